This design comes from an exercise in tuning for small area on the open sky130 flow, not from production work. At most, simulation tests tie the RTL to the original design; equivalence was not proved. Runs are listed by start time; runs that overlapped did not see each other's results, and the first one shown may already differ from the original design. The series may have gaps, and a smaller design here may also do less where the tests do not look. Only the layout flow was run in runs 2, 3, 7 to 9, 11 and 16; the RTL was not checked for function there. In runs 14 to 16 the design's own scripts or RTL, not TritonCTS, make the clock network. No driver is modelled on the clock port, so clock power and skew are understated where the tree is cut down; a real chip needs a root buffer or a tree. Power and IR drop assume default switching activity.

[flow/run.sh]
#!/bin/bash
# synth_recipe.tcl (not shown) runs the flow's synth.tcl, then flattens the netlist and writes it again
# the make line also repeats each setting of config.mk as NAME=value (left out here)
make -C /OpenROAD-flow-scripts/flow DESIGN_CONFIG=/design/flow/config.mk WORK_HOME=/design/flow/orfs CLKGATE_MAP_FILE= SYNTH_SCRIPT=/design/flow/synth_recipe.tcl finish
[flow/config.mk]
export PLATFORM = sky130hd
export DESIGN_NAME = MLP
export DESIGN_NICKNAME = MLP
export VERILOG_FILES = /design/flow/design.v
export SDC_FILE = /design/flow/constraint.sdc
export NUM_CORES = 4
export LEC_CHECK = 0
export CAP_MARGIN = 20
export CORE_MARGIN = 2
export CORE_UTILIZATION = 40
export SLEW_MARGIN = 20
[flow/constraint.sdc]
create_clock -name core_clock -period 7.0 [get_ports {clk}]
set_input_delay 1.4000 -clock core_clock [delete_from_list [all_inputs] [get_ports {clk}]]
set_output_delay 1.4000 -clock core_clock [all_outputs]
set_load 0.01 [all_outputs]
[flow/design.v]
`timescale  1ns/10ps
module neuron2
(
    input   clk,         
    input   rst,         
    input   input1,      
    input   input2,      
    input   [7:0]  weight1,
    input   [7:0]  weight2,
    input   [7:0]  bias,
    output  reg [9:0] neuron_out
);
    reg [9:0] tmp_out;
    always@(posedge clk) begin
        if (rst) begin
            neuron_out <= 10'b000000000;          
        end
        else begin
            tmp_out <= (input1 * weight1) + (input2 * weight2) + bias;
            neuron_out <= (tmp_out <= 10'b000000000) ? 10'b000000000 : tmp_out[9:0];
        end
    end
endmodule
`timescale  1ns/10ps
module neuron3
(
    input   clk,                 
    input   rst,                 
    input   [9:0] input1,       
    input   [9:0] input2,   
    input   [9:0] input3,     
    input   [7:0]  weight1,
    input   [7:0]  weight2,
    input   [7:0]  weight3,
    input   [7:0]  bias,
    output  reg [10:0] neuron_out
);
    reg     [10:0] tmp_out;
    always@(posedge clk) begin
        if (rst) begin
            neuron_out <= 11'b00000000000;          
        end
        else begin
            tmp_out <= (input1 * weight1) + (input2 * weight2) + (input3 * weight3) + bias;
            neuron_out <= (tmp_out <= 11'b00000000000) ? 11'b00000000000 : tmp_out[10:0];
        end
    end
endmodule
`timescale 1ns/10ps
module  MLP (
    input clk,               
    input reset,             
    input in1,               
    input in2,               
    input signed [7:0] hidden_weight1,
    input signed [7:0] hidden_weight2,
    input signed [7:0] hidden_bias1,
    input signed [7:0] hidden_weight3,
    input signed [7:0] hidden_weight4,
    input signed [7:0] hidden_bias2  ,
    input signed [7:0] hidden_weight5,
    input signed [7:0] hidden_weight6,
    input signed [7:0] hidden_bias3  ,
    input signed [7:0] output_weight1,
    input signed [7:0] output_weight2,
    input signed [7:0] output_weight3,
    input signed [7:0] output_bias   ,
    output reg final_out     
);
    wire [9:0] hidden_neuron1_out;
    wire [9:0] hidden_neuron2_out;
    wire [9:0] hidden_neuron3_out;
    neuron2 hidden_neuron1(
        .clk(clk),
        .rst(reset),
        .input1(in1),
        .input2(in2),
        .weight1(hidden_weight1),
        .weight2(hidden_weight2),
        .bias(hidden_bias1),
        .neuron_out(hidden_neuron1_out)
    );
    neuron2 hidden_neuron2(
        .clk(clk),
        .rst(reset),
        .input1(in1),
        .input2(in2),
        .weight1(hidden_weight3),
        .weight2(hidden_weight4),
        .bias(hidden_bias2),
        .neuron_out(hidden_neuron2_out)
    );
    neuron2 hidden_neuron3(
        .clk(clk),
        .rst(reset),
        .input1(in1),
        .input2(in2),
        .weight1(hidden_weight5),
        .weight2(hidden_weight6),
        .bias(hidden_bias3),
        .neuron_out(hidden_neuron3_out)
    );
    wire [10:0] output_neuron_out;
    neuron3 output_neuron(
        .clk(clk),
        .rst(reset),
        .input1(hidden_neuron1_out),
        .input2(hidden_neuron2_out),
        .input3(hidden_neuron3_out),
        .weight1(output_weight1),
        .weight2(output_weight2),
        .weight3(output_weight3),
        .bias(output_bias),
        .neuron_out(output_neuron_out)
    );
    always@(posedge clk) begin
        if(reset) begin                  
            final_out <= 0;
        end
        else begin
            final_out <= output_neuron_out[10];
        end
    end 
endmodule
==> impl_metrics.toml, run 1 <==
[outcome]
run_status = "no timing/DRC/antenna violations"

[critical_path]
timing.critical_path.required_ns = 7.08
worst-r2r-cell-count = 19
start_of_the_worst_register_to_register_path = "hidden_neuron1.neuron_out[3]$_SDFF_PP0_"
timing.critical_path.cells = "clkdlybuf4s50_1, buf_4, nand2_1, fa_1, fa_1, fa_1, inv_1, fa_1, fa_1, fa_1, inv_1, fa_1, inv_1, ha_1, inv_1, o21bai_1, a21oi_1, o21ai_1, xnor2_1, xnor2_1"
rrSetupSlack_ns = 1.42
timing.critical_path.slowest_cell_delay_ns = 0.58
worstSetupPathType = "in2reg"
critical_path.top_delay_family = "adder cells"
crit_path_max_fanout = 4
critical_path.slowest_cell = "sky130_fd_sc_hd__fa_1"
crit_buf_inv = 6
startpoint_type = "primary input"
worst_setup_path_end_kind = "flip-flop"
reg_to_reg_end = "output_neuron.tmp_out[10]$_DFFE_PN_"
critical_path.most_common_cell = "sky130_fd_sc_hd__fa_1"
critical_path_arrival_ns = 6.80

[logic_synthesis]
yosys.area.top_type_share = 0.352
syn_inst = 892
synth_area_in_compound_gates = 0.0242
synth-seq-area-share = 0.183
top_cells_by_count_synth = "sky130_fd_sc_hd__inv_1 (218), sky130_fd_sc_hd__fa_1 (151), sky130_fd_sc_hd__nand2_1 (116), sky130_fd_sc_hd__and2_1 (104), sky130_fd_sc_hd__ha_1 (78)"
ys_types = 23
synth-edff-count = 31
ys_ff_latch = 63
yosys.cell_count.top_type = "sky130_fd_sc_hd__inv_1"
synth_top_family_by_area = "adder cells"
synthFlopType = "sky130_fd_sc_hd__dfxtp_1"
synthSimpleGateAreaFrac = 0.166
asyncSetResetFlopFracSynth = 0
synth.cell_area_um2 = 8590
largest_cells_by_area_after_synthesis = "sky130_fd_sc_hd__fa_1 (35%), sky130_fd_sc_hd__ha_1 (11%), sky130_fd_sc_hd__edfxtp_1 (11%)"
ys_warn_count = 3
synthAdderAreaFrac = 0.465
synth_top_cell_by_area = "sky130_fd_sc_hd__fa_1"
syn_area_per_cell_um2 = 9.63
mux_share_of_post_synthesis_cell_area = 0
synthesized_area_fraction_occupied_by_xor_and_xnor_cells = 0.0602

[detailed_routing]
drt_pass1_iterations = 4
route.detailed.drc = 0
initialDrtViolationCount = 183
routedWlPerCell_um = 12.8
drtAntennaViolNets = 0
detail_route.wirelength_um = 16600
routed-via-count = 5734
avgViaCountPerCell = 4.41

[timing]
hold_violations = 0
portion_of_the_clock_cycle_consumed_by_the_worst_path_in_the_final_layout = 0.960
finalSetupViolations = 0
worst_slew_margin_rel = 0.475
setup_tns_ns = 0
slew_violations = 0
postLayoutSetupSlackWorst_ns = 0.280
rsz0062_at_grt = "false"
tightest_slew_ns = 0.785
fmax_mhz = 149
post_route_skew_ns = 0.0114
whs_ns = 0.440
period_minus_slack_ns = 6.72

[floorplan]
die_w_um = 151
core-area_um2 = 21000
pin_count = 109
die_h_um = 151
fp.dieArea_um2 = 22700
placement_rows = 53
floorplan.initialDensity = 0.409

[final_layout]
area_growth_syn_to_layout_pct = 21.5
layout.area.seq_um2 = 1570
fillers = 1987
n_antenna_cell = 0
finish.cell_count_without_fillers = 1301
finalInstanceArea_um2 = 10400
multiInputGateArea_um2 = 6150
post_route_cells_drive_above_1_share = 0.0448
design.final.nets = 1358

[clocking]
cts.sinks = 63
cts.clk_slew.worst_paths_ns = 0.06
clk-insertion-delay-late_ns = 0.33
cts_tree = "yes"
htreeDepth = 3
total_clock_buffers_created_by_cts = 9
cts-root-to-sink-buffers = 2
cts_root_buf = "sky130_fd_sc_hd__clkbuf_16"

[placed_design]
placed_cells = 1285
finalWeightedCongestion = 0.838
dpl-instance-area_um2 = 10100
dp_worst_setup_slack_ns = -0.195
port_buffers = 108
detailedPlacementHpwl_um = 15100

[hold_path]
whs_endpoint = "hidden_neuron2.neuron_out[6]$_SDFF_PP0_"
worst_hold_startpoint = "hidden_neuron2.tmp_out[6]$_DFFE_PN_"
worst_hold_path.num_cells = 1
holdCritPathClass = "reg2reg"

[grt]
via_count_of_the_first_global_routing_pass = 6155
grt_max_degree = 34
grt_use_total = 0.161
grt_antenna_before_repair = 1
grt_pass1_wl_um = 28400
grt.overflow.total = 0

[power_and_ir_drop]
power.density_nw_per_um2 = 346
total_leakage_power_nw = 4.89
peakVddDrop_mv = 0.482

[run]
maxCapViolations = 0
flip-flops by register name, indices dropped and copies added, names as in the netlist:
register / flops
output_neuron.neuron_out: 1
hidden_neuron3.neuron_out: 10
hidden_neuron3.tmp_out: 10
hidden_neuron2.tmp_out: 10
output_neuron.tmp_out: 1
hidden_neuron2.neuron_out: 10
final_out: 1
hidden_neuron1.tmp_out: 10
hidden_neuron1.neuron_out: 10
metal layers:
layer | vias to the layer above | global-route usage | part of all wire
met5 | - | 0 | 0
met4 | 0 | 0.0542 | 0.027
met1 | 2719 | 0.191 | 0.41
met3 | 24 | 0.0227 | 0.046
li1 | 2855 | - | -
met2 | 136 | 0.298 | 0.51
worst max path at each step:
stage,startpoint,endpoint,slack [ns],cells past startpoint
2_1_floorplan,output_weight1[0],output_neuron.tmp_out[10]$_DFFE_PN_,0.55,19
3_3_place_gp,output_weight1[0],output_neuron.tmp_out[10]$_DFFE_PN_,-0.07,19
3_5_place_dp,output_weight1[0],output_neuron.tmp_out[10]$_DFFE_PN_,-0.20,20
4_1_cts,output_weight1[0],output_neuron.tmp_out[10]$_DFFE_PN_,0.14,20
5_1_grt,output_weight1[2],output_neuron.tmp_out[10]$_DFFE_PN_,0.03,20
6_report,output_weight1[3],output_neuron.tmp_out[10]$_DFFE_PN_,0.28,20
cell usage in the layout (no fill, tap or decap), types with 31 or more instances in the layout:
master / instances
sky130_fd_sc_hd__fa_1: 151
sky130_fd_sc_hd__nor2b_1: 38
sky130_fd_sc_hd__dfxtp_1: 32
sky130_fd_sc_hd__ha_1: 78
sky130_fd_sc_hd__nand2_1: 116
sky130_fd_sc_hd__xnor2_1: 48
sky130_fd_sc_hd__and2_1: 104
sky130_fd_sc_hd__edfxtp_1: 31
sky130_fd_sc_hd__clkdlybuf4s50_1: 105
sky130_fd_sc_hd__inv_1: 218
logic make-up after synthesis:
kind of cell	Yosys count
buffers and inverters	229
DFF	63
and+or+nand+nor	276
AOI/OAI and AO/OA	36
xor gates and xnor gates	59
adders and majority gates	229
worst reg2reg max path: stages (launching register included):
cell	delay, ns
sky130_fd_sc_hd__dfxtp_1	0.53
sky130_fd_sc_hd__nand2_1	0.15
sky130_fd_sc_hd__fa_1	0.53
sky130_fd_sc_hd__inv_1	0.04
sky130_fd_sc_hd__ha_1	0.31
sky130_fd_sc_hd__fa_1	0.50
sky130_fd_sc_hd__fa_1	0.51
sky130_fd_sc_hd__inv_1	0.05
sky130_fd_sc_hd__fa_1	0.56
sky130_fd_sc_hd__fa_1	0.43
sky130_fd_sc_hd__fa_1	0.49
sky130_fd_sc_hd__inv_1	0.04
sky130_fd_sc_hd__ha_1	0.26
sky130_fd_sc_hd__a21o_1	0.18
sky130_fd_sc_hd__a21oi_1	0.13
sky130_fd_sc_hd__o21bai_1	0.08
sky130_fd_sc_hd__a21oi_1	0.17
sky130_fd_sc_hd__o21ai_1	0.11
sky130_fd_sc_hd__xnor2_1	0.19
sky130_fd_sc_hd__xnor2_1	0.08
layout make-up:
| type | instances | share of cell area |
|---|---|---|
| sequential | 63 | 0.151 |
| clock buffer | 10 | 0.0229 |
| clock inverter | 6 | 0.00575 |
| inverter | 218 | 0.0784 |
| tap | 275 | 0.0330 |
| multi-input combinational | 600 | 0.589 |
| timing repair buffer | 129 | 0.120 |
where the power goes:
group | switching, mW | internal (mW) | leakage [nW]
clock | 0.150 | 0.282 | 0.144
sequential | 0.0468 | 0.512 | 0.569
combinational | 1.33 | 1.30 | 4.18
through the flow:
step                      total power [mW]   util
after floorplan                       2.67      -
after global placement                3.11  0.481
after detailed placement              3.22  0.482
after CTS                             3.67  0.496
after global routing                  4.10  0.497
final                                 3.62  0.497
repair_timing:
action                     4_1_cts  5_1_grt
hold buffers                     0        0
setup buffers                    0        0
setup endpoints to repair        0        1
gates resized for setup          0        3
==> run 2: changes to the inputs <==
==> flow/design.v (replaced) <==
`timescale  1ns/10ps
module neuron2
(
    input   input1,
    input   input2,
    input   [7:0]  weight1,
    input   [7:0]  weight2,
    input   [7:0]  bias,
    output  [9:0] neuron_out
);
    wire p_1_0 = input1 & weight1[0];
    wire p_2_0 = input2 & weight2[0];
    wire bb0 = bias[0];
    wire p_1_1 = input1 & weight1[1];
    wire p_2_1 = input2 & weight2[1];
    wire bb1 = bias[1];
    wire p_1_2 = input1 & weight1[2];
    wire p_2_2 = input2 & weight2[2];
    wire bb2 = bias[2];
    wire p_1_3 = input1 & weight1[3];
    wire p_2_3 = input2 & weight2[3];
    wire bb3 = bias[3];
    wire p_1_4 = input1 & weight1[4];
    wire p_2_4 = input2 & weight2[4];
    wire bb4 = bias[4];
    wire p_1_5 = input1 & weight1[5];
    wire p_2_5 = input2 & weight2[5];
    wire bb5 = bias[5];
    wire p_1_6 = input1 & weight1[6];
    wire p_2_6 = input2 & weight2[6];
    wire bb6 = bias[6];
    wire p_1_7 = input1 & weight1[7];
    wire p_2_7 = input2 & weight2[7];
    wire bb7 = bias[7];
    wire h_s2, h_c1;
    mlp_fa uh_s2 (.a(bb0), .b(p_1_0), .c(p_2_0), .s(h_s2), .co(h_c1));
    wire h_s4, h_c3;
    mlp_fa uh_s4 (.a(bb1), .b(p_1_1), .c(p_2_1), .s(h_s4), .co(h_c3));
    wire h_s6, h_c5;
    mlp_ha uh_s6 (.a(h_c1), .b(h_s4), .s(h_s6), .co(h_c5));
    wire h_s8, h_c7;
    mlp_fa uh_s8 (.a(bb2), .b(p_1_2), .c(p_2_2), .s(h_s8), .co(h_c7));
    wire h_s10, h_c9;
    mlp_fa uh_s10 (.a(h_c3), .b(h_s8), .c(h_c5), .s(h_s10), .co(h_c9));
    wire h_s12, h_c11;
    mlp_fa uh_s12 (.a(bb3), .b(p_1_3), .c(p_2_3), .s(h_s12), .co(h_c11));
    wire h_s14, h_c13;
    mlp_fa uh_s14 (.a(h_c7), .b(h_s12), .c(h_c9), .s(h_s14), .co(h_c13));
    wire h_s16, h_c15;
    mlp_fa uh_s16 (.a(bb4), .b(p_1_4), .c(p_2_4), .s(h_s16), .co(h_c15));
    wire h_s18, h_c17;
    mlp_fa uh_s18 (.a(h_c11), .b(h_s16), .c(h_c13), .s(h_s18), .co(h_c17));
    wire h_s20, h_c19;
    mlp_fa uh_s20 (.a(bb5), .b(p_1_5), .c(p_2_5), .s(h_s20), .co(h_c19));
    wire h_s22, h_c21;
    mlp_fa uh_s22 (.a(h_c15), .b(h_s20), .c(h_c17), .s(h_s22), .co(h_c21));
    wire h_s24, h_c23;
    mlp_fa uh_s24 (.a(bb6), .b(p_1_6), .c(p_2_6), .s(h_s24), .co(h_c23));
    wire h_s26, h_c25;
    mlp_fa uh_s26 (.a(h_c19), .b(h_s24), .c(h_c21), .s(h_s26), .co(h_c25));
    wire h_s28, h_c27;
    mlp_fa uh_s28 (.a(bb7), .b(p_1_7), .c(p_2_7), .s(h_s28), .co(h_c27));
    wire h_s30, h_c29;
    mlp_fa uh_s30 (.a(h_c23), .b(h_s28), .c(h_c25), .s(h_s30), .co(h_c29));
    wire h_s32, h_c31;
    mlp_ha uh_s32 (.a(h_c27), .b(h_c29), .s(h_s32), .co(h_c31));
    assign neuron_out = {h_c31, h_s32, h_s30, h_s26, h_s22, h_s18, h_s14, h_s10, h_s6, h_s2};
endmodule
`timescale  1ns/10ps
module neuron3
(
    input   [9:0] in1,
    input   [9:0] in2,
    input   [9:0] in3,
    input   [7:0]  w1,
    input   [7:0]  w2,
    input   [7:0]  w3,
    input   [7:0]  bias,
    output  msb_out
);
    wire p1_0_0 = ~(in1[0] & w1[0]);
    wire p1_1_0 = ~(in1[1] & w1[0]);
    wire p1_2_0 = ~(in1[2] & w1[0]);
    wire p1_3_0 = ~(in1[3] & w1[0]);
    wire p1_4_0 = ~(in1[4] & w1[0]);
    wire p1_5_0 = ~(in1[5] & w1[0]);
    wire p1_6_0 = ~(in1[6] & w1[0]);
    wire p1_7_0 = ~(in1[7] & w1[0]);
    wire p1_8_0 = ~(in1[8] & w1[0]);
    wire p1_9_0 = ~(in1[9] & w1[0]);
    wire p1_0_1 = ~(in1[0] & w1[1]);
    wire p1_1_1 = ~(in1[1] & w1[1]);
    wire p1_2_1 = ~(in1[2] & w1[1]);
    wire p1_3_1 = ~(in1[3] & w1[1]);
    wire p1_4_1 = ~(in1[4] & w1[1]);
    wire p1_5_1 = ~(in1[5] & w1[1]);
    wire p1_6_1 = ~(in1[6] & w1[1]);
    wire p1_7_1 = ~(in1[7] & w1[1]);
    wire p1_8_1 = ~(in1[8] & w1[1]);
    wire p1_9_1 = ~(in1[9] & w1[1]);
    wire p1_0_2 = ~(in1[0] & w1[2]);
    wire p1_1_2 = ~(in1[1] & w1[2]);
    wire p1_2_2 = ~(in1[2] & w1[2]);
    wire p1_3_2 = ~(in1[3] & w1[2]);
    wire p1_4_2 = ~(in1[4] & w1[2]);
    wire p1_5_2 = ~(in1[5] & w1[2]);
    wire p1_6_2 = ~(in1[6] & w1[2]);
    wire p1_7_2 = ~(in1[7] & w1[2]);
    wire p1_8_2 = ~(in1[8] & w1[2]);
    wire p1_0_3 = ~(in1[0] & w1[3]);
    wire p1_1_3 = ~(in1[1] & w1[3]);
    wire p1_2_3 = ~(in1[2] & w1[3]);
    wire p1_3_3 = ~(in1[3] & w1[3]);
    wire p1_4_3 = ~(in1[4] & w1[3]);
    wire p1_5_3 = ~(in1[5] & w1[3]);
    wire p1_6_3 = ~(in1[6] & w1[3]);
    wire p1_7_3 = ~(in1[7] & w1[3]);
    wire p1_0_4 = ~(in1[0] & w1[4]);
    wire p1_1_4 = ~(in1[1] & w1[4]);
    wire p1_2_4 = ~(in1[2] & w1[4]);
    wire p1_3_4 = ~(in1[3] & w1[4]);
    wire p1_4_4 = ~(in1[4] & w1[4]);
    wire p1_5_4 = ~(in1[5] & w1[4]);
    wire p1_6_4 = ~(in1[6] & w1[4]);
    wire p1_0_5 = ~(in1[0] & w1[5]);
    wire p1_1_5 = ~(in1[1] & w1[5]);
    wire p1_2_5 = ~(in1[2] & w1[5]);
    wire p1_3_5 = ~(in1[3] & w1[5]);
    wire p1_4_5 = ~(in1[4] & w1[5]);
    wire p1_5_5 = ~(in1[5] & w1[5]);
    wire p1_0_6 = ~(in1[0] & w1[6]);
    wire p1_1_6 = ~(in1[1] & w1[6]);
    wire p1_2_6 = ~(in1[2] & w1[6]);
    wire p1_3_6 = ~(in1[3] & w1[6]);
    wire p1_4_6 = ~(in1[4] & w1[6]);
    wire p1_0_7 = ~(in1[0] & w1[7]);
    wire p1_1_7 = ~(in1[1] & w1[7]);
    wire p1_2_7 = ~(in1[2] & w1[7]);
    wire p1_3_7 = ~(in1[3] & w1[7]);
    wire p2_0_0 = ~(in2[0] & w2[0]);
    wire p2_1_0 = ~(in2[1] & w2[0]);
    wire p2_2_0 = ~(in2[2] & w2[0]);
    wire p2_3_0 = ~(in2[3] & w2[0]);
    wire p2_4_0 = ~(in2[4] & w2[0]);
    wire p2_5_0 = ~(in2[5] & w2[0]);
    wire p2_6_0 = ~(in2[6] & w2[0]);
    wire p2_7_0 = ~(in2[7] & w2[0]);
    wire p2_8_0 = ~(in2[8] & w2[0]);
    wire p2_9_0 = ~(in2[9] & w2[0]);
    wire p2_0_1 = ~(in2[0] & w2[1]);
    wire p2_1_1 = ~(in2[1] & w2[1]);
    wire p2_2_1 = ~(in2[2] & w2[1]);
    wire p2_3_1 = ~(in2[3] & w2[1]);
    wire p2_4_1 = ~(in2[4] & w2[1]);
    wire p2_5_1 = ~(in2[5] & w2[1]);
    wire p2_6_1 = ~(in2[6] & w2[1]);
    wire p2_7_1 = ~(in2[7] & w2[1]);
    wire p2_8_1 = ~(in2[8] & w2[1]);
    wire p2_9_1 = ~(in2[9] & w2[1]);
    wire p2_0_2 = ~(in2[0] & w2[2]);
    wire p2_1_2 = ~(in2[1] & w2[2]);
    wire p2_2_2 = ~(in2[2] & w2[2]);
    wire p2_3_2 = ~(in2[3] & w2[2]);
    wire p2_4_2 = ~(in2[4] & w2[2]);
    wire p2_5_2 = ~(in2[5] & w2[2]);
    wire p2_6_2 = ~(in2[6] & w2[2]);
    wire p2_7_2 = ~(in2[7] & w2[2]);
    wire p2_8_2 = ~(in2[8] & w2[2]);
    wire p2_0_3 = ~(in2[0] & w2[3]);
    wire p2_1_3 = ~(in2[1] & w2[3]);
    wire p2_2_3 = ~(in2[2] & w2[3]);
    wire p2_3_3 = ~(in2[3] & w2[3]);
    wire p2_4_3 = ~(in2[4] & w2[3]);
    wire p2_5_3 = ~(in2[5] & w2[3]);
    wire p2_6_3 = ~(in2[6] & w2[3]);
    wire p2_7_3 = ~(in2[7] & w2[3]);
    wire p2_0_4 = ~(in2[0] & w2[4]);
    wire p2_1_4 = ~(in2[1] & w2[4]);
    wire p2_2_4 = ~(in2[2] & w2[4]);
    wire p2_3_4 = ~(in2[3] & w2[4]);
    wire p2_4_4 = ~(in2[4] & w2[4]);
    wire p2_5_4 = ~(in2[5] & w2[4]);
    wire p2_6_4 = ~(in2[6] & w2[4]);
    wire p2_0_5 = ~(in2[0] & w2[5]);
    wire p2_1_5 = ~(in2[1] & w2[5]);
    wire p2_2_5 = ~(in2[2] & w2[5]);
    wire p2_3_5 = ~(in2[3] & w2[5]);
    wire p2_4_5 = ~(in2[4] & w2[5]);
    wire p2_5_5 = ~(in2[5] & w2[5]);
    wire p2_0_6 = ~(in2[0] & w2[6]);
    wire p2_1_6 = ~(in2[1] & w2[6]);
    wire p2_2_6 = ~(in2[2] & w2[6]);
    wire p2_3_6 = ~(in2[3] & w2[6]);
    wire p2_4_6 = ~(in2[4] & w2[6]);
    wire p2_0_7 = ~(in2[0] & w2[7]);
    wire p2_1_7 = ~(in2[1] & w2[7]);
    wire p2_2_7 = ~(in2[2] & w2[7]);
    wire p2_3_7 = ~(in2[3] & w2[7]);
    wire p3_0_0 = ~(in3[0] & w3[0]);
    wire p3_1_0 = ~(in3[1] & w3[0]);
    wire p3_2_0 = ~(in3[2] & w3[0]);
    wire p3_3_0 = ~(in3[3] & w3[0]);
    wire p3_4_0 = ~(in3[4] & w3[0]);
    wire p3_5_0 = ~(in3[5] & w3[0]);
    wire p3_6_0 = ~(in3[6] & w3[0]);
    wire p3_7_0 = ~(in3[7] & w3[0]);
    wire p3_8_0 = ~(in3[8] & w3[0]);
    wire p3_9_0 = ~(in3[9] & w3[0]);
    wire p3_0_1 = ~(in3[0] & w3[1]);
    wire p3_1_1 = ~(in3[1] & w3[1]);
    wire p3_2_1 = ~(in3[2] & w3[1]);
    wire p3_3_1 = ~(in3[3] & w3[1]);
    wire p3_4_1 = ~(in3[4] & w3[1]);
    wire p3_5_1 = ~(in3[5] & w3[1]);
    wire p3_6_1 = ~(in3[6] & w3[1]);
    wire p3_7_1 = ~(in3[7] & w3[1]);
    wire p3_8_1 = ~(in3[8] & w3[1]);
    wire p3_9_1 = ~(in3[9] & w3[1]);
    wire p3_0_2 = ~(in3[0] & w3[2]);
    wire p3_1_2 = ~(in3[1] & w3[2]);
    wire p3_2_2 = ~(in3[2] & w3[2]);
    wire p3_3_2 = ~(in3[3] & w3[2]);
    wire p3_4_2 = ~(in3[4] & w3[2]);
    wire p3_5_2 = ~(in3[5] & w3[2]);
    wire p3_6_2 = ~(in3[6] & w3[2]);
    wire p3_7_2 = ~(in3[7] & w3[2]);
    wire p3_8_2 = ~(in3[8] & w3[2]);
    wire p3_0_3 = ~(in3[0] & w3[3]);
    wire p3_1_3 = ~(in3[1] & w3[3]);
    wire p3_2_3 = ~(in3[2] & w3[3]);
    wire p3_3_3 = ~(in3[3] & w3[3]);
    wire p3_4_3 = ~(in3[4] & w3[3]);
    wire p3_5_3 = ~(in3[5] & w3[3]);
    wire p3_6_3 = ~(in3[6] & w3[3]);
    wire p3_7_3 = ~(in3[7] & w3[3]);
    wire p3_0_4 = ~(in3[0] & w3[4]);
    wire p3_1_4 = ~(in3[1] & w3[4]);
    wire p3_2_4 = ~(in3[2] & w3[4]);
    wire p3_3_4 = ~(in3[3] & w3[4]);
    wire p3_4_4 = ~(in3[4] & w3[4]);
    wire p3_5_4 = ~(in3[5] & w3[4]);
    wire p3_6_4 = ~(in3[6] & w3[4]);
    wire p3_0_5 = ~(in3[0] & w3[5]);
    wire p3_1_5 = ~(in3[1] & w3[5]);
    wire p3_2_5 = ~(in3[2] & w3[5]);
    wire p3_3_5 = ~(in3[3] & w3[5]);
    wire p3_4_5 = ~(in3[4] & w3[5]);
    wire p3_5_5 = ~(in3[5] & w3[5]);
    wire p3_0_6 = ~(in3[0] & w3[6]);
    wire p3_1_6 = ~(in3[1] & w3[6]);
    wire p3_2_6 = ~(in3[2] & w3[6]);
    wire p3_3_6 = ~(in3[3] & w3[6]);
    wire p3_4_6 = ~(in3[4] & w3[6]);
    wire p3_0_7 = ~(in3[0] & w3[7]);
    wire p3_1_7 = ~(in3[1] & w3[7]);
    wire p3_2_7 = ~(in3[2] & w3[7]);
    wire p3_3_7 = ~(in3[3] & w3[7]);
    wire bb0 = ~bias[0];
    wire bb1 = ~bias[1];
    wire bb2 = ~bias[2];
    wire bb3 = ~bias[3];
    wire bb4 = ~bias[4];
    wire bb5 = ~bias[5];
    wire bb6 = ~bias[6];
    wire bb7 = ~bias[7];
    wire m_c1 = bb0 | p1_0_0;
    wire m_s2 = ~(bb0 ^ p1_0_0);
    wire m_s4, m_c3;
    mlp_fa um_s4 (.a(p2_0_0), .b(p3_0_0), .c(m_s2), .s(m_s4), .co(m_c3));
    wire m_s6, m_c5;
    mlp_fa um_s6 (.a(bb1), .b(p1_0_1), .c(p1_1_0), .s(m_s6), .co(m_c5));
    wire m_s8, m_c7;
    mlp_fa um_s8 (.a(p2_0_1), .b(p2_1_0), .c(p3_0_1), .s(m_s8), .co(m_c7));
    wire m_s10, m_c9;
    mlp_fa um_s10 (.a(p3_1_0), .b(m_c1), .c(m_s6), .s(m_s10), .co(m_c9));
    wire m_s12, m_c11;
    mlp_fa um_s12 (.a(m_s8), .b(m_c3), .c(m_s10), .s(m_s12), .co(m_c11));
    wire m_c13 = bb2 | p1_0_2;
    wire m_s14 = ~(bb2 ^ p1_0_2);
    wire m_s16, m_c15;
    mlp_fa um_s16 (.a(p1_1_1), .b(p1_2_0), .c(p2_0_2), .s(m_s16), .co(m_c15));
    wire m_s18, m_c17;
    mlp_fa um_s18 (.a(p2_1_1), .b(p2_2_0), .c(p3_0_2), .s(m_s18), .co(m_c17));
    wire m_s20, m_c19;
    mlp_fa um_s20 (.a(p3_1_1), .b(p3_2_0), .c(m_s14), .s(m_s20), .co(m_c19));
    wire m_s22, m_c21;
    mlp_fa um_s22 (.a(m_c5), .b(m_c7), .c(m_s16), .s(m_s22), .co(m_c21));
    wire m_s24, m_c23;
    mlp_fa um_s24 (.a(m_s18), .b(m_s20), .c(m_c9), .s(m_s24), .co(m_c23));
    wire m_s26, m_c25;
    mlp_fa um_s26 (.a(m_s22), .b(m_c11), .c(m_s24), .s(m_s26), .co(m_c25));
    wire m_c27 = bb3 | p1_0_3;
    wire m_s28 = ~(bb3 ^ p1_0_3);
    wire m_s30, m_c29;
    mlp_fa um_s30 (.a(p1_1_2), .b(p1_2_1), .c(p1_3_0), .s(m_s30), .co(m_c29));
    wire m_s32, m_c31;
    mlp_fa um_s32 (.a(p2_0_3), .b(p2_1_2), .c(p2_2_1), .s(m_s32), .co(m_c31));
    wire m_s34, m_c33;
    mlp_fa um_s34 (.a(p2_3_0), .b(p3_0_3), .c(p3_1_2), .s(m_s34), .co(m_c33));
    wire m_s36, m_c35;
    mlp_fa um_s36 (.a(p3_2_1), .b(p3_3_0), .c(m_s28), .s(m_s36), .co(m_c35));
    wire m_s38, m_c37;
    mlp_fa um_s38 (.a(m_c13), .b(m_c15), .c(m_c17), .s(m_s38), .co(m_c37));
    wire m_s40, m_c39;
    mlp_fa um_s40 (.a(m_s30), .b(m_s32), .c(m_s34), .s(m_s40), .co(m_c39));
    wire m_s42, m_c41;
    mlp_fa um_s42 (.a(m_c19), .b(m_s36), .c(m_c21), .s(m_s42), .co(m_c41));
    wire m_s44, m_c43;
    mlp_fa um_s44 (.a(m_s38), .b(m_s40), .c(m_c23), .s(m_s44), .co(m_c43));
    wire m_s46, m_c45;
    mlp_fa um_s46 (.a(m_s42), .b(m_c25), .c(m_s44), .s(m_s46), .co(m_c45));
    wire m_c47 = bb4 | p1_0_4;
    wire m_s48 = ~(bb4 ^ p1_0_4);
    wire m_s50, m_c49;
    mlp_fa um_s50 (.a(p1_1_3), .b(p1_2_2), .c(p1_3_1), .s(m_s50), .co(m_c49));
    wire m_s52, m_c51;
    mlp_fa um_s52 (.a(p1_4_0), .b(p2_0_4), .c(p2_1_3), .s(m_s52), .co(m_c51));
    wire m_s54, m_c53;
    mlp_fa um_s54 (.a(p2_2_2), .b(p2_3_1), .c(p2_4_0), .s(m_s54), .co(m_c53));
    wire m_s56, m_c55;
    mlp_fa um_s56 (.a(p3_0_4), .b(p3_1_3), .c(p3_2_2), .s(m_s56), .co(m_c55));
    wire m_s58, m_c57;
    mlp_fa um_s58 (.a(p3_3_1), .b(p3_4_0), .c(m_s48), .s(m_s58), .co(m_c57));
    wire m_s60, m_c59;
    mlp_fa um_s60 (.a(m_c27), .b(m_c29), .c(m_c31), .s(m_s60), .co(m_c59));
    wire m_s62, m_c61;
    mlp_fa um_s62 (.a(m_c33), .b(m_s50), .c(m_s52), .s(m_s62), .co(m_c61));
    wire m_s64, m_c63;
    mlp_fa um_s64 (.a(m_s54), .b(m_s56), .c(m_c35), .s(m_s64), .co(m_c63));
    wire m_s66, m_c65;
    mlp_fa um_s66 (.a(m_s58), .b(m_c37), .c(m_c39), .s(m_s66), .co(m_c65));
    wire m_s68, m_c67;
    mlp_fa um_s68 (.a(m_s60), .b(m_s62), .c(m_s64), .s(m_s68), .co(m_c67));
    wire m_s70, m_c69;
    mlp_fa um_s70 (.a(m_c41), .b(m_s66), .c(m_s68), .s(m_s70), .co(m_c69));
    wire m_s72, m_c71;
    mlp_fa um_s72 (.a(m_c43), .b(m_s70), .c(m_c45), .s(m_s72), .co(m_c71));
    wire m_c73 = bb5 | p1_0_5;
    wire m_s74 = ~(bb5 ^ p1_0_5);
    wire m_s76, m_c75;
    mlp_fa um_s76 (.a(p1_1_4), .b(p1_2_3), .c(p1_3_2), .s(m_s76), .co(m_c75));
    wire m_s78, m_c77;
    mlp_fa um_s78 (.a(p1_4_1), .b(p1_5_0), .c(p2_0_5), .s(m_s78), .co(m_c77));
    wire m_s80, m_c79;
    mlp_fa um_s80 (.a(p2_1_4), .b(p2_2_3), .c(p2_3_2), .s(m_s80), .co(m_c79));
    wire m_s82, m_c81;
    mlp_fa um_s82 (.a(p2_4_1), .b(p2_5_0), .c(p3_0_5), .s(m_s82), .co(m_c81));
    wire m_s84, m_c83;
    mlp_fa um_s84 (.a(p3_1_4), .b(p3_2_3), .c(p3_3_2), .s(m_s84), .co(m_c83));
    wire m_s86, m_c85;
    mlp_fa um_s86 (.a(p3_4_1), .b(p3_5_0), .c(m_s74), .s(m_s86), .co(m_c85));
    wire m_s88, m_c87;
    mlp_fa um_s88 (.a(m_c47), .b(m_c49), .c(m_c51), .s(m_s88), .co(m_c87));
    wire m_s90, m_c89;
    mlp_fa um_s90 (.a(m_c53), .b(m_c55), .c(m_s76), .s(m_s90), .co(m_c89));
    wire m_s92, m_c91;
    mlp_fa um_s92 (.a(m_s78), .b(m_s80), .c(m_s82), .s(m_s92), .co(m_c91));
    wire m_s94, m_c93;
    mlp_fa um_s94 (.a(m_s84), .b(m_c57), .c(m_s86), .s(m_s94), .co(m_c93));
    wire m_s96, m_c95;
    mlp_fa um_s96 (.a(m_c59), .b(m_c61), .c(m_s88), .s(m_s96), .co(m_c95));
    wire m_s98, m_c97;
    mlp_fa um_s98 (.a(m_s90), .b(m_s92), .c(m_c63), .s(m_s98), .co(m_c97));
    wire m_s100, m_c99;
    mlp_fa um_s100 (.a(m_s94), .b(m_c65), .c(m_s96), .s(m_s100), .co(m_c99));
    wire m_s102, m_c101;
    mlp_fa um_s102 (.a(m_c67), .b(m_s98), .c(m_s100), .s(m_s102), .co(m_c101));
    wire m_s104, m_c103;
    mlp_fa um_s104 (.a(m_c69), .b(m_s102), .c(m_c71), .s(m_s104), .co(m_c103));
    wire m_c105 = bb6 | p1_0_6;
    wire m_s106 = ~(bb6 ^ p1_0_6);
    wire m_s108, m_c107;
    mlp_fa um_s108 (.a(p1_1_5), .b(p1_2_4), .c(p1_3_3), .s(m_s108), .co(m_c107));
    wire m_s110, m_c109;
    mlp_fa um_s110 (.a(p1_4_2), .b(p1_5_1), .c(p1_6_0), .s(m_s110), .co(m_c109));
    wire m_s112, m_c111;
    mlp_fa um_s112 (.a(p2_0_6), .b(p2_1_5), .c(p2_2_4), .s(m_s112), .co(m_c111));
    wire m_s114, m_c113;
    mlp_fa um_s114 (.a(p2_3_3), .b(p2_4_2), .c(p2_5_1), .s(m_s114), .co(m_c113));
    wire m_s116, m_c115;
    mlp_fa um_s116 (.a(p2_6_0), .b(p3_0_6), .c(p3_1_5), .s(m_s116), .co(m_c115));
    wire m_s118, m_c117;
    mlp_fa um_s118 (.a(p3_2_4), .b(p3_3_3), .c(p3_4_2), .s(m_s118), .co(m_c117));
    wire m_s120, m_c119;
    mlp_fa um_s120 (.a(p3_5_1), .b(p3_6_0), .c(m_s106), .s(m_s120), .co(m_c119));
    wire m_s122, m_c121;
    mlp_fa um_s122 (.a(m_c73), .b(m_c75), .c(m_c77), .s(m_s122), .co(m_c121));
    wire m_s124, m_c123;
    mlp_fa um_s124 (.a(m_c79), .b(m_c81), .c(m_c83), .s(m_s124), .co(m_c123));
    wire m_s126, m_c125;
    mlp_fa um_s126 (.a(m_s108), .b(m_s110), .c(m_s112), .s(m_s126), .co(m_c125));
    wire m_s128, m_c127;
    mlp_fa um_s128 (.a(m_s114), .b(m_s116), .c(m_s118), .s(m_s128), .co(m_c127));
    wire m_s130, m_c129;
    mlp_fa um_s130 (.a(m_c85), .b(m_s120), .c(m_c87), .s(m_s130), .co(m_c129));
    wire m_s132, m_c131;
    mlp_fa um_s132 (.a(m_c89), .b(m_c91), .c(m_s122), .s(m_s132), .co(m_c131));
    wire m_s134, m_c133;
    mlp_fa um_s134 (.a(m_s124), .b(m_s126), .c(m_s128), .s(m_s134), .co(m_c133));
    wire m_s136, m_c135;
    mlp_fa um_s136 (.a(m_c93), .b(m_c95), .c(m_s130), .s(m_s136), .co(m_c135));
    wire m_s138, m_c137;
    mlp_fa um_s138 (.a(m_s132), .b(m_s134), .c(m_c97), .s(m_s138), .co(m_c137));
    wire m_s140, m_c139;
    mlp_fa um_s140 (.a(m_c99), .b(m_s136), .c(m_s138), .s(m_s140), .co(m_c139));
    wire m_s142, m_c141;
    mlp_fa um_s142 (.a(m_c101), .b(m_s140), .c(m_c103), .s(m_s142), .co(m_c141));
    wire m_c143 = bb7 | p1_0_7;
    wire m_s144 = ~(bb7 ^ p1_0_7);
    wire m_s146, m_c145;
    mlp_fa um_s146 (.a(p1_1_6), .b(p1_2_5), .c(p1_3_4), .s(m_s146), .co(m_c145));
    wire m_s148, m_c147;
    mlp_fa um_s148 (.a(p1_4_3), .b(p1_5_2), .c(p1_6_1), .s(m_s148), .co(m_c147));
    wire m_s150, m_c149;
    mlp_fa um_s150 (.a(p1_7_0), .b(p2_0_7), .c(p2_1_6), .s(m_s150), .co(m_c149));
    wire m_s152, m_c151;
    mlp_fa um_s152 (.a(p2_2_5), .b(p2_3_4), .c(p2_4_3), .s(m_s152), .co(m_c151));
    wire m_s154, m_c153;
    mlp_fa um_s154 (.a(p2_5_2), .b(p2_6_1), .c(p2_7_0), .s(m_s154), .co(m_c153));
    wire m_s156, m_c155;
    mlp_fa um_s156 (.a(p3_0_7), .b(p3_1_6), .c(p3_2_5), .s(m_s156), .co(m_c155));
    wire m_s158, m_c157;
    mlp_fa um_s158 (.a(p3_3_4), .b(p3_4_3), .c(p3_5_2), .s(m_s158), .co(m_c157));
    wire m_s160, m_c159;
    mlp_fa um_s160 (.a(p3_6_1), .b(p3_7_0), .c(m_s144), .s(m_s160), .co(m_c159));
    wire m_s162, m_c161;
    mlp_fa um_s162 (.a(m_c105), .b(m_c107), .c(m_c109), .s(m_s162), .co(m_c161));
    wire m_s164, m_c163;
    mlp_fa um_s164 (.a(m_c111), .b(m_c113), .c(m_c115), .s(m_s164), .co(m_c163));
    wire m_s166, m_c165;
    mlp_fa um_s166 (.a(m_c117), .b(m_s146), .c(m_s148), .s(m_s166), .co(m_c165));
    wire m_s168, m_c167;
    mlp_fa um_s168 (.a(m_s150), .b(m_s152), .c(m_s154), .s(m_s168), .co(m_c167));
    wire m_s170, m_c169;
    mlp_fa um_s170 (.a(m_s156), .b(m_s158), .c(m_c119), .s(m_s170), .co(m_c169));
    wire m_s172, m_c171;
    mlp_fa um_s172 (.a(m_s160), .b(m_c121), .c(m_c123), .s(m_s172), .co(m_c171));
    wire m_s174, m_c173;
    mlp_fa um_s174 (.a(m_c125), .b(m_c127), .c(m_s162), .s(m_s174), .co(m_c173));
    wire m_s176, m_c175;
    mlp_fa um_s176 (.a(m_s164), .b(m_s166), .c(m_s168), .s(m_s176), .co(m_c175));
    wire m_s178, m_c177;
    mlp_fa um_s178 (.a(m_s170), .b(m_c129), .c(m_c131), .s(m_s178), .co(m_c177));
    wire m_s180, m_c179;
    mlp_fa um_s180 (.a(m_s172), .b(m_c133), .c(m_s174), .s(m_s180), .co(m_c179));
    wire m_s182, m_c181;
    mlp_fa um_s182 (.a(m_s176), .b(m_c135), .c(m_s178), .s(m_s182), .co(m_c181));
    wire m_s184, m_c183;
    mlp_fa um_s184 (.a(m_s180), .b(m_c137), .c(m_s182), .s(m_s184), .co(m_c183));
    wire m_s186, m_c185;
    mlp_fa um_s186 (.a(m_c139), .b(m_s184), .c(m_c141), .s(m_s186), .co(m_c185));
    wire m_c187 = p1_1_7 | p1_2_6;
    wire m_s188 = ~(p1_1_7 ^ p1_2_6);
    wire m_s190, m_c189;
    mlp_fa um_s190 (.a(p1_3_5), .b(p1_4_4), .c(p1_5_3), .s(m_s190), .co(m_c189));
    wire m_s192, m_c191;
    mlp_fa um_s192 (.a(p1_6_2), .b(p1_7_1), .c(p1_8_0), .s(m_s192), .co(m_c191));
    wire m_s194, m_c193;
    mlp_fa um_s194 (.a(p2_1_7), .b(p2_2_6), .c(p2_3_5), .s(m_s194), .co(m_c193));
    wire m_s196, m_c195;
    mlp_fa um_s196 (.a(p2_4_4), .b(p2_5_3), .c(p2_6_2), .s(m_s196), .co(m_c195));
    wire m_s198, m_c197;
    mlp_fa um_s198 (.a(p2_7_1), .b(p2_8_0), .c(p3_1_7), .s(m_s198), .co(m_c197));
    wire m_s200, m_c199;
    mlp_fa um_s200 (.a(p3_2_6), .b(p3_3_5), .c(p3_4_4), .s(m_s200), .co(m_c199));
    wire m_s202, m_c201;
    mlp_fa um_s202 (.a(p3_5_3), .b(p3_6_2), .c(p3_7_1), .s(m_s202), .co(m_c201));
    wire m_s204, m_c203;
    mlp_fa um_s204 (.a(p3_8_0), .b(m_s188), .c(m_c143), .s(m_s204), .co(m_c203));
    wire m_s206, m_c205;
    mlp_fa um_s206 (.a(m_c145), .b(m_c147), .c(m_c149), .s(m_s206), .co(m_c205));
    wire m_s208, m_c207;
    mlp_fa um_s208 (.a(m_c151), .b(m_c153), .c(m_c155), .s(m_s208), .co(m_c207));
    wire m_s210, m_c209;
    mlp_fa um_s210 (.a(m_c157), .b(m_s190), .c(m_s192), .s(m_s210), .co(m_c209));
    wire m_s212, m_c211;
    mlp_fa um_s212 (.a(m_s194), .b(m_s196), .c(m_s198), .s(m_s212), .co(m_c211));
    wire m_s214, m_c213;
    mlp_fa um_s214 (.a(m_s200), .b(m_s202), .c(m_c159), .s(m_s214), .co(m_c213));
    wire m_s216, m_c215;
    mlp_fa um_s216 (.a(m_s204), .b(m_c161), .c(m_c163), .s(m_s216), .co(m_c215));
    wire m_s218, m_c217;
    mlp_fa um_s218 (.a(m_c165), .b(m_c167), .c(m_s206), .s(m_s218), .co(m_c217));
    wire m_s220, m_c219;
    mlp_fa um_s220 (.a(m_s208), .b(m_s210), .c(m_s212), .s(m_s220), .co(m_c219));
    wire m_s222, m_c221;
    mlp_fa um_s222 (.a(m_c169), .b(m_s214), .c(m_c171), .s(m_s222), .co(m_c221));
    wire m_s224, m_c223;
    mlp_fa um_s224 (.a(m_c173), .b(m_s216), .c(m_c175), .s(m_s224), .co(m_c223));
    wire m_s226, m_c225;
    mlp_fa um_s226 (.a(m_s218), .b(m_s220), .c(m_c177), .s(m_s226), .co(m_c225));
    wire m_s228, m_c227;
    mlp_fa um_s228 (.a(m_s222), .b(m_c179), .c(m_s224), .s(m_s228), .co(m_c227));
    wire m_s230, m_c229;
    mlp_fa um_s230 (.a(m_s226), .b(m_c181), .c(m_s228), .s(m_s230), .co(m_c229));
    wire m_s232, m_c231;
    mlp_fa um_s232 (.a(m_c183), .b(m_s230), .c(m_c185), .s(m_s232), .co(m_c231));
    wire m_s234, m_c233;
    mlp_fa um_s234 (.a(p1_2_7), .b(p1_3_6), .c(p1_4_5), .s(m_s234), .co(m_c233));
    wire m_s236, m_c235;
    mlp_fa um_s236 (.a(p1_5_4), .b(p1_6_3), .c(p1_7_2), .s(m_s236), .co(m_c235));
    wire m_s238, m_c237;
    mlp_fa um_s238 (.a(p1_8_1), .b(p1_9_0), .c(p2_2_7), .s(m_s238), .co(m_c237));
    wire m_s240, m_c239;
    mlp_fa um_s240 (.a(p2_3_6), .b(p2_4_5), .c(p2_5_4), .s(m_s240), .co(m_c239));
    wire m_s242, m_c241;
    mlp_fa um_s242 (.a(p2_6_3), .b(p2_7_2), .c(p2_8_1), .s(m_s242), .co(m_c241));
    wire m_s244, m_c243;
    mlp_fa um_s244 (.a(p2_9_0), .b(p3_2_7), .c(p3_3_6), .s(m_s244), .co(m_c243));
    wire m_s246, m_c245;
    mlp_fa um_s246 (.a(p3_4_5), .b(p3_5_4), .c(p3_6_3), .s(m_s246), .co(m_c245));
    wire m_s248, m_c247;
    mlp_fa um_s248 (.a(p3_7_2), .b(p3_8_1), .c(p3_9_0), .s(m_s248), .co(m_c247));
    wire m_s250, m_c249;
    mlp_fa um_s250 (.a(m_c187), .b(m_c189), .c(m_c191), .s(m_s250), .co(m_c249));
    wire m_s252, m_c251;
    mlp_fa um_s252 (.a(m_c193), .b(m_c195), .c(m_c197), .s(m_s252), .co(m_c251));
    wire m_s254, m_c253;
    mlp_fa um_s254 (.a(m_c199), .b(m_c201), .c(m_s234), .s(m_s254), .co(m_c253));
    wire m_s256, m_c255;
    mlp_fa um_s256 (.a(m_s236), .b(m_s238), .c(m_s240), .s(m_s256), .co(m_c255));
    wire m_s258, m_c257;
    mlp_fa um_s258 (.a(m_s242), .b(m_s244), .c(m_s246), .s(m_s258), .co(m_c257));
    wire m_s260, m_c259;
    mlp_fa um_s260 (.a(m_s248), .b(m_c203), .c(m_c205), .s(m_s260), .co(m_c259));
    wire m_s262, m_c261;
    mlp_fa um_s262 (.a(m_c207), .b(m_c209), .c(m_c211), .s(m_s262), .co(m_c261));
    wire m_s264, m_c263;
    mlp_fa um_s264 (.a(m_s250), .b(m_s252), .c(m_s254), .s(m_s264), .co(m_c263));
    wire m_s266, m_c265;
    mlp_fa um_s266 (.a(m_s256), .b(m_s258), .c(m_c213), .s(m_s266), .co(m_c265));
    wire m_s268, m_c267;
    mlp_fa um_s268 (.a(m_c215), .b(m_c217), .c(m_s260), .s(m_s268), .co(m_c267));
    wire m_s270, m_c269;
    mlp_fa um_s270 (.a(m_c219), .b(m_s262), .c(m_s264), .s(m_s270), .co(m_c269));
    wire m_s272, m_c271;
    mlp_fa um_s272 (.a(m_s266), .b(m_c221), .c(m_c223), .s(m_s272), .co(m_c271));
    wire m_s274, m_c273;
    mlp_fa um_s274 (.a(m_s268), .b(m_s270), .c(m_c225), .s(m_s274), .co(m_c273));
    wire m_s276, m_c275;
    mlp_fa um_s276 (.a(m_c227), .b(m_s272), .c(m_s274), .s(m_s276), .co(m_c275));
    wire m_c277 = (m_c229 & m_s276) | (m_c229 & m_c231) | (m_s276 & m_c231);
    wire m_x278 = p1_3_7 ^ p1_4_6;
    wire m_x279 = p1_5_5 ^ p1_6_4;
    wire m_x280 = p1_7_3 ^ p1_8_2;
    wire m_x281 = p1_9_1 ^ p2_3_7;
    wire m_x282 = p2_4_6 ^ p2_5_5;
    wire m_x283 = p2_6_4 ^ p2_7_3;
    wire m_x284 = p2_8_2 ^ p2_9_1;
    wire m_x285 = p3_3_7 ^ p3_4_6;
    wire m_x286 = p3_5_5 ^ p3_6_4;
    wire m_x287 = p3_7_3 ^ p3_8_2;
    wire m_x288 = p3_9_1 ^ m_x278;
    wire m_x289 = m_x279 ^ m_x280;
    wire m_x290 = m_x281 ^ m_x282;
    wire m_x291 = m_x283 ^ m_x284;
    wire m_x292 = m_x285 ^ m_x286;
    wire m_x293 = m_x287 ^ m_c233;
    wire m_x294 = m_c235 ^ m_c237;
    wire m_x295 = m_c239 ^ m_c241;
    wire m_x296 = m_c243 ^ m_c245;
    wire m_x297 = m_c247 ^ m_x288;
    wire m_x298 = m_x289 ^ m_x290;
    wire m_x299 = m_x291 ^ m_x292;
    wire m_x300 = m_x293 ^ m_x294;
    wire m_x301 = m_x295 ^ m_x296;
    wire m_x302 = m_x297 ^ m_x298;
    wire m_x303 = m_x299 ^ m_c249;
    wire m_x304 = m_c251 ^ m_x300;
    wire m_x305 = m_x301 ^ m_c253;
    wire m_x306 = m_c255 ^ m_c257;
    wire m_x307 = m_x302 ^ m_x303;
    wire m_x308 = m_x304 ^ m_x305;
    wire m_x309 = m_x306 ^ m_c259;
    wire m_x310 = m_x307 ^ m_c261;
    wire m_x311 = m_x308 ^ m_c263;
    wire m_x312 = m_c265 ^ m_x309;
    wire m_x313 = m_x310 ^ m_x311;
    wire m_x314 = m_x312 ^ m_c267;
    wire m_x315 = m_x313 ^ m_c269;
    wire m_x316 = m_x314 ^ m_x315;
    wire m_x317 = m_c271 ^ m_x316;
    wire m_x318 = m_x317 ^ m_c273;
    wire m_x319 = m_x318 ^ m_c275;
    wire m_x320 = m_x319 ^ m_c277;
    wire m_n321 = ~m_x320;
    assign msb_out = ~m_n321;
endmodule
module mlp_fa (input a, input b, input c, output s, output co);
    assign s  = a ^ b ^ c;
    assign co = (a & b) | (a & c) | (b & c);
endmodule
module mlp_ha (input a, input b, output s, output co);
    assign s  = a ^ b;
    assign co = a & b;
endmodule
`timescale 1ns/10ps
module  MLP (
    input clk,               
    input reset,             
    input in1,               
    input in2,               
    input signed [7:0] hidden_weight1,
    input signed [7:0] hidden_weight2,
    input signed [7:0] hidden_bias1,
    input signed [7:0] hidden_weight3,
    input signed [7:0] hidden_weight4,
    input signed [7:0] hidden_bias2  ,
    input signed [7:0] hidden_weight5,
    input signed [7:0] hidden_weight6,
    input signed [7:0] hidden_bias3  ,
    input signed [7:0] output_weight1,
    input signed [7:0] output_weight2,
    input signed [7:0] output_weight3,
    input signed [7:0] output_bias   ,
    output reg final_out     
);
    wire [9:0] h1, h2, h3;
    neuron2 hidden_neuron1(
        .input1(in1), .input2(in2),
        .weight1(hidden_weight1), .weight2(hidden_weight2), .bias(hidden_bias1),
        .neuron_out(h1)
    );
    neuron2 hidden_neuron2(
        .input1(in1), .input2(in2),
        .weight1(hidden_weight3), .weight2(hidden_weight4), .bias(hidden_bias2),
        .neuron_out(h2)
    );
    neuron2 hidden_neuron3(
        .input1(in1), .input2(in2),
        .weight1(hidden_weight5), .weight2(hidden_weight6), .bias(hidden_bias3),
        .neuron_out(h3)
    );
    reg [9:0] hid1_q1, hid1_q2, hid1_q3;    
    reg [9:0] hid2_q1, hid2_q2, hid2_q3;    
    always @(posedge clk) begin
        hid1_q1 <= h1;
        hid1_q2 <= h2;
        hid1_q3 <= h3;
        hid2_q1 <= hid1_q1;
        hid2_q2 <= hid1_q2;
        hid2_q3 <= hid1_q3;
    end
    wire msb;
    neuron3 output_neuron(
        .in1(hid2_q1), .in2(hid2_q2), .in3(hid2_q3),
        .w1(output_weight1), .w2(output_weight2), .w3(output_weight3),
        .bias(output_bias),
        .msb_out(msb)
    );
    reg msb1_q, msb2_q;
    always @(posedge clk) begin
        msb1_q <= msb;
        msb2_q <= msb1_q;
        if (reset)
            final_out <= 1'b0;
        else
            final_out <= msb2_q;
    end
endmodule
--- a/flow/config.mk
+++ b/flow/config.mk
@@ -9,3 +9,5 @@
 export CORE_MARGIN = 2
 export CORE_UTILIZATION = 40
 export SLEW_MARGIN = 20
+export SYNTH_HIERARCHICAL = 1
+export SYNTH_MINIMUM_KEEP_SIZE = 0
==> run 2 against run 1 <==
  * Synthesized cell count decreased by 35%
  * Non-clock buffer count increased by 1
  * Maximum frequency decreased by 2.0%
  * Wire length decreased by 9.9%
  * Utilization increased by 0.50 points
  * Worst setup slack got worse by 0.13 ns
  * Clock skew decreased by 0.0052 ns
  * Largest cell class unchanged
  * Highest routed layer unchanged
  * Die area decreased by 21%
==> impl_metrics.toml, run 2 <==
[outcome]
run_status = "no timing/DRC/antenna violations"

[grt]
grt_use_total = 0.185
grt_pass1_wl_um = 24900
via_count_of_the_first_global_routing_pass = 4916
grt.overflow.total = 0
grt_max_degree = 25
grt_antenna_before_repair = 0

[logic_synthesis]
top_cells_by_count_synth = "sky130_fd_sc_hd__fa_1 (172), sky130_fd_sc_hd__nand2_1 (164), sky130_fd_sc_hd__dfxtp_1 (63), sky130_fd_sc_hd__and2_1 (57), sky130_fd_sc_hd__buf_4 (33)"
yosys.cell_count.top_type = "sky130_fd_sc_hd__fa_1"
ys_ff_latch = 63
synth.cell_area_um2 = 6710
synthAdderAreaFrac = 0.540
ys_types = 19
synthSimpleGateAreaFrac = 0.151
synth_top_family_by_area = "adder cells"
syn_area_per_cell_um2 = 11.5
yosys.area.top_type_share = 0.513
synth_top_cell_by_area = "sky130_fd_sc_hd__fa_1"
ys_warn_count = 7
largest_cells_by_area_after_synthesis = "sky130_fd_sc_hd__fa_1 (51%), sky130_fd_sc_hd__dfxtp_1 (19%), sky130_fd_sc_hd__nand2_1 (9.2%)"
synth-edff-count = 0
synthesized_area_fraction_occupied_by_xor_and_xnor_cells = 0.0613
synth-seq-area-share = 0.188
synthFlopType = "sky130_fd_sc_hd__dfxtp_1"
asyncSetResetFlopFracSynth = 0
synth_area_in_compound_gates = 0
mux_share_of_post_synthesis_cell_area = 0
syn_inst = 582

[placed_design]
finalWeightedCongestion = 0.872
placed_cells = 882
port_buffers = 108
detailedPlacementHpwl_um = 13400
dp_worst_setup_slack_ns = -0.464

[timing]
fmax_mhz = 146
rsz0062_at_grt = "false"
slew_violations = 0
period_minus_slack_ns = 6.85
postLayoutSetupSlackWorst_ns = 0.147
whs_ns = 0.323
hold_violations = 0
post_route_skew_ns = 0.00612
worst_slew_margin_rel = 0.510
portion_of_the_clock_cycle_consumed_by_the_worst_path_in_the_final_layout = 0.979
tightest_slew_ns = 0.732
finalSetupViolations = 0

[floorplan]
core-area_um2 = 16500
die_h_um = 134
placement_rows = 47
die_w_um = 134
floorplan.initialDensity = 0.408
pin_count = 109
fp.dieArea_um2 = 17800

[detailed_routing]
routedWlPerCell_um = 16.7
avgViaCountPerCell = 4.65
initialDrtViolationCount = 193
detail_route.wirelength_um = 15000
route.detailed.drc = 0
drt_pass1_iterations = 4
drtAntennaViolNets = 0
routed-via-count = 4173

[final_layout]
leading_cell_type_in_the_layout_fill_and_taps_excluded = "sky130_fd_sc_hd__nand2_1"
n_antenna_cell = 0
post_route_cells_drive_above_1_share = 0.0826
final_cell_mix = "sky130_fd_sc_hd__nand2_1 (164), sky130_fd_sc_hd__fa_1 (161), sky130_fd_sc_hd__clkdlybuf4s50_1 (108)"
postLayoutCoreUtil = 0.502
area_growth_syn_to_layout_pct = 23.0
design.final.nets = 967
finish.cell_count_without_fillers = 898

[clocking]
clk-insertion-delay-late_ns = 0.33
cts.clk_slew.worst_paths_ns = 0.05
cts-root-to-sink-buffers = 2
total_clock_buffers_created_by_cts = 9
htreeDepth = 3
cts_root_buf = "sky130_fd_sc_hd__clkbuf_16"
cts.sinks = 63
cts-hold-fix-buffers = 0
cts_tree = "yes"

[hold_path]
holdCritPathClass = "reg2reg"

[critical_path]
critical_path_arrival_ns = 7.06
crit_path_max_fanout = 9
worstSetupPathType = "in2reg"
worst_setup_path_end_kind = "flip-flop"
timing.critical_path.required_ns = 7.21
startpoint_type = "primary input"

[run]
maxCapViolations = 0
## run 2: cell types whose count changed after synthesis, moves of 19 or more
| cell | previous run | this run |
|---|---|---|
| sky130_fd_sc_hd__xnor2_1 | 48 | 29 |
| sky130_fd_sc_hd__ha_1 | 78 | 14 |
| sky130_fd_sc_hd__nor2b_1 | 38 | 0 |
| sky130_fd_sc_hd__fa_1 | 151 | 172 |
| sky130_fd_sc_hd__and2_1 | 104 | 57 |
| sky130_fd_sc_hd__edfxtp_1 | 31 | 0 |
| sky130_fd_sc_hd__inv_1 | 218 | 17 |
| sky130_fd_sc_hd__nand2_1 | 116 | 164 |
| sky130_fd_sc_hd__buf_4 | 1 | 33 |
| sky130_fd_sc_hd__dfxtp_1 | 32 | 63 |
## run 2: final timing paths
| path | cells past startpoint | endpoint | slack, ns | from |
|---|---|---|---|---|
| worst max-delay path | 16 | msb1_q$_DFF_P_ | 0.15 | output_weight1[1] |
| worst min-delay path | 0 | hid2_q1[3]$_DFF_P_ | 0.32 | hid1_q1[3]$_DFF_P_ |
| worst max register to register | 15 | msb1_q$_DFF_P_ | 1.21 | hid2_q1[1]$_DFF_P_ |
| worst min register to register | 0 | hid2_q1[3]$_DFF_P_ | 0.32 | hid1_q1[3]$_DFF_P_ |
## run 2: through the flow
step | setup TNS [ns] | area (um^2)
2_1_floorplan | 0 | 6710
3_3_place_gp | -0.330 | 7900
3_5_place_dp | -0.464 | 7900
4_1_cts | 0 | 8250
5_1_grt | 0 | 8260
6_report | 0 | 8260
## run 2: layout make-up
cell class / instances / area (um^2)
fill: 1479 / 8210
multi-input combinational: 452 / 5080
sequential: 63 / 1260
timing repair buffer: 130 / 1250
tap: 220 / 275
clock buffer: 11 / 243
clock inverter: 5 / 81.3
inverter: 17 / 63.8
## run 2: routing by layer
metal / global-route usage / up-vias / wire [um]
met5: 0 / - / 0
met4: 0.0798 / 0 / 600
met3: 0.0297 / 32 / 775
met2: 0.325 / 137 / 7780
met1: 0.226 / 2126 / 5800
li1: - / 1878 / -
## run 2: logic make-up (layout without fill, tap and decap cells)
group                    after synthesis  after routing
AND/OR/NAND/NOR                      226            226
adder cells (fa/ha/maj)              187            187
buffers and inverters                 67            163
flip-flops                            63             63
XOR/XNOR                              39             39
## run 2: per-module statistics from Yosys, one instance, submodules excluded
module / flip-flops and latches / copies in the design / cell area (um^2) / cells inside
mlp_ha: 0 / 6 / 12.5 / 1
MLP: 63 / 1 / 1270 / 64
mlp_fa: 0 / 172 / 20.0 / 1
neuron3: 0 / 1 / 1400 / 262
neuron2: 0 / 3 / 175 / 26
## run 2: critical path: stages
cell,delay [ns]
sky130_fd_sc_hd__clkdlybuf4s50_1,0.52
sky130_fd_sc_hd__buf_6,0.16
sky130_fd_sc_hd__nand2_1,0.07
sky130_fd_sc_hd__fa_1,0.40
sky130_fd_sc_hd__fa_1,0.53
sky130_fd_sc_hd__fa_1,0.44
sky130_fd_sc_hd__fa_1,0.52
sky130_fd_sc_hd__fa_1,0.43
sky130_fd_sc_hd__fa_1,0.42
sky130_fd_sc_hd__fa_2,0.35
sky130_fd_sc_hd__fa_2,0.34
sky130_fd_sc_hd__fa_1,0.38
sky130_fd_sc_hd__maj3_2,0.33
sky130_fd_sc_hd__xnor2_1,0.15
sky130_fd_sc_hd__xnor3_1,0.25
sky130_fd_sc_hd__xnor3_1,0.34
## run 2: timing repair
action | in CTS | in global routing
resized for setup | 9 | 4
pin swaps | 3 | 1
endpoints found under the setup margin | 1 | 1
buffers inserted | 0 | 0
Power of run 2 is not shown: the default activity estimate is doubtful for this run.
==> run 3: changes to the inputs <==
--- a/flow/config.mk
+++ b/flow/config.mk
@@ -5,6 +5,7 @@
 export SDC_FILE = /design/flow/constraint.sdc
 export NUM_CORES = 4
 export LEC_CHECK = 0
+export ABC_AREA = 1
 export CAP_MARGIN = 20
 export CORE_MARGIN = 2
 export CORE_UTILIZATION = 40
==> run 3 against run 2 <==
  * First-iteration DRC count fell by 19%
  * Die area rose by 7.5%
  * Synthesized area rose by 7.7%
  * Final cell count rose by 22%
  * Register-to-register slack improved by 0.10 ns
  * Sequential share of layout area fell by 0.70 points
  * Sequential cell count did not move
  * Critical path depth rose by 6
  * Wire length rose by 11%
  * Via count rose by 20%
  * Maximum frequency rose by 1.5%
  * Synthesized cell count rose by 35%
==> impl_metrics.toml, run 3 <==
[hold_path]
holdCritPathClass = "reg2reg"

[clocking]
cts.sinks = 63
cts.repair_timing.setup_buffer_count = 0
total_clock_buffers_created_by_cts = 9
cts_tree = "yes"
clk-insertion-delay-late_ns = 0.34
cts.repair.resized = 0
cts-root-to-sink-buffers = 2
cts.clk_slew.worst_paths_ns = 0.05
cts_root_buf = "sky130_fd_sc_hd__clkbuf_16"
htreeDepth = 3
cts-hold-fix-buffers = 0

[critical_path]
critical_path.most_common_cell = "sky130_fd_sc_hd__fa_1"
crit_buf_inv = 3
timing.critical_path.required_ns = 7.24
critical_path.top_delay_family = "adder cells"
crit_path_max_fanout = 4
worst_setup_path_end_kind = "flip-flop"
rrSetupSlack_ns = 1.31
startpoint_type = "primary input"
timing.critical_path.slowest_cell_delay_ns = 0.62
critical_path_arrival_ns = 6.99
timing.critical_path.cells = "clkdlybuf4s50_1, nand2_1, fa_1, fa_1, fa_1, fa_1, fa_1, fa_1, fa_1, fa_1, fa_1, inv_1, o21bai_1, nand2_1, xor2_1, nand2_1, nand2_1, inv_1, nand2_1, nand2_1, nor2_1, nor2_1"
critical_path.slowest_cell = "sky130_fd_sc_hd__clkdlybuf4s50_1"
worstSetupPathType = "in2reg"

[timing]
finalSetupViolations = 0
whs_ns = 0.320
fmax_mhz = 148
period_minus_slack_ns = 6.75
tightest_slew_ns = 0.920
portion_of_the_clock_cycle_consumed_by_the_worst_path_in_the_final_layout = 0.965
post_route_skew_ns = 0.00367
slew_violations = 0
hold_violations = 0
worst_slew_margin_rel = 0.385
rsz0062_at_grt = "false"

[detailed_routing]
routedWlPerCell_um = 15.1
detail_route.wirelength_um = 16600
route.detailed.drc = 0
routed-via-count = 5018
avgViaCountPerCell = 4.57
drt_pass1_iterations = 4
initialDrtViolationCount = 157
drtAntennaViolNets = 0

[logic_synthesis]
asyncSetResetFlopFracSynth = 0
synth.cell_area_um2 = 7230
largest_cells_by_area_after_synthesis = "sky130_fd_sc_hd__fa_1 (48%), sky130_fd_sc_hd__dfxtp_1 (17%), sky130_fd_sc_hd__nand2_1 (16%)"
synth_top_cell_by_area = "sky130_fd_sc_hd__fa_1"
ys_types = 23
yosys.cell_count.top_type = "sky130_fd_sc_hd__nand2_1"
ys_warn_count = 7
synth-edff-count = 0
syn_area_per_cell_um2 = 9.22
yosys.area.top_type_share = 0.476
syn_inst = 784
ys_ff_latch = 63
top_cells_by_count_synth = "sky130_fd_sc_hd__nand2_1 (305), sky130_fd_sc_hd__fa_1 (172), sky130_fd_sc_hd__inv_1 (101), sky130_fd_sc_hd__dfxtp_1 (63), sky130_fd_sc_hd__buf_4 (35)"
synth-seq-area-share = 0.174
synthFlopType = "sky130_fd_sc_hd__dfxtp_1"

[placed_design]
detailedPlacementHpwl_um = 14600
port_buffers = 108
placed_cells = 1084
finalWeightedCongestion = 0.884
dpl-instance-area_um2 = 8390

[final_layout]
final_cell_mix = "sky130_fd_sc_hd__nand2_1 (305), sky130_fd_sc_hd__fa_1 (172), sky130_fd_sc_hd__clkdlybuf4s50_1 (108)"
postLayoutCoreUtil = 0.485
area_growth_syn_to_layout_pct = 19.7
design.final.nets = 1160
finalInstanceArea_um2 = 8660
n_antenna_cell = 0
post_route_cells_drive_above_1_share = 0.0793
leading_cell_type_in_the_layout_fill_and_taps_excluded = "sky130_fd_sc_hd__nand2_1"
finish.cell_count_without_fillers = 1099

[floorplan]
fp.dieArea_um2 = 19200
pin_count = 109
core-area_um2 = 17800
placement_rows = 49
floorplan.initialDensity = 0.405
die_h_um = 138
die_w_um = 138

[outcome]
run_status = "no timing/DRC/antenna violations"

[grt]
grt_max_degree = 25
grt_antenna_before_repair = 0
grt_use_total = 0.190
grt.overflow.total = 0
via_count_of_the_first_global_routing_pass = 5684
grt_pass1_wl_um = 28000

[run]
maxCapViolations = 0
==> run 3: logic make-up after synthesis <==
group / after synthesis / synth area share
fa+ha+maj: 186 / 0.500
compound gates: 1 / 0.00104
xor+xnor: 12 / 0.0166
flops: 63 / 0.174
simple gates: 354 / 0.199
buf+inv: 168 / 0.109
==> run 3: path summary, 6_finish.rpt <==
| kind | from | endpoint | cells after the start |
|---|---|---|---|
| max | output_weight2[2] | msb1_q$_DFF_P_ | 22 |
| min | hid1_q1[9]$_DFF_P_ | hid2_q1[9]$_DFF_P_ | 0 |
| max reg2reg | hid2_q1[0]$_DFF_P_ | msb1_q$_DFF_P_ | 22 |
| min reg2reg | hid1_q1[9]$_DFF_P_ | hid2_q1[9]$_DFF_P_ | 0 |
==> run 3: final cells by class <==
cell class              count  area [um^2]
repair buffers            132         1260
flip-flops and latches     63         1260
inverters                 107          402
clock buffers               9          225
well taps                 229          287
clock inverters             6         38.8
multi-input cells         553         5180
fillers                  1706         9180
==> run 3: per-stage QoR <==
step / TNS (ns) / worst slack, ns
floorplan: 0 / 0.388
global placement: -0.00485 / -0.00485
detailed placement: -0.0734 / -0.0734
CTS: 0 / 0.282
global route: 0 / 0.0460
finish: 0 / 0.246
==> run 3: Yosys stat by module, one instance, submodules excluded <==
| module | area [um^2] | cells |
|---|---|---|
| mlp_fa | 20.0 | 1 |
| neuron3 | 1830 | 409 |
| neuron2 | 205 | 44 |
| mlp_ha | 12.5 | 1 |
| MLP | 1270 | 65 |
==> run 3: metal layers <==
layer / global-route usage / vias to the layer above / part of all wire
met1: 0.232 / 2488 / 0.40
met4: 0.0612 / 0 / 0.024
met3: 0.0450 / 20 / 0.054
li1: - / 2390 / -
met2: 0.334 / 120 / 0.52
met5: 0 / - / 0
==> run 3: worst reg2reg max path, stage by stage (launching register included) <==
cell	delay [ns]
sky130_fd_sc_hd__dfxtp_1	0.49
sky130_fd_sc_hd__nand2_1	0.12
sky130_fd_sc_hd__fa_1	0.55
sky130_fd_sc_hd__fa_1	0.43
sky130_fd_sc_hd__fa_1	0.40
sky130_fd_sc_hd__fa_1	0.43
sky130_fd_sc_hd__fa_1	0.41
sky130_fd_sc_hd__fa_1	0.39
sky130_fd_sc_hd__fa_1	0.39
sky130_fd_sc_hd__fa_1	0.39
sky130_fd_sc_hd__fa_1	0.39
sky130_fd_sc_hd__fa_1	0.36
sky130_fd_sc_hd__inv_1	0.07
sky130_fd_sc_hd__o21bai_1	0.06
sky130_fd_sc_hd__nand2_1	0.10
sky130_fd_sc_hd__xor2_1	0.16
sky130_fd_sc_hd__nand2_1	0.07
sky130_fd_sc_hd__nand2_1	0.08
sky130_fd_sc_hd__inv_1	0.05
sky130_fd_sc_hd__nand2_1	0.06
sky130_fd_sc_hd__nand2_1	0.06
sky130_fd_sc_hd__nor2_1	0.09
sky130_fd_sc_hd__nor2_1	0.05
Power of run 3 is not shown: the default activity estimate is doubtful for this run.
==> run 4: changes to the inputs <==
==> flow/design.v (replaced) <==
`timescale  1ns/10ps
module neuron2
(
    input   input1,
    input   input2,
    input   [7:0]  weight1,
    input   [7:0]  weight2,
    input   [7:0]  bias,
    output  [9:0] neuron_out
);
    wire p_1_0 = input1 & weight1[0];
    wire p_2_0 = input2 & weight2[0];
    wire bb0 = bias[0];
    wire p_1_1 = input1 & weight1[1];
    wire p_2_1 = input2 & weight2[1];
    wire bb1 = bias[1];
    wire p_1_2 = input1 & weight1[2];
    wire p_2_2 = input2 & weight2[2];
    wire bb2 = bias[2];
    wire p_1_3 = input1 & weight1[3];
    wire p_2_3 = input2 & weight2[3];
    wire bb3 = bias[3];
    wire p_1_4 = input1 & weight1[4];
    wire p_2_4 = input2 & weight2[4];
    wire bb4 = bias[4];
    wire p_1_5 = input1 & weight1[5];
    wire p_2_5 = input2 & weight2[5];
    wire bb5 = bias[5];
    wire p_1_6 = input1 & weight1[6];
    wire p_2_6 = input2 & weight2[6];
    wire bb6 = bias[6];
    wire p_1_7 = input1 & weight1[7];
    wire p_2_7 = input2 & weight2[7];
    wire bb7 = bias[7];
    wire h_s2, h_c1;
    mlp_fa uh_s2 (.a(bb0), .b(p_1_0), .c(p_2_0), .s(h_s2), .co(h_c1));
    wire h_s4, h_c3;
    mlp_fa uh_s4 (.a(bb1), .b(p_1_1), .c(p_2_1), .s(h_s4), .co(h_c3));
    wire h_s5, h_c6;
    mlp_ha uh_s5 (.a(h_c1), .b(h_s4), .s(h_s5), .co(h_c6));
    wire h_s8, h_c7;
    mlp_fa uh_s8 (.a(bb2), .b(p_1_2), .c(p_2_2), .s(h_s8), .co(h_c7));
    wire h_s10, h_c9;
    mlp_fa uh_s10 (.a(h_c3), .b(h_s8), .c(h_c6), .s(h_s10), .co(h_c9));
    wire h_s12, h_c11;
    mlp_fa uh_s12 (.a(bb3), .b(p_1_3), .c(p_2_3), .s(h_s12), .co(h_c11));
    wire h_s14, h_c13;
    mlp_fa uh_s14 (.a(h_c7), .b(h_s12), .c(h_c9), .s(h_s14), .co(h_c13));
    wire h_s16, h_c15;
    mlp_fa uh_s16 (.a(bb4), .b(p_1_4), .c(p_2_4), .s(h_s16), .co(h_c15));
    wire h_s18, h_c17;
    mlp_fa uh_s18 (.a(h_c11), .b(h_s16), .c(h_c13), .s(h_s18), .co(h_c17));
    wire h_s20, h_c19;
    mlp_fa uh_s20 (.a(bb5), .b(p_1_5), .c(p_2_5), .s(h_s20), .co(h_c19));
    wire h_s22, h_c21;
    mlp_fa uh_s22 (.a(h_c15), .b(h_s20), .c(h_c17), .s(h_s22), .co(h_c21));
    wire h_s24, h_c23;
    mlp_fa uh_s24 (.a(bb6), .b(p_1_6), .c(p_2_6), .s(h_s24), .co(h_c23));
    wire h_s26, h_c25;
    mlp_fa uh_s26 (.a(h_c19), .b(h_s24), .c(h_c21), .s(h_s26), .co(h_c25));
    wire h_s28, h_c27;
    mlp_fa uh_s28 (.a(bb7), .b(p_1_7), .c(p_2_7), .s(h_s28), .co(h_c27));
    wire h_s30, h_c29;
    mlp_fa uh_s30 (.a(h_c23), .b(h_s28), .c(h_c25), .s(h_s30), .co(h_c29));
    wire h_s31, h_c32;
    mlp_ha uh_s31 (.a(h_c27), .b(h_c29), .s(h_s31), .co(h_c32));
    assign neuron_out = {h_c32, h_s31, h_s30, h_s26, h_s22, h_s18, h_s14, h_s10, h_s5, h_s2};
endmodule
`timescale  1ns/10ps
module neuron3
(
    input   [9:0] in1,
    input   [9:0] in2,
    input   [9:0] in3,
    input   [7:0]  w1,
    input   [7:0]  w2,
    input   [7:0]  w3,
    input   [7:0]  bias,
    output  msb_out
);
    wire p1_0_0 = ~(in1[0] & w1[0]);
    wire p1_1_0 = ~(in1[1] & w1[0]);
    wire p1_2_0 = ~(in1[2] & w1[0]);
    wire p1_3_0 = ~(in1[3] & w1[0]);
    wire p1_4_0 = ~(in1[4] & w1[0]);
    wire p1_5_0 = ~(in1[5] & w1[0]);
    wire p1_6_0 = ~(in1[6] & w1[0]);
    wire p1_7_0 = ~(in1[7] & w1[0]);
    wire p1_8_0 = ~(in1[8] & w1[0]);
    wire p1_9_0 = ~(in1[9] & w1[0]);
    wire p1_0_1 = ~(in1[0] & w1[1]);
    wire p1_1_1 = ~(in1[1] & w1[1]);
    wire p1_2_1 = ~(in1[2] & w1[1]);
    wire p1_3_1 = ~(in1[3] & w1[1]);
    wire p1_4_1 = ~(in1[4] & w1[1]);
    wire p1_5_1 = ~(in1[5] & w1[1]);
    wire p1_6_1 = ~(in1[6] & w1[1]);
    wire p1_7_1 = ~(in1[7] & w1[1]);
    wire p1_8_1 = ~(in1[8] & w1[1]);
    wire p1_9_1 = ~(in1[9] & w1[1]);
    wire p1_0_2 = ~(in1[0] & w1[2]);
    wire p1_1_2 = ~(in1[1] & w1[2]);
    wire p1_2_2 = ~(in1[2] & w1[2]);
    wire p1_3_2 = ~(in1[3] & w1[2]);
    wire p1_4_2 = ~(in1[4] & w1[2]);
    wire p1_5_2 = ~(in1[5] & w1[2]);
    wire p1_6_2 = ~(in1[6] & w1[2]);
    wire p1_7_2 = ~(in1[7] & w1[2]);
    wire p1_8_2 = ~(in1[8] & w1[2]);
    wire p1_0_3 = ~(in1[0] & w1[3]);
    wire p1_1_3 = ~(in1[1] & w1[3]);
    wire p1_2_3 = ~(in1[2] & w1[3]);
    wire p1_3_3 = ~(in1[3] & w1[3]);
    wire p1_4_3 = ~(in1[4] & w1[3]);
    wire p1_5_3 = ~(in1[5] & w1[3]);
    wire p1_6_3 = ~(in1[6] & w1[3]);
    wire p1_7_3 = ~(in1[7] & w1[3]);
    wire p1_0_4 = ~(in1[0] & w1[4]);
    wire p1_1_4 = ~(in1[1] & w1[4]);
    wire p1_2_4 = ~(in1[2] & w1[4]);
    wire p1_3_4 = ~(in1[3] & w1[4]);
    wire p1_4_4 = ~(in1[4] & w1[4]);
    wire p1_5_4 = ~(in1[5] & w1[4]);
    wire p1_6_4 = ~(in1[6] & w1[4]);
    wire p1_0_5 = ~(in1[0] & w1[5]);
    wire p1_1_5 = ~(in1[1] & w1[5]);
    wire p1_2_5 = ~(in1[2] & w1[5]);
    wire p1_3_5 = ~(in1[3] & w1[5]);
    wire p1_4_5 = ~(in1[4] & w1[5]);
    wire p1_5_5 = ~(in1[5] & w1[5]);
    wire p1_0_6 = ~(in1[0] & w1[6]);
    wire p1_1_6 = ~(in1[1] & w1[6]);
    wire p1_2_6 = ~(in1[2] & w1[6]);
    wire p1_3_6 = ~(in1[3] & w1[6]);
    wire p1_4_6 = ~(in1[4] & w1[6]);
    wire p1_0_7 = ~(in1[0] & w1[7]);
    wire p1_1_7 = ~(in1[1] & w1[7]);
    wire p1_2_7 = ~(in1[2] & w1[7]);
    wire p1_3_7 = ~(in1[3] & w1[7]);
    wire p2_0_0 = ~(in2[0] & w2[0]);
    wire p2_1_0 = ~(in2[1] & w2[0]);
    wire p2_2_0 = ~(in2[2] & w2[0]);
    wire p2_3_0 = ~(in2[3] & w2[0]);
    wire p2_4_0 = ~(in2[4] & w2[0]);
    wire p2_5_0 = ~(in2[5] & w2[0]);
    wire p2_6_0 = ~(in2[6] & w2[0]);
    wire p2_7_0 = ~(in2[7] & w2[0]);
    wire p2_8_0 = ~(in2[8] & w2[0]);
    wire p2_9_0 = ~(in2[9] & w2[0]);
    wire p2_0_1 = ~(in2[0] & w2[1]);
    wire p2_1_1 = ~(in2[1] & w2[1]);
    wire p2_2_1 = ~(in2[2] & w2[1]);
    wire p2_3_1 = ~(in2[3] & w2[1]);
    wire p2_4_1 = ~(in2[4] & w2[1]);
    wire p2_5_1 = ~(in2[5] & w2[1]);
    wire p2_6_1 = ~(in2[6] & w2[1]);
    wire p2_7_1 = ~(in2[7] & w2[1]);
    wire p2_8_1 = ~(in2[8] & w2[1]);
    wire p2_9_1 = ~(in2[9] & w2[1]);
    wire p2_0_2 = ~(in2[0] & w2[2]);
    wire p2_1_2 = ~(in2[1] & w2[2]);
    wire p2_2_2 = ~(in2[2] & w2[2]);
    wire p2_3_2 = ~(in2[3] & w2[2]);
    wire p2_4_2 = ~(in2[4] & w2[2]);
    wire p2_5_2 = ~(in2[5] & w2[2]);
    wire p2_6_2 = ~(in2[6] & w2[2]);
    wire p2_7_2 = ~(in2[7] & w2[2]);
    wire p2_8_2 = ~(in2[8] & w2[2]);
    wire p2_0_3 = ~(in2[0] & w2[3]);
    wire p2_1_3 = ~(in2[1] & w2[3]);
    wire p2_2_3 = ~(in2[2] & w2[3]);
    wire p2_3_3 = ~(in2[3] & w2[3]);
    wire p2_4_3 = ~(in2[4] & w2[3]);
    wire p2_5_3 = ~(in2[5] & w2[3]);
    wire p2_6_3 = ~(in2[6] & w2[3]);
    wire p2_7_3 = ~(in2[7] & w2[3]);
    wire p2_0_4 = ~(in2[0] & w2[4]);
    wire p2_1_4 = ~(in2[1] & w2[4]);
    wire p2_2_4 = ~(in2[2] & w2[4]);
    wire p2_3_4 = ~(in2[3] & w2[4]);
    wire p2_4_4 = ~(in2[4] & w2[4]);
    wire p2_5_4 = ~(in2[5] & w2[4]);
    wire p2_6_4 = ~(in2[6] & w2[4]);
    wire p2_0_5 = ~(in2[0] & w2[5]);
    wire p2_1_5 = ~(in2[1] & w2[5]);
    wire p2_2_5 = ~(in2[2] & w2[5]);
    wire p2_3_5 = ~(in2[3] & w2[5]);
    wire p2_4_5 = ~(in2[4] & w2[5]);
    wire p2_5_5 = ~(in2[5] & w2[5]);
    wire p2_0_6 = ~(in2[0] & w2[6]);
    wire p2_1_6 = ~(in2[1] & w2[6]);
    wire p2_2_6 = ~(in2[2] & w2[6]);
    wire p2_3_6 = ~(in2[3] & w2[6]);
    wire p2_4_6 = ~(in2[4] & w2[6]);
    wire p2_0_7 = ~(in2[0] & w2[7]);
    wire p2_1_7 = ~(in2[1] & w2[7]);
    wire p2_2_7 = ~(in2[2] & w2[7]);
    wire p2_3_7 = ~(in2[3] & w2[7]);
    wire p3_0_0 = ~(in3[0] & w3[0]);
    wire p3_1_0 = ~(in3[1] & w3[0]);
    wire p3_2_0 = ~(in3[2] & w3[0]);
    wire p3_3_0 = ~(in3[3] & w3[0]);
    wire p3_4_0 = ~(in3[4] & w3[0]);
    wire p3_5_0 = ~(in3[5] & w3[0]);
    wire p3_6_0 = ~(in3[6] & w3[0]);
    wire p3_7_0 = ~(in3[7] & w3[0]);
    wire p3_8_0 = ~(in3[8] & w3[0]);
    wire p3_9_0 = ~(in3[9] & w3[0]);
    wire p3_0_1 = ~(in3[0] & w3[1]);
    wire p3_1_1 = ~(in3[1] & w3[1]);
    wire p3_2_1 = ~(in3[2] & w3[1]);
    wire p3_3_1 = ~(in3[3] & w3[1]);
    wire p3_4_1 = ~(in3[4] & w3[1]);
    wire p3_5_1 = ~(in3[5] & w3[1]);
    wire p3_6_1 = ~(in3[6] & w3[1]);
    wire p3_7_1 = ~(in3[7] & w3[1]);
    wire p3_8_1 = ~(in3[8] & w3[1]);
    wire p3_9_1 = ~(in3[9] & w3[1]);
    wire p3_0_2 = ~(in3[0] & w3[2]);
    wire p3_1_2 = ~(in3[1] & w3[2]);
    wire p3_2_2 = ~(in3[2] & w3[2]);
    wire p3_3_2 = ~(in3[3] & w3[2]);
    wire p3_4_2 = ~(in3[4] & w3[2]);
    wire p3_5_2 = ~(in3[5] & w3[2]);
    wire p3_6_2 = ~(in3[6] & w3[2]);
    wire p3_7_2 = ~(in3[7] & w3[2]);
    wire p3_8_2 = ~(in3[8] & w3[2]);
    wire p3_0_3 = ~(in3[0] & w3[3]);
    wire p3_1_3 = ~(in3[1] & w3[3]);
    wire p3_2_3 = ~(in3[2] & w3[3]);
    wire p3_3_3 = ~(in3[3] & w3[3]);
    wire p3_4_3 = ~(in3[4] & w3[3]);
    wire p3_5_3 = ~(in3[5] & w3[3]);
    wire p3_6_3 = ~(in3[6] & w3[3]);
    wire p3_7_3 = ~(in3[7] & w3[3]);
    wire p3_0_4 = ~(in3[0] & w3[4]);
    wire p3_1_4 = ~(in3[1] & w3[4]);
    wire p3_2_4 = ~(in3[2] & w3[4]);
    wire p3_3_4 = ~(in3[3] & w3[4]);
    wire p3_4_4 = ~(in3[4] & w3[4]);
    wire p3_5_4 = ~(in3[5] & w3[4]);
    wire p3_6_4 = ~(in3[6] & w3[4]);
    wire p3_0_5 = ~(in3[0] & w3[5]);
    wire p3_1_5 = ~(in3[1] & w3[5]);
    wire p3_2_5 = ~(in3[2] & w3[5]);
    wire p3_3_5 = ~(in3[3] & w3[5]);
    wire p3_4_5 = ~(in3[4] & w3[5]);
    wire p3_5_5 = ~(in3[5] & w3[5]);
    wire p3_0_6 = ~(in3[0] & w3[6]);
    wire p3_1_6 = ~(in3[1] & w3[6]);
    wire p3_2_6 = ~(in3[2] & w3[6]);
    wire p3_3_6 = ~(in3[3] & w3[6]);
    wire p3_4_6 = ~(in3[4] & w3[6]);
    wire p3_0_7 = ~(in3[0] & w3[7]);
    wire p3_1_7 = ~(in3[1] & w3[7]);
    wire p3_2_7 = ~(in3[2] & w3[7]);
    wire p3_3_7 = ~(in3[3] & w3[7]);
    wire bb0 = ~bias[0];
    wire bb1 = ~bias[1];
    wire bb2 = ~bias[2];
    wire bb3 = ~bias[3];
    wire bb4 = ~bias[4];
    wire bb5 = ~bias[5];
    wire bb6 = ~bias[6];
    wire bb7 = ~bias[7];
    wire m_s2, m_c1;
    mlp_fa um_s2 (.a(bb0), .b(p1_0_0), .c(p2_0_0), .s(m_s2), .co(m_c1));
    wire m_c3 = p3_0_0 | m_s2;
    wire m_s5, m_c4;
    mlp_fa um_s5 (.a(bb1), .b(p1_0_1), .c(p1_1_0), .s(m_s5), .co(m_c4));
    wire m_s7, m_c6;
    mlp_fa um_s7 (.a(p2_0_1), .b(p2_1_0), .c(p3_0_1), .s(m_s7), .co(m_c6));
    wire m_s9, m_c8;
    mlp_fa um_s9 (.a(p3_1_0), .b(m_c1), .c(m_s5), .s(m_s9), .co(m_c8));
    wire m_c10 = (m_s7 & m_c3) | (m_s7 & m_s9) | (m_c3 & m_s9);
    wire m_s12, m_c11;
    mlp_fa um_s12 (.a(bb2), .b(p1_0_2), .c(p1_1_1), .s(m_s12), .co(m_c11));
    wire m_s14, m_c13;
    mlp_fa um_s14 (.a(p1_2_0), .b(p2_0_2), .c(p2_1_1), .s(m_s14), .co(m_c13));
    wire m_s16, m_c15;
    mlp_fa um_s16 (.a(p2_2_0), .b(p3_0_2), .c(p3_1_1), .s(m_s16), .co(m_c15));
    wire m_s18, m_c17;
    mlp_fa um_s18 (.a(p3_2_0), .b(m_c4), .c(m_c6), .s(m_s18), .co(m_c17));
    wire m_s20, m_c19;
    mlp_fa um_s20 (.a(m_s12), .b(m_s14), .c(m_s16), .s(m_s20), .co(m_c19));
    wire m_s22, m_c21;
    mlp_fa um_s22 (.a(m_c8), .b(m_s18), .c(m_s20), .s(m_s22), .co(m_c21));
    wire m_c23 = m_c10 | m_s22;
    wire m_s25, m_c24;
    mlp_fa um_s25 (.a(bb3), .b(p1_0_3), .c(p1_1_2), .s(m_s25), .co(m_c24));
    wire m_s27, m_c26;
    mlp_fa um_s27 (.a(p1_2_1), .b(p1_3_0), .c(p2_0_3), .s(m_s27), .co(m_c26));
    wire m_s29, m_c28;
    mlp_fa um_s29 (.a(p2_1_2), .b(p2_2_1), .c(p2_3_0), .s(m_s29), .co(m_c28));
    wire m_s31, m_c30;
    mlp_fa um_s31 (.a(p3_0_3), .b(p3_1_2), .c(p3_2_1), .s(m_s31), .co(m_c30));
    wire m_s33, m_c32;
    mlp_fa um_s33 (.a(p3_3_0), .b(m_c11), .c(m_c13), .s(m_s33), .co(m_c32));
    wire m_s35, m_c34;
    mlp_fa um_s35 (.a(m_c15), .b(m_s25), .c(m_s27), .s(m_s35), .co(m_c34));
    wire m_s37, m_c36;
    mlp_fa um_s37 (.a(m_s29), .b(m_s31), .c(m_c17), .s(m_s37), .co(m_c36));
    wire m_s39, m_c38;
    mlp_fa um_s39 (.a(m_c19), .b(m_s33), .c(m_s35), .s(m_s39), .co(m_c38));
    wire m_s41, m_c40;
    mlp_fa um_s41 (.a(m_s37), .b(m_c21), .c(m_s39), .s(m_s41), .co(m_c40));
    wire m_c42 = m_c23 | m_s41;
    wire m_s44, m_c43;
    mlp_fa um_s44 (.a(bb4), .b(p1_0_4), .c(p1_1_3), .s(m_s44), .co(m_c43));
    wire m_s46, m_c45;
    mlp_fa um_s46 (.a(p1_2_2), .b(p1_3_1), .c(p1_4_0), .s(m_s46), .co(m_c45));
    wire m_s48, m_c47;
    mlp_fa um_s48 (.a(p2_0_4), .b(p2_1_3), .c(p2_2_2), .s(m_s48), .co(m_c47));
    wire m_s50, m_c49;
    mlp_fa um_s50 (.a(p2_3_1), .b(p2_4_0), .c(p3_0_4), .s(m_s50), .co(m_c49));
    wire m_s52, m_c51;
    mlp_fa um_s52 (.a(p3_1_3), .b(p3_2_2), .c(p3_3_1), .s(m_s52), .co(m_c51));
    wire m_s54, m_c53;
    mlp_fa um_s54 (.a(p3_4_0), .b(m_c24), .c(m_c26), .s(m_s54), .co(m_c53));
    wire m_s56, m_c55;
    mlp_fa um_s56 (.a(m_c28), .b(m_c30), .c(m_s44), .s(m_s56), .co(m_c55));
    wire m_s58, m_c57;
    mlp_fa um_s58 (.a(m_s46), .b(m_s48), .c(m_s50), .s(m_s58), .co(m_c57));
    wire m_s60, m_c59;
    mlp_fa um_s60 (.a(m_s52), .b(m_c32), .c(m_c34), .s(m_s60), .co(m_c59));
    wire m_s62, m_c61;
    mlp_fa um_s62 (.a(m_s54), .b(m_s56), .c(m_s58), .s(m_s62), .co(m_c61));
    wire m_s64, m_c63;
    mlp_fa um_s64 (.a(m_c36), .b(m_s60), .c(m_c38), .s(m_s64), .co(m_c63));
    wire m_s66, m_c65;
    mlp_fa um_s66 (.a(m_s62), .b(m_c40), .c(m_s64), .s(m_s66), .co(m_c65));
    wire m_c67 = m_c42 | m_s66;
    wire m_s69, m_c68;
    mlp_fa um_s69 (.a(bb5), .b(p1_0_5), .c(p1_1_4), .s(m_s69), .co(m_c68));
    wire m_s71, m_c70;
    mlp_fa um_s71 (.a(p1_2_3), .b(p1_3_2), .c(p1_4_1), .s(m_s71), .co(m_c70));
    wire m_s73, m_c72;
    mlp_fa um_s73 (.a(p1_5_0), .b(p2_0_5), .c(p2_1_4), .s(m_s73), .co(m_c72));
    wire m_s75, m_c74;
    mlp_fa um_s75 (.a(p2_2_3), .b(p2_3_2), .c(p2_4_1), .s(m_s75), .co(m_c74));
    wire m_s77, m_c76;
    mlp_fa um_s77 (.a(p2_5_0), .b(p3_0_5), .c(p3_1_4), .s(m_s77), .co(m_c76));
    wire m_s79, m_c78;
    mlp_fa um_s79 (.a(p3_2_3), .b(p3_3_2), .c(p3_4_1), .s(m_s79), .co(m_c78));
    wire m_s81, m_c80;
    mlp_fa um_s81 (.a(p3_5_0), .b(m_c43), .c(m_c45), .s(m_s81), .co(m_c80));
    wire m_s83, m_c82;
    mlp_fa um_s83 (.a(m_c47), .b(m_c49), .c(m_c51), .s(m_s83), .co(m_c82));
    wire m_s85, m_c84;
    mlp_fa um_s85 (.a(m_s69), .b(m_s71), .c(m_s73), .s(m_s85), .co(m_c84));
    wire m_s87, m_c86;
    mlp_fa um_s87 (.a(m_s75), .b(m_s77), .c(m_s79), .s(m_s87), .co(m_c86));
    wire m_s89, m_c88;
    mlp_fa um_s89 (.a(m_c53), .b(m_c55), .c(m_c57), .s(m_s89), .co(m_c88));
    wire m_s91, m_c90;
    mlp_fa um_s91 (.a(m_s81), .b(m_s83), .c(m_s85), .s(m_s91), .co(m_c90));
    wire m_s93, m_c92;
    mlp_fa um_s93 (.a(m_s87), .b(m_c59), .c(m_c61), .s(m_s93), .co(m_c92));
    wire m_s95, m_c94;
    mlp_fa um_s95 (.a(m_s89), .b(m_s91), .c(m_c63), .s(m_s95), .co(m_c94));
    wire m_s97, m_c96;
    mlp_fa um_s97 (.a(m_s93), .b(m_s95), .c(m_c65), .s(m_s97), .co(m_c96));
    wire m_c98 = m_c67 | m_s97;
    wire m_s100, m_c99;
    mlp_fa um_s100 (.a(bb6), .b(p1_0_6), .c(p1_1_5), .s(m_s100), .co(m_c99));
    wire m_s102, m_c101;
    mlp_fa um_s102 (.a(p1_2_4), .b(p1_3_3), .c(p1_4_2), .s(m_s102), .co(m_c101));
    wire m_s104, m_c103;
    mlp_fa um_s104 (.a(p1_5_1), .b(p1_6_0), .c(p2_0_6), .s(m_s104), .co(m_c103));
    wire m_s106, m_c105;
    mlp_fa um_s106 (.a(p2_1_5), .b(p2_2_4), .c(p2_3_3), .s(m_s106), .co(m_c105));
    wire m_s108, m_c107;
    mlp_fa um_s108 (.a(p2_4_2), .b(p2_5_1), .c(p2_6_0), .s(m_s108), .co(m_c107));
    wire m_s110, m_c109;
    mlp_fa um_s110 (.a(p3_0_6), .b(p3_1_5), .c(p3_2_4), .s(m_s110), .co(m_c109));
    wire m_s112, m_c111;
    mlp_fa um_s112 (.a(p3_3_3), .b(p3_4_2), .c(p3_5_1), .s(m_s112), .co(m_c111));
    wire m_s114, m_c113;
    mlp_fa um_s114 (.a(p3_6_0), .b(m_c68), .c(m_c70), .s(m_s114), .co(m_c113));
    wire m_s116, m_c115;
    mlp_fa um_s116 (.a(m_c72), .b(m_c74), .c(m_c76), .s(m_s116), .co(m_c115));
    wire m_s118, m_c117;
    mlp_fa um_s118 (.a(m_c78), .b(m_s100), .c(m_s102), .s(m_s118), .co(m_c117));
    wire m_s120, m_c119;
    mlp_fa um_s120 (.a(m_s104), .b(m_s106), .c(m_s108), .s(m_s120), .co(m_c119));
    wire m_s122, m_c121;
    mlp_fa um_s122 (.a(m_s110), .b(m_s112), .c(m_c80), .s(m_s122), .co(m_c121));
    wire m_s124, m_c123;
    mlp_fa um_s124 (.a(m_c82), .b(m_c84), .c(m_c86), .s(m_s124), .co(m_c123));
    wire m_s126, m_c125;
    mlp_fa um_s126 (.a(m_s114), .b(m_s116), .c(m_s118), .s(m_s126), .co(m_c125));
    wire m_s128, m_c127;
    mlp_fa um_s128 (.a(m_s120), .b(m_s122), .c(m_c88), .s(m_s128), .co(m_c127));
    wire m_s130, m_c129;
    mlp_fa um_s130 (.a(m_c90), .b(m_s124), .c(m_s126), .s(m_s130), .co(m_c129));
    wire m_s132, m_c131;
    mlp_fa um_s132 (.a(m_c92), .b(m_s128), .c(m_s130), .s(m_s132), .co(m_c131));
    wire m_s134, m_c133;
    mlp_fa um_s134 (.a(m_c94), .b(m_s132), .c(m_c96), .s(m_s134), .co(m_c133));
    wire m_c135 = m_c98 | m_s134;
    wire m_s137, m_c136;
    mlp_fa um_s137 (.a(bb7), .b(p1_0_7), .c(p1_1_6), .s(m_s137), .co(m_c136));
    wire m_s139, m_c138;
    mlp_fa um_s139 (.a(p1_2_5), .b(p1_3_4), .c(p1_4_3), .s(m_s139), .co(m_c138));
    wire m_s141, m_c140;
    mlp_fa um_s141 (.a(p1_5_2), .b(p1_6_1), .c(p1_7_0), .s(m_s141), .co(m_c140));
    wire m_s143, m_c142;
    mlp_fa um_s143 (.a(p2_0_7), .b(p2_1_6), .c(p2_2_5), .s(m_s143), .co(m_c142));
    wire m_s145, m_c144;
    mlp_fa um_s145 (.a(p2_3_4), .b(p2_4_3), .c(p2_5_2), .s(m_s145), .co(m_c144));
    wire m_s147, m_c146;
    mlp_fa um_s147 (.a(p2_6_1), .b(p2_7_0), .c(p3_0_7), .s(m_s147), .co(m_c146));
    wire m_s149, m_c148;
    mlp_fa um_s149 (.a(p3_1_6), .b(p3_2_5), .c(p3_3_4), .s(m_s149), .co(m_c148));
    wire m_s151, m_c150;
    mlp_fa um_s151 (.a(p3_4_3), .b(p3_5_2), .c(p3_6_1), .s(m_s151), .co(m_c150));
    wire m_s153, m_c152;
    mlp_fa um_s153 (.a(p3_7_0), .b(m_c101), .c(m_c103), .s(m_s153), .co(m_c152));
    wire m_s155, m_c154;
    mlp_fa um_s155 (.a(m_c105), .b(m_c107), .c(m_c109), .s(m_s155), .co(m_c154));
    wire m_s157, m_c156;
    mlp_fa um_s157 (.a(m_c111), .b(m_c99), .c(m_s137), .s(m_s157), .co(m_c156));
    wire m_s159, m_c158;
    mlp_fa um_s159 (.a(m_s139), .b(m_s141), .c(m_s143), .s(m_s159), .co(m_c158));
    wire m_s161, m_c160;
    mlp_fa um_s161 (.a(m_s145), .b(m_s147), .c(m_s149), .s(m_s161), .co(m_c160));
    wire m_s163, m_c162;
    mlp_fa um_s163 (.a(m_s151), .b(m_c113), .c(m_c115), .s(m_s163), .co(m_c162));
    wire m_s165, m_c164;
    mlp_fa um_s165 (.a(m_c117), .b(m_c119), .c(m_s153), .s(m_s165), .co(m_c164));
    wire m_s167, m_c166;
    mlp_fa um_s167 (.a(m_s155), .b(m_s157), .c(m_s159), .s(m_s167), .co(m_c166));
    wire m_s169, m_c168;
    mlp_fa um_s169 (.a(m_s161), .b(m_c121), .c(m_c123), .s(m_s169), .co(m_c168));
    wire m_s171, m_c170;
    mlp_fa um_s171 (.a(m_s163), .b(m_c125), .c(m_s165), .s(m_s171), .co(m_c170));
    wire m_s173, m_c172;
    mlp_fa um_s173 (.a(m_s167), .b(m_c127), .c(m_s169), .s(m_s173), .co(m_c172));
    wire m_s175, m_c174;
    mlp_fa um_s175 (.a(m_c129), .b(m_s171), .c(m_s173), .s(m_s175), .co(m_c174));
    wire m_s177, m_c176;
    mlp_fa um_s177 (.a(m_c131), .b(m_s175), .c(m_c133), .s(m_s177), .co(m_c176));
    wire m_c178 = m_c135 | m_s177;
    wire m_s180, m_c179;
    mlp_fa um_s180 (.a(p1_1_7), .b(p1_2_6), .c(p1_3_5), .s(m_s180), .co(m_c179));
    wire m_s182, m_c181;
    mlp_fa um_s182 (.a(p1_4_4), .b(p1_5_3), .c(p1_6_2), .s(m_s182), .co(m_c181));
    wire m_s184, m_c183;
    mlp_fa um_s184 (.a(p1_7_1), .b(p1_8_0), .c(p2_1_7), .s(m_s184), .co(m_c183));
    wire m_s186, m_c185;
    mlp_fa um_s186 (.a(p2_2_6), .b(p2_3_5), .c(p2_4_4), .s(m_s186), .co(m_c185));
    wire m_s188, m_c187;
    mlp_fa um_s188 (.a(p2_5_3), .b(p2_6_2), .c(p2_7_1), .s(m_s188), .co(m_c187));
    wire m_s190, m_c189;
    mlp_fa um_s190 (.a(p2_8_0), .b(p3_1_7), .c(p3_2_6), .s(m_s190), .co(m_c189));
    wire m_s192, m_c191;
    mlp_fa um_s192 (.a(p3_3_5), .b(p3_4_4), .c(p3_5_3), .s(m_s192), .co(m_c191));
    wire m_s194, m_c193;
    mlp_fa um_s194 (.a(p3_6_2), .b(p3_7_1), .c(p3_8_0), .s(m_s194), .co(m_c193));
    wire m_s196, m_c195;
    mlp_fa um_s196 (.a(m_c136), .b(m_c138), .c(m_c140), .s(m_s196), .co(m_c195));
    wire m_s198, m_c197;
    mlp_fa um_s198 (.a(m_c142), .b(m_c144), .c(m_c146), .s(m_s198), .co(m_c197));
    wire m_s200, m_c199;
    mlp_fa um_s200 (.a(m_c148), .b(m_c150), .c(m_s180), .s(m_s200), .co(m_c199));
    wire m_s202, m_c201;
    mlp_fa um_s202 (.a(m_s182), .b(m_s184), .c(m_s186), .s(m_s202), .co(m_c201));
    wire m_s204, m_c203;
    mlp_fa um_s204 (.a(m_s188), .b(m_s190), .c(m_s192), .s(m_s204), .co(m_c203));
    wire m_s206, m_c205;
    mlp_fa um_s206 (.a(m_s194), .b(m_c152), .c(m_c154), .s(m_s206), .co(m_c205));
    wire m_s208, m_c207;
    mlp_fa um_s208 (.a(m_c156), .b(m_c158), .c(m_c160), .s(m_s208), .co(m_c207));
    wire m_s210, m_c209;
    mlp_fa um_s210 (.a(m_s196), .b(m_s198), .c(m_s200), .s(m_s210), .co(m_c209));
    wire m_s212, m_c211;
    mlp_fa um_s212 (.a(m_s202), .b(m_s204), .c(m_c162), .s(m_s212), .co(m_c211));
    wire m_s214, m_c213;
    mlp_fa um_s214 (.a(m_c164), .b(m_s206), .c(m_c166), .s(m_s214), .co(m_c213));
    wire m_s216, m_c215;
    mlp_fa um_s216 (.a(m_s208), .b(m_s210), .c(m_s212), .s(m_s216), .co(m_c215));
    wire m_s218, m_c217;
    mlp_fa um_s218 (.a(m_c168), .b(m_c170), .c(m_s214), .s(m_s218), .co(m_c217));
    wire m_s220, m_c219;
    mlp_fa um_s220 (.a(m_s216), .b(m_c172), .c(m_s218), .s(m_s220), .co(m_c219));
    wire m_s222, m_c221;
    mlp_fa um_s222 (.a(m_c174), .b(m_s220), .c(m_c176), .s(m_s222), .co(m_c221));
    wire m_c223 = m_c178 | m_s222;
    wire m_s225, m_c224;
    mlp_fa um_s225 (.a(p1_2_7), .b(p1_3_6), .c(p1_4_5), .s(m_s225), .co(m_c224));
    wire m_s227, m_c226;
    mlp_fa um_s227 (.a(p1_5_4), .b(p1_6_3), .c(p1_7_2), .s(m_s227), .co(m_c226));
    wire m_s229, m_c228;
    mlp_fa um_s229 (.a(p1_8_1), .b(p1_9_0), .c(p2_2_7), .s(m_s229), .co(m_c228));
    wire m_s231, m_c230;
    mlp_fa um_s231 (.a(p2_3_6), .b(p2_4_5), .c(p2_5_4), .s(m_s231), .co(m_c230));
    wire m_s233, m_c232;
    mlp_fa um_s233 (.a(p2_6_3), .b(p2_7_2), .c(p2_8_1), .s(m_s233), .co(m_c232));
    wire m_s235, m_c234;
    mlp_fa um_s235 (.a(p2_9_0), .b(p3_2_7), .c(p3_3_6), .s(m_s235), .co(m_c234));
    wire m_s237, m_c236;
    mlp_fa um_s237 (.a(p3_4_5), .b(p3_5_4), .c(p3_6_3), .s(m_s237), .co(m_c236));
    wire m_s239, m_c238;
    mlp_fa um_s239 (.a(p3_7_2), .b(p3_8_1), .c(p3_9_0), .s(m_s239), .co(m_c238));
    wire m_s241, m_c240;
    mlp_fa um_s241 (.a(m_c179), .b(m_c181), .c(m_c183), .s(m_s241), .co(m_c240));
    wire m_s243, m_c242;
    mlp_fa um_s243 (.a(m_c185), .b(m_c187), .c(m_c189), .s(m_s243), .co(m_c242));
    wire m_s245, m_c244;
    mlp_fa um_s245 (.a(m_c191), .b(m_c193), .c(m_s225), .s(m_s245), .co(m_c244));
    wire m_s247, m_c246;
    mlp_fa um_s247 (.a(m_s227), .b(m_s229), .c(m_s231), .s(m_s247), .co(m_c246));
    wire m_s249, m_c248;
    mlp_fa um_s249 (.a(m_s233), .b(m_s235), .c(m_s237), .s(m_s249), .co(m_c248));
    wire m_s251, m_c250;
    mlp_fa um_s251 (.a(m_s239), .b(m_c195), .c(m_c197), .s(m_s251), .co(m_c250));
    wire m_s253, m_c252;
    mlp_fa um_s253 (.a(m_c199), .b(m_c201), .c(m_c203), .s(m_s253), .co(m_c252));
    wire m_s255, m_c254;
    mlp_fa um_s255 (.a(m_s241), .b(m_s243), .c(m_s245), .s(m_s255), .co(m_c254));
    wire m_s257, m_c256;
    mlp_fa um_s257 (.a(m_s247), .b(m_s249), .c(m_c205), .s(m_s257), .co(m_c256));
    wire m_s259, m_c258;
    mlp_fa um_s259 (.a(m_c207), .b(m_c209), .c(m_s251), .s(m_s259), .co(m_c258));
    wire m_s261, m_c260;
    mlp_fa um_s261 (.a(m_s253), .b(m_s255), .c(m_c211), .s(m_s261), .co(m_c260));
    wire m_s263, m_c262;
    mlp_fa um_s263 (.a(m_s257), .b(m_c213), .c(m_s259), .s(m_s263), .co(m_c262));
    wire m_s265, m_c264;
    mlp_fa um_s265 (.a(m_c215), .b(m_s261), .c(m_c217), .s(m_s265), .co(m_c264));
    wire m_s267, m_c266;
    mlp_fa um_s267 (.a(m_s263), .b(m_s265), .c(m_c219), .s(m_s267), .co(m_c266));
    wire m_c268 = (m_s267 & m_c221) | (m_s267 & m_c223) | (m_c221 & m_c223);
    wire m_x269 = p1_3_7 ^ p1_4_6;
    wire m_x270 = p1_5_5 ^ p1_6_4;
    wire m_x271 = p1_7_3 ^ p1_8_2;
    wire m_x272 = p1_9_1 ^ p2_3_7;
    wire m_x273 = p2_4_6 ^ p2_5_5;
    wire m_x274 = p2_6_4 ^ p2_7_3;
    wire m_x275 = p2_8_2 ^ p2_9_1;
    wire m_x276 = p3_3_7 ^ p3_4_6;
    wire m_x277 = p3_5_5 ^ p3_6_4;
    wire m_x278 = p3_7_3 ^ p3_8_2;
    wire m_x279 = p3_9_1 ^ m_x269;
    wire m_x280 = m_x270 ^ m_x271;
    wire m_x281 = m_x272 ^ m_x273;
    wire m_x282 = m_x274 ^ m_x275;
    wire m_x283 = m_x276 ^ m_x277;
    wire m_x284 = m_x278 ^ m_c224;
    wire m_x285 = m_c226 ^ m_c228;
    wire m_x286 = m_c230 ^ m_c232;
    wire m_x287 = m_c234 ^ m_c236;
    wire m_x288 = m_c238 ^ m_x279;
    wire m_x289 = m_x280 ^ m_x281;
    wire m_x290 = m_x282 ^ m_x283;
    wire m_x291 = m_x284 ^ m_x285;
    wire m_x292 = m_x286 ^ m_x287;
    wire m_x293 = m_x288 ^ m_x289;
    wire m_x294 = m_x290 ^ m_c240;
    wire m_x295 = m_c242 ^ m_x291;
    wire m_x296 = m_x292 ^ m_x293;
    wire m_x297 = m_c244 ^ m_c246;
    wire m_x298 = m_c248 ^ m_x294;
    wire m_x299 = m_x295 ^ m_x296;
    wire m_x300 = m_x297 ^ m_c250;
    wire m_x301 = m_x298 ^ m_x299;
    wire m_x302 = m_c252 ^ m_c254;
    wire m_x303 = m_x300 ^ m_x301;
    wire m_x304 = m_x302 ^ m_c256;
    wire m_x305 = m_x303 ^ m_c258;
    wire m_x306 = m_x304 ^ m_x305;
    wire m_x307 = m_c260 ^ m_x306;
    wire m_x308 = m_c262 ^ m_x307;
    wire m_x309 = m_c264 ^ m_x308;
    wire m_x310 = m_x309 ^ m_c266;
    wire m_x311 = m_x310 ^ m_c268;
    wire m_n312 = ~m_x311;
    assign msb_out = ~m_n312;
endmodule
module mlp_fa (input a, input b, input c, output s, output co);
    assign s  = a ^ b ^ c;
    assign co = (a & b) | (a & c) | (b & c);
endmodule
module mlp_ha (input a, input b, output s, output co);
    assign s  = a ^ b;
    assign co = a & b;
endmodule
`timescale 1ns/10ps
module  MLP (
    input clk,               
    input reset,             
    input in1,               
    input in2,               
    input signed [7:0] hidden_weight1,
    input signed [7:0] hidden_weight2,
    input signed [7:0] hidden_bias1,
    input signed [7:0] hidden_weight3,
    input signed [7:0] hidden_weight4,
    input signed [7:0] hidden_bias2  ,
    input signed [7:0] hidden_weight5,
    input signed [7:0] hidden_weight6,
    input signed [7:0] hidden_bias3  ,
    input signed [7:0] output_weight1,
    input signed [7:0] output_weight2,
    input signed [7:0] output_weight3,
    input signed [7:0] output_bias   ,
    output reg final_out     
);
    wire [9:0] h1, h2, h3;
    neuron2 hidden_neuron1(
        .input1(in1), .input2(in2),
        .weight1(hidden_weight1), .weight2(hidden_weight2), .bias(hidden_bias1),
        .neuron_out(h1)
    );
    neuron2 hidden_neuron2(
        .input1(in1), .input2(in2),
        .weight1(hidden_weight3), .weight2(hidden_weight4), .bias(hidden_bias2),
        .neuron_out(h2)
    );
    neuron2 hidden_neuron3(
        .input1(in1), .input2(in2),
        .weight1(hidden_weight5), .weight2(hidden_weight6), .bias(hidden_bias3),
        .neuron_out(h3)
    );
    reg [9:0] hid1_q1, hid1_q2, hid1_q3;    
    reg [9:0] hid2_q1, hid2_q2, hid2_q3;    
    always @(posedge clk) begin
        hid1_q1 <= h1;
        hid1_q2 <= h2;
        hid1_q3 <= h3;
        hid2_q1 <= hid1_q1;
        hid2_q2 <= hid1_q2;
        hid2_q3 <= hid1_q3;
    end
    wire msb;
    neuron3 output_neuron(
        .in1(hid2_q1), .in2(hid2_q2), .in3(hid2_q3),
        .w1(output_weight1), .w2(output_weight2), .w3(output_weight3),
        .bias(output_bias),
        .msb_out(msb)
    );
    reg msb1_q, msb2_q;
    always @(posedge clk) begin
        msb1_q <= msb;
        msb2_q <= msb1_q;
        if (reset)
            final_out <= 1'b0;
        else
            final_out <= msb2_q;
    end
endmodule
--- a/flow/config.mk
+++ b/flow/config.mk
@@ -5,7 +5,6 @@
 export SDC_FILE = /design/flow/constraint.sdc
 export NUM_CORES = 4
 export LEC_CHECK = 0
-export ABC_AREA = 1
 export CAP_MARGIN = 20
 export CORE_MARGIN = 2
 export CORE_UTILIZATION = 40
==> run 4 against run 3 <==
  * Wire length shrank 5.6%
  * Hold slack worse by 0.0020 ns
  * Final cell count down 20%
  * Synthesized area down 9.6%
  * Clock skew is 0.0023 ns higher
  * Synthesized cell count shrank 27%
  * Sequential share of layout area grew 1.2 points
  * Via count decreased by 17%
  * Final area decreased by 7.5%
  * Critical path type unchanged
  * Highest routed layer unchanged
==> impl_metrics.toml, run 4 <==
[grt]
grt_pass1_wl_um = 25800
global_route.usage.met1 = 0.230
grt.overflow.total = 0
grt_max_degree = 25
grt_antenna_before_repair = 0
grt_use_total = 0.196
via_count_of_the_first_global_routing_pass = 5010
grt.met3_usage = 0.0327
busiest_layer = "met2"
grt_util_met2 = 0.339

[detailed_routing]
detail_route.wirelength_um = 15700
avgViaCountPerCell = 4.71
routed-via-count = 4144
route.detailed.drc = 0
routedWlPerCell_um = 17.8
drtAntennaViolNets = 0
initialDrtViolationCount = 176
drt_pass1_iterations = 5

[floorplan]
core-area_um2 = 15900
die_h_um = 132
fp.dieArea_um2 = 17400
placement_rows = 46
floorplan.initialDensity = 0.410
pin_count = 109
die_w_um = 132

[timing]
whs_ns = 0.318
post_route_skew_ns = 0.00601
portion_of_the_clock_cycle_consumed_by_the_worst_path_in_the_final_layout = 0.967
fmax_mhz = 148
tightest_slew_ns = 0.639
hold_violations = 0
worst_slew_margin_rel = 0.573
finalSetupViolations = 0
period_minus_slack_ns = 6.77
slew_violations = 0
rsz0062_at_grt = "false"

[logic_synthesis]
synth_top_cell_by_area = "sky130_fd_sc_hd__fa_1"
syn_inst = 576
synthFlopType = "sky130_fd_sc_hd__dfxtp_1"
ys_types = 20
synth.cell_area_um2 = 6540
largest_cells_by_area_after_synthesis = "sky130_fd_sc_hd__fa_1 (52%), sky130_fd_sc_hd__dfxtp_1 (19%), sky130_fd_sc_hd__nand2_1 (10%)"
synth-edff-count = 0
yosys.cell_count.top_type = "sky130_fd_sc_hd__nand2_1"
synth-seq-area-share = 0.193
asyncSetResetFlopFracSynth = 0
ys_ff_latch = 63
top_cells_by_count_synth = "sky130_fd_sc_hd__nand2_1 (178), sky130_fd_sc_hd__fa_1 (171), sky130_fd_sc_hd__dfxtp_1 (63), sky130_fd_sc_hd__and2_1 (48)"
yosys.area.top_type_share = 0.524
syn_area_per_cell_um2 = 11.3
ys_warn_count = 7

[critical_path]
worstSetupPathType = "in2reg"
start_of_the_worst_register_to_register_path = "hid2_q1[0]$_DFF_P_"
timing.critical_path.required_ns = 7.21
critical_path.slowest_cell = "sky130_fd_sc_hd__fa_1"
worst_setup_path_end_kind = "flip-flop"
crit_buf_inv = 1
critical_path.most_common_cell = "sky130_fd_sc_hd__fa_1"
critical_path.top_delay_family = "adder cells"
crit_path_max_fanout = 2
timing.critical_path.slowest_cell_delay_ns = 0.57
reg_to_reg_end = "msb1_q$_DFF_P_"
rrSetupSlack_ns = 1.20
startpoint_type = "primary input"
worst-r2r-cell-count = 14
critical_path_depth = 15
timing.critical_path.cells = "clkdlybuf4s50_1, nand2_2, fa_1, fa_2, fa_1, fa_2, fa_1, fa_2, fa_1, fa_1, fa_1, nor4_2, nand4_1, maj3_1, xnor3_1"
critical_path_arrival_ns = 6.98

[clocking]
cts_tree = "yes"
cts_root_buf = "sky130_fd_sc_hd__clkbuf_16"
htreeDepth = 3
total_clock_buffers_created_by_cts = 9
cts.repair_timing.setup_buffer_count = 0
clk-insertion-delay-late_ns = 0.33
cts.clk_slew.worst_paths_ns = 0.05
cts.sinks = 63
cts-root-to-sink-buffers = 2

[final_layout]
final_cell_mix = "sky130_fd_sc_hd__nand2_1 (177), sky130_fd_sc_hd__fa_1 (164), sky130_fd_sc_hd__clkdlybuf4s50_1 (104)"
area_growth_syn_to_layout_pct = 22.5
design.final.nets = 946
post_route_cells_drive_above_1_share = 0.0678
fillers = 1449
n_antenna_cell = 0
leading_cell_type_in_the_layout_fill_and_taps_excluded = "sky130_fd_sc_hd__nand2_1"

[hold_path]
worst_hold_path.num_cells = 0
worst_hold_startpoint = "hid1_q1[9]$_DFF_P_"
holdCritPathClass = "reg2reg"
whs_endpoint = "hid2_q1[9]$_DFF_P_"

[outcome]
run_status = "no timing/DRC/antenna violations"

[placed_design]
port_buffers = 108
detailedPlacementHpwl_um = 14000
finalWeightedCongestion = 0.878

[run]
maxCapViolations = 0
## run 4: metal layers
metal / share of wire / vias up
li1: - / 1855
met1: 0.39 / 2088
met2: 0.51 / 156
met3: 0.051 / 45
met4: 0.057 / 0
met5: 0 / -
## run 4: layout make-up
class                      instances  area [um^2]  share of cell area
clock buffer                      11          253              0.0316
clock inverter                     3         20.0             0.00250
inverter                           8         30.0             0.00375
multi-input combinational        451         4930               0.616
sequential                        63         1260               0.158
tap                              216          270              0.0338
timing repair buffer             128         1240               0.155
## run 4: modules after synthesis, one instance, submodules excluded
module	flip-flops and latches	copies in the design	area, um^2	cells inside
neuron2	0	3	175	26
neuron3	0	1	1240	257
mlp_fa	0	171	20.0	1
mlp_ha	0	6	12.5	1
MLP	63	1	1270	64
## run 4: what timing repair did
action / CTS / global route
setup endpoints to repair: 0 / 1
resized for setup: 0 / 13
hold buffers: 0 / 0
## run 4: metrics by stage
stage / TNS (ns) / cells / area, um^2 / util / worst slack [ns]
3_5_place_dp: -0.251 / 866 / 7700 / 0.483 / -0.251
4_1_cts: 0 / 880 / 7970 / 0.500 / 0.0909
3_3_place_gp: -0.0829 / 866 / 7700 / 0.483 / -0.0829
6_report: 0 / 880 / 8010 / 0.502 / 0.229
5_1_grt: 0 / 880 / 8010 / 0.502 / 0.0213
2_1_floorplan: 0 / 576 / 6540 / - / 0.335
## run 4: cell families after synthesis
family,synth area share
AO/OA/AOI/OAI,0.000958
adder cells (fa/ha/maj),0.537
buffers and inverters,0.0567
XOR/XNOR,0.0595
AND/OR/NAND/NOR,0.153
flip-flops,0.193
## run 4: how the worst max path moves through the flow
stage | start | to | slack, ns
floorplan | output_weight2[0] | msb1_q$_DFF_P_ | 0.33
global placement | output_weight3[2] | msb1_q$_DFF_P_ | -0.08
detailed placement | output_weight1[0] | msb1_q$_DFF_P_ | -0.25
CTS | output_weight1[0] | msb1_q$_DFF_P_ | 0.09
global route | output_weight2[3] | msb1_q$_DFF_P_ | 0.02
finish | output_weight2[3] | msb1_q$_DFF_P_ | 0.23
Power of run 4 is left out: the tool's default activity adds up to more than one toggle a clock period on the data nets, which glitch-free logic cannot reach.
==> run 5: changes to the inputs <==
==> flow/flow/run.sh (new file) <==
#!/bin/bash
# Own layout flow: the standard flow (standard.sh) with smaller port
# buffers, synthesis buffers removed at floorplan, and a leaner clock tree.
set -euo pipefail
bash standard.sh \
  'BUFFER_PORTS_ARGS=-buffer_cell sky130_fd_sc_hd__buf_1' \
  REMOVE_ABC_BUFFERS=1 \
  'CTS_ARGS=-sink_clustering_enable -repair_clock_nets -dont_use_dummy_load -buf_list sky130_fd_sc_hd__clkbuf_4' \
  finish > standard_flow.log 2>&1
==> flow/standard.sh (new file) <==
#!/bin/bash
# synth_recipe.tcl (not shown) runs the flow's synth.tcl, then flattens the netlist and writes it again
# the make line also repeats each setting of config.mk as NAME=value (left out here)
make -C /OpenROAD-flow-scripts/flow DESIGN_CONFIG=/design/flow/config.mk WORK_HOME=/design/flow/orfs CLKGATE_MAP_FILE= SYNTH_SCRIPT=/design/flow/synth_recipe.tcl "${@:-finish}"
removed: flow/run.sh
==> run 5 against run 4 <==
  * Die area unchanged
  * Sequential share of layout area increased by 2.1 points
  * Wire length down 2.4%
  * Worst setup slack better by 0.29 ns
  * Non-clock buffer count decreased by 5
  * Clock skew increased by 0.021 ns
  * Final cell count is 1.1% lower
  * Maximum frequency increased by 4.5%
==> impl_metrics.toml, run 5 <==
[outcome]
run_status = "no timing/DRC/antenna violations"

[clocking]
cts.sinks = 63
cts.clk_slew.worst_paths_ns = 0.09
cts-hold-fix-buffers = 0
cts_tree = "yes"
cts.repair_timing.setup_buffer_count = 0
cts_root_buf = "sky130_fd_sc_hd__clkbuf_4"
htreeDepth = 3
clk-insertion-delay-late_ns = 0.43
cts-root-to-sink-buffers = 2
total_clock_buffers_created_by_cts = 9
cts.repair.resized = 0

[placed_design]
finalWeightedCongestion = 0.919
port_buffers = 108
placed_cells = 861
detailedPlacementHpwl_um = 13600
dpl-instance-area_um2 = 6980

[logic_synthesis]
syn_inst = 576
ys_warn_count = 7
yosys.area.top_type_share = 0.524
synth_top_family_by_area = "adder cells"
synth_area_in_compound_gates = 0.000957
synthSimpleGateAreaFrac = 0.153
mux_share_of_post_synthesis_cell_area = 0
synth_top_cell_by_area = "sky130_fd_sc_hd__fa_1"
yosys.cell_count.top_type = "sky130_fd_sc_hd__nand2_1"
synth-seq-area-share = 0.193
syn_area_per_cell_um2 = 11.3
ys_ff_latch = 63
synthFlopType = "sky130_fd_sc_hd__dfxtp_1"
synthesized_area_fraction_occupied_by_xor_and_xnor_cells = 0.0595
synth.cell_area_um2 = 6540
top_cells_by_count_synth = "sky130_fd_sc_hd__nand2_1 (178), sky130_fd_sc_hd__fa_1 (171), sky130_fd_sc_hd__dfxtp_1 (63), sky130_fd_sc_hd__and2_1 (48)"
largest_cells_by_area_after_synthesis = "sky130_fd_sc_hd__fa_1 (52%), sky130_fd_sc_hd__dfxtp_1 (19%), sky130_fd_sc_hd__nand2_1 (10%)"
synth-edff-count = 0
ys_types = 20
asyncSetResetFlopFracSynth = 0
synthAdderAreaFrac = 0.537

[timing]
post_route_skew_ns = 0.0272
worst_slew_margin_rel = 0.333
hold_violations = 0
setup_tns_ns = 0
finalSetupViolations = 0
fmax_mhz = 154
period_minus_slack_ns = 6.48
whs_ns = 0.313
tightest_slew_ns = 1.00
rsz0062_at_grt = "false"
slew_violations = 0
portion_of_the_clock_cycle_consumed_by_the_worst_path_in_the_final_layout = 0.926

[final_layout]
post_route_cells_drive_above_1_share = 0.0413
leading_cell_type_in_the_layout_fill_and_taps_excluded = "sky130_fd_sc_hd__nand2_1"
finalInstanceArea_um2 = 7050
design.final.nets = 941
area_growth_syn_to_layout_pct = 7.91
final_cell_mix = "sky130_fd_sc_hd__nand2_1 (178), sky130_fd_sc_hd__fa_1 (171), sky130_fd_sc_hd__buf_1 (107)"
finish.cell_count_without_fillers = 870
n_antenna_cell = 0

[grt]
grt_pass1_wl_um = 25200
grt_max_degree = 25
grt_antenna_before_repair = 0
grt_use_total = 0.192
grt.overflow.total = 0
via_count_of_the_first_global_routing_pass = 4794

[detailed_routing]
detail_route.wirelength_um = 15300
route.detailed.drc = 0
routedWlPerCell_um = 17.6
initialDrtViolationCount = 247
routed-via-count = 4113
avgViaCountPerCell = 4.73
drtAntennaViolNets = 0
drt_pass1_iterations = 6

[critical_path]
worst-r2r-cell-count = 14
crit_path_max_fanout = 5
timing.critical_path.required_ns = 7.30
critical_path_arrival_ns = 6.78
worstSetupPathType = "in2reg"
startpoint_type = "primary input"
worst_setup_path_end_kind = "flip-flop"

[floorplan]
fp.dieArea_um2 = 17400
floorplan.initialDensity = 0.410
die_w_um = 132
die_h_um = 132
placement_rows = 46
core-area_um2 = 15900
pin_count = 109

[run]
maxCapViolations = 0

[hold_path]
holdCritPathClass = "reg2reg"
worst_hold_path.num_cells = 0
==> run 5: path summary, 6_finish.rpt <==
| kind | from | endpoint | slack, ns |
|---|---|---|---|
| setup / recovery | output_weight1[0] | msb1_q$_DFF_P_ | 0.52 |
| hold / removal | hid1_q2[0]$_DFF_P_ | hid2_q2[0]$_DFF_P_ | 0.31 |
| setup reg to reg | hid2_q1[2]$_DFF_P_ | msb1_q$_DFF_P_ | 1.14 |
| hold reg to reg | hid1_q2[0]$_DFF_P_ | hid2_q2[0]$_DFF_P_ | 0.31 |
==> run 5: metrics by stage <==
step                      setup WS (ns)  utilization
after floorplan                   0.640            -
after global placement            0.234        0.438
after detailed placement         0.0873        0.438
after CTS                         0.534        0.442
after global routing              0.307        0.442
final                             0.517        0.442
==> run 5: layout make-up <==
| cell class | instances | area, um^2 |
|---|---|---|
| tap | 216 | 270 |
| timing repair buffer | 123 | 519 |
| sequential | 63 | 1260 |
| fill | 1584 | 8890 |
| clock buffer | 9 | 67.6 |
| inverter | 8 | 30.0 |
| multi-input combinational | 451 | 4900 |
==> run 5: routing by layer <==
metal	vias up	wire [um]	GRT usage
met5	-	0	0
met4	0	514	0.0670
li1	1840	-	-
met2	155	7900	0.334
met1	2094	5990	0.240
met3	24	880	0.0388
==> run 5: worst max-delay path, cell delays in order <==
cell and delay, ns:
sky130_fd_sc_hd__buf_1 0.25, sky130_fd_sc_hd__nand2_1 0.14, sky130_fd_sc_hd__fa_1 0.50, sky130_fd_sc_hd__fa_1 0.42, sky130_fd_sc_hd__fa_1 0.48, sky130_fd_sc_hd__fa_1 0.43, sky130_fd_sc_hd__fa_1 0.47, sky130_fd_sc_hd__fa_1 0.42
sky130_fd_sc_hd__fa_1 0.40, sky130_fd_sc_hd__fa_1 0.39, sky130_fd_sc_hd__fa_1 0.43, sky130_fd_sc_hd__nor4_1 0.18, sky130_fd_sc_hd__nand4_1 0.13, sky130_fd_sc_hd__maj3_1 0.37, sky130_fd_sc_hd__xnor3_1 0.37
==> run 5: modules after synthesis, one instance, submodules excluded <==
module / flip-flops and latches / area (um^2) / cells
neuron3: 0 / 1240 / 257
mlp_ha: 0 / 12.5 / 1
neuron2: 0 / 175 / 26
MLP: 63 / 1270 / 64
mlp_fa: 0 / 20.0 / 1
==> run 5: kinds of logic after synthesis <==
family,Yosys count
simple gates,230
flops,63
compound gates,1
fa+ha+maj,178
xor+xnor,42
buf+inv,62
Power of run 5 is left out for the same reason.
==> run 6: changes to the inputs <==
==> flow/flow/run.sh (replaced) <==
#!/bin/bash
# Own layout flow: the standard flow (standard.sh) with smaller port
# buffers, synthesis buffers removed at floorplan, and a leaner clock tree.
set -euo pipefail
bash standard.sh \
  'BUFFER_PORTS_ARGS=-buffer_cell sky130_fd_sc_hd__buf_1' \
  REMOVE_ABC_BUFFERS=1 \
  'CTS_ARGS=-sink_clustering_enable -sink_clustering_size 32 -sink_clustering_max_diameter 300 -repair_clock_nets -dont_use_dummy_load -buf_list sky130_fd_sc_hd__clkbuf_8' \
  finish > standard_flow.log 2>&1
--- a/flow/config.mk
+++ b/flow/config.mk
@@ -5,9 +5,10 @@
 export SDC_FILE = /design/flow/constraint.sdc
 export NUM_CORES = 4
 export LEC_CHECK = 0
-export CAP_MARGIN = 20
+export CAP_MARGIN = 0
 export CORE_MARGIN = 2
 export CORE_UTILIZATION = 40
-export SLEW_MARGIN = 20
+export GPL_TIMING_DRIVEN = 0
+export SLEW_MARGIN = 0
 export SYNTH_HIERARCHICAL = 1
 export SYNTH_MINIMUM_KEEP_SIZE = 0
==> run 6 against run 5 <==
  * Die area stayed put
  * Sequential share of layout area is 0.12 points higher
  * Final cell count is 1.7% lower
  * Synthesized area stayed put
  * Hold slack better by 0.0092 ns
==> impl_metrics.toml, run 6 <==
[outcome]
run_status = "no timing/DRC/antenna violations"

[floorplan]
pin_count = 109
placement_rows = 46
core-area_um2 = 15900
fp.dieArea_um2 = 17400
die_w_um = 132
floorplan.initialDensity = 0.410
die_h_um = 132

[clocking]
htreeDepth = 3
cts.clk_slew.worst_paths_ns = 0.06
cts.sinks = 63
cts_root_buf = "sky130_fd_sc_hd__clkbuf_8"
cts_tree = "yes"
clk-insertion-delay-late_ns = 0.35
cts-root-to-sink-buffers = 2
total_clock_buffers_created_by_cts = 9
cts-hold-fix-buffers = 0

[placed_design]
placed_cells = 846
detailedPlacementHpwl_um = 12500
port_buffers = 108
finalWeightedCongestion = 0.881
dp_worst_setup_slack_ns = -0.281

[logic_synthesis]
synth-edff-count = 0
synth.cell_area_um2 = 6540
synthAdderAreaFrac = 0.537
ys_types = 20
syn_area_per_cell_um2 = 11.3
mux_share_of_post_synthesis_cell_area = 0
syn_inst = 576
largest_cells_by_area_after_synthesis = "sky130_fd_sc_hd__fa_1 (52%), sky130_fd_sc_hd__dfxtp_1 (19%), sky130_fd_sc_hd__nand2_1 (10%)"
top_cells_by_count_synth = "sky130_fd_sc_hd__nand2_1 (178), sky130_fd_sc_hd__fa_1 (171), sky130_fd_sc_hd__dfxtp_1 (63), sky130_fd_sc_hd__and2_1 (48)"
synthFlopType = "sky130_fd_sc_hd__dfxtp_1"
yosys.cell_count.top_type = "sky130_fd_sc_hd__nand2_1"
synth-seq-area-share = 0.193
synth_area_in_compound_gates = 0.000957
synthSimpleGateAreaFrac = 0.153
synth_top_cell_by_area = "sky130_fd_sc_hd__fa_1"
ys_ff_latch = 63
synthesized_area_fraction_occupied_by_xor_and_xnor_cells = 0.0595
synth_top_family_by_area = "adder cells"
asyncSetResetFlopFracSynth = 0
ys_warn_count = 7
yosys.area.top_type_share = 0.524

[timing]
rsz0062_at_grt = "false"
hold_violations = 0
setup_tns_ns = 0
slew_violations = 0
finalSetupViolations = 0
worst_slew_margin_rel = 0.397
tightest_slew_ns = 0.904
postLayoutSetupSlackWorst_ns = 0.199
post_route_skew_ns = 0.0128
period_minus_slack_ns = 6.80
portion_of_the_clock_cycle_consumed_by_the_worst_path_in_the_final_layout = 0.972
fmax_mhz = 147

[detailed_routing]
drtAntennaViolNets = 0
routedWlPerCell_um = 16.4
avgViaCountPerCell = 4.72
route.detailed.drc = 0
routed-via-count = 4036
initialDrtViolationCount = 231
drt_pass1_iterations = 5
detail_route.wirelength_um = 14100

[grt]
busiest_layer = "met2"
grt_util_met2 = 0.327
grt_antenna_before_repair = 0
grt.met3_usage = 0.0338
grt.overflow.total = 0
global_route.usage.met1 = 0.213
grt_pass1_wl_um = 24100
via_count_of_the_first_global_routing_pass = 4750
grt_max_degree = 25
grt_use_total = 0.180

[critical_path]
critical_path_arrival_ns = 7.03
startpoint_type = "primary input"
worst_setup_path_end_kind = "flip-flop"
worstSetupPathType = "in2reg"
worst-r2r-cell-count = 14
timing.critical_path.required_ns = 7.23
crit_path_max_fanout = 9

[final_layout]
n_antenna_cell = 0
final_cell_mix = "sky130_fd_sc_hd__nand2_1 (178), sky130_fd_sc_hd__fa_1 (171), sky130_fd_sc_hd__buf_1 (99)"
area_growth_syn_to_layout_pct = 7.20
design.final.nets = 926
finish.cell_count_without_fillers = 855
post_route_cells_drive_above_1_share = 0.0313
leading_cell_type_in_the_layout_fill_and_taps_excluded = "sky130_fd_sc_hd__nand2_1"

[hold_path]
holdCritPathClass = "reg2reg"
worst_hold_path.num_cells = 0

[run]
maxCapViolations = 0
run 6: cell count changes in the layout (fill, tap and decap cells not counted):
cell	change
sky130_fd_sc_hd__clkbuf_2	+8
sky130_fd_sc_hd__clkbuf_4	-9
sky130_fd_sc_hd__buf_4	-15
sky130_fd_sc_hd__buf_1	-8
sky130_fd_sc_hd__clkbuf_8	+9
run 6: path summary, 6_finish.rpt:
check | start | to | slack [ns]
max reg2reg | hid2_q1[2]$_DFF_P_ | msb1_q$_DFF_P_ | 1.08
max | output_weight2[2] | msb1_q$_DFF_P_ | 0.20
min reg2reg | hid1_q1[0]$_DFF_P_ | hid2_q1[0]$_DFF_P_ | 0.32
min | hid1_q1[0]$_DFF_P_ | hid2_q1[0]$_DFF_P_ | 0.32
run 6: modules after synthesis, one instance, submodules excluded:
module	cells inside	area [um^2]
MLP	64	1270
neuron2	26	175
mlp_ha	1	12.5
mlp_fa	1	20.0
neuron3	257	1240
run 6: logic make-up after synthesis:
group,Yosys count
adders and majority gates,178
DFF,63
and+or+nand+nor,230
buffers and inverters,62
xor gates and xnor gates,42
AOI/OAI and AO/OA,1
run 6: worst max-delay path: stages:
cell	delay, ns
sky130_fd_sc_hd__buf_1	0.35
sky130_fd_sc_hd__nand2_1	0.15
sky130_fd_sc_hd__fa_1	0.51
sky130_fd_sc_hd__fa_1	0.44
sky130_fd_sc_hd__fa_1	0.50
sky130_fd_sc_hd__fa_1	0.42
sky130_fd_sc_hd__fa_1	0.42
sky130_fd_sc_hd__fa_1	0.39
sky130_fd_sc_hd__fa_1	0.38
sky130_fd_sc_hd__fa_1	0.38
sky130_fd_sc_hd__fa_1	0.48
sky130_fd_sc_hd__nor4_1	0.19
sky130_fd_sc_hd__nand4_1	0.18
sky130_fd_sc_hd__maj3_1	0.44
sky130_fd_sc_hd__xnor3_1	0.39
run 6: layout make-up:
type | instances | area, um^2
multi-input combinational | 451 | 4900
timing repair buffer | 108 | 417
fill | 1557 | 8940
clock buffer | 9 | 124
inverter | 8 | 30.0
sequential | 63 | 1260
tap | 216 | 270
run 6: per-stage QoR:
step                area, um^2  utilization  hold WS [ns]
floorplan                 6190            -         0.310
global placement          6870        0.431         0.312
detailed placement        6870        0.431         0.312
CTS                       6990        0.439         0.325
global route              7010        0.439         0.331
finish                    7010        0.439         0.322
run 6: per-layer routing:
metal | up-vias | share of wire
met5 | - | 0
met4 | 0 | 0.031
met3 | 27 | 0.060
met2 | 153 | 0.54
met1 | 2048 | 0.37
li1 | 1808 | -
run 6: timing repair:
item	CTS	global route
buffers inserted	0	0
endpoints found under the setup margin	0	1
gates resized for setup	0	9
Power of run 6 is left out for the same reason.
==> run 7: changes to the inputs <==
--- a/flow/design.v
+++ b/flow/design.v
@@ -87,7 +87,6 @@
     wire p1_6_0 = ~(in1[6] & w1[0]);
     wire p1_7_0 = ~(in1[7] & w1[0]);
     wire p1_8_0 = ~(in1[8] & w1[0]);
-    wire p1_9_0 = ~(in1[9] & w1[0]);
     wire p1_0_1 = ~(in1[0] & w1[1]);
     wire p1_1_1 = ~(in1[1] & w1[1]);
     wire p1_2_1 = ~(in1[2] & w1[1]);
@@ -96,8 +95,6 @@
     wire p1_5_1 = ~(in1[5] & w1[1]);
     wire p1_6_1 = ~(in1[6] & w1[1]);
     wire p1_7_1 = ~(in1[7] & w1[1]);
-    wire p1_8_1 = ~(in1[8] & w1[1]);
-    wire p1_9_1 = ~(in1[9] & w1[1]);
     wire p1_0_2 = ~(in1[0] & w1[2]);
     wire p1_1_2 = ~(in1[1] & w1[2]);
     wire p1_2_2 = ~(in1[2] & w1[2]);
@@ -106,7 +103,6 @@
     wire p1_5_2 = ~(in1[5] & w1[2]);
     wire p1_6_2 = ~(in1[6] & w1[2]);
     wire p1_7_2 = ~(in1[7] & w1[2]);
-    wire p1_8_2 = ~(in1[8] & w1[2]);
     wire p1_0_3 = ~(in1[0] & w1[3]);
     wire p1_1_3 = ~(in1[1] & w1[3]);
     wire p1_2_3 = ~(in1[2] & w1[3]);
@@ -137,6 +133,8 @@
     wire p1_1_7 = ~(in1[1] & w1[7]);
     wire p1_2_7 = ~(in1[2] & w1[7]);
     wire p1_3_7 = ~(in1[3] & w1[7]);
+    wire q1_9 = ~((in1[9] & w1[0]) | (in1[8] & w1[1]));
+    wire q1_10 = ~((in1[9] & w1[1]) | (in1[8] & w1[2]));
     wire p2_0_0 = ~(in2[0] & w2[0]);
     wire p2_1_0 = ~(in2[1] & w2[0]);
     wire p2_2_0 = ~(in2[2] & w2[0]);
@@ -146,7 +144,6 @@
     wire p2_6_0 = ~(in2[6] & w2[0]);
     wire p2_7_0 = ~(in2[7] & w2[0]);
     wire p2_8_0 = ~(in2[8] & w2[0]);
-    wire p2_9_0 = ~(in2[9] & w2[0]);
     wire p2_0_1 = ~(in2[0] & w2[1]);
     wire p2_1_1 = ~(in2[1] & w2[1]);
     wire p2_2_1 = ~(in2[2] & w2[1]);
@@ -155,8 +152,6 @@
     wire p2_5_1 = ~(in2[5] & w2[1]);
     wire p2_6_1 = ~(in2[6] & w2[1]);
     wire p2_7_1 = ~(in2[7] & w2[1]);
-    wire p2_8_1 = ~(in2[8] & w2[1]);
-    wire p2_9_1 = ~(in2[9] & w2[1]);
     wire p2_0_2 = ~(in2[0] & w2[2]);
     wire p2_1_2 = ~(in2[1] & w2[2]);
     wire p2_2_2 = ~(in2[2] & w2[2]);
@@ -165,7 +160,6 @@
     wire p2_5_2 = ~(in2[5] & w2[2]);
     wire p2_6_2 = ~(in2[6] & w2[2]);
     wire p2_7_2 = ~(in2[7] & w2[2]);
-    wire p2_8_2 = ~(in2[8] & w2[2]);
     wire p2_0_3 = ~(in2[0] & w2[3]);
     wire p2_1_3 = ~(in2[1] & w2[3]);
     wire p2_2_3 = ~(in2[2] & w2[3]);
@@ -196,6 +190,8 @@
     wire p2_1_7 = ~(in2[1] & w2[7]);
     wire p2_2_7 = ~(in2[2] & w2[7]);
     wire p2_3_7 = ~(in2[3] & w2[7]);
+    wire q2_9 = ~((in2[9] & w2[0]) | (in2[8] & w2[1]));
+    wire q2_10 = ~((in2[9] & w2[1]) | (in2[8] & w2[2]));
     wire p3_0_0 = ~(in3[0] & w3[0]);
     wire p3_1_0 = ~(in3[1] & w3[0]);
     wire p3_2_0 = ~(in3[2] & w3[0]);
@@ -205,7 +201,6 @@
     wire p3_6_0 = ~(in3[6] & w3[0]);
     wire p3_7_0 = ~(in3[7] & w3[0]);
     wire p3_8_0 = ~(in3[8] & w3[0]);
-    wire p3_9_0 = ~(in3[9] & w3[0]);
     wire p3_0_1 = ~(in3[0] & w3[1]);
     wire p3_1_1 = ~(in3[1] & w3[1]);
     wire p3_2_1 = ~(in3[2] & w3[1]);
@@ -214,8 +209,6 @@
     wire p3_5_1 = ~(in3[5] & w3[1]);
     wire p3_6_1 = ~(in3[6] & w3[1]);
     wire p3_7_1 = ~(in3[7] & w3[1]);
-    wire p3_8_1 = ~(in3[8] & w3[1]);
-    wire p3_9_1 = ~(in3[9] & w3[1]);
     wire p3_0_2 = ~(in3[0] & w3[2]);
     wire p3_1_2 = ~(in3[1] & w3[2]);
     wire p3_2_2 = ~(in3[2] & w3[2]);
@@ -224,7 +217,6 @@
     wire p3_5_2 = ~(in3[5] & w3[2]);
     wire p3_6_2 = ~(in3[6] & w3[2]);
     wire p3_7_2 = ~(in3[7] & w3[2]);
-    wire p3_8_2 = ~(in3[8] & w3[2]);
     wire p3_0_3 = ~(in3[0] & w3[3]);
     wire p3_1_3 = ~(in3[1] & w3[3]);
     wire p3_2_3 = ~(in3[2] & w3[3]);
@@ -255,6 +247,8 @@
     wire p3_1_7 = ~(in3[1] & w3[7]);
     wire p3_2_7 = ~(in3[2] & w3[7]);
     wire p3_3_7 = ~(in3[3] & w3[7]);
+    wire q3_9 = ~((in3[9] & w3[0]) | (in3[8] & w3[1]));
+    wire q3_10 = ~((in3[9] & w3[1]) | (in3[8] & w3[2]));
     wire bb0 = ~bias[0];
     wire bb1 = ~bias[1];
     wire bb2 = ~bias[2];
@@ -491,91 +485,85 @@
     wire m_s227, m_c226;
     mlp_fa um_s227 (.a(p1_5_4), .b(p1_6_3), .c(p1_7_2), .s(m_s227), .co(m_c226));
     wire m_s229, m_c228;
-    mlp_fa um_s229 (.a(p1_8_1), .b(p1_9_0), .c(p2_2_7), .s(m_s229), .co(m_c228));
+    mlp_fa um_s229 (.a(p2_2_7), .b(p2_3_6), .c(p2_4_5), .s(m_s229), .co(m_c228));
     wire m_s231, m_c230;
-    mlp_fa um_s231 (.a(p2_3_6), .b(p2_4_5), .c(p2_5_4), .s(m_s231), .co(m_c230));
+    mlp_fa um_s231 (.a(p2_5_4), .b(p2_6_3), .c(p2_7_2), .s(m_s231), .co(m_c230));
     wire m_s233, m_c232;
-    mlp_fa um_s233 (.a(p2_6_3), .b(p2_7_2), .c(p2_8_1), .s(m_s233), .co(m_c232));
+    mlp_fa um_s233 (.a(p3_2_7), .b(p3_3_6), .c(p3_4_5), .s(m_s233), .co(m_c232));
     wire m_s235, m_c234;
-    mlp_fa um_s235 (.a(p2_9_0), .b(p3_2_7), .c(p3_3_6), .s(m_s235), .co(m_c234));
+    mlp_fa um_s235 (.a(p3_5_4), .b(p3_6_3), .c(p3_7_2), .s(m_s235), .co(m_c234));
     wire m_s237, m_c236;
-    mlp_fa um_s237 (.a(p3_4_5), .b(p3_5_4), .c(p3_6_3), .s(m_s237), .co(m_c236));
+    mlp_fa um_s237 (.a(q1_9), .b(q2_9), .c(q3_9), .s(m_s237), .co(m_c236));
     wire m_s239, m_c238;
-    mlp_fa um_s239 (.a(p3_7_2), .b(p3_8_1), .c(p3_9_0), .s(m_s239), .co(m_c238));
+    mlp_fa um_s239 (.a(m_c179), .b(m_c181), .c(m_c183), .s(m_s239), .co(m_c238));
     wire m_s241, m_c240;
-    mlp_fa um_s241 (.a(m_c179), .b(m_c181), .c(m_c183), .s(m_s241), .co(m_c240));
+    mlp_fa um_s241 (.a(m_c185), .b(m_c187), .c(m_c189), .s(m_s241), .co(m_c240));
     wire m_s243, m_c242;
-    mlp_fa um_s243 (.a(m_c185), .b(m_c187), .c(m_c189), .s(m_s243), .co(m_c242));
+    mlp_fa um_s243 (.a(m_c191), .b(m_c193), .c(m_s225), .s(m_s243), .co(m_c242));
     wire m_s245, m_c244;
-    mlp_fa um_s245 (.a(m_c191), .b(m_c193), .c(m_s225), .s(m_s245), .co(m_c244));
+    mlp_fa um_s245 (.a(m_s227), .b(m_s229), .c(m_s231), .s(m_s245), .co(m_c244));
     wire m_s247, m_c246;
-    mlp_fa um_s247 (.a(m_s227), .b(m_s229), .c(m_s231), .s(m_s247), .co(m_c246));
+    mlp_fa um_s247 (.a(m_s233), .b(m_s235), .c(m_s237), .s(m_s247), .co(m_c246));
     wire m_s249, m_c248;
-    mlp_fa um_s249 (.a(m_s233), .b(m_s235), .c(m_s237), .s(m_s249), .co(m_c248));
+    mlp_fa um_s249 (.a(m_c195), .b(m_c197), .c(m_c199), .s(m_s249), .co(m_c248));
     wire m_s251, m_c250;
-    mlp_fa um_s251 (.a(m_s239), .b(m_c195), .c(m_c197), .s(m_s251), .co(m_c250));
+    mlp_fa um_s251 (.a(m_c201), .b(m_c203), .c(m_s239), .s(m_s251), .co(m_c250));
     wire m_s253, m_c252;
-    mlp_fa um_s253 (.a(m_c199), .b(m_c201), .c(m_c203), .s(m_s253), .co(m_c252));
+    mlp_fa um_s253 (.a(m_s241), .b(m_s243), .c(m_s245), .s(m_s253), .co(m_c252));
     wire m_s255, m_c254;
-    mlp_fa um_s255 (.a(m_s241), .b(m_s243), .c(m_s245), .s(m_s255), .co(m_c254));
+    mlp_fa um_s255 (.a(m_s247), .b(m_c205), .c(m_c207), .s(m_s255), .co(m_c254));
     wire m_s257, m_c256;
-    mlp_fa um_s257 (.a(m_s247), .b(m_s249), .c(m_c205), .s(m_s257), .co(m_c256));
+    mlp_fa um_s257 (.a(m_c209), .b(m_s249), .c(m_s251), .s(m_s257), .co(m_c256));
     wire m_s259, m_c258;
-    mlp_fa um_s259 (.a(m_c207), .b(m_c209), .c(m_s251), .s(m_s259), .co(m_c258));
+    mlp_fa um_s259 (.a(m_s253), .b(m_c211), .c(m_c213), .s(m_s259), .co(m_c258));
     wire m_s261, m_c260;
-    mlp_fa um_s261 (.a(m_s253), .b(m_s255), .c(m_c211), .s(m_s261), .co(m_c260));
+    mlp_fa um_s261 (.a(m_s255), .b(m_s257), .c(m_c215), .s(m_s261), .co(m_c260));
     wire m_s263, m_c262;
-    mlp_fa um_s263 (.a(m_s257), .b(m_c213), .c(m_s259), .s(m_s263), .co(m_c262));
+    mlp_fa um_s263 (.a(m_c217), .b(m_s259), .c(m_s261), .s(m_s263), .co(m_c262));
     wire m_s265, m_c264;
-    mlp_fa um_s265 (.a(m_c215), .b(m_s261), .c(m_c217), .s(m_s265), .co(m_c264));
-    wire m_s267, m_c266;
-    mlp_fa um_s267 (.a(m_s263), .b(m_s265), .c(m_c219), .s(m_s267), .co(m_c266));
-    wire m_c268 = (m_s267 & m_c221) | (m_s267 & m_c223) | (m_c221 & m_c223);
-    wire m_x269 = p1_3_7 ^ p1_4_6;
-    wire m_x270 = p1_5_5 ^ p1_6_4;
-    wire m_x271 = p1_7_3 ^ p1_8_2;
-    wire m_x272 = p1_9_1 ^ p2_3_7;
-    wire m_x273 = p2_4_6 ^ p2_5_5;
-    wire m_x274 = p2_6_4 ^ p2_7_3;
-    wire m_x275 = p2_8_2 ^ p2_9_1;
-    wire m_x276 = p3_3_7 ^ p3_4_6;
-    wire m_x277 = p3_5_5 ^ p3_6_4;
-    wire m_x278 = p3_7_3 ^ p3_8_2;
-    wire m_x279 = p3_9_1 ^ m_x269;
-    wire m_x280 = m_x270 ^ m_x271;
-    wire m_x281 = m_x272 ^ m_x273;
-    wire m_x282 = m_x274 ^ m_x275;
-    wire m_x283 = m_x276 ^ m_x277;
-    wire m_x284 = m_x278 ^ m_c224;
-    wire m_x285 = m_c226 ^ m_c228;
-    wire m_x286 = m_c230 ^ m_c232;
-    wire m_x287 = m_c234 ^ m_c236;
-    wire m_x288 = m_c238 ^ m_x279;
-    wire m_x289 = m_x280 ^ m_x281;
-    wire m_x290 = m_x282 ^ m_x283;
-    wire m_x291 = m_x284 ^ m_x285;
-    wire m_x292 = m_x286 ^ m_x287;
-    wire m_x293 = m_x288 ^ m_x289;
-    wire m_x294 = m_x290 ^ m_c240;
-    wire m_x295 = m_c242 ^ m_x291;
-    wire m_x296 = m_x292 ^ m_x293;
-    wire m_x297 = m_c244 ^ m_c246;
-    wire m_x298 = m_c248 ^ m_x294;
-    wire m_x299 = m_x295 ^ m_x296;
-    wire m_x300 = m_x297 ^ m_c250;
-    wire m_x301 = m_x298 ^ m_x299;
-    wire m_x302 = m_c252 ^ m_c254;
-    wire m_x303 = m_x300 ^ m_x301;
-    wire m_x304 = m_x302 ^ m_c256;
-    wire m_x305 = m_x303 ^ m_c258;
-    wire m_x306 = m_x304 ^ m_x305;
-    wire m_x307 = m_c260 ^ m_x306;
-    wire m_x308 = m_c262 ^ m_x307;
-    wire m_x309 = m_c264 ^ m_x308;
-    wire m_x310 = m_x309 ^ m_c266;
-    wire m_x311 = m_x310 ^ m_c268;
-    wire m_n312 = ~m_x311;
-    assign msb_out = ~m_n312;
+    mlp_fa um_s265 (.a(m_c219), .b(m_s263), .c(m_c221), .s(m_s265), .co(m_c264));
+    wire m_c266 = m_c223 | m_s265;
+    wire m_x267 = p1_3_7 ^ p1_4_6;
+    wire m_x268 = p1_5_5 ^ p1_6_4;
+    wire m_x269 = p1_7_3 ^ p2_3_7;
+    wire m_x270 = p2_4_6 ^ p2_5_5;
+    wire m_x271 = p2_6_4 ^ p2_7_3;
+    wire m_x272 = p3_3_7 ^ p3_4_6;
+    wire m_x273 = p3_5_5 ^ p3_6_4;
+    wire m_x274 = p3_7_3 ^ q1_10;
+    wire m_x275 = q2_10 ^ q3_10;
+    wire m_x276 = m_x267 ^ m_x268;
+    wire m_x277 = m_x269 ^ m_x270;
+    wire m_x278 = m_x271 ^ m_x272;
+    wire m_x279 = m_x273 ^ m_x274;
+    wire m_x280 = m_x275 ^ m_c224;
+    wire m_x281 = m_c226 ^ m_c228;
+    wire m_x282 = m_c230 ^ m_c232;
+    wire m_x283 = m_c234 ^ m_x276;
+    wire m_x284 = m_x277 ^ m_x278;
+    wire m_x285 = m_c236 ^ m_x279;
+    wire m_x286 = m_x280 ^ m_x281;
+    wire m_x287 = m_x282 ^ m_x283;
+    wire m_x288 = m_x284 ^ m_x285;
+    wire m_x289 = m_c238 ^ m_c240;
+    wire m_x290 = m_x286 ^ m_x287;
+    wire m_x291 = m_c242 ^ m_c244;
+    wire m_x292 = m_x288 ^ m_c246;
+    wire m_x293 = m_x289 ^ m_x290;
+    wire m_x294 = m_x291 ^ m_x292;
+    wire m_x295 = m_c248 ^ m_x293;
+    wire m_x296 = m_c250 ^ m_c252;
+    wire m_x297 = m_x294 ^ m_x295;
+    wire m_x298 = m_x296 ^ m_c254;
+    wire m_x299 = m_x297 ^ m_c256;
+    wire m_x300 = m_x298 ^ m_x299;
+    wire m_x301 = m_c258 ^ m_x300;
+    wire m_x302 = m_c260 ^ m_x301;
+    wire m_x303 = m_x302 ^ m_c262;
+    wire m_x304 = m_x303 ^ m_c264;
+    wire m_x305 = m_x304 ^ m_c266;
+    wire m_n306 = ~m_x305;
+    assign msb_out = ~m_n306;
 endmodule
 module mlp_fa (input a, input b, input c, output s, output co);
     assign s  = a ^ b ^ c;
==> flow/flow/run.sh (replaced) <==
#!/bin/bash
# Own layout flow: the standard flow (standard.sh) with smaller port
# buffers, synthesis buffers removed at floorplan, and a leaner clock tree.
set -euo pipefail
bash standard.sh \
  'BUFFER_PORTS_ARGS=-buffer_cell sky130_fd_sc_hd__buf_1' \
  REMOVE_ABC_BUFFERS=1 \
  'CTS_ARGS=-sink_clustering_enable -repair_clock_nets -dont_use_dummy_load -buf_list sky130_fd_sc_hd__clkbuf_4' \
  finish > standard_flow.log 2>&1
==> flow/config.mk (replaced) <==
export PLATFORM = sky130hd
export DESIGN_NAME = MLP
export DESIGN_NICKNAME = MLP
export VERILOG_FILES = /design/flow/design.v
export SDC_FILE = /design/flow/constraint.sdc
export NUM_CORES = 4
export LEC_CHECK = 0
export CAP_MARGIN = 20
export CORE_MARGIN = 2
export CORE_UTILIZATION = 40
export SLEW_MARGIN = 20
export SYNTH_HIERARCHICAL = 1
export SYNTH_MINIMUM_KEEP_SIZE = 0
==> run 7 against run 6 <==
  * Worst setup slack gained 0.028 ns
  * Count of clock-buffer cells in the layout did not move
  * Non-clock buffer count rose by 29
  * Sequential share of layout area fell by 0.39 points
  * Hold slack lost 0.021 ns
  * Die area down 0.61%
  * Synthesized cell count decreased by 2.8%
  * Clock skew grew 0.021 ns
  * Via count is 2.9% higher
  * Highest routed layer is now met5
==> impl_metrics.toml, run 7 <==
[outcome]
run_status = "no timing/DRC/antenna violations"

[critical_path]
worst-r2r-cell-count = 16
timing.critical_path.slowest_cell_delay_ns = 0.59
worst_setup_path_end_kind = "flip-flop"
reg_to_reg_end = "msb1_q$_DFF_P_"
timing.critical_path.required_ns = 7.30
timing.critical_path.cells = "buf_1, buf_4, nand2_1, fa_1, fa_2, fa_1, fa_2, fa_1, fa_2, fa_2, fa_2, fa_2, fa_1, nor4_2, o2111ai_1, xnor3_1, xnor2_1, xnor3_1"
critical_path_arrival_ns = 7.07
startpoint_type = "primary input"
worstSetupPathType = "in2reg"
start_of_the_worst_register_to_register_path = "hid2_q2[0]$_DFF_P_"
critical_path.most_common_cell = "sky130_fd_sc_hd__fa_2"
crit_path_max_fanout = 3
rrSetupSlack_ns = 0.76
critical_path.slowest_cell = "sky130_fd_sc_hd__fa_1"

[final_layout]
leading_cell_type_in_the_layout_fill_and_taps_excluded = "sky130_fd_sc_hd__nand2_1"
n_antenna_cell = 0
final_cell_mix = "sky130_fd_sc_hd__nand2_1 (164), sky130_fd_sc_hd__fa_1 (163), sky130_fd_sc_hd__buf_1 (102)"
area_growth_syn_to_layout_pct = 10.3
post_route_cells_drive_above_1_share = 0.0858
design.final.nets = 939

[logic_synthesis]
top_cells_by_count_synth = "sky130_fd_sc_hd__fa_1 (170), sky130_fd_sc_hd__nand2_1 (165), sky130_fd_sc_hd__dfxtp_1 (63), sky130_fd_sc_hd__and2_1 (48), sky130_fd_sc_hd__buf_4 (32)"
synthSimpleGateAreaFrac = 0.148
synth-edff-count = 0
asyncSetResetFlopFracSynth = 0
synth_top_family_by_area = "adder cells"
synth-seq-area-share = 0.194
syn_area_per_cell_um2 = 11.6
synthAdderAreaFrac = 0.536
largest_cells_by_area_after_synthesis = "sky130_fd_sc_hd__fa_1 (52%), sky130_fd_sc_hd__dfxtp_1 (19%), sky130_fd_sc_hd__nand2_1 (9.5%)"
mux_share_of_post_synthesis_cell_area = 0
synth.cell_area_um2 = 6490
ys_types = 20
synth_top_cell_by_area = "sky130_fd_sc_hd__fa_1"
synthFlopType = "sky130_fd_sc_hd__dfxtp_1"
yosys.area.top_type_share = 0.524
ys_warn_count = 7
ys_ff_latch = 63
yosys.cell_count.top_type = "sky130_fd_sc_hd__fa_1"
synth_area_in_compound_gates = 0.00829
syn_inst = 560
synthesized_area_fraction_occupied_by_xor_and_xnor_cells = 0.0586

[timing]
hold_violations = 0
setup_tns_ns = 0
portion_of_the_clock_cycle_consumed_by_the_worst_path_in_the_final_layout = 0.968
rsz0062_at_grt = "false"
fmax_mhz = 148
post_route_skew_ns = 0.0334
worst_slew_margin_rel = 0.687
period_minus_slack_ns = 6.77
tightest_slew_ns = 0.469
finalSetupViolations = 0
slew_violations = 0

[clocking]
cts.repair_timing.setup_buffer_count = 0
cts-hold-fix-buffers = 0
cts_root_buf = "sky130_fd_sc_hd__clkbuf_4"
cts_tree = "yes"
cts-root-to-sink-buffers = 2
total_clock_buffers_created_by_cts = 9
htreeDepth = 3
cts.clk_slew.worst_paths_ns = 0.11
cts.sinks = 63
clk-insertion-delay-late_ns = 0.45

[detailed_routing]
drtAntennaViolNets = 0
drt_pass1_iterations = 5
avgViaCountPerCell = 4.78
route.detailed.drc = 0
initialDrtViolationCount = 221
routedWlPerCell_um = 17.8
routed-via-count = 4153
detail_route.wirelength_um = 15500

[grt]
busiest_layer = "met2"
grt_util_met2 = 0.343
grt.met3_usage = 0.0432
grt.overflow.total = 0
via_count_of_the_first_global_routing_pass = 5065
grt_pass1_wl_um = 25900
grt_use_total = 0.199
grt_antenna_before_repair = 2
grt_max_degree = 25
global_route.usage.met1 = 0.240

[hold_path]
worst_hold_path.num_cells = 0
worst_hold_startpoint = "hid1_q3[5]$_DFF_P_"
holdCritPathClass = "reg2reg"
whs_endpoint = "hid2_q3[5]$_DFF_P_"

[run]
maxCapViolations = 0

[floorplan]
pin_count = 109
die_h_um = 131
floorplan.initialDensity = 0.409
placement_rows = 46
fp.dieArea_um2 = 17300
core-area_um2 = 15900
die_w_um = 131

[placed_design]
detailedPlacementHpwl_um = 13700
port_buffers = 108
finalWeightedCongestion = 0.867
run 7: changes by cell type in the layout (fill, tap and decap cells not counted), moves of 3 or more:
cell,previous run,this run
sky130_fd_sc_hd__buf_4,0,29
sky130_fd_sc_hd__nand2_1,178,164
sky130_fd_sc_hd__clkbuf_4,0,9
sky130_fd_sc_hd__clkbuf_8,9,0
sky130_fd_sc_hd__fa_1,171,163
sky130_fd_sc_hd__fa_2,0,7
sky130_fd_sc_hd__xnor2_1,32,25
sky130_fd_sc_hd__a22oi_1,0,6
sky130_fd_sc_hd__buf_1,99,102
sky130_fd_sc_hd__clkbuf_2,9,6
sky130_fd_sc_hd__xnor3_1,1,4
sky130_fd_sc_hd__xor2_1,8,5
run 7: logic make-up (layout without fill, tap and decap cells):
| family | after synthesis | in the layout |
|---|---|---|
| buf+inv | 61 | 154 |
| fa+ha+maj | 176 | 176 |
| xor+xnor | 35 | 35 |
| compound gates | 7 | 7 |
| simple gates | 218 | 218 |
| flops | 63 | 63 |
run 7: how the worst max path moves through the flow:
stage | start | slack [ns] | depth (start not counted) | endpoint
6_report | output_weight2[3] | 0.23 | 18 | msb1_q$_DFF_P_
3_3_place_gp | output_weight2[1] | -0.35 | 17 | msb1_q$_DFF_P_
2_1_floorplan | output_weight1[3] | 0.04 | 16 | msb1_q$_DFF_P_
5_1_grt | output_weight2[3] | 0.02 | 18 | msb1_q$_DFF_P_
4_1_cts | output_weight2[1] | 0.003 | 17 | msb1_q$_DFF_P_
3_5_place_dp | output_weight1[0] | -0.49 | 17 | msb1_q$_DFF_P_
run 7: layout make-up:
cell class                      count  area (um^2)
Clock buffer                        9         67.6
Tap cell                          216          270
Timing Repair Buffer              137          631
Sequential cell                    63         1260
Fill cell                        1529         8730
Inverter                            8         30.0
Multi-Input combinational cell    436         4900
run 7: stage by stage:
step | hold WS, ns | setup slack [ns] | area [um^2] | utilization | cells
final | 0.301 | 0.227 | 7160 | 0.451 | 869
after global routing | 0.304 | 0.0182 | 7160 | 0.451 | 869
after CTS | 0.304 | 0.00257 | 7130 | 0.449 | 869
after detailed placement | 0.312 | -0.493 | 7060 | 0.444 | 860
after global placement | 0.312 | -0.354 | 7060 | 0.444 | 860
after floorplan | 0.310 | 0.0440 | 6160 | - | 507
run 7: per-layer routing:
| layer | up-vias | share of wire |
|---|---|---|
| met5 | - | 0.00084 |
| met4 | 2 | 0.040 |
| met3 | 43 | 0.053 |
| met2 | 144 | 0.51 |
| met1 | 2122 | 0.40 |
| li1 | 1842 | - |
run 7: critical path: cells and delay by family:
family          cells  cell delay, ns
xor+xnor            3            0.76
simple gates        2            0.32
buf+inv             2            0.23
fa+ha+maj          10            4.23
compound gates      1            0.15
run 7: per-module statistics from Yosys, one instance, submodules excluded:
module   cells  area (um^2)  flops+latches
mlp_ha       1         12.5              0
neuron3    242         1210              0
mlp_fa       1         20.0              0
neuron2     26          175              0
MLP         64         1270             63
run 7: repair_timing:
item | in CTS | in global routing
endpoints found under the setup margin | 1 | 1
pin swaps | 0 | 6
gates resized for setup | 1 | 12
Power of run 7 is left out for the same reason.
==> run 8: changes to the inputs <==
--- a/flow/config.mk
+++ b/flow/config.mk
@@ -5,9 +5,10 @@
 export SDC_FILE = /design/flow/constraint.sdc
 export NUM_CORES = 4
 export LEC_CHECK = 0
-export CAP_MARGIN = 20
+export CAP_MARGIN = 0
 export CORE_MARGIN = 2
 export CORE_UTILIZATION = 40
-export SLEW_MARGIN = 20
+export GPL_TIMING_DRIVEN = 0
+export SLEW_MARGIN = 0
 export SYNTH_HIERARCHICAL = 1
 export SYNTH_MINIMUM_KEEP_SIZE = 0
==> run 8 against run 7 <==
  * Largest cell class unchanged
  * Clock skew decreased by 0.012 ns
  * Utilization fell by 1.1 points
  * Highest routed layer is now met4
  * First-iteration DRC count shrank 18%
  * Hold slack gained 0.0072 ns
  * Non-clock buffer count down 29
  * Still clean on timing, DRC and antenna
==> impl_metrics.toml, run 8 <==
[logic_synthesis]
ys_ff_latch = 63
ys_warn_count = 7
synth.cell_area_um2 = 6490
synthFlopType = "sky130_fd_sc_hd__dfxtp_1"
ys_types = 20
synth-edff-count = 0
yosys.cell_count.top_type = "sky130_fd_sc_hd__fa_1"
syn_inst = 560
synth_top_cell_by_area = "sky130_fd_sc_hd__fa_1"
largest_cells_by_area_after_synthesis = "sky130_fd_sc_hd__fa_1 (52%), sky130_fd_sc_hd__dfxtp_1 (19%), sky130_fd_sc_hd__nand2_1 (9.5%)"
syn_area_per_cell_um2 = 11.6
synth-seq-area-share = 0.194
yosys.area.top_type_share = 0.524
top_cells_by_count_synth = "sky130_fd_sc_hd__fa_1 (170), sky130_fd_sc_hd__nand2_1 (165), sky130_fd_sc_hd__dfxtp_1 (63), sky130_fd_sc_hd__and2_1 (48), sky130_fd_sc_hd__buf_4 (32)"
asyncSetResetFlopFracSynth = 0

[final_layout]
leading_cell_type_in_the_layout_fill_and_taps_excluded = "sky130_fd_sc_hd__nand2_1"
area_growth_syn_to_layout_pct = 7.57
final_cell_mix = "sky130_fd_sc_hd__nand2_1 (165), sky130_fd_sc_hd__fa_1 (160), sky130_fd_sc_hd__buf_1 (94)"
n_antenna_cell = 0
finalInstanceArea_um2 = 6990
post_route_cells_drive_above_1_share = 0.0609
design.final.nets = 910

[grt]
grt_use_total = 0.178
grt_pass1_wl_um = 23700
grt_antenna_before_repair = 0
grt.overflow.total = 0
grt_max_degree = 25
via_count_of_the_first_global_routing_pass = 4810

[floorplan]
die_h_um = 131
floorplan.initialDensity = 0.409
placement_rows = 46
core-area_um2 = 15900
die_w_um = 131
fp.dieArea_um2 = 17300
pin_count = 109

[clocking]
htreeDepth = 3
cts-root-to-sink-buffers = 2
cts.repair_timing.setup_buffer_count = 0
cts_root_buf = "sky130_fd_sc_hd__clkbuf_4"
cts_tree = "yes"
total_clock_buffers_created_by_cts = 9
cts-hold-fix-buffers = 0
cts.sinks = 63
clk-insertion-delay-late_ns = 0.41
cts.clk_slew.worst_paths_ns = 0.11

[detailed_routing]
routed-via-count = 4037
drtAntennaViolNets = 0
initialDrtViolationCount = 182
detail_route.wirelength_um = 13900
routedWlPerCell_um = 16.6
route.detailed.drc = 0
avgViaCountPerCell = 4.81
drt_pass1_iterations = 4

[critical_path]
crit_path_max_fanout = 8
startpoint_type = "primary input"
startpoint = "output_weight2[3]"
critical_path_arrival_ns = 7.11
start_of_the_worst_register_to_register_path = "hid2_q2[2]$_DFF_P_"
rrSetupSlack_ns = 0.69
worstSetupPathType = "in2reg"
timing.critical_path.required_ns = 7.28
worst_setup_path_end_kind = "flip-flop"

[timing]
fmax_mhz = 146
portion_of_the_clock_cycle_consumed_by_the_worst_path_in_the_final_layout = 0.976
hold_violations = 0
worst_slew_margin_rel = 0.345
finalSetupViolations = 0
slew_violations = 0
period_minus_slack_ns = 6.83
tightest_slew_ns = 0.983
post_route_skew_ns = 0.0216
rsz0062_at_grt = "false"

[placed_design]
port_buffers = 108
finalWeightedCongestion = 0.891
dpl-instance-area_um2 = 6840
detailedPlacementHpwl_um = 12300

[hold_path]
holdCritPathClass = "reg2reg"
worst_hold_startpoint = "hid1_q3[5]$_DFF_P_"

[run]
maxCapViolations = 0

[outcome]
run_status = "no timing/DRC/antenna violations"
==> run 8: cell counts after synthesis <==
No cell type changed its count.
==> run 8: area by class of cell <==
type | instances | area [um^2]
fill | 1581 | 8900
multi-input combinational | 436 | 4910
timing repair buffer | 108 | 445
clock buffer | 9 | 67.6
inverter | 8 | 30.0
sequential | 63 | 1260
tap | 216 | 270
==> run 8: stage by stage <==
stage | cells | setup TNS [ns] | hold slack (ns) | worst slack (ns) | utilization
3_5_place_dp | 831 | -1.02 | 0.312 | -1.02 | 0.431
6_report | 840 | 0 | 0.308 | 0.167 | 0.440
2_1_floorplan | 507 | 0 | 0.310 | 0.0440 | -
3_3_place_gp | 831 | -0.950 | 0.312 | -0.950 | 0.431
5_1_grt | 840 | 0 | 0.318 | 0.0324 | 0.440
4_1_cts | 840 | 0 | 0.316 | 0.000828 | 0.437
==> run 8: worst max-delay path, cell delays in order <==
cell,delay [ns]
sky130_fd_sc_hd__clkbuf_4,0.18
sky130_fd_sc_hd__nand2_1,0.11
sky130_fd_sc_hd__fa_1,0.47
sky130_fd_sc_hd__fa_2,0.55
sky130_fd_sc_hd__fa_2,0.44
sky130_fd_sc_hd__fa_2,0.35
sky130_fd_sc_hd__fa_1,0.40
sky130_fd_sc_hd__fa_1,0.39
sky130_fd_sc_hd__fa_2,0.35
sky130_fd_sc_hd__fa_2,0.34
sky130_fd_sc_hd__fa_2,0.35
sky130_fd_sc_hd__fa_1,0.54
sky130_fd_sc_hd__nor4_2,0.31
sky130_fd_sc_hd__o2111ai_2,0.24
sky130_fd_sc_hd__xnor3_1,0.26
sky130_fd_sc_hd__xnor2_1,0.18
sky130_fd_sc_hd__xnor3_1,0.24
==> run 8: kinds of logic after synthesis <==
logic type,synth area share
AO/OA/AOI/OAI,0.00828
XOR/XNOR,0.0586
adder cells (fa/ha/maj),0.536
buffers and inverters,0.0553
flip-flops,0.194
AND/OR/NAND/NOR,0.148
==> run 8: path summary, 6_finish.rpt <==
kind | cells after the start | end
max | 17 | msb1_q$_DFF_P_
min | 0 | hid2_q3[5]$_DFF_P_
max reg2reg | 16 | msb1_q$_DFF_P_
min reg2reg | 0 | hid2_q3[5]$_DFF_P_
==> run 8: what timing repair did <==
item	CTS	global route
pin swaps	2	6
setup endpoints to repair	1	1
gates resized for setup	17	19
==> run 8: layer usage <==
metal | wire length, um | up-vias | global-route usage
li1 | - | 1781 | -
met1 | 5150 | 2067 | 0.218
met2 | 7340 | 153 | 0.312
met3 | 774 | 36 | 0.0255
met4 | 635 | 0 | 0.0815
met5 | 0 | - | 0
==> run 8: Yosys stat by module (local to each module, per instance) <==
module	times used	flip-flops and latches
mlp_ha	6	0
mlp_fa	170	0
MLP	1	63
neuron2	3	0
neuron3	1	0
Power of run 8 is left out for the same reason.
==> run 9: changes to the inputs <==
--- a/flow/config.mk
+++ b/flow/config.mk
@@ -7,7 +7,7 @@
 export LEC_CHECK = 0
 export CAP_MARGIN = 0
 export CORE_MARGIN = 2
-export CORE_UTILIZATION = 40
+export CORE_UTILIZATION = 60
 export GPL_TIMING_DRIVEN = 0
 export SLEW_MARGIN = 0
 export SYNTH_HIERARCHICAL = 1
==> run 9 against run 8 <==
  * Still clean
  * Synthesized area stayed put
  * Final cell count fell by 9.5%
  * Clock skew decreased by 0.0077 ns
  * Largest cell class unchanged
  * Highest routed layer unchanged
==> impl_metrics.toml, run 9 <==
[hold_path]
holdCritPathClass = "reg2reg"
worst_hold_path.num_cells = 0
worst_hold_startpoint = "hid1_q1[4]$_DFF_P_"
whs_endpoint = "hid2_q1[4]$_DFF_P_"

[logic_synthesis]
ys_warn_count = 7
synth-edff-count = 0
syn_area_per_cell_um2 = 11.6
synth-seq-area-share = 0.194
synth.cell_area_um2 = 6490
top_cells_by_count_synth = "sky130_fd_sc_hd__fa_1 (170), sky130_fd_sc_hd__nand2_1 (165), sky130_fd_sc_hd__dfxtp_1 (63), sky130_fd_sc_hd__and2_1 (48), sky130_fd_sc_hd__buf_4 (32)"
ys_types = 20
ys_ff_latch = 63
asyncSetResetFlopFracSynth = 0
yosys.area.top_type_share = 0.524
largest_cells_by_area_after_synthesis = "sky130_fd_sc_hd__fa_1 (52%), sky130_fd_sc_hd__dfxtp_1 (19%), sky130_fd_sc_hd__nand2_1 (9.5%)"
yosys.cell_count.top_type = "sky130_fd_sc_hd__fa_1"
synth_top_cell_by_area = "sky130_fd_sc_hd__fa_1"
synthFlopType = "sky130_fd_sc_hd__dfxtp_1"
syn_inst = 560

[critical_path]
crit_path_max_fanout = 10
crit_buf_inv = 1
critical_path.most_common_cell = "sky130_fd_sc_hd__fa_1"
worst-r2r-cell-count = 16
worstSetupPathType = "in2reg"
critical_path_arrival_ns = 7.11
critical_path.top_delay_family = "adder cells"
startpoint_type = "primary input"
rrSetupSlack_ns = 0.67
timing.critical_path.required_ns = 7.27
reg_to_reg_end = "msb1_q$_DFF_P_"
timing.critical_path.cells = "buf_6, nand2_1, fa_1, fa_1, fa_1, fa_2, fa_1, fa_1, fa_2, fa_1, fa_2, fa_2, nor4_4, o2111ai_2, xnor3_1, xnor2_2, xnor3_1"
timing.critical_path.slowest_cell_delay_ns = 0.58
start_of_the_worst_register_to_register_path = "hid2_q1[1]$_DFF_P_"
worst_setup_path_end_kind = "flip-flop"
critical_path.slowest_cell = "sky130_fd_sc_hd__fa_1"

[floorplan]
floorplan.initialDensity = 0.623
fp.dieArea_um2 = 11700
placement_rows = 37
core-area_um2 = 10400
pin_count = 109
die_w_um = 108
die_h_um = 108

[detailed_routing]
drtAntennaViolNets = 0
routed-via-count = 4068
avgViaCountPerCell = 5.35
routedLengthMet1_um = 5620
drt_pass1_iterations = 4
met3WireLength_um = 915
routedWlPerCell_um = 19.5
route.top_layer_used = "met4"
initialDrtViolationCount = 262
route.detailed.drc = 0
route.met2.wl_um = 7560
detail_route.wirelength_um = 14800

[timing]
hold_violations = 0
rsz0062_at_grt = "false"
finalSetupViolations = 0
portion_of_the_clock_cycle_consumed_by_the_worst_path_in_the_final_layout = 0.977
whs_ns = 0.312
tightest_slew_ns = 0.822
worst_slew_margin_rel = 0.452
post_route_skew_ns = 0.0138
postLayoutSetupSlackWorst_ns = 0.158
period_minus_slack_ns = 6.84
fmax_mhz = 146
slew_violations = 0

[placed_design]
finalWeightedCongestion = 0.900
port_buffers = 108
dp_worst_setup_slack_ns = -1.39
detailedPlacementHpwl_um = 12400

[clocking]
cts.sinks = 63
cts.clk_slew.worst_paths_ns = 0.09
cts_tree = "yes"
cts-root-to-sink-buffers = 2
total_clock_buffers_created_by_cts = 9
clk-insertion-delay-late_ns = 0.39
cts-hold-fix-buffers = 0
htreeDepth = 3
cts_root_buf = "sky130_fd_sc_hd__clkbuf_4"

[final_layout]
area_growth_syn_to_layout_pct = 6.42
design.final.nets = 910
postLayoutCoreUtil = 0.663
post_route_cells_drive_above_1_share = 0.0593
final_cell_mix = "sky130_fd_sc_hd__nand2_1 (165), sky130_fd_sc_hd__fa_1 (162), sky130_fd_sc_hd__buf_1 (94)"
n_antenna_cell = 0
leading_cell_type_in_the_layout_fill_and_taps_excluded = "sky130_fd_sc_hd__nand2_1"

[grt]
grt_pass1_wl_um = 24200
grt_antenna_before_repair = 0
via_count_of_the_first_global_routing_pass = 4703
grt_use_total = 0.287
grt.overflow.total = 0
grt_max_degree = 25

[run]
maxCapViolations = 0

[outcome]
run_status = "no timing/DRC/antenna violations"
## run 9: cell type report
class                           count  area (um^2)
Clock buffer                        9         67.6
Fill cell                         829         3510
Inverter                            8         30.0
Multi-Input combinational cell    436         4920
Sequential cell                    63         1260
Tap cell                          136          170
Timing Repair Buffer              108          459
## run 9: logic make-up (layout without fill, tap and decap cells)
kind of cell    after synthesis  after routing  share of synthesized area
flops                        63             63                      0.194
xor+xnor                     35             35                     0.0586
compound gates                7              7                    0.00828
fa+ha+maj                   176            176                      0.536
simple gates                218            218                      0.148
buf+inv                      61            125                     0.0553
## run 9: how the worst max path moves through the flow
stage                      startpoint             end  slack, ns  depth (start not counted)
finish              output_weight1[1]  msb1_q$_DFF_P_       0.16                         17
global route        output_weight1[2]  msb1_q$_DFF_P_       0.03                         17
CTS                 output_weight1[2]  msb1_q$_DFF_P_       0.07                         17
detailed placement  output_weight1[1]  msb1_q$_DFF_P_      -1.39                         17
global placement    output_weight1[1]  msb1_q$_DFF_P_      -1.30                         17
floorplan           output_weight1[3]  msb1_q$_DFF_P_       0.04                         16
## run 9: per-stage QoR
step	area, um^2	setup TNS, ns	std cells
final	6910	0	760
after global routing	6910	0	760
after CTS	6900	0	760
after detailed placement	6740	-1.39	751
after global placement	6740	-1.30	751
after floorplan	6160	0	507
## run 9: repair_timing
action                     in CTS  in global routing
pin swaps                       7                  2
gates resized for setup        38                  1
buffers inserted                0                  0
setup endpoints to repair       1                  1
## run 9: modules after synthesis, one instance, submodules excluded
module	cells inside	copies in the design	flops+latches	cell area (um^2)
MLP	64	1	63	1270
neuron2	26	3	0	175
mlp_fa	1	170	0	20.0
mlp_ha	1	6	0	12.5
neuron3	242	1	0	1210
## run 9: layer usage
layer  vias to the layer above  track usage
met2                       179        0.487
met5                         -            0
met3                        44       0.0561
met4                         0        0.152
met1                      2056        0.350
li1                       1789            -
Power of run 9 is left out for the same reason.
==> run 10: changes to the inputs <==
==> flow/design.v (replaced) <==
`timescale  1ns/10ps
module neuron2
(
    input   input1,
    input   input2,
    input   [7:0]  weight1,
    input   [7:0]  weight2,
    input   [7:0]  bias,
    output  [9:0] neuron_out
);
    wire p_1_0 = input1 & weight1[0];
    wire p_2_0 = input2 & weight2[0];
    wire bb0 = bias[0];
    wire p_1_1 = input1 & weight1[1];
    wire p_2_1 = input2 & weight2[1];
    wire bb1 = bias[1];
    wire p_1_2 = input1 & weight1[2];
    wire p_2_2 = input2 & weight2[2];
    wire bb2 = bias[2];
    wire p_1_3 = input1 & weight1[3];
    wire p_2_3 = input2 & weight2[3];
    wire bb3 = bias[3];
    wire p_1_4 = input1 & weight1[4];
    wire p_2_4 = input2 & weight2[4];
    wire bb4 = bias[4];
    wire p_1_5 = input1 & weight1[5];
    wire p_2_5 = input2 & weight2[5];
    wire bb5 = bias[5];
    wire p_1_6 = input1 & weight1[6];
    wire p_2_6 = input2 & weight2[6];
    wire bb6 = bias[6];
    wire p_1_7 = input1 & weight1[7];
    wire p_2_7 = input2 & weight2[7];
    wire bb7 = bias[7];
    wire h_s2, h_c1;
    mlp_fa uh_s2 (.a(bb0), .b(p_1_0), .c(p_2_0), .s(h_s2), .co(h_c1));
    wire h_s4, h_c3;
    mlp_fa uh_s4 (.a(bb1), .b(p_1_1), .c(p_2_1), .s(h_s4), .co(h_c3));
    wire h_s5, h_c6;
    mlp_ha uh_s5 (.a(h_c1), .b(h_s4), .s(h_s5), .co(h_c6));
    wire h_s8, h_c7;
    mlp_fa uh_s8 (.a(bb2), .b(p_1_2), .c(p_2_2), .s(h_s8), .co(h_c7));
    wire h_s10, h_c9;
    mlp_fa uh_s10 (.a(h_c3), .b(h_s8), .c(h_c6), .s(h_s10), .co(h_c9));
    wire h_s12, h_c11;
    mlp_fa uh_s12 (.a(bb3), .b(p_1_3), .c(p_2_3), .s(h_s12), .co(h_c11));
    wire h_s14, h_c13;
    mlp_fa uh_s14 (.a(h_c7), .b(h_s12), .c(h_c9), .s(h_s14), .co(h_c13));
    wire h_s16, h_c15;
    mlp_fa uh_s16 (.a(bb4), .b(p_1_4), .c(p_2_4), .s(h_s16), .co(h_c15));
    wire h_s18, h_c17;
    mlp_fa uh_s18 (.a(h_c11), .b(h_s16), .c(h_c13), .s(h_s18), .co(h_c17));
    wire h_s20, h_c19;
    mlp_fa uh_s20 (.a(bb5), .b(p_1_5), .c(p_2_5), .s(h_s20), .co(h_c19));
    wire h_s22, h_c21;
    mlp_fa uh_s22 (.a(h_c15), .b(h_s20), .c(h_c17), .s(h_s22), .co(h_c21));
    wire h_s24, h_c23;
    mlp_fa uh_s24 (.a(bb6), .b(p_1_6), .c(p_2_6), .s(h_s24), .co(h_c23));
    wire h_s26, h_c25;
    mlp_fa uh_s26 (.a(h_c19), .b(h_s24), .c(h_c21), .s(h_s26), .co(h_c25));
    wire h_s28, h_c27;
    mlp_fa uh_s28 (.a(bb7), .b(p_1_7), .c(p_2_7), .s(h_s28), .co(h_c27));
    wire h_s30, h_c29;
    mlp_fa uh_s30 (.a(h_c23), .b(h_s28), .c(h_c25), .s(h_s30), .co(h_c29));
    wire h_s31, h_c32;
    mlp_ha uh_s31 (.a(h_c27), .b(h_c29), .s(h_s31), .co(h_c32));
    assign neuron_out = {h_c32, h_s31, h_s30, h_s26, h_s22, h_s18, h_s14, h_s10, h_s5, h_s2};
endmodule
`timescale  1ns/10ps
module neuron3
(
    input   [9:0] in1,
    input   [9:0] in2,
    input   [9:0] in3,
    input   [7:0]  w1,
    input   [7:0]  w2,
    input   [7:0]  w3,
    input   [7:0]  bias,
    output  msb_out
);
    wire p1_0_0 = ~(in1[0] & w1[0]);
    wire p1_1_0 = ~(in1[1] & w1[0]);
    wire p1_2_0 = ~(in1[2] & w1[0]);
    wire p1_3_0 = ~(in1[3] & w1[0]);
    wire p1_4_0 = ~(in1[4] & w1[0]);
    wire p1_5_0 = ~(in1[5] & w1[0]);
    wire p1_6_0 = ~(in1[6] & w1[0]);
    wire p1_7_0 = ~(in1[7] & w1[0]);
    wire p1_8_0 = ~(in1[8] & w1[0]);
    wire p1_0_1 = ~(in1[0] & w1[1]);
    wire p1_1_1 = ~(in1[1] & w1[1]);
    wire p1_2_1 = ~(in1[2] & w1[1]);
    wire p1_3_1 = ~(in1[3] & w1[1]);
    wire p1_4_1 = ~(in1[4] & w1[1]);
    wire p1_5_1 = ~(in1[5] & w1[1]);
    wire p1_6_1 = ~(in1[6] & w1[1]);
    wire p1_7_1 = ~(in1[7] & w1[1]);
    wire p1_0_2 = ~(in1[0] & w1[2]);
    wire p1_1_2 = ~(in1[1] & w1[2]);
    wire p1_2_2 = ~(in1[2] & w1[2]);
    wire p1_3_2 = ~(in1[3] & w1[2]);
    wire p1_4_2 = ~(in1[4] & w1[2]);
    wire p1_5_2 = ~(in1[5] & w1[2]);
    wire p1_6_2 = ~(in1[6] & w1[2]);
    wire p1_7_2 = ~(in1[7] & w1[2]);
    wire p1_0_3 = ~(in1[0] & w1[3]);
    wire p1_1_3 = ~(in1[1] & w1[3]);
    wire p1_2_3 = ~(in1[2] & w1[3]);
    wire p1_3_3 = ~(in1[3] & w1[3]);
    wire p1_4_3 = ~(in1[4] & w1[3]);
    wire p1_5_3 = ~(in1[5] & w1[3]);
    wire p1_6_3 = ~(in1[6] & w1[3]);
    wire p1_7_3 = ~(in1[7] & w1[3]);
    wire p1_0_4 = ~(in1[0] & w1[4]);
    wire p1_1_4 = ~(in1[1] & w1[4]);
    wire p1_2_4 = ~(in1[2] & w1[4]);
    wire p1_3_4 = ~(in1[3] & w1[4]);
    wire p1_4_4 = ~(in1[4] & w1[4]);
    wire p1_5_4 = ~(in1[5] & w1[4]);
    wire p1_6_4 = ~(in1[6] & w1[4]);
    wire p1_0_5 = ~(in1[0] & w1[5]);
    wire p1_1_5 = ~(in1[1] & w1[5]);
    wire p1_2_5 = ~(in1[2] & w1[5]);
    wire p1_3_5 = ~(in1[3] & w1[5]);
    wire p1_4_5 = ~(in1[4] & w1[5]);
    wire p1_5_5 = ~(in1[5] & w1[5]);
    wire p1_0_6 = ~(in1[0] & w1[6]);
    wire p1_1_6 = ~(in1[1] & w1[6]);
    wire p1_2_6 = ~(in1[2] & w1[6]);
    wire p1_3_6 = ~(in1[3] & w1[6]);
    wire p1_4_6 = ~(in1[4] & w1[6]);
    wire p1_0_7 = ~(in1[0] & w1[7]);
    wire p1_1_7 = ~(in1[1] & w1[7]);
    wire p1_2_7 = ~(in1[2] & w1[7]);
    wire p1_3_7 = ~(in1[3] & w1[7]);
    wire q1_9 = ~((in1[9] & w1[0]) | (in1[8] & w1[1]));
    wire q1_10 = ~((in1[9] & w1[1]) | (in1[8] & w1[2]));
    wire p2_0_0 = ~(in2[0] & w2[0]);
    wire p2_1_0 = ~(in2[1] & w2[0]);
    wire p2_2_0 = ~(in2[2] & w2[0]);
    wire p2_3_0 = ~(in2[3] & w2[0]);
    wire p2_4_0 = ~(in2[4] & w2[0]);
    wire p2_5_0 = ~(in2[5] & w2[0]);
    wire p2_6_0 = ~(in2[6] & w2[0]);
    wire p2_7_0 = ~(in2[7] & w2[0]);
    wire p2_8_0 = ~(in2[8] & w2[0]);
    wire p2_0_1 = ~(in2[0] & w2[1]);
    wire p2_1_1 = ~(in2[1] & w2[1]);
    wire p2_2_1 = ~(in2[2] & w2[1]);
    wire p2_3_1 = ~(in2[3] & w2[1]);
    wire p2_4_1 = ~(in2[4] & w2[1]);
    wire p2_5_1 = ~(in2[5] & w2[1]);
    wire p2_6_1 = ~(in2[6] & w2[1]);
    wire p2_7_1 = ~(in2[7] & w2[1]);
    wire p2_0_2 = ~(in2[0] & w2[2]);
    wire p2_1_2 = ~(in2[1] & w2[2]);
    wire p2_2_2 = ~(in2[2] & w2[2]);
    wire p2_3_2 = ~(in2[3] & w2[2]);
    wire p2_4_2 = ~(in2[4] & w2[2]);
    wire p2_5_2 = ~(in2[5] & w2[2]);
    wire p2_6_2 = ~(in2[6] & w2[2]);
    wire p2_7_2 = ~(in2[7] & w2[2]);
    wire p2_0_3 = ~(in2[0] & w2[3]);
    wire p2_1_3 = ~(in2[1] & w2[3]);
    wire p2_2_3 = ~(in2[2] & w2[3]);
    wire p2_3_3 = ~(in2[3] & w2[3]);
    wire p2_4_3 = ~(in2[4] & w2[3]);
    wire p2_5_3 = ~(in2[5] & w2[3]);
    wire p2_6_3 = ~(in2[6] & w2[3]);
    wire p2_7_3 = ~(in2[7] & w2[3]);
    wire p2_0_4 = ~(in2[0] & w2[4]);
    wire p2_1_4 = ~(in2[1] & w2[4]);
    wire p2_2_4 = ~(in2[2] & w2[4]);
    wire p2_3_4 = ~(in2[3] & w2[4]);
    wire p2_4_4 = ~(in2[4] & w2[4]);
    wire p2_5_4 = ~(in2[5] & w2[4]);
    wire p2_6_4 = ~(in2[6] & w2[4]);
    wire p2_0_5 = ~(in2[0] & w2[5]);
    wire p2_1_5 = ~(in2[1] & w2[5]);
    wire p2_2_5 = ~(in2[2] & w2[5]);
    wire p2_3_5 = ~(in2[3] & w2[5]);
    wire p2_4_5 = ~(in2[4] & w2[5]);
    wire p2_5_5 = ~(in2[5] & w2[5]);
    wire p2_0_6 = ~(in2[0] & w2[6]);
    wire p2_1_6 = ~(in2[1] & w2[6]);
    wire p2_2_6 = ~(in2[2] & w2[6]);
    wire p2_3_6 = ~(in2[3] & w2[6]);
    wire p2_4_6 = ~(in2[4] & w2[6]);
    wire p2_0_7 = ~(in2[0] & w2[7]);
    wire p2_1_7 = ~(in2[1] & w2[7]);
    wire p2_2_7 = ~(in2[2] & w2[7]);
    wire p2_3_7 = ~(in2[3] & w2[7]);
    wire q2_9 = ~((in2[9] & w2[0]) | (in2[8] & w2[1]));
    wire q2_10 = ~((in2[9] & w2[1]) | (in2[8] & w2[2]));
    wire p3_0_0 = ~(in3[0] & w3[0]);
    wire p3_1_0 = ~(in3[1] & w3[0]);
    wire p3_2_0 = ~(in3[2] & w3[0]);
    wire p3_3_0 = ~(in3[3] & w3[0]);
    wire p3_4_0 = ~(in3[4] & w3[0]);
    wire p3_5_0 = ~(in3[5] & w3[0]);
    wire p3_6_0 = ~(in3[6] & w3[0]);
    wire p3_7_0 = ~(in3[7] & w3[0]);
    wire p3_8_0 = ~(in3[8] & w3[0]);
    wire p3_0_1 = ~(in3[0] & w3[1]);
    wire p3_1_1 = ~(in3[1] & w3[1]);
    wire p3_2_1 = ~(in3[2] & w3[1]);
    wire p3_3_1 = ~(in3[3] & w3[1]);
    wire p3_4_1 = ~(in3[4] & w3[1]);
    wire p3_5_1 = ~(in3[5] & w3[1]);
    wire p3_6_1 = ~(in3[6] & w3[1]);
    wire p3_7_1 = ~(in3[7] & w3[1]);
    wire p3_0_2 = ~(in3[0] & w3[2]);
    wire p3_1_2 = ~(in3[1] & w3[2]);
    wire p3_2_2 = ~(in3[2] & w3[2]);
    wire p3_3_2 = ~(in3[3] & w3[2]);
    wire p3_4_2 = ~(in3[4] & w3[2]);
    wire p3_5_2 = ~(in3[5] & w3[2]);
    wire p3_6_2 = ~(in3[6] & w3[2]);
    wire p3_7_2 = ~(in3[7] & w3[2]);
    wire p3_0_3 = ~(in3[0] & w3[3]);
    wire p3_1_3 = ~(in3[1] & w3[3]);
    wire p3_2_3 = ~(in3[2] & w3[3]);
    wire p3_3_3 = ~(in3[3] & w3[3]);
    wire p3_4_3 = ~(in3[4] & w3[3]);
    wire p3_5_3 = ~(in3[5] & w3[3]);
    wire p3_6_3 = ~(in3[6] & w3[3]);
    wire p3_7_3 = ~(in3[7] & w3[3]);
    wire p3_0_4 = ~(in3[0] & w3[4]);
    wire p3_1_4 = ~(in3[1] & w3[4]);
    wire p3_2_4 = ~(in3[2] & w3[4]);
    wire p3_3_4 = ~(in3[3] & w3[4]);
    wire p3_4_4 = ~(in3[4] & w3[4]);
    wire p3_5_4 = ~(in3[5] & w3[4]);
    wire p3_6_4 = ~(in3[6] & w3[4]);
    wire p3_0_5 = ~(in3[0] & w3[5]);
    wire p3_1_5 = ~(in3[1] & w3[5]);
    wire p3_2_5 = ~(in3[2] & w3[5]);
    wire p3_3_5 = ~(in3[3] & w3[5]);
    wire p3_4_5 = ~(in3[4] & w3[5]);
    wire p3_5_5 = ~(in3[5] & w3[5]);
    wire p3_0_6 = ~(in3[0] & w3[6]);
    wire p3_1_6 = ~(in3[1] & w3[6]);
    wire p3_2_6 = ~(in3[2] & w3[6]);
    wire p3_3_6 = ~(in3[3] & w3[6]);
    wire p3_4_6 = ~(in3[4] & w3[6]);
    wire p3_0_7 = ~(in3[0] & w3[7]);
    wire p3_1_7 = ~(in3[1] & w3[7]);
    wire p3_2_7 = ~(in3[2] & w3[7]);
    wire p3_3_7 = ~(in3[3] & w3[7]);
    wire q3_9 = ~((in3[9] & w3[0]) | (in3[8] & w3[1]));
    wire q3_10 = ~((in3[9] & w3[1]) | (in3[8] & w3[2]));
    wire bb0 = ~bias[0];
    wire bb1 = ~bias[1];
    wire bb2 = ~bias[2];
    wire bb3 = ~bias[3];
    wire bb4 = ~bias[4];
    wire bb5 = ~bias[5];
    wire bb6 = ~bias[6];
    wire bb7 = ~bias[7];
    wire m_s2, m_c1;
    mlp_fa um_s2 (.a(bb0), .b(p1_0_0), .c(p2_0_0), .s(m_s2), .co(m_c1));
    wire m_c3 = p3_0_0 | m_s2;
    wire m_s4 = ~(p3_0_0 ^ m_s2);
    wire m_s6, m_c5;
    mlp_fa um_s6 (.a(bb1), .b(p1_0_1), .c(p1_1_0), .s(m_s6), .co(m_c5));
    wire m_s8, m_c7;
    mlp_fa um_s8 (.a(p2_0_1), .b(p2_1_0), .c(p3_0_1), .s(m_s8), .co(m_c7));
    wire m_s10, m_c9;
    mlp_fa um_s10 (.a(p3_1_0), .b(m_c1), .c(m_s6), .s(m_s10), .co(m_c9));
    wire m_s12, m_c11;
    mlp_fa um_s12 (.a(m_s8), .b(m_c3), .c(m_s10), .s(m_s12), .co(m_c11));
    wire m_s14, m_c13;
    mlp_fa um_s14 (.a(bb2), .b(p1_0_2), .c(p1_1_1), .s(m_s14), .co(m_c13));
    wire m_s16, m_c15;
    mlp_fa um_s16 (.a(p1_2_0), .b(p2_0_2), .c(p2_1_1), .s(m_s16), .co(m_c15));
    wire m_s18, m_c17;
    mlp_fa um_s18 (.a(p2_2_0), .b(p3_0_2), .c(p3_1_1), .s(m_s18), .co(m_c17));
    wire m_s20, m_c19;
    mlp_fa um_s20 (.a(p3_2_0), .b(m_c5), .c(m_c7), .s(m_s20), .co(m_c19));
    wire m_s22, m_c21;
    mlp_fa um_s22 (.a(m_s14), .b(m_s16), .c(m_s18), .s(m_s22), .co(m_c21));
    wire m_s24, m_c23;
    mlp_fa um_s24 (.a(m_c9), .b(m_s20), .c(m_s22), .s(m_s24), .co(m_c23));
    wire m_c25 = m_c11 | m_s24;
    wire m_s26 = ~(m_c11 ^ m_s24);
    wire m_s28, m_c27;
    mlp_fa um_s28 (.a(bb3), .b(p1_0_3), .c(p1_1_2), .s(m_s28), .co(m_c27));
    wire m_s30, m_c29;
    mlp_fa um_s30 (.a(p1_2_1), .b(p1_3_0), .c(p2_0_3), .s(m_s30), .co(m_c29));
    wire m_s32, m_c31;
    mlp_fa um_s32 (.a(p2_1_2), .b(p2_2_1), .c(p2_3_0), .s(m_s32), .co(m_c31));
    wire m_s34, m_c33;
    mlp_fa um_s34 (.a(p3_0_3), .b(p3_1_2), .c(p3_2_1), .s(m_s34), .co(m_c33));
    wire m_s36, m_c35;
    mlp_fa um_s36 (.a(p3_3_0), .b(m_c13), .c(m_c15), .s(m_s36), .co(m_c35));
    wire m_s38, m_c37;
    mlp_fa um_s38 (.a(m_c17), .b(m_s28), .c(m_s30), .s(m_s38), .co(m_c37));
    wire m_s40, m_c39;
    mlp_fa um_s40 (.a(m_s32), .b(m_s34), .c(m_c19), .s(m_s40), .co(m_c39));
    wire m_s42, m_c41;
    mlp_fa um_s42 (.a(m_c21), .b(m_s36), .c(m_s38), .s(m_s42), .co(m_c41));
    wire m_s44, m_c43;
    mlp_fa um_s44 (.a(m_s40), .b(m_c23), .c(m_s42), .s(m_s44), .co(m_c43));
    wire m_c45 = m_c25 | m_s44;
    wire m_s46 = ~(m_c25 ^ m_s44);
    wire m_s48, m_c47;
    mlp_fa um_s48 (.a(bb4), .b(p1_0_4), .c(p1_1_3), .s(m_s48), .co(m_c47));
    wire m_s50, m_c49;
    mlp_fa um_s50 (.a(p1_2_2), .b(p1_3_1), .c(p1_4_0), .s(m_s50), .co(m_c49));
    wire m_s52, m_c51;
    mlp_fa um_s52 (.a(p2_0_4), .b(p2_1_3), .c(p2_2_2), .s(m_s52), .co(m_c51));
    wire m_s54, m_c53;
    mlp_fa um_s54 (.a(p2_3_1), .b(p2_4_0), .c(p3_0_4), .s(m_s54), .co(m_c53));
    wire m_s56, m_c55;
    mlp_fa um_s56 (.a(p3_1_3), .b(p3_2_2), .c(p3_3_1), .s(m_s56), .co(m_c55));
    wire m_s58, m_c57;
    mlp_fa um_s58 (.a(p3_4_0), .b(m_c27), .c(m_c29), .s(m_s58), .co(m_c57));
    wire m_s60, m_c59;
    mlp_fa um_s60 (.a(m_c31), .b(m_c33), .c(m_s48), .s(m_s60), .co(m_c59));
    wire m_s62, m_c61;
    mlp_fa um_s62 (.a(m_s50), .b(m_s52), .c(m_s54), .s(m_s62), .co(m_c61));
    wire m_s64, m_c63;
    mlp_fa um_s64 (.a(m_s56), .b(m_c35), .c(m_c37), .s(m_s64), .co(m_c63));
    wire m_s66, m_c65;
    mlp_fa um_s66 (.a(m_s58), .b(m_s60), .c(m_s62), .s(m_s66), .co(m_c65));
    wire m_s68, m_c67;
    mlp_fa um_s68 (.a(m_c39), .b(m_s64), .c(m_c41), .s(m_s68), .co(m_c67));
    wire m_s70, m_c69;
    mlp_fa um_s70 (.a(m_s66), .b(m_c43), .c(m_s68), .s(m_s70), .co(m_c69));
    wire m_c71 = m_c45 | m_s70;
    wire m_s72 = ~(m_c45 ^ m_s70);
    wire m_s74, m_c73;
    mlp_fa um_s74 (.a(bb5), .b(p1_0_5), .c(p1_1_4), .s(m_s74), .co(m_c73));
    wire m_s76, m_c75;
    mlp_fa um_s76 (.a(p1_2_3), .b(p1_3_2), .c(p1_4_1), .s(m_s76), .co(m_c75));
    wire m_s78, m_c77;
    mlp_fa um_s78 (.a(p1_5_0), .b(p2_0_5), .c(p2_1_4), .s(m_s78), .co(m_c77));
    wire m_s80, m_c79;
    mlp_fa um_s80 (.a(p2_2_3), .b(p2_3_2), .c(p2_4_1), .s(m_s80), .co(m_c79));
    wire m_s82, m_c81;
    mlp_fa um_s82 (.a(p2_5_0), .b(p3_0_5), .c(p3_1_4), .s(m_s82), .co(m_c81));
    wire m_s84, m_c83;
    mlp_fa um_s84 (.a(p3_2_3), .b(p3_3_2), .c(p3_4_1), .s(m_s84), .co(m_c83));
    wire m_s86, m_c85;
    mlp_fa um_s86 (.a(p3_5_0), .b(m_c47), .c(m_c49), .s(m_s86), .co(m_c85));
    wire m_s88, m_c87;
    mlp_fa um_s88 (.a(m_c51), .b(m_c53), .c(m_c55), .s(m_s88), .co(m_c87));
    wire m_s90, m_c89;
    mlp_fa um_s90 (.a(m_s74), .b(m_s76), .c(m_s78), .s(m_s90), .co(m_c89));
    wire m_s92, m_c91;
    mlp_fa um_s92 (.a(m_s80), .b(m_s82), .c(m_s84), .s(m_s92), .co(m_c91));
    wire m_s94, m_c93;
    mlp_fa um_s94 (.a(m_c57), .b(m_c59), .c(m_c61), .s(m_s94), .co(m_c93));
    wire m_s96, m_c95;
    mlp_fa um_s96 (.a(m_s86), .b(m_s88), .c(m_s90), .s(m_s96), .co(m_c95));
    wire m_s98, m_c97;
    mlp_fa um_s98 (.a(m_s92), .b(m_c63), .c(m_c65), .s(m_s98), .co(m_c97));
    wire m_s100, m_c99;
    mlp_fa um_s100 (.a(m_s94), .b(m_s96), .c(m_c67), .s(m_s100), .co(m_c99));
    wire m_s102, m_c101;
    mlp_fa um_s102 (.a(m_s98), .b(m_s100), .c(m_c69), .s(m_s102), .co(m_c101));
    wire m_c103 = m_c71 | m_s102;
    wire m_s104 = ~(m_c71 ^ m_s102);
    wire m_s106, m_c105;
    mlp_fa um_s106 (.a(bb6), .b(p1_0_6), .c(p1_1_5), .s(m_s106), .co(m_c105));
    wire m_s108, m_c107;
    mlp_fa um_s108 (.a(p1_2_4), .b(p1_3_3), .c(p1_4_2), .s(m_s108), .co(m_c107));
    wire m_s110, m_c109;
    mlp_fa um_s110 (.a(p1_5_1), .b(p1_6_0), .c(p2_0_6), .s(m_s110), .co(m_c109));
    wire m_s112, m_c111;
    mlp_fa um_s112 (.a(p2_1_5), .b(p2_2_4), .c(p2_3_3), .s(m_s112), .co(m_c111));
    wire m_s114, m_c113;
    mlp_fa um_s114 (.a(p2_4_2), .b(p2_5_1), .c(p2_6_0), .s(m_s114), .co(m_c113));
    wire m_s116, m_c115;
    mlp_fa um_s116 (.a(p3_0_6), .b(p3_1_5), .c(p3_2_4), .s(m_s116), .co(m_c115));
    wire m_s118, m_c117;
    mlp_fa um_s118 (.a(p3_3_3), .b(p3_4_2), .c(p3_5_1), .s(m_s118), .co(m_c117));
    wire m_s120, m_c119;
    mlp_fa um_s120 (.a(p3_6_0), .b(m_c73), .c(m_c75), .s(m_s120), .co(m_c119));
    wire m_s122, m_c121;
    mlp_fa um_s122 (.a(m_c77), .b(m_c79), .c(m_c81), .s(m_s122), .co(m_c121));
    wire m_s124, m_c123;
    mlp_fa um_s124 (.a(m_c83), .b(m_s106), .c(m_s108), .s(m_s124), .co(m_c123));
    wire m_s126, m_c125;
    mlp_fa um_s126 (.a(m_s110), .b(m_s112), .c(m_s114), .s(m_s126), .co(m_c125));
    wire m_s128, m_c127;
    mlp_fa um_s128 (.a(m_s116), .b(m_s118), .c(m_c85), .s(m_s128), .co(m_c127));
    wire m_s130, m_c129;
    mlp_fa um_s130 (.a(m_c87), .b(m_c89), .c(m_c91), .s(m_s130), .co(m_c129));
    wire m_s132, m_c131;
    mlp_fa um_s132 (.a(m_s120), .b(m_s122), .c(m_s124), .s(m_s132), .co(m_c131));
    wire m_s134, m_c133;
    mlp_fa um_s134 (.a(m_s126), .b(m_s128), .c(m_c93), .s(m_s134), .co(m_c133));
    wire m_s136, m_c135;
    mlp_fa um_s136 (.a(m_c95), .b(m_s130), .c(m_s132), .s(m_s136), .co(m_c135));
    wire m_s138, m_c137;
    mlp_fa um_s138 (.a(m_c97), .b(m_s134), .c(m_s136), .s(m_s138), .co(m_c137));
    wire m_s140, m_c139;
    mlp_fa um_s140 (.a(m_c99), .b(m_s138), .c(m_c101), .s(m_s140), .co(m_c139));
    wire m_c141 = m_c103 | m_s140;
    wire m_s142 = ~(m_c103 ^ m_s140);
    wire m_s144, m_c143;
    mlp_fa um_s144 (.a(bb7), .b(p1_0_7), .c(p1_1_6), .s(m_s144), .co(m_c143));
    wire m_s146, m_c145;
    mlp_fa um_s146 (.a(p1_2_5), .b(p1_3_4), .c(p1_4_3), .s(m_s146), .co(m_c145));
    wire m_s148, m_c147;
    mlp_fa um_s148 (.a(p1_5_2), .b(p1_6_1), .c(p1_7_0), .s(m_s148), .co(m_c147));
    wire m_s150, m_c149;
    mlp_fa um_s150 (.a(p2_0_7), .b(p2_1_6), .c(p2_2_5), .s(m_s150), .co(m_c149));
    wire m_s152, m_c151;
    mlp_fa um_s152 (.a(p2_3_4), .b(p2_4_3), .c(p2_5_2), .s(m_s152), .co(m_c151));
    wire m_s154, m_c153;
    mlp_fa um_s154 (.a(p2_6_1), .b(p2_7_0), .c(p3_0_7), .s(m_s154), .co(m_c153));
    wire m_s156, m_c155;
    mlp_fa um_s156 (.a(p3_1_6), .b(p3_2_5), .c(p3_3_4), .s(m_s156), .co(m_c155));
    wire m_s158, m_c157;
    mlp_fa um_s158 (.a(p3_4_3), .b(p3_5_2), .c(p3_6_1), .s(m_s158), .co(m_c157));
    wire m_s160, m_c159;
    mlp_fa um_s160 (.a(p3_7_0), .b(m_c105), .c(m_c107), .s(m_s160), .co(m_c159));
    wire m_s162, m_c161;
    mlp_fa um_s162 (.a(m_c109), .b(m_c111), .c(m_c113), .s(m_s162), .co(m_c161));
    wire m_s164, m_c163;
    mlp_fa um_s164 (.a(m_c115), .b(m_c117), .c(m_s144), .s(m_s164), .co(m_c163));
    wire m_s166, m_c165;
    mlp_fa um_s166 (.a(m_s146), .b(m_s148), .c(m_s150), .s(m_s166), .co(m_c165));
    wire m_s168, m_c167;
    mlp_fa um_s168 (.a(m_s152), .b(m_s154), .c(m_s156), .s(m_s168), .co(m_c167));
    wire m_s170, m_c169;
    mlp_fa um_s170 (.a(m_s158), .b(m_c119), .c(m_c121), .s(m_s170), .co(m_c169));
    wire m_s172, m_c171;
    mlp_fa um_s172 (.a(m_c123), .b(m_c125), .c(m_s160), .s(m_s172), .co(m_c171));
    wire m_s174, m_c173;
    mlp_fa um_s174 (.a(m_s162), .b(m_s164), .c(m_s166), .s(m_s174), .co(m_c173));
    wire m_s176, m_c175;
    mlp_fa um_s176 (.a(m_s168), .b(m_c127), .c(m_c129), .s(m_s176), .co(m_c175));
    wire m_s178, m_c177;
    mlp_fa um_s178 (.a(m_s170), .b(m_c131), .c(m_s172), .s(m_s178), .co(m_c177));
    wire m_s180, m_c179;
    mlp_fa um_s180 (.a(m_s174), .b(m_c133), .c(m_s176), .s(m_s180), .co(m_c179));
    wire m_s182, m_c181;
    mlp_fa um_s182 (.a(m_c135), .b(m_s178), .c(m_s180), .s(m_s182), .co(m_c181));
    wire m_s184, m_c183;
    mlp_fa um_s184 (.a(m_c137), .b(m_s182), .c(m_c139), .s(m_s184), .co(m_c183));
    wire m_c185 = m_c141 | m_s184;
    wire m_s186 = ~(m_c141 ^ m_s184);
    wire m_s188, m_c187;
    mlp_fa um_s188 (.a(p1_1_7), .b(p1_2_6), .c(p1_3_5), .s(m_s188), .co(m_c187));
    wire m_s190, m_c189;
    mlp_fa um_s190 (.a(p1_4_4), .b(p1_5_3), .c(p1_6_2), .s(m_s190), .co(m_c189));
    wire m_s192, m_c191;
    mlp_fa um_s192 (.a(p1_7_1), .b(p1_8_0), .c(p2_1_7), .s(m_s192), .co(m_c191));
    wire m_s194, m_c193;
    mlp_fa um_s194 (.a(p2_2_6), .b(p2_3_5), .c(p2_4_4), .s(m_s194), .co(m_c193));
    wire m_s196, m_c195;
    mlp_fa um_s196 (.a(p2_5_3), .b(p2_6_2), .c(p2_7_1), .s(m_s196), .co(m_c195));
    wire m_s198, m_c197;
    mlp_fa um_s198 (.a(p2_8_0), .b(p3_1_7), .c(p3_2_6), .s(m_s198), .co(m_c197));
    wire m_s200, m_c199;
    mlp_fa um_s200 (.a(p3_3_5), .b(p3_4_4), .c(p3_5_3), .s(m_s200), .co(m_c199));
    wire m_s202, m_c201;
    mlp_fa um_s202 (.a(p3_6_2), .b(p3_7_1), .c(p3_8_0), .s(m_s202), .co(m_c201));
    wire m_s204, m_c203;
    mlp_fa um_s204 (.a(m_c143), .b(m_c145), .c(m_c147), .s(m_s204), .co(m_c203));
    wire m_s206, m_c205;
    mlp_fa um_s206 (.a(m_c149), .b(m_c151), .c(m_c153), .s(m_s206), .co(m_c205));
    wire m_s208, m_c207;
    mlp_fa um_s208 (.a(m_c155), .b(m_c157), .c(m_s188), .s(m_s208), .co(m_c207));
    wire m_s210, m_c209;
    mlp_fa um_s210 (.a(m_s190), .b(m_s192), .c(m_s194), .s(m_s210), .co(m_c209));
    wire m_s212, m_c211;
    mlp_fa um_s212 (.a(m_s196), .b(m_s198), .c(m_s200), .s(m_s212), .co(m_c211));
    wire m_s214, m_c213;
    mlp_fa um_s214 (.a(m_s202), .b(m_c159), .c(m_c161), .s(m_s214), .co(m_c213));
    wire m_s216, m_c215;
    mlp_fa um_s216 (.a(m_c163), .b(m_c165), .c(m_c167), .s(m_s216), .co(m_c215));
    wire m_s218, m_c217;
    mlp_fa um_s218 (.a(m_s204), .b(m_s206), .c(m_s208), .s(m_s218), .co(m_c217));
    wire m_s220, m_c219;
    mlp_fa um_s220 (.a(m_s210), .b(m_s212), .c(m_c169), .s(m_s220), .co(m_c219));
    wire m_s222, m_c221;
    mlp_fa um_s222 (.a(m_c171), .b(m_s214), .c(m_c173), .s(m_s222), .co(m_c221));
    wire m_s224, m_c223;
    mlp_fa um_s224 (.a(m_s216), .b(m_s218), .c(m_s220), .s(m_s224), .co(m_c223));
    wire m_s226, m_c225;
    mlp_fa um_s226 (.a(m_c175), .b(m_c177), .c(m_s222), .s(m_s226), .co(m_c225));
    wire m_s228, m_c227;
    mlp_fa um_s228 (.a(m_s224), .b(m_c179), .c(m_s226), .s(m_s228), .co(m_c227));
    wire m_s230, m_c229;
    mlp_fa um_s230 (.a(m_c181), .b(m_s228), .c(m_c183), .s(m_s230), .co(m_c229));
    wire m_c231 = m_c185 | m_s230;
    wire m_s232 = ~(m_c185 ^ m_s230);
    wire m_s234, m_c233;
    mlp_fa um_s234 (.a(p1_2_7), .b(p1_3_6), .c(p1_4_5), .s(m_s234), .co(m_c233));
    wire m_s236, m_c235;
    mlp_fa um_s236 (.a(p1_5_4), .b(p1_6_3), .c(p1_7_2), .s(m_s236), .co(m_c235));
    wire m_s238, m_c237;
    mlp_fa um_s238 (.a(p2_2_7), .b(p2_3_6), .c(p2_4_5), .s(m_s238), .co(m_c237));
    wire m_s240, m_c239;
    mlp_fa um_s240 (.a(p2_5_4), .b(p2_6_3), .c(p2_7_2), .s(m_s240), .co(m_c239));
    wire m_s242, m_c241;
    mlp_fa um_s242 (.a(p3_2_7), .b(p3_3_6), .c(p3_4_5), .s(m_s242), .co(m_c241));
    wire m_s244, m_c243;
    mlp_fa um_s244 (.a(p3_5_4), .b(p3_6_3), .c(p3_7_2), .s(m_s244), .co(m_c243));
    wire m_s246, m_c245;
    mlp_fa um_s246 (.a(q1_9), .b(q2_9), .c(q3_9), .s(m_s246), .co(m_c245));
    wire m_s248, m_c247;
    mlp_fa um_s248 (.a(m_c187), .b(m_c189), .c(m_c191), .s(m_s248), .co(m_c247));
    wire m_s250, m_c249;
    mlp_fa um_s250 (.a(m_c193), .b(m_c195), .c(m_c197), .s(m_s250), .co(m_c249));
    wire m_s252, m_c251;
    mlp_fa um_s252 (.a(m_c199), .b(m_c201), .c(m_s234), .s(m_s252), .co(m_c251));
    wire m_s254, m_c253;
    mlp_fa um_s254 (.a(m_s236), .b(m_s238), .c(m_s240), .s(m_s254), .co(m_c253));
    wire m_s256, m_c255;
    mlp_fa um_s256 (.a(m_s242), .b(m_s244), .c(m_s246), .s(m_s256), .co(m_c255));
    wire m_s258, m_c257;
    mlp_fa um_s258 (.a(m_c203), .b(m_c205), .c(m_c207), .s(m_s258), .co(m_c257));
    wire m_s260, m_c259;
    mlp_fa um_s260 (.a(m_c209), .b(m_c211), .c(m_s248), .s(m_s260), .co(m_c259));
    wire m_s262, m_c261;
    mlp_fa um_s262 (.a(m_s250), .b(m_s252), .c(m_s254), .s(m_s262), .co(m_c261));
    wire m_s264, m_c263;
    mlp_fa um_s264 (.a(m_s256), .b(m_c213), .c(m_c215), .s(m_s264), .co(m_c263));
    wire m_s266, m_c265;
    mlp_fa um_s266 (.a(m_c217), .b(m_s258), .c(m_s260), .s(m_s266), .co(m_c265));
    wire m_s268, m_c267;
    mlp_fa um_s268 (.a(m_s262), .b(m_c219), .c(m_c221), .s(m_s268), .co(m_c267));
    wire m_s270, m_c269;
    mlp_fa um_s270 (.a(m_s264), .b(m_s266), .c(m_c223), .s(m_s270), .co(m_c269));
    wire m_s272, m_c271;
    mlp_fa um_s272 (.a(m_c225), .b(m_s268), .c(m_s270), .s(m_s272), .co(m_c271));
    wire m_s274, m_c273;
    mlp_fa um_s274 (.a(m_c227), .b(m_s272), .c(m_c229), .s(m_s274), .co(m_c273));
    wire m_c275 = m_c231 | m_s274;
    wire m_s276 = ~(m_c231 ^ m_s274);
    wire m_x277 = p1_3_7 ^ p1_4_6;
    wire m_x278 = p1_5_5 ^ p1_6_4;
    wire m_x279 = p1_7_3 ^ p2_3_7;
    wire m_x280 = p2_4_6 ^ p2_5_5;
    wire m_x281 = p2_6_4 ^ p2_7_3;
    wire m_x282 = p3_3_7 ^ p3_4_6;
    wire m_x283 = p3_5_5 ^ p3_6_4;
    wire m_x284 = p3_7_3 ^ q1_10;
    wire m_x285 = q2_10 ^ q3_10;
    wire m_x286 = m_x277 ^ m_x278;
    wire m_x287 = m_x279 ^ m_x280;
    wire m_x288 = m_x281 ^ m_x282;
    wire m_x289 = m_x283 ^ m_x284;
    wire m_x290 = m_x285 ^ m_c233;
    wire m_x291 = m_c235 ^ m_c237;
    wire m_x292 = m_c239 ^ m_c241;
    wire m_x293 = m_c243 ^ m_x286;
    wire m_x294 = m_x287 ^ m_x288;
    wire m_x295 = m_c245 ^ m_x289;
    wire m_x296 = m_x290 ^ m_x291;
    wire m_x297 = m_x292 ^ m_x293;
    wire m_x298 = m_x294 ^ m_x295;
    wire m_x299 = m_c247 ^ m_c249;
    wire m_x300 = m_x296 ^ m_x297;
    wire m_x301 = m_c251 ^ m_c253;
    wire m_x302 = m_x298 ^ m_c255;
    wire m_x303 = m_x299 ^ m_x300;
    wire m_x304 = m_x301 ^ m_x302;
    wire m_x305 = m_c257 ^ m_x303;
    wire m_x306 = m_c259 ^ m_c261;
    wire m_x307 = m_x304 ^ m_x305;
    wire m_x308 = m_x306 ^ m_c263;
    wire m_x309 = m_x307 ^ m_c265;
    wire m_x310 = m_x308 ^ m_x309;
    wire m_x311 = m_c267 ^ m_x310;
    wire m_x312 = m_c269 ^ m_x311;
    wire m_x313 = m_x312 ^ m_c271;
    wire m_x314 = m_x313 ^ m_c273;
    wire m_x315 = m_x314 ^ m_c275;
    wire m_n316 = ~m_x315;
    assign msb_out = ~m_n316;
endmodule
module mlp_fa (input a, input b, input c, output s, output co);
    assign s  = a ^ b ^ c;
    assign co = (a & b) | (a & c) | (b & c);
endmodule
module mlp_ha (input a, input b, output s, output co);
    assign s  = a ^ b;
    assign co = a & b;
endmodule
`timescale 1ns/10ps
module  MLP (
    input clk,               
    input reset,             
    input in1,               
    input in2,               
    input signed [7:0] hidden_weight1,
    input signed [7:0] hidden_weight2,
    input signed [7:0] hidden_bias1,
    input signed [7:0] hidden_weight3,
    input signed [7:0] hidden_weight4,
    input signed [7:0] hidden_bias2  ,
    input signed [7:0] hidden_weight5,
    input signed [7:0] hidden_weight6,
    input signed [7:0] hidden_bias3  ,
    input signed [7:0] output_weight1,
    input signed [7:0] output_weight2,
    input signed [7:0] output_weight3,
    input signed [7:0] output_bias   ,
    output reg final_out     
);
    wire [9:0] h1, h2, h3;
    neuron2 hidden_neuron1(
        .input1(in1), .input2(in2),
        .weight1(hidden_weight1), .weight2(hidden_weight2), .bias(hidden_bias1),
        .neuron_out(h1)
    );
    neuron2 hidden_neuron2(
        .input1(in1), .input2(in2),
        .weight1(hidden_weight3), .weight2(hidden_weight4), .bias(hidden_bias2),
        .neuron_out(h2)
    );
    neuron2 hidden_neuron3(
        .input1(in1), .input2(in2),
        .weight1(hidden_weight5), .weight2(hidden_weight6), .bias(hidden_bias3),
        .neuron_out(h3)
    );
    reg [9:0] hid1_q1, hid1_q2, hid1_q3;    
    reg [9:0] hid2_q1, hid2_q2, hid2_q3;    
    always @(posedge clk) begin
        hid1_q1 <= h1;
        hid1_q2 <= h2;
        hid1_q3 <= h3;
        hid2_q1 <= hid1_q1;
        hid2_q2 <= hid1_q2;
        hid2_q3 <= hid1_q3;
    end
    wire msb;
    neuron3 output_neuron(
        .in1(hid2_q1), .in2(hid2_q2), .in3(hid2_q3),
        .w1(output_weight1), .w2(output_weight2), .w3(output_weight3),
        .bias(output_bias),
        .msb_out(msb)
    );
    reg msb1_q, msb2_q;
    always @(posedge clk) begin
        msb1_q <= msb;
        msb2_q <= msb1_q;
        if (reset)
            final_out <= 1'b0;
        else
            final_out <= msb2_q;
    end
endmodule
--- a/flow/config.mk
+++ b/flow/config.mk
@@ -7,7 +7,7 @@
 export LEC_CHECK = 0
 export CAP_MARGIN = 0
 export CORE_MARGIN = 2
-export CORE_UTILIZATION = 60
+export CORE_UTILIZATION = 40
 export GPL_TIMING_DRIVEN = 0
 export SLEW_MARGIN = 0
 export SYNTH_HIERARCHICAL = 1
==> run 10 against run 9 <==
  * Still clean on timing, DRC and antenna
  * Wire length is 4.3% lower
  * Non-clock buffer count is the same
  * Utilization is 23 points lower
  * Worst setup slack better by 0.14 ns
  * Via count shrank 0.25%
  * Hold slack lost 0.0010 ns
  * Largest cell class unchanged
==> impl_metrics.toml, run 10 <==
[outcome]
run_status = "no timing/DRC/antenna violations"

[critical_path]
crit_buf_inv = 1
critical_path.top_delay_family = "adder cells"
worstSetupPathType = "in2reg"
critical_path.slowest_cell = "sky130_fd_sc_hd__fa_1"
crit_path_max_fanout = 8
critical_path.most_common_cell = "sky130_fd_sc_hd__fa_1"
start_of_the_worst_register_to_register_path = "hid2_q2[0]$_DFF_P_"
timing.critical_path.required_ns = 7.25
critical_path_arrival_ns = 6.95
timing.critical_path.slowest_cell_delay_ns = 0.48
startpoint_type = "primary input"
worst_setup_path_end_kind = "flip-flop"
timing.critical_path.cells = "buf_2, nand2_1, fa_1, fa_1, fa_1, fa_1, fa_1, fa_1, fa_1, fa_1, fa_1, fa_1, nor2_1, nand3_2, xnor2_2, xnor2_1, xnor3_1"
startpoint = "output_weight2[3]"

[timing]
post_route_skew_ns = 0.0370
slew_violations = 0
worst_slew_margin_rel = 0.401
whs_ns = 0.311
setup_tns_ns = 0
tightest_slew_ns = 0.899
period_minus_slack_ns = 6.70
rsz0062_at_grt = "false"
postLayoutSetupSlackWorst_ns = 0.296
hold_violations = 0
finalSetupViolations = 0
fmax_mhz = 149
portion_of_the_clock_cycle_consumed_by_the_worst_path_in_the_final_layout = 0.958

[clocking]
cts.sinks = 63
cts-hold-fix-buffers = 0
htreeDepth = 3
cts_root_buf = "sky130_fd_sc_hd__clkbuf_4"
clk-insertion-delay-late_ns = 0.40
cts_tree = "yes"
total_clock_buffers_created_by_cts = 9
cts-root-to-sink-buffers = 2
cts.clk_slew.worst_paths_ns = 0.10

[logic_synthesis]
synth-edff-count = 0
yosys.cell_count.top_type = "sky130_fd_sc_hd__fa_1"
largest_cells_by_area_after_synthesis = "sky130_fd_sc_hd__fa_1 (53%), sky130_fd_sc_hd__dfxtp_1 (19%), sky130_fd_sc_hd__nand2_1 (9.3%)"
asyncSetResetFlopFracSynth = 0
synth.cell_area_um2 = 6520
ys_ff_latch = 63
top_cells_by_count_synth = "sky130_fd_sc_hd__fa_1 (171), sky130_fd_sc_hd__nand2_1 (162), sky130_fd_sc_hd__dfxtp_1 (63), sky130_fd_sc_hd__and2_1 (48), sky130_fd_sc_hd__buf_4 (33)"
synthFlopType = "sky130_fd_sc_hd__dfxtp_1"
ys_warn_count = 7
synth_top_cell_by_area = "sky130_fd_sc_hd__fa_1"
syn_inst = 561
ys_types = 23
synth-seq-area-share = 0.194
yosys.area.top_type_share = 0.525
syn_area_per_cell_um2 = 11.6

[final_layout]
final_cell_mix = "sky130_fd_sc_hd__fa_1 (169), sky130_fd_sc_hd__nand2_1 (162), sky130_fd_sc_hd__buf_1 (98)"
design.final.nets = 911
post_route_cells_drive_above_1_share = 0.0433
layout.area.seq_um2 = 1260
leading_cell_type_in_the_layout_fill_and_taps_excluded = "sky130_fd_sc_hd__fa_1"
fillers = 1552
n_antenna_cell = 0
area_growth_syn_to_layout_pct = 6.76
multiInputGateArea_um2 = 4890

[detailed_routing]
routedWlPerCell_um = 16.9
drt_pass1_iterations = 5
initialDrtViolationCount = 225
drtAntennaViolNets = 0
route.detailed.drc = 0
detail_route.wirelength_um = 14200
avgViaCountPerCell = 4.83
routed-via-count = 4058

[grt]
grt_max_degree = 25
grt_pass1_wl_um = 24500
grt.overflow.total = 0
grt_use_total = 0.183
via_count_of_the_first_global_routing_pass = 4909
grt_antenna_before_repair = 0

[placed_design]
port_buffers = 108
finalWeightedCongestion = 0.862
detailedPlacementHpwl_um = 12600
dp_worst_setup_slack_ns = -0.617

[hold_path]
holdCritPathClass = "reg2reg"
worst_hold_startpoint = "hid1_q3[5]$_DFF_P_"

[floorplan]
floorplan.initialDensity = 0.410
pin_count = 109
placement_rows = 46
fp.dieArea_um2 = 17300
die_w_um = 132
die_h_um = 132
core-area_um2 = 15900

[run]
maxCapViolations = 0
run 10: cell types whose count changed after synthesis, moves of 2 or more:
cell                       previous run  this run
sky130_fd_sc_hd__nand2_2              0         2
sky130_fd_sc_hd__nand2_1            165       162
sky130_fd_sc_hd__clkbuf_1            18        12
sky130_fd_sc_hd__buf_2                2         7
run 10: per-module statistics from Yosys, one instance, submodules excluded:
module	flip-flops and latches	cells	copies in the design
MLP	63	64	1
neuron3	0	242	1
mlp_ha	0	1	6
neuron2	0	26	3
mlp_fa	0	1	171
run 10: cell families after synthesis:
family	synth area share
fa+ha+maj	0.537
xor+xnor	0.0566
simple gates	0.148
compound gates	0.00710
flops	0.194
buf+inv	0.0584
run 10: metal layers:
layer | global-route usage | part of all wire
met2 | 0.330 | 0.52
met1 | 0.220 | 0.39
met5 | 0 | 0
met4 | 0.0719 | 0.035
met3 | 0.0270 | 0.055
run 10: repair_timing:
| item | 4_1_cts | 5_1_grt |
|---|---|---|
| setup endpoints to repair | 1 | 1 |
| setup buffers | 0 | 0 |
| gates resized for setup | 10 | 11 |
| gates cloned | 0 | 0 |
| pin swaps | 0 | 4 |
run 10: area by class of cell:
class | instances | share of cell area
clock buffers | 9 | 0.00971
repair buffers | 108 | 0.0626
inverters | 8 | 0.00432
flip-flops and latches | 63 | 0.181
well taps | 216 | 0.0388
multi-input cells | 436 | 0.703
run 10: stage by stage:
step / cells / cell area, um^2 / utilization
after global routing: 840 / 6960 / 0.438
after detailed placement: 831 / 6840 / 0.431
after global placement: 831 / 6840 / 0.431
after CTS: 840 / 6920 / 0.436
after floorplan: 507 / 6170 / -
final: 840 / 6960 / 0.438
run 10: path summary, 6_finish.rpt:
| path | endpoint | slack [ns] | cells past startpoint |
|---|---|---|---|
| max reg2reg | msb1_q$_DFF_P_ | 0.91 | 16 |
| min | hid2_q3[5]$_DFF_P_ | 0.31 | 0 |
| min reg2reg | hid2_q3[5]$_DFF_P_ | 0.31 | 0 |
| max | msb1_q$_DFF_P_ | 0.30 | 17 |
Power of run 10 is left out for the same reason.
==> run 11: changes to the inputs <==
==> flow/design.v (replaced) <==
`timescale  1ns/10ps
module neuron2
(
    input   input1,
    input   input2,
    input   [7:0]  weight1,
    input   [7:0]  weight2,
    input   [7:0]  bias,
    output  [9:0] neuron_out
);
    wire p_1_0 = input1 & weight1[0];
    wire p_2_0 = input2 & weight2[0];
    wire bb0 = bias[0];
    wire p_1_1 = input1 & weight1[1];
    wire p_2_1 = input2 & weight2[1];
    wire bb1 = bias[1];
    wire p_1_2 = input1 & weight1[2];
    wire p_2_2 = input2 & weight2[2];
    wire bb2 = bias[2];
    wire p_1_3 = input1 & weight1[3];
    wire p_2_3 = input2 & weight2[3];
    wire bb3 = bias[3];
    wire p_1_4 = input1 & weight1[4];
    wire p_2_4 = input2 & weight2[4];
    wire bb4 = bias[4];
    wire p_1_5 = input1 & weight1[5];
    wire p_2_5 = input2 & weight2[5];
    wire bb5 = bias[5];
    wire p_1_6 = input1 & weight1[6];
    wire p_2_6 = input2 & weight2[6];
    wire bb6 = bias[6];
    wire p_1_7 = input1 & weight1[7];
    wire p_2_7 = input2 & weight2[7];
    wire bb7 = bias[7];
    wire h_s2, h_c1;
    mlp_fa uh_s2 (.a(bb0), .b(p_1_0), .c(p_2_0), .s(h_s2), .co(h_c1));
    wire h_s4, h_c3;
    mlp_fa uh_s4 (.a(bb1), .b(p_1_1), .c(p_2_1), .s(h_s4), .co(h_c3));
    wire h_s5, h_c6;
    mlp_ha uh_s5 (.a(h_c1), .b(h_s4), .s(h_s5), .co(h_c6));
    wire h_s8, h_c7;
    mlp_fa uh_s8 (.a(bb2), .b(p_1_2), .c(p_2_2), .s(h_s8), .co(h_c7));
    wire h_s10, h_c9;
    mlp_fa uh_s10 (.a(h_c3), .b(h_s8), .c(h_c6), .s(h_s10), .co(h_c9));
    wire h_s12, h_c11;
    mlp_fa uh_s12 (.a(bb3), .b(p_1_3), .c(p_2_3), .s(h_s12), .co(h_c11));
    wire h_s14, h_c13;
    mlp_fa uh_s14 (.a(h_c7), .b(h_s12), .c(h_c9), .s(h_s14), .co(h_c13));
    wire h_s16, h_c15;
    mlp_fa uh_s16 (.a(bb4), .b(p_1_4), .c(p_2_4), .s(h_s16), .co(h_c15));
    wire h_s18, h_c17;
    mlp_fa uh_s18 (.a(h_c11), .b(h_s16), .c(h_c13), .s(h_s18), .co(h_c17));
    wire h_s20, h_c19;
    mlp_fa uh_s20 (.a(bb5), .b(p_1_5), .c(p_2_5), .s(h_s20), .co(h_c19));
    wire h_s22, h_c21;
    mlp_fa uh_s22 (.a(h_c15), .b(h_s20), .c(h_c17), .s(h_s22), .co(h_c21));
    wire h_s24, h_c23;
    mlp_fa uh_s24 (.a(bb6), .b(p_1_6), .c(p_2_6), .s(h_s24), .co(h_c23));
    wire h_s26, h_c25;
    mlp_fa uh_s26 (.a(h_c19), .b(h_s24), .c(h_c21), .s(h_s26), .co(h_c25));
    wire h_s28, h_c27;
    mlp_fa uh_s28 (.a(bb7), .b(p_1_7), .c(p_2_7), .s(h_s28), .co(h_c27));
    wire h_s30, h_c29;
    mlp_fa uh_s30 (.a(h_c23), .b(h_s28), .c(h_c25), .s(h_s30), .co(h_c29));
    wire h_s31, h_c32;
    mlp_ha uh_s31 (.a(h_c27), .b(h_c29), .s(h_s31), .co(h_c32));
    assign neuron_out = {h_c32, h_s31, h_s30, h_s26, h_s22, h_s18, h_s14, h_s10, h_s5, h_s2};
endmodule
`timescale  1ns/10ps
module neuron3
(
    input   [9:0] in1,
    input   [9:0] in2,
    input   [9:0] in3,
    input   [7:0]  w1,
    input   [7:0]  w2,
    input   [7:0]  w3,
    input   [7:0]  bias,
    output  msb_out
);
    wire p1_0_0 = ~(in1[0] & w1[0]);
    wire p1_1_0 = ~(in1[1] & w1[0]);
    wire p1_2_0 = ~(in1[2] & w1[0]);
    wire p1_3_0 = ~(in1[3] & w1[0]);
    wire p1_4_0 = ~(in1[4] & w1[0]);
    wire p1_5_0 = ~(in1[5] & w1[0]);
    wire p1_6_0 = ~(in1[6] & w1[0]);
    wire p1_7_0 = ~(in1[7] & w1[0]);
    wire p1_8_0 = ~(in1[8] & w1[0]);
    wire p1_0_1 = ~(in1[0] & w1[1]);
    wire p1_1_1 = ~(in1[1] & w1[1]);
    wire p1_2_1 = ~(in1[2] & w1[1]);
    wire p1_3_1 = ~(in1[3] & w1[1]);
    wire p1_4_1 = ~(in1[4] & w1[1]);
    wire p1_5_1 = ~(in1[5] & w1[1]);
    wire p1_6_1 = ~(in1[6] & w1[1]);
    wire p1_7_1 = ~(in1[7] & w1[1]);
    wire p1_0_2 = ~(in1[0] & w1[2]);
    wire p1_1_2 = ~(in1[1] & w1[2]);
    wire p1_2_2 = ~(in1[2] & w1[2]);
    wire p1_3_2 = ~(in1[3] & w1[2]);
    wire p1_4_2 = ~(in1[4] & w1[2]);
    wire p1_5_2 = ~(in1[5] & w1[2]);
    wire p1_6_2 = ~(in1[6] & w1[2]);
    wire p1_7_2 = ~(in1[7] & w1[2]);
    wire p1_0_3 = ~(in1[0] & w1[3]);
    wire p1_1_3 = ~(in1[1] & w1[3]);
    wire p1_2_3 = ~(in1[2] & w1[3]);
    wire p1_3_3 = ~(in1[3] & w1[3]);
    wire p1_4_3 = ~(in1[4] & w1[3]);
    wire p1_5_3 = ~(in1[5] & w1[3]);
    wire p1_6_3 = ~(in1[6] & w1[3]);
    wire p1_7_3 = ~(in1[7] & w1[3]);
    wire p1_0_4 = ~(in1[0] & w1[4]);
    wire p1_1_4 = ~(in1[1] & w1[4]);
    wire p1_2_4 = ~(in1[2] & w1[4]);
    wire p1_3_4 = ~(in1[3] & w1[4]);
    wire p1_4_4 = ~(in1[4] & w1[4]);
    wire p1_5_4 = ~(in1[5] & w1[4]);
    wire p1_6_4 = ~(in1[6] & w1[4]);
    wire p1_0_5 = ~(in1[0] & w1[5]);
    wire p1_1_5 = ~(in1[1] & w1[5]);
    wire p1_2_5 = ~(in1[2] & w1[5]);
    wire p1_3_5 = ~(in1[3] & w1[5]);
    wire p1_4_5 = ~(in1[4] & w1[5]);
    wire p1_5_5 = ~(in1[5] & w1[5]);
    wire p1_0_6 = ~(in1[0] & w1[6]);
    wire p1_1_6 = ~(in1[1] & w1[6]);
    wire p1_2_6 = ~(in1[2] & w1[6]);
    wire p1_3_6 = ~(in1[3] & w1[6]);
    wire p1_4_6 = ~(in1[4] & w1[6]);
    wire p1_0_7 = ~(in1[0] & w1[7]);
    wire p1_1_7 = ~(in1[1] & w1[7]);
    wire p1_2_7 = ~(in1[2] & w1[7]);
    wire p1_3_7 = ~(in1[3] & w1[7]);
    wire q1_9 = ~((in1[9] & w1[0]) | (in1[8] & w1[1]));
    wire q1_10 = ~((in1[9] & w1[1]) | (in1[8] & w1[2]));
    wire p2_0_0 = ~(in2[0] & w2[0]);
    wire p2_1_0 = ~(in2[1] & w2[0]);
    wire p2_2_0 = ~(in2[2] & w2[0]);
    wire p2_3_0 = ~(in2[3] & w2[0]);
    wire p2_4_0 = ~(in2[4] & w2[0]);
    wire p2_5_0 = ~(in2[5] & w2[0]);
    wire p2_6_0 = ~(in2[6] & w2[0]);
    wire p2_7_0 = ~(in2[7] & w2[0]);
    wire p2_8_0 = ~(in2[8] & w2[0]);
    wire p2_0_1 = ~(in2[0] & w2[1]);
    wire p2_1_1 = ~(in2[1] & w2[1]);
    wire p2_2_1 = ~(in2[2] & w2[1]);
    wire p2_3_1 = ~(in2[3] & w2[1]);
    wire p2_4_1 = ~(in2[4] & w2[1]);
    wire p2_5_1 = ~(in2[5] & w2[1]);
    wire p2_6_1 = ~(in2[6] & w2[1]);
    wire p2_7_1 = ~(in2[7] & w2[1]);
    wire p2_0_2 = ~(in2[0] & w2[2]);
    wire p2_1_2 = ~(in2[1] & w2[2]);
    wire p2_2_2 = ~(in2[2] & w2[2]);
    wire p2_3_2 = ~(in2[3] & w2[2]);
    wire p2_4_2 = ~(in2[4] & w2[2]);
    wire p2_5_2 = ~(in2[5] & w2[2]);
    wire p2_6_2 = ~(in2[6] & w2[2]);
    wire p2_7_2 = ~(in2[7] & w2[2]);
    wire p2_0_3 = ~(in2[0] & w2[3]);
    wire p2_1_3 = ~(in2[1] & w2[3]);
    wire p2_2_3 = ~(in2[2] & w2[3]);
    wire p2_3_3 = ~(in2[3] & w2[3]);
    wire p2_4_3 = ~(in2[4] & w2[3]);
    wire p2_5_3 = ~(in2[5] & w2[3]);
    wire p2_6_3 = ~(in2[6] & w2[3]);
    wire p2_7_3 = ~(in2[7] & w2[3]);
    wire p2_0_4 = ~(in2[0] & w2[4]);
    wire p2_1_4 = ~(in2[1] & w2[4]);
    wire p2_2_4 = ~(in2[2] & w2[4]);
    wire p2_3_4 = ~(in2[3] & w2[4]);
    wire p2_4_4 = ~(in2[4] & w2[4]);
    wire p2_5_4 = ~(in2[5] & w2[4]);
    wire p2_6_4 = ~(in2[6] & w2[4]);
    wire p2_0_5 = ~(in2[0] & w2[5]);
    wire p2_1_5 = ~(in2[1] & w2[5]);
    wire p2_2_5 = ~(in2[2] & w2[5]);
    wire p2_3_5 = ~(in2[3] & w2[5]);
    wire p2_4_5 = ~(in2[4] & w2[5]);
    wire p2_5_5 = ~(in2[5] & w2[5]);
    wire p2_0_6 = ~(in2[0] & w2[6]);
    wire p2_1_6 = ~(in2[1] & w2[6]);
    wire p2_2_6 = ~(in2[2] & w2[6]);
    wire p2_3_6 = ~(in2[3] & w2[6]);
    wire p2_4_6 = ~(in2[4] & w2[6]);
    wire p2_0_7 = ~(in2[0] & w2[7]);
    wire p2_1_7 = ~(in2[1] & w2[7]);
    wire p2_2_7 = ~(in2[2] & w2[7]);
    wire p2_3_7 = ~(in2[3] & w2[7]);
    wire q2_9 = ~((in2[9] & w2[0]) | (in2[8] & w2[1]));
    wire q2_10 = ~((in2[9] & w2[1]) | (in2[8] & w2[2]));
    wire p3_0_0 = ~(in3[0] & w3[0]);
    wire p3_1_0 = ~(in3[1] & w3[0]);
    wire p3_2_0 = ~(in3[2] & w3[0]);
    wire p3_3_0 = ~(in3[3] & w3[0]);
    wire p3_4_0 = ~(in3[4] & w3[0]);
    wire p3_5_0 = ~(in3[5] & w3[0]);
    wire p3_6_0 = ~(in3[6] & w3[0]);
    wire p3_7_0 = ~(in3[7] & w3[0]);
    wire p3_8_0 = ~(in3[8] & w3[0]);
    wire p3_0_1 = ~(in3[0] & w3[1]);
    wire p3_1_1 = ~(in3[1] & w3[1]);
    wire p3_2_1 = ~(in3[2] & w3[1]);
    wire p3_3_1 = ~(in3[3] & w3[1]);
    wire p3_4_1 = ~(in3[4] & w3[1]);
    wire p3_5_1 = ~(in3[5] & w3[1]);
    wire p3_6_1 = ~(in3[6] & w3[1]);
    wire p3_7_1 = ~(in3[7] & w3[1]);
    wire p3_0_2 = ~(in3[0] & w3[2]);
    wire p3_1_2 = ~(in3[1] & w3[2]);
    wire p3_2_2 = ~(in3[2] & w3[2]);
    wire p3_3_2 = ~(in3[3] & w3[2]);
    wire p3_4_2 = ~(in3[4] & w3[2]);
    wire p3_5_2 = ~(in3[5] & w3[2]);
    wire p3_6_2 = ~(in3[6] & w3[2]);
    wire p3_7_2 = ~(in3[7] & w3[2]);
    wire p3_0_3 = ~(in3[0] & w3[3]);
    wire p3_1_3 = ~(in3[1] & w3[3]);
    wire p3_2_3 = ~(in3[2] & w3[3]);
    wire p3_3_3 = ~(in3[3] & w3[3]);
    wire p3_4_3 = ~(in3[4] & w3[3]);
    wire p3_5_3 = ~(in3[5] & w3[3]);
    wire p3_6_3 = ~(in3[6] & w3[3]);
    wire p3_7_3 = ~(in3[7] & w3[3]);
    wire p3_0_4 = ~(in3[0] & w3[4]);
    wire p3_1_4 = ~(in3[1] & w3[4]);
    wire p3_2_4 = ~(in3[2] & w3[4]);
    wire p3_3_4 = ~(in3[3] & w3[4]);
    wire p3_4_4 = ~(in3[4] & w3[4]);
    wire p3_5_4 = ~(in3[5] & w3[4]);
    wire p3_6_4 = ~(in3[6] & w3[4]);
    wire p3_0_5 = ~(in3[0] & w3[5]);
    wire p3_1_5 = ~(in3[1] & w3[5]);
    wire p3_2_5 = ~(in3[2] & w3[5]);
    wire p3_3_5 = ~(in3[3] & w3[5]);
    wire p3_4_5 = ~(in3[4] & w3[5]);
    wire p3_5_5 = ~(in3[5] & w3[5]);
    wire p3_0_6 = ~(in3[0] & w3[6]);
    wire p3_1_6 = ~(in3[1] & w3[6]);
    wire p3_2_6 = ~(in3[2] & w3[6]);
    wire p3_3_6 = ~(in3[3] & w3[6]);
    wire p3_4_6 = ~(in3[4] & w3[6]);
    wire p3_0_7 = ~(in3[0] & w3[7]);
    wire p3_1_7 = ~(in3[1] & w3[7]);
    wire p3_2_7 = ~(in3[2] & w3[7]);
    wire p3_3_7 = ~(in3[3] & w3[7]);
    wire q3_9 = ~((in3[9] & w3[0]) | (in3[8] & w3[1]));
    wire q3_10 = ~((in3[9] & w3[1]) | (in3[8] & w3[2]));
    wire bb0 = ~bias[0];
    wire bb1 = ~bias[1];
    wire bb2 = ~bias[2];
    wire bb3 = ~bias[3];
    wire bb4 = ~bias[4];
    wire bb5 = ~bias[5];
    wire bb6 = ~bias[6];
    wire bb7 = ~bias[7];
    wire m_s2, m_c1;
    mlp_fa um_s2 (.a(bb0), .b(p1_0_0), .c(p2_0_0), .s(m_s2), .co(m_c1));
    wire m_c3 = p3_0_0 | m_s2;
    wire m_s5, m_c4;
    mlp_fa um_s5 (.a(bb1), .b(p1_0_1), .c(p1_1_0), .s(m_s5), .co(m_c4));
    wire m_s7, m_c6;
    mlp_fa um_s7 (.a(p2_0_1), .b(p2_1_0), .c(p3_0_1), .s(m_s7), .co(m_c6));
    wire m_s9, m_c8;
    mlp_fa um_s9 (.a(p3_1_0), .b(m_c1), .c(m_s5), .s(m_s9), .co(m_c8));
    wire m_c10 = (m_s7 & m_c3) | (m_s7 & m_s9) | (m_c3 & m_s9);
    wire m_s12, m_c11;
    mlp_fa um_s12 (.a(bb2), .b(p1_0_2), .c(p1_1_1), .s(m_s12), .co(m_c11));
    wire m_s14, m_c13;
    mlp_fa um_s14 (.a(p1_2_0), .b(p2_0_2), .c(p2_1_1), .s(m_s14), .co(m_c13));
    wire m_s16, m_c15;
    mlp_fa um_s16 (.a(p2_2_0), .b(p3_0_2), .c(p3_1_1), .s(m_s16), .co(m_c15));
    wire m_s18, m_c17;
    mlp_fa um_s18 (.a(p3_2_0), .b(m_c4), .c(m_c6), .s(m_s18), .co(m_c17));
    wire m_s20, m_c19;
    mlp_fa um_s20 (.a(m_s12), .b(m_s14), .c(m_s16), .s(m_s20), .co(m_c19));
    wire m_s22, m_c21;
    mlp_fa um_s22 (.a(m_c8), .b(m_s18), .c(m_s20), .s(m_s22), .co(m_c21));
    wire m_c23 = m_c10 | m_s22;
    wire m_s25, m_c24;
    mlp_fa um_s25 (.a(bb3), .b(p1_0_3), .c(p1_1_2), .s(m_s25), .co(m_c24));
    wire m_s27, m_c26;
    mlp_fa um_s27 (.a(p1_2_1), .b(p1_3_0), .c(p2_0_3), .s(m_s27), .co(m_c26));
    wire m_s29, m_c28;
    mlp_fa um_s29 (.a(p2_1_2), .b(p2_2_1), .c(p2_3_0), .s(m_s29), .co(m_c28));
    wire m_s31, m_c30;
    mlp_fa um_s31 (.a(p3_0_3), .b(p3_1_2), .c(p3_2_1), .s(m_s31), .co(m_c30));
    wire m_s33, m_c32;
    mlp_fa um_s33 (.a(p3_3_0), .b(m_c11), .c(m_c13), .s(m_s33), .co(m_c32));
    wire m_s35, m_c34;
    mlp_fa um_s35 (.a(m_c15), .b(m_s25), .c(m_s27), .s(m_s35), .co(m_c34));
    wire m_s37, m_c36;
    mlp_fa um_s37 (.a(m_s29), .b(m_s31), .c(m_c17), .s(m_s37), .co(m_c36));
    wire m_s39, m_c38;
    mlp_fa um_s39 (.a(m_c19), .b(m_s33), .c(m_s35), .s(m_s39), .co(m_c38));
    wire m_s41, m_c40;
    mlp_fa um_s41 (.a(m_s37), .b(m_c21), .c(m_s39), .s(m_s41), .co(m_c40));
    wire m_c42 = m_c23 | m_s41;
    wire m_s44, m_c43;
    mlp_fa um_s44 (.a(bb4), .b(p1_0_4), .c(p1_1_3), .s(m_s44), .co(m_c43));
    wire m_s46, m_c45;
    mlp_fa um_s46 (.a(p1_2_2), .b(p1_3_1), .c(p1_4_0), .s(m_s46), .co(m_c45));
    wire m_s48, m_c47;
    mlp_fa um_s48 (.a(p2_0_4), .b(p2_1_3), .c(p2_2_2), .s(m_s48), .co(m_c47));
    wire m_s50, m_c49;
    mlp_fa um_s50 (.a(p2_3_1), .b(p2_4_0), .c(p3_0_4), .s(m_s50), .co(m_c49));
    wire m_s52, m_c51;
    mlp_fa um_s52 (.a(p3_1_3), .b(p3_2_2), .c(p3_3_1), .s(m_s52), .co(m_c51));
    wire m_s54, m_c53;
    mlp_fa um_s54 (.a(p3_4_0), .b(m_c24), .c(m_c26), .s(m_s54), .co(m_c53));
    wire m_s56, m_c55;
    mlp_fa um_s56 (.a(m_c28), .b(m_c30), .c(m_s44), .s(m_s56), .co(m_c55));
    wire m_s58, m_c57;
    mlp_fa um_s58 (.a(m_s46), .b(m_s48), .c(m_s50), .s(m_s58), .co(m_c57));
    wire m_s60, m_c59;
    mlp_fa um_s60 (.a(m_s52), .b(m_c32), .c(m_c34), .s(m_s60), .co(m_c59));
    wire m_s62, m_c61;
    mlp_fa um_s62 (.a(m_s54), .b(m_s56), .c(m_s58), .s(m_s62), .co(m_c61));
    wire m_s64, m_c63;
    mlp_fa um_s64 (.a(m_c36), .b(m_s60), .c(m_c38), .s(m_s64), .co(m_c63));
    wire m_s66, m_c65;
    mlp_fa um_s66 (.a(m_s62), .b(m_c40), .c(m_s64), .s(m_s66), .co(m_c65));
    wire m_c67 = m_c42 | m_s66;
    wire m_s69, m_c68;
    mlp_fa um_s69 (.a(bb5), .b(p1_0_5), .c(p1_1_4), .s(m_s69), .co(m_c68));
    wire m_s71, m_c70;
    mlp_fa um_s71 (.a(p1_2_3), .b(p1_3_2), .c(p1_4_1), .s(m_s71), .co(m_c70));
    wire m_s73, m_c72;
    mlp_fa um_s73 (.a(p1_5_0), .b(p2_0_5), .c(p2_1_4), .s(m_s73), .co(m_c72));
    wire m_s75, m_c74;
    mlp_fa um_s75 (.a(p2_2_3), .b(p2_3_2), .c(p2_4_1), .s(m_s75), .co(m_c74));
    wire m_s77, m_c76;
    mlp_fa um_s77 (.a(p2_5_0), .b(p3_0_5), .c(p3_1_4), .s(m_s77), .co(m_c76));
    wire m_s79, m_c78;
    mlp_fa um_s79 (.a(p3_2_3), .b(p3_3_2), .c(p3_4_1), .s(m_s79), .co(m_c78));
    wire m_s81, m_c80;
    mlp_fa um_s81 (.a(p3_5_0), .b(m_c43), .c(m_c45), .s(m_s81), .co(m_c80));
    wire m_s83, m_c82;
    mlp_fa um_s83 (.a(m_c47), .b(m_c49), .c(m_c51), .s(m_s83), .co(m_c82));
    wire m_s85, m_c84;
    mlp_fa um_s85 (.a(m_s69), .b(m_s71), .c(m_s73), .s(m_s85), .co(m_c84));
    wire m_s87, m_c86;
    mlp_fa um_s87 (.a(m_s75), .b(m_s77), .c(m_s79), .s(m_s87), .co(m_c86));
    wire m_s89, m_c88;
    mlp_fa um_s89 (.a(m_c53), .b(m_c55), .c(m_c57), .s(m_s89), .co(m_c88));
    wire m_s91, m_c90;
    mlp_fa um_s91 (.a(m_s81), .b(m_s83), .c(m_s85), .s(m_s91), .co(m_c90));
    wire m_s93, m_c92;
    mlp_fa um_s93 (.a(m_s87), .b(m_c59), .c(m_c61), .s(m_s93), .co(m_c92));
    wire m_s95, m_c94;
    mlp_fa um_s95 (.a(m_s89), .b(m_s91), .c(m_c63), .s(m_s95), .co(m_c94));
    wire m_s97, m_c96;
    mlp_fa um_s97 (.a(m_s93), .b(m_s95), .c(m_c65), .s(m_s97), .co(m_c96));
    wire m_c98 = m_c67 | m_s97;
    wire m_s100, m_c99;
    mlp_fa um_s100 (.a(bb6), .b(p1_0_6), .c(p1_1_5), .s(m_s100), .co(m_c99));
    wire m_s102, m_c101;
    mlp_fa um_s102 (.a(p1_2_4), .b(p1_3_3), .c(p1_4_2), .s(m_s102), .co(m_c101));
    wire m_s104, m_c103;
    mlp_fa um_s104 (.a(p1_5_1), .b(p1_6_0), .c(p2_0_6), .s(m_s104), .co(m_c103));
    wire m_s106, m_c105;
    mlp_fa um_s106 (.a(p2_1_5), .b(p2_2_4), .c(p2_3_3), .s(m_s106), .co(m_c105));
    wire m_s108, m_c107;
    mlp_fa um_s108 (.a(p2_4_2), .b(p2_5_1), .c(p2_6_0), .s(m_s108), .co(m_c107));
    wire m_s110, m_c109;
    mlp_fa um_s110 (.a(p3_0_6), .b(p3_1_5), .c(p3_2_4), .s(m_s110), .co(m_c109));
    wire m_s112, m_c111;
    mlp_fa um_s112 (.a(p3_3_3), .b(p3_4_2), .c(p3_5_1), .s(m_s112), .co(m_c111));
    wire m_s114, m_c113;
    mlp_fa um_s114 (.a(p3_6_0), .b(m_c68), .c(m_c70), .s(m_s114), .co(m_c113));
    wire m_s116, m_c115;
    mlp_fa um_s116 (.a(m_c72), .b(m_c74), .c(m_c76), .s(m_s116), .co(m_c115));
    wire m_s118, m_c117;
    mlp_fa um_s118 (.a(m_c78), .b(m_s100), .c(m_s102), .s(m_s118), .co(m_c117));
    wire m_s120, m_c119;
    mlp_fa um_s120 (.a(m_s104), .b(m_s106), .c(m_s108), .s(m_s120), .co(m_c119));
    wire m_s122, m_c121;
    mlp_fa um_s122 (.a(m_s110), .b(m_s112), .c(m_c80), .s(m_s122), .co(m_c121));
    wire m_s124, m_c123;
    mlp_fa um_s124 (.a(m_c82), .b(m_c84), .c(m_c86), .s(m_s124), .co(m_c123));
    wire m_s126, m_c125;
    mlp_fa um_s126 (.a(m_s114), .b(m_s116), .c(m_s118), .s(m_s126), .co(m_c125));
    wire m_s128, m_c127;
    mlp_fa um_s128 (.a(m_s120), .b(m_s122), .c(m_c88), .s(m_s128), .co(m_c127));
    wire m_s130, m_c129;
    mlp_fa um_s130 (.a(m_c90), .b(m_s124), .c(m_s126), .s(m_s130), .co(m_c129));
    wire m_s132, m_c131;
    mlp_fa um_s132 (.a(m_c92), .b(m_s128), .c(m_s130), .s(m_s132), .co(m_c131));
    wire m_s134, m_c133;
    mlp_fa um_s134 (.a(m_c94), .b(m_s132), .c(m_c96), .s(m_s134), .co(m_c133));
    wire m_c135 = m_c98 | m_s134;
    wire m_s137, m_c136;
    mlp_fa um_s137 (.a(bb7), .b(p1_0_7), .c(p1_1_6), .s(m_s137), .co(m_c136));
    wire m_s139, m_c138;
    mlp_fa um_s139 (.a(p1_2_5), .b(p1_3_4), .c(p1_4_3), .s(m_s139), .co(m_c138));
    wire m_s141, m_c140;
    mlp_fa um_s141 (.a(p1_5_2), .b(p1_6_1), .c(p1_7_0), .s(m_s141), .co(m_c140));
    wire m_s143, m_c142;
    mlp_fa um_s143 (.a(p2_0_7), .b(p2_1_6), .c(p2_2_5), .s(m_s143), .co(m_c142));
    wire m_s145, m_c144;
    mlp_fa um_s145 (.a(p2_3_4), .b(p2_4_3), .c(p2_5_2), .s(m_s145), .co(m_c144));
    wire m_s147, m_c146;
    mlp_fa um_s147 (.a(p2_6_1), .b(p2_7_0), .c(p3_0_7), .s(m_s147), .co(m_c146));
    wire m_s149, m_c148;
    mlp_fa um_s149 (.a(p3_1_6), .b(p3_2_5), .c(p3_3_4), .s(m_s149), .co(m_c148));
    wire m_s151, m_c150;
    mlp_fa um_s151 (.a(p3_4_3), .b(p3_5_2), .c(p3_6_1), .s(m_s151), .co(m_c150));
    wire m_s153, m_c152;
    mlp_fa um_s153 (.a(p3_7_0), .b(m_c101), .c(m_c103), .s(m_s153), .co(m_c152));
    wire m_s155, m_c154;
    mlp_fa um_s155 (.a(m_c105), .b(m_c107), .c(m_c109), .s(m_s155), .co(m_c154));
    wire m_s157, m_c156;
    mlp_fa um_s157 (.a(m_c111), .b(m_c99), .c(m_s137), .s(m_s157), .co(m_c156));
    wire m_s159, m_c158;
    mlp_fa um_s159 (.a(m_s139), .b(m_s141), .c(m_s143), .s(m_s159), .co(m_c158));
    wire m_s161, m_c160;
    mlp_fa um_s161 (.a(m_s145), .b(m_s147), .c(m_s149), .s(m_s161), .co(m_c160));
    wire m_s163, m_c162;
    mlp_fa um_s163 (.a(m_s151), .b(m_c113), .c(m_c115), .s(m_s163), .co(m_c162));
    wire m_s165, m_c164;
    mlp_fa um_s165 (.a(m_c117), .b(m_c119), .c(m_s153), .s(m_s165), .co(m_c164));
    wire m_s167, m_c166;
    mlp_fa um_s167 (.a(m_s155), .b(m_s157), .c(m_s159), .s(m_s167), .co(m_c166));
    wire m_s169, m_c168;
    mlp_fa um_s169 (.a(m_s161), .b(m_c121), .c(m_c123), .s(m_s169), .co(m_c168));
    wire m_s171, m_c170;
    mlp_fa um_s171 (.a(m_s163), .b(m_c125), .c(m_s165), .s(m_s171), .co(m_c170));
    wire m_s173, m_c172;
    mlp_fa um_s173 (.a(m_s167), .b(m_c127), .c(m_s169), .s(m_s173), .co(m_c172));
    wire m_s175, m_c174;
    mlp_fa um_s175 (.a(m_c129), .b(m_s171), .c(m_s173), .s(m_s175), .co(m_c174));
    wire m_s177, m_c176;
    mlp_fa um_s177 (.a(m_c131), .b(m_s175), .c(m_c133), .s(m_s177), .co(m_c176));
    wire m_c178 = m_c135 | m_s177;
    wire m_s180, m_c179;
    mlp_fa um_s180 (.a(p1_1_7), .b(p1_2_6), .c(p1_3_5), .s(m_s180), .co(m_c179));
    wire m_s182, m_c181;
    mlp_fa um_s182 (.a(p1_4_4), .b(p1_5_3), .c(p1_6_2), .s(m_s182), .co(m_c181));
    wire m_s184, m_c183;
    mlp_fa um_s184 (.a(p1_7_1), .b(p1_8_0), .c(p2_1_7), .s(m_s184), .co(m_c183));
    wire m_s186, m_c185;
    mlp_fa um_s186 (.a(p2_2_6), .b(p2_3_5), .c(p2_4_4), .s(m_s186), .co(m_c185));
    wire m_s188, m_c187;
    mlp_fa um_s188 (.a(p2_5_3), .b(p2_6_2), .c(p2_7_1), .s(m_s188), .co(m_c187));
    wire m_s190, m_c189;
    mlp_fa um_s190 (.a(p2_8_0), .b(p3_1_7), .c(p3_2_6), .s(m_s190), .co(m_c189));
    wire m_s192, m_c191;
    mlp_fa um_s192 (.a(p3_3_5), .b(p3_4_4), .c(p3_5_3), .s(m_s192), .co(m_c191));
    wire m_s194, m_c193;
    mlp_fa um_s194 (.a(p3_6_2), .b(p3_7_1), .c(p3_8_0), .s(m_s194), .co(m_c193));
    wire m_s196, m_c195;
    mlp_fa um_s196 (.a(m_c136), .b(m_c138), .c(m_c140), .s(m_s196), .co(m_c195));
    wire m_s198, m_c197;
    mlp_fa um_s198 (.a(m_c142), .b(m_c144), .c(m_c146), .s(m_s198), .co(m_c197));
    wire m_s200, m_c199;
    mlp_fa um_s200 (.a(m_c148), .b(m_c150), .c(m_s180), .s(m_s200), .co(m_c199));
    wire m_s202, m_c201;
    mlp_fa um_s202 (.a(m_s182), .b(m_s184), .c(m_s186), .s(m_s202), .co(m_c201));
    wire m_s204, m_c203;
    mlp_fa um_s204 (.a(m_s188), .b(m_s190), .c(m_s192), .s(m_s204), .co(m_c203));
    wire m_s206, m_c205;
    mlp_fa um_s206 (.a(m_s194), .b(m_c152), .c(m_c154), .s(m_s206), .co(m_c205));
    wire m_s208, m_c207;
    mlp_fa um_s208 (.a(m_c156), .b(m_c158), .c(m_c160), .s(m_s208), .co(m_c207));
    wire m_s210, m_c209;
    mlp_fa um_s210 (.a(m_s196), .b(m_s198), .c(m_s200), .s(m_s210), .co(m_c209));
    wire m_s212, m_c211;
    mlp_fa um_s212 (.a(m_s202), .b(m_s204), .c(m_c162), .s(m_s212), .co(m_c211));
    wire m_s214, m_c213;
    mlp_fa um_s214 (.a(m_c164), .b(m_s206), .c(m_c166), .s(m_s214), .co(m_c213));
    wire m_s216, m_c215;
    mlp_fa um_s216 (.a(m_s208), .b(m_s210), .c(m_s212), .s(m_s216), .co(m_c215));
    wire m_s218, m_c217;
    mlp_fa um_s218 (.a(m_c168), .b(m_c170), .c(m_s214), .s(m_s218), .co(m_c217));
    wire m_s220, m_c219;
    mlp_fa um_s220 (.a(m_s216), .b(m_c172), .c(m_s218), .s(m_s220), .co(m_c219));
    wire m_s222, m_c221;
    mlp_fa um_s222 (.a(m_c174), .b(m_s220), .c(m_c176), .s(m_s222), .co(m_c221));
    wire m_c223 = m_c178 | m_s222;
    wire m_s225, m_c224;
    mlp_fa um_s225 (.a(p1_2_7), .b(p1_3_6), .c(p1_4_5), .s(m_s225), .co(m_c224));
    wire m_s227, m_c226;
    mlp_fa um_s227 (.a(p1_5_4), .b(p1_6_3), .c(p1_7_2), .s(m_s227), .co(m_c226));
    wire m_s229, m_c228;
    mlp_fa um_s229 (.a(p2_2_7), .b(p2_3_6), .c(p2_4_5), .s(m_s229), .co(m_c228));
    wire m_s231, m_c230;
    mlp_fa um_s231 (.a(p2_5_4), .b(p2_6_3), .c(p2_7_2), .s(m_s231), .co(m_c230));
    wire m_s233, m_c232;
    mlp_fa um_s233 (.a(p3_2_7), .b(p3_3_6), .c(p3_4_5), .s(m_s233), .co(m_c232));
    wire m_s235, m_c234;
    mlp_fa um_s235 (.a(p3_5_4), .b(p3_6_3), .c(p3_7_2), .s(m_s235), .co(m_c234));
    wire m_s237, m_c236;
    mlp_fa um_s237 (.a(q1_9), .b(q2_9), .c(q3_9), .s(m_s237), .co(m_c236));
    wire m_s239, m_c238;
    mlp_fa um_s239 (.a(m_c179), .b(m_c181), .c(m_c183), .s(m_s239), .co(m_c238));
    wire m_s241, m_c240;
    mlp_fa um_s241 (.a(m_c185), .b(m_c187), .c(m_c189), .s(m_s241), .co(m_c240));
    wire m_s243, m_c242;
    mlp_fa um_s243 (.a(m_c191), .b(m_c193), .c(m_s225), .s(m_s243), .co(m_c242));
    wire m_s245, m_c244;
    mlp_fa um_s245 (.a(m_s227), .b(m_s229), .c(m_s231), .s(m_s245), .co(m_c244));
    wire m_s247, m_c246;
    mlp_fa um_s247 (.a(m_s233), .b(m_s235), .c(m_s237), .s(m_s247), .co(m_c246));
    wire m_s249, m_c248;
    mlp_fa um_s249 (.a(m_c195), .b(m_c197), .c(m_c199), .s(m_s249), .co(m_c248));
    wire m_s251, m_c250;
    mlp_fa um_s251 (.a(m_c201), .b(m_c203), .c(m_s239), .s(m_s251), .co(m_c250));
    wire m_s253, m_c252;
    mlp_fa um_s253 (.a(m_s241), .b(m_s243), .c(m_s245), .s(m_s253), .co(m_c252));
    wire m_s255, m_c254;
    mlp_fa um_s255 (.a(m_s247), .b(m_c205), .c(m_c207), .s(m_s255), .co(m_c254));
    wire m_s257, m_c256;
    mlp_fa um_s257 (.a(m_c209), .b(m_s249), .c(m_s251), .s(m_s257), .co(m_c256));
    wire m_s259, m_c258;
    mlp_fa um_s259 (.a(m_s253), .b(m_c211), .c(m_c213), .s(m_s259), .co(m_c258));
    wire m_s261, m_c260;
    mlp_fa um_s261 (.a(m_s255), .b(m_s257), .c(m_c215), .s(m_s261), .co(m_c260));
    wire m_s263, m_c262;
    mlp_fa um_s263 (.a(m_c217), .b(m_s259), .c(m_s261), .s(m_s263), .co(m_c262));
    wire m_s265, m_c264;
    mlp_fa um_s265 (.a(m_c219), .b(m_s263), .c(m_c221), .s(m_s265), .co(m_c264));
    wire m_c266 = m_c223 | m_s265;
    wire m_x267;
    mlp_xor um_x267 (.a(p1_3_7), .b(p1_4_6), .y(m_x267));
    wire m_x268;
    mlp_xor um_x268 (.a(p1_5_5), .b(p1_6_4), .y(m_x268));
    wire m_x269;
    mlp_xor um_x269 (.a(p1_7_3), .b(p2_3_7), .y(m_x269));
    wire m_x270;
    mlp_xor um_x270 (.a(p2_4_6), .b(p2_5_5), .y(m_x270));
    wire m_x271;
    mlp_xor um_x271 (.a(p2_6_4), .b(p2_7_3), .y(m_x271));
    wire m_x272;
    mlp_xor um_x272 (.a(p3_3_7), .b(p3_4_6), .y(m_x272));
    wire m_x273;
    mlp_xor um_x273 (.a(p3_5_5), .b(p3_6_4), .y(m_x273));
    wire m_x274;
    mlp_xor um_x274 (.a(p3_7_3), .b(q1_10), .y(m_x274));
    wire m_x275;
    mlp_xor um_x275 (.a(q2_10), .b(q3_10), .y(m_x275));
    wire m_x276;
    mlp_xor um_x276 (.a(m_x267), .b(m_x268), .y(m_x276));
    wire m_x277;
    mlp_xor um_x277 (.a(m_x269), .b(m_x270), .y(m_x277));
    wire m_x278;
    mlp_xor um_x278 (.a(m_x271), .b(m_x272), .y(m_x278));
    wire m_x279;
    mlp_xor um_x279 (.a(m_x273), .b(m_x274), .y(m_x279));
    wire m_x280;
    mlp_xor um_x280 (.a(m_x275), .b(m_c224), .y(m_x280));
    wire m_x281;
    mlp_xor um_x281 (.a(m_c226), .b(m_c228), .y(m_x281));
    wire m_x282;
    mlp_xor um_x282 (.a(m_c230), .b(m_c232), .y(m_x282));
    wire m_x283;
    mlp_xor um_x283 (.a(m_c234), .b(m_x276), .y(m_x283));
    wire m_x284;
    mlp_xor um_x284 (.a(m_x277), .b(m_x278), .y(m_x284));
    wire m_x285;
    mlp_xor um_x285 (.a(m_c236), .b(m_x279), .y(m_x285));
    wire m_x286;
    mlp_xor um_x286 (.a(m_x280), .b(m_x281), .y(m_x286));
    wire m_x287;
    mlp_xor um_x287 (.a(m_x282), .b(m_x283), .y(m_x287));
    wire m_x288;
    mlp_xor um_x288 (.a(m_x284), .b(m_x285), .y(m_x288));
    wire m_x289;
    mlp_xor um_x289 (.a(m_c238), .b(m_c240), .y(m_x289));
    wire m_x290;
    mlp_xor um_x290 (.a(m_x286), .b(m_x287), .y(m_x290));
    wire m_x291;
    mlp_xor um_x291 (.a(m_c242), .b(m_c244), .y(m_x291));
    wire m_x292;
    mlp_xor um_x292 (.a(m_x288), .b(m_c246), .y(m_x292));
    wire m_x293;
    mlp_xor um_x293 (.a(m_x289), .b(m_x290), .y(m_x293));
    wire m_x294;
    mlp_xor um_x294 (.a(m_x291), .b(m_x292), .y(m_x294));
    wire m_x295;
    mlp_xor um_x295 (.a(m_c248), .b(m_x293), .y(m_x295));
    wire m_x296;
    mlp_xor um_x296 (.a(m_c250), .b(m_c252), .y(m_x296));
    wire m_x297;
    mlp_xor um_x297 (.a(m_x294), .b(m_x295), .y(m_x297));
    wire m_x298;
    mlp_xor um_x298 (.a(m_x296), .b(m_c254), .y(m_x298));
    wire m_x299;
    mlp_xor um_x299 (.a(m_x297), .b(m_c256), .y(m_x299));
    wire m_x300;
    mlp_xor um_x300 (.a(m_x298), .b(m_x299), .y(m_x300));
    wire m_x301;
    mlp_xor um_x301 (.a(m_c258), .b(m_x300), .y(m_x301));
    wire m_x302;
    mlp_xor um_x302 (.a(m_c260), .b(m_x301), .y(m_x302));
    wire m_x303;
    mlp_xor um_x303 (.a(m_x302), .b(m_c262), .y(m_x303));
    wire m_x304;
    mlp_xor um_x304 (.a(m_x303), .b(m_c264), .y(m_x304));
    wire m_x305;
    mlp_xor um_x305 (.a(m_x304), .b(m_c266), .y(m_x305));
    assign msb_out = m_x305;
endmodule
module mlp_fa (input a, input b, input c, output s, output co);
    assign s  = a ^ b ^ c;
    assign co = (a & b) | (a & c) | (b & c);
endmodule
module mlp_ha (input a, input b, output s, output co);
    assign s  = a ^ b;
    assign co = a & b;
endmodule
module mlp_xor (input a, input b, output y);
    assign y = a ^ b;
endmodule
module mlp_xnor (input a, input b, output y);
    assign y = ~(a ^ b);
endmodule
`timescale 1ns/10ps
module  MLP (
    input clk,               
    input reset,             
    input in1,               
    input in2,               
    input signed [7:0] hidden_weight1,
    input signed [7:0] hidden_weight2,
    input signed [7:0] hidden_bias1,
    input signed [7:0] hidden_weight3,
    input signed [7:0] hidden_weight4,
    input signed [7:0] hidden_bias2  ,
    input signed [7:0] hidden_weight5,
    input signed [7:0] hidden_weight6,
    input signed [7:0] hidden_bias3  ,
    input signed [7:0] output_weight1,
    input signed [7:0] output_weight2,
    input signed [7:0] output_weight3,
    input signed [7:0] output_bias   ,
    output reg final_out     
);
    wire [9:0] h1, h2, h3;
    neuron2 hidden_neuron1(
        .input1(in1), .input2(in2),
        .weight1(hidden_weight1), .weight2(hidden_weight2), .bias(hidden_bias1),
        .neuron_out(h1)
    );
    neuron2 hidden_neuron2(
        .input1(in1), .input2(in2),
        .weight1(hidden_weight3), .weight2(hidden_weight4), .bias(hidden_bias2),
        .neuron_out(h2)
    );
    neuron2 hidden_neuron3(
        .input1(in1), .input2(in2),
        .weight1(hidden_weight5), .weight2(hidden_weight6), .bias(hidden_bias3),
        .neuron_out(h3)
    );
    reg [9:0] hid1_q1, hid1_q2, hid1_q3;    
    reg [9:0] hid2_q1, hid2_q2, hid2_q3;    
    always @(posedge clk) begin
        hid1_q1 <= h1;
        hid1_q2 <= h2;
        hid1_q3 <= h3;
        hid2_q1 <= hid1_q1;
        hid2_q2 <= hid1_q2;
        hid2_q3 <= hid1_q3;
    end
    wire msb;
    neuron3 output_neuron(
        .in1(hid2_q1), .in2(hid2_q2), .in3(hid2_q3),
        .w1(output_weight1), .w2(output_weight2), .w3(output_weight3),
        .bias(output_bias),
        .msb_out(msb)
    );
    reg msb1_q, msb2_q;
    always @(posedge clk) begin
        msb1_q <= msb;
        msb2_q <= msb1_q;
        if (reset)
            final_out <= 1'b0;
        else
            final_out <= msb2_q;
    end
endmodule
--- a/flow/flow/run.sh
+++ b/flow/flow/run.sh
@@ -4,6 +4,6 @@
 set -euo pipefail
 bash standard.sh \
   'BUFFER_PORTS_ARGS=-buffer_cell sky130_fd_sc_hd__buf_1' \
-  REMOVE_ABC_BUFFERS=1 \
+  REMOVE_ABC_BUFFERS=1 RECOVER_POWER=100 \
   'CTS_ARGS=-sink_clustering_enable -repair_clock_nets -dont_use_dummy_load -buf_list sky130_fd_sc_hd__clkbuf_4' \
   finish > standard_flow.log 2>&1
==> run 11 against run 10 <==
  * Still clean
  * Utilization down 0.49 points
  * Sequential cell count unchanged
  * Hold slack better by 0.014 ns
  * Via count down 1.6%
  * Register-to-register slack better by 0.38 ns
  * Synthesized area down 0.40%
  * Largest cell class unchanged
  * Highest routed layer unchanged
==> impl_metrics.toml, run 11 <==
[outcome]
run_status = "no timing/DRC/antenna violations"

[timing]
fmax_mhz = 152
slew_violations = 0
post_route_skew_ns = 0.0343
tightest_slew_ns = 0.956
rsz0062_at_grt = "false"
hold_violations = 0
worst_slew_margin_rel = 0.362
portion_of_the_clock_cycle_consumed_by_the_worst_path_in_the_final_layout = 0.943
finalSetupViolations = 0
period_minus_slack_ns = 6.60

[clocking]
clk-insertion-delay-late_ns = 0.43
cts.repair.resized = 0
cts_root_buf = "sky130_fd_sc_hd__clkbuf_4"
cts_tree = "yes"
cts.clk_slew.worst_paths_ns = 0.08
cts-root-to-sink-buffers = 2
cts-hold-fix-buffers = 0
cts.sinks = 63
htreeDepth = 3
cts.repair_timing.setup_buffer_count = 0
total_clock_buffers_created_by_cts = 9

[logic_synthesis]
yosys.cell_count.top_type = "sky130_fd_sc_hd__fa_1"
largest_cells_by_area_after_synthesis = "sky130_fd_sc_hd__fa_1 (52%), sky130_fd_sc_hd__dfxtp_1 (19%), sky130_fd_sc_hd__nand2_1 (9.5%)"
yosys.area.top_type_share = 0.524
top_cells_by_count_synth = "sky130_fd_sc_hd__fa_1 (170), sky130_fd_sc_hd__nand2_1 (165), sky130_fd_sc_hd__dfxtp_1 (63), sky130_fd_sc_hd__and2_1 (48), sky130_fd_sc_hd__xor2_1 (39)"
synth-seq-area-share = 0.194
ys_warn_count = 7
syn_inst = 565
asyncSetResetFlopFracSynth = 0
syn_area_per_cell_um2 = 11.5
synth_top_cell_by_area = "sky130_fd_sc_hd__fa_1"
ys_types = 16
synth-edff-count = 0
ys_ff_latch = 63
synth.cell_area_um2 = 6490
synthFlopType = "sky130_fd_sc_hd__dfxtp_1"

[floorplan]
placement_rows = 46
die_h_um = 131
pin_count = 109
core-area_um2 = 15900
die_w_um = 131
floorplan.initialDensity = 0.409
fp.dieArea_um2 = 17300

[grt]
via_count_of_the_first_global_routing_pass = 4766
grt_antenna_before_repair = 0
grt_use_total = 0.175
grt.overflow.total = 0
grt_pass1_wl_um = 23300
grt_max_degree = 25

[placed_design]
finalWeightedCongestion = 0.921
port_buffers = 108
placed_cells = 835
detailedPlacementHpwl_um = 12100

[critical_path]
crit_path_max_fanout = 10
critical_path_arrival_ns = 6.88
critical_path.most_common_cell = "sky130_fd_sc_hd__fa_1"
startpoint_type = "primary input"
critical_path.slowest_cell = "sky130_fd_sc_hd__fa_1"
timing.critical_path.required_ns = 7.28
timing.critical_path.cells = "buf_1, nand2_1, fa_1, fa_1, fa_1, fa_1, fa_1, fa_1, fa_1, fa_1, fa_1, fa_1, nor4_1, nand4_1, xor2_1"
worstSetupPathType = "in2reg"
timing.critical_path.slowest_cell_delay_ns = 0.54
worst_setup_path_end_kind = "flip-flop"
rrSetupSlack_ns = 1.29

[final_layout]
n_antenna_cell = 0
fillers = 1568
postLayoutCoreUtil = 0.433
final_cell_mix = "sky130_fd_sc_hd__fa_1 (170), sky130_fd_sc_hd__nand2_1 (165), sky130_fd_sc_hd__buf_1 (105)"
area_growth_syn_to_layout_pct = 5.99
post_route_cells_drive_above_1_share = 0.0191
leading_cell_type_in_the_layout_fill_and_taps_excluded = "sky130_fd_sc_hd__fa_1"
finish.cell_count_without_fillers = 844
design.final.nets = 914

[detailed_routing]
drt_pass1_iterations = 6
detail_route.wirelength_um = 13700
routed-via-count = 3992
routedWlPerCell_um = 16.2
route.detailed.drc = 0
avgViaCountPerCell = 4.73
initialDrtViolationCount = 276
drtAntennaViolNets = 0

[run]
maxCapViolations = 0

[hold_path]
holdCritPathClass = "reg2reg"
==> run 11: worst paths after layout <==
| kind | from | to | depth (start not counted) |
|---|---|---|---|
| worst min register to register | hid1_q3[3]$_DFF_P_ | hid2_q3[3]$_DFF_P_ | 0 |
| worst max-delay path | output_weight1[0] | msb1_q$_DFF_P_ | 15 |
| worst max register to register | hid2_q3[0]$_DFF_P_ | msb1_q$_DFF_P_ | 14 |
| worst min-delay path | hid1_q3[3]$_DFF_P_ | hid2_q3[3]$_DFF_P_ | 0 |
==> run 11: worst max-delay path: cells and delay by family <==
family / cells / cell delay [ns]
fa+ha+maj: 10 / 4.40
simple gates: 3 / 0.50
buf+inv: 1 / 0.39
xor+xnor: 1 / 0.18
==> run 11: per-module statistics from Yosys, one instance, submodules excluded <==
| module | cells | area, um^2 | copies in the design | flip-flops and latches |
|---|---|---|---|---|
| mlp_xor | 1 | 8.76 | 39 | 0 |
| mlp_fa | 1 | 20.0 | 170 | 0 |
| mlp_ha | 1 | 12.5 | 6 | 0 |
| MLP | 64 | 1270 | 1 | 63 |
| neuron3 | 208 | 871 | 1 | 0 |
| neuron2 | 26 | 175 | 3 | 0 |
==> run 11: through the flow <==
stage / hold slack [ns] / worst slack, ns / TNS [ns] / area [um^2]
2_1_floorplan: 0.310 / 0.792 / 0 / 6140
3_3_place_gp: 0.312 / 0.0909 / 0 / 6810
3_5_place_dp: 0.312 / -0.0278 / -0.0278 / 6810
4_1_cts: 0.331 / 0.407 / 0 / 6880
5_1_grt: 0.335 / 0.0472 / 0 / 6880
6_report: 0.326 / 0.401 / 0 / 6880
==> run 11: metal layers <==
layer / wire length [um] / share of wire / track usage
met5: 0 / 0 / 0
met4: 435 / 0.032 / 0.0694
met3: 671 / 0.049 / 0.0340
met2: 7360 / 0.54 / 0.321
met1: 5220 / 0.38 / 0.201
==> run 11: area by class of cell <==
class	count	area, um^2	share of cell area
Clock buffer	9	67.6	0.00982
Inverter	8	30.0	0.00436
Multi-Input combinational cell	440	4850	0.704
Sequential cell	63	1260	0.183
Tap cell	216	270	0.0393
Timing Repair Buffer	108	405	0.0589
==> run 11: kinds of logic after synthesis <==
family,synth area share
compound gates,0.00829
xor+xnor,0.0526
fa+ha+maj,0.536
buf+inv,0.0592
flops,0.194
simple gates,0.150
Power of run 11 is left out for the same reason.
==> run 12: changes to the inputs <==
==> flow/design.v (replaced) <==
`timescale  1ns/10ps
module neuron2
(
    input   input1,
    input   input2,
    input   [7:0]  weight1,
    input   [7:0]  weight2,
    input   [7:0]  bias,
    output  [9:0] neuron_out
);
    wire p_1_0 = input1 & weight1[0];
    wire p_2_0 = input2 & weight2[0];
    wire bb0 = bias[0];
    wire p_1_1 = input1 & weight1[1];
    wire p_2_1 = input2 & weight2[1];
    wire bb1 = bias[1];
    wire p_1_2 = input1 & weight1[2];
    wire p_2_2 = input2 & weight2[2];
    wire bb2 = bias[2];
    wire p_1_3 = input1 & weight1[3];
    wire p_2_3 = input2 & weight2[3];
    wire bb3 = bias[3];
    wire p_1_4 = input1 & weight1[4];
    wire p_2_4 = input2 & weight2[4];
    wire bb4 = bias[4];
    wire p_1_5 = input1 & weight1[5];
    wire p_2_5 = input2 & weight2[5];
    wire bb5 = bias[5];
    wire p_1_6 = input1 & weight1[6];
    wire p_2_6 = input2 & weight2[6];
    wire bb6 = bias[6];
    wire p_1_7 = input1 & weight1[7];
    wire p_2_7 = input2 & weight2[7];
    wire bb7 = bias[7];
    wire h_s2, h_c1;
    mlp_fa uh_s2 (.a(bb0), .b(p_1_0), .c(p_2_0), .s(h_s2), .co(h_c1));
    wire h_s4, h_c3;
    mlp_fa uh_s4 (.a(bb1), .b(p_1_1), .c(p_2_1), .s(h_s4), .co(h_c3));
    wire h_s5, h_c6;
    mlp_ha uh_s5 (.a(h_c1), .b(h_s4), .s(h_s5), .co(h_c6));
    wire h_s8, h_c7;
    mlp_fa uh_s8 (.a(bb2), .b(p_1_2), .c(p_2_2), .s(h_s8), .co(h_c7));
    wire h_s10, h_c9;
    mlp_fa uh_s10 (.a(h_c3), .b(h_s8), .c(h_c6), .s(h_s10), .co(h_c9));
    wire h_s12, h_c11;
    mlp_fa uh_s12 (.a(bb3), .b(p_1_3), .c(p_2_3), .s(h_s12), .co(h_c11));
    wire h_s14, h_c13;
    mlp_fa uh_s14 (.a(h_c7), .b(h_s12), .c(h_c9), .s(h_s14), .co(h_c13));
    wire h_s16, h_c15;
    mlp_fa uh_s16 (.a(bb4), .b(p_1_4), .c(p_2_4), .s(h_s16), .co(h_c15));
    wire h_s18, h_c17;
    mlp_fa uh_s18 (.a(h_c11), .b(h_s16), .c(h_c13), .s(h_s18), .co(h_c17));
    wire h_s20, h_c19;
    mlp_fa uh_s20 (.a(bb5), .b(p_1_5), .c(p_2_5), .s(h_s20), .co(h_c19));
    wire h_s22, h_c21;
    mlp_fa uh_s22 (.a(h_c15), .b(h_s20), .c(h_c17), .s(h_s22), .co(h_c21));
    wire h_s24, h_c23;
    mlp_fa uh_s24 (.a(bb6), .b(p_1_6), .c(p_2_6), .s(h_s24), .co(h_c23));
    wire h_s26, h_c25;
    mlp_fa uh_s26 (.a(h_c19), .b(h_s24), .c(h_c21), .s(h_s26), .co(h_c25));
    wire h_s28, h_c27;
    mlp_fa uh_s28 (.a(bb7), .b(p_1_7), .c(p_2_7), .s(h_s28), .co(h_c27));
    wire h_s30, h_c29;
    mlp_fa uh_s30 (.a(h_c23), .b(h_s28), .c(h_c25), .s(h_s30), .co(h_c29));
    wire h_s31, h_c32;
    mlp_ha uh_s31 (.a(h_c27), .b(h_c29), .s(h_s31), .co(h_c32));
    assign neuron_out = {h_c32, h_s31, h_s30, h_s26, h_s22, h_s18, h_s14, h_s10, h_s5, h_s2};
endmodule
`timescale  1ns/10ps
module neuron3
(
    input   [9:0] in1,
    input   [9:0] in2,
    input   [9:0] in3,
    input   [7:0]  w1,
    input   [7:0]  w2,
    input   [7:0]  w3,
    input   [7:0]  bias,
    output  msb_out
);
    wire p1_0_0 = ~(in1[0] & w1[0]);
    wire p1_1_0 = ~(in1[1] & w1[0]);
    wire p1_2_0 = ~(in1[2] & w1[0]);
    wire p1_3_0 = ~(in1[3] & w1[0]);
    wire p1_4_0 = ~(in1[4] & w1[0]);
    wire p1_5_0 = ~(in1[5] & w1[0]);
    wire p1_6_0 = ~(in1[6] & w1[0]);
    wire p1_7_0 = ~(in1[7] & w1[0]);
    wire p1_8_0 = ~(in1[8] & w1[0]);
    wire p1_0_1 = ~(in1[0] & w1[1]);
    wire p1_1_1 = ~(in1[1] & w1[1]);
    wire p1_2_1 = ~(in1[2] & w1[1]);
    wire p1_3_1 = ~(in1[3] & w1[1]);
    wire p1_4_1 = ~(in1[4] & w1[1]);
    wire p1_5_1 = ~(in1[5] & w1[1]);
    wire p1_6_1 = ~(in1[6] & w1[1]);
    wire p1_7_1 = ~(in1[7] & w1[1]);
    wire p1_0_2 = ~(in1[0] & w1[2]);
    wire p1_1_2 = ~(in1[1] & w1[2]);
    wire p1_2_2 = ~(in1[2] & w1[2]);
    wire p1_3_2 = ~(in1[3] & w1[2]);
    wire p1_4_2 = ~(in1[4] & w1[2]);
    wire p1_5_2 = ~(in1[5] & w1[2]);
    wire p1_6_2 = ~(in1[6] & w1[2]);
    wire p1_7_2 = ~(in1[7] & w1[2]);
    wire p1_0_3 = ~(in1[0] & w1[3]);
    wire p1_1_3 = ~(in1[1] & w1[3]);
    wire p1_2_3 = ~(in1[2] & w1[3]);
    wire p1_3_3 = ~(in1[3] & w1[3]);
    wire p1_4_3 = ~(in1[4] & w1[3]);
    wire p1_5_3 = ~(in1[5] & w1[3]);
    wire p1_6_3 = ~(in1[6] & w1[3]);
    wire p1_7_3 = ~(in1[7] & w1[3]);
    wire p1_0_4 = ~(in1[0] & w1[4]);
    wire p1_1_4 = ~(in1[1] & w1[4]);
    wire p1_2_4 = ~(in1[2] & w1[4]);
    wire p1_3_4 = ~(in1[3] & w1[4]);
    wire p1_4_4 = ~(in1[4] & w1[4]);
    wire p1_5_4 = ~(in1[5] & w1[4]);
    wire p1_6_4 = ~(in1[6] & w1[4]);
    wire p1_0_5 = ~(in1[0] & w1[5]);
    wire p1_1_5 = ~(in1[1] & w1[5]);
    wire p1_2_5 = ~(in1[2] & w1[5]);
    wire p1_3_5 = ~(in1[3] & w1[5]);
    wire p1_4_5 = ~(in1[4] & w1[5]);
    wire p1_5_5 = ~(in1[5] & w1[5]);
    wire p1_0_6 = ~(in1[0] & w1[6]);
    wire p1_1_6 = ~(in1[1] & w1[6]);
    wire p1_2_6 = ~(in1[2] & w1[6]);
    wire p1_3_6 = ~(in1[3] & w1[6]);
    wire p1_4_6 = ~(in1[4] & w1[6]);
    wire p1_0_7 = ~(in1[0] & w1[7]);
    wire p1_1_7 = ~(in1[1] & w1[7]);
    wire p1_2_7 = ~(in1[2] & w1[7]);
    wire p1_3_7 = ~(in1[3] & w1[7]);
    wire q1_9 = ~((in1[9] & w1[0]) | (in1[8] & w1[1]));
    wire q1_10 = ~((in1[9] & w1[1]) | (in1[8] & w1[2]));
    wire p2_0_0 = ~(in2[0] & w2[0]);
    wire p2_1_0 = ~(in2[1] & w2[0]);
    wire p2_2_0 = ~(in2[2] & w2[0]);
    wire p2_3_0 = ~(in2[3] & w2[0]);
    wire p2_4_0 = ~(in2[4] & w2[0]);
    wire p2_5_0 = ~(in2[5] & w2[0]);
    wire p2_6_0 = ~(in2[6] & w2[0]);
    wire p2_7_0 = ~(in2[7] & w2[0]);
    wire p2_8_0 = ~(in2[8] & w2[0]);
    wire p2_0_1 = ~(in2[0] & w2[1]);
    wire p2_1_1 = ~(in2[1] & w2[1]);
    wire p2_2_1 = ~(in2[2] & w2[1]);
    wire p2_3_1 = ~(in2[3] & w2[1]);
    wire p2_4_1 = ~(in2[4] & w2[1]);
    wire p2_5_1 = ~(in2[5] & w2[1]);
    wire p2_6_1 = ~(in2[6] & w2[1]);
    wire p2_7_1 = ~(in2[7] & w2[1]);
    wire p2_0_2 = ~(in2[0] & w2[2]);
    wire p2_1_2 = ~(in2[1] & w2[2]);
    wire p2_2_2 = ~(in2[2] & w2[2]);
    wire p2_3_2 = ~(in2[3] & w2[2]);
    wire p2_4_2 = ~(in2[4] & w2[2]);
    wire p2_5_2 = ~(in2[5] & w2[2]);
    wire p2_6_2 = ~(in2[6] & w2[2]);
    wire p2_7_2 = ~(in2[7] & w2[2]);
    wire p2_0_3 = ~(in2[0] & w2[3]);
    wire p2_1_3 = ~(in2[1] & w2[3]);
    wire p2_2_3 = ~(in2[2] & w2[3]);
    wire p2_3_3 = ~(in2[3] & w2[3]);
    wire p2_4_3 = ~(in2[4] & w2[3]);
    wire p2_5_3 = ~(in2[5] & w2[3]);
    wire p2_6_3 = ~(in2[6] & w2[3]);
    wire p2_7_3 = ~(in2[7] & w2[3]);
    wire p2_0_4 = ~(in2[0] & w2[4]);
    wire p2_1_4 = ~(in2[1] & w2[4]);
    wire p2_2_4 = ~(in2[2] & w2[4]);
    wire p2_3_4 = ~(in2[3] & w2[4]);
    wire p2_4_4 = ~(in2[4] & w2[4]);
    wire p2_5_4 = ~(in2[5] & w2[4]);
    wire p2_6_4 = ~(in2[6] & w2[4]);
    wire p2_0_5 = ~(in2[0] & w2[5]);
    wire p2_1_5 = ~(in2[1] & w2[5]);
    wire p2_2_5 = ~(in2[2] & w2[5]);
    wire p2_3_5 = ~(in2[3] & w2[5]);
    wire p2_4_5 = ~(in2[4] & w2[5]);
    wire p2_5_5 = ~(in2[5] & w2[5]);
    wire p2_0_6 = ~(in2[0] & w2[6]);
    wire p2_1_6 = ~(in2[1] & w2[6]);
    wire p2_2_6 = ~(in2[2] & w2[6]);
    wire p2_3_6 = ~(in2[3] & w2[6]);
    wire p2_4_6 = ~(in2[4] & w2[6]);
    wire p2_0_7 = ~(in2[0] & w2[7]);
    wire p2_1_7 = ~(in2[1] & w2[7]);
    wire p2_2_7 = ~(in2[2] & w2[7]);
    wire p2_3_7 = ~(in2[3] & w2[7]);
    wire q2_9 = ~((in2[9] & w2[0]) | (in2[8] & w2[1]));
    wire q2_10 = ~((in2[9] & w2[1]) | (in2[8] & w2[2]));
    wire p3_0_0 = ~(in3[0] & w3[0]);
    wire p3_1_0 = ~(in3[1] & w3[0]);
    wire p3_2_0 = ~(in3[2] & w3[0]);
    wire p3_3_0 = ~(in3[3] & w3[0]);
    wire p3_4_0 = ~(in3[4] & w3[0]);
    wire p3_5_0 = ~(in3[5] & w3[0]);
    wire p3_6_0 = ~(in3[6] & w3[0]);
    wire p3_7_0 = ~(in3[7] & w3[0]);
    wire p3_8_0 = ~(in3[8] & w3[0]);
    wire p3_0_1 = ~(in3[0] & w3[1]);
    wire p3_1_1 = ~(in3[1] & w3[1]);
    wire p3_2_1 = ~(in3[2] & w3[1]);
    wire p3_3_1 = ~(in3[3] & w3[1]);
    wire p3_4_1 = ~(in3[4] & w3[1]);
    wire p3_5_1 = ~(in3[5] & w3[1]);
    wire p3_6_1 = ~(in3[6] & w3[1]);
    wire p3_7_1 = ~(in3[7] & w3[1]);
    wire p3_0_2 = ~(in3[0] & w3[2]);
    wire p3_1_2 = ~(in3[1] & w3[2]);
    wire p3_2_2 = ~(in3[2] & w3[2]);
    wire p3_3_2 = ~(in3[3] & w3[2]);
    wire p3_4_2 = ~(in3[4] & w3[2]);
    wire p3_5_2 = ~(in3[5] & w3[2]);
    wire p3_6_2 = ~(in3[6] & w3[2]);
    wire p3_7_2 = ~(in3[7] & w3[2]);
    wire p3_0_3 = ~(in3[0] & w3[3]);
    wire p3_1_3 = ~(in3[1] & w3[3]);
    wire p3_2_3 = ~(in3[2] & w3[3]);
    wire p3_3_3 = ~(in3[3] & w3[3]);
    wire p3_4_3 = ~(in3[4] & w3[3]);
    wire p3_5_3 = ~(in3[5] & w3[3]);
    wire p3_6_3 = ~(in3[6] & w3[3]);
    wire p3_7_3 = ~(in3[7] & w3[3]);
    wire p3_0_4 = ~(in3[0] & w3[4]);
    wire p3_1_4 = ~(in3[1] & w3[4]);
    wire p3_2_4 = ~(in3[2] & w3[4]);
    wire p3_3_4 = ~(in3[3] & w3[4]);
    wire p3_4_4 = ~(in3[4] & w3[4]);
    wire p3_5_4 = ~(in3[5] & w3[4]);
    wire p3_6_4 = ~(in3[6] & w3[4]);
    wire p3_0_5 = ~(in3[0] & w3[5]);
    wire p3_1_5 = ~(in3[1] & w3[5]);
    wire p3_2_5 = ~(in3[2] & w3[5]);
    wire p3_3_5 = ~(in3[3] & w3[5]);
    wire p3_4_5 = ~(in3[4] & w3[5]);
    wire p3_5_5 = ~(in3[5] & w3[5]);
    wire p3_0_6 = ~(in3[0] & w3[6]);
    wire p3_1_6 = ~(in3[1] & w3[6]);
    wire p3_2_6 = ~(in3[2] & w3[6]);
    wire p3_3_6 = ~(in3[3] & w3[6]);
    wire p3_4_6 = ~(in3[4] & w3[6]);
    wire p3_0_7 = ~(in3[0] & w3[7]);
    wire p3_1_7 = ~(in3[1] & w3[7]);
    wire p3_2_7 = ~(in3[2] & w3[7]);
    wire p3_3_7 = ~(in3[3] & w3[7]);
    wire q3_9 = ~((in3[9] & w3[0]) | (in3[8] & w3[1]));
    wire q3_10 = ~((in3[9] & w3[1]) | (in3[8] & w3[2]));
    wire bb0 = ~bias[0];
    wire bb1 = ~bias[1];
    wire bb2 = ~bias[2];
    wire bb3 = ~bias[3];
    wire bb4 = ~bias[4];
    wire bb5 = ~bias[5];
    wire bb6 = ~bias[6];
    wire bb7 = ~bias[7];
    wire m_s2, m_c1;
    mlp_fa um_s2 (.a(bb0), .b(p1_0_0), .c(p2_0_0), .s(m_s2), .co(m_c1));
    wire m_c3 = p3_0_0 | m_s2;
    wire m_s4 = ~(p3_0_0 ^ m_s2);
    wire m_s6, m_c5;
    mlp_fa um_s6 (.a(bb1), .b(p1_0_1), .c(p1_1_0), .s(m_s6), .co(m_c5));
    wire m_s8, m_c7;
    mlp_fa um_s8 (.a(p2_0_1), .b(p2_1_0), .c(p3_0_1), .s(m_s8), .co(m_c7));
    wire m_s10, m_c9;
    mlp_fa um_s10 (.a(p3_1_0), .b(m_c1), .c(m_s6), .s(m_s10), .co(m_c9));
    wire m_s12, m_c11;
    mlp_fa um_s12 (.a(m_s8), .b(m_c3), .c(m_s10), .s(m_s12), .co(m_c11));
    wire m_s14, m_c13;
    mlp_fa um_s14 (.a(bb2), .b(p1_0_2), .c(p1_1_1), .s(m_s14), .co(m_c13));
    wire m_s16, m_c15;
    mlp_fa um_s16 (.a(p1_2_0), .b(p2_0_2), .c(p2_1_1), .s(m_s16), .co(m_c15));
    wire m_s18, m_c17;
    mlp_fa um_s18 (.a(p2_2_0), .b(p3_0_2), .c(p3_1_1), .s(m_s18), .co(m_c17));
    wire m_s20, m_c19;
    mlp_fa um_s20 (.a(p3_2_0), .b(m_c5), .c(m_c7), .s(m_s20), .co(m_c19));
    wire m_s22, m_c21;
    mlp_fa um_s22 (.a(m_s14), .b(m_s16), .c(m_s18), .s(m_s22), .co(m_c21));
    wire m_s24, m_c23;
    mlp_fa um_s24 (.a(m_c9), .b(m_s20), .c(m_s22), .s(m_s24), .co(m_c23));
    wire m_c25 = m_c11 | m_s24;
    wire m_s26 = ~(m_c11 ^ m_s24);
    wire m_s28, m_c27;
    mlp_fa um_s28 (.a(bb3), .b(p1_0_3), .c(p1_1_2), .s(m_s28), .co(m_c27));
    wire m_s30, m_c29;
    mlp_fa um_s30 (.a(p1_2_1), .b(p1_3_0), .c(p2_0_3), .s(m_s30), .co(m_c29));
    wire m_s32, m_c31;
    mlp_fa um_s32 (.a(p2_1_2), .b(p2_2_1), .c(p2_3_0), .s(m_s32), .co(m_c31));
    wire m_s34, m_c33;
    mlp_fa um_s34 (.a(p3_0_3), .b(p3_1_2), .c(p3_2_1), .s(m_s34), .co(m_c33));
    wire m_s36, m_c35;
    mlp_fa um_s36 (.a(p3_3_0), .b(m_c13), .c(m_c15), .s(m_s36), .co(m_c35));
    wire m_s38, m_c37;
    mlp_fa um_s38 (.a(m_c17), .b(m_s28), .c(m_s30), .s(m_s38), .co(m_c37));
    wire m_s40, m_c39;
    mlp_fa um_s40 (.a(m_s32), .b(m_s34), .c(m_c19), .s(m_s40), .co(m_c39));
    wire m_s42, m_c41;
    mlp_fa um_s42 (.a(m_c21), .b(m_s36), .c(m_s38), .s(m_s42), .co(m_c41));
    wire m_s44, m_c43;
    mlp_fa um_s44 (.a(m_s40), .b(m_c23), .c(m_s42), .s(m_s44), .co(m_c43));
    wire m_c45 = m_c25 | m_s44;
    wire m_s46 = ~(m_c25 ^ m_s44);
    wire m_s48, m_c47;
    mlp_fa um_s48 (.a(bb4), .b(p1_0_4), .c(p1_1_3), .s(m_s48), .co(m_c47));
    wire m_s50, m_c49;
    mlp_fa um_s50 (.a(p1_2_2), .b(p1_3_1), .c(p1_4_0), .s(m_s50), .co(m_c49));
    wire m_s52, m_c51;
    mlp_fa um_s52 (.a(p2_0_4), .b(p2_1_3), .c(p2_2_2), .s(m_s52), .co(m_c51));
    wire m_s54, m_c53;
    mlp_fa um_s54 (.a(p2_3_1), .b(p2_4_0), .c(p3_0_4), .s(m_s54), .co(m_c53));
    wire m_s56, m_c55;
    mlp_fa um_s56 (.a(p3_1_3), .b(p3_2_2), .c(p3_3_1), .s(m_s56), .co(m_c55));
    wire m_s58, m_c57;
    mlp_fa um_s58 (.a(p3_4_0), .b(m_c27), .c(m_c29), .s(m_s58), .co(m_c57));
    wire m_s60, m_c59;
    mlp_fa um_s60 (.a(m_c31), .b(m_c33), .c(m_s48), .s(m_s60), .co(m_c59));
    wire m_s62, m_c61;
    mlp_fa um_s62 (.a(m_s50), .b(m_s52), .c(m_s54), .s(m_s62), .co(m_c61));
    wire m_s64, m_c63;
    mlp_fa um_s64 (.a(m_s56), .b(m_c35), .c(m_c37), .s(m_s64), .co(m_c63));
    wire m_s66, m_c65;
    mlp_fa um_s66 (.a(m_s58), .b(m_s60), .c(m_s62), .s(m_s66), .co(m_c65));
    wire m_s68, m_c67;
    mlp_fa um_s68 (.a(m_c39), .b(m_s64), .c(m_c41), .s(m_s68), .co(m_c67));
    wire m_s70, m_c69;
    mlp_fa um_s70 (.a(m_s66), .b(m_c43), .c(m_s68), .s(m_s70), .co(m_c69));
    wire m_c71 = m_c45 | m_s70;
    wire m_s72 = ~(m_c45 ^ m_s70);
    wire m_s74, m_c73;
    mlp_fa um_s74 (.a(bb5), .b(p1_0_5), .c(p1_1_4), .s(m_s74), .co(m_c73));
    wire m_s76, m_c75;
    mlp_fa um_s76 (.a(p1_2_3), .b(p1_3_2), .c(p1_4_1), .s(m_s76), .co(m_c75));
    wire m_s78, m_c77;
    mlp_fa um_s78 (.a(p1_5_0), .b(p2_0_5), .c(p2_1_4), .s(m_s78), .co(m_c77));
    wire m_s80, m_c79;
    mlp_fa um_s80 (.a(p2_2_3), .b(p2_3_2), .c(p2_4_1), .s(m_s80), .co(m_c79));
    wire m_s82, m_c81;
    mlp_fa um_s82 (.a(p2_5_0), .b(p3_0_5), .c(p3_1_4), .s(m_s82), .co(m_c81));
    wire m_s84, m_c83;
    mlp_fa um_s84 (.a(p3_2_3), .b(p3_3_2), .c(p3_4_1), .s(m_s84), .co(m_c83));
    wire m_s86, m_c85;
    mlp_fa um_s86 (.a(p3_5_0), .b(m_c47), .c(m_c49), .s(m_s86), .co(m_c85));
    wire m_s88, m_c87;
    mlp_fa um_s88 (.a(m_c51), .b(m_c53), .c(m_c55), .s(m_s88), .co(m_c87));
    wire m_s90, m_c89;
    mlp_fa um_s90 (.a(m_s74), .b(m_s76), .c(m_s78), .s(m_s90), .co(m_c89));
    wire m_s92, m_c91;
    mlp_fa um_s92 (.a(m_s80), .b(m_s82), .c(m_s84), .s(m_s92), .co(m_c91));
    wire m_s94, m_c93;
    mlp_fa um_s94 (.a(m_c57), .b(m_c59), .c(m_c61), .s(m_s94), .co(m_c93));
    wire m_s96, m_c95;
    mlp_fa um_s96 (.a(m_s86), .b(m_s88), .c(m_s90), .s(m_s96), .co(m_c95));
    wire m_s98, m_c97;
    mlp_fa um_s98 (.a(m_s92), .b(m_c63), .c(m_c65), .s(m_s98), .co(m_c97));
    wire m_s100, m_c99;
    mlp_fa um_s100 (.a(m_s94), .b(m_s96), .c(m_c67), .s(m_s100), .co(m_c99));
    wire m_s102, m_c101;
    mlp_fa um_s102 (.a(m_s98), .b(m_s100), .c(m_c69), .s(m_s102), .co(m_c101));
    wire m_c103 = m_c71 | m_s102;
    wire m_s104 = ~(m_c71 ^ m_s102);
    wire m_s106, m_c105;
    mlp_fa um_s106 (.a(bb6), .b(p1_0_6), .c(p1_1_5), .s(m_s106), .co(m_c105));
    wire m_s108, m_c107;
    mlp_fa um_s108 (.a(p1_2_4), .b(p1_3_3), .c(p1_4_2), .s(m_s108), .co(m_c107));
    wire m_s110, m_c109;
    mlp_fa um_s110 (.a(p1_5_1), .b(p1_6_0), .c(p2_0_6), .s(m_s110), .co(m_c109));
    wire m_s112, m_c111;
    mlp_fa um_s112 (.a(p2_1_5), .b(p2_2_4), .c(p2_3_3), .s(m_s112), .co(m_c111));
    wire m_s114, m_c113;
    mlp_fa um_s114 (.a(p2_4_2), .b(p2_5_1), .c(p2_6_0), .s(m_s114), .co(m_c113));
    wire m_s116, m_c115;
    mlp_fa um_s116 (.a(p3_0_6), .b(p3_1_5), .c(p3_2_4), .s(m_s116), .co(m_c115));
    wire m_s118, m_c117;
    mlp_fa um_s118 (.a(p3_3_3), .b(p3_4_2), .c(p3_5_1), .s(m_s118), .co(m_c117));
    wire m_s120, m_c119;
    mlp_fa um_s120 (.a(p3_6_0), .b(m_c73), .c(m_c75), .s(m_s120), .co(m_c119));
    wire m_s122, m_c121;
    mlp_fa um_s122 (.a(m_c77), .b(m_c79), .c(m_c81), .s(m_s122), .co(m_c121));
    wire m_s124, m_c123;
    mlp_fa um_s124 (.a(m_c83), .b(m_s106), .c(m_s108), .s(m_s124), .co(m_c123));
    wire m_s126, m_c125;
    mlp_fa um_s126 (.a(m_s110), .b(m_s112), .c(m_s114), .s(m_s126), .co(m_c125));
    wire m_s128, m_c127;
    mlp_fa um_s128 (.a(m_s116), .b(m_s118), .c(m_c85), .s(m_s128), .co(m_c127));
    wire m_s130, m_c129;
    mlp_fa um_s130 (.a(m_c87), .b(m_c89), .c(m_c91), .s(m_s130), .co(m_c129));
    wire m_s132, m_c131;
    mlp_fa um_s132 (.a(m_s120), .b(m_s122), .c(m_s124), .s(m_s132), .co(m_c131));
    wire m_s134, m_c133;
    mlp_fa um_s134 (.a(m_s126), .b(m_s128), .c(m_c93), .s(m_s134), .co(m_c133));
    wire m_s136, m_c135;
    mlp_fa um_s136 (.a(m_c95), .b(m_s130), .c(m_s132), .s(m_s136), .co(m_c135));
    wire m_s138, m_c137;
    mlp_fa um_s138 (.a(m_c97), .b(m_s134), .c(m_s136), .s(m_s138), .co(m_c137));
    wire m_s140, m_c139;
    mlp_fa um_s140 (.a(m_c99), .b(m_s138), .c(m_c101), .s(m_s140), .co(m_c139));
    wire m_c141 = m_c103 | m_s140;
    wire m_s142 = ~(m_c103 ^ m_s140);
    wire m_s144, m_c143;
    mlp_fa um_s144 (.a(bb7), .b(p1_0_7), .c(p1_1_6), .s(m_s144), .co(m_c143));
    wire m_s146, m_c145;
    mlp_fa um_s146 (.a(p1_2_5), .b(p1_3_4), .c(p1_4_3), .s(m_s146), .co(m_c145));
    wire m_s148, m_c147;
    mlp_fa um_s148 (.a(p1_5_2), .b(p1_6_1), .c(p1_7_0), .s(m_s148), .co(m_c147));
    wire m_s150, m_c149;
    mlp_fa um_s150 (.a(p2_0_7), .b(p2_1_6), .c(p2_2_5), .s(m_s150), .co(m_c149));
    wire m_s152, m_c151;
    mlp_fa um_s152 (.a(p2_3_4), .b(p2_4_3), .c(p2_5_2), .s(m_s152), .co(m_c151));
    wire m_s154, m_c153;
    mlp_fa um_s154 (.a(p2_6_1), .b(p2_7_0), .c(p3_0_7), .s(m_s154), .co(m_c153));
    wire m_s156, m_c155;
    mlp_fa um_s156 (.a(p3_1_6), .b(p3_2_5), .c(p3_3_4), .s(m_s156), .co(m_c155));
    wire m_s158, m_c157;
    mlp_fa um_s158 (.a(p3_4_3), .b(p3_5_2), .c(p3_6_1), .s(m_s158), .co(m_c157));
    wire m_s160, m_c159;
    mlp_fa um_s160 (.a(p3_7_0), .b(m_c105), .c(m_c107), .s(m_s160), .co(m_c159));
    wire m_s162, m_c161;
    mlp_fa um_s162 (.a(m_c109), .b(m_c111), .c(m_c113), .s(m_s162), .co(m_c161));
    wire m_s164, m_c163;
    mlp_fa um_s164 (.a(m_c115), .b(m_c117), .c(m_s144), .s(m_s164), .co(m_c163));
    wire m_s166, m_c165;
    mlp_fa um_s166 (.a(m_s146), .b(m_s148), .c(m_s150), .s(m_s166), .co(m_c165));
    wire m_s168, m_c167;
    mlp_fa um_s168 (.a(m_s152), .b(m_s154), .c(m_s156), .s(m_s168), .co(m_c167));
    wire m_s170, m_c169;
    mlp_fa um_s170 (.a(m_s158), .b(m_c119), .c(m_c121), .s(m_s170), .co(m_c169));
    wire m_s172, m_c171;
    mlp_fa um_s172 (.a(m_c123), .b(m_c125), .c(m_s160), .s(m_s172), .co(m_c171));
    wire m_s174, m_c173;
    mlp_fa um_s174 (.a(m_s162), .b(m_s164), .c(m_s166), .s(m_s174), .co(m_c173));
    wire m_s176, m_c175;
    mlp_fa um_s176 (.a(m_s168), .b(m_c127), .c(m_c129), .s(m_s176), .co(m_c175));
    wire m_s178, m_c177;
    mlp_fa um_s178 (.a(m_s170), .b(m_c131), .c(m_s172), .s(m_s178), .co(m_c177));
    wire m_s180, m_c179;
    mlp_fa um_s180 (.a(m_s174), .b(m_c133), .c(m_s176), .s(m_s180), .co(m_c179));
    wire m_s182, m_c181;
    mlp_fa um_s182 (.a(m_c135), .b(m_s178), .c(m_s180), .s(m_s182), .co(m_c181));
    wire m_s184, m_c183;
    mlp_fa um_s184 (.a(m_c137), .b(m_s182), .c(m_c139), .s(m_s184), .co(m_c183));
    wire m_c185 = m_c141 | m_s184;
    wire m_s186 = ~(m_c141 ^ m_s184);
    wire m_s188, m_c187;
    mlp_fa um_s188 (.a(p1_1_7), .b(p1_2_6), .c(p1_3_5), .s(m_s188), .co(m_c187));
    wire m_s190, m_c189;
    mlp_fa um_s190 (.a(p1_4_4), .b(p1_5_3), .c(p1_6_2), .s(m_s190), .co(m_c189));
    wire m_s192, m_c191;
    mlp_fa um_s192 (.a(p1_7_1), .b(p1_8_0), .c(p2_1_7), .s(m_s192), .co(m_c191));
    wire m_s194, m_c193;
    mlp_fa um_s194 (.a(p2_2_6), .b(p2_3_5), .c(p2_4_4), .s(m_s194), .co(m_c193));
    wire m_s196, m_c195;
    mlp_fa um_s196 (.a(p2_5_3), .b(p2_6_2), .c(p2_7_1), .s(m_s196), .co(m_c195));
    wire m_s198, m_c197;
    mlp_fa um_s198 (.a(p2_8_0), .b(p3_1_7), .c(p3_2_6), .s(m_s198), .co(m_c197));
    wire m_s200, m_c199;
    mlp_fa um_s200 (.a(p3_3_5), .b(p3_4_4), .c(p3_5_3), .s(m_s200), .co(m_c199));
    wire m_s202, m_c201;
    mlp_fa um_s202 (.a(p3_6_2), .b(p3_7_1), .c(p3_8_0), .s(m_s202), .co(m_c201));
    wire m_s204, m_c203;
    mlp_fa um_s204 (.a(m_c143), .b(m_c145), .c(m_c147), .s(m_s204), .co(m_c203));
    wire m_s206, m_c205;
    mlp_fa um_s206 (.a(m_c149), .b(m_c151), .c(m_c153), .s(m_s206), .co(m_c205));
    wire m_s208, m_c207;
    mlp_fa um_s208 (.a(m_c155), .b(m_c157), .c(m_s188), .s(m_s208), .co(m_c207));
    wire m_s210, m_c209;
    mlp_fa um_s210 (.a(m_s190), .b(m_s192), .c(m_s194), .s(m_s210), .co(m_c209));
    wire m_s212, m_c211;
    mlp_fa um_s212 (.a(m_s196), .b(m_s198), .c(m_s200), .s(m_s212), .co(m_c211));
    wire m_s214, m_c213;
    mlp_fa um_s214 (.a(m_s202), .b(m_c159), .c(m_c161), .s(m_s214), .co(m_c213));
    wire m_s216, m_c215;
    mlp_fa um_s216 (.a(m_c163), .b(m_c165), .c(m_c167), .s(m_s216), .co(m_c215));
    wire m_s218, m_c217;
    mlp_fa um_s218 (.a(m_s204), .b(m_s206), .c(m_s208), .s(m_s218), .co(m_c217));
    wire m_s220, m_c219;
    mlp_fa um_s220 (.a(m_s210), .b(m_s212), .c(m_c169), .s(m_s220), .co(m_c219));
    wire m_s222, m_c221;
    mlp_fa um_s222 (.a(m_c171), .b(m_s214), .c(m_c173), .s(m_s222), .co(m_c221));
    wire m_s224, m_c223;
    mlp_fa um_s224 (.a(m_s216), .b(m_s218), .c(m_s220), .s(m_s224), .co(m_c223));
    wire m_s226, m_c225;
    mlp_fa um_s226 (.a(m_c175), .b(m_c177), .c(m_s222), .s(m_s226), .co(m_c225));
    wire m_s228, m_c227;
    mlp_fa um_s228 (.a(m_s224), .b(m_c179), .c(m_s226), .s(m_s228), .co(m_c227));
    wire m_s230, m_c229;
    mlp_fa um_s230 (.a(m_c181), .b(m_s228), .c(m_c183), .s(m_s230), .co(m_c229));
    wire m_c231 = m_c185 | m_s230;
    wire m_s232 = ~(m_c185 ^ m_s230);
    wire m_s234, m_c233;
    mlp_fa um_s234 (.a(p1_2_7), .b(p1_3_6), .c(p1_4_5), .s(m_s234), .co(m_c233));
    wire m_s236, m_c235;
    mlp_fa um_s236 (.a(p1_5_4), .b(p1_6_3), .c(p1_7_2), .s(m_s236), .co(m_c235));
    wire m_s238, m_c237;
    mlp_fa um_s238 (.a(p2_2_7), .b(p2_3_6), .c(p2_4_5), .s(m_s238), .co(m_c237));
    wire m_s240, m_c239;
    mlp_fa um_s240 (.a(p2_5_4), .b(p2_6_3), .c(p2_7_2), .s(m_s240), .co(m_c239));
    wire m_s242, m_c241;
    mlp_fa um_s242 (.a(p3_2_7), .b(p3_3_6), .c(p3_4_5), .s(m_s242), .co(m_c241));
    wire m_s244, m_c243;
    mlp_fa um_s244 (.a(p3_5_4), .b(p3_6_3), .c(p3_7_2), .s(m_s244), .co(m_c243));
    wire m_s246, m_c245;
    mlp_fa um_s246 (.a(q1_9), .b(q2_9), .c(q3_9), .s(m_s246), .co(m_c245));
    wire m_s248, m_c247;
    mlp_fa um_s248 (.a(m_c187), .b(m_c189), .c(m_c191), .s(m_s248), .co(m_c247));
    wire m_s250, m_c249;
    mlp_fa um_s250 (.a(m_c193), .b(m_c195), .c(m_c197), .s(m_s250), .co(m_c249));
    wire m_s252, m_c251;
    mlp_fa um_s252 (.a(m_c199), .b(m_c201), .c(m_s234), .s(m_s252), .co(m_c251));
    wire m_s254, m_c253;
    mlp_fa um_s254 (.a(m_s236), .b(m_s238), .c(m_s240), .s(m_s254), .co(m_c253));
    wire m_s256, m_c255;
    mlp_fa um_s256 (.a(m_s242), .b(m_s244), .c(m_s246), .s(m_s256), .co(m_c255));
    wire m_s258, m_c257;
    mlp_fa um_s258 (.a(m_c203), .b(m_c205), .c(m_c207), .s(m_s258), .co(m_c257));
    wire m_s260, m_c259;
    mlp_fa um_s260 (.a(m_c209), .b(m_c211), .c(m_s248), .s(m_s260), .co(m_c259));
    wire m_s262, m_c261;
    mlp_fa um_s262 (.a(m_s250), .b(m_s252), .c(m_s254), .s(m_s262), .co(m_c261));
    wire m_s264, m_c263;
    mlp_fa um_s264 (.a(m_s256), .b(m_c213), .c(m_c215), .s(m_s264), .co(m_c263));
    wire m_s266, m_c265;
    mlp_fa um_s266 (.a(m_c217), .b(m_s258), .c(m_s260), .s(m_s266), .co(m_c265));
    wire m_s268, m_c267;
    mlp_fa um_s268 (.a(m_s262), .b(m_c219), .c(m_c221), .s(m_s268), .co(m_c267));
    wire m_s270, m_c269;
    mlp_fa um_s270 (.a(m_s264), .b(m_s266), .c(m_c223), .s(m_s270), .co(m_c269));
    wire m_s272, m_c271;
    mlp_fa um_s272 (.a(m_c225), .b(m_s268), .c(m_s270), .s(m_s272), .co(m_c271));
    wire m_s274, m_c273;
    mlp_fa um_s274 (.a(m_c227), .b(m_s272), .c(m_c229), .s(m_s274), .co(m_c273));
    wire m_c275 = m_c231 | m_s274;
    wire m_s276 = ~(m_c231 ^ m_s274);
    wire m_x277;
    mlp_xor um_x277 (.a(p1_3_7), .b(p1_4_6), .y(m_x277));
    wire m_x278;
    mlp_xor um_x278 (.a(p1_5_5), .b(p1_6_4), .y(m_x278));
    wire m_x279;
    mlp_xor um_x279 (.a(p1_7_3), .b(p2_3_7), .y(m_x279));
    wire m_x280;
    mlp_xor um_x280 (.a(p2_4_6), .b(p2_5_5), .y(m_x280));
    wire m_x281;
    mlp_xor um_x281 (.a(p2_6_4), .b(p2_7_3), .y(m_x281));
    wire m_x282;
    mlp_xor um_x282 (.a(p3_3_7), .b(p3_4_6), .y(m_x282));
    wire m_x283;
    mlp_xor um_x283 (.a(p3_5_5), .b(p3_6_4), .y(m_x283));
    wire m_x284;
    mlp_xor um_x284 (.a(p3_7_3), .b(q1_10), .y(m_x284));
    wire m_x285;
    mlp_xor um_x285 (.a(q2_10), .b(q3_10), .y(m_x285));
    wire m_x286;
    mlp_xor um_x286 (.a(m_x277), .b(m_x278), .y(m_x286));
    wire m_x287;
    mlp_xor um_x287 (.a(m_x279), .b(m_x280), .y(m_x287));
    wire m_x288;
    mlp_xor um_x288 (.a(m_x281), .b(m_x282), .y(m_x288));
    wire m_x289;
    mlp_xor um_x289 (.a(m_x283), .b(m_x284), .y(m_x289));
    wire m_x290;
    mlp_xor um_x290 (.a(m_x285), .b(m_c233), .y(m_x290));
    wire m_x291;
    mlp_xor um_x291 (.a(m_c235), .b(m_c237), .y(m_x291));
    wire m_x292;
    mlp_xor um_x292 (.a(m_c239), .b(m_c241), .y(m_x292));
    wire m_x293;
    mlp_xor um_x293 (.a(m_c243), .b(m_x286), .y(m_x293));
    wire m_x294;
    mlp_xor um_x294 (.a(m_x287), .b(m_x288), .y(m_x294));
    wire m_x295;
    mlp_xor um_x295 (.a(m_c245), .b(m_x289), .y(m_x295));
    wire m_x296;
    mlp_xor um_x296 (.a(m_x290), .b(m_x291), .y(m_x296));
    wire m_x297;
    mlp_xor um_x297 (.a(m_x292), .b(m_x293), .y(m_x297));
    wire m_x298;
    mlp_xor um_x298 (.a(m_x294), .b(m_x295), .y(m_x298));
    wire m_x299;
    mlp_xor um_x299 (.a(m_c247), .b(m_c249), .y(m_x299));
    wire m_x300;
    mlp_xor um_x300 (.a(m_x296), .b(m_x297), .y(m_x300));
    wire m_x301;
    mlp_xor um_x301 (.a(m_c251), .b(m_c253), .y(m_x301));
    wire m_x302;
    mlp_xor um_x302 (.a(m_x298), .b(m_c255), .y(m_x302));
    wire m_x303;
    mlp_xor um_x303 (.a(m_x299), .b(m_x300), .y(m_x303));
    wire m_x304;
    mlp_xor um_x304 (.a(m_x301), .b(m_x302), .y(m_x304));
    wire m_x305;
    mlp_xor um_x305 (.a(m_c257), .b(m_x303), .y(m_x305));
    wire m_x306;
    mlp_xor um_x306 (.a(m_c259), .b(m_c261), .y(m_x306));
    wire m_x307;
    mlp_xor um_x307 (.a(m_x304), .b(m_x305), .y(m_x307));
    wire m_x308;
    mlp_xor um_x308 (.a(m_x306), .b(m_c263), .y(m_x308));
    wire m_x309;
    mlp_xor um_x309 (.a(m_x307), .b(m_c265), .y(m_x309));
    wire m_x310;
    mlp_xor um_x310 (.a(m_x308), .b(m_x309), .y(m_x310));
    wire m_x311;
    mlp_xor um_x311 (.a(m_c267), .b(m_x310), .y(m_x311));
    wire m_x312;
    mlp_xor um_x312 (.a(m_c269), .b(m_x311), .y(m_x312));
    wire m_x313;
    mlp_xor um_x313 (.a(m_x312), .b(m_c271), .y(m_x313));
    wire m_x314;
    mlp_xor um_x314 (.a(m_x313), .b(m_c273), .y(m_x314));
    wire m_x315;
    mlp_xor um_x315 (.a(m_x314), .b(m_c275), .y(m_x315));
    assign msb_out = m_x315;
endmodule
module mlp_fa (input a, input b, input c, output s, output co);
    assign s  = a ^ b ^ c;
    assign co = (a & b) | (a & c) | (b & c);
endmodule
module mlp_ha (input a, input b, output s, output co);
    assign s  = a ^ b;
    assign co = a & b;
endmodule
module mlp_xor (input a, input b, output y);
    assign y = a ^ b;
endmodule
module mlp_xnor (input a, input b, output y);
    assign y = ~(a ^ b);
endmodule
`timescale 1ns/10ps
module  MLP (
    input clk,               
    input reset,             
    input in1,               
    input in2,               
    input signed [7:0] hidden_weight1,
    input signed [7:0] hidden_weight2,
    input signed [7:0] hidden_bias1,
    input signed [7:0] hidden_weight3,
    input signed [7:0] hidden_weight4,
    input signed [7:0] hidden_bias2  ,
    input signed [7:0] hidden_weight5,
    input signed [7:0] hidden_weight6,
    input signed [7:0] hidden_bias3  ,
    input signed [7:0] output_weight1,
    input signed [7:0] output_weight2,
    input signed [7:0] output_weight3,
    input signed [7:0] output_bias   ,
    output reg final_out     
);
    wire [9:0] h1, h2, h3;
    neuron2 hidden_neuron1(
        .input1(in1), .input2(in2),
        .weight1(hidden_weight1), .weight2(hidden_weight2), .bias(hidden_bias1),
        .neuron_out(h1)
    );
    neuron2 hidden_neuron2(
        .input1(in1), .input2(in2),
        .weight1(hidden_weight3), .weight2(hidden_weight4), .bias(hidden_bias2),
        .neuron_out(h2)
    );
    neuron2 hidden_neuron3(
        .input1(in1), .input2(in2),
        .weight1(hidden_weight5), .weight2(hidden_weight6), .bias(hidden_bias3),
        .neuron_out(h3)
    );
    reg [9:0] hid1_q1, hid1_q2, hid1_q3;    
    reg [9:0] hid2_q1, hid2_q2, hid2_q3;    
    always @(posedge clk) begin
        hid1_q1 <= h1;
        hid1_q2 <= h2;
        hid1_q3 <= h3;
        hid2_q1 <= hid1_q1;
        hid2_q2 <= hid1_q2;
        hid2_q3 <= hid1_q3;
    end
    wire msb;
    neuron3 output_neuron(
        .in1(hid2_q1), .in2(hid2_q2), .in3(hid2_q3),
        .w1(output_weight1), .w2(output_weight2), .w3(output_weight3),
        .bias(output_bias),
        .msb_out(msb)
    );
    reg msb1_q, msb2_q;
    always @(posedge clk) begin
        msb1_q <= msb;
        msb2_q <= msb1_q;
        if (reset)
            final_out <= 1'b0;
        else
            final_out <= msb2_q;
    end
endmodule
==> run 12 against run 11 <==
  * Still clean on timing, DRC and antenna
  * Final cell count unchanged
  * Clock skew down 0.011 ns
  * Non-clock buffer count unchanged
  * Die area down 0.19%
  * Synthesized area down 0.19%
  * Register-to-register slack better by 0.14 ns
  * Hold slack worse by 0.0090 ns
  * Sequential cell count unchanged
==> impl_metrics.toml, run 12 <==
[floorplan]
core-area_um2 = 15900
placement_rows = 46
fp.dieArea_um2 = 17200
die_h_um = 131
floorplan.initialDensity = 0.408
die_w_um = 131
pin_count = 109

[placed_design]
detailedPlacementHpwl_um = 12200
placed_cells = 835
dp_worst_setup_slack_ns = 0.0868
dpl-instance-area_um2 = 6810
port_buffers = 108
finalWeightedCongestion = 0.914

[hold_path]
holdCritPathClass = "reg2reg"
worst_hold_path.num_cells = 0

[timing]
tightest_slew_ns = 0.924
post_route_skew_ns = 0.0233
fmax_mhz = 154
period_minus_slack_ns = 6.49
postLayoutSetupSlackWorst_ns = 0.513
rsz0062_at_grt = "false"
worst_slew_margin_rel = 0.384
setup_tns_ns = 0
finalSetupViolations = 0
slew_violations = 0
hold_violations = 0
portion_of_the_clock_cycle_consumed_by_the_worst_path_in_the_final_layout = 0.927

[logic_synthesis]
synth_top_cell_by_area = "sky130_fd_sc_hd__fa_1"
synth_area_in_compound_gates = 0.00695
synthSimpleGateAreaFrac = 0.148
top_cells_by_count_synth = "sky130_fd_sc_hd__fa_1 (171), sky130_fd_sc_hd__nand2_1 (164), sky130_fd_sc_hd__dfxtp_1 (63), sky130_fd_sc_hd__and2_1 (48), sky130_fd_sc_hd__xor2_1 (39)"
synth-seq-area-share = 0.195
largest_cells_by_area_after_synthesis = "sky130_fd_sc_hd__fa_1 (53%), sky130_fd_sc_hd__dfxtp_1 (19%), sky130_fd_sc_hd__nand2_1 (9.5%)"
ys_warn_count = 7
asyncSetResetFlopFracSynth = 0
synthFlopType = "sky130_fd_sc_hd__dfxtp_1"
mux_share_of_post_synthesis_cell_area = 0
syn_inst = 565
synthAdderAreaFrac = 0.540
synthesized_area_fraction_occupied_by_xor_and_xnor_cells = 0.0527
yosys.area.top_type_share = 0.528
ys_types = 16
syn_area_per_cell_um2 = 11.5
ys_ff_latch = 63
yosys.cell_count.top_type = "sky130_fd_sc_hd__fa_1"
synth_top_family_by_area = "adder cells"
synth-edff-count = 0
synth.cell_area_um2 = 6480

[final_layout]
fillers = 1547
finalInstanceArea_um2 = 6880
multiInputGateArea_um2 = 4840
final_cell_mix = "sky130_fd_sc_hd__fa_1 (171), sky130_fd_sc_hd__nand2_1 (164), sky130_fd_sc_hd__buf_1 (106)"
layout.area.seq_um2 = 1260
design.final.nets = 915
leading_cell_type_in_the_layout_fill_and_taps_excluded = "sky130_fd_sc_hd__fa_1"
n_antenna_cell = 0
finish.cell_count_without_fillers = 844
post_route_cells_drive_above_1_share = 0.0159
area_growth_syn_to_layout_pct = 6.14

[clocking]
cts.sinks = 63
cts_root_buf = "sky130_fd_sc_hd__clkbuf_4"
total_clock_buffers_created_by_cts = 9
cts_tree = "yes"
cts-hold-fix-buffers = 0
cts-root-to-sink-buffers = 2
cts.repair_timing.setup_buffer_count = 0
cts.clk_slew.worst_paths_ns = 0.09
htreeDepth = 3
cts.repair.resized = 0
clk-insertion-delay-late_ns = 0.44

[detailed_routing]
detail_route.wirelength_um = 13900
route.detailed.drc = 0
drtAntennaViolNets = 0
avgViaCountPerCell = 4.75
initialDrtViolationCount = 240
routed-via-count = 4010
routedWlPerCell_um = 16.5
drt_pass1_iterations = 4

[run]
maxCapViolations = 0

[critical_path]
worstSetupPathType = "in2reg"
crit_path_max_fanout = 10
worst-r2r-cell-count = 14
startpoint_type = "primary input"
timing.critical_path.required_ns = 7.31
critical_path_arrival_ns = 6.79
rrSetupSlack_ns = 1.43
worst_setup_path_end_kind = "flip-flop"

[grt]
via_count_of_the_first_global_routing_pass = 4661
grt_pass1_wl_um = 23300
grt_use_total = 0.178
grt_max_degree = 25
grt.overflow.total = 0
grt_antenna_before_repair = 0

[outcome]
run_status = "no timing/DRC/antenna violations"
==> run 12: path summary, 6_finish.rpt <==
| kind | endpoint | startpoint |
|---|---|---|
| hold / removal | hid2_q1[7]$_DFF_P_ | hid1_q1[7]$_DFF_P_ |
| setup / recovery | msb1_q$_DFF_P_ | output_weight1[0] |
| hold reg to reg | hid2_q1[7]$_DFF_P_ | hid1_q1[7]$_DFF_P_ |
| setup reg to reg | msb1_q$_DFF_P_ | hid2_q2[2]$_DFF_P_ |
==> run 12: metal layers <==
layer / vias up / routed length, um / GRT usage
li1: 1788 / - / -
met1: 2043 / 5300 / 0.204
met2: 144 / 7370 / 0.320
met3: 35 / 744 / 0.0401
met4: 0 / 472 / 0.0731
met5: - / 0 / 0
==> run 12: per-module statistics from Yosys (local to each module, per instance) <==
| module | area [um^2] | flip-flops and latches | copies in the design | cells |
|---|---|---|---|---|
| mlp_fa | 20.0 | 0 | 171 | 1 |
| MLP | 1270 | 63 | 1 | 64 |
| mlp_ha | 12.5 | 0 | 6 | 1 |
| neuron2 | 175 | 0 | 3 | 26 |
| mlp_xor | 8.76 | 0 | 39 | 1 |
| neuron3 | 838 | 0 | 1 | 207 |
==> run 12: area by class of cell <==
type,instances,area share
Clock buffer,9,0.00983
Inverter,8,0.00437
Multi-Input combinational cell,440,0.704
Sequential cell,63,0.183
Tap cell,216,0.0393
Timing Repair Buffer,108,0.0590
==> run 12: worst max-delay path, cell delays in order <==
cell	delay, ns
sky130_fd_sc_hd__buf_1	0.48
sky130_fd_sc_hd__nand2_1	0.21
sky130_fd_sc_hd__fa_1	0.51
sky130_fd_sc_hd__fa_1	0.39
sky130_fd_sc_hd__fa_1	0.47
sky130_fd_sc_hd__fa_1	0.44
sky130_fd_sc_hd__fa_1	0.48
sky130_fd_sc_hd__fa_1	0.42
sky130_fd_sc_hd__fa_1	0.39
sky130_fd_sc_hd__fa_1	0.39
sky130_fd_sc_hd__fa_1	0.39
sky130_fd_sc_hd__fa_1	0.43
sky130_fd_sc_hd__nor2_1	0.12
sky130_fd_sc_hd__nand3_1	0.10
sky130_fd_sc_hd__xor2_1	0.17
==> run 12: per-stage QoR <==
stage,util,hold WS [ns]
after floorplan,-,0.310
after global routing,0.433,0.317
after CTS,0.433,0.312
after detailed placement,0.429,0.312
after global placement,0.429,0.313
final,0.433,0.317
==> run 12: logic make-up (layout without fill, tap and decap cells) <==
family | Yosys count | after routing
simple gates | 218 | 218
fa+ha+maj | 177 | 177
flops | 63 | 63
buf+inv | 62 | 125
xor+xnor | 39 | 39
compound gates | 6 | 6
Power of run 12 is left out for the same reason.
==> run 13: changes to the inputs <==
--- a/flow/flow/run.sh
+++ b/flow/flow/run.sh
@@ -4,6 +4,6 @@
 set -euo pipefail
 bash standard.sh \
   'BUFFER_PORTS_ARGS=-buffer_cell sky130_fd_sc_hd__buf_1' \
-  REMOVE_ABC_BUFFERS=1 RECOVER_POWER=100 \
+  REMOVE_ABC_BUFFERS=1 \
   'CTS_ARGS=-sink_clustering_enable -repair_clock_nets -dont_use_dummy_load -buf_list sky130_fd_sc_hd__clkbuf_4' \
   finish > standard_flow.log 2>&1
==> run 13 against run 12 <==
  * Critical endpoint unchanged
  * Final area unchanged
  * Clock skew about the same
  * First-iteration DRC count down 9.6%
  * Critical path type unchanged
  * Critical path depth did not move
  * Maximum frequency hardly changed
  * Die area is the same
  * Global-route usage unchanged
  * Worst setup slack got worse by 0.00080 ns
  * Via count rose by 0.17%
  * Still clean
  * Largest cell class unchanged
  * Register-to-register slack about the same
  * Hold slack hardly changed
  * Count of clock-buffer cells in the layout stayed put
==> impl_metrics.toml, run 13 <==
[outcome]
run_status = "no timing/DRC/antenna violations"

[logic_synthesis]
ys_ff_latch = 63
synth_top_cell_by_area = "sky130_fd_sc_hd__fa_1"
syn_inst = 565
yosys.area.top_type_share = 0.528
ys_warn_count = 7
synthFlopType = "sky130_fd_sc_hd__dfxtp_1"
yosys.cell_count.top_type = "sky130_fd_sc_hd__fa_1"
ys_types = 16
top_cells_by_count_synth = "sky130_fd_sc_hd__fa_1 (171), sky130_fd_sc_hd__nand2_1 (164), sky130_fd_sc_hd__dfxtp_1 (63), sky130_fd_sc_hd__and2_1 (48), sky130_fd_sc_hd__xor2_1 (39)"
synth.cell_area_um2 = 6480
synth-seq-area-share = 0.195
asyncSetResetFlopFracSynth = 0
syn_area_per_cell_um2 = 11.5
synth-edff-count = 0
largest_cells_by_area_after_synthesis = "sky130_fd_sc_hd__fa_1 (53%), sky130_fd_sc_hd__dfxtp_1 (19%), sky130_fd_sc_hd__nand2_1 (9.5%)"

[clocking]
cts.sinks = 63
cts.repair_timing.setup_buffer_count = 0
cts_tree = "yes"
cts_root_buf = "sky130_fd_sc_hd__clkbuf_4"
cts-root-to-sink-buffers = 2
htreeDepth = 3
cts-hold-fix-buffers = 0
cts.clk_slew.worst_paths_ns = 0.09
cts.repair.resized = 0
clk-insertion-delay-late_ns = 0.44
total_clock_buffers_created_by_cts = 9

[floorplan]
floorplan.initialDensity = 0.408
placement_rows = 46
pin_count = 109
die_w_um = 131
fp.dieArea_um2 = 17200
core-area_um2 = 15900
die_h_um = 131

[final_layout]
area_growth_syn_to_layout_pct = 6.14
design.final.nets = 915
leading_cell_type_in_the_layout_fill_and_taps_excluded = "sky130_fd_sc_hd__fa_1"
fillers = 1547
layout.area.seq_um2 = 1260
n_antenna_cell = 0
final_cell_mix = "sky130_fd_sc_hd__fa_1 (171), sky130_fd_sc_hd__nand2_1 (164), sky130_fd_sc_hd__buf_1 (108)"
post_route_cells_drive_above_1_share = 0.0159
multiInputGateArea_um2 = 4840
postLayoutCoreUtil = 0.433

[timing]
portion_of_the_clock_cycle_consumed_by_the_worst_path_in_the_final_layout = 0.927
period_minus_slack_ns = 6.49
worst_slew_margin_rel = 0.367
rsz0062_at_grt = "false"
fmax_mhz = 154
finalSetupViolations = 0
slew_violations = 0
tightest_slew_ns = 0.949
post_route_skew_ns = 0.0233
setup_tns_ns = 0
hold_violations = 0

[detailed_routing]
avgViaCountPerCell = 4.76
routed-via-count = 4017
detail_route.wirelength_um = 13900
drt_pass1_iterations = 5
initialDrtViolationCount = 217
drtAntennaViolNets = 0
routedWlPerCell_um = 16.5
route.detailed.drc = 0

[grt]
grt.overflow.total = 0
grt_pass1_wl_um = 23300
grt_max_degree = 25
grt_use_total = 0.178
grt_antenna_before_repair = 0
via_count_of_the_first_global_routing_pass = 4661

[placed_design]
port_buffers = 108
detailedPlacementHpwl_um = 12200
finalWeightedCongestion = 0.914

[critical_path]
crit_path_max_fanout = 10
startpoint_type = "primary input"
worst_setup_path_end_kind = "flip-flop"
worstSetupPathType = "in2reg"
critical_path_arrival_ns = 6.79
timing.critical_path.required_ns = 7.31

[hold_path]
holdCritPathClass = "reg2reg"

[run]
maxCapViolations = 0
-- run 13: metal layers --
metal | vias up | GRT usage | part of all wire
met1 | 2045 | 0.204 | 0.38
li1 | 1787 | - | -
met5 | - | 0 | 0
met4 | 0 | 0.0731 | 0.034
met2 | 151 | 0.320 | 0.53
met3 | 34 | 0.0401 | 0.057
-- run 13: area by class of cell --
type                    instances  area share
repair buffers                108      0.0590
clock buffers                   9     0.00983
flip-flops and latches         63       0.183
multi-input cells             440       0.704
well taps                     216      0.0393
inverters                       8     0.00437
-- run 13: kinds of logic (layout without fill, tap and decap cells) --
family / count (synthesis) / in the layout / share of synthesized area
AND/OR/NAND/NOR: 218 / 218 / 0.148
adder cells (fa/ha/maj): 177 / 177 / 0.540
flip-flops: 63 / 63 / 0.195
buffers and inverters: 62 / 125 / 0.0579
XOR/XNOR: 39 / 39 / 0.0527
AO/OA/AOI/OAI: 6 / 6 / 0.00695
-- run 13: path summary, 6_finish.rpt --
path	slack, ns	endpoint	cells past startpoint	from
setup / recovery	0.51	msb1_q$_DFF_P_	15	output_weight1[0]
hold / removal	0.32	hid2_q1[7]$_DFF_P_	0	hid1_q1[7]$_DFF_P_
setup reg to reg	1.43	msb1_q$_DFF_P_	14	hid2_q2[2]$_DFF_P_
hold reg to reg	0.32	hid2_q1[7]$_DFF_P_	0	hid1_q1[7]$_DFF_P_
-- run 13: metrics by stage --
stage | worst slack, ns | cell area, um^2 | instances | hold slack [ns]
after floorplan | 0.915 | 6130 | 511 | 0.310
after global placement | 0.176 | 6810 | 835 | 0.313
after detailed placement | 0.0868 | 6810 | 835 | 0.312
after CTS | 0.565 | 6880 | 844 | 0.312
after global routing | 0.349 | 6880 | 844 | 0.317
final | 0.512 | 6880 | 844 | 0.317
-- run 13: per-module statistics from Yosys, one instance, submodules excluded --
| module | times used | flops+latches | cell area [um^2] | cells inside |
|---|---|---|---|---|
| neuron2 | 3 | 0 | 175 | 26 |
| mlp_fa | 171 | 0 | 20.0 | 1 |
| mlp_ha | 6 | 0 | 12.5 | 1 |
| mlp_xor | 39 | 0 | 8.76 | 1 |
| neuron3 | 1 | 0 | 838 | 207 |
| MLP | 1 | 63 | 1270 | 64 |
-- run 13: critical path: stages --
cell,delay (ns)
sky130_fd_sc_hd__buf_1,0.47
sky130_fd_sc_hd__nand2_1,0.21
sky130_fd_sc_hd__fa_1,0.51
sky130_fd_sc_hd__fa_1,0.39
sky130_fd_sc_hd__fa_1,0.47
sky130_fd_sc_hd__fa_1,0.44
sky130_fd_sc_hd__fa_1,0.48
sky130_fd_sc_hd__fa_1,0.42
sky130_fd_sc_hd__fa_1,0.39
sky130_fd_sc_hd__fa_1,0.39
sky130_fd_sc_hd__fa_1,0.39
sky130_fd_sc_hd__fa_1,0.43
sky130_fd_sc_hd__nor2_1,0.12
sky130_fd_sc_hd__nand3_1,0.10
sky130_fd_sc_hd__xor2_1,0.17
Power of run 13 is left out for the same reason.
==> run 14: changes to the inputs <==
==> flow/flow/run.sh (replaced) <==
#!/bin/bash
# Own layout flow: the standard flow (standard.sh) with smaller port
# buffers, synthesis buffers removed at floorplan, and a small fixed clock
# tree (flow/manual_cts.tcl: four clock buffers, one per group of flip-flops,
# in place of TritonCTS's nine).
set -euo pipefail
bash standard.sh \
  'BUFFER_PORTS_ARGS=-buffer_cell sky130_fd_sc_hd__buf_1' \
  REMOVE_ABC_BUFFERS=1 \
  "PRE_CTS_TCL=$PWD/flow/manual_cts.tcl" \
  finish > standard_flow.log 2>&1
==> flow/flow/manual_cts.tcl (new file) <==

proc manual_clock_tree { cell k } {
  set block [ord::get_db_block]
  set clknet [$block findNet clk]
  set master [[ord::get_db] findMaster $cell]
  set sinks {}
  foreach it [$clknet getITerms] {
    set loc [[$it getInst] getLocation]
    lappend sinks [list $it [lindex $loc 0] [lindex $loc 1]]
  }
  set sorted [lsort -integer -index 1 $sinks]
  set n [llength $sorted]
  set cent {}
  for {set i 0} {$i < $k} {incr i} {
    set s [lindex $sorted [expr {($i * $n) / $k + $n / (2 * $k)}]]
    lappend cent [list [lindex $s 1] [lindex $s 2]]
  }
  for {set iter 0} {$iter < 50} {incr iter} {
    set sumx [lrepeat $k 0]; set sumy [lrepeat $k 0]; set cnt [lrepeat $k 0]
    set assign {}
    foreach s $sinks {
      set best 0; set bd -1
      for {set i 0} {$i < $k} {incr i} {
        set c [lindex $cent $i]
        set d [expr {abs([lindex $s 1] - [lindex $c 0]) + abs([lindex $s 2] - [lindex $c 1])}]
        if {$bd < 0 || $d < $bd} { set bd $d; set best $i }
      }
      lappend assign $best
      lset sumx $best [expr {[lindex $sumx $best] + [lindex $s 1]}]
      lset sumy $best [expr {[lindex $sumy $best] + [lindex $s 2]}]
      lset cnt $best [expr {[lindex $cnt $best] + 1}]
    }
    set newcent {}
    for {set i 0} {$i < $k} {incr i} {
      if {[lindex $cnt $i] > 0} {
        lappend newcent [list [expr {[lindex $sumx $i] / [lindex $cnt $i]}] [expr {[lindex $sumy $i] / [lindex $cnt $i]}]]
      } else {
        lappend newcent [lindex $cent $i]
      }
    }
    set cent $newcent
  }
  for {set i 0} {$i < $k} {incr i} {
    set inst [odb::dbInst_create $block $master clkbuf_m$i]
    set net [odb::dbNet_create $block clknet_m$i]
    $net setSigType CLOCK
    [$inst findITerm A] connect $clknet
    [$inst findITerm X] connect $net
    set c [lindex $cent $i]
    $inst setLocation [lindex $c 0] [lindex $c 1]
    $inst setPlacementStatus PLACED
    set nets($i) $net
  }
  foreach s $sinks a $assign {
    set it [lindex $s 0]
    $it disconnect
    $it connect $nets($a)
  }
  puts "manual clock tree: $k x $cell, group sizes $cnt"
}

rename clock_tree_synthesis orig_clock_tree_synthesis
proc clock_tree_synthesis { args } {
  manual_clock_tree sky130_fd_sc_hd__clkbuf_8 4
  # the ORFS CTS step legalises the placement and repairs timing next
}
==> run 14 against run 13 <==
  * Final cell count is 0.59% lower
  * Die area stayed put
  * Via count is 1.6% lower
  * Register-to-register slack worse by 0.06 ns
  * Final area is 0.18% lower
  * Wire length is 1.5% lower
  * Critical endpoint unchanged
  * Maximum frequency is 4.0% lower
  * Synthesized cell count stayed put
  * Utilization is 0.079 points lower
  * Critical path depth stayed put
  * Hold slack better by 0.015 ns
  * Clock skew is 0.0045 ns higher
==> impl_metrics.toml, run 14 <==
[floorplan]
die_h_um = 131
core-area_um2 = 15900
die_w_um = 131
floorplan.initialDensity = 0.408
fp.dieArea_um2 = 17200
placement_rows = 46
pin_count = 109

[placed_design]
port_buffers = 108
detailedPlacementHpwl_um = 12200
finalWeightedCongestion = 0.914
dp_worst_setup_slack_ns = 0.0868

[clocking]
clk-insertion-delay-late_ns = 0.17
cts.clk_slew.worst_paths_ns = 0.07
cts-hold-fix-buffers = 0
cts.repair.resized = 0
cts.repair_timing.setup_buffer_count = 0

[grt]
grt_pass1_wl_um = 23000
grt_max_degree = 25
grt_use_total = 0.167
grt_antenna_before_repair = 0
grt.overflow.total = 0
via_count_of_the_first_global_routing_pass = 4631

[final_layout]
area_growth_syn_to_layout_pct = 5.95
leading_cell_type_in_the_layout_fill_and_taps_excluded = "sky130_fd_sc_hd__fa_1"
fillers = 1542
post_route_cells_drive_above_1_share = 0.00803
design.final.nets = 910
postLayoutCoreUtil = 0.432
n_antenna_cell = 0
final_cell_mix = "sky130_fd_sc_hd__fa_1 (171), sky130_fd_sc_hd__nand2_1 (164), sky130_fd_sc_hd__buf_1 (108)"

[critical_path]
critical_path_arrival_ns = 6.78
critical_path.slowest_cell = "sky130_fd_sc_hd__fa_1"
timing.critical_path.slowest_cell_delay_ns = 0.53
crit_path_max_fanout = 10
timing.critical_path.required_ns = 7.02
critical_path.top_delay_family = "adder cells"
crit_buf_inv = 1
worst_setup_path_end_kind = "flip-flop"
startpoint_type = "primary input"
critical_path.most_common_cell = "sky130_fd_sc_hd__fa_1"
timing.critical_path.cells = "buf_1, nand2_1, fa_1, fa_1, fa_1, fa_1, fa_1, fa_1, fa_1, fa_1, fa_1, fa_1, nor2_1, nand3_1, xor2_1"
worstSetupPathType = "in2reg"

[detailed_routing]
detail_route.wirelength_um = 13700
routedWlPerCell_um = 16.3
drt_pass1_iterations = 5
avgViaCountPerCell = 4.71
initialDrtViolationCount = 241
route.detailed.drc = 0
drtAntennaViolNets = 0
routed-via-count = 3953

[logic_synthesis]
synth.cell_area_um2 = 6480
ys_ff_latch = 63
synth_top_cell_by_area = "sky130_fd_sc_hd__fa_1"
top_cells_by_count_synth = "sky130_fd_sc_hd__fa_1 (171), sky130_fd_sc_hd__nand2_1 (164), sky130_fd_sc_hd__dfxtp_1 (63), sky130_fd_sc_hd__and2_1 (48), sky130_fd_sc_hd__xor2_1 (39)"
syn_inst = 565
syn_area_per_cell_um2 = 11.5
asyncSetResetFlopFracSynth = 0
yosys.cell_count.top_type = "sky130_fd_sc_hd__fa_1"
ys_warn_count = 7
largest_cells_by_area_after_synthesis = "sky130_fd_sc_hd__fa_1 (53%), sky130_fd_sc_hd__dfxtp_1 (19%), sky130_fd_sc_hd__nand2_1 (9.5%)"
synthFlopType = "sky130_fd_sc_hd__dfxtp_1"
synth-seq-area-share = 0.195
synth-edff-count = 0
yosys.area.top_type_share = 0.528
ys_types = 16

[timing]
tightest_slew_ns = 0.930
slew_violations = 0
postLayoutSetupSlackWorst_ns = 0.241
post_route_skew_ns = 0.0278
hold_violations = 0
worst_slew_margin_rel = 0.380
finalSetupViolations = 0
setup_tns_ns = 0
period_minus_slack_ns = 6.76
fmax_mhz = 148
whs_ns = 0.332
portion_of_the_clock_cycle_consumed_by_the_worst_path_in_the_final_layout = 0.966
rsz0062_at_grt = "false"

[outcome]
run_status = "no timing/DRC/antenna violations"

[run]
maxCapViolations = 0

[hold_path]
holdCritPathClass = "reg2reg"
run 14: cell counts after synthesis:
No cell type changed its count.
run 14: Yosys stat by module (local to each module, per instance):
module | cells | times used | flip-flops and latches | area, um^2
neuron2 | 26 | 3 | 0 | 175
MLP | 64 | 1 | 63 | 1270
mlp_xor | 1 | 39 | 0 | 8.76
neuron3 | 207 | 1 | 0 | 838
mlp_ha | 1 | 6 | 0 | 12.5
mlp_fa | 1 | 171 | 0 | 20.0
run 14: cell families after synthesis:
kind of cell             Yosys count  synth area share
buffers and inverters             62            0.0579
flip-flops                        63             0.195
AND/OR/NAND/NOR                  218             0.148
adder cells (fa/ha/maj)          177             0.540
AO/OA/AOI/OAI                      6           0.00695
XOR/XNOR                          39            0.0527
run 14: final timing paths:
| path | depth (start not counted) | slack (ns) | endpoint | startpoint |
|---|---|---|---|---|
| worst max-delay path | 15 | 0.24 | msb1_q$_DFF_P_ | output_weight1[0] |
| worst max register to register | 14 | 1.37 | msb1_q$_DFF_P_ | hid2_q2[2]$_DFF_P_ |
| worst min register to register | 0 | 0.33 | msb2_q$_DFF_P_ | msb1_q$_DFF_P_ |
| worst min-delay path | 0 | 0.33 | msb2_q$_DFF_P_ | msb1_q$_DFF_P_ |
run 14: metrics by stage:
| step | instances | area (um^2) |
|---|---|---|
| 2_1_floorplan | 511 | 6130 |
| 3_3_place_gp | 835 | 6810 |
| 3_5_place_dp | 835 | 6810 |
| 4_1_cts | 839 | 6860 |
| 5_1_grt | 839 | 6860 |
| 6_report | 839 | 6860 |
run 14: final cells by class:
class,instances,area [um^2],share of cell area
repair buffers,108,405,0.0591
multi-input cells,440,4840,0.705
flip-flops and latches,63,1260,0.184
inverters,8,30.0,0.00437
plain buffers,4,55.1,0.00802
well taps,216,270,0.0394
run 14: routing by layer:
metal,global-route usage,routed length [um],up-vias
li1,-,-,1774
met4,0.0399,410,0
met3,0.0166,683,23
met5,0,0,-
met1,0.203,5250,2024
met2,0.318,7340,132
Power of run 14 is left out for the same reason.
==> run 15: changes to the inputs <==
--- a/flow/flow/manual_cts.tcl
+++ b/flow/flow/manual_cts.tcl
@@ -64,3 +64,23 @@
   manual_clock_tree sky130_fd_sc_hd__clkbuf_8 4
   # the ORFS CTS step legalises the placement and repairs timing next
 }
+
+# Logic cells that synthesis sized up (drive 2 or more) go back to drive 1
+# where the library has one; the CTS step's timing repair that follows
+# sizes up again whatever needs it.
+proc downsize_logic { } {
+  set db [ord::get_db]
+  set n 0
+  foreach inst [[ord::get_db_block] getInsts] {
+    set m [[$inst getMaster] getName]
+    if {![regexp {^(sky130_fd_sc_hd__\w+)_([0-9]+)$} $m -> base drive]} { continue }
+    if {$drive <= 1} { continue }
+    if {[regexp {buf|inv|dfx|dfr|conb|tap|fill|decap|dly} $base]} { continue }
+    set small [$db findMaster ${base}_1]
+    if {$small eq "NULL" || $small eq ""} { continue }
+    $inst swapMaster $small
+    incr n
+  }
+  puts "downsize_logic: $n cells set to drive 1"
+}
+downsize_logic
==> run 15 against run 14 <==
  * Still clean on timing, DRC and antenna
  * Register-to-register slack hardly changed
  * Final cell count unchanged
  * Worst setup slack hardly changed
  * Maximum frequency hardly changed
  * Global-route usage stayed put
  * Hold slack about the same
  * First-iteration DRC count is the same
  * Synthesized area is the same
  * Die area unchanged
  * Via count decreased by 0.18%
  * Largest cell class unchanged
==> impl_metrics.toml, run 15 <==
[logic_synthesis]
asyncSetResetFlopFracSynth = 0
ys_ff_latch = 63
syn_area_per_cell_um2 = 11.5
synth-edff-count = 0
synth_top_cell_by_area = "sky130_fd_sc_hd__fa_1"
yosys.area.top_type_share = 0.528
synth.cell_area_um2 = 6480
ys_warn_count = 7
syn_inst = 565
synthFlopType = "sky130_fd_sc_hd__dfxtp_1"
synth-seq-area-share = 0.195
top_cells_by_count_synth = "sky130_fd_sc_hd__fa_1 (171), sky130_fd_sc_hd__nand2_1 (164), sky130_fd_sc_hd__dfxtp_1 (63), sky130_fd_sc_hd__and2_1 (48), sky130_fd_sc_hd__xor2_1 (39)"
largest_cells_by_area_after_synthesis = "sky130_fd_sc_hd__fa_1 (53%), sky130_fd_sc_hd__dfxtp_1 (19%), sky130_fd_sc_hd__nand2_1 (9.5%)"
ys_types = 16
yosys.cell_count.top_type = "sky130_fd_sc_hd__fa_1"

[floorplan]
die_w_um = 131
placement_rows = 46
floorplan.initialDensity = 0.408
fp.dieArea_um2 = 17200
pin_count = 109
die_h_um = 131
core-area_um2 = 15900

[final_layout]
area_growth_syn_to_layout_pct = 5.83
postLayoutCoreUtil = 0.432
fillers = 1542
multiInputGateArea_um2 = 4830
n_antenna_cell = 0
post_route_cells_drive_above_1_share = 0.00642
design.final.nets = 910
layout.area.seq_um2 = 1260
final_cell_mix = "sky130_fd_sc_hd__fa_1 (171), sky130_fd_sc_hd__nand2_1 (164), sky130_fd_sc_hd__buf_1 (108)"
leading_cell_type_in_the_layout_fill_and_taps_excluded = "sky130_fd_sc_hd__fa_1"

[placed_design]
port_buffers = 108
detailedPlacementHpwl_um = 12200
finalWeightedCongestion = 0.914

[detailed_routing]
drtAntennaViolNets = 0
avgViaCountPerCell = 4.70
route.detailed.drc = 0
initialDrtViolationCount = 241
detail_route.wirelength_um = 13700
drt_pass1_iterations = 4
routed-via-count = 3946
routedWlPerCell_um = 16.3

[timing]
setup_tns_ns = 0
fmax_mhz = 148
tightest_slew_ns = 0.930
finalSetupViolations = 0
worst_slew_margin_rel = 0.380
slew_violations = 0
period_minus_slack_ns = 6.76
rsz0062_at_grt = "false"
post_route_skew_ns = 0.0280
portion_of_the_clock_cycle_consumed_by_the_worst_path_in_the_final_layout = 0.966
hold_violations = 0

[grt]
grt_max_degree = 25
grt.overflow.total = 0
via_count_of_the_first_global_routing_pass = 4631
grt_use_total = 0.167
grt_pass1_wl_um = 23000
grt_antenna_before_repair = 0

[critical_path]
startpoint_type = "primary input"
critical_path.most_common_cell = "sky130_fd_sc_hd__fa_1"
critical_path.top_delay_family = "adder cells"
crit_buf_inv = 1
critical_path.slowest_cell = "sky130_fd_sc_hd__fa_1"
worst_setup_path_end_kind = "flip-flop"
timing.critical_path.cells = "buf_1, nand2_1, fa_1, fa_1, fa_1, fa_1, fa_1, fa_1, fa_1, fa_1, fa_1, fa_1, nor2_1, nand3_1, xor2_1"
timing.critical_path.required_ns = 7.02
timing.critical_path.slowest_cell_delay_ns = 0.53
worstSetupPathType = "in2reg"
crit_path_max_fanout = 10
critical_path_arrival_ns = 6.78

[clocking]
cts-hold-fix-buffers = 0
cts.clk_slew.worst_paths_ns = 0.07
cts.repair_timing.setup_buffer_count = 0
cts.repair.resized = 0
clk-insertion-delay-late_ns = 0.17

[run]
maxCapViolations = 0

[outcome]
run_status = "no timing/DRC/antenna violations"

[hold_path]
holdCritPathClass = "reg2reg"
run 15: cell families (layout without fill, tap and decap cells):
group | count (synthesis) | in the layout | synth area share
DFF | 63 | 63 | 0.195
adders and majority gates | 177 | 177 | 0.540
AOI/OAI and AO/OA | 6 | 6 | 0.00695
xor gates and xnor gates | 39 | 39 | 0.0527
buffers and inverters | 62 | 120 | 0.0579
and+or+nand+nor | 218 | 218 | 0.148
run 15: metrics by stage:
| stage | std cells | setup slack, ns | hold WS (ns) | area, um^2 |
|---|---|---|---|---|
| final | 839 | 0.241 | 0.332 | 6860 |
| after global routing | 839 | 0.0337 | 0.336 | 6860 |
| after CTS | 839 | 0.0804 | 0.312 | 6860 |
| after detailed placement | 835 | 0.0868 | 0.312 | 6810 |
| after global placement | 835 | 0.176 | 0.313 | 6810 |
| after floorplan | 511 | 0.915 | 0.310 | 6130 |
run 15: final timing paths:
kind / startpoint / end / slack [ns] / cells past startpoint
max reg2reg: hid2_q2[2]$_DFF_P_ / msb1_q$_DFF_P_ / 1.38 / 14
max: output_weight1[0] / msb1_q$_DFF_P_ / 0.24 / 15
min reg2reg: msb1_q$_DFF_P_ / msb2_q$_DFF_P_ / 0.33 / 0
min: msb1_q$_DFF_P_ / msb2_q$_DFF_P_ / 0.33 / 0
run 15: layout make-up:
| cell class | count | area share |
|---|---|---|
| tap | 216 | 0.0394 |
| multi-input combinational | 440 | 0.705 |
| timing repair buffer | 108 | 0.0591 |
| inverter | 8 | 0.00438 |
| buffer | 4 | 0.00803 |
| sequential | 63 | 0.184 |
run 15: modules after synthesis, one instance, submodules excluded:
module / cell area (um^2) / cells inside / flip-flops and latches / times used
neuron3: 838 / 207 / 0 / 1
MLP: 1270 / 64 / 63 / 1
mlp_fa: 20.0 / 1 / 0 / 171
mlp_xor: 8.76 / 1 / 0 / 39
neuron2: 175 / 26 / 0 / 3
mlp_ha: 12.5 / 1 / 0 / 6
run 15: metal layers:
metal | wire (um) | part of all wire | GRT usage
met2 | 7330 | 0.54 | 0.318
met1 | 5260 | 0.38 | 0.203
met4 | 410 | 0.030 | 0.0399
met5 | 0 | 0 | 0
met3 | 679 | 0.050 | 0.0166
Power of run 15 is left out for the same reason.
==> run 16: changes to the inputs <==
==> flow/design.v: back to that of run 11 <==
==> run 16 against run 15 <==
  * Sequential share of layout area is the same
  * Sequential cell count is the same
  * Final cell count is the same
  * First-iteration DRC count shrank 1.7%
  * Die area grew 0.19%
  * Clock skew shrank 0.0034 ns
  * Hold slack lost 0.0042 ns
  * Critical endpoint unchanged
==> impl_metrics.toml, run 16 <==
[outcome]
run_status = "no timing/DRC/antenna violations"

[timing]
worst_slew_margin_rel = 0.370
fmax_mhz = 151
finalSetupViolations = 0
hold_violations = 0
rsz0062_at_grt = "false"
post_route_skew_ns = 0.0246
slew_violations = 0
portion_of_the_clock_cycle_consumed_by_the_worst_path_in_the_final_layout = 0.944
period_minus_slack_ns = 6.61
tightest_slew_ns = 0.944

[final_layout]
design.final.nets = 909
n_antenna_cell = 0
leading_cell_type_in_the_layout_fill_and_taps_excluded = "sky130_fd_sc_hd__fa_1"
post_route_cells_drive_above_1_share = 0.0225
area_growth_syn_to_layout_pct = 5.63
final_cell_mix = "sky130_fd_sc_hd__fa_1 (170), sky130_fd_sc_hd__nand2_1 (165), sky130_fd_sc_hd__buf_1 (98)"
finalInstanceArea_um2 = 6860
fillers = 1573
postLayoutCoreUtil = 0.432

[clocking]
clk-insertion-delay-late_ns = 0.16
cts.clk_slew.worst_paths_ns = 0.08
cts-hold-fix-buffers = 0

[critical_path]
startpoint_type = "primary input"
timing.critical_path.required_ns = 7.03
worst_setup_path_end_kind = "flip-flop"
startpoint = "output_weight1[1]"
critical_path_arrival_ns = 6.64
start_of_the_worst_register_to_register_path = "hid2_q2[2]$_DFF_P_"
reg_to_reg_end = "msb1_q$_DFF_P_"
worstSetupPathType = "in2reg"
crit_path_max_fanout = 10
worst-r2r-cell-count = 14
rrSetupSlack_ns = 1.30
cp-endpoint = "msb1_q$_DFF_P_"

[detailed_routing]
drtAntennaViolNets = 0
routedWlPerCell_um = 16.2
avgViaCountPerCell = 4.79
initialDrtViolationCount = 237
routed-via-count = 4015
detail_route.wirelength_um = 13600
drt_pass1_iterations = 5
route.detailed.drc = 0

[logic_synthesis]
synth-seq-area-share = 0.194
top_cells_by_count_synth = "sky130_fd_sc_hd__fa_1 (170), sky130_fd_sc_hd__nand2_1 (165), sky130_fd_sc_hd__dfxtp_1 (63), sky130_fd_sc_hd__and2_1 (48), sky130_fd_sc_hd__xor2_1 (39)"
synth_area_in_compound_gates = 0.00829
synth_top_family_by_area = "adder cells"
syn_inst = 565
synth_top_cell_by_area = "sky130_fd_sc_hd__fa_1"
synthFlopType = "sky130_fd_sc_hd__dfxtp_1"
yosys.area.top_type_share = 0.524
synth-edff-count = 0
mux_share_of_post_synthesis_cell_area = 0
synthAdderAreaFrac = 0.536
synthSimpleGateAreaFrac = 0.150
synth.cell_area_um2 = 6490
ys_types = 16
largest_cells_by_area_after_synthesis = "sky130_fd_sc_hd__fa_1 (52%), sky130_fd_sc_hd__dfxtp_1 (19%), sky130_fd_sc_hd__nand2_1 (9.5%)"
ys_warn_count = 7
yosys.cell_count.top_type = "sky130_fd_sc_hd__fa_1"
syn_area_per_cell_um2 = 11.5
asyncSetResetFlopFracSynth = 0
synthesized_area_fraction_occupied_by_xor_and_xnor_cells = 0.0526
ys_ff_latch = 63

[grt]
grt_util_met2 = 0.314
grt.met3_usage = 0.0154
busiest_layer = "met2"
grt_use_total = 0.166
grt_pass1_wl_um = 23000
global_route.usage.met1 = 0.198
grt_max_degree = 25
grt.overflow.total = 0
grt_antenna_before_repair = 0
via_count_of_the_first_global_routing_pass = 4744

[floorplan]
fp.dieArea_um2 = 17300
die_w_um = 131
floorplan.initialDensity = 0.409
core-area_um2 = 15900
pin_count = 109
placement_rows = 46
die_h_um = 131

[placed_design]
detailedPlacementHpwl_um = 12100
dpl-instance-area_um2 = 6810
port_buffers = 108
finalWeightedCongestion = 0.921

[hold_path]
holdCritPathClass = "reg2reg"

[run]
maxCapViolations = 0
==> run 16: worst min path at each step <==
stage | startpoint | end | cells past startpoint
6_report | hid1_q1[5]$_DFF_P_ | hid2_q1[5]$_DFF_P_ | 0
4_1_cts | hid1_q1[5]$_DFF_P_ | hid2_q1[5]$_DFF_P_ | 0
2_1_floorplan | hid1_q1[0]$_DFF_P_ | hid2_q1[0]$_DFF_P_ | 0
3_5_place_dp | hid1_q1[5]$_DFF_P_ | hid2_q1[5]$_DFF_P_ | 0
5_1_grt | hid1_q1[6]$_DFF_P_ | hid2_q1[6]$_DFF_P_ | 0
3_3_place_gp | hid1_q2[2]$_DFF_P_ | hid2_q2[2]$_DFF_P_ | 0
==> run 16: critical path, cell delays in order <==
cell and delay (ns):
sky130_fd_sc_hd__clkbuf_2 0.23, sky130_fd_sc_hd__nand2_1 0.12, sky130_fd_sc_hd__fa_1 0.58, sky130_fd_sc_hd__fa_1 0.43, sky130_fd_sc_hd__fa_1 0.47, sky130_fd_sc_hd__fa_1 0.41
sky130_fd_sc_hd__fa_1 0.42, sky130_fd_sc_hd__fa_1 0.40, sky130_fd_sc_hd__fa_1 0.40, sky130_fd_sc_hd__fa_1 0.39, sky130_fd_sc_hd__fa_1 0.40, sky130_fd_sc_hd__fa_1 0.48
sky130_fd_sc_hd__nor4_1 0.19, sky130_fd_sc_hd__nand4_1 0.14, sky130_fd_sc_hd__xor2_1 0.18
==> run 16: logic make-up (layout without fill, tap and decap cells) <==
kind of cell / after synthesis / count (layout)
AOI/OAI and AO/OA: 7 / 7
DFF: 63 / 63
xor gates and xnor gates: 39 / 39
adders and majority gates: 176 / 176
and+or+nand+nor: 218 / 218
buffers and inverters: 62 / 120
==> run 16: through the flow <==
stage,worst slack (ns),setup TNS (ns),std cells,hold WS [ns]
floorplan,0.792,0,511,0.310
global placement,0.0909,0,835,0.312
detailed placement,-0.0278,-0.0278,835,0.312
CTS,0.0153,0,839,0.312
global route,0.0643,0,839,0.333
finish,0.390,0,839,0.327
==> run 16: timing repair <==
| action | in CTS | in global routing |
|---|---|---|
| endpoints found under the setup margin | 1 | 1 |
| endpoints found under the hold margin | 0 | 0 |
| resized for setup | 2 | 8 |
| setup buffers | 0 | 0 |
==> run 16: cell type report <==
type	instances	area (um^2)	share of cell area
multi-input cells	440	4820	0.703
flip-flops and latches	63	1260	0.184
repair buffers	108	418	0.0609
well taps	216	270	0.0394
plain buffers	4	55.1	0.00803
inverters	8	30.0	0.00438
==> run 16: modules after synthesis, one instance, submodules excluded <==
module	area, um^2	cells inside	flip-flops and latches
MLP	1270	64	63
neuron3	871	208	0
mlp_ha	12.5	1	0
neuron2	175	26	0
mlp_xor	8.76	1	0
mlp_fa	20.0	1	0
==> run 16: per-layer routing <==
metal,wire (um),up-vias
met1,5160,2041
li1,-,1781
met5,0,-
met3,745,37
met4,566,0
met2,7120,156
Power of run 16 is left out for the same reason.

## what the ideal ports hide
How much do the figures lean on ideal ports? The routed layouts below were timed once more, with nothing changed but the port constraints. Step 1 assumes that a clkbuf_16 drives the clock port and a buf_2 every other input. Step 2, shift: input delay + t, output delay - t, t = (earliest + latest rising clock arrival at the registers) / 2. This alone moves slack from input paths to output paths. Three values: ideal ports, drivers, drivers and shift; two values: the first two.
run	t (ns)	setup slack, ns	worst data-port slew with drivers (ns)
run 1	0.362	0.280 / 0.285 / -0.078	0.06
run 2	0.359	0.147 / 0.159 / -0.201	0.05
run 3	0.384	0.246 / 0.247 / -0.137	0.05
run 4	0.365	0.229 / 0.239 / -0.126	0.05
run 5	0.444	0.517 / 0.507 / 0.063	0.05
run 6	0.372	0.199 / 0.193 / -0.180	0.05
run 7	0.463	0.227 / 0.227 / -0.236	0.05
run 8	0.427	0.167 / 0.156 / -0.272	0.05
run 9	0.407	0.158 / 0.146 / -0.261	0.05
run 10	0.413	0.296 / 0.293 / -0.121	0.04
run 11	0.445	0.401 / 0.396 / -0.049	0.04
run 12	0.456	0.513 / 0.509 / 0.053	0.05
run 13	0.456	0.512 / 0.508 / 0.052	0.05
run 14	0.221	0.241 / 0.274 / 0.052	0.05
run 15	0.221	0.241 / 0.273 / 0.052	0.05
run 16	0.216	0.390 / 0.423 / 0.207	0.05
Met with ideal ports but missed after step 2: setup timing in 10 of these runs. For run 7, which loses most, drivers alone change the setup slack by 0.000 ns; drivers and shift together by -0.463 ns.
